Source: an optimization exercise on an open RTL-to-GDS flow (aim: small area and a short achievable clock period). Production flows keep margins and buffers that such runs may drop.
Where RTL was checked, it was by simulation tests only, not by an equivalence proof against the original.
The runs stand in the order in which they began. Some may have run side by side, so a run need not build on the results above it, and the first need not be the original design.
The series may have gaps, and a smaller design here may also do less where the tests do not look.
Only the layout flow was run in runs 2 to 7, 13, 15, 16, 21 to 23, 26 to 29, 32, 33, 38 and 39; the RTL was not checked for function there.
Power figures rest on the tool's default switching activity, not on a simulated workload.

$ cat flow/design.v
`default_nettype none
module fadd_p2 (input wire [31:0] x1,
		input wire [31:0] x2,
		output reg [31:0] y,
		output reg 	  ovf,
		input wire 	  clk,
		input wire 	  rstn);
   wire s1 = x1[31];
    wire s2 = x2[31];
    wire [7:0] e1 = x1[30:23];
    wire [7:0] e2 = x2[30:23];
    wire [22:0] m1 = x1[22:0];
    wire [22:0] m2 = x2[22:0];
    wire [24:0] m1a = (e1 == 0) ? {2'b00, m1} : {2'b01, m1};
    wire [24:0] m2a = (e2 == 0) ? {2'b00, m2} : {2'b01, m2};
    wire [7:0] e1a = (e1 == 0) ? 1 : e1;
    wire [7:0] e2a = (e2 == 0) ? 1 : e2;
    wire [7:0] e2ai = ~e2a;
    wire [8:0] te = {1'b0, e1a} + {1'b0, e2ai};
    wire ce = te[8] ? 0 : 1;
    wire [7:0] te1 = te + 1; 
    wire [7:0] tde = (ce == 0) ? te1[7:0] : (~te[7:0]);
    wire [4:0] de = (|tde[7:5]) ? 31 : tde[4:0]; 
    wire sel = (de != 0) ? ce :
               (m1a > m2a) ? 0 : 1;
    wire [24:0] ms = sel ? m2a : m1a;
    wire [24:0] mi = sel ? m1a : m2a;
    wire [7:0] es = sel ? e2a : e1a;
    wire [7:0] ei = sel ? e1a : e2a;
    wire [55:0] mie = {mi, 31'b0};
    wire [55:0] mia = mie[55:0] >> de;
    wire [26:0] mye = (s1 == s2) ? {ms, 2'b0} + mia[55:29] : {ms, 2'b0} - mia[55:29];
    wire [7:0] esi = es + 1;
    wire [26:0] myd = (~mye[26]) ? mye :
                      (&esi) ? {2'b01, 25'b0} : (mye >> 1); 
    wire [7:0] eyd = (~mye[26]) ? es :
                     (&esi) ? 255 : esi; 
    wire tstck = |(mia[28:0]);
    wire stck = (~mye[26]) ? tstck :
                (&esi) ? 1'b0 : (tstck || mye[0]); 
    wire [4:0] se= myd[25] ? 0 :
                   myd[24] ? 1 :
                   myd[23] ? 2 :
                   myd[22] ? 3 :
                   myd[21] ? 4 :
                   myd[20] ? 5 :
                   myd[19] ? 6 :
                   myd[18] ? 7 :
                   myd[17] ? 8 :
                   myd[16] ? 9 :
                   myd[15] ? 10 :
                   myd[14] ? 11 :
                   myd[13] ? 12 :
                   myd[12] ? 13 :
                   myd[11] ? 14 :
                   myd[10] ? 15 :
                   myd[9] ? 16 :
                   myd[8] ? 17 :
                   myd[7] ? 18 :
                   myd[6] ? 19 :
                   myd[5] ? 20 :
                   myd[4] ? 21 :
                   myd[3] ? 22 :
                   myd[2] ? 23 :
                   myd[1] ? 24 :
                   myd[0] ? 25 : 26; 
    reg [7:0] eydreg;
    reg stckreg;
    reg selreg;
    reg [4:0] sereg;
    reg [26:0] mydreg;
    reg s1reg; 
    reg s2reg; 
    reg [7:0] e1reg;
    reg [7:0] e2reg;
    reg [22:0] m1reg;
    reg [22:0] m2reg;
    wire ss = selreg ? s2reg : s1reg;
    wire [8:0] eyf =  {1'b0, eydreg} - {4'b0, sereg};
    wire [7:0] eyr = (eyf[8] || (~(|eyf))) ? 8'b0 : eyf[7:0];
    wire [26:0] myf = (eyf[8] || (~(|eyf))) ? (mydreg << (eydreg[4:0] - 1)) : (mydreg << sereg);
    wire [24:0] myr = (myf[1] == 1 && myf[0] == 0 && stckreg == 0 && myf[2] == 1)
                    || (myf[1] == 1 && myf[0] == 0 && s1reg == s2reg && stckreg ==1)
                    || (myf[1] == 1 && myf[0] == 1)
                    ? myf[26:2] + 25'b1
                    : myf[26:2];
    wire [7:0] enri = eyr + 8'b1;
    wire [7:0] ey = (myr[24]) ? enri[7:0] :
                   (~(|myr[23:0]))  ? 0 : eyr;
    wire [22:0] my = (myr[24]) ? 23'b0 :
                   (~(|myr[23:0])) ? 23'b0 : myr[22:0];
    wire sy = ((ey == 0) && (my == 0)) ? (s1reg && s2reg) : ss;
    wire nzm1 = |(m1reg[22:0]);
    wire nzm2 = |(m2reg[22:0]);
    wire flag_e1 = (&e1reg) ? 1 : 0;  
    wire flag_e2 = (&e2reg) ? 1 : 0;
    reg [31:0] yr;
    assign yr = (flag_e1 && (~flag_e2)) ? {s1reg, 8'd255, nzm1, m1reg[21:0]} :
                       (flag_e2 && (~flag_e1)) ? {s2reg, 8'd255, nzm2, m2reg[21:0]} :
                       (flag_e1 && flag_e2 && nzm1) ? {s1reg, 8'd255, 1'b1, m1reg[21:0]} :
                       (flag_e1 && flag_e2 && nzm2) ? {s2reg, 8'd255, 1'b1, m2reg[21:0]} :
                       (flag_e1 && flag_e2 && (s1reg == s2reg)) ? {s1reg, 8'd255, 23'b0} :
                       (flag_e1 && flag_e2) ? {1'b1, 8'd255, 1'b1, 22'b0} : {sy, ey, my};
    reg ovfr;
    assign ovfr = ~(flag_e1) && ~(flag_e2) && (&ey) ? 1 : 0;
    always @(posedge clk) begin
        if (~rstn) begin
        y <= 0;
	    ovf <= 0;
        s1reg <= 0;
        s2reg <= 0;
        e1reg <= 0;
        e2reg <= 0;
        m1reg <= 0;
        m2reg <= 0;
        eydreg <= 0;
        stckreg <= 0;
        selreg <= 0;
        sereg <= 0;
        mydreg <= 0;
        end else begin
        s1reg <= s1;
        s2reg <= s2;
        e1reg <= e1;
        e2reg <= e2;
        m1reg <= m1;
        m2reg <= m2;
        eydreg <= eyd;
        stckreg <= stck;
        selreg <= sel;
        sereg <= se;
        mydreg <= myd;
        y <= yr;
        ovf <= ovfr;
        end
    end
endmodule
`default_nettype wire
$ cat flow/run.sh
#!/bin/bash
# synth_recipe.tcl (not shown) runs the flow's synth.tcl, then flattens the netlist and writes it again
# the make line also repeats each setting of config.mk as NAME=value (left out here)
make -C /OpenROAD-flow-scripts/flow DESIGN_CONFIG=/design/flow/config.mk WORK_HOME=/design/flow/orfs CLKGATE_MAP_FILE= SYNTH_SCRIPT=/design/flow/synth_recipe.tcl finish
$ cat flow/config.mk
export PLATFORM = sky130hd
export DESIGN_NAME = fadd_p2
export DESIGN_NICKNAME = fadd_p2
export VERILOG_FILES = /design/flow/design.v
export SDC_FILE = /design/flow/constraint.sdc
export NUM_CORES = 4
export LEC_CHECK = 0
export CAP_MARGIN = 20
export CORE_MARGIN = 2
export CORE_UTILIZATION = 45
export PLACE_DENSITY = 0.6
export SLEW_MARGIN = 20
$ cat flow/constraint.sdc
create_clock -name core_clock -period 15.0 [get_ports {clk}]
set_input_delay 3.0000 -clock core_clock [delete_from_list [all_inputs] [get_ports {clk}]]
set_output_delay 3.0000 -clock core_clock [all_outputs]
set_load 0.01 [all_outputs]
==> results of run 1 <==
-- logic make-up after synthesis --
group	Yosys count	synth area share
and+or+nand+nor	917	0.283
buffers and inverters	232	0.0616
muxes	88	0.0574
AOI/OAI and AO/OA	723	0.306
DFF	138	0.172
adders and majority gates	96	0.0760
xor gates and xnor gates	78	0.0436
-- worst max-delay path, delay by kind of cell --
family          cells  cell delay (ns)
fa+ha+maj           4             1.09
buf+inv             3             1.02
simple gates       12             2.53
xor+xnor            1             0.12
compound gates     20             5.37
mux                 3             0.82
-- layout make-up --
| type | instances | area [um^2] |
|---|---|---|
| timing repair buffer | 129 | 1220 |
| tap | 461 | 577 |
| multi-input combinational | 1902 | 12400 |
| clock inverter | 13 | 179 |
| clock buffer | 18 | 439 |
| inverter | 103 | 392 |
| fill | 3629 | 17400 |
| sequential | 138 | 2760 |
-- report_power, final --
group | internal (mW) | switching [mW] | leakage (nW)
clock | 0.269 | 0.168 | 0.301
combinational | 0.594 | 1.09 | 5.80
sequential | 0.424 | 0.0381 | 1.14
total | 1.29 | 1.29 | 7.25
-- registers in the layout (all words and copies together), names as in the netlist --
signal	count
selreg	1
stckreg	1
e2reg	8
s1reg	1
sereg	5
ovf	1
mydreg	26
m2reg	23
s2reg	1
y	32
m1reg	23
e1reg	8
eydreg	8
-- cells in the final DEF (no fill, tap or decap), types with 30 or more instances in the layout --
| master | n |
|---|---|
| clkdlybuf4s50_1 | 97 |
| nor3_1 | 73 |
| o21ai_0 | 154 |
| ha_1 | 93 |
| a211oi_1 | 32 |
| buf_4 | 30 |
| dfxtp_1 | 138 |
| mux2i_1 | 64 |
| nor2_1 | 267 |
| nand2_1 | 225 |
| and3_1 | 38 |
| nand3_1 | 69 |
| xnor2_1 | 53 |
| inv_1 | 100 |
| a21oi_1 | 166 |
| and2_1 | 58 |
-- per-layer routing --
metal,global-route usage,vias up,routed length (um)
met5,0,-,0
li1,-,8423,-
met1,0.463,8593,28100
met2,0.557,955,29400
met3,0.0351,187,4400
met4,0.200,0,4000
-- path summary, 6_finish.rpt --
| check | from | endpoint | slack, ns | cells after the start |
|---|---|---|---|---|
| setup / recovery | x2[24] | sereg[2] | 1.39 | 43 |
| hold / removal | m2reg[12] | y[12] | 0.54 | 2 |
| setup reg to reg | eydreg[0] | y[16] | 6.24 | 28 |
| hold reg to reg | m2reg[12] | y[12] | 0.54 | 2 |
-- through the flow --
| step | utilization | power (mW) | worst slack (ns) | instance area, um^2 |
|---|---|---|---|---|
| after floorplan | - | 1.60 | 3.45 | 16100 |
| after global placement | 0.490 | 2.10 | 1.43 | 17300 |
| after detailed placement | 0.490 | 2.09 | 1.19 | 17300 |
| after CTS | 0.507 | 2.54 | 1.61 | 17900 |
| after global routing | 0.508 | 2.72 | 0.338 | 18000 |
| final | 0.508 | 2.58 | 1.39 | 18000 |
==> run_results.csv, run 1 <==
group,metric,value,unit
yosys,post_synth.cell_area_avg,7.08,um^2
routing,routed_wl,66.0,mm
global_routing,antenna_found_initial,1,
clock_network,clockRootBuffer,"clkbuf_16",
routing,num_vias,18200,
sta,setup_viol,0,
clock_network,clk_path_buf_depth,2,
floorplan,core-area,35400,um^2
finish,fin_nets,2453,
worst_setup_path,cp_slowest_cell,"o21ai_2",
yosys,async_flop_share,0,
worst_setup_path,max_stage_delay,0.74,ns
placed_design,gp_congestion,1.00,
yosys,ys_top_cells_by_count,"nor2_1 (267), nand2_1 (225), a21oi_1 (166)",
yosys,syn_nets,2434,
worst_setup_path,arrival,13.97,ns
finish,diodes,0,
sta,slew_headroom,0.255,
worst_setup_path,crit_required,15.36,ns
sta,rsz0062_at_grt,"false",
global_routing,grt_pass1_wl,100,mm
floorplan,initial_utilization,0.455,
yosys,synth_area_leaders,"dfxtp_1 (17%), ha_1 (7.2%), nor2_1 (6.2%)",
global_routing,grtUsageTotal,0.350,
power,powerDensity,144,nW/um^2
yosys,ys_ff_latch,138,
sta,period_needed,13.61,ns
placed_design,portBuffers,98,
routing,drt_first_pass_iters,6,
power,p_leak,7.25,nW
finish,layout-drive-gt1-share,0.0769,
yosys,synth.most_common_cell,"nor2_1",
clock_network,cts-buffers-inserted,17,
worst_setup_path,startpoint_type,"primary input",
sta,finalCritPeriodShare,0.907,
yosys,yosysTopAreaCell,"dfxtp_1",
finish,syn2layout_area_growth,11.7,%
run,max_cap_viol_count,0,
floorplan,boundaryPins,99,
floorplan,dieHeight,193,um
yosys,synth_flop_cell,"dfxtp_1",
clock_network,worstSkewPairLatency,0.44,ns
clock_network,cts.htree.levels,4,
clock_network,clock_sinks,138,
yosys,syn_area,16100,um^2
global_routing,grt_max_degree,70,
sta,tightest_slew,1.11,ns
yosys,synth_top_area_share,0.172,
floorplan,dieArea,37300,um^2
floorplan,rows,69,
yosys,synth-edff-count,0,
sta,max_freq,73.5,MHz
placed_design,dp_hpwl,52.8,mm
routing,wl_per_cell,23.9,um
power,max-vdd-ir-drop,0.0744,mV
clock_network,cts.clk_slew.worst_paths,0.06,ns
sta,tns,0,ns
yosys,yosysWarnings,3,
worst_setup_path,crit_type,"in2reg",
routing,drc,0,
yosys,ys_seq_area_frac,0.172,
sta,slew_violations,0,
placed_design,placedCellCount,2732,
routing,drt_iter0_markers,2189,
clock_network,post_cts_resized,0,
clock_network,cts_tree,"done",
sta,fin_hold_ws,0.542,ns
sta,hold_viol_final,0,
worst_setup_path,cp_max_fo,35,
hold_path,hp-class,"reg2reg",
routing,ant_nets,0,
yosys,synth_cell_types,123,
worst_setup_path,cp_common_cell,"nor2_1",
finish,fin_cells,2764,
clock_network,cts_setup_buffers,0,
yosys,netlist_instances,2272,
sta,skew,0.0147,ns
global_routing,gr-total-overflow,0,
worst_setup_path,cp-end-kind,"flop",
floorplan,dieWidth,193,um
run_status,status,"timing/DRC/antenna clean",
global_routing,grt_pass1_vias,17000,
routing,viasPerCell,6.57,
clock_network,cts_hold_buf,0,
==> run 2: changes to the inputs <==
==> flow/design.v (replaced) <==
`default_nettype none
module fadd_p2 (input wire [31:0] x1,
                input wire [31:0] x2,
                output reg [31:0] y,
                output reg        ovf,
                input wire        clk,
                input wire        rstn);
   wire        s1 = x1[31];
   wire        s2 = x2[31];
   wire [7:0]  e1 = x1[30:23];
   wire [7:0]  e2 = x2[30:23];
   wire [22:0] m1 = x1[22:0];
   wire [22:0] m2 = x2[22:0];
   wire        h1 = |e1;
   wire        h2 = |e2;
   wire [7:0]  e1a = {e1[7:1], e1[0] | ~h1};
   wire [7:0]  e2a = {e2[7:1], e2[0] | ~h2};
   wire        f1 = &e1;
   wire        f2 = &e2;
   wire        spec = f1 | f2;
   wire        nz1 = |m1;
   wire        nz2 = |m2;
   wire        pick1 = f1 & (~f2 | nz1);
   wire        sub = s1 ^ s2;
   wire        infnan = f1 & f2 & ~nz1 & ~nz2 & sub;
   wire        nzp = pick1 ? nz1 : nz2;
   wire        sel = spec ? ~pick1 : (x2[30:0] >= x1[30:0]);
   wire [7:0]  es = sel ? e2a : e1a;
   wire [23:0] msx = sel ? {h2, m2} : {h1, m1};
   wire [23:0] ms = {msx[23], msx[22] | (spec & (nzp | infnan)), msx[21:0]};
   wire [23:0] mi = sel ? {h1, m1} : {h2, m2};
   wire        ss = (sel ? s2 : s1) | infnan;
   wire [8:0]  d12 = {1'b0, e1a} - {1'b0, e2a};
   wire [7:0]  d21 = e2a - e1a;
   wire [7:0]  tde = d12[8] ? d21 : d12[7:0];
   wire [4:0]  de = (spec | (|tde[7:5])) ? 5'd31 : tde[4:0];
   wire [25:0] a0 = {mi, 2'b00};
   wire [25:0] a1 = de[4] ? {16'b0, a0[25:16]} : a0;
   wire        t1 = de[4] & (|a0[15:0]);
   wire [25:0] a2 = de[3] ? {8'b0, a1[25:8]} : a1;
   wire        t2 = de[3] & (|a1[7:0]);
   wire [25:0] a3 = de[2] ? {4'b0, a2[25:4]} : a2;
   wire        t3 = de[2] & (|a2[3:0]);
   wire [25:0] a4 = de[1] ? {2'b0, a3[25:2]} : a3;
   wire        t4 = de[1] & (|a3[1:0]);
   wire [25:0] a5 = de[0] ? {1'b0, a4[25:1]} : a4;
   wire        t5 = de[0] & a4[0];
   wire        tstck = t1 | t2 | t3 | t4 | t5;
   reg [23:0]  msr;
   reg [25:0]  miar;
   reg         stckr;
   reg         subr;
   reg         ssr;
   reg         specr;
   reg [7:0]   er;       
   always @(posedge clk) begin
      msr   <= ms;
      miar  <= a5;
      stckr <= tstck;
      subr  <= sub;
      ssr   <= ss;
      specr <= spec;
      er    <= es + 8'd1;
   end
   wire [26:0] aa = {1'b0, msr, 2'b00};
   wire [26:0] bb = {1'b0, miar} ^ {27{subr}};
   wire [26:0] p0 = aa ^ bb;
   wire [26:0] g0 = aa & bb;
   reg  [26:0] g, p;
   integer     i, l;
   always @* begin
      g = g0; p = p0;
      g[0] = g0[0] | (p0[0] & subr);
      for (l = 0; l < 5; l = l + 1)
        for (i = (2 << l) - 1; i < 27; i = i + (2 << l)) begin
           g[i] = g[i] | (p[i] & g[i - (1 << l)]);
           p[i] = p[i] & p[i - (1 << l)];
        end
      for (l = 3; l >= 0; l = l - 1)
        for (i = (3 << l) - 1; i < 27; i = i + (2 << l)) begin
           g[i] = g[i] | (p[i] & g[i - (1 << l)]);
           p[i] = p[i] & p[i - (1 << l)];
        end
   end
   wire [26:0] mye = p0 ^ {g[25:0], subr};
   reg  [26:0] sent;
   always @* begin
      for (i = 0; i < 27; i = i + 1)
        sent[i] = (er == 8'd27 - i[7:0]);
   end
   wire [26:0] n0 = mye | sent;
   wire [31:0] lzi = {n0, 5'b11111};
   reg  [15:0] v1;  reg [15:0] c1;
   reg  [7:0]  v2;  reg [15:0] c2;
   reg  [3:0]  v3;  reg [11:0] c3;
   reg  [1:0]  v4;  reg [7:0]  c4;
   reg  [4:0]  sh;
   always @* begin
      for (i = 0; i < 16; i = i + 1) begin
         v1[i] = lzi[2*i+1] | lzi[2*i];
         c1[i] = ~lzi[2*i+1];
      end
      for (i = 0; i < 8; i = i + 1) begin
         v2[i] = v1[2*i+1] | v1[2*i];
         c2[2*i +: 2] = v1[2*i+1] ? {1'b0, c1[2*i+1]} : {1'b1, c1[2*i]};
      end
      for (i = 0; i < 4; i = i + 1) begin
         v3[i] = v2[2*i+1] | v2[2*i];
         c3[3*i +: 3] = v2[2*i+1] ? {1'b0, c2[2*(2*i+1) +: 2]} : {1'b1, c2[2*(2*i) +: 2]};
      end
      for (i = 0; i < 2; i = i + 1) begin
         v4[i] = v3[2*i+1] | v3[2*i];
         c4[4*i +: 4] = v3[2*i+1] ? {1'b0, c3[3*(2*i+1) +: 3]} : {1'b1, c3[3*(2*i) +: 3]};
      end
      sh = v4[1] ? {1'b0, c4[7:4]} : {1'b1, c4[3:0]};
   end
   wire [26:0] k1 = sh[4] ? {mye[10:0], 16'b0} : mye;
   wire [26:0] k2 = sh[3] ? {k1[18:0], 8'b0} : k1;
   wire [26:0] k3 = sh[2] ? {k2[22:0], 4'b0} : k2;
   wire [26:0] k4 = sh[1] ? {k3[24:0], 2'b0} : k3;
   wire [26:0] myf = sh[0] ? {k4[25:0], 1'b0} : k4;
   wire        den = ~myf[26];
   wire [7:0]  eyr = den ? 8'd0 : (er - {3'b0, sh});
   wire        ovfp = (&er) & mye[26];
   wire        stk = stckr | myf[0];
   wire        up = ~ovfp & myf[2] & (myf[1] | (stk ? ~subr : myf[3]));
   wire [30:0] yr = {eyr, myf[25:3] & {23{~ovfp}}} + {30'b0, up};
   wire        zero = ~|mye;
   wire        sy = ssr & (~subr | ~zero);
   always @(posedge clk) begin
      if (~rstn) begin
         y   <= 32'd0;
         ovf <= 1'b0;
      end else begin
         y   <= {sy, yr};
         ovf <= ~specr & (&yr[30:23]);
      end
   end
endmodule
`default_nettype wire
--- a/flow/config.mk
+++ b/flow/config.mk
@@ -5,6 +5,7 @@
 export SDC_FILE = /design/flow/constraint.sdc
 export NUM_CORES = 4
 export LEC_CHECK = 0
+export ABC_AREA = 1
 export CAP_MARGIN = 20
 export CORE_MARGIN = 2
 export CORE_UTILIZATION = 45
==> run_results.csv, run 2 <==
group,metric,value,unit
yosys,muxShareOfSynthArea,0.0218,
worst_setup_path,cp_max_fo,31,
floorplan,initial_utilization,0.454,
yosys,synthAdderAreaFrac,0.117,
sta,skew,0.00843,ns
finish,mostFrequentLayoutCells,"nand2_1 (395), inv_1 (182), nand3_1 (178)",
sta,tns,0,ns
placed_design,gp_congestion,0.950,
yosys,synth.most_common_cell,"nand2_1",
global_routing,antenna_found_initial,0,
global_routing,gr-total-overflow,0,
power,p_leak,5.67,nW
worst_setup_path,r2r_start,"subr",
floorplan,rows,56,
sta,tightest_slew,0.867,ns
clock_network,clockRootBuffer,"clkbuf_16",
clock_network,worstSkewPairLatency,0.35,ns
clock_network,cts_setup_buffers,0,
clock_network,cts_hold_buf,0,
global_routing,grt_pass1_wl,53.4,mm
sta,period_needed,7.81,ns
sta,rsz0062_at_grt,"false",
floorplan,dieArea,24700,um^2
clock_network,cts.htree.levels,3,
yosys,ys_seq_area_frac,0.180,
routing,ant_nets,0,
worst_setup_path,r2r_slack,7.63,ns
floorplan,core-area,23300,um^2
finish,fin_nets,1869,
sta,worst_slack,7.19,ns
worst_setup_path,r2r-end,"ovf",
routing,drt_first_pass_iters,7,
worst_setup_path,cp_slowest_cell,"nor2_1",
finish,largest_reg_flops,32,
clock_network,post_cts_resized,0,
finish,syn2layout_area_growth,13.6,%
yosys,yosysTopAreaCell,"dfxtp_1",
yosys,synth_flop_cell,"dfxtp_1",
floorplan,dieWidth,157,um
clock_network,cts_tree,"done",
yosys,ys_top_cells_by_count,"nand2_1 (396), inv_1 (182), nand3_1 (178)",
placed_design,dp_slack,6.84,ns
clock_network,clk_path_buf_depth,2,
finish,top_regs,"y x32, miar x26, msr x24",
yosys,synth-edff-count,0,
worst_setup_path,endpoint,"miar[0]",
placed_design,dp_hpwl,27.6,mm
worst_setup_path,ff2ff_path_depth,35,
sta,hold_viol_final,0,
yosys,synth-simple-area-share,0.373,
finish,final_common_cell,"nand2_1",
clock_network,clock_sinks,95,
finish,largest-register,"y",
sta,finalCritPeriodShare,0.521,
floorplan,dieHeight,157,um
global_routing,grtUsageTotal,0.272,
global_routing,grt_max_degree,113,
yosys,ys_ff_latch,95,
global_routing,grt_pass1_vias,10100,
sta,max_freq,128,MHz
placed_design,portBuffers,98,
yosys,synth-xor-area-share,0.0497,
worst_setup_path,crit_type,"in2reg",
worst_setup_path,path_cells,"clkdlybuf4s50_1 > nor4_1 > nand4_1 > inv_1 > nor2_1 > ha_1 > fa_1 > o21ai_1 > a21oi_1 > o21ai_1 > a21oi_1 > o21ai_2 > inv_2 > nand2_1 > nand2_1 > xnor2_1 > nor2_1 > nand3b_1 > nor2_1 > inv_1 > o21ai_0 > nand2_1 > nand2_1",
worst_setup_path,startpoint_type,"primary input",
worst_setup_path,startpoint,"x1[29]",
yosys,synth_area_leaders,"dfxtp_1 (18%), nand2_1 (14%), ha_1 (8.9%)",
finish,layout-drive-gt1-share,0.0711,
routing,routed_wl,33.2,mm
worst_setup_path,cp_common_cell,"nand2_1",
run,max_cap_viol_count,0,
yosys,post_synth.cell_area_avg,6.40,um^2
yosys,synth_top_area_share,0.180,
worst_setup_path,crit_required,15.29,ns
sta,slew_violations,0,
yosys,syn_area,10600,um^2
hold_path,hp-class,"reg2reg",
run_status,status,"timing/DRC/antenna clean",
finish,n_fill_cell,2474,
finish,diodes,0,
yosys,netlist_instances,1651,
yosys,synth_cell_types,63,
worst_setup_path,cp-end-kind,"flop",
hold_path,hp-start,"specr",
yosys,async_flop_share,0,
clock_network,cts-buffers-inserted,9,
clock_network,cts.clk_slew.worst_paths,0.07,ns
yosys,yosysWarnings,1,
power,powerDensity,197,nW/um^2
yosys,synth-compound-area-share,0.159,
routing,num_vias,11000,
routing,wl_per_cell,16.3,um
routing,drc,0,
routing,viasPerCell,5.40,
worst_setup_path,max_stage_delay,0.70,ns
power,max-vdd-ir-drop,0.104,mV
sta,slew_headroom,0.415,
sta,setup_viol,0,
routing,drt_iter0_markers,956,
yosys,syn_nets,1807,
worst_setup_path,arrival,8.10,ns
floorplan,boundaryPins,99,
sta,fin_hold_ws,0.494,ns
yosys,synth_top_family_by_area,"simple AND/OR/NAND/NOR gates",
==> run 2: how the worst min path moves through the flow <==
stage,to,slack [ns],cells after the start
floorplan,y[31],0.44,2
global placement,ovf,0.48,3
detailed placement,ovf,0.49,3
CTS,ovf,0.50,3
global route,ovf,0.51,3
finish,ovf,0.49,3
==> run 2: cells by family after synthesis <==
group | count (synthesis)
simple gates | 843
compound gates | 287
buf+inv | 253
flops | 95
fa+ha+maj | 90
xor+xnor | 60
mux | 23
==> run 2: power by group <==
part / total [mW] / internal, mW / switching [mW] / leakage, nW
clock network: 0.236 / 0.133 / 0.102 / 0.149
logic: 1.78 / 0.593 / 1.19 / 4.73
registers: 0.351 / 0.320 / 0.0311 / 0.789
==> run 2: critical path, delay by kind of cell <==
| family | cells | cell delay [ns] |
|---|---|---|
| fa+ha+maj | 2 | 0.63 |
| simple gates | 10 | 1.78 |
| xor+xnor | 1 | 0.11 |
| buf+inv | 4 | 1.32 |
| compound gates | 6 | 1.24 |
==> run 2: layout make-up <==
type | count | area (um^2) | share of cell area
Clock buffer | 10 | 239 | 0.0199
Sequential cell | 95 | 1900 | 0.158
Tap cell | 319 | 399 | 0.0333
Multi-Input combinational cell | 1303 | 7620 | 0.635
Clock inverter | 5 | 57.6 | 0.00479
Inverter | 198 | 748 | 0.0623
Timing Repair Buffer | 106 | 1040 | 0.0867
==> run 2: metrics by stage <==
stage | area (um^2) | total power, mW | instances | util
2_1_floorplan | 10600 | 1.67 | 1651 | -
3_3_place_gp | 11700 | 2.11 | 2020 | 0.503
3_5_place_dp | 11700 | 2.12 | 2021 | 0.503
4_1_cts | 12000 | 2.37 | 2036 | 0.516
5_1_grt | 12000 | 2.62 | 2036 | 0.516
6_report | 12000 | 2.37 | 2036 | 0.516
==> run 2: routing by layer <==
metal,wire [um],GRT usage,up-vias
li1,-,-,5630
met5,0,0,-
met1,16200,0.390,5024
met4,605,0.0632,0
met3,1420,0.0262,38
met2,14900,0.441,308
==> run 3: changes to the inputs <==
--- a/flow/design.v
+++ b/flow/design.v
@@ -124,17 +124,29 @@
    wire        ovfp = (&er) & mye[26];
    wire        stk = stckr | myf[0];
    wire        up = ~ovfp & myf[2] & (myf[1] | (stk ? ~subr : myf[3]));
-   wire [30:0] yr = {eyr, myf[25:3] & {23{~ovfp}}} + {30'b0, up};
    wire        zero = ~|mye;
    wire        sy = ssr & (~subr | ~zero);
+   reg         syr;
+   reg [30:0]  yur;
+   reg         upr;
+   reg         nspr;
    always @(posedge clk) begin
       if (~rstn) begin
-         y   <= 32'd0;
-         ovf <= 1'b0;
+         syr  <= 1'b0;
+         yur  <= 31'd0;
+         upr  <= 1'b0;
+         nspr <= 1'b0;
       end else begin
-         y   <= {sy, yr};
-         ovf <= ~specr & (&yr[30:23]);
+         syr  <= sy;
+         yur  <= {eyr, myf[25:3] & {23{~ovfp}}};
+         upr  <= up;
+         nspr <= ~specr;
       end
+   end
+   wire [30:0] yr = yur + {30'b0, upr};
+   always @* begin
+      y   = {syr, yr};
+      ovf = nspr & (&yr[30:23]);
    end
 endmodule
 `default_nettype wire
==> run_results.csv, run 3 <==
group,metric,value,unit
global_routing,gr-total-overflow,0,
placed_design,portBuffers,98,
sta,fin_hold_ws,0.493,ns
sta,skew,0.0133,ns
routing,drt_first_pass_iters,6,
global_routing,grtUsageTotal,0.255,
global_routing,grt_pass1_wl,50.9,mm
finish,diodes,0,
power,seqPwrFrac,0.182,
yosys,yosysWarnings,1,
finish,largest_reg_flops,31,
sta,setup_viol,0,
routing,ant_nets,0,
floorplan,dieWidth,159,um
yosys,post_synth.cell_area_avg,6.33,um^2
power,p_clk_frac,0.121,
clock_network,clk_path_buf_depth,2,
finish,final_core_util,0.516,
power,max-vdd-ir-drop,0.0779,mV
routing,wl_per_cell,15.0,um
run_status,status,"timing/DRC/antenna clean",
power,combPwrFrac,0.697,
yosys,ys_ff_latch,96,
yosys,async_flop_share,0,
clock_network,cts_hold_buf,0,
floorplan,core-area,23500,um^2
yosys,synth_cell_types,58,
sta,hold_viol_final,0,
global_routing,antenna_found_initial,0,
clock_network,worstSkewPairLatency,0.36,ns
clock_network,cts_setup_buffers,0,
run,max_cap_viol_count,0,
floorplan,rows,56,
sta,worst_slack,7.78,ns
worst_setup_path,r2r_slack,8.89,ns
yosys,synth_flop_cell,"dfxtp_1",
finish,syn2layout_area_growth,12.7,%
floorplan,initial_utilization,0.458,
finish,n_fill_cell,2471,
global_routing,grt_max_degree,92,
routing,num_vias,10900,
worst_setup_path,cp-end-kind,"flop",
finish,top_regs,"yur x31, miar x26, msr x24",
sta,max_freq,138,MHz
finish,final_common_cell,"nand2_1",
clock_network,cts.htree.levels,3,
global_routing,grt_pass1_vias,10100,
power,p_switching,1.10,mW
yosys,netlist_instances,1699,
yosys,synth-edff-count,0,
worst_setup_path,arrival,7.44,ns
yosys,ys_seq_area_frac,0.179,
yosys,synth.most_common_cell,"nand2_1",
clock_network,clockRootBuffer,"clkbuf_16",
worst_setup_path,cp_max_fo,28,
power,powerDensity,171,nW/um^2
placed_design,dp_hpwl,26.2,mm
placed_design,gp_congestion,0.943,
yosys,synth_area_leaders,"dfxtp_1 (18%), nand2_1 (16%), nand3_1 (10%)",
yosys,synth_top_area_share,0.179,
finish,largest-register,"yur",
placed_design,dp_slack,7.46,ns
hold_path,hp-class,"reg2reg",
routing,drt_iter0_markers,823,
floorplan,dieHeight,159,um
worst_setup_path,crit_type,"in2reg",
yosys,yosysTopAreaCell,"dfxtp_1",
floorplan,dieArea,25200,um^2
yosys,syn_area,10800,um^2
finish,stdcell_area,12100,um^2
finish,fin_nets,1904,
routing,drc,0,
finish,mostFrequentLayoutCells,"nand2_1 (453), nand3_1 (216), inv_1 (185)",
power,power,2.07,mW
sta,tightest_slew,1.01,ns
clock_network,post_cts_resized,0,
clock_network,cts_tree,"done",
floorplan,boundaryPins,99,
placed_design,placed_area,11800,um^2
finish,fin_cells,2074,
sta,period_needed,7.22,ns
worst_setup_path,startpoint_type,"primary input",
finish,layout-drive-gt1-share,0.0689,
routing,routed_wl,31.1,mm
worst_setup_path,crit_required,15.22,ns
sta,finalCritPeriodShare,0.482,
clock_network,cts.clk_slew.worst_paths,0.07,ns
power,p_leak,5.84,nW
sta,slew_violations,0,
sta,tns,0,ns
routing,viasPerCell,5.26,
yosys,ys_top_cells_by_count,"nand2_1 (453), nand3_1 (216), inv_1 (185)",
clock_network,cts-buffers-inserted,9,
power,p_sw_frac,0.529,
clock_network,clock_sinks,96,
placed_design,placedCellCount,2058,
sta,rsz0062_at_grt,"false",
power,internal_power,976,uW
sta,slew_headroom,0.328,
yosys,syn_nets,1853,
[run 3: changes by cell type after synthesis, moves of 9 or more]
cell,delta
a21oi_1,-19
buf_2,+18
clkbuf_1,-18
inv_2,+9
mux2i_1,-19
nand2_1,+57
nand3_1,+38
o211ai_1,+10
o21ai_0,-77
o21ai_1,+19
xor2_1,+26
[run 3: path summary, 6_finish.rpt]
kind | startpoint | to | depth (start not counted)
setup / recovery | x2[24] | miar[21] | 22
hold / removal | specr | nspr | 1
setup reg to reg | subr | yur[29] | 33
hold reg to reg | specr | nspr | 1
[run 3: logic make-up (layout without fill, tap and decap cells)]
family | after synthesis | after routing | synth area share
muxes | 4 | 4 | 0.00372
and+or+nand+nor | 950 | 950 | 0.414
AOI/OAI and AO/OA | 205 | 205 | 0.114
adders and majority gates | 88 | 88 | 0.113
buffers and inverters | 270 | 326 | 0.107
xor gates and xnor gates | 86 | 86 | 0.0700
DFF | 96 | 96 | 0.179
[run 3: cell type report]
cell class,count,area [um^2],area share
clock buffer,9,225,0.0186
clock inverter,7,97.6,0.00805
inverter,209,785,0.0647
multi-input combinational,1333,7680,0.634
sequential,96,1920,0.159
tap,319,399,0.0329
timing repair buffer,101,1000,0.0828
[run 3: per-layer routing]
layer  vias up  routed length [um]  global-route usage
li1       5686                   -                   -
met1      4822               14000               0.325
met2       335               14600               0.445
met3        60                1440              0.0259
met4         0                1010              0.0970
met5         -                   0                   0
[run 3: power by group through the flow]
stage | Combinational, mW | Sequential, mW | Clock [mW]
6_report | 1.45 | 0.378 | 0.251
5_1_grt | 1.63 | 0.387 | 0.267
4_1_cts | 1.44 | 0.379 | 0.257
3_5_place_dp | 1.44 | 0.385 | 0
3_3_place_gp | 1.43 | 0.383 | 0
2_1_floorplan | 1.08 | 0.371 | 0
[run 3: worst max-delay path, stage by stage]
cell and delay (ns):
clkdlybuf4s50_1 0.58, inv_1 0.14, nand4_1 0.12, nor2_1 0.07, nor2_1 0.13, inv_1 0.08
ha_1 0.21, fa_1 0.41, o21ai_2 0.23, nand2_1 0.09, nand3_2 0.18, inv_2 0.07
nand2_1 0.07, nand2_1 0.08, nor2_4 0.14, nand3_2 0.16, nor2_2 0.80, inv_2 0.42
nand2_1 0.16, o21ai_0 0.12, nand2_1 0.08, o21ai_0 0.08
==> run 4: changes to the inputs <==
==> flow/flow/run.sh (new file) <==
#!/bin/bash
# Standard ORFS layout with small port buffers and a tighter setup target for repair_timing.
set -euo pipefail
export BUFFER_PORTS_ARGS="-buffer_cell sky130_fd_sc_hd__buf_1"
export SETUP_SLACK_MARGIN=0
bash standard.sh > standard.log 2>&1
==> flow/standard.sh (new file) <==
#!/bin/bash
# synth_recipe.tcl (not shown) runs the flow's synth.tcl, then flattens the netlist and writes it again
# the make line also repeats each setting of config.mk as NAME=value (left out here)
make -C /OpenROAD-flow-scripts/flow DESIGN_CONFIG=/design/flow/config.mk WORK_HOME=/design/flow/orfs CLKGATE_MAP_FILE= SYNTH_SCRIPT=/design/flow/synth_recipe.tcl "${@:-finish}"
removed: flow/run.sh
==> run_results.csv, run 4 <==
group,metric,value,unit
run_status,status,"timing/DRC/antenna clean",
clock_network,cts.clk_slew.worst_paths,0.07,ns
placed_design,dp_hpwl,25.7,mm
floorplan,boundaryPins,99,
sta,hold_viol_final,0,
sta,max_freq,147,MHz
sta,rsz0062_at_grt,"false",
worst_setup_path,crit_type,"in2reg",
sta,slew_headroom,0.320,
routing,ant_nets,0,
sta,tns,0,ns
finish,largest_reg_flops,31,
power,combPwrFrac,0.697,
clock_network,cts_setup_buffers,0,
yosys,yosysWarnings,1,
floorplan,rows,56,
power,powerDensity,174,nW/um^2
floorplan,dieArea,25200,um^2
yosys,netlist_instances,1699,
yosys,post_synth.cell_area_avg,6.33,um^2
power,p_leak,5.57,nW
global_routing,grt_pass1_wl,49.9,mm
yosys,synth_cell_types,58,
yosys,ys_top_cells_by_count,"nand2_1 (453), nand3_1 (216), inv_1 (185)",
clock_network,cts_tree,"done",
floorplan,dieHeight,159,um
routing,num_vias,10900,
finish,final_core_util,0.489,
clock_network,cts-buffers-inserted,9,
sta,tightest_slew,1.02,ns
floorplan,dieWidth,159,um
yosys,syn_area,10800,um^2
yosys,async_flop_share,0,
worst_setup_path,arrival,7.02,ns
worst_setup_path,ff2ff_path_depth,33,
routing,routed_wl,30.9,mm
worst_setup_path,crit_required,15.23,ns
sta,setup_viol,0,
clock_network,cts.htree.levels,3,
sta,slew_violations,0,
clock_network,clockRootBuffer,"clkbuf_16",
routing,drt_iter0_markers,770,
power,max-vdd-ir-drop,0.0899,mV
power,p_sw_frac,0.548,
finish,top_regs,"yur x31, miar x26, msr x24",
clock_network,worstSkewPairLatency,0.36,ns
yosys,syn_nets,1853,
floorplan,core-area,23500,um^2
routing,wl_per_cell,14.9,um
global_routing,antenna_found_initial,0,
clock_network,clk_path_buf_depth,2,
routing,drt_first_pass_iters,6,
finish,diodes,0,
finish,syn2layout_area_growth,6.63,%
finish,final_common_cell,"nand2_1",
worst_setup_path,cp-end-kind,"flop",
run,max_cap_viol_count,0,
finish,largest-register,"yur",
yosys,synth_top_area_share,0.179,
finish,fin_nets,1904,
routing,viasPerCell,5.23,
yosys,yosysTopAreaCell,"dfxtp_1",
global_routing,grt_max_degree,92,
worst_setup_path,startpoint_type,"primary input",
routing,drc,0,
global_routing,grtUsageTotal,0.251,
yosys,synth_flop_cell,"dfxtp_1",
yosys,synth_area_leaders,"dfxtp_1 (18%), nand2_1 (16%), nand3_1 (10%)",
placed_design,portBuffers,98,
floorplan,initial_utilization,0.458,
power,p_clk_frac,0.113,
yosys,ys_ff_latch,96,
hold_path,holdPathStages,1,
finish,layout-drive-gt1-share,0.0689,
yosys,ys_seq_area_frac,0.179,
yosys,synth-edff-count,0,
finish,mostFrequentLayoutCells,"nand2_1 (453), nand3_1 (216), inv_1 (185)",
sta,skew,0.00922,ns
placed_design,gp_congestion,0.943,
clock_network,clock_sinks,96,
sta,finalCritPeriodShare,0.453,
clock_network,post_cts_resized,0,
global_routing,gr-total-overflow,0,
power,p_switching,1.10,mW
sta,period_needed,6.79,ns
power,internal_power,903,uW
worst_setup_path,cp_max_fo,28,
clock_network,cts_hold_buf,0,
hold_path,hp-class,"reg2reg",
yosys,synth.most_common_cell,"nand2_1",
global_routing,grt_pass1_vias,10000,
power,seqPwrFrac,0.190,
==> run 4: cell counts after synthesis <==
No cell type changed its count.
==> run 4: power by group through the flow <==
stage	registers, mW	clock network, mW	logic [mW]
final	0.379	0.226	1.39
after global routing	0.387	0.242	1.58
after floorplan	0.371	0	1.08
after CTS	0.379	0.233	1.39
after detailed placement	0.385	0	1.38
after global placement	0.384	0	1.38
==> run 4: critical path, stage by stage <==
cell and delay [ns]:
buf_1 0.16, nor4_1 0.30, nand2_1 0.11, inv_1 0.09, nor2_1 0.07, ha_1 0.23
fa_1 0.41, o21ai_2 0.20, nand2_1 0.08, nand3_2 0.18, inv_2 0.07, nand2_1 0.07
nand2_1 0.08, nor2_4 0.15, nand3_2 0.16, nor2_2 0.81, inv_2 0.40, nand2_1 0.15
o21ai_0 0.11, nand2_1 0.08, o21ai_0 0.09
==> run 4: logic make-up after synthesis <==
logic type | count (synthesis) | synth area share
xor gates and xnor gates | 86 | 0.0700
adders and majority gates | 88 | 0.113
AOI/OAI and AO/OA | 205 | 0.114
and+or+nand+nor | 950 | 0.414
muxes | 4 | 0.00372
DFF | 96 | 0.179
buffers and inverters | 270 | 0.107
==> run 4: cell type report <==
| type | count | area, um^2 |
|---|---|---|
| fill | 2544 | 12000 |
| inverter | 209 | 785 |
| sequential | 96 | 1920 |
| tap | 319 | 399 |
| multi-input combinational | 1333 | 7680 |
| clock buffer | 9 | 225 |
| timing repair buffer | 101 | 390 |
| clock inverter | 7 | 61.3 |
==> run 4: routing by layer <==
metal | up-vias | wire length, um | GRT usage
li1 | 5687 | - | -
met1 | 4793 | 14300 | 0.323
met2 | 310 | 14300 | 0.434
met3 | 66 | 1180 | 0.0269
met4 | 0 | 1080 | 0.0935
met5 | - | 0 | 0
==> run 4: stage by stage <==
stage | cell area [um^2] | hold slack [ns] | worst slack [ns] | std cells | total power [mW]
after global placement | 11200 | 0.469 | 7.95 | 2058 | 1.77
after CTS | 11500 | 0.490 | 8.23 | 2074 | 2.00
after detailed placement | 11200 | 0.470 | 7.85 | 2058 | 1.77
after global routing | 11500 | 0.498 | 7.64 | 2074 | 2.20
final | 11500 | 0.489 | 8.21 | 2074 | 2.00
after floorplan | 10800 | 0.366 | 9.06 | 1699 | 1.45
==> run 4: final timing paths <==
kind / slack, ns / start / endpoint
worst max-delay path: 8.21 / x1[24] / miar[21]
worst min-delay path: 0.49 / specr / nspr
worst max register to register: 8.85 / subr / yur[29]
worst min register to register: 0.49 / specr / nspr
==> run 5: changes to the inputs <==
==> flow/flow/run.sh (replaced) <==
#!/bin/bash
# Standard ORFS layout with small port buffers and a tighter setup target for repair_timing.
set -euo pipefail
export BUFFER_PORTS_ARGS="-buffer_cell sky130_fd_sc_hd__buf_1"
export SETUP_SLACK_MARGIN=8.5
bash standard.sh > standard.log 2>&1
==> run_results.csv, run 5 <==
group,metric,value,unit
finish,fin_nets,1931,
finish,largest-register,"yur",
yosys,ys_top_cells_by_count,"nand2_1 (453), nand3_1 (216), inv_1 (185)",
worst_setup_path,cp-end-kind,"primary output",
floorplan,boundaryPins,99,
worst_setup_path,max_stage_delay,0.32,ns
floorplan,dieHeight,159,um
finish,top_regs,"yur x31, miar x26, msr x24",
power,powerDensity,172,nW/um^2
finish,mostFrequentLayoutCells,"nand2_1 (453), nand3_1 (215), inv_1 (182)",
clock_network,cts_hold_buf,0,
clock_network,clockRootBuffer,"clkbuf_16",
yosys,post_synth.cell_area_avg,6.33,um^2
yosys,yosysWarnings,1,
sta,max_freq,160,MHz
clock_network,clk_path_buf_depth,2,
worst_setup_path,cp_max_fo,3,
power,p_clk_frac,0.111,
global_routing,antenna_found_initial,0,
routing,wl_met3,1.37,mm
worst_setup_path,path_depth,15,
routing,wl_per_cell,15.4,um
placed_design,placedCellCount,2058,
power,p_leak,5.71,nW
sta,rsz0062_at_grt,"true",
worst_setup_path,arrival,3.23,ns
finish,fin_cells,2101,
sta,tightest_slew,1.07,ns
finish,final_core_util,0.505,
sta,skew,0.00951,ns
worst_setup_path,critPathBufInv,2,
clock_network,cts_tree,"done",
sta,slew_headroom,0.286,
yosys,synth_flop_cell,"dfxtp_1",
routing,wl_met2,15.1,mm
sta,setup_viol,0,
power,combPwrFrac,0.703,
routing,route.layer.met1.wl,14.6,mm
sta,worst_slack,8.77,ns
yosys,yosysTopAreaCell,"dfxtp_1",
run_status,status,"timing/DRC/antenna clean",
routing,drt_iter0_markers,858,
yosys,synth_top_area_share,0.179,
yosys,synth_area_leaders,"dfxtp_1 (18%), nand2_1 (16%), nand3_1 (10%)",
floorplan,dieArea,25200,um^2
routing,ant_nets,0,
global_routing,gr-total-overflow,0,
routing,viasPerCell,5.34,
yosys,async_flop_share,0,
clock_network,clock_sinks,96,
routing,num_vias,11200,
floorplan,rows,56,
sta,finalCritPeriodShare,0.416,
yosys,syn_nets,1853,
placed_design,dp_slack,7.85,ns
clock_network,worstSkewPairLatency,0.36,ns
hold_path,hp-class,"reg2reg",
clock_network,cts.htree.levels,3,
power,internal_power,924,uW
routing,routed_wl,32.3,mm
worst_setup_path,cp_slowest_cell,"dfxtp_1",
floorplan,initial_utilization,0.458,
sta,hold_viol_final,0,
worst_setup_path,startpoint,"yur[0]",
finish,diodes,0,
finish,final_common_cell,"nand2_1",
hold_path,hp-start,"specr",
yosys,synth_cell_types,58,
global_routing,grt_pass1_vias,10100,
clock_network,cts.clk_slew.worst_paths,0.07,ns
placed_design,dp_hpwl,25.7,mm
finish,largest_reg_flops,31,
placed_design,gp_congestion,0.943,
yosys,synth.most_common_cell,"nand2_1",
worst_setup_path,crit_type,"reg2out",
sta,tns,0,ns
placed_design,portBuffers,98,
floorplan,core-area,23500,um^2
global_routing,grtUsageTotal,0.253,
routing,drt_first_pass_iters,6,
yosys,synth-edff-count,0,
power,p_sw_frac,0.548,
worst_setup_path,cp_common_cell,"nand4_1",
yosys,syn_area,10800,um^2
sta,slew_violations,0,
sta,period_needed,6.23,ns
finish,syn2layout_area_growth,10.3,%
power,p_switching,1.12,mW
power,seqPwrFrac,0.186,
yosys,netlist_instances,1699,
power,max-vdd-ir-drop,0.0889,mV
yosys,ys_seq_area_frac,0.179,
worst_setup_path,ff2ff_path_depth,33,
worst_setup_path,startpoint_type,"flop",
worst_setup_path,path_cells,"ha_1 > ha_2 > and3_4 > nand3_4 > nor3_4 > nand4_1 > nor3_2 > nand4_1 > nor3_2 > nand4_1 > xor2_1 > inv_1 > nand4_1 > nor3_2 > buf_2",
finish,layout-drive-gt1-share,0.0909,
hold_path,holdPathStages,1,
floorplan,dieWidth,159,um
routing,topRoutingLayerUsed,"met4",
routing,drc,0,
run,max_cap_viol_count,0,
worst_setup_path,r2r_start,"subr",
worst_setup_path,crit_required,12.00,ns
clock_network,cts-buffers-inserted,9,
worst_setup_path,critPathTopFamily,"simple AND/OR/NAND/NOR gates",
global_routing,grt_max_degree,92,
yosys,ys_ff_latch,96,
global_routing,grt_pass1_wl,50.3,mm
## run 5: cell counts after synthesis
No cell type changed its count.
## run 5: worst paths after layout
kind / endpoint / slack (ns)
worst max-delay path: ovf / 8.77
worst min-delay path: nspr / 0.49
worst max register to register: yur[29] / 9.07
worst min register to register: nspr / 0.49
## run 5: kinds of logic (layout without fill, tap and decap cells)
family / count (synthesis) / in the layout / share of synthesized area
and+or+nand+nor: 950 / 954 / 0.414
buffers and inverters: 270 / 349 / 0.107
AOI/OAI and AO/OA: 205 / 205 / 0.114
DFF: 96 / 96 / 0.179
adders and majority gates: 88 / 88 / 0.113
xor gates and xnor gates: 86 / 86 / 0.0700
muxes: 4 / 4 / 0.00372
## run 5: worst register-to-register path, delay by kind of cell, from the launching register on
kind                     cells  cell delay (ns)
AO/OA/AOI/OAI                4             0.47
AND/OR/NAND/NOR             15             2.02
buffers and inverters        8             1.10
flip-flops                   1             0.33
XOR/XNOR                     2             0.39
adder cells (fa/ha/maj)      4             1.57
## run 5: routing by layer
layer	track usage	up-vias
met5	0	-
met4	0.0957	0
met3	0.0269	86
met2	0.439	376
met1	0.324	5002
li1	-	5754
## run 5: power by group through the flow
stage / sequential (mW) / combinational, mW / clock [mW]
2_1_floorplan: 0.371 / 1.08 / 0
3_3_place_gp: 0.384 / 1.38 / 0
3_5_place_dp: 0.385 / 1.38 / 0
4_1_cts: 0.379 / 1.40 / 0.233
5_1_grt: 0.389 / 1.62 / 0.242
6_report: 0.381 / 1.44 / 0.226
## run 5: final cells by class
class                      count  area [um^2]
fill                        2499        11600
multi-input combinational   1337         7830
sequential                    96         1920
inverter                     209          813
timing repair buffer         121          589
tap                          319          399
clock buffer                   9          225
clock inverter                 7         61.3
timing repair inverter         3         22.5
## run 5: timing repair
action                                  in CTS  in global routing
gates cloned                                 3                  5
resized for setup                            6                 36
endpoints found under the setup margin      26                 36
endpoints found under the hold margin        0                  0
buffers inserted                             0                 19
pin swaps                                    1                 15
## run 5: through the flow
step | power, mW | hold WS [ns] | instance area, um^2
finish | 2.04 | 0.488 | 11900
global route | 2.25 | 0.498 | 11900
CTS | 2.01 | 0.490 | 11500
detailed placement | 1.77 | 0.470 | 11200
global placement | 1.77 | 0.469 | 11200
floorplan | 1.45 | 0.366 | 10800
==> run 6: changes to the inputs <==
==> flow/flow/run.sh (replaced) <==
#!/bin/bash
# Standard ORFS layout with small port buffers and a tighter setup target for repair_timing.
set -euo pipefail
export BUFFER_PORTS_ARGS="-buffer_cell sky130_fd_sc_hd__buf_1"
export SETUP_SLACK_MARGIN=9.5
bash standard.sh > standard.log 2>&1
==> run_results.csv, run 6 <==
group,metric,value,unit
global_routing,grt_pass1_vias,11100,
floorplan,core-area,23500,um^2
clock_network,cts-buffers-inserted,9,
run_status,status,"timing/DRC/antenna clean",
yosys,synth_top_area_share,0.179,
power,power,2.37,mW
clock_network,clockRootBuffer,"clkbuf_16",
power,p_leak,6.96,nW
finish,fin_nets,2053,
yosys,ys_top_cells_by_count,"nand2_1 (453), nand3_1 (216), inv_1 (185)",
placed_design,gp_congestion,0.940,
sta,slew_headroom,0.415,
finish,largest_reg_flops,31,
routing,wl_per_cell,17.6,um
worst_setup_path,startpoint_type,"primary input",
sta,slew_violations,0,
routing,routed_wl,39.1,mm
yosys,yosysWarnings,1,
global_routing,gr-total-overflow,0,
floorplan,rows,56,
clock_network,cts.htree.levels,3,
worst_setup_path,cp_common_cell,"nand2_2",
finish,diodes,0,
sta,finalCritPeriodShare,0.407,
finish,largest-register,"yur",
global_routing,grtUsageTotal,0.280,
sta,rsz0062_at_grt,"true",
sta,tightest_slew,0.868,ns
sta,period_needed,6.10,ns
clock_network,cts_tree,"done",
clock_network,cts_hold_buf,0,
yosys,synth-edff-count,0,
worst_setup_path,cp_slowest_cell,"fa_2",
finish,final_common_cell,"nand2_1",
yosys,synth.most_common_cell,"nand2_1",
clock_network,worstSkewPairLatency,0.36,ns
worst_setup_path,cp-end-kind,"flop",
global_routing,antenna_found_initial,1,
sta,tns,0,ns
run,max_cap_viol_count,0,
power,max-vdd-ir-drop,0.0797,mV
clock_network,cts.clk_slew.worst_paths,0.08,ns
finish,mostFrequentLayoutCells,"nand2_1 (396), inv_1 (175), nand3_1 (152)",
yosys,yosysTopAreaCell,"dfxtp_1",
worst_setup_path,max_stage_delay,0.42,ns
yosys,post_synth.cell_area_avg,6.33,um^2
yosys,netlist_instances,1699,
yosys,syn_area,10800,um^2
global_routing,grt_pass1_wl,55.6,mm
placed_design,portBuffers,98,
worst_setup_path,critPathBufInv,6,
routing,drc,0,
routing,viasPerCell,5.56,
yosys,ys_ff_latch,96,
finish,syn2layout_area_growth,37.9,%
routing,drt_iter0_markers,917,
global_routing,grt_max_degree,46,
worst_setup_path,cp_max_fo,7,
clock_network,clock_sinks,96,
worst_setup_path,crit_type,"in2reg",
sta,hold_viol_final,0,
routing,drt_first_pass_iters,5,
routing,ant_nets,0,
sta,setup_viol,0,
yosys,async_flop_share,0,
finish,layout-drive-gt1-share,0.288,
yosys,ys_seq_area_frac,0.179,
floorplan,initial_utilization,0.458,
routing,num_vias,12400,
floorplan,dieWidth,159,um
sta,max_freq,164,MHz
worst_setup_path,critPathTopFamily,"simple AND/OR/NAND/NOR gates",
clock_network,clk_path_buf_depth,2,
yosys,synth_cell_types,58,
floorplan,dieHeight,159,um
yosys,syn_nets,1853,
yosys,synth_area_leaders,"dfxtp_1 (18%), nand2_1 (16%), nand3_1 (10%)",
worst_setup_path,crit_required,15.31,ns
sta,skew,0.0144,ns
hold_path,hp-class,"reg2reg",
floorplan,dieArea,25200,um^2
worst_setup_path,arrival,6.41,ns
power,powerDensity,160,nW/um^2
placed_design,dp_hpwl,25.6,mm
yosys,synth_flop_cell,"dfxtp_1",
finish,top_regs,"yur x31, miar x26, msr x24",
floorplan,boundaryPins,99,
-- run 6: final timing paths --
path	startpoint	to	slack (ns)	cells after the start
hold / removal	specr	nspr	0.50	1
setup reg to reg	subr	yur[29]	9.84	32
setup / recovery	x2[23]	miar[9]	8.90	25
hold reg to reg	specr	nspr	0.50	1
-- run 6: repair_timing --
item | CTS | global route
gates resized for setup | 226 | 247
endpoints found under the setup margin | 65 | 52
hold endpoints to repair | 0 | 0
cloned | 15 | 13
pin swaps | 98 | 113
setup buffers | 75 | 46
-- run 6: area by class of cell --
class | instances | area (um^2)
Multi-Input combinational cell | 1343 | 9350
Fill cell | 2104 | 8640
Tap cell | 319 | 399
Timing Repair Buffer | 231 | 1890
Timing Repair inverter | 9 | 83.8
Sequential cell | 96 | 1930
Clock inverter | 7 | 95.1
Inverter | 209 | 855
Clock buffer | 9 | 225
-- run 6: per-layer routing --
| metal | GRT usage | share of wire |
|---|---|---|
| met3 | 0.0357 | 0.061 |
| met4 | 0.138 | 0.065 |
| met5 | 0 | 0 |
| met1 | 0.336 | 0.39 |
| met2 | 0.494 | 0.48 |
-- run 6: kinds of logic after synthesis --
kind of cell               count (synthesis)  share of synthesized area
muxes                                      4                    0.00372
DFF                                       96                      0.179
xor gates and xnor gates                  86                     0.0700
buffers and inverters                    270                      0.107
adders and majority gates                 88                      0.113
and+or+nand+nor                          950                      0.414
AOI/OAI and AO/OA                        205                      0.114
-- run 6: per-stage QoR --
stage,area (um^2),setup WS (ns),utilization,hold WS [ns],cells
after global placement,11300,8.02,0.479,0.473,2058
final,14800,8.90,0.632,0.498,2223
after CTS,13300,8.88,0.565,0.503,2164
after global routing,14800,8.75,0.632,0.536,2223
after detailed placement,11300,7.94,0.479,0.484,2058
after floorplan,10800,9.24,-,0.366,1699
-- run 6: worst register-to-register path, delay by kind of cell, from the launching register on --
family / cells / cell delay, ns
fa+ha+maj: 4 / 1.40
xor+xnor: 3 / 0.51
buf+inv: 6 / 0.59
flops: 1 / 0.39
simple gates: 15 / 1.70
compound gates: 4 / 0.49
-- run 6: power breakdown --
group / total (mW) / internal (mW) / leakage (nW) / switching [mW]
clock network: 0.251 / 0.135 / 0.157 / 0.117
logic: 1.73 / 0.629 / 6.00 / 1.11
registers: 0.387 / 0.327 / 0.799 / 0.0599
==> run 7: changes to the inputs <==
==> flow/flow/run.sh (replaced) <==
#!/bin/bash
# Standard ORFS layout with small port buffers and a tighter setup target for repair_timing.
set -euo pipefail
export BUFFER_PORTS_ARGS="-buffer_cell sky130_fd_sc_hd__buf_1"
export SETUP_SLACK_MARGIN=10.5
bash standard.sh > standard.log 2>&1
==> run_results.csv, run 7 <==
group,metric,value,unit
run_status,status,"timing/DRC/antenna clean",
placed_design,placed_area,11700,um^2
floorplan,dieArea,25200,um^2
worst_setup_path,ff2ff_path_depth,30,
global_routing,top_usage_layer,"met2",
yosys,synth_flop_cell,"dfxtp_1",
global_routing,antenna_found_initial,2,
worst_setup_path,endpoint,"ovf",
finish,final_common_cell,"nand2_1",
global_routing,grt_pass1_wl,63.1,mm
worst_setup_path,r2r-end,"yur[29]",
worst_setup_path,crit_type,"reg2out",
worst_setup_path,startpoint_type,"flop",
yosys,ys_seq_area_frac,0.179,
finish,stdcell_area,17100,um^2
yosys,ys_ff_latch,96,
sta,slew_violations,0,
worst_setup_path,path_cells,"ha_4 > ha_4 > and3_4 > nand3_4 > nor3_4 > nand4_1 > buf_4 > or4_4 > nor3_4 > xnor2_1 > inv_2 > nand4_1 > nor3_2 > buf_2",
global_routing,grt_max_degree,29,
global_routing,grtUsageMet1,0.356,
finish,fin_nets,2154,
global_routing,grtUsageTotal,0.324,
yosys,syn_area,10800,um^2
clock_network,cts.clk_slew.worst_paths,0.08,ns
clock_network,worstSkewPairLatency,0.37,ns
finish,fin_cells,2324,
clock_network,cts-buffers-inserted,9,
yosys,yosysTopAreaCell,"dfxtp_1",
finish,diodes,0,
floorplan,initial_utilization,0.458,
clock_network,cts_tree,"done",
sta,slew_headroom,0.512,
yosys,synth.most_common_cell,"nand2_1",
sta,hold_viol_final,0,
sta,setup_viol,0,
placed_design,dp_hpwl,26.3,mm
floorplan,dieWidth,159,um
worst_setup_path,r2r_slack,10.22,ns
worst_setup_path,arrival,3.02,ns
power,p_leak,7.80,nW
run,max_cap_viol_count,0,
clock_network,clockRootBuffer,"clkbuf_16",
routing,viasPerCell,5.72,
worst_setup_path,max_stage_delay,0.51,ns
sta,skew,0.0148,ns
worst_setup_path,r2r_start,"subr",
floorplan,rows,56,
yosys,post_synth.cell_area_avg,6.33,um^2
global_routing,met3_usage,0.0381,
clock_network,cts_hold_buf,0,
yosys,async_flop_share,0,
finish,n_fill_cell,1799,
hold_path,hp-class,"reg2reg",
finish,largest-register,"yur",
finish,mostFrequentLayoutCells,"nand2_1 (367), buf_4 (151), inv_1 (150)",
routing,drc,0,
routing,wl_per_cell,19.0,um
routing,ant_nets,0,
global_routing,gr-total-overflow,0,
finish,layout-drive-gt1-share,0.431,
worst_setup_path,startpoint,"yur[0]",
worst_setup_path,cp_max_fo,3,
clock_network,clk_path_buf_depth,2,
clock_network,clock_sinks,96,
global_routing,grt_pass1_vias,12300,
yosys,yosysWarnings,1,
routing,routed_wl,44.1,mm
finish,top_regs,"yur x31, miar x26, msr x24",
yosys,synth_area_leaders,"dfxtp_1 (18%), nand2_1 (16%), nand3_1 (10%)",
power,powerDensity,166,nW/um^2
hold_path,hp-start,"specr",
sta,tightest_slew,0.726,ns
yosys,netlist_instances,1699,
sta,rsz0062_at_grt,"true",
floorplan,dieHeight,159,um
routing,drt_first_pass_iters,6,
sta,finalCritPeriodShare,0.401,
finish,largest_reg_flops,31,
yosys,synth-edff-count,0,
yosys,synth_cell_types,58,
global_routing,grtUsageMet2,0.576,
yosys,synth_top_area_share,0.179,
routing,drt_iter0_markers,1131,
routing,num_vias,13300,
floorplan,core-area,23500,um^2
placed_design,portBuffers,98,
sta,tns,0,ns
yosys,ys_top_cells_by_count,"nand2_1 (453), nand3_1 (216), inv_1 (185)",
worst_setup_path,crit_required,12.00,ns
sta,max_freq,166,MHz
sta,period_needed,6.02,ns
placed_design,gp_congestion,0.952,
floorplan,boundaryPins,99,
worst_setup_path,cp-end-kind,"primary output",
worst_setup_path,cp_slowest_cell,"or4_4",
finish,syn2layout_area_growth,59.0,%
placed_design,placedCellCount,2057,
clock_network,cts.htree.levels,3,
yosys,syn_nets,1853,
power,max-vdd-ir-drop,0.0881,mV
run 7: through the flow:
step / setup slack [ns] / util / hold WS, ns / power [mW]
floorplan: 9.24 / - / 0.366 / 1.51
global placement: 7.98 / 0.500 / 0.470 / 1.82
detailed placement: 7.91 / 0.500 / 0.488 / 1.82
CTS: 9.06 / 0.665 / 0.518 / 2.51
global route: 8.82 / 0.729 / 0.527 / 3.03
finish: 8.98 / 0.729 / 0.533 / 2.84
run 7: critical path: cells and delay by family (launching register included):
kind	cells	cell delay, ns
and+or+nand+nor	8	1.55
buffers and inverters	3	0.40
DFF	1	0.34
adders and majority gates	2	0.27
xor gates and xnor gates	1	0.10
run 7: worst min path at each step:
stage                end  slack, ns  cells past startpoint
floorplan           nspr       0.37                      1
global placement    nspr       0.47                      1
detailed placement  nspr       0.49                      1
CTS                 nspr       0.52                      1
global route        nspr       0.53                      1
finish              nspr       0.53                      1
run 7: logic make-up after synthesis:
family / count (synthesis) / share of synthesized area
and+or+nand+nor: 950 / 0.414
buffers and inverters: 270 / 0.107
AOI/OAI and AO/OA: 205 / 0.114
DFF: 96 / 0.179
adders and majority gates: 88 / 0.113
xor gates and xnor gates: 86 / 0.0700
muxes: 4 / 0.00372
run 7: metal layers:
layer / vias up / wire (um)
met5: - / 24
met3: 273 / 2640
met4: 4 / 3880
met1: 6116 / 16300
met2: 682 / 21300
li1: 6223 / -
run 7: where the power goes:
group	switching (mW)	total, mW	internal, mW
Clock	0.115	0.236	0.121
Combinational	1.33	2.21	0.880
Sequential	0.0686	0.396	0.327
run 7: final cells by class:
type | count | area [um^2] | area share
well taps | 319 | 399 | 0.0233
inverters | 209 | 888 | 0.0519
repair inverters | 7 | 65.1 | 0.00380
clock buffers | 10 | 239 | 0.0140
flip-flops and latches | 96 | 1930 | 0.113
multi-input cells | 1352 | 10700 | 0.623
repair buffers | 325 | 2870 | 0.168
clock inverters | 6 | 61.3 | 0.00358
run 7: timing repair:
item / 4_1_cts / 5_1_grt
setup endpoints to repair: 120 / 121
cloned: 30 / 5
buffers inserted: 156 / 60
pin swaps: 129 / 119
hold endpoints to repair: 0 / 0
resized for setup: 476 / 225
==> run 8: changes to the inputs <==
--- a/flow/design.v
+++ b/flow/design.v
@@ -24,15 +24,44 @@
    wire        sub = s1 ^ s2;
    wire        infnan = f1 & f2 & ~nz1 & ~nz2 & sub;
    wire        nzp = pick1 ? nz1 : nz2;
-   wire        sel = spec ? ~pick1 : (x2[30:0] >= x1[30:0]);
-   wire [7:0]  es = sel ? e2a : e1a;
+   reg  [31:0] cg0, ce0;
+   reg  [15:0] cg1, ce1;
+   reg  [7:0]  cg2, ce2;
+   reg  [3:0]  cg3, ce3;
+   reg  [1:0]  cg4, ce4;
+   integer     k;
+   always @* begin
+      for (k = 0; k < 32; k = k + 1) begin
+         cg0[k] = (k < 31) ? (x2[k] & ~x1[k]) : 1'b0;
+         ce0[k] = (k < 31) ? ~(x2[k] ^ x1[k]) : 1'b1;
+      end
+      for (k = 0; k < 16; k = k + 1) begin
+         cg1[k] = cg0[2*k+1] | (ce0[2*k+1] & cg0[2*k]);
+         ce1[k] = ce0[2*k+1] & ce0[2*k];
+      end
+      for (k = 0; k < 8; k = k + 1) begin
+         cg2[k] = cg1[2*k+1] | (ce1[2*k+1] & cg1[2*k]);
+         ce2[k] = ce1[2*k+1] & ce1[2*k];
+      end
+      for (k = 0; k < 4; k = k + 1) begin
+         cg3[k] = cg2[2*k+1] | (ce2[2*k+1] & cg2[2*k]);
+         ce3[k] = ce2[2*k+1] & ce2[2*k];
+      end
+      for (k = 0; k < 2; k = k + 1) begin
+         cg4[k] = cg3[2*k+1] | (ce3[2*k+1] & cg3[2*k]);
+         ce4[k] = ce3[2*k+1] & ce3[2*k];
+      end
+   end
+   wire        ge21 = cg4[1] | (ce4[1] & (cg4[0] | ce4[0]));
+   wire        sel = spec ? ~pick1 : ge21;
    wire [23:0] msx = sel ? {h2, m2} : {h1, m1};
    wire [23:0] ms = {msx[23], msx[22] | (spec & (nzp | infnan)), msx[21:0]};
    wire [23:0] mi = sel ? {h1, m1} : {h2, m2};
    wire        ss = (sel ? s2 : s1) | infnan;
-   wire [8:0]  d12 = {1'b0, e1a} - {1'b0, e2a};
-   wire [7:0]  d21 = e2a - e1a;
-   wire [7:0]  tde = d12[8] ? d21 : d12[7:0];
+   wire        ce = (e2 > e1);
+   wire [7:0]  es = ce ? e2a : e1a;
+   wire [7:0]  ei = ce ? e1a : e2a;
+   wire [7:0]  tde = es - ei;
    wire [4:0]  de = (spec | (|tde[7:5])) ? 5'd31 : tde[4:0];
    wire [25:0] a0 = {mi, 2'b00};
    wire [25:0] a1 = de[4] ? {16'b0, a0[25:16]} : a0;
@@ -143,7 +172,17 @@
          nspr <= ~specr;
       end
    end
-   wire [30:0] yr = yur + {30'b0, upr};
+   wire [31:0] yu32 = {1'b0, yur};
+   reg  [31:0] ic;
+   reg  [7:0]  ibc;
+   always @* begin
+      ibc[0] = upr;
+      for (i = 1; i < 8; i = i + 1)
+        ibc[i] = ibc[i-1] & (&yu32[4*i-4 +: 4]);
+      for (i = 0; i < 32; i = i + 1)
+        ic[i] = (i % 4 == 0) ? ibc[i/4] : (ic[i-1] & yur[i-1]);
+   end
+   wire [30:0] yr = yur ^ ic[30:0];
    always @* begin
       y   = {syr, yr};
       ovf = nspr & (&yr[30:23]);
==> flow/flow/run.sh (replaced) <==
#!/bin/bash
# Standard ORFS layout with small port buffers and a tighter setup target for repair_timing.
set -euo pipefail
export BUFFER_PORTS_ARGS="-buffer_cell sky130_fd_sc_hd__buf_1"
export SETUP_SLACK_MARGIN=7.5
bash standard.sh > standard.log 2>&1
==> run_results.csv, run 8 <==
group,metric,value,unit
worst_setup_path,crit_type,"in2reg",
power,p_leak,5.46,nW
worst_setup_path,r2r_start,"subr",
clock_network,clockRootBuffer,"clkbuf_16",
floorplan,dieHeight,153,um
sta,slew_headroom,0.409,
sta,setup_viol,0,
yosys,syn_area,10000,um^2
routing,ant_nets,0,
worst_setup_path,cp_slowest_cell,"nor2_4",
yosys,ys_seq_area_frac,0.192,
yosys,synth_top_area_share,0.192,
finish,largest-register,"yur",
yosys,post_synth.cell_area_avg,6.41,um^2
floorplan,rows,54,
placed_design,placed_area,10400,um^2
worst_setup_path,path_cells,"buf_1 > inv_1 > ha_1 > nand2_1 > nor3_4 > nand2_2 > nand2_4 > inv_1 > o21ai_0 > ha_1 > inv_1 > nand3_1 > nand3_2 > nand2_1 > nand3_1 > nand2_1 > nand2_2 > nor2_4 > nand2_4 > nor2_4 > inv_2 > nor3_1",
global_routing,grt_pass1_vias,9033,
worst_setup_path,ff2ff_path_depth,31,
floorplan,initial_utilization,0.458,
finish,stdcell_area,10800,um^2
sta,rsz0062_at_grt,"false",
finish,mostFrequentLayoutCells,"nand2_1 (414), nand3_1 (197), inv_1 (169)",
floorplan,core-area,21800,um^2
clock_network,worstSkewPairLatency,0.36,ns
power,p_switching,954,uW
routing,drt_first_pass_iters,6,
yosys,yosysWarnings,1,
routing,wl_per_cell,14.9,um
worst_setup_path,startpoint_type,"primary input",
global_routing,gr-total-overflow,0,
worst_setup_path,crit_required,15.23,ns
power,combPwrFrac,0.666,
worst_setup_path,arrival,7.21,ns
yosys,synth_area_leaders,"dfxtp_1 (19%), nand2_1 (16%), ha_1 (11%)",
yosys,synth_flop_cell,"dfxtp_1",
routing,viasPerCell,5.35,
yosys,synth.most_common_cell,"nand2_1",
sta,slew_violations,0,
worst_setup_path,path_depth,22,
power,internal_power,842,uW
yosys,ys_top_cells_by_count,"nand2_1 (415), nand3_1 (197), inv_1 (169)",
worst_setup_path,cp-end-kind,"flop",
hold_path,hp-class,"reg2reg",
routing,num_vias,10200,
power,powerDensity,167,nW/um^2
sta,period_needed,6.98,ns
routing,drt_iter0_markers,691,
global_routing,grt_pass1_wl,46.0,mm
run,max_cap_viol_count,0,
clock_network,clk_path_buf_depth,2,
worst_setup_path,critPathBufInv,5,
worst_setup_path,max_stage_delay,0.49,ns
routing,drc,0,
worst_setup_path,r2r-end,"yur[29]",
finish,diodes,0,
worst_setup_path,r2r_slack,8.33,ns
routing,routed_wl,28.5,mm
power,seqPwrFrac,0.203,
power,p_clk_frac,0.131,
yosys,synth-edff-count,0,
sta,skew,0.00942,ns
finish,top_regs,"yur x31, miar x26, msr x24",
finish,syn2layout_area_growth,7.69,%
global_routing,antenna_found_initial,0,
hold_path,hp-start,"specr",
clock_network,cts.clk_slew.worst_paths,0.07,ns
yosys,synth_cell_types,56,
clock_network,cts_hold_buf,0,
yosys,ys_ff_latch,96,
placed_design,gp_congestion,0.922,
clock_network,cts.htree.levels,3,
global_routing,grt_max_degree,81,
worst_setup_path,critPathTopFamily,"simple AND/OR/NAND/NOR gates",
yosys,netlist_instances,1561,
placed_design,portBuffers,98,
floorplan,dieWidth,153,um
run_status,status,"timing/DRC/antenna clean",
finish,layout-drive-gt1-share,0.0528,
finish,fin_nets,1791,
floorplan,dieArea,23400,um^2
finish,largest_reg_flops,31,
hold_path,min_to,"nspr",
placed_design,dp_hpwl,23.2,mm
floorplan,boundaryPins,99,
power,max-vdd-ir-drop,0.0587,mV
yosys,yosysTopAreaCell,"dfxtp_1",
sta,finalCritPeriodShare,0.465,
clock_network,clock_sinks,96,
power,p_sw_frac,0.531,
sta,tns,0,ns
finish,final_core_util,0.494,
finish,final_common_cell,"nand2_1",
hold_path,holdPathStages,1,
worst_setup_path,cp_max_fo,26,
yosys,async_flop_share,0,
global_routing,grtUsageTotal,0.238,
yosys,syn_nets,1728,
clock_network,cts-buffers-inserted,9,
sta,max_freq,143,MHz
clock_network,cts_tree,"done",
sta,tightest_slew,0.887,ns
sta,hold_viol_final,0,
-- run 8: cell count changes after synthesis, moves of 16 or more --
cell | before | now
o21ai_0 | 69 | 88
o21ai_1 | 34 | 13
inv_1 | 185 | 169
nand2_1 | 453 | 415
xor2_1 | 66 | 43
nand3_1 | 216 | 197
-- run 8: power groups by stage --
stage,Combinational [mW],Clock (mW),Sequential [mW]
after floorplan,0.908,0,0.358
final,1.20,0.235,0.364
after detailed placement,1.18,0,0.370
after CTS,1.18,0.238,0.364
after global placement,1.17,0,0.369
after global routing,1.35,0.250,0.372
-- run 8: kinds of logic after synthesis --
| logic type | Yosys count | synth area share |
|---|---|---|
| flip-flops | 96 | 0.192 |
| buffers and inverters | 233 | 0.0996 |
| XOR/XNOR | 59 | 0.0517 |
| adder cells (fa/ha/maj) | 101 | 0.136 |
| AND/OR/NAND/NOR | 846 | 0.384 |
| multiplexers | 1 | 0.00100 |
| AO/OA/AOI/OAI | 225 | 0.135 |
-- run 8: stage by stage --
stage               total power, mW  worst slack, ns  cells  hold WS (ns)
global placement               1.54             7.49   1889         0.411
global route                   1.97             7.50   1909         0.458
finish                         1.80             8.02   1909         0.412
detailed placement             1.55             7.39   1889         0.424
floorplan                      1.27             8.77   1561         0.366
CTS                            1.78             7.77   1905         0.427
-- run 8: repair_timing --
item / in CTS / in global routing
resized for setup: 0 / 2
buffers inserted: 0 / 3
endpoints found under the setup margin: 0 / 28
-- run 8: area by class of cell --
class / instances / area [um^2]
Timing Repair Buffer: 105 / 433
Tap cell: 280 / 350
Clock buffer: 9 / 225
Sequential cell: 96 / 1920
Multi-Input combinational cell: 1233 / 7100
Fill cell: 2329 / 11100
Inverter: 179 / 674
Clock inverter: 7 / 62.6
-- run 8: worst max-delay path by stage --
stage                       from       end
after floorplan           x1[29]  miar[10]
after global placement    x1[29]     stckr
after detailed placement  x1[29]     stckr
after CTS                 x1[29]     stckr
after global routing      x1[29]  miar[21]
final                     x1[29]  miar[25]
-- run 8: metal layers --
layer,track usage,part of all wire
met4,0.0591,0.020
met3,0.0224,0.039
met5,0,0
met2,0.394,0.46
met1,0.334,0.48
==> run 9: changes to the inputs <==
==> flow/flow/run.sh (replaced) <==
#!/bin/bash
# Standard ORFS layout with small port buffers and a tighter setup target for repair_timing.
set -euo pipefail
export BUFFER_PORTS_ARGS="-buffer_cell sky130_fd_sc_hd__buf_1"
export SETUP_SLACK_MARGIN=8.5
bash standard.sh > standard.log 2>&1
==> run_results.csv, run 9 <==
group,metric,value,unit
run_status,status,"timing/DRC/antenna clean",
finish,final_core_util,0.517,
power,powerDensity,164,nW/um^2
worst_setup_path,crit_required,15.32,ns
yosys,async_flop_share,0,
global_routing,antenna_found_initial,0,
floorplan,rows,54,
sta,max_freq,160,MHz
yosys,post_synth.cell_area_avg,6.41,um^2
placed_design,dp_slack,7.39,ns
sta,slew_violations,0,
yosys,ys_seq_area_frac,0.192,
yosys,ys_top_cells_by_count,"nand2_1 (415), nand3_1 (197), inv_1 (169)",
placed_design,dp_hpwl,23.2,mm
sta,tightest_slew,0.809,ns
finish,n_fill_cell,2283,
placed_design,placed_area,10400,um^2
finish,final_common_cell,"nand2_1",
sta,rsz0062_at_grt,"false",
finish,fin_nets,1821,
worst_setup_path,cp_max_fo,9,
floorplan,dieWidth,153,um
floorplan,initial_utilization,0.458,
global_routing,grt_pass1_vias,9266,
finish,largest-register,"yur",
power,power,1.85,mW
yosys,synth_cell_types,56,
routing,num_vias,10600,
yosys,yosysWarnings,1,
clock_network,cts_tree,"done",
clock_network,cts-buffers-inserted,9,
yosys,synth.most_common_cell,"nand2_1",
power,p_clk_frac,0.127,
finish,layout-drive-gt1-share,0.0904,
clock_network,clockRootBuffer,"clkbuf_16",
clock_network,clk_path_buf_depth,2,
hold_path,hp-class,"reg2reg",
power,internal_power,867,uW
yosys,synth_top_area_share,0.192,
global_routing,grt_max_degree,81,
sta,slew_headroom,0.458,
global_routing,grtUsageTotal,0.248,
sta,tns,0,ns
routing,drt_first_pass_iters,6,
power,p_leak,5.64,nW
floorplan,dieHeight,153,um
worst_setup_path,crit_type,"in2reg",
sta,worst_slack,8.75,ns
finish,stdcell_area,11300,um^2
placed_design,gp_congestion,0.922,
finish,syn2layout_area_growth,12.9,%
routing,drt_iter0_markers,794,
worst_setup_path,arrival,6.57,ns
run,max_cap_viol_count,0,
global_routing,grt_pass1_wl,47.6,mm
finish,diodes,0,
sta,period_needed,6.25,ns
clock_network,worstSkewPairLatency,0.37,ns
yosys,yosysTopAreaCell,"dfxtp_1",
finish,top_regs,"yur x31, miar x26, msr x24",
yosys,syn_nets,1728,
sta,finalCritPeriodShare,0.417,
routing,ant_nets,0,
worst_setup_path,cp-end-kind,"flop",
sta,skew,0.00977,ns
global_routing,gr-total-overflow,0,
yosys,synth_area_leaders,"dfxtp_1 (19%), nand2_1 (16%), ha_1 (11%)",
yosys,synth_flop_cell,"dfxtp_1",
sta,hold_viol_final,0,
finish,mostFrequentLayoutCells,"nand2_1 (413), nand3_1 (195), inv_1 (167)",
floorplan,dieArea,23400,um^2
worst_setup_path,startpoint_type,"primary input",
sta,setup_viol,0,
finish,largest_reg_flops,31,
power,combPwrFrac,0.676,
routing,routed_wl,29.8,mm
yosys,ys_ff_latch,96,
power,max-vdd-ir-drop,0.0588,mV
clock_network,cts_hold_buf,0,
power,p_switching,985,uW
floorplan,core-area,21800,um^2
yosys,syn_area,10000,um^2
routing,wl_per_cell,15.3,um
power,seqPwrFrac,0.197,
clock_network,clock_sinks,96,
yosys,synth-edff-count,0,
routing,drc,0,
yosys,netlist_instances,1561,
floorplan,boundaryPins,99,
placed_design,portBuffers,98,
clock_network,cts.clk_slew.worst_paths,0.08,ns
power,p_sw_frac,0.532,
routing,viasPerCell,5.44,
clock_network,cts.htree.levels,3,
-- run 9: per-stage QoR --
step / instances / hold WS (ns)
after detailed placement: 1889 / 0.424
after floorplan: 1561 / 0.366
final: 1939 / 0.414
after global placement: 1889 / 0.411
after global routing: 1939 / 0.458
after CTS: 1921 / 0.427
-- run 9: timing repair --
action / CTS / global route
setup endpoints to repair: 31 / 31
gates cloned: 9 / 4
setup buffers: 7 / 14
pin swaps: 8 / 7
hold endpoints to repair: 0 / 0
resized for setup: 17 / 54
-- run 9: path summary, 6_finish.rpt --
kind / endpoint / start / slack [ns] / depth (start not counted)
min reg2reg: nspr / specr / 0.41 / 1
min: nspr / specr / 0.41 / 1
max reg2reg: yur[30] / subr / 9.05 / 28
max: miar[13] / x2[27] / 8.75 / 26
-- run 9: routing by layer --
layer | vias up | part of all wire | track usage
met4 | 0 | 0.021 | 0.0666
met1 | 4744 | 0.46 | 0.345
met5 | - | 0 | 0
met3 | 46 | 0.052 | 0.0232
li1 | 5415 | - | -
met2 | 347 | 0.46 | 0.410
-- run 9: power by group through the flow --
stage | clock network [mW] | registers [mW] | logic [mW]
3_5_place_dp | 0 | 0.370 | 1.18
4_1_cts | 0.238 | 0.364 | 1.21
3_3_place_gp | 0 | 0.369 | 1.17
5_1_grt | 0.251 | 0.372 | 1.41
6_report | 0.236 | 0.364 | 1.25
2_1_floorplan | 0 | 0.358 | 0.908
-- run 9: logic make-up after synthesis --
group | share of synthesized area
simple gates | 0.384
buf+inv | 0.0996
compound gates | 0.135
fa+ha+maj | 0.136
flops | 0.192
xor+xnor | 0.0517
mux | 0.00100
-- run 9: area by class of cell --
| class | count | area, um^2 | area share |
|---|---|---|---|
| clock inverters | 7 | 62.6 | 0.00554 |
| clock buffers | 9 | 225 | 0.0200 |
| inverters | 179 | 713 | 0.0632 |
| multi-input cells | 1241 | 7370 | 0.653 |
| well taps | 280 | 350 | 0.0310 |
| repair inverters | 4 | 35.0 | 0.00310 |
| flip-flops and latches | 96 | 1920 | 0.170 |
| repair buffers | 123 | 613 | 0.0543 |
-- run 9: worst max-delay path, stage by stage --
cell and delay (ns):
buf_1 0.18, ha_4 0.37, nand2_2 0.10, nor3_4 0.21, nand2_2 0.12, nand2_8 0.11, clkinvlp_4 0.16, nand2_1 0.10
o21ai_2 0.05, ha_1 0.17, inv_1 0.08, ha_1 0.15, inv_1 0.04, nand2_1 0.11, nand2_1 0.10, nand3_1 0.09
nand2_1 0.08, a21oi_4 0.17, buf_12 0.16, nand3_4 0.19, or2_1 0.30, nand2_1 0.10, nand3_1 0.10, o211ai_1 0.13
nand3_1 0.10, nand2_1 0.08
==> run 10: changes to the inputs <==
--- a/flow/config.mk
+++ b/flow/config.mk
@@ -8,6 +8,6 @@
 export ABC_AREA = 1
 export CAP_MARGIN = 20
 export CORE_MARGIN = 2
-export CORE_UTILIZATION = 45
-export PLACE_DENSITY = 0.6
+export CORE_UTILIZATION = 65
+export PLACE_DENSITY = 0.8
 export SLEW_MARGIN = 20
==> run_results.csv, run 10 <==
group,metric,value,unit
power,p_leak,5.65,nW
global_routing,grt_max_degree,81,
finish,diodes,0,
power,powerDensity,162,nW/um^2
clock_network,cts_tree,"done",
floorplan,boundaryPins,99,
yosys,synth-compound-area-share,0.135,
sta,setup_viol,0,
sta,finalCritPeriodShare,0.421,
yosys,async_flop_share,0,
routing,routed_wl,28.6,mm
placed_design,portBuffers,98,
finish,layout-drive-gt1-share,0.0945,
worst_setup_path,cp-end-kind,"flop",
finish,stdcell_area,11200,um^2
sta,slew_headroom,0.425,
floorplan,dieHeight,128,um
finish,largest-register,"yur",
finish,largest_reg_flops,31,
worst_setup_path,crit_type,"in2reg",
yosys,netlist_instances,1561,
yosys,yosysWarnings,1,
clock_network,cts.clk_slew.worst_paths,0.06,ns
yosys,synth-xor-area-share,0.0517,
worst_setup_path,cp_slowest_cell,"ha_4",
sta,tns,0,ns
routing,num_vias,10800,
routing,drc,0,
finish,final_common_cell,"nand2_1",
sta,slew_violations,0,
placed_design,dp_hpwl,21.8,mm
finish,fin_nets,1825,
hold_path,hp-class,"reg2reg",
floorplan,core-area,15100,um^2
sta,hold_viol_final,0,
run,max_cap_viol_count,0,
finish,final_core_util,0.739,
worst_setup_path,r2r_slack,9.04,ns
placed_design,placedCellCount,1796,
run_status,status,"timing/DRC/antenna clean",
power,internal_power,862,uW
worst_setup_path,cp_common_cell,"nand2_1",
worst_setup_path,arrival,6.60,ns
global_routing,gr-total-overflow,0,
placed_design,placed_area,10300,um^2
yosys,ys_top_cells_by_count,"nand2_1 (415), nand3_1 (197), inv_1 (169)",
worst_setup_path,max_stage_delay,0.34,ns
clock_network,cts.htree.levels,3,
worst_setup_path,cp_max_fo,9,
yosys,ys_ff_latch,96,
sta,max_freq,158,MHz
yosys,synthAdderAreaFrac,0.136,
power,p_sw_frac,0.526,
routing,drt_first_pass_iters,6,
placed_design,gp_congestion,0.982,
global_routing,antenna_found_initial,0,
power,p_clk_frac,0.118,
global_routing,grt_pass1_vias,9519,
finish,mostFrequentLayoutCells,"nand2_1 (409), nand3_1 (195), inv_1 (164)",
floorplan,initial_utilization,0.660,
yosys,synth-edff-count,0,
clock_network,clk_path_buf_depth,2,
yosys,synth_flop_cell,"dfxtp_1",
floorplan,dieArea,16400,um^2
routing,ant_nets,0,
routing,drt_iter0_markers,1280,
yosys,yosysTopAreaCell,"dfxtp_1",
clock_network,clockRootBuffer,"clkbuf_16",
routing,viasPerCell,5.86,
clock_network,worstSkewPairLatency,0.36,ns
yosys,synth-simple-area-share,0.384,
floorplan,dieWidth,128,um
yosys,synth_cell_types,56,
yosys,synth_top_family_by_area,"simple AND/OR/NAND/NOR gates",
power,seqPwrFrac,0.200,
sta,period_needed,6.32,ns
sta,rsz0062_at_grt,"false",
power,combPwrFrac,0.682,
yosys,syn_nets,1728,
worst_setup_path,crit_required,15.28,ns
global_routing,grt_pass1_wl,45.0,mm
yosys,ys_seq_area_frac,0.192,
routing,wl_per_cell,15.5,um
yosys,synth_area_leaders,"dfxtp_1 (19%), nand2_1 (16%), ha_1 (11%)",
floorplan,rows,45,
worst_setup_path,startpoint_type,"primary input",
yosys,syn_area,10000,um^2
sta,tightest_slew,0.858,ns
power,max-vdd-ir-drop,0.0822,mV
clock_network,cts-buffers-inserted,9,
finish,top_regs,"yur x31, miar x26, msr x24",
yosys,post_synth.cell_area_avg,6.41,um^2
finish,syn2layout_area_growth,12.0,%
sta,skew,0.00954,ns
power,p_switching,956,uW
global_routing,grtUsageTotal,0.340,
yosys,muxShareOfSynthArea,0.00100,
yosys,synth_top_area_share,0.192,
clock_network,clock_sinks,96,
yosys,synth.most_common_cell,"nand2_1",
finish,fin_cells,1850,
run 10: logic make-up after synthesis:
family / after synthesis
compound gates: 225
mux: 1
simple gates: 846
fa+ha+maj: 101
flops: 96
xor+xnor: 59
buf+inv: 233
run 10: routing by layer:
layer | track usage | up-vias | part of all wire
met3 | 0.0492 | 128 | 0.065
met5 | 0 | - | 0
li1 | - | 5429 | -
met2 | 0.590 | 499 | 0.46
met1 | 0.417 | 4791 | 0.42
met4 | 0.154 | 0 | 0.049
run 10: final cells by class:
| class | instances | area, um^2 |
|---|---|---|
| Clock buffer | 10 | 229 |
| Inverter | 179 | 718 |
| Sequential cell | 96 | 1920 |
| Timing Repair inverter | 1 | 11.3 |
| Fill cell | 1272 | 3950 |
| Clock inverter | 5 | 35.0 |
| Tap cell | 188 | 235 |
| Multi-Input combinational cell | 1239 | 7360 |
| Timing Repair Buffer | 132 | 683 |
run 10: timing repair:
action,CTS,global route
hold buffers,0,0
pin swaps,7,11
setup buffers,15,16
gates resized for setup,19,59
cloned,4,4
endpoints found under the setup margin,31,31
run 10: stage by stage:
stage	hold WS, ns	power (mW)	worst slack, ns
after floorplan	0.366	1.27	8.77
after global placement	0.442	1.50	7.51
after detailed placement	0.437	1.52	7.41
after CTS	0.450	1.76	8.49
after global routing	0.464	1.99	8.47
final	0.461	1.82	8.68
run 10: final timing paths:
kind	startpoint	end	depth (start not counted)
setup / recovery	x2[26]	miar[23]	29
hold / removal	specr	nspr	1
setup reg to reg	subr	yur[29]	28
hold reg to reg	specr	nspr	1
run 10: power groups by stage:
stage / Combinational, mW / Clock [mW] / Sequential (mW)
after floorplan: 0.908 / 0 / 0.358
after global placement: 1.14 / 0 / 0.367
after detailed placement: 1.15 / 0 / 0.369
after CTS: 1.18 / 0.214 / 0.364
after global routing: 1.39 / 0.225 / 0.370
final: 1.24 / 0.214 / 0.364
run 10: worst max-delay path: cells and delay by family:
family,cells,cell delay (ns)
AND/OR/NAND/NOR,15,1.53
buffers and inverters,7,0.72
adder cells (fa/ha/maj),3,0.67
AO/OA/AOI/OAI,4,0.65
==> run 11: changes to the inputs <==
==> flow/flow/run.sh (replaced) <==
#!/bin/bash
# Standard ORFS layout with small port buffers and a tighter setup target for repair_timing.
set -euo pipefail
export BUFFER_PORTS_ARGS="-buffer_cell sky130_fd_sc_hd__buf_1"
export SETUP_SLACK_MARGIN=9
bash standard.sh > standard.log 2>&1
--- a/flow/config.mk
+++ b/flow/config.mk
@@ -8,6 +8,6 @@
 export ABC_AREA = 1
 export CAP_MARGIN = 20
 export CORE_MARGIN = 2
-export CORE_UTILIZATION = 65
-export PLACE_DENSITY = 0.8
+export CORE_UTILIZATION = 45
+export PLACE_DENSITY = 0.6
 export SLEW_MARGIN = 20
==> run_results.csv, run 11 <==
group,metric,value,unit
sta,fin_hold_ws,0.421,ns
finish,n_fill_cell,2214,
power,p_leak,6.09,nW
finish,diodes,0,
sta,tightest_slew,0.809,ns
power,p_clk_frac,0.127,
sta,tns,0,ns
floorplan,dieWidth,153,um
finish,largest_reg_flops,31,
placed_design,dp_hpwl,23.7,mm
power,combPwrFrac,0.688,
yosys,synth.most_common_cell,"nand2_1",
clock_network,clock_sinks,96,
routing,ant_nets,0,
finish,layout-drive-gt1-share,0.167,
finish,fin_cells,1983,
worst_setup_path,cp_max_fo,6,
power,power,1.97,mW
global_routing,grt_pass1_vias,9818,
floorplan,rows,54,
yosys,yosysTopAreaCell,"dfxtp_1",
yosys,ys_seq_area_frac,0.192,
floorplan,dieHeight,153,um
yosys,synth_flop_cell,"dfxtp_1",
worst_setup_path,crit_required,15.30,ns
global_routing,gr-total-overflow,0,
clock_network,cts.clk_slew.worst_paths,0.07,ns
routing,drt_first_pass_iters,6,
yosys,ys_top_cells_by_count,"nand2_1 (415), nand3_1 (197), inv_1 (169)",
worst_setup_path,cp-end-kind,"flop",
worst_setup_path,crit_type,"in2reg",
finish,syn2layout_area_growth,24.3,%
power,powerDensity,158,nW/um^2
finish,top_regs,"yur x31, miar x26, msr x24",
sta,max_freq,166,MHz
yosys,ys_ff_latch,96,
finish,mostFrequentLayoutCells,"nand2_1 (386), nand3_1 (169), inv_1 (154)",
power,seqPwrFrac,0.186,
sta,rsz0062_at_grt,"true",
finish,fin_nets,1867,
finish,multi_input_area,7900,um^2
routing,routed_wl,32.1,mm
run_status,status,"timing/DRC/antenna clean",
global_routing,grtUsageTotal,0.256,
clock_network,cts_tree,"done",
power,p_sw_frac,0.519,
power,max-vdd-ir-drop,0.0627,mV
routing,drc,0,
global_routing,grt_max_degree,81,
run,max_cap_viol_count,0,
power,p_switching,1.02,mW
floorplan,dieArea,23400,um^2
worst_setup_path,cp_common_cell,"nand2_1",
finish,final_core_util,0.569,
clock_network,clockRootBuffer,"clkbuf_16",
hold_path,hp-class,"reg2reg",
placed_design,portBuffers,98,
yosys,async_flop_share,0,
yosys,syn_area,10000,um^2
sta,setup_viol,0,
sta,hold_viol_final,0,
routing,num_vias,10800,
yosys,yosysWarnings,1,
yosys,post_synth.cell_area_avg,6.41,um^2
finish,stdcell_area,12400,um^2
global_routing,grt_pass1_wl,49.2,mm
sta,skew,0.00718,ns
floorplan,boundaryPins,99,
sta,slew_headroom,0.458,
yosys,synth_cell_types,56,
yosys,synth-edff-count,0,
worst_setup_path,cp_slowest_cell,"ha_4",
finish,largest-register,"yur",
worst_setup_path,max_stage_delay,0.27,ns
routing,wl_per_cell,16.2,um
clock_network,cts_hold_buf,0,
clock_network,clk_path_buf_depth,2,
yosys,syn_nets,1728,
clock_network,cts.htree.levels,3,
placed_design,gp_congestion,0.915,
sta,finalCritPeriodShare,0.401,
global_routing,antenna_found_initial,0,
yosys,synth_area_leaders,"dfxtp_1 (19%), nand2_1 (16%), ha_1 (11%)",
routing,drt_iter0_markers,839,
floorplan,core-area,21800,um^2
sta,slew_violations,0,
worst_setup_path,arrival,6.32,ns
worst_setup_path,startpoint_type,"primary input",
worst_setup_path,critPathBufInv,7,
power,internal_power,947,uW
yosys,synth_top_area_share,0.192,
routing,viasPerCell,5.47,
clock_network,worstSkewPairLatency,0.35,ns
worst_setup_path,critPathTopFamily,"simple AND/OR/NAND/NOR gates",
finish,regArea,1920,um^2
placed_design,placedCellCount,1888,
placed_design,dp_slack,7.66,ns
clock_network,cts-buffers-inserted,9,
placed_design,placed_area,10600,um^2
yosys,netlist_instances,1561,
finish,final_common_cell,"nand2_1",
sta,period_needed,6.02,ns
floorplan,initial_utilization,0.458,
sta,worst_slack,8.98,ns
run 11: cell type report:
class / instances / area share
flip-flops and latches: 96 / 0.155
inverters: 179 / 0.0595
clock buffers: 9 / 0.0181
well taps: 280 / 0.0282
repair inverters: 3 / 0.00332
clock inverters: 5 / 0.00665
repair buffers: 167 / 0.0936
multi-input cells: 1244 / 0.636
run 11: per-layer routing:
metal  GRT usage  part of all wire  vias up
met2       0.446              0.49      334
met3      0.0250             0.042       77
met1       0.333              0.44     4925
met4      0.0798             0.029        0
li1            -                 -     5506
met5           0                 0        -
run 11: kinds of logic after synthesis:
logic type      after synthesis  synth area share
fa+ha+maj                   101             0.136
flops                        96             0.192
simple gates                846             0.384
buf+inv                     233            0.0996
xor+xnor                     59            0.0517
compound gates              225             0.135
mux                           1           0.00100
run 11: final timing paths:
path | start | endpoint | slack (ns) | depth (start not counted)
worst min-delay path | specr | nspr | 0.42 | 1
worst min register to register | specr | nspr | 0.42 | 1
worst max register to register | subr | yur[29] | 9.45 | 29
worst max-delay path | x2[26] | miar[20] | 8.98 | 30
run 11: power groups by stage:
| stage | registers, mW | clock network, mW | logic [mW] |
|---|---|---|---|
| 3_3_place_gp | 0.369 | 0 | 1.18 |
| 3_5_place_dp | 0.370 | 0 | 1.18 |
| 6_report | 0.365 | 0.249 | 1.35 |
| 2_1_floorplan | 0.358 | 0 | 0.919 |
| 5_1_grt | 0.374 | 0.264 | 1.52 |
| 4_1_cts | 0.365 | 0.255 | 1.24 |
run 11: repair_timing:
action,4_1_cts,5_1_grt
pin swaps,12,84
cloned,11,6
buffers inserted,18,46
resized for setup,44,200
endpoints found under the setup margin,40,34
run 11: worst register-to-register path, delay by kind of cell, from the launching register on:
family / cells / cell delay (ns)
and+or+nand+nor: 16 / 2.09
adders and majority gates: 4 / 1.63
buffers and inverters: 4 / 0.67
AOI/OAI and AO/OA: 4 / 0.52
DFF: 1 / 0.30
xor gates and xnor gates: 1 / 0.22
==> run 12: changes to the inputs <==
==> flow/flow/run.sh (replaced) <==
#!/bin/bash
# Standard ORFS layout with small port buffers and a tighter setup target for repair_timing.
set -euo pipefail
export BUFFER_PORTS_ARGS="-buffer_cell sky130_fd_sc_hd__buf_1"
export SETUP_SLACK_MARGIN=8.5
bash standard.sh > standard.log 2>&1
--- a/flow/config.mk
+++ b/flow/config.mk
@@ -9,5 +9,6 @@
 export CAP_MARGIN = 20
 export CORE_MARGIN = 2
 export CORE_UTILIZATION = 45
+export CTS_BUF_LIST = sky130_fd_sc_hd__clkbuf_8
 export PLACE_DENSITY = 0.6
 export SLEW_MARGIN = 20
==> run_results.csv, run 12 <==
group,metric,value,unit
yosys,synth_area_leaders,"dfxtp_1 (19%), nand2_1 (16%), ha_1 (11%)",
sta,hold_viol_final,0,
sta,tightest_slew,0.808,ns
routing,routed_wl,29.6,mm
routing,viasPerCell,5.42,
yosys,syn_nets,1728,
finish,final_core_util,0.511,
routing,drc,0,
yosys,yosysTopAreaCell,"dfxtp_1",
yosys,yosysWarnings,1,
worst_setup_path,crit_type,"in2reg",
yosys,syn_area,10000,um^2
global_routing,grt_max_degree,81,
sta,slew_headroom,0.459,
placed_design,portBuffers,98,
worst_setup_path,cp-end-kind,"flop",
floorplan,dieArea,23400,um^2
finish,mostFrequentLayoutCells,"nand2_1 (412), nand3_1 (196), inv_1 (167)",
routing,num_vias,10500,
yosys,synth_flop_cell,"dfxtp_1",
floorplan,initial_utilization,0.458,
worst_setup_path,startpoint_type,"primary input",
yosys,netlist_instances,1561,
yosys,post_synth.cell_area_avg,6.41,um^2
finish,largest-register,"yur",
hold_path,hp-class,"reg2reg",
worst_setup_path,crit_required,15.34,ns
sta,rsz0062_at_grt,"true",
run,max_cap_viol_count,0,
global_routing,gr-total-overflow,0,
global_routing,grt_pass1_vias,9271,
sta,tns,0,ns
sta,period_needed,6.26,ns
finish,fin_nets,1818,
finish,n_fill_cell,2295,
worst_setup_path,arrival,6.60,ns
power,p_leak,5.57,nW
sta,setup_viol,0,
yosys,ys_ff_latch,96,
routing,drt_iter0_markers,720,
yosys,synth_cell_types,56,
sta,worst_slack,8.74,ns
floorplan,boundaryPins,99,
placed_design,dp_slack,7.39,ns
yosys,ys_seq_area_frac,0.192,
floorplan,dieHeight,153,um
yosys,synth_top_area_share,0.192,
finish,final_common_cell,"nand2_1",
finish,syn2layout_area_growth,11.6,%
clock_network,cts_hold_buf,0,
yosys,ys_top_cells_by_count,"nand2_1 (415), nand3_1 (197), inv_1 (169)",
routing,drt_first_pass_iters,7,
worst_setup_path,cp_max_fo,9,
routing,ant_nets,0,
finish,top_regs,"yur x31, miar x26, msr x24",
clock_network,clk_path_buf_depth,2,
yosys,async_flop_share,0,
power,powerDensity,160,nW/um^2
placed_design,placed_area,10400,um^2
yosys,synth.most_common_cell,"nand2_1",
clock_network,cts.clk_slew.worst_paths,0.11,ns
routing,wl_per_cell,15.3,um
sta,skew,0.0142,ns
floorplan,dieWidth,153,um
sta,finalCritPeriodShare,0.417,
power,max-vdd-ir-drop,0.0662,mV
clock_network,cts-buffers-inserted,9,
clock_network,cts.htree.levels,3,
finish,fin_cells,1936,
floorplan,core-area,21800,um^2
yosys,synth-edff-count,0,
clock_network,cts_tree,"done",
global_routing,grt_pass1_wl,47.4,mm
placed_design,placedCellCount,1889,
finish,layout-drive-gt1-share,0.0845,
placed_design,dp_hpwl,23.2,mm
global_routing,antenna_found_initial,0,
run_status,status,"timing/DRC/antenna clean",
finish,stdcell_area,11200,um^2
clock_network,clock_sinks,96,
sta,slew_violations,0,
floorplan,rows,54,
clock_network,clockRootBuffer,"clkbuf_8",
placed_design,gp_congestion,0.922,
global_routing,grtUsageTotal,0.246,
sta,max_freq,160,MHz
finish,diodes,0,
clock_network,worstSkewPairLatency,0.40,ns
finish,largest_reg_flops,31,
run 12: power breakdown:
| part | internal, mW | total (mW) | switching, mW | leakage [nW] |
|---|---|---|---|---|
| Sequential | 0.324 | 0.364 | 0.0394 | 0.798 |
| Combinational | 0.424 | 1.25 | 0.824 | 4.68 |
| Clock | 0.0642 | 0.173 | 0.109 | 0.0980 |
run 12: final timing paths:
kind	from	endpoint	slack [ns]	depth (start not counted)
setup / recovery	x1[26]	stckr	8.74	27
hold / removal	specr	nspr	0.42	1
setup reg to reg	subr	yur[30]	9.04	28
hold reg to reg	specr	nspr	0.42	1
run 12: cells by family (layout without fill, tap and decap cells):
| family | after synthesis | count (layout) | share of synthesized area |
|---|---|---|---|
| buf+inv | 233 | 320 | 0.0996 |
| mux | 1 | 1 | 0.00100 |
| compound gates | 225 | 225 | 0.135 |
| fa+ha+maj | 101 | 101 | 0.136 |
| simple gates | 846 | 854 | 0.384 |
| flops | 96 | 96 | 0.192 |
| xor+xnor | 59 | 59 | 0.0517 |
run 12: stage by stage:
step | hold WS (ns) | power (mW)
global route | 0.457 | 1.96
finish | 0.420 | 1.78
detailed placement | 0.424 | 1.55
floorplan | 0.366 | 1.27
CTS | 0.427 | 1.75
global placement | 0.411 | 1.54
run 12: area by class of cell:
type / count / area, um^2 / share of cell area
multi-input combinational: 1240 / 7360 / 0.659
tap: 280 / 350 / 0.0314
clock inverter: 7 / 62.6 / 0.00561
sequential: 96 / 1920 / 0.172
inverter: 179 / 713 / 0.0639
timing repair buffer: 122 / 603 / 0.0541
timing repair inverter: 3 / 25.0 / 0.00224
clock buffer: 9 / 124 / 0.0111
run 12: critical path, cell delays in order:
cell	delay (ns)
buf_1	0.14
inv_1	0.11
ha_4	0.30
nand3_1	0.12
nor3_4	0.24
nand2_2	0.12
nand2_8	0.11
clkinvlp_4	0.14
nand2_1	0.08
o21ai_1	0.06
ha_1	0.17
inv_1	0.08
ha_1	0.15
inv_1	0.04
nand2_1	0.11
nand2_1	0.10
nand3_1	0.09
nand2_1	0.08
a21oi_4	0.17
buf_12	0.16
nand3_4	0.20
or2_1	0.31
nand2_1	0.11
nand3_1	0.10
nand3_1	0.11
nand3_1	0.08
nand3_1	0.10
run 12: layer usage:
metal | track usage | routed length, um | vias up
li1 | - | - | 5396
met4 | 0.0661 | 711 | 0
met1 | 0.336 | 13500 | 4718
met5 | 0 | 0 | -
met2 | 0.410 | 13700 | 323
met3 | 0.0323 | 1640 | 60
run 12: repair_timing:
action                                  CTS  global route
resized for setup                        15            47
gates cloned                              8             3
hold endpoints to repair                  0             0
pin swaps                                 8             4
setup buffers                             7            13
endpoints found under the setup margin   31            31
==> run 13: changes to the inputs <==
--- a/flow/design.v
+++ b/flow/design.v
@@ -58,12 +58,12 @@
    wire [23:0] ms = {msx[23], msx[22] | (spec & (nzp | infnan)), msx[21:0]};
    wire [23:0] mi = sel ? {h1, m1} : {h2, m2};
    wire        ss = (sel ? s2 : s1) | infnan;
-   wire        ce = (e2 > e1);
-   wire [7:0]  es = ce ? e2a : e1a;
-   wire [7:0]  ei = ce ? e1a : e2a;
-   wire [7:0]  tde = es - ei;
+   wire [8:0]  t9 = {1'b0, e1a} + {1'b0, ~e2a};
+   wire        cx = t9[8];
+   wire [7:0]  es = cx ? e1a : e2a;
+   wire [7:0]  tde = cx ? t9[7:0] : ~t9[7:0];
    wire [4:0]  de = (spec | (|tde[7:5])) ? 5'd31 : tde[4:0];
-   wire [25:0] a0 = {mi, 2'b00};
+   wire [25:0] a0 = cx ? {1'b0, h2, m2, 1'b0} : {mi, 2'b00};
    wire [25:0] a1 = de[4] ? {16'b0, a0[25:16]} : a0;
    wire        t1 = de[4] & (|a0[15:0]);
    wire [25:0] a2 = de[3] ? {8'b0, a1[25:8]} : a1;
==> run_results.csv, run 13 <==
group,metric,value,unit
placed_design,placed_area,11000,um^2
sta,finalCritPeriodShare,0.418,
sta,max_freq,160,MHz
yosys,synth_top_area_share,0.183,
yosys,synth-edff-count,0,
finish,final_common_cell,"nand2_1",
sta,period_needed,6.27,ns
floorplan,dieArea,24600,um^2
clock_network,cts-buffers-inserted,9,
run,max_cap_viol_count,0,
worst_setup_path,startpoint_type,"primary input",
routing,wl_per_cell,15.5,um
sta,slew_violations,0,
finish,final_core_util,0.507,
clock_network,cts_tree,"done",
routing,num_vias,10900,
yosys,synth_area_leaders,"dfxtp_1 (18%), nand2_1 (16%), nand3_1 (12%)",
floorplan,boundaryPins,99,
clock_network,clock_sinks,96,
clock_network,worstSkewPairLatency,0.40,ns
floorplan,initial_utilization,0.461,
finish,mostFrequentLayoutCells,"nand2_1 (439), nand3_1 (253), inv_1 (161)",
clock_network,cts.clk_slew.worst_paths,0.10,ns
sta,slew_headroom,0.316,
worst_setup_path,cp-end-kind,"flop",
power,max-vdd-ir-drop,0.0759,mV
yosys,async_flop_share,0,
global_routing,grt_max_degree,73,
routing,viasPerCell,5.31,
floorplan,dieHeight,157,um
yosys,synth.most_common_cell,"nand2_1",
global_routing,grtUsageTotal,0.261,
placed_design,dp_slack,7.40,ns
finish,syn2layout_area_growth,10.1,%
worst_setup_path,crit_type,"in2reg",
clock_network,clockRootBuffer,"clkbuf_8",
sta,skew,0.0164,ns
floorplan,dieWidth,157,um
power,powerDensity,176,nW/um^2
yosys,synth_cell_types,55,
global_routing,antenna_found_initial,0,
sta,fin_hold_ws,0.468,ns
sta,tns,0,ns
placed_design,portBuffers,98,
hold_path,hp-class,"reg2reg",
finish,layout-drive-gt1-share,0.0843,
sta,worst_slack,8.73,ns
yosys,netlist_instances,1657,
yosys,synth_flop_cell,"dfxtp_1",
worst_setup_path,max_stage_delay,0.40,ns
run_status,status,"timing/DRC/antenna clean",
yosys,ys_top_cells_by_count,"nand2_1 (443), nand3_1 (254), inv_1 (163)",
worst_setup_path,arrival,6.60,ns
floorplan,core-area,22800,um^2
finish,fin_nets,1899,
worst_setup_path,cp_max_fo,7,
finish,largest-register,"yur",
placed_design,dp_hpwl,25.6,mm
yosys,post_synth.cell_area_avg,6.33,um^2
yosys,syn_area,10500,um^2
finish,n_fill_cell,2412,
worst_setup_path,cp_slowest_cell,"fa_1",
yosys,syn_nets,1830,
yosys,ys_seq_area_frac,0.183,
power,p_leak,5.71,nW
routing,ant_nets,0,
routing,drt_iter0_markers,632,
clock_network,cts.htree.levels,3,
routing,routed_wl,31.8,mm
finish,diodes,0,
floorplan,rows,55,
finish,largest_reg_flops,31,
worst_setup_path,path_cells,"buf_1 > nor4_2 > nand3_1 > inv_1 > nor2_1 > ha_1 > fa_1 > nand3_1 > nand3_2 > nand2_2 > o211ai_4 > buf_4 > xor2_2 > nand4_4 > or2_2 > nor2_1 > o21ai_0 > o21ai_1 > nand2_1 > o21ai_1",
yosys,ys_ff_latch,96,
sta,setup_viol,0,
routing,drc,0,
sta,rsz0062_at_grt,"true",
sta,hold_viol_final,0,
global_routing,grt_pass1_wl,50.9,mm
routing,drt_first_pass_iters,5,
worst_setup_path,crit_required,15.33,ns
yosys,yosysTopAreaCell,"dfxtp_1",
finish,top_regs,"yur x31, miar x26, msr x24",
finish,stdcell_area,11600,um^2
clock_network,clk_path_buf_depth,2,
global_routing,grt_pass1_vias,9916,
placed_design,gp_congestion,0.992,
global_routing,gr-total-overflow,0,
sta,tightest_slew,1.02,ns
yosys,yosysWarnings,1,
[run 13: changes by cell type in the layout (fill, tap and decap cells not counted), moves of 9 or more]
cell	before	now
o21ai_0	84	62
buf_4	18	9
nor2_2	6	15
nand2_1	412	439
nand3_1	196	253
o211ai_1	22	5
o21ai_1	13	25
inv_2	2	12
ha_1	81	93
[run 13: through the flow]
| stage | total power, mW | cells |
|---|---|---|
| 6_report | 2.03 | 2044 |
| 4_1_cts | 2.02 | 2034 |
| 3_5_place_dp | 1.78 | 2010 |
| 2_1_floorplan | 1.46 | 1657 |
| 3_3_place_gp | 1.78 | 2010 |
| 5_1_grt | 2.25 | 2044 |
[run 13: cell families (layout without fill, tap and decap cells)]
logic type,count (synthesis),count (layout),share of synthesized area
AOI/OAI and AO/OA,190,191,0.104
xor gates and xnor gates,69,69,0.0576
adders and majority gates,107,107,0.138
buffers and inverters,245,314,0.0981
DFF,96,96,0.183
and+or+nand+nor,950,954,0.420
[run 13: worst paths after layout]
check                             from        to  slack [ns]  depth (start not counted)
worst max register to register    subr   yur[29]        9.02                         30
worst min register to register   specr      nspr        0.47                          1
worst min-delay path             specr      nspr        0.47                          1
worst max-delay path            x2[28]  miar[21]        8.73                         20
[run 13: power by group]
group	internal, mW	total (mW)	switching [mW]
registers	0.329	0.371	0.0419
logic	0.485	1.45	0.961
clock network	0.121	0.218	0.0971
total	0.935	2.03	1.10
[run 13: critical path: cells and delay by family]
| family | cells | cell delay, ns |
|---|---|---|
| AOI/OAI and AO/OA | 4 | 0.51 |
| adders and majority gates | 2 | 0.61 |
| and+or+nand+nor | 10 | 1.69 |
| xor gates and xnor gates | 1 | 0.33 |
| buffers and inverters | 3 | 0.44 |
[run 13: layout make-up]
type                       instances  area [um^2]  share of cell area
clock buffer                      11          151              0.0131
clock inverter                     5          108             0.00931
inverter                         180          697              0.0603
multi-input combinational       1321         7740               0.670
sequential                        96         1920               0.166
tap                              313          392              0.0339
timing repair buffer             113          505              0.0438
timing repair inverter             5         37.5             0.00325
[run 13: layer usage]
layer	part of all wire	track usage
met1	0.45	0.324
met2	0.48	0.458
met3	0.036	0.0235
met4	0.041	0.112
met5	0	0
[run 13: timing repair]
action / 4_1_cts / 5_1_grt
resized for setup: 20 / 29
setup buffers: 1 / 6
cloned: 7 / 4
hold buffers: 0 / 0
pin swaps: 2 / 4
endpoints found under the setup margin: 27 / 31
==> run 14: changes to the inputs <==
--- a/flow/design.v
+++ b/flow/design.v
@@ -54,16 +54,16 @@
    end
    wire        ge21 = cg4[1] | (ce4[1] & (cg4[0] | ce4[0]));
    wire        sel = spec ? ~pick1 : ge21;
+   wire [7:0]  es = sel ? e2a : e1a;
    wire [23:0] msx = sel ? {h2, m2} : {h1, m1};
    wire [23:0] ms = {msx[23], msx[22] | (spec & (nzp | infnan)), msx[21:0]};
    wire [23:0] mi = sel ? {h1, m1} : {h2, m2};
    wire        ss = (sel ? s2 : s1) | infnan;
-   wire [8:0]  t9 = {1'b0, e1a} + {1'b0, ~e2a};
-   wire        cx = t9[8];
-   wire [7:0]  es = cx ? e1a : e2a;
-   wire [7:0]  tde = cx ? t9[7:0] : ~t9[7:0];
+   wire [8:0]  d12 = {1'b0, e1a} - {1'b0, e2a};
+   wire [7:0]  d21 = e2a - e1a;
+   wire [7:0]  tde = d12[8] ? d21 : d12[7:0];
    wire [4:0]  de = (spec | (|tde[7:5])) ? 5'd31 : tde[4:0];
-   wire [25:0] a0 = cx ? {1'b0, h2, m2, 1'b0} : {mi, 2'b00};
+   wire [25:0] a0 = {mi, 2'b00};
    wire [25:0] a1 = de[4] ? {16'b0, a0[25:16]} : a0;
    wire        t1 = de[4] & (|a0[15:0]);
    wire [25:0] a2 = de[3] ? {8'b0, a1[25:8]} : a1;
==> flow/flow/run.sh (replaced) <==
#!/bin/bash
# Standard ORFS layout, except: synthesis leaves adders to ABC (no full/half-adder
# cell extraction), ports get small buffers, and repair_timing aims for extra setup slack.
set -euo pipefail
export BUFFER_PORTS_ARGS="-buffer_cell sky130_fd_sc_hd__buf_1"
export SETUP_SLACK_MARGIN=8.5
bash standard.sh ADDER_MAP_FILE= finish > standard.log 2>&1
==> run_results.csv, run 14 <==
group,metric,value,unit
yosys,synth_flop_cell,"dfxtp_1",
yosys,synth_cell_types,55,
sta,finalCritPeriodShare,0.419,
worst_setup_path,ff2ff_path_depth,27,
clock_network,cts.clk_slew.worst_paths,0.11,ns
worst_setup_path,crit_required,12.00,ns
worst_setup_path,max_stage_delay,0.37,ns
sta,rsz0062_at_grt,"true",
placed_design,placedCellCount,2247,
finish,top_regs,"yur x31, miar x26, msr x24",
global_routing,grt_pass1_wl,51.1,mm
clock_network,cts-buffers-inserted,9,
global_routing,grtUsageTotal,0.260,
sta,max_freq,159,MHz
run,max_cap_viol_count,0,
worst_setup_path,cp-end-kind,"primary output",
worst_setup_path,cp_slowest_cell,"dfxtp_2",
routing,viasPerCell,5.19,
power,p_leak,5.58,nW
clock_network,clockRootBuffer,"clkbuf_8",
worst_setup_path,cp_common_cell,"nand2_2",
placed_design,dp_hpwl,26.3,mm
finish,mostFrequentLayoutCells,"nand2_1 (618), inv_1 (241), nor2_1 (218)",
clock_network,clk_path_buf_depth,2,
run_status,status,"timing/DRC/antenna clean",
worst_setup_path,cp_max_fo,4,
finish,final_common_cell,"nand2_1",
floorplan,core-area,22600,um^2
clock_network,worstSkewPairLatency,0.40,ns
yosys,post_synth.cell_area_avg,5.41,um^2
worst_setup_path,startpoint_type,"flop",
sta,setup_viol,0,
sta,slew_headroom,0.309,
power,max-vdd-ir-drop,0.0497,mV
sta,fin_hold_ws,0.381,ns
clock_network,clock_sinks,96,
routing,num_vias,11800,
routing,drt_first_pass_iters,5,
floorplan,initial_utilization,0.458,
global_routing,grt_pass1_vias,10700,
hold_path,holdPathStages,1,
finish,final_core_util,0.494,
routing,drc,0,
yosys,netlist_instances,1917,
finish,largest-register,"yur",
hold_path,hp-class,"reg2reg",
floorplan,rows,55,
worst_setup_path,path_cells,"and3_4 > nand2_2 > nor2_4 > nand3_4 > nor3b_4 > nand4_1 > nor2_2 > nand2_2 > nor2_4 > nand2_2 > nor2_2 > nand4_1 > nor2_1 > nand4_1 > nand2_1 > nand2_2 > nor3_2 > nand3_1 > nor2_1 > buf_2",
yosys,yosysTopAreaCell,"nand2_1",
yosys,syn_area,10400,um^2
finish,fin_cells,2269,
finish,diodes,0,
clock_network,cts_tree,"done",
sta,tightest_slew,1.03,ns
finish,fin_nets,2045,
clock_network,cts.htree.levels,3,
yosys,syn_nets,1983,
worst_setup_path,r2r_start,"subr",
finish,largest_reg_flops,31,
floorplan,dieArea,24300,um^2
routing,routed_wl,31.4,mm
floorplan,dieHeight,156,um
global_routing,grt_max_degree,90,
floorplan,boundaryPins,99,
finish,stdcell_area,11200,um^2
global_routing,antenna_found_initial,2,
routing,ant_nets,0,
placed_design,placed_area,10800,um^2
yosys,synth-edff-count,0,
floorplan,dieWidth,156,um
sta,tns,0,ns
yosys,yosysWarnings,1,
yosys,synth_area_leaders,"nand2_1 (23%), dfxtp_1 (19%), nand3_1 (9.2%)",
finish,syn2layout_area_growth,7.87,%
worst_setup_path,r2r_slack,10.00,ns
global_routing,gr-total-overflow,0,
worst_setup_path,crit_type,"reg2out",
worst_setup_path,arrival,3.28,ns
finish,layout-drive-gt1-share,0.0685,
placed_design,gp_congestion,0.924,
yosys,ys_top_cells_by_count,"nand2_1 (628), inv_1 (241), nor2_1 (222)",
yosys,ys_seq_area_frac,0.185,
worst_setup_path,r2r-end,"yur[30]",
yosys,synth_top_area_share,0.227,
sta,hold_viol_final,0,
yosys,async_flop_share,0,
yosys,synth.most_common_cell,"nand2_1",
hold_path,hp-start,"specr",
routing,wl_per_cell,13.8,um
routing,drt_iter0_markers,620,
yosys,ys_ff_latch,96,
clock_network,cts_hold_buf,0,
sta,period_needed,6.28,ns
sta,slew_violations,0,
power,powerDensity,140,nW/um^2
hold_path,min_to,"nspr",
sta,skew,0.0127,ns
placed_design,portBuffers,98,
## run 14: power by group
group	switching (mW)	internal, mW	leakage (nW)
logic	0.697	0.319	4.69
registers	0.0558	0.324	0.799
clock network	0.107	0.0638	0.0934
total	0.860	0.707	5.58
## run 14: repair_timing
item,4_1_cts,5_1_grt
pin swaps,3,9
endpoints found under the setup margin,35,31
hold endpoints to repair,0,0
resized for setup,15,32
buffers inserted,3,3
## run 14: stage by stage
stage	setup slack, ns	power, mW
after floorplan	9.08	1.15
after global placement	7.68	1.37
after detailed placement	7.57	1.38
after CTS	8.52	1.56
after global routing	8.45	1.74
final	8.72	1.57
## run 14: per-layer routing
metal	routed length (um)	track usage
met1	14400	0.322
met2	14800	0.461
met3	1160	0.0258
met4	1090	0.107
met5	13	0
## run 14: worst max-delay path by stage
stage	startpoint	end	slack [ns]	cells after the start
after global routing	upr	ovf	8.45	20
after CTS	upr	ovf	8.52	17
final	upr	ovf	8.72	20
after detailed placement	x1[27]	miar[18]	7.57	24
after global placement	x1[30]	miar[16]	7.68	24
after floorplan	yur[0]	ovf	9.08	16
## run 14: critical path: cells and delay by family (launching register included)
kind          cells  cell delay (ns)
simple gates     19             2.37
buf+inv           1             0.14
flops             1             0.37
## run 14: final cells by class
cell class              instances  area, um^2
clock buffers                   9         124
clock inverters                 7        65.1
fillers                      2550       11500
inverters                     259         986
multi-input cells            1504        7260
flip-flops and latches         96        1920
well taps                     285         357
repair buffers                109         464
## run 14: kinds of logic (layout without fill, tap and decap cells)
family,Yosys count,after routing,share of synthesized area
DFF,96,96,0.185
AOI/OAI and AO/OA,244,244,0.132
buffers and inverters,317,384,0.126
xor gates and xnor gates,54,54,0.0463
and+or+nand+nor,1206,1206,0.511
==> run 15: changes to the inputs <==
--- a/flow/design.v
+++ b/flow/design.v
@@ -155,37 +155,26 @@
    wire        up = ~ovfp & myf[2] & (myf[1] | (stk ? ~subr : myf[3]));
    wire        zero = ~|mye;
    wire        sy = ssr & (~subr | ~zero);
-   reg         syr;
-   reg [30:0]  yur;
-   reg         upr;
-   reg         nspr;
-   always @(posedge clk) begin
-      if (~rstn) begin
-         syr  <= 1'b0;
-         yur  <= 31'd0;
-         upr  <= 1'b0;
-         nspr <= 1'b0;
-      end else begin
-         syr  <= sy;
-         yur  <= {eyr, myf[25:3] & {23{~ovfp}}};
-         upr  <= up;
-         nspr <= ~specr;
-      end
-   end
-   wire [31:0] yu32 = {1'b0, yur};
+   wire [30:0] yu = {eyr, myf[25:3] & {23{~ovfp}}};
+   wire [31:0] yu32 = {1'b0, yu};
    reg  [31:0] ic;
    reg  [7:0]  ibc;
    always @* begin
-      ibc[0] = upr;
+      ibc[0] = up;
       for (i = 1; i < 8; i = i + 1)
         ibc[i] = ibc[i-1] & (&yu32[4*i-4 +: 4]);
       for (i = 0; i < 32; i = i + 1)
-        ic[i] = (i % 4 == 0) ? ibc[i/4] : (ic[i-1] & yur[i-1]);
+        ic[i] = (i % 4 == 0) ? ibc[i/4] : (ic[i-1] & yu[i-1]);
    end
-   wire [30:0] yr = yur ^ ic[30:0];
-   always @* begin
-      y   = {syr, yr};
-      ovf = nspr & (&yr[30:23]);
+   wire [30:0] yr = yu ^ ic[30:0];
+   always @(posedge clk) begin
+      if (~rstn) begin
+         y   <= 32'd0;
+         ovf <= 1'b0;
+      end else begin
+         y   <= {sy, yr};
+         ovf <= ~specr & (&yr[30:23]);
+      end
    end
 endmodule
 `default_nettype wire
==> run_results.csv, run 15 <==
group,metric,value,unit
yosys,syn_area,10300,um^2
finish,fin_nets,2047,
floorplan,rows,55,
yosys,ys_ff_latch,95,
sta,hold_viol_final,0,
finish,largest_reg_flops,32,
yosys,post_synth.cell_area_avg,5.45,um^2
finish,syn2layout_area_growth,11.3,%
run,max_cap_viol_count,0,
sta,max_freq,157,MHz
sta,skew,0.0184,ns
power,powerDensity,160,nW/um^2
power,seqPwrFrac,0.192,
run_status,status,"timing/DRC/antenna clean",
finish,mostFrequentLayoutCells,"nand2_1 (612), inv_1 (231), nor2_1 (195)",
finish,final_common_cell,"nand2_1",
worst_setup_path,cp_slowest_cell,"nor4_1",
finish,diodes,0,
finish,largest-register,"y",
floorplan,boundaryPins,99,
yosys,netlist_instances,1897,
clock_network,cts-buffers-inserted,9,
clock_network,cts.clk_slew.worst_paths,0.10,ns
yosys,synth_flop_cell,"dfxtp_1",
routing,wl_per_cell,14.8,um
worst_setup_path,crit_type,"in2reg",
clock_network,clock_sinks,95,
global_routing,grt_pass1_wl,53.7,mm
finish,layout-drive-gt1-share,0.0967,
power,p_leak,5.83,nW
global_routing,grt_max_degree,104,
yosys,synth.most_common_cell,"nand2_1",
clock_network,clockRootBuffer,"clkbuf_8",
clock_network,cts.htree.levels,3,
sta,setup_viol,0,
power,p_switching,1.03,mW
yosys,syn_nets,1963,
routing,drt_iter0_markers,1111,
yosys,async_flop_share,0,
global_routing,gr-total-overflow,0,
power,p_clk_frac,0.109,
yosys,synth_cell_types,56,
floorplan,dieHeight,156,um
routing,viasPerCell,5.29,
routing,drc,0,
yosys,ys_seq_area_frac,0.184,
power,max-vdd-ir-drop,0.0630,mV
floorplan,dieWidth,156,um
routing,drt_first_pass_iters,6,
sta,slew_headroom,0.429,
sta,tns,0,ns
global_routing,grtUsageTotal,0.275,
floorplan,core-area,22600,um^2
clock_network,clk_path_buf_depth,2,
sta,slew_violations,0,
floorplan,dieArea,24200,um^2
worst_setup_path,cp_common_cell,"nand2_1",
finish,top_regs,"y x32, miar x26, msr x24",
worst_setup_path,cp-end-kind,"flop",
clock_network,cts_tree,"done",
yosys,yosysTopAreaCell,"nand2_1",
worst_setup_path,startpoint_type,"primary input",
power,internal_power,810,uW
placed_design,portBuffers,98,
global_routing,grt_pass1_vias,10700,
placed_design,dp_hpwl,26.9,mm
yosys,yosysWarnings,1,
yosys,synth-edff-count,0,
worst_setup_path,crit_required,15.28,ns
sta,rsz0062_at_grt,"true",
hold_path,hp-class,"reg2reg",
yosys,synth_area_leaders,"nand2_1 (22%), dfxtp_1 (18%), nand3_1 (9.0%)",
power,combPwrFrac,0.699,
finish,n_fill_cell,2453,
routing,num_vias,12000,
routing,routed_wl,33.5,mm
yosys,synth_top_area_share,0.224,
sta,tightest_slew,0.852,ns
floorplan,initial_utilization,0.458,
sta,period_needed,6.37,ns
worst_setup_path,max_stage_delay,0.30,ns
sta,finalCritPeriodShare,0.425,
worst_setup_path,arrival,6.65,ns
worst_setup_path,cp_max_fo,9,
routing,ant_nets,0,
global_routing,antenna_found_initial,1,
clock_network,worstSkewPairLatency,0.39,ns
power,p_sw_frac,0.559,
finish,final_core_util,0.510,
yosys,ys_top_cells_by_count,"nand2_1 (617), inv_1 (235), nor2_1 (208)",
placed_design,gp_congestion,0.977,
-- run 15: per-layer routing --
metal  wire, um  GRT usage
met3       1650     0.0283
met5          0          0
met2      15000      0.450
met1      16400      0.392
met4        512     0.0568
-- run 15: final cells by class --
class | instances | area, um^2 | area share
multi-input combinational | 1479 | 7290 | 0.634
sequential | 95 | 1900 | 0.165
inverter | 261 | 1000 | 0.0869
timing repair buffer | 127 | 663 | 0.0576
tap | 285 | 357 | 0.0310
clock buffer | 9 | 124 | 0.0108
clock inverter | 7 | 113 | 0.00979
timing repair inverter | 8 | 55.1 | 0.00479
-- run 15: worst paths after layout --
| path | start | end | slack (ns) | cells past startpoint |
|---|---|---|---|---|
| worst min-delay path | ssr | y[31] | 0.49 | 2 |
| worst max register to register | subr | ovf | 9.27 | 37 |
| worst max-delay path | x2[26] | miar[15] | 8.63 | 26 |
| worst min register to register | ssr | y[31] | 0.49 | 2 |
-- run 15: repair_timing --
item / 4_1_cts / 5_1_grt
hold buffers: 0 / 0
endpoints found under the setup margin: 29 / 31
gates cloned: 5 / 7
resized for setup: 27 / 73
hold endpoints to repair: 0 / 0
pin swaps: 0 / 11
buffers inserted: 4 / 10
-- run 15: worst max-delay path, delay by kind of cell --
kind | cells | cell delay (ns)
compound gates | 7 | 1.06
mux | 1 | 0.29
buf+inv | 5 | 0.67
simple gates | 13 | 1.66
-- run 15: cells by family (layout without fill, tap and decap cells) --
| kind of cell | Yosys count | count (layout) | synth area share |
|---|---|---|---|
| and+or+nand+nor | 1167 | 1167 | 0.506 |
| buffers and inverters | 323 | 412 | 0.130 |
| AOI/OAI and AO/OA | 274 | 274 | 0.146 |
| DFF | 95 | 95 | 0.184 |
| xor gates and xnor gates | 27 | 27 | 0.0229 |
| muxes | 11 | 11 | 0.0107 |
-- run 15: metrics by stage --
stage	setup slack (ns)	cells	hold slack (ns)	area (um^2)	power, mW
finish	8.63	2271	0.489	11500	1.84
global route	8.40	2271	0.520	11500	2.03
CTS	8.51	2254	0.500	11200	1.80
detailed placement	7.48	2229	0.456	10800	1.59
global placement	7.54	2229	0.452	10800	1.58
floorplan	8.57	1897	0.401	10300	1.32
-- run 15: power groups by stage --
stage	clock network (mW)	logic, mW	registers, mW
final	0.201	1.28	0.352
after CTS	0.206	1.25	0.353
after global routing	0.215	1.46	0.359
after global placement	0	1.22	0.357
after floorplan	0	0.952	0.367
after detailed placement	0	1.23	0.359
==> run 16: changes to the inputs <==
--- a/flow/design.v
+++ b/flow/design.v
@@ -70,13 +70,10 @@
    wire        t2 = de[3] & (|a1[7:0]);
    wire [25:0] a3 = de[2] ? {4'b0, a2[25:4]} : a2;
    wire        t3 = de[2] & (|a2[3:0]);
-   wire [25:0] a4 = de[1] ? {2'b0, a3[25:2]} : a3;
-   wire        t4 = de[1] & (|a3[1:0]);
-   wire [25:0] a5 = de[0] ? {1'b0, a4[25:1]} : a4;
-   wire        t5 = de[0] & a4[0];
-   wire        tstck = t1 | t2 | t3 | t4 | t5;
+   wire        tstck = t1 | t2 | t3;
    reg [23:0]  msr;
    reg [25:0]  miar;
+   reg [1:0]   der;
    reg         stckr;
    reg         subr;
    reg         ssr;
@@ -84,7 +81,8 @@
    reg [7:0]   er;       
    always @(posedge clk) begin
       msr   <= ms;
-      miar  <= a5;
+      miar  <= a3;
+      der   <= de[1:0];
       stckr <= tstck;
       subr  <= sub;
       ssr   <= ss;
@@ -92,7 +90,11 @@
       er    <= es + 8'd1;
    end
    wire [26:0] aa = {1'b0, msr, 2'b00};
-   wire [26:0] bb = {1'b0, miar} ^ {27{subr}};
+   wire [25:0] a4 = der[1] ? {2'b0, miar[25:2]} : miar;
+   wire        t4 = der[1] & (|miar[1:0]);
+   wire [25:0] a5 = der[0] ? {1'b0, a4[25:1]} : a4;
+   wire        t5 = der[0] & a4[0];
+   wire [26:0] bb = {1'b0, a5} ^ {27{subr}};
    wire [26:0] p0 = aa ^ bb;
    wire [26:0] g0 = aa & bb;
    reg  [26:0] g, p;
@@ -151,7 +153,7 @@
    wire        den = ~myf[26];
    wire [7:0]  eyr = den ? 8'd0 : (er - {3'b0, sh});
    wire        ovfp = (&er) & mye[26];
-   wire        stk = stckr | myf[0];
+   wire        stk = stckr | t4 | t5 | myf[0];
    wire        up = ~ovfp & myf[2] & (myf[1] | (stk ? ~subr : myf[3]));
    wire        zero = ~|mye;
    wire        sy = ssr & (~subr | ~zero);
==> run_results.csv, run 16 <==
group,metric,value,unit
yosys,synth_flop_cell,"dfxtp_1",
clock_network,worstSkewPairLatency,0.39,ns
worst_setup_path,arrival,6.44,ns
routing,num_vias,12100,
clock_network,cts.htree.levels,3,
yosys,yosysWarnings,1,
global_routing,grt_max_degree,89,
yosys,synth_area_leaders,"nand2_1 (19%), dfxtp_1 (18%), nand3_1 (11%)",
yosys,ys_ff_latch,97,
yosys,synth.most_common_cell,"nand2_1",
sta,max_freq,162,MHz
clock_network,cts-buffers-inserted,9,
sta,skew,0.0243,ns
floorplan,dieArea,25100,um^2
yosys,ys_seq_area_frac,0.181,
power,p_sw_frac,0.573,
power,p_switching,1.09,mW
worst_setup_path,startpoint_type,"primary input",
power,internal_power,814,uW
floorplan,initial_utilization,0.457,
routing,viasPerCell,5.24,
finish,top_regs,"y x32, miar x26, msr x24",
yosys,ys_top_cells_by_count,"nand2_1 (557), nand3_1 (231), inv_1 (227)",
worst_setup_path,crit_type,"in2reg",
placed_design,gp_congestion,0.949,
yosys,async_flop_share,0,
floorplan,core-area,23500,um^2
floorplan,boundaryPins,99,
worst_setup_path,crit_required,15.27,ns
clock_network,clockRootBuffer,"clkbuf_8",
run,max_cap_viol_count,0,
global_routing,grt_pass1_vias,10800,
global_routing,antenna_found_initial,1,
global_routing,grt_pass1_wl,53.9,mm
clock_network,cts_hold_buf,0,
finish,fin_nets,2057,
sta,finalCritPeriodShare,0.411,
placed_design,dp_hpwl,26.8,mm
routing,drt_first_pass_iters,5,
floorplan,rows,56,
sta,hold_viol_final,0,
power,seqPwrFrac,0.185,
hold_path,hp-class,"reg2reg",
clock_network,clock_sinks,97,
clock_network,cts.clk_slew.worst_paths,0.11,ns
sta,slew_headroom,0.430,
finish,largest-register,"y",
clock_network,cts_tree,"done",
routing,routed_wl,33.5,mm
finish,layout-drive-gt1-share,0.111,
finish,largest_reg_flops,32,
sta,rsz0062_at_grt,"true",
clock_network,clk_path_buf_depth,2,
finish,fin_cells,2314,
floorplan,dieWidth,158,um
sta,tns,0,ns
yosys,synth_cell_types,65,
power,powerDensity,164,nW/um^2
power,combPwrFrac,0.732,
power,p_leak,5.73,nW
yosys,post_synth.cell_area_avg,5.62,um^2
placed_design,placedCellCount,2271,
finish,mostFrequentLayoutCells,"nand2_1 (555), nand3_1 (230), inv_1 (225)",
power,power,1.91,mW
sta,period_needed,6.17,ns
routing,ant_nets,0,
power,max-vdd-ir-drop,0.0715,mV
routing,wl_per_cell,14.5,um
sta,setup_viol,0,
sta,slew_violations,0,
yosys,yosysTopAreaCell,"nand2_1",
global_routing,gr-total-overflow,0,
finish,final_common_cell,"nand2_1",
finish,final_core_util,0.495,
yosys,syn_nets,1976,
placed_design,portBuffers,98,
finish,syn2layout_area_growth,8.24,%
global_routing,grtUsageTotal,0.269,
floorplan,dieHeight,158,um
routing,drc,0,
routing,drt_iter0_markers,967,
run_status,status,"timing/DRC/antenna clean",
worst_setup_path,cp_max_fo,44,
yosys,synth_top_area_share,0.195,
yosys,synth-edff-count,0,
yosys,netlist_instances,1910,
sta,tightest_slew,0.846,ns
finish,diodes,0,
power,p_clk_frac,0.083,
worst_setup_path,cp-end-kind,"flop",
yosys,syn_area,10700,um^2
-- run 16: cell types whose count changed in the layout (fill, tap and decap cells not counted), sizes merged, moves of 5 or more --
cell and change:
nand4 -5, a31oi -10, mux2i -8, clkinvlp -6, nand3 +63, o21ai -9, xor2 +6, buf +8
xnor2 -7, nand2 -33
-- run 16: layout make-up --
class                           count  area, um^2
Fill cell                        2668       11900
Multi-Input combinational cell   1493        7440
Sequential cell                    97        1940
Inverter                          256         997
Timing Repair Buffer              130         646
Tap cell                          319         399
Clock buffer                       10         138
Clock inverter                      5        31.3
Timing Repair inverter              4        27.5
-- run 16: cells by family (layout without fill, tap and decap cells) --
kind of cell,Yosys count,after routing,share of synthesized area
DFF,97,97,0.181
muxes,3,3,0.00280
AOI/OAI and AO/OA,265,265,0.139
buffers and inverters,321,405,0.135
and+or+nand+nor,1198,1199,0.521
xor gates and xnor gates,26,26,0.0212
-- run 16: metal layers --
| metal | part of all wire | global-route usage | up-vias |
|---|---|---|---|
| met4 | 0.014 | 0.0639 | 0 |
| met2 | 0.44 | 0.431 | 334 |
| met1 | 0.50 | 0.390 | 5414 |
| met3 | 0.048 | 0.0229 | 27 |
| li1 | - | - | 6358 |
| met5 | 0 | 0 | - |
-- run 16: path summary, 6_finish.rpt --
kind	slack, ns	cells past startpoint	start	endpoint
setup / recovery	8.83	24	x1[1]	stckr
hold / removal	0.45	2	ssr	y[31]
setup reg to reg	9.19	40	der[1]	ovf
hold reg to reg	0.45	2	ssr	y[31]
-- run 16: per-stage QoR --
stage,area [um^2],worst slack (ns),hold WS [ns]
3_5_place_dp,11100,7.29,0.449
4_1_cts,11300,8.48,0.464
6_report,11600,8.83,0.455
2_1_floorplan,10700,8.79,0.401
3_3_place_gp,11100,7.39,0.440
5_1_grt,11600,8.45,0.490
-- run 16: power by group through the flow --
stage               clock network (mW)  logic, mW  registers [mW]
floorplan                            0       1.08           0.368
global placement                     0       1.35           0.359
detailed placement                   0       1.36           0.360
CTS                              0.163       1.37           0.354
global route                     0.170       1.59           0.361
finish                           0.158       1.40           0.354
-- run 16: timing repair --
action | 4_1_cts | 5_1_grt
resized for setup | 8 | 37
setup endpoints to repair | 28 | 57
setup buffers | 2 | 20
pin swaps | 1 | 3
gates cloned | 1 | 5
-- run 16: worst max-delay path, cell delays in order --
cell and delay, ns:
buf_1 0.15, inv_1 0.08, a211oi_1 0.20, o21bai_1 0.09, a21oi_1 0.13, a21oi_1 0.05
o21ai_0 0.16, nand2_1 0.07, a21oi_1 0.19, o21ai_0 0.13, nand4_1 0.09, nand3_1 0.08
a21oi_2 0.18, o21ai_0 0.10, a31o_2 0.27, nand2_8 0.15, buf_12 0.21, clkinvlp_4 0.17
nand2_1 0.08, o21ai_0 0.17, nor2_1 0.13, nand3b_1 0.09, nor4_1 0.29, o221ai_1 0.15
==> run 17: changes to the inputs <==
==> flow/design.v: back to that of run 14 <==
==> flow/flow/run.sh (replaced) <==
#!/bin/bash
# Standard ORFS layout with small port buffers and a tighter setup target for repair_timing.
set -euo pipefail
export BUFFER_PORTS_ARGS="-buffer_cell sky130_fd_sc_hd__buf_1"
export SETUP_SLACK_MARGIN=8.0
bash standard.sh > standard.log 2>&1
==> run_results.csv, run 17 <==
group,metric,value,unit
run_status,status,"timing/DRC/antenna clean",
routing,wl_met3,970,um
yosys,post_synth.cell_area_avg,6.33,um^2
sta,rsz0062_at_grt,"false",
sta,skew,0.0225,ns
routing,wl_met2,13.0,mm
finish,syn2layout_area_growth,6.65,%
yosys,yosysTopAreaCell,"dfxtp_1",
finish,mostFrequentLayoutCells,"nand2_1 (439), nand3_1 (173), inv_1 (160)",
global_routing,grt_max_degree,88,
global_routing,grt_pass1_vias,9336,
worst_setup_path,critPathTopFamily,"simple AND/OR/NAND/NOR gates",
floorplan,dieArea,23700,um^2
worst_setup_path,cp_max_fo,35,
sta,tightest_slew,0.830,ns
power,max-vdd-ir-drop,0.0570,mV
yosys,synth.most_common_cell,"nand2_1",
finish,diodes,0,
yosys,synth_cell_types,56,
power,combPwrFrac,0.698,
placed_design,dp_hpwl,23.8,mm
placed_design,gp_congestion,0.932,
routing,drt_iter0_markers,567,
sta,setup_viol,0,
clock_network,clock_sinks,96,
routing,routed_wl,28.4,mm
clock_network,cts_setup_buffers,0,
clock_network,worstSkewPairLatency,0.39,ns
sta,period_needed,6.52,ns
hold_path,hp-class,"reg2reg",
clock_network,cts.clk_slew.worst_paths,0.10,ns
power,p_clk_frac,0.100,
worst_setup_path,r2r_slack,8.77,ns
finish,top_regs,"yur x31, miar x26, msr x24",
routing,num_vias,10100,
sta,slew_headroom,0.441,
floorplan,dieWidth,154,um
yosys,syn_nets,1776,
sta,max_freq,153,MHz
sta,hold_viol_final,0,
worst_setup_path,startpoint_type,"primary input",
finish,layout-drive-gt1-share,0.0511,
clock_network,cts_tree,"done",
yosys,synth_area_leaders,"dfxtp_1 (19%), nand2_1 (16%), ha_1 (12%)",
yosys,netlist_instances,1601,
worst_setup_path,max_stage_delay,0.56,ns
finish,fin_nets,1833,
placed_design,placed_area,10600,um^2
finish,final_common_cell,"nand2_1",
power,powerDensity,170,nW/um^2
finish,stdcell_area,10800,um^2
clock_network,post_cts_resized,0,
hold_path,hp-start,"specr",
worst_setup_path,cp_slowest_cell,"nor2_4",
yosys,ys_top_cells_by_count,"nand2_1 (439), nand3_1 (173), inv_1 (160)",
worst_setup_path,critPathBufInv,5,
placed_design,placedCellCount,1927,
global_routing,grtUsageTotal,0.241,
sta,finalCritPeriodShare,0.435,
hold_path,min_to,"nspr",
power,p_sw_frac,0.539,
worst_setup_path,ff2ff_path_depth,31,
power,p_switching,990,uW
hold_path,holdPathStages,1,
finish,largest_reg_flops,31,
floorplan,dieHeight,154,um
clock_network,clockRootBuffer,"clkbuf_8",
clock_network,cts_hold_buf,0,
routing,ant_nets,0,
yosys,yosysWarnings,1,
routing,drc,0,
floorplan,core-area,22000,um^2
clock_network,cts.htree.levels,3,
worst_setup_path,cp-end-kind,"flop",
routing,topRoutingLayerUsed,"met4",
sta,tns,0,ns
global_routing,grt_pass1_wl,46.6,mm
finish,largest-register,"yur",
global_routing,antenna_found_initial,0,
routing,wl_per_cell,14.6,um
yosys,synth-edff-count,0,
finish,fin_cells,1943,
clock_network,cts-buffers-inserted,9,
yosys,async_flop_share,0,
floorplan,boundaryPins,99,
power,p_leak,5.40,nW
placed_design,portBuffers,98,
sta,fin_hold_ws,0.424,ns
yosys,synth_top_area_share,0.190,
yosys,syn_area,10100,um^2
worst_setup_path,r2r-end,"yur[29]",
routing,drt_first_pass_iters,5,
routing,route.layer.met1.wl,13.8,mm
floorplan,initial_utilization,0.461,
yosys,ys_ff_latch,96,
yosys,ys_seq_area_frac,0.190,
power,seqPwrFrac,0.201,
worst_setup_path,crit_type,"in2reg",
worst_setup_path,r2r_start,"subr",
routing,viasPerCell,5.21,
worst_setup_path,crit_required,15.25,ns
run,max_cap_viol_count,0,
sta,slew_violations,0,
power,internal_power,846,uW
yosys,synth_flop_cell,"dfxtp_1",
floorplan,rows,54,
worst_setup_path,cp_common_cell,"nand2_1",
worst_setup_path,arrival,6.77,ns
clock_network,clk_path_buf_depth,2,
global_routing,gr-total-overflow,0,
run 17: worst max-delay path by stage:
stage	startpoint	end	slack, ns	cells after the start
floorplan	x2[25]	stckr	9.14	23
global placement	x1[24]	miar[14]	8.22	24
detailed placement	x2[25]	miar[14]	8.18	26
CTS	yur[3]	ovf	8.58	12
global route	x2[25]	stckr	8.04	27
finish	x2[25]	stckr	8.48	27
run 17: layer usage:
metal | up-vias | global-route usage
met5 | - | 0
met4 | 0 | 0.0770
met3 | 38 | 0.0251
met2 | 229 | 0.404
met1 | 4472 | 0.325
li1 | 5382 | -
run 17: through the flow:
| stage | utilization | total power, mW | worst slack [ns] |
|---|---|---|---|
| 2_1_floorplan | - | 1.36 | 9.14 |
| 3_3_place_gp | 0.482 | 1.65 | 8.22 |
| 3_5_place_dp | 0.482 | 1.66 | 8.18 |
| 4_1_cts | 0.492 | 1.85 | 8.58 |
| 5_1_grt | 0.492 | 2.04 | 8.04 |
| 6_report | 0.492 | 1.84 | 8.48 |
run 17: worst register-to-register path, delay by kind of cell, from the launching register on:
family,cells,cell delay [ns]
xor+xnor,1,0.22
buf+inv,5,1.41
simple gates,17,1.93
flops,1,0.33
fa+ha+maj,4,1.69
compound gates,4,0.58
run 17: power by group through the flow:
stage	Combinational [mW]	Clock (mW)	Sequential [mW]
after detailed placement	1.28	0	0.376
final	1.28	0.184	0.369
after floorplan	0.998	0	0.362
after global routing	1.47	0.200	0.376
after global placement	1.28	0	0.374
after CTS	1.29	0.191	0.370
run 17: area by class of cell:
type / instances / area (um^2)
fillers: 2410 / 11200
multi-input cells: 1272 / 7240
flip-flops and latches: 96 / 1920
inverters: 174 / 653
repair buffers: 105 / 420
well taps: 280 / 350
clock buffers: 11 / 151
clock inverters: 5 / 60.1
run 17: logic make-up (layout without fill, tap and decap cells):
logic type                 Yosys count  count (layout)  share of synthesized area
AOI/OAI and AO/OA                  229             229                      0.127
xor gates and xnor gates            64              64                     0.0553
adders and majority gates          109             109                      0.146
buffers and inverters              233             295                     0.0955
DFF                                 96              96                      0.190
muxes                                3               3                    0.00297
and+or+nand+nor                    867             867                      0.384
==> run 18: changes to the inputs <==
==> flow/flow/run.sh (replaced) <==
#!/bin/bash
# Standard ORFS layout with small port buffers and a tighter setup target for repair_timing.
set -euo pipefail
export BUFFER_PORTS_ARGS="-buffer_cell sky130_fd_sc_hd__buf_1"
export SETUP_SLACK_MARGIN=8.8
bash standard.sh > standard.log 2>&1
==> run_results.csv, run 18 <==
group,metric,value,unit
global_routing,grt_max_degree,88,
power,seqPwrFrac,0.193,
yosys,ys_top_cells_by_count,"nand2_1 (439), nand3_1 (173), inv_1 (160)",
routing,wl_per_cell,15.1,um
yosys,syn_area,10100,um^2
yosys,yosysWarnings,1,
hold_path,hp-class,"reg2reg",
finish,mostFrequentLayoutCells,"nand2_1 (429), nand3_1 (171), inv_1 (158)",
global_routing,grtUsageTotal,0.244,
finish,fin_cells,1983,
sta,period_needed,6.04,ns
finish,fin_nets,1873,
floorplan,initial_utilization,0.461,
worst_setup_path,cp-end-kind,"flop",
floorplan,boundaryPins,99,
global_routing,grt_pass1_vias,9436,
floorplan,dieHeight,154,um
routing,drt_first_pass_iters,5,
sta,tightest_slew,0.891,ns
yosys,ys_seq_area_frac,0.190,
yosys,post_synth.cell_area_avg,6.33,um^2
clock_network,worstSkewPairLatency,0.39,ns
finish,diodes,0,
run,max_cap_viol_count,0,
yosys,yosysTopAreaCell,"dfxtp_1",
clock_network,clk_path_buf_depth,2,
yosys,synth_area_leaders,"dfxtp_1 (19%), nand2_1 (16%), ha_1 (12%)",
placed_design,dp_hpwl,23.8,mm
global_routing,gr-total-overflow,0,
finish,largest-register,"yur",
sta,slew_headroom,0.400,
floorplan,dieArea,23700,um^2
sta,max_freq,165,MHz
yosys,syn_nets,1776,
routing,num_vias,10400,
worst_setup_path,startpoint_type,"primary input",
global_routing,antenna_found_initial,0,
sta,skew,0.0249,ns
clock_network,cts_tree,"done",
clock_network,cts_hold_buf,0,
sta,slew_violations,0,
floorplan,core-area,22000,um^2
finish,final_core_util,0.526,
yosys,synth_top_area_share,0.190,
yosys,ys_ff_latch,96,
clock_network,clockRootBuffer,"clkbuf_8",
floorplan,rows,54,
power,powerDensity,166,nW/um^2
finish,largest_reg_flops,31,
power,p_leak,5.73,nW
routing,drt_iter0_markers,666,
clock_network,cts-buffers-inserted,9,
sta,finalCritPeriodShare,0.403,
routing,viasPerCell,5.22,
power,max-vdd-ir-drop,0.0575,mV
clock_network,cts.clk_slew.worst_paths,0.10,ns
clock_network,cts.htree.levels,3,
power,p_switching,1.03,mW
placed_design,gp_congestion,0.932,
routing,drc,0,
yosys,synth.most_common_cell,"nand2_1",
yosys,synth_flop_cell,"dfxtp_1",
worst_setup_path,cp_max_fo,8,
worst_setup_path,crit_required,15.34,ns
finish,top_regs,"yur x31, miar x26, msr x24",
worst_setup_path,crit_type,"in2reg",
floorplan,dieWidth,154,um
placed_design,portBuffers,98,
yosys,async_flop_share,0,
routing,routed_wl,30.0,mm
sta,tns,0,ns
placed_design,placedCellCount,1927,
power,internal_power,888,uW
global_routing,grt_pass1_wl,47.1,mm
power,combPwrFrac,0.710,
yosys,synth-edff-count,0,
sta,hold_viol_final,0,
sta,setup_viol,0,
sta,rsz0062_at_grt,"true",
yosys,synth_cell_types,56,
finish,layout-drive-gt1-share,0.104,
finish,final_common_cell,"nand2_1",
clock_network,clock_sinks,96,
run_status,status,"timing/DRC/antenna clean",
routing,ant_nets,0,
power,p_sw_frac,0.537,
worst_setup_path,arrival,6.38,ns
power,p_clk_frac,0.097,
yosys,netlist_instances,1601,
finish,syn2layout_area_growth,14.0,%
-- run 18: cell counts after synthesis --
No cell type changed its count.
-- run 18: cell families after synthesis --
group | Yosys count | share of synthesized area
AO/OA/AOI/OAI | 229 | 0.127
XOR/XNOR | 64 | 0.0553
adder cells (fa/ha/maj) | 109 | 0.146
buffers and inverters | 233 | 0.0955
flip-flops | 96 | 0.190
multiplexers | 3 | 0.00297
AND/OR/NAND/NOR | 867 | 0.384
-- run 18: final timing paths --
kind             end  depth (start not counted)   start  slack, ns
max reg2reg  yur[29]                         32    subr       9.26
min             nspr                          1   specr       0.42
min reg2reg     nspr                          1   specr       0.42
max          miar[7]                         27  x2[30]       8.96
-- run 18: area by class of cell --
cell class	count	area, um^2
repair buffers	141	848
well taps	280	350
clock inverters	5	60.1
fillers	2339	10400
multi-input cells	1275	7530
inverters	174	671
flip-flops and latches	96	1920
clock buffers	11	151
repair inverters	1	7.51
-- run 18: worst max-delay path, stage by stage --
cell,delay [ns]
buf_8,0.10
nor4_4,0.25
nand4_1,0.14
inv_1,0.10
nor2_2,0.05
inv_1,0.08
ha_2,0.21
fa_2,0.24
nor2_4,0.05
nor2_4,0.15
inv_2,0.06
a31oi_4,0.25
inv_2,0.11
nand2_2,0.07
nand2_2,0.06
nor2_4,0.13
nand3_4,0.13
nor2_4,0.20
buf_12,0.14
buf_8,0.13
nand2_1,0.10
o21ai_2,0.16
or2_1,0.14
o21ai_0,0.09
nand2_1,0.09
nand3_1,0.07
nand2_1,0.07
-- run 18: power by group through the flow --
stage	clock network (mW)	registers (mW)	logic, mW
global route	0.200	0.377	1.54
global placement	0	0.374	1.28
detailed placement	0	0.376	1.28
finish	0.186	0.370	1.36
CTS	0.191	0.370	1.30
floorplan	0	0.362	0.998
-- run 18: routing by layer --
metal	track usage	vias up	routed length, um
met5	0	-	0
met4	0.0797	0	762
met3	0.0251	50	1100
met2	0.413	238	14000
met1	0.325	4600	14000
li1	-	5472	-
-- run 18: stage by stage --
step / total power, mW / hold WS, ns / setup WS [ns] / area [um^2]
floorplan: 1.36 / 0.366 / 9.14 / 10100
global placement: 1.65 / 0.404 / 8.22 / 10600
detailed placement: 1.66 / 0.412 / 8.18 / 10600
CTS: 1.86 / 0.428 / 8.73 / 10900
global route: 2.12 / 0.454 / 8.73 / 11500
finish: 1.92 / 0.424 / 8.96 / 11500
-- run 18: repair_timing --
action                     in CTS  in global routing
cloned                          2                  5
gates resized for setup         5                109
buffers inserted                6                 27
pin swaps                       3                 29
setup endpoints to repair      27                 33
==> run 19: changes to the inputs <==
==> flow/flow/run.sh (replaced) <==
#!/bin/bash
# Standard ORFS layout with small port buffers and a tighter setup target for repair_timing.
set -euo pipefail
export BUFFER_PORTS_ARGS="-buffer_cell sky130_fd_sc_hd__buf_1"
export SETUP_SLACK_MARGIN=8.5
bash standard.sh > standard.log 2>&1
==> run_results.csv, run 19 <==
group,metric,value,unit
run_status,status,"timing/DRC/antenna clean",
floorplan,initial_utilization,0.461,
power,p_sw_frac,0.539,
yosys,synth.most_common_cell,"nand2_1",
routing,wl_per_cell,14.8,um
sta,period_needed,6.21,ns
global_routing,grt_max_degree,88,
placed_design,gp_congestion,0.932,
finish,largest_reg_flops,31,
finish,top_regs,"yur x31, miar x26, msr x24",
clock_network,cts-buffers-inserted,9,
worst_setup_path,arrival,6.46,ns
routing,ant_nets,0,
global_routing,gr-total-overflow,0,
worst_setup_path,cp_max_fo,17,
floorplan,dieArea,23700,um^2
finish,fin_nets,1843,
power,max-vdd-ir-drop,0.0575,mV
yosys,synth_cell_types,56,
yosys,synth_top_area_share,0.190,
placed_design,dp_hpwl,23.8,mm
sta,tightest_slew,0.856,ns
power,internal_power,856,uW
worst_setup_path,startpoint_type,"primary input",
hold_path,hp-class,"reg2reg",
sta,setup_viol,0,
yosys,synth_area_leaders,"dfxtp_1 (19%), nand2_1 (16%), ha_1 (12%)",
finish,n_fill_cell,2394,
yosys,syn_area,10100,um^2
finish,layout-drive-gt1-share,0.0592,
yosys,async_flop_share,0,
routing,routed_wl,29.0,mm
power,p_clk_frac,0.100,
run,max_cap_viol_count,0,
sta,finalCritPeriodShare,0.414,
clock_network,clockRootBuffer,"clkbuf_8",
clock_network,clk_path_buf_depth,2,
sta,slew_headroom,0.423,
placed_design,portBuffers,98,
yosys,yosysTopAreaCell,"dfxtp_1",
finish,multi_input_area,7290,um^2
placed_design,dp_slack,8.18,ns
finish,regArea,1920,um^2
floorplan,boundaryPins,99,
global_routing,grt_pass1_wl,46.6,mm
worst_setup_path,max_stage_delay,0.30,ns
routing,drc,0,
yosys,ys_ff_latch,96,
floorplan,core-area,22000,um^2
sta,slew_violations,0,
clock_network,worstSkewPairLatency,0.39,ns
worst_setup_path,cp_common_cell,"nand2_1",
yosys,yosysWarnings,1,
yosys,ys_seq_area_frac,0.190,
worst_setup_path,critPathTopFamily,"simple AND/OR/NAND/NOR gates",
worst_setup_path,crit_type,"in2reg",
clock_network,cts.htree.levels,3,
sta,skew,0.0238,ns
global_routing,grt_pass1_vias,9336,
routing,num_vias,10300,
finish,final_common_cell,"nand2_1",
routing,viasPerCell,5.25,
power,p_switching,1.00,mW
finish,mostFrequentLayoutCells,"nand2_1 (439), nand3_1 (173), inv_1 (159)",
global_routing,antenna_found_initial,0,
power,seqPwrFrac,0.199,
routing,drt_first_pass_iters,5,
power,power,1.86,mW
worst_setup_path,critPathBufInv,6,
finish,largest-register,"yur",
finish,diodes,0,
floorplan,dieWidth,154,um
yosys,netlist_instances,1601,
sta,hold_viol_final,0,
yosys,synth_flop_cell,"dfxtp_1",
sta,tns,0,ns
power,powerDensity,170,nW/um^2
yosys,syn_nets,1776,
worst_setup_path,cp_slowest_cell,"nor4_1",
yosys,ys_top_cells_by_count,"nand2_1 (439), nand3_1 (173), inv_1 (160)",
sta,rsz0062_at_grt,"true",
yosys,post_synth.cell_area_avg,6.33,um^2
clock_network,clock_sinks,96,
worst_setup_path,crit_required,15.26,ns
clock_network,cts.clk_slew.worst_paths,0.10,ns
floorplan,rows,54,
power,p_leak,5.44,nW
sta,max_freq,161,MHz
finish,syn2layout_area_growth,8.06,%
yosys,synth-edff-count,0,
power,combPwrFrac,0.701,
sta,worst_slack,8.79,ns
floorplan,dieHeight,154,um
routing,drt_iter0_markers,644,
clock_network,cts_tree,"done",
global_routing,grtUsageTotal,0.241,
worst_setup_path,cp-end-kind,"flop",
==> run 19: cell counts after synthesis <==
No cell type changed its count.
==> run 19: area by class of cell <==
cell class                      count  area share
Tap cell                          280      0.0320
Clock inverter                      5     0.00549
Inverter                          174      0.0605
Multi-Input combinational cell   1275       0.666
Sequential cell                    96       0.176
Clock buffer                       11      0.0138
Timing Repair Buffer              112      0.0465
==> run 19: timing repair <==
action	in CTS	in global routing
hold buffers	0	0
hold endpoints to repair	0	0
setup buffers	0	7
gates resized for setup	0	19
endpoints found under the setup margin	0	29
==> run 19: worst paths after layout <==
kind,from,endpoint,slack (ns),cells past startpoint
min,specr,nspr,0.42,1
max reg2reg,subr,yur[29],9.12,32
max,x2[25],stckr,8.79,28
min reg2reg,specr,nspr,0.42,1
==> run 19: cells by family (layout without fill, tap and decap cells) <==
family	after synthesis	in the layout	share of synthesized area
fa+ha+maj	109	109	0.146
compound gates	229	229	0.127
mux	3	3	0.00297
flops	96	96	0.190
simple gates	867	870	0.384
buf+inv	233	302	0.0955
xor+xnor	64	64	0.0553
==> run 19: metrics by stage <==
step	instance area [um^2]	hold slack, ns	util	cells
CTS	10800	0.428	0.492	1943
detailed placement	10600	0.412	0.482	1927
global placement	10600	0.404	0.482	1927
global route	10900	0.454	0.498	1953
floorplan	10100	0.366	-	1601
finish	10900	0.424	0.498	1953
==> run 19: layer usage <==
layer | GRT usage | wire length [um]
met1 | 0.325 | 13700
met4 | 0.0770 | 724
met2 | 0.404 | 13400
met5 | 0 | 0
met3 | 0.0251 | 1150
==> run 19: power by group through the flow <==
stage | clock network (mW) | registers [mW] | logic (mW)
after CTS | 0.191 | 0.370 | 1.29
after global placement | 0 | 0.374 | 1.28
after floorplan | 0 | 0.362 | 0.998
after global routing | 0.200 | 0.377 | 1.48
after detailed placement | 0 | 0.376 | 1.28
final | 0.185 | 0.370 | 1.30
==> run 19: worst register-to-register path: cells and delay by family (launching register included) <==
kind                     cells  cell delay, ns
AO/OA/AOI/OAI                5            0.79
XOR/XNOR                     1            0.30
adder cells (fa/ha/maj)      4            1.44
buffers and inverters        6            1.12
flip-flops                   1            0.38
AND/OR/NAND/NOR             16            1.75
==> run 20: changes to the inputs <==
--- a/flow/config.mk
+++ b/flow/config.mk
@@ -9,6 +9,8 @@
 export CAP_MARGIN = 20
 export CORE_MARGIN = 2
 export CORE_UTILIZATION = 45
-export CTS_BUF_LIST = sky130_fd_sc_hd__clkbuf_8
+export CTS_BUF_LIST = sky130_fd_sc_hd__clkbuf_16
+export CTS_CLUSTER_DIAMETER = 200
+export CTS_CLUSTER_SIZE = 40
 export PLACE_DENSITY = 0.6
 export SLEW_MARGIN = 20
==> run_results.csv, run 20 <==
group,metric,value,unit
floorplan,core-area,22000,um^2
global_routing,grtUsageTotal,0.242,
worst_setup_path,cp_common_cell,"nand2_1",
sta,tns,0,ns
global_routing,grt_max_degree,88,
yosys,ys_top_cells_by_count,"nand2_1 (439), nand3_1 (173), inv_1 (160)",
yosys,syn_area,10100,um^2
worst_setup_path,arrival,6.48,ns
floorplan,dieWidth,154,um
sta,max_freq,162,MHz
floorplan,boundaryPins,99,
power,combPwrFrac,0.684,
power,internal_power,898,uW
clock_network,cts-buffers-inserted,9,
finish,fin_nets,1843,
floorplan,dieArea,23700,um^2
routing,wl_per_cell,14.9,um
power,seqPwrFrac,0.194,
power,powerDensity,173,nW/um^2
finish,multi_input_area,7300,um^2
yosys,synth-edff-count,0,
floorplan,rows,54,
floorplan,initial_utilization,0.461,
placed_design,portBuffers,98,
yosys,synth_top_area_share,0.190,
routing,routed_wl,29.1,mm
worst_setup_path,startpoint_type,"primary input",
worst_setup_path,cp-end-kind,"flop",
clock_network,clk_path_buf_depth,2,
finish,syn2layout_area_growth,9.06,%
yosys,synth_flop_cell,"dfxtp_1",
power,p_clk_frac,0.122,
clock_network,cts_tree,"done",
floorplan,dieHeight,154,um
global_routing,antenna_found_initial,0,
worst_setup_path,max_stage_delay,0.28,ns
sta,period_needed,6.19,ns
run_status,status,"timing/DRC/antenna clean",
finish,final_core_util,0.503,
routing,drt_first_pass_iters,6,
worst_setup_path,cp_slowest_cell,"nor4_2",
routing,drc,0,
worst_setup_path,cp_max_fo,17,
yosys,async_flop_share,0,
finish,top_regs,"yur x31, miar x26, msr x24",
yosys,netlist_instances,1601,
routing,drt_iter0_markers,679,
sta,slew_headroom,0.434,
finish,diodes,0,
placed_design,dp_slack,8.18,ns
sta,tightest_slew,0.839,ns
sta,slew_violations,0,
run,max_cap_viol_count,0,
yosys,synth_area_leaders,"dfxtp_1 (19%), nand2_1 (16%), ha_1 (12%)",
yosys,yosysWarnings,1,
clock_network,cts.htree.levels,3,
yosys,ys_seq_area_frac,0.190,
routing,ant_nets,0,
yosys,syn_nets,1776,
placed_design,gp_congestion,0.932,
power,power,1.91,mW
yosys,post_synth.cell_area_avg,6.33,um^2
yosys,ys_ff_latch,96,
sta,setup_viol,0,
finish,n_fill_cell,2381,
clock_network,clock_sinks,96,
finish,final_common_cell,"nand2_1",
sta,worst_slack,8.81,ns
power,p_sw_frac,0.529,
power,p_leak,5.48,nW
global_routing,grt_pass1_wl,46.6,mm
clock_network,worstSkewPairLatency,0.35,ns
placed_design,dp_hpwl,23.8,mm
finish,layout-drive-gt1-share,0.0598,
global_routing,gr-total-overflow,0,
worst_setup_path,crit_type,"in2reg",
yosys,synth.most_common_cell,"nand2_1",
clock_network,cts.clk_slew.worst_paths,0.07,ns
finish,largest_reg_flops,31,
sta,finalCritPeriodShare,0.412,
routing,viasPerCell,5.27,
hold_path,hp-class,"reg2reg",
yosys,synth_cell_types,56,
sta,skew,0.0143,ns
finish,mostFrequentLayoutCells,"nand2_1 (439), nand3_1 (173), inv_1 (159)",
yosys,yosysTopAreaCell,"dfxtp_1",
power,p_switching,1.01,mW
sta,hold_viol_final,0,
worst_setup_path,crit_required,15.29,ns
finish,largest-register,"yur",
routing,num_vias,10300,
global_routing,grt_pass1_vias,9342,
finish,regArea,1920,um^2
clock_network,clockRootBuffer,"clkbuf_16",
sta,rsz0062_at_grt,"true",
power,max-vdd-ir-drop,0.0576,mV
-- run 20: cell counts after synthesis --
No cell type changed its count.
-- run 20: stage by stage --
step,hold slack (ns),instances,area (um^2)
global route,0.450,1953,11000
global placement,0.404,1927,10600
finish,0.419,1953,11000
detailed placement,0.412,1927,10600
floorplan,0.366,1601,10100
CTS,0.424,1943,10900
-- run 20: cell type report --
class / instances / area share
multi-input combinational: 1275 / 0.661
sequential: 96 / 0.174
inverter: 174 / 0.0599
timing repair buffer: 112 / 0.0466
tap: 280 / 0.0317
clock buffer: 9 / 0.0204
clock inverter: 7 / 0.00612
-- run 20: final timing paths --
kind | depth (start not counted) | startpoint | slack [ns] | endpoint
setup / recovery | 27 | x2[25] | 8.81 | miar[7]
hold / removal | 1 | specr | 0.42 | nspr
setup reg to reg | 32 | subr | 9.11 | yur[29]
hold reg to reg | 1 | specr | 0.42 | nspr
-- run 20: cells by family after synthesis --
kind of cell               Yosys count  share of synthesized area
and+or+nand+nor                    867                      0.384
buffers and inverters              233                     0.0955
muxes                                3                    0.00297
DFF                                 96                      0.190
xor gates and xnor gates            64                     0.0553
adders and majority gates          109                      0.146
AOI/OAI and AO/OA                  229                      0.127
-- run 20: power groups by stage --
stage | Combinational, mW | Sequential [mW] | Clock [mW]
after floorplan | 0.998 | 0.362 | 0
after global placement | 1.28 | 0.374 | 0
after detailed placement | 1.28 | 0.376 | 0
after CTS | 1.29 | 0.370 | 0.238
after global routing | 1.49 | 0.377 | 0.251
final | 1.31 | 0.370 | 0.232
-- run 20: repair_timing --
item / in CTS / in global routing
gates resized for setup: 0 / 22
hold buffers: 0 / 0
setup endpoints to repair: 0 / 29
endpoints found under the hold margin: 0 / 0
buffers inserted: 0 / 7
-- run 20: worst max-delay path: cells and delay by family --
| kind | cells | cell delay, ns |
|---|---|---|
| buf+inv | 7 | 0.75 |
| compound gates | 3 | 0.55 |
| fa+ha+maj | 2 | 0.39 |
| simple gates | 15 | 1.76 |
-- run 20: routing by layer --
| metal | wire length (um) | GRT usage | up-vias |
|---|---|---|---|
| li1 | - | - | 5411 |
| met1 | 14000 | 0.325 | 4596 |
| met2 | 13400 | 0.404 | 234 |
| met3 | 895 | 0.0276 | 49 |
| met4 | 777 | 0.0779 | 0 |
| met5 | 0 | 0 | - |
==> run 21: changes to the inputs <==
--- a/flow/design.v
+++ b/flow/design.v
@@ -58,7 +58,8 @@
    wire [23:0] msx = sel ? {h2, m2} : {h1, m1};
    wire [23:0] ms = {msx[23], msx[22] | (spec & (nzp | infnan)), msx[21:0]};
    wire [23:0] mi = sel ? {h1, m1} : {h2, m2};
-   wire        ss = (sel ? s2 : s1) | infnan;
+   wire        eqm = ce4[1] & ce4[0];
+   wire        ss = ((sel ? s2 : s1) & ~(sub & eqm & ~spec)) | infnan;
    wire [8:0]  d12 = {1'b0, e1a} - {1'b0, e2a};
    wire [7:0]  d21 = e2a - e1a;
    wire [7:0]  tde = d12[8] ? d21 : d12[7:0];
@@ -72,11 +73,10 @@
    wire        t3 = de[2] & (|a2[3:0]);
    wire [25:0] a4 = de[1] ? {2'b0, a3[25:2]} : a3;
    wire        t4 = de[1] & (|a3[1:0]);
-   wire [25:0] a5 = de[0] ? {1'b0, a4[25:1]} : a4;
-   wire        t5 = de[0] & a4[0];
-   wire        tstck = t1 | t2 | t3 | t4 | t5;
+   wire        tstck = t1 | t2 | t3 | t4;
    reg [23:0]  msr;
    reg [25:0]  miar;
+   reg         de0r;
    reg         stckr;
    reg         subr;
    reg         ssr;
@@ -84,7 +84,8 @@
    reg [7:0]   er;       
    always @(posedge clk) begin
       msr   <= ms;
-      miar  <= a5;
+      miar  <= a4;
+      de0r  <= de[0];
       stckr <= tstck;
       subr  <= sub;
       ssr   <= ss;
@@ -92,7 +93,9 @@
       er    <= es + 8'd1;
    end
    wire [26:0] aa = {1'b0, msr, 2'b00};
-   wire [26:0] bb = {1'b0, miar} ^ {27{subr}};
+   wire [25:0] a5 = de0r ? {1'b0, miar[25:1]} : miar;
+   wire        t5 = de0r & miar[0];
+   wire [26:0] bb = {1'b0, a5} ^ {27{subr}};
    wire [26:0] p0 = aa ^ bb;
    wire [26:0] g0 = aa & bb;
    reg  [26:0] g, p;
@@ -151,10 +154,9 @@
    wire        den = ~myf[26];
    wire [7:0]  eyr = den ? 8'd0 : (er - {3'b0, sh});
    wire        ovfp = (&er) & mye[26];
-   wire        stk = stckr | myf[0];
+   wire        stk = stckr | t5 | myf[0];
    wire        up = ~ovfp & myf[2] & (myf[1] | (stk ? ~subr : myf[3]));
-   wire        zero = ~|mye;
-   wire        sy = ssr & (~subr | ~zero);
+   wire        sy = ssr;
    reg         syr;
    reg [30:0]  yur;
    reg         upr;
--- a/flow/config.mk
+++ b/flow/config.mk
@@ -9,8 +9,6 @@
 export CAP_MARGIN = 20
 export CORE_MARGIN = 2
 export CORE_UTILIZATION = 45
-export CTS_BUF_LIST = sky130_fd_sc_hd__clkbuf_16
-export CTS_CLUSTER_DIAMETER = 200
-export CTS_CLUSTER_SIZE = 40
+export CTS_BUF_LIST = sky130_fd_sc_hd__clkbuf_8
 export PLACE_DENSITY = 0.6
 export SLEW_MARGIN = 20
==> run_results.csv, run 21 <==
group,metric,value,unit
yosys,yosysWarnings,1,
clock_network,worstSkewPairLatency,0.40,ns
global_routing,grt_pass1_vias,9327,
finish,top_regs,"yur x31, miar x26, msr x24",
routing,ant_nets,0,
yosys,post_synth.cell_area_avg,6.40,um^2
yosys,synth_area_leaders,"dfxtp_1 (19%), nand2_1 (17%), ha_1 (12%)",
yosys,yosysTopAreaCell,"dfxtp_1",
routing,routed_wl,29.7,mm
sta,finalCritPeriodShare,0.417,
yosys,ys_ff_latch,97,
placed_design,gp_congestion,0.965,
run_status,status,"timing/DRC/antenna clean",
placed_design,portBuffers,98,
sta,fin_hold_ws,0.394,ns
placed_design,placedCellCount,1905,
floorplan,rows,54,
worst_setup_path,crit_required,15.29,ns
sta,tightest_slew,0.820,ns
finish,mostFrequentLayoutCells,"nand2_1 (450), inv_1 (162), nand3_1 (123), nor2_1 (123), o21ai_0 (110)",
clock_network,cts-buffers-inserted,9,
worst_setup_path,path_cells,"clkbuf_2 > inv_2 > nand4_1 > nor4_1 > nor2_1 > ha_1 > fa_1 > o21ai_0 > a21oi_1 > o211ai_1 > nand2_1 > nand3_1 > nand2_1 > inv_1 > nand3_4 > nor2_4 > buf_12 > inv_6 > nand2_1 > o21ai_1 > or2_1 > o211ai_1 > nand2_1",
worst_setup_path,cp_common_cell,"nand2_1",
worst_setup_path,cp-end-kind,"flop",
clock_network,clk_path_buf_depth,2,
worst_setup_path,cp_max_fo,24,
placed_design,dp_hpwl,23.3,mm
sta,hold_viol_final,0,
floorplan,dieWidth,154,um
routing,drt_iter0_markers,894,
yosys,synth_flop_cell,"dfxtp_1",
worst_setup_path,crit_type,"in2reg",
placed_design,placed_area,10600,um^2
sta,worst_slack,8.75,ns
sta,skew,0.0129,ns
yosys,synth-compound-area-share,0.140,
finish,final_core_util,0.512,
sta,max_freq,160,MHz
finish,diodes,0,
yosys,syn_nets,1756,
yosys,netlist_instances,1581,
global_routing,gr-total-overflow,0,
finish,n_fill_cell,2306,
routing,viasPerCell,5.31,
floorplan,initial_utilization,0.461,
worst_setup_path,max_stage_delay,0.41,ns
global_routing,grt_pass1_wl,46.8,mm
yosys,ys_seq_area_frac,0.192,
finish,largest_reg_flops,31,
placed_design,dp_slack,7.56,ns
power,power,1.75,mW
global_routing,grt_max_degree,106,
yosys,synth.most_common_cell,"nand2_1",
clock_network,cts.clk_slew.worst_paths,0.11,ns
clock_network,cts.htree.levels,3,
yosys,synthAdderAreaFrac,0.146,
worst_setup_path,arrival,6.54,ns
power,powerDensity,156,nW/um^2
finish,fin_cells,1962,
worst_setup_path,cp_slowest_cell,"fa_1",
yosys,synth-xor-area-share,0.0537,
routing,num_vias,10400,
yosys,synth-edff-count,0,
clock_network,clockRootBuffer,"clkbuf_8",
routing,wl_per_cell,15.1,um
clock_network,cts_tree,"done",
floorplan,boundaryPins,99,
run,max_cap_viol_count,0,
clock_network,cts_hold_buf,0,
sta,rsz0062_at_grt,"true",
sta,slew_headroom,0.438,
yosys,muxShareOfSynthArea,0.00396,
finish,layout-drive-gt1-share,0.0916,
floorplan,dieHeight,154,um
finish,largest-register,"yur",
global_routing,grtUsageTotal,0.244,
hold_path,hp-class,"reg2reg",
finish,stdcell_area,11300,um^2
sta,period_needed,6.25,ns
sta,tns,0,ns
finish,syn2layout_area_growth,11.3,%
yosys,ys_top_cells_by_count,"nand2_1 (452), inv_1 (167), nand3_1 (124), nor2_1 (124), o21ai_0 (112)",
clock_network,clock_sinks,97,
power,max-vdd-ir-drop,0.0570,mV
sta,setup_viol,0,
floorplan,dieArea,23700,um^2
finish,fin_nets,1852,
global_routing,antenna_found_initial,0,
routing,drc,0,
floorplan,core-area,22000,um^2
yosys,synth_top_area_share,0.192,
sta,slew_violations,0,
yosys,synth-simple-area-share,0.366,
yosys,syn_area,10100,um^2
worst_setup_path,startpoint_type,"primary input",
yosys,async_flop_share,0,
yosys,synth_cell_types,59,
power,p_leak,5.51,nW
finish,final_common_cell,"nand2_1",
routing,drt_first_pass_iters,6,
yosys,synth_top_family_by_area,"simple AND/OR/NAND/NOR gates",
-- run 21: cell types whose count changed after synthesis, moves of 6 or more --
| cell | delta |
|---|---|
| a21oi_1 | -7 |
| clkbuf_1 | +6 |
| inv_1 | +7 |
| inv_2 | -6 |
| nand2_1 | +13 |
| nand3_1 | -49 |
| nor2_1 | -7 |
| nor2_2 | +6 |
| o211ai_1 | +8 |
| o21ai_0 | +20 |
| o21ai_1 | -14 |
| xnor2_1 | -7 |
-- run 21: cells by family after synthesis --
group	after synthesis
buf+inv	236
compound gates	249
flops	97
xor+xnor	62
simple gates	824
mux	4
fa+ha+maj	109
-- run 21: final timing paths --
path,startpoint,end,slack (ns),depth (start not counted)
worst max-delay path,x2[24],miar[3],8.75,23
worst max register to register,de0r,yur[29],8.83,34
worst min-delay path,specr,nspr,0.39,1
worst min register to register,specr,nspr,0.39,1
-- run 21: final cells by class --
type	count	area, um^2	share of cell area
Clock inverter	6	58.8	0.00523
Sequential cell	97	1940	0.173
Timing Repair Buffer	135	713	0.0634
Clock buffer	10	138	0.0122
Tap cell	280	350	0.0311
Multi-Input combinational cell	1254	7330	0.652
Timing Repair inverter	4	30.0	0.00267
Inverter	176	689	0.0613
-- run 21: repair_timing --
action                     in CTS  in global routing
gates cloned                    8                  3
buffers inserted                5                 25
setup endpoints to repair      34                 33
pin swaps                       4                  8
gates resized for setup        20                 22
-- run 21: routing by layer --
metal / vias up / GRT usage / wire length [um]
li1: 5398 / - / -
met1: 4641 / 0.320 / 13500
met2: 306 / 0.418 / 13900
met3: 73 / 0.0178 / 1220
met4: 0 / 0.0943 / 989
met5: - / 0 / 0
-- run 21: critical path, delay by kind of cell --
family,cells,cell delay (ns)
AND/OR/NAND/NOR,11,1.46
AO/OA/AOI/OAI,5,0.76
adder cells (fa/ha/maj),2,0.67
buffers and inverters,5,0.63
-- run 21: where the power goes --
part / switching, mW / internal (mW) / total (mW)
clock: 0.104 / 0.0689 / 0.173
combinational: 0.795 / 0.419 / 1.21
sequential: 0.0380 / 0.325 / 0.363
==> run 22: changes to the inputs <==
--- a/flow/design.v
+++ b/flow/design.v
@@ -58,8 +58,7 @@
    wire [23:0] msx = sel ? {h2, m2} : {h1, m1};
    wire [23:0] ms = {msx[23], msx[22] | (spec & (nzp | infnan)), msx[21:0]};
    wire [23:0] mi = sel ? {h1, m1} : {h2, m2};
-   wire        eqm = ce4[1] & ce4[0];
-   wire        ss = ((sel ? s2 : s1) & ~(sub & eqm & ~spec)) | infnan;
+   wire        ss = (sel ? s2 : s1) | infnan;
    wire [8:0]  d12 = {1'b0, e1a} - {1'b0, e2a};
    wire [7:0]  d21 = e2a - e1a;
    wire [7:0]  tde = d12[8] ? d21 : d12[7:0];
@@ -73,10 +72,11 @@
    wire        t3 = de[2] & (|a2[3:0]);
    wire [25:0] a4 = de[1] ? {2'b0, a3[25:2]} : a3;
    wire        t4 = de[1] & (|a3[1:0]);
-   wire        tstck = t1 | t2 | t3 | t4;
+   wire [25:0] a5 = de[0] ? {1'b0, a4[25:1]} : a4;
+   wire        t5 = de[0] & a4[0];
+   wire        tstck = t1 | t2 | t3 | t4 | t5;
    reg [23:0]  msr;
    reg [25:0]  miar;
-   reg         de0r;
    reg         stckr;
    reg         subr;
    reg         ssr;
@@ -84,8 +84,7 @@
    reg [7:0]   er;       
    always @(posedge clk) begin
       msr   <= ms;
-      miar  <= a4;
-      de0r  <= de[0];
+      miar  <= a5;
       stckr <= tstck;
       subr  <= sub;
       ssr   <= ss;
@@ -93,9 +92,7 @@
       er    <= es + 8'd1;
    end
    wire [26:0] aa = {1'b0, msr, 2'b00};
-   wire [25:0] a5 = de0r ? {1'b0, miar[25:1]} : miar;
-   wire        t5 = de0r & miar[0];
-   wire [26:0] bb = {1'b0, a5} ^ {27{subr}};
+   wire [26:0] bb = {1'b0, miar} ^ {27{subr}};
    wire [26:0] p0 = aa ^ bb;
    wire [26:0] g0 = aa & bb;
    reg  [26:0] g, p;
@@ -115,18 +112,13 @@
         end
    end
    wire [26:0] mye = p0 ^ {g[25:0], subr};
-   reg  [26:0] sent;
-   always @* begin
-      for (i = 0; i < 27; i = i + 1)
-        sent[i] = (er == 8'd27 - i[7:0]);
-   end
-   wire [26:0] n0 = mye | sent;
+   wire [26:0] n0 = mye;
    wire [31:0] lzi = {n0, 5'b11111};
    reg  [15:0] v1;  reg [15:0] c1;
    reg  [7:0]  v2;  reg [15:0] c2;
    reg  [3:0]  v3;  reg [11:0] c3;
    reg  [1:0]  v4;  reg [7:0]  c4;
-   reg  [4:0]  sh;
+   reg  [4:0]  lz;
    always @* begin
       for (i = 0; i < 16; i = i + 1) begin
          v1[i] = lzi[2*i+1] | lzi[2*i];
@@ -144,7 +136,19 @@
          v4[i] = v3[2*i+1] | v3[2*i];
          c4[4*i +: 4] = v3[2*i+1] ? {1'b0, c3[3*(2*i+1) +: 3]} : {1'b1, c3[3*(2*i) +: 3]};
       end
-      sh = v4[1] ? {1'b0, c4[7:4]} : {1'b1, c4[3:0]};
+      lz = v4[1] ? {1'b0, c4[7:4]} : {1'b1, c4[3:0]};
+   end
+   wire [4:0]  lim = (er == 8'd0 || er > 8'd27) ? 5'd31 : (er[4:0] - 5'd1);
+   reg  [4:0]  sh;
+   reg         eqa, lzlt;
+   integer     q;
+   always @* begin
+      eqa = 1'b1; lzlt = 1'b0;
+      for (q = 4; q >= 0; q = q - 1) begin
+         sh[q] = eqa ? (lz[q] & lim[q]) : (lzlt ? lz[q] : lim[q]);
+         lzlt = lzlt | (eqa & ~lz[q] & lim[q]);
+         eqa = eqa & ~(lz[q] ^ lim[q]);
+      end
    end
    wire [26:0] k1 = sh[4] ? {mye[10:0], 16'b0} : mye;
    wire [26:0] k2 = sh[3] ? {k1[18:0], 8'b0} : k1;
@@ -154,9 +158,10 @@
    wire        den = ~myf[26];
    wire [7:0]  eyr = den ? 8'd0 : (er - {3'b0, sh});
    wire        ovfp = (&er) & mye[26];
-   wire        stk = stckr | t5 | myf[0];
+   wire        stk = stckr | myf[0];
    wire        up = ~ovfp & myf[2] & (myf[1] | (stk ? ~subr : myf[3]));
-   wire        sy = ssr;
+   wire        zero = ~|mye;
+   wire        sy = ssr & (~subr | ~zero);
    reg         syr;
    reg [30:0]  yur;
    reg         upr;
==> run_results.csv, run 22 <==
group,metric,value,unit
routing,drt_iter0_markers,647,
routing,viasPerCell,5.22,
finish,final_core_util,0.506,
worst_setup_path,startpoint_type,"primary input",
power,p_leak,5.80,nW
worst_setup_path,max_stage_delay,0.35,ns
worst_setup_path,cp_common_cell,"nand2_1",
yosys,post_synth.cell_area_avg,6.27,um^2
run,max_cap_viol_count,0,
sta,finalCritPeriodShare,0.425,
placed_design,dp_slack,7.37,ns
power,power,1.77,mW
power,p_clk_frac,0.112,
power,p_sw_frac,0.528,
yosys,synth_flop_cell,"dfxtp_1",
yosys,ys_seq_area_frac,0.184,
global_routing,grtUsageTotal,0.227,
floorplan,core-area,22700,um^2
worst_setup_path,cp_max_fo,14,
sta,skew,0.0150,ns
clock_network,worstSkewPairLatency,0.40,ns
global_routing,grt_max_degree,78,
finish,final_common_cell,"nand2_1",
routing,routed_wl,28.6,mm
yosys,ys_top_cells_by_count,"nand2_1 (521), inv_1 (187), nand3_1 (123)",
routing,num_vias,10600,
clock_network,clockRootBuffer,"clkbuf_8",
yosys,synth_top_area_share,0.188,
global_routing,grtUsageMet2,0.387,
routing,ant_nets,0,
yosys,muxShareOfSynthArea,0.00288,
clock_network,cts-buffers-inserted,9,
finish,n_fill_cell,2396,
clock_network,cts.htree.levels,3,
power,max-vdd-ir-drop,0.0643,mV
yosys,async_flop_share,0,
finish,diodes,0,
yosys,synth_cell_types,59,
yosys,yosysWarnings,1,
power,seqPwrFrac,0.204,
sta,period_needed,6.38,ns
sta,slew_headroom,0.459,
worst_setup_path,arrival,6.68,ns
hold_path,hp-class,"reg2reg",
global_routing,antenna_found_initial,0,
floorplan,dieHeight,156,um
sta,tightest_slew,0.802,ns
finish,top_regs,"yur x31, miar x26, msr x24",
yosys,synth_area_leaders,"nand2_1 (19%), dfxtp_1 (18%), ha_1 (12%)",
finish,fin_nets,1920,
yosys,ys_ff_latch,96,
yosys,synth-simple-area-share,0.367,
finish,syn2layout_area_growth,10.3,%
yosys,synth-compound-area-share,0.138,
clock_network,cts_tree,"done",
sta,worst_slack,8.62,ns
power,p_switching,937,uW
finish,layout-drive-gt1-share,0.0838,
yosys,synth.most_common_cell,"nand2_1",
sta,max_freq,157,MHz
routing,drc,0,
worst_setup_path,crit_type,"in2reg",
floorplan,dieArea,24400,um^2
floorplan,boundaryPins,99,
clock_network,clk_path_buf_depth,2,
finish,largest-register,"yur",
run_status,status,"timing/DRC/antenna clean",
floorplan,rows,55,
yosys,synth-xor-area-share,0.0510,
sta,slew_violations,0,
worst_setup_path,cp_slowest_cell,"fa_1",
yosys,synth-edff-count,0,
global_routing,grt_pass1_vias,9216,
sta,rsz0062_at_grt,"true",
yosys,syn_area,10400,um^2
power,internal_power,837,uW
clock_network,clock_sinks,96,
finish,mostFrequentLayoutCells,"nand2_1 (519), inv_1 (186), nand3_1 (121)",
placed_design,gp_congestion,0.899,
worst_setup_path,cp-end-kind,"flop",
routing,wl_per_cell,14.1,um
yosys,syn_nets,1845,
global_routing,met3_usage,0.0191,
sta,hold_viol_final,0,
placed_design,portBuffers,98,
finish,largest_reg_flops,31,
worst_setup_path,crit_required,15.30,ns
placed_design,dp_hpwl,22.7,mm
global_routing,gr-total-overflow,0,
sta,setup_viol,0,
yosys,synthAdderAreaFrac,0.150,
floorplan,dieWidth,156,um
floorplan,initial_utilization,0.459,
routing,drt_first_pass_iters,5,
yosys,synth_top_family_by_area,"simple AND/OR/NAND/NOR gates",
power,powerDensity,154,nW/um^2
global_routing,grtUsageMet1,0.302,
sta,tns,0,ns
yosys,yosysTopAreaCell,"nand2_1",
global_routing,top_usage_layer,"met2",
global_routing,grt_pass1_wl,45.0,mm
yosys,netlist_instances,1662,
power,combPwrFrac,0.684,
clock_network,cts.clk_slew.worst_paths,0.10,ns
clock_network,cts_hold_buf,0,
[run 22: cell types whose count changed after synthesis, moves of 6 or more]
cell,previous run,this run
a31oi_1,6,12
ha_1,94,103
inv_1,167,187
nand2_1,452,521
nor2_2,12,3
nor3_2,0,6
o211ai_1,19,13
o21ai_0,112,101
o21ai_1,28,42
xor2_1,53,43
[run 22: cell type report]
class | count | area (um^2) | area share
well taps | 285 | 357 | 0.0310
inverters | 199 | 785 | 0.0682
multi-input cells | 1307 | 7560 | 0.657
repair buffers | 121 | 632 | 0.0549
repair inverters | 3 | 21.3 | 0.00185
clock buffers | 9 | 124 | 0.0108
flip-flops and latches | 96 | 1920 | 0.167
clock inverters | 7 | 104 | 0.00903
[run 22: kinds of logic (layout without fill, tap and decap cells)]
logic type	after synthesis	in the layout
DFF	96	96
adders and majority gates	117	117
AOI/OAI and AO/OA	250	250
muxes	3	3
xor gates and xnor gates	59	59
and+or+nand+nor	875	878
buffers and inverters	262	339
[run 22: power groups by stage]
stage,combinational [mW],clock [mW],sequential (mW)
after global placement,1.14,0,0.366
after detailed placement,1.15,0,0.366
after CTS,1.17,0.204,0.360
after global routing,1.38,0.213,0.369
after floorplan,0.920,0,0.355
final,1.21,0.198,0.361
[run 22: worst paths after layout]
| check | from | to | slack [ns] | cells after the start |
|---|---|---|---|---|
| setup / recovery | x1[29] | miar[9] | 8.62 | 26 |
| hold / removal | specr | nspr | 0.43 | 1 |
| setup reg to reg | subr | yur[29] | 9.03 | 42 |
| hold reg to reg | specr | nspr | 0.43 | 1 |
[run 22: per-layer routing]
| metal | up-vias | part of all wire |
|---|---|---|
| met5 | - | 0 |
| met4 | 0 | 0.024 |
| met3 | 46 | 0.044 |
| met2 | 298 | 0.46 |
| met1 | 4678 | 0.47 |
| li1 | 5555 | - |
[run 22: timing repair]
action	CTS	global route
setup endpoints to repair	34	45
buffers inserted	4	12
pin swaps	2	14
gates cloned	3	6
resized for setup	10	51
[run 22: metrics by stage]
step / cell area (um^2) / hold WS [ns] / instances
4_1_cts: 11100 / 0.443 / 2009
2_1_floorplan: 10400 / 0.366 / 1662
5_1_grt: 11500 / 0.448 / 2027
6_report: 11500 / 0.431 / 2027
3_3_place_gp: 10800 / 0.429 / 1986
3_5_place_dp: 10800 / 0.422 / 1986
[run 22: critical path: cells and delay by family]
family	cells	cell delay [ns]
mux	1	0.26
simple gates	14	1.85
xor+xnor	1	0.20
fa+ha+maj	2	0.55
compound gates	3	0.33
buf+inv	5	0.47
==> run 23: changes to the inputs <==
--- a/flow/design.v
+++ b/flow/design.v
@@ -62,19 +62,22 @@
    wire [8:0]  d12 = {1'b0, e1a} - {1'b0, e2a};
    wire [7:0]  d21 = e2a - e1a;
    wire [7:0]  tde = d12[8] ? d21 : d12[7:0];
-   wire [4:0]  de = (spec | (|tde[7:5])) ? 5'd31 : tde[4:0];
+   wire        sat = spec | (|tde[7:5]);
+   wire [4:0]  de = tde[4:0];
    wire [25:0] a0 = {mi, 2'b00};
-   wire [25:0] a1 = de[4] ? {16'b0, a0[25:16]} : a0;
-   wire        t1 = de[4] & (|a0[15:0]);
-   wire [25:0] a2 = de[3] ? {8'b0, a1[25:8]} : a1;
-   wire        t2 = de[3] & (|a1[7:0]);
+   wire [25:0] a1 = de[0] ? {1'b0, a0[25:1]} : a0;
+   wire        t1 = de[0] & a0[0];
+   wire [25:0] a2 = de[1] ? {2'b0, a1[25:2]} : a1;
+   wire        t2 = de[1] & (|a1[1:0]);
    wire [25:0] a3 = de[2] ? {4'b0, a2[25:4]} : a2;
    wire        t3 = de[2] & (|a2[3:0]);
-   wire [25:0] a4 = de[1] ? {2'b0, a3[25:2]} : a3;
-   wire        t4 = de[1] & (|a3[1:0]);
-   wire [25:0] a5 = de[0] ? {1'b0, a4[25:1]} : a4;
-   wire        t5 = de[0] & a4[0];
-   wire        tstck = t1 | t2 | t3 | t4 | t5;
+   wire [25:0] a4 = de[3] ? {8'b0, a3[25:8]} : a3;
+   wire        t4 = de[3] & (|a3[7:0]);
+   wire [25:0] a5s = de[4] ? {16'b0, a4[25:16]} : a4;
+   wire        t5 = de[4] & (|a4[15:0]);
+   wire [25:0] a5 = sat ? 26'd0 : a5s;
+   wire        nzi = sel ? (h1 | nz1) : (h2 | nz2);
+   wire        tstck = sat ? nzi : (t1 | t2 | t3 | t4 | t5);
    reg [23:0]  msr;
    reg [25:0]  miar;
    reg         stckr;
@@ -112,13 +115,18 @@
         end
    end
    wire [26:0] mye = p0 ^ {g[25:0], subr};
-   wire [26:0] n0 = mye;
+   reg  [26:0] sent;
+   always @* begin
+      for (i = 0; i < 27; i = i + 1)
+        sent[i] = (er == 8'd27 - i[7:0]);
+   end
+   wire [26:0] n0 = mye | sent;
    wire [31:0] lzi = {n0, 5'b11111};
    reg  [15:0] v1;  reg [15:0] c1;
    reg  [7:0]  v2;  reg [15:0] c2;
    reg  [3:0]  v3;  reg [11:0] c3;
    reg  [1:0]  v4;  reg [7:0]  c4;
-   reg  [4:0]  lz;
+   reg  [4:0]  sh;
    always @* begin
       for (i = 0; i < 16; i = i + 1) begin
          v1[i] = lzi[2*i+1] | lzi[2*i];
@@ -136,19 +144,7 @@
          v4[i] = v3[2*i+1] | v3[2*i];
          c4[4*i +: 4] = v3[2*i+1] ? {1'b0, c3[3*(2*i+1) +: 3]} : {1'b1, c3[3*(2*i) +: 3]};
       end
-      lz = v4[1] ? {1'b0, c4[7:4]} : {1'b1, c4[3:0]};
-   end
-   wire [4:0]  lim = (er == 8'd0 || er > 8'd27) ? 5'd31 : (er[4:0] - 5'd1);
-   reg  [4:0]  sh;
-   reg         eqa, lzlt;
-   integer     q;
-   always @* begin
-      eqa = 1'b1; lzlt = 1'b0;
-      for (q = 4; q >= 0; q = q - 1) begin
-         sh[q] = eqa ? (lz[q] & lim[q]) : (lzlt ? lz[q] : lim[q]);
-         lzlt = lzlt | (eqa & ~lz[q] & lim[q]);
-         eqa = eqa & ~(lz[q] ^ lim[q]);
-      end
+      sh = v4[1] ? {1'b0, c4[7:4]} : {1'b1, c4[3:0]};
    end
    wire [26:0] k1 = sh[4] ? {mye[10:0], 16'b0} : mye;
    wire [26:0] k2 = sh[3] ? {k1[18:0], 8'b0} : k1;
==> run_results.csv, run 23 <==
group,metric,value,unit
finish,final_common_cell,"nand2_1",
finish,top_regs,"yur x31, miar x26, msr x24",
sta,tns,0,ns
yosys,post_synth.cell_area_avg,6.33,um^2
yosys,yosysWarnings,1,
yosys,synth_flop_cell,"dfxtp_1",
routing,routed_wl,33.4,mm
finish,largest_reg_flops,31,
yosys,yosysTopAreaCell,"dfxtp_1",
floorplan,core-area,21900,um^2
routing,drt_first_pass_iters,5,
yosys,ys_ff_latch,96,
worst_setup_path,crit_type,"in2reg",
clock_network,clock_sinks,96,
routing,drt_iter0_markers,882,
global_routing,gr-total-overflow,0,
routing,drc,0,
clock_network,clk_path_buf_depth,2,
placed_design,portBuffers,98,
global_routing,grt_pass1_wl,53.0,mm
routing,viasPerCell,5.57,
clock_network,worstSkewPairLatency,0.38,ns
worst_setup_path,r2r_start,"subr",
floorplan,dieWidth,154,um
yosys,synth_top_area_share,0.191,
finish,mostFrequentLayoutCells,"nand2_1 (351), nand3_1 (303), inv_1 (164)",
floorplan,rows,54,
yosys,syn_nets,1769,
sta,finalCritPeriodShare,0.417,
floorplan,dieArea,23600,um^2
yosys,ys_top_cells_by_count,"nand2_1 (354), nand3_1 (303), inv_1 (164)",
yosys,netlist_instances,1594,
worst_setup_path,endpoint,"miar[1]",
routing,num_vias,10800,
yosys,syn_area,10100,um^2
worst_setup_path,r2r_slack,8.91,ns
worst_setup_path,arrival,6.53,ns
finish,layout-drive-gt1-share,0.0589,
clock_network,cts-buffers-inserted,9,
finish,largest-register,"yur",
sta,period_needed,6.26,ns
finish,n_fill_cell,2403,
placed_design,dp_hpwl,26.9,mm
sta,skew,0.0117,ns
yosys,ys_seq_area_frac,0.191,
run_status,status,"timing/DRC/antenna clean",
hold_path,hp-class,"reg2reg",
yosys,synth_area_leaders,"dfxtp_1 (19%), nand3_1 (15%), nand2_1 (13%)",
sta,setup_viol,0,
global_routing,grtUsageTotal,0.275,
clock_network,cts_tree,"done",
clock_network,clockRootBuffer,"clkbuf_8",
sta,max_freq,160,MHz
finish,syn2layout_area_growth,8.83,%
floorplan,boundaryPins,99,
worst_setup_path,cp_max_fo,11,
yosys,async_flop_share,0,
floorplan,dieHeight,154,um
yosys,synth_cell_types,54,
placed_design,gp_congestion,0.977,
run,max_cap_viol_count,0,
routing,wl_per_cell,17.2,um
worst_setup_path,startpoint,"x2[27]",
worst_setup_path,crit_required,15.27,ns
yosys,synth-edff-count,0,
global_routing,grt_max_degree,40,
power,p_leak,5.44,nW
worst_setup_path,cp-end-kind,"flop",
worst_setup_path,ff2ff_path_depth,30,
global_routing,antenna_found_initial,1,
worst_setup_path,startpoint_type,"primary input",
routing,ant_nets,0,
global_routing,grt_pass1_vias,10200,
power,powerDensity,157,nW/um^2
floorplan,initial_utilization,0.461,
power,max-vdd-ir-drop,0.0536,mV
sta,slew_violations,0,
finish,fin_nets,1835,
clock_network,cts_hold_buf,0,
sta,tightest_slew,1.04,ns
sta,hold_viol_final,0,
clock_network,cts.clk_slew.worst_paths,0.10,ns
sta,slew_headroom,0.307,
worst_setup_path,r2r-end,"yur[29]",
sta,rsz0062_at_grt,"true",
clock_network,cts.htree.levels,3,
finish,final_core_util,0.501,
yosys,synth.most_common_cell,"nand2_1",
run 23: area by class of cell:
class                           count  area [um^2]  share of cell area
Timing Repair Buffer              106          448              0.0408
Multi-Input combinational cell   1264         7320               0.667
Antenna cell                        1         2.50            0.000228
Sequential cell                    96         1920               0.175
Tap cell                          280          350              0.0319
Timing Repair inverter              1         7.51            0.000684
Clock buffer                       10          138              0.0125
Clock inverter                      6         78.8             0.00718
Inverter                          182          712              0.0649
run 23: critical path, stage by stage:
cell and delay (ns):
buf_1 0.12, nor4_1 0.35, nand2_1 0.11, inv_1 0.10, nor2_1 0.06, inv_1 0.07
ha_1 0.16, inv_1 0.07, fa_1 0.40, nand3_1 0.13, nand2_1 0.10, nand4_1 0.13
o311ai_4 0.20, o21ai_0 0.34, xor2_1 0.42, inv_1 0.12, nor2_2 0.19, inv_1 0.15
o21ai_0 0.29
run 23: cells by family (layout without fill, tap and decap cells):
kind of cell | Yosys count | count (layout) | synth area share
and+or+nand+nor | 904 | 907 | 0.408
buffers and inverters | 238 | 305 | 0.0964
DFF | 96 | 96 | 0.191
xor gates and xnor gates | 60 | 60 | 0.0528
other | 0 | 1 | 0
adders and majority gates | 109 | 109 | 0.146
AOI/OAI and AO/OA | 187 | 188 | 0.106
run 23: worst min path at each step:
stage                     startpoint    to  slack [ns]  cells after the start
after floorplan                specr  nspr        0.37                      1
after global placement         specr  nspr        0.43                      1
after detailed placement       specr  nspr        0.44                      1
after CTS                      specr  nspr        0.46                      1
after global routing           specr  nspr        0.49                      1
final                          specr  nspr        0.45                      1
run 23: routing by layer:
layer	track usage	share of wire	vias up
li1	-	-	5460
met1	0.356	0.44	4938
met2	0.484	0.48	362
met3	0.0183	0.040	71
met4	0.0987	0.040	0
met5	0	0	-
run 23: power breakdown:
part | switching [mW] | total [mW] | internal, mW
combinational | 0.806 | 1.19 | 0.380
sequential | 0.0358 | 0.352 | 0.316
clock | 0.0981 | 0.182 | 0.0842
total | 0.940 | 1.72 | 0.780
run 23: repair_timing:
item | CTS | global route
setup buffers | 0 | 5
cloned | 1 | 4
endpoints found under the setup margin | 33 | 37
pin swaps | 1 | 5
resized for setup | 8 | 27
run 23: metrics by stage:
| step | setup WS (ns) | power, mW | std cells | area, um^2 | hold slack [ns] |
|---|---|---|---|---|---|
| 2_1_floorplan | 9.06 | 1.23 | 1594 | 10100 | 0.366 |
| 3_3_place_gp | 7.57 | 1.50 | 1919 | 10500 | 0.426 |
| 3_5_place_dp | 7.59 | 1.50 | 1919 | 10500 | 0.438 |
| 4_1_cts | 8.54 | 1.69 | 1936 | 10800 | 0.459 |
| 5_1_grt | 8.37 | 1.89 | 1946 | 11000 | 0.490 |
| 6_report | 8.74 | 1.72 | 1946 | 11000 | 0.453 |
==> run 24: changes to the inputs <==
--- a/flow/design.v
+++ b/flow/design.v
@@ -62,22 +62,19 @@
    wire [8:0]  d12 = {1'b0, e1a} - {1'b0, e2a};
    wire [7:0]  d21 = e2a - e1a;
    wire [7:0]  tde = d12[8] ? d21 : d12[7:0];
-   wire        sat = spec | (|tde[7:5]);
-   wire [4:0]  de = tde[4:0];
+   wire [4:0]  de = (spec | (|tde[7:5])) ? 5'd31 : tde[4:0];
    wire [25:0] a0 = {mi, 2'b00};
-   wire [25:0] a1 = de[0] ? {1'b0, a0[25:1]} : a0;
-   wire        t1 = de[0] & a0[0];
-   wire [25:0] a2 = de[1] ? {2'b0, a1[25:2]} : a1;
-   wire        t2 = de[1] & (|a1[1:0]);
+   wire [25:0] a1 = de[4] ? {16'b0, a0[25:16]} : a0;
+   wire        t1 = de[4] & (|a0[15:0]);
+   wire [25:0] a2 = de[3] ? {8'b0, a1[25:8]} : a1;
+   wire        t2 = de[3] & (|a1[7:0]);
    wire [25:0] a3 = de[2] ? {4'b0, a2[25:4]} : a2;
    wire        t3 = de[2] & (|a2[3:0]);
-   wire [25:0] a4 = de[3] ? {8'b0, a3[25:8]} : a3;
-   wire        t4 = de[3] & (|a3[7:0]);
-   wire [25:0] a5s = de[4] ? {16'b0, a4[25:16]} : a4;
-   wire        t5 = de[4] & (|a4[15:0]);
-   wire [25:0] a5 = sat ? 26'd0 : a5s;
-   wire        nzi = sel ? (h1 | nz1) : (h2 | nz2);
-   wire        tstck = sat ? nzi : (t1 | t2 | t3 | t4 | t5);
+   wire [25:0] a4 = de[1] ? {2'b0, a3[25:2]} : a3;
+   wire        t4 = de[1] & (|a3[1:0]);
+   wire [25:0] a5 = de[0] ? {1'b0, a4[25:1]} : a4;
+   wire        t5 = de[0] & a4[0];
+   wire        tstck = t1 | t2 | t3 | t4 | t5;
    reg [23:0]  msr;
    reg [25:0]  miar;
    reg         stckr;
--- a/flow/flow/run.sh
+++ b/flow/flow/run.sh
@@ -3,4 +3,5 @@
 set -euo pipefail
 export BUFFER_PORTS_ARGS="-buffer_cell sky130_fd_sc_hd__buf_1"
 export SETUP_SLACK_MARGIN=8.5
+export RECOVER_POWER=50
 bash standard.sh > standard.log 2>&1
==> run_results.csv, run 24 <==
group,metric,value,unit
routing,num_vias,10200,
global_routing,met3_usage,0.0251,
floorplan,core-area,22000,um^2
worst_setup_path,r2r_slack,7.29,ns
finish,top_regs,"yur x31, miar x26, msr x24",
routing,drc,0,
routing,ant_nets,0,
sta,skew,0.0227,ns
run_status,so_faults,"capacitance limit, slew limit",
global_routing,grtUsageTotal,0.241,
placed_design,dp_hpwl,23.8,mm
routing,drt_first_pass_iters,5,
worst_setup_path,cp_common_cell,"nand2_1",
worst_setup_path,cp_slowest_cell,"clkbuf_1",
global_routing,gr-total-overflow,0,
clock_network,clockRootBuffer,"clkbuf_8",
worst_setup_path,cp-end-kind,"flop",
yosys,netlist_instances,1601,
yosys,ys_ff_latch,96,
sta,setup_viol,0,
sta,slew_headroom,-0.788,
sta,slew_violations,119,
clock_network,worstSkewPairLatency,0.39,ns
worst_setup_path,r2r_start,"subr",
clock_network,cts_tree,"done",
finish,largest_reg_flops,31,
sta,period_needed,8.75,ns
clock_network,cts_hold_buf,0,
finish,final_common_cell,"nand2_1",
clock_network,clock_sinks,96,
floorplan,dieHeight,154,um
finish,mostFrequentLayoutCells,"nand2_1 (442), nand3_1 (175), inv_1 (161)",
yosys,ys_seq_area_frac,0.190,
routing,drt_iter0_markers,697,
worst_setup_path,arrival,9.08,ns
global_routing,grt_max_degree,88,
yosys,yosysWarnings,1,
worst_setup_path,endpoint,"stckr",
placed_design,portBuffers,98,
floorplan,boundaryPins,99,
power,max-vdd-ir-drop,0.0568,mV
power,powerDensity,170,nW/um^2
finish,layout-drive-gt1-share,0.0514,
worst_setup_path,ff2ff_path_depth,28,
clock_network,cts-buffers-inserted,9,
clock_network,cts.clk_slew.worst_paths,0.10,ns
power,p_leak,5.42,nW
worst_setup_path,cp_max_fo,87,
routing,wl_per_cell,14.9,um
finish,regArea,1920,um^2
sta,tns,0,ns
yosys,synth_cell_types,56,
finish,multi_input_area,7230,um^2
worst_setup_path,max_stage_delay,1.96,ns
global_routing,grtUsageMet1,0.325,
routing,routed_wl,29.0,mm
clock_network,cts.htree.levels,3,
placed_design,placedCellCount,1927,
floorplan,rows,54,
finish,largest-register,"yur",
clock_network,clk_path_buf_depth,2,
yosys,syn_nets,1776,
worst_setup_path,critPathTopFamily,"buffers and inverters",
global_routing,grt_pass1_wl,46.6,mm
worst_setup_path,path_cells,"clkbuf_1 > inv_1 > nor4_1 > nand2_1 > nand2_1 > clkbuf_1 > clkinv_1 > nand2_1 > nand2_1 > nand2_1 > o21ai_0 > nand2_1 > nor2_1 > nand2_1 > nand2_1 > nand2_1 > nor2_1 > nand3_1",
global_routing,grtUsageMet2,0.404,
finish,n_fill_cell,2410,
worst_setup_path,critPathBufInv,4,
run,max_cap_viol_count,2,
finish,fin_nets,1843,
sta,max_freq,114,MHz
hold_path,hp-class,"reg2reg",
yosys,async_flop_share,0,
worst_setup_path,startpoint,"x1[24]",
yosys,ys_top_cells_by_count,"nand2_1 (439), nand3_1 (173), inv_1 (160)",
sta,rsz0062_at_grt,"true",
global_routing,top_usage_layer,"met2",
yosys,post_synth.cell_area_avg,6.33,um^2
finish,fin_cells,1953,
yosys,synth_flop_cell,"dfxtp_1",
yosys,synth-edff-count,0,
routing,viasPerCell,5.23,
floorplan,initial_utilization,0.461,
finish,syn2layout_area_growth,7.19,%
yosys,syn_area,10100,um^2
yosys,synth_top_area_share,0.190,
yosys,synth_area_leaders,"dfxtp_1 (19%), nand2_1 (16%), ha_1 (12%)",
sta,hold_viol_final,0,
worst_setup_path,crit_required,15.32,ns
sta,tightest_slew,2.68,ns
sta,finalCritPeriodShare,0.584,
worst_setup_path,startpoint_type,"primary input",
worst_setup_path,crit_type,"in2reg",
worst_setup_path,path_depth,18,
run_status,status,"failed layout checks",
yosys,synth.most_common_cell,"nand2_1",
finish,diodes,0,
floorplan,dieArea,23700,um^2
placed_design,gp_congestion,0.932,
global_routing,grt_pass1_vias,9336,
floorplan,dieWidth,154,um
global_routing,antenna_found_initial,0,
worst_setup_path,r2r-end,"yur[30]",
yosys,yosysTopAreaCell,"dfxtp_1",
## run 24: cell types whose count changed after synthesis, sizes merged, moves of 4 or more
cell and delta:
a21oi -6, inv -8, nand2 +81, nand3 -124, nor2 -14, nor3 +4
o211ai +4, o21ai +49, or2 +9, xor2 +4
## run 24: how the worst min path moves through the flow
stage	start	endpoint	slack, ns	cells after the start
finish	specr	nspr	0.42	1
global route	specr	nspr	0.45	1
CTS	specr	nspr	0.43	1
detailed placement	specr	nspr	0.41	1
global placement	specr	nspr	0.40	1
floorplan	specr	nspr	0.37	1
## run 24: logic make-up (layout without fill, tap and decap cells)
kind of cell	Yosys count	in the layout	share of synthesized area
XOR/XNOR	64	64	0.0553
AND/OR/NAND/NOR	867	870	0.384
adder cells (fa/ha/maj)	109	109	0.146
AO/OA/AOI/OAI	229	229	0.127
buffers and inverters	233	302	0.0955
flip-flops	96	96	0.190
multiplexers	3	3	0.00297
## run 24: per-stage QoR
stage / hold WS (ns) / power (mW) / instance area [um^2] / setup slack (ns) / utilization
finish: 0.424 / 1.85 / 10900 / 6.25 / 0.494
detailed placement: 0.412 / 1.66 / 10600 / 8.18 / 0.482
global placement: 0.404 / 1.65 / 10600 / 8.22 / 0.482
CTS: 0.428 / 1.85 / 10800 / 8.58 / 0.492
global route: 0.454 / 2.05 / 10900 / 5.52 / 0.494
floorplan: 0.366 / 1.36 / 10100 / 9.14 / -
## run 24: routing by layer
metal	part of all wire	vias to the layer above	wire, um
li1	-	5409	-
met1	0.48	4540	14000
met2	0.46	225	13300
met3	0.033	48	951
met4	0.026	0	749
met5	0	-	0
## run 24: what timing repair did
action	4_1_cts	5_1_grt
gates resized for setup	0	19
setup endpoints to repair	0	29
setup buffers	0	7
## run 24: area by class of cell
cell class,count,area share
Clock buffer,11,0.0139
Clock inverter,5,0.00553
Inverter,174,0.0610
Multi-Input combinational cell,1275,0.666
Sequential cell,96,0.177
Tap cell,280,0.0323
Timing Repair Buffer,112,0.0440
## run 24: worst reg2reg max path, delay by kind of cell, from the launching register on
family                   cells  cell delay, ns
flip-flops                   1            0.33
buffers and inverters        3            2.57
AND/OR/NAND/NOR             15            1.67
adder cells (fa/ha/maj)      3            1.30
AO/OA/AOI/OAI                6            1.45
XOR/XNOR                     1            0.35
## run 24: power breakdown
group          switching (mW)  internal [mW]  leakage, nW  total (mW)
logic                   0.855          0.438         4.51        1.29
clock network          0.0976         0.0872        0.106       0.185
registers              0.0428          0.327        0.799       0.370
==> run 25: changes to the inputs <==
--- a/flow/flow/run.sh
+++ b/flow/flow/run.sh
@@ -3,5 +3,5 @@
 set -euo pipefail
 export BUFFER_PORTS_ARGS="-buffer_cell sky130_fd_sc_hd__buf_1"
 export SETUP_SLACK_MARGIN=8.5
-export RECOVER_POWER=50
+export RECOVER_POWER=100
 bash standard.sh > standard.log 2>&1
==> run_results.csv, run 25 <==
group,metric,value,unit
run_status,status,"failed layout checks",
run_status,so_faults,"capacitance limit, slew limit",
worst_setup_path,cp_max_fo,87,
floorplan,core-area,22000,um^2
yosys,synth_flop_cell,"dfxtp_1",
yosys,synth_cell_types,56,
yosys,netlist_instances,1601,
yosys,syn_nets,1776,
yosys,synth.most_common_cell,"nand2_1",
finish,syn2layout_area_growth,7.03,%
finish,mostFrequentLayoutCells,"nand2_1 (442), nand3_1 (176), inv_1 (161)",
clock_network,worstSkewPairLatency,0.39,ns
placed_design,gp_congestion,0.932,
sta,period_needed,8.76,ns
routing,drc,0,
finish,final_common_cell,"nand2_1",
yosys,ys_seq_area_frac,0.190,
finish,largest_reg_flops,31,
hold_path,hp-class,"reg2reg",
floorplan,dieHeight,154,um
finish,diodes,0,
worst_setup_path,crit_type,"in2reg",
finish,stdcell_area,10800,um^2
power,powerDensity,170,nW/um^2
floorplan,dieArea,23700,um^2
power,p_leak,5.41,nW
power,max-vdd-ir-drop,0.0573,mV
clock_network,clk_path_buf_depth,2,
yosys,yosysTopAreaCell,"dfxtp_1",
floorplan,rows,54,
routing,ant_nets,0,
routing,routed_wl,29.0,mm
yosys,yosysWarnings,1,
global_routing,grt_max_degree,88,
finish,n_fill_cell,2414,
run,max_cap_viol_count,2,
placed_design,dp_hpwl,23.8,mm
global_routing,antenna_found_initial,0,
sta,rsz0062_at_grt,"true",
worst_setup_path,cp-end-kind,"flop",
sta,tns,0,ns
worst_setup_path,crit_required,15.28,ns
sta,slew_violations,119,
global_routing,grt_pass1_vias,9336,
sta,slew_headroom,-0.781,
routing,viasPerCell,5.23,
finish,final_core_util,0.494,
yosys,async_flop_share,0,
yosys,ys_ff_latch,96,
clock_network,cts.clk_slew.worst_paths,0.10,ns
yosys,synth_area_leaders,"dfxtp_1 (19%), nand2_1 (16%), ha_1 (12%)",
sta,tightest_slew,2.67,ns
routing,num_vias,10200,
clock_network,cts-buffers-inserted,9,
global_routing,gr-total-overflow,0,
worst_setup_path,startpoint_type,"primary input",
worst_setup_path,cp_slowest_cell,"clkbuf_1",
sta,skew,0.0245,ns
sta,hold_viol_final,0,
routing,drt_iter0_markers,661,
yosys,post_synth.cell_area_avg,6.33,um^2
finish,multi_input_area,7220,um^2
finish,layout-drive-gt1-share,0.0502,
worst_setup_path,max_stage_delay,1.95,ns
yosys,syn_area,10100,um^2
yosys,synth_top_area_share,0.190,
yosys,synth-edff-count,0,
sta,finalCritPeriodShare,0.584,
yosys,ys_top_cells_by_count,"nand2_1 (439), nand3_1 (173), inv_1 (160)",
floorplan,dieWidth,154,um
routing,wl_per_cell,14.8,um
worst_setup_path,arrival,9.04,ns
placed_design,dp_slack,8.18,ns
placed_design,portBuffers,98,
routing,drt_first_pass_iters,6,
placed_design,placed_area,10600,um^2
clock_network,cts.htree.levels,3,
floorplan,initial_utilization,0.461,
finish,regArea,1920,um^2
global_routing,grtUsageTotal,0.241,
floorplan,boundaryPins,99,
worst_setup_path,path_cells,"clkbuf_1 > inv_1 > nor4_1 > nand2_1 > nand2_1 > clkbuf_1 > clkinv_1 > nand2_1 > a21oi_1 > nand2_1 > o21ai_0 > o21ai_0 > mux2i_1 > nand2_1 > nand2_1",
worst_setup_path,cp_common_cell,"nand2_1",
finish,fin_nets,1843,
finish,largest-register,"yur",
clock_network,cts_tree,"done",
global_routing,grt_pass1_wl,46.6,mm
finish,top_regs,"yur x31, miar x26, msr x24",
clock_network,clockRootBuffer,"clkbuf_8",
sta,max_freq,114,MHz
clock_network,clock_sinks,96,
power,power,1.84,mW
sta,setup_viol,0,
sta,worst_slack,6.24,ns
-- run 25: repair_timing --
action,in CTS,in global routing
setup endpoints to repair,0,29
hold buffers,0,0
buffers inserted,0,7
resized for setup,0,19
endpoints found under the hold margin,0,0
-- run 25: layout make-up --
class / count / area share
multi-input combinational: 1275 / 0.666
sequential: 96 / 0.177
inverter: 174 / 0.0611
timing repair buffer: 112 / 0.0441
tap: 280 / 0.0323
clock buffer: 11 / 0.0140
clock inverter: 5 / 0.00554
-- run 25: metal layers --
metal,part of all wire,GRT usage
met2,0.46,0.404
met5,0,0
met4,0.027,0.0770
met1,0.48,0.325
met3,0.036,0.0251
-- run 25: cells by family (layout without fill, tap and decap cells) --
family | after synthesis | count (layout) | synth area share
AOI/OAI and AO/OA | 229 | 229 | 0.127
DFF | 96 | 96 | 0.190
adders and majority gates | 109 | 109 | 0.146
muxes | 3 | 3 | 0.00297
buffers and inverters | 233 | 302 | 0.0955
and+or+nand+nor | 867 | 870 | 0.384
xor gates and xnor gates | 64 | 64 | 0.0553
-- run 25: power breakdown --
group | switching, mW | internal, mW | total [mW]
Sequential | 0.0426 | 0.327 | 0.369
Combinational | 0.851 | 0.436 | 1.29
Clock | 0.0982 | 0.0872 | 0.185
-- run 25: worst paths after layout --
kind / start / to / slack, ns / cells after the start
hold / removal: specr / nspr / 0.42 / 1
setup reg to reg: subr / yur[27] / 7.14 / 24
hold reg to reg: specr / nspr / 0.42 / 1
setup / recovery: x1[24] / miar[10] / 6.24 / 15
-- run 25: worst max-delay path, delay by kind of cell --
kind,cells,cell delay [ns]
AOI/OAI and AO/OA,3,0.51
buffers and inverters,4,3.29
muxes,1,0.15
and+or+nand+nor,7,2.06
-- run 25: per-stage QoR --
step / hold slack (ns) / instances
floorplan: 0.366 / 1601
global placement: 0.404 / 1927
detailed placement: 0.412 / 1927
CTS: 0.428 / 1943
global route: 0.454 / 1953
finish: 0.423 / 1953
==> run 26: changes to the inputs <==
--- a/flow/design.v
+++ b/flow/design.v
@@ -57,10 +57,13 @@
    wire [7:0]  es = sel ? e2a : e1a;
    wire [23:0] msx = sel ? {h2, m2} : {h1, m1};
    wire [23:0] ms = {msx[23], msx[22] | (spec & (nzp | infnan)), msx[21:0]};
-   wire [23:0] mi = sel ? {h1, m1} : {h2, m2};
+   wire        hx = h1 ^ h2;
+   wire [23:0] mv1 = hx ? {m1, 1'b0} : {h1, m1};
+   wire [23:0] mv2 = hx ? {m2, 1'b0} : {h2, m2};
+   wire [23:0] mi = sel ? mv1 : mv2;
    wire        ss = (sel ? s2 : s1) | infnan;
-   wire [8:0]  d12 = {1'b0, e1a} - {1'b0, e2a};
-   wire [7:0]  d21 = e2a - e1a;
+   wire [8:0]  d12 = {1'b0, e1} - {1'b0, e2};
+   wire [7:0]  d21 = e2 - e1;
    wire [7:0]  tde = d12[8] ? d21 : d12[7:0];
    wire [4:0]  de = (spec | (|tde[7:5])) ? 5'd31 : tde[4:0];
    wire [25:0] a0 = {mi, 2'b00};
@@ -149,7 +152,21 @@
    wire [26:0] k4 = sh[1] ? {k3[24:0], 2'b0} : k3;
    wire [26:0] myf = sh[0] ? {k4[25:0], 1'b0} : k4;
    wire        den = ~myf[26];
-   wire [7:0]  eyr = den ? 8'd0 : (er - {3'b0, sh});
+   wire [7:0]  xb = ~{3'b0, sh};
+   wire [7:0]  xp0 = er ^ xb;
+   reg  [7:0]  xg, xp;
+   always @* begin
+      xg = er & xb; xp = xp0;
+      xg[0] = xg[0] | xp0[0];
+      for (l = 0; l < 3; l = l + 1)
+        for (i = 0; i < 8; i = i + 1)
+          if (i[l]) begin
+             xg[i] = xg[i] | (xp[i] & xg[((i >> l) << l) - 1]);
+             xp[i] = xp[i] & xp[((i >> l) << l) - 1];
+          end
+   end
+   wire [7:0]  xd = xp0 ^ {xg[6:0], 1'b1};
+   wire [7:0]  eyr = den ? 8'd0 : xd;
    wire        ovfp = (&er) & mye[26];
    wire        stk = stckr | myf[0];
    wire        up = ~ovfp & myf[2] & (myf[1] | (stk ? ~subr : myf[3]));
@@ -174,18 +191,24 @@
    end
    wire [31:0] yu32 = {1'b0, yur};
    reg  [31:0] ic;
-   reg  [7:0]  ibc;
-   always @* begin
+   reg  [7:0]  ibc, ibk;
+   reg         ibp;
+   always @* begin
+      for (i = 0; i < 8; i = i + 1)
+        ibk[i] = &yu32[4*i +: 4];
       ibc[0] = upr;
-      for (i = 1; i < 8; i = i + 1)
-        ibc[i] = ibc[i-1] & (&yu32[4*i-4 +: 4]);
+      ibp = 1'b1;
+      for (i = 1; i < 8; i = i + 1) begin
+         ibp = ibp & ibk[i-1];
+         ibc[i] = upr & ibp;
+      end
       for (i = 0; i < 32; i = i + 1)
         ic[i] = (i % 4 == 0) ? ibc[i/4] : (ic[i-1] & yur[i-1]);
    end
    wire [30:0] yr = yur ^ ic[30:0];
    always @* begin
       y   = {syr, yr};
-      ovf = nspr & (&yr[30:23]);
+      ovf = nspr & ((&yur[30:23]) | ((yur[30:23] == 8'hfe) & ic[23]));
    end
 endmodule
 `default_nettype wire
--- a/flow/flow/run.sh
+++ b/flow/flow/run.sh
@@ -3,5 +3,4 @@
 set -euo pipefail
 export BUFFER_PORTS_ARGS="-buffer_cell sky130_fd_sc_hd__buf_1"
 export SETUP_SLACK_MARGIN=8.5
-export RECOVER_POWER=100
 bash standard.sh > standard.log 2>&1
==> run_results.csv, run 26 <==
group,metric,value,unit
run_status,status,"timing/DRC/antenna clean",
finish,diodes,0,
floorplan,boundaryPins,99,
sta,finalCritPeriodShare,0.410,
finish,largest_reg_flops,31,
finish,largest-register,"yur",
clock_network,clk_path_buf_depth,2,
finish,fin_nets,1928,
global_routing,grt_pass1_vias,9677,
sta,slew_violations,0,
sta,max_freq,162,MHz
routing,wl_per_cell,15.0,um
sta,rsz0062_at_grt,"true",
worst_setup_path,startpoint_type,"primary input",
worst_setup_path,path_cells,"buf_1 > inv_1 > ha_1 > fa_1 > inv_1 > nand2_2 > nand2_2 > a21oi_2 > o21ai_2 > nand2_2 > nand2_4 > inv_4 > nand2_1 > o21ai_0 > xnor2_1 > nor2_4 > inv_2 > nand3_1 > nand2_1 > nand2_1 > nand3_1 > nand2_1",
yosys,syn_area,10700,um^2
yosys,synth_top_area_share,0.180,
global_routing,gr-total-overflow,0,
sta,period_needed,6.16,ns
yosys,synth_flop_cell,"dfxtp_1",
sta,setup_viol,0,
clock_network,clock_sinks,96,
worst_setup_path,startpoint,"x1[23]",
worst_setup_path,r2r_slack,9.02,ns
placed_design,gp_congestion,0.905,
routing,drt_first_pass_iters,6,
routing,ant_nets,0,
sta,worst_slack,8.84,ns
finish,regArea,1920,um^2
finish,multi_input_area,7730,um^2
placed_design,dp_hpwl,25.2,mm
global_routing,grt_pass1_wl,48.8,mm
sta,tightest_slew,0.722,ns
global_routing,top_usage_layer,"met2",
floorplan,rows,56,
yosys,ys_ff_latch,96,
sta,skew,0.0197,ns
power,powerDensity,163,nW/um^2
clock_network,cts.clk_slew.worst_paths,0.10,ns
floorplan,initial_utilization,0.457,
clock_network,cts-buffers-inserted,9,
hold_path,hp-start,"specr",
worst_setup_path,crit_required,15.29,ns
yosys,syn_nets,1877,
routing,drc,0,
finish,mostFrequentLayoutCells,"nand2_1 (491), nand3_1 (177), inv_1 (169)",
yosys,yosysWarnings,1,
yosys,post_synth.cell_area_avg,6.29,um^2
yosys,netlist_instances,1700,
floorplan,dieArea,25000,um^2
finish,layout-drive-gt1-share,0.0649,
hold_path,hp-class,"reg2reg",
clock_network,cts.htree.levels,3,
clock_network,cts_tree,"done",
worst_setup_path,cp_common_cell,"nand2_1",
global_routing,grt_max_degree,105,
yosys,synth.most_common_cell,"nand2_1",
yosys,ys_seq_area_frac,0.180,
yosys,synth_area_leaders,"dfxtp_1 (18%), nand2_1 (17%), ha_1 (11%)",
clock_network,worstSkewPairLatency,0.40,ns
yosys,yosysTopAreaCell,"dfxtp_1",
yosys,async_flop_share,0,
finish,syn2layout_area_growth,6.79,%
finish,final_core_util,0.488,
floorplan,core-area,23400,um^2
global_routing,grtUsageMet1,0.331,
worst_setup_path,cp_max_fo,24,
floorplan,dieWidth,158,um
worst_setup_path,max_stage_delay,0.57,ns
worst_setup_path,cp_slowest_cell,"xnor2_1",
routing,drt_iter0_markers,554,
power,max-vdd-ir-drop,0.0737,mV
worst_setup_path,arrival,6.45,ns
routing,routed_wl,31.1,mm
global_routing,met3_usage,0.0172,
placed_design,dp_slack,8.05,ns
floorplan,dieHeight,158,um
yosys,synth_cell_types,60,
run,max_cap_viol_count,0,
global_routing,antenna_found_initial,0,
routing,num_vias,10900,
worst_setup_path,crit_type,"in2reg",
yosys,synth-edff-count,0,
clock_network,clockRootBuffer,"clkbuf_8",
routing,viasPerCell,5.23,
placed_design,portBuffers,98,
worst_setup_path,r2r_start,"subr",
yosys,ys_top_cells_by_count,"nand2_1 (493), nand3_1 (177), inv_1 (169)",
finish,final_common_cell,"nand2_1",
sta,slew_headroom,0.519,
finish,n_fill_cell,2542,
global_routing,grtUsageTotal,0.245,
finish,top_regs,"yur x31, miar x26, msr x24",
power,p_leak,5.68,nW
sta,tns,0,ns
worst_setup_path,cp-end-kind,"flop",
global_routing,grtUsageMet2,0.412,
sta,hold_viol_final,0,
==> run 26: cell count changes after synthesis, moves of 6 or more <==
cell,before,now
nor3_1,17,10
o31ai_1,1,7
o211ai_1,11,5
nand2_2,9,17
o21ai_0,92,118
o21ai_1,42,36
a21oi_1,57,49
o21ai_2,2,8
nand2_1,439,493
inv_1,160,169
==> run 26: through the flow <==
step | power, mW | hold WS [ns] | cells | instance area (um^2)
floorplan | 1.35 | 0.366 | 1700 | 10700
global placement | 1.63 | 0.403 | 2055 | 11100
detailed placement | 1.64 | 0.405 | 2055 | 11100
CTS | 1.85 | 0.418 | 2071 | 11400
global route | 2.05 | 0.446 | 2075 | 11400
finish | 1.86 | 0.415 | 2075 | 11400
==> run 26: area by class of cell <==
cell class,count,share of cell area
clock buffers,9,0.0108
clock inverters,7,0.00997
inverters,184,0.0619
multi-input cells,1356,0.677
flip-flops and latches,96,0.168
well taps,319,0.0350
repair buffers,104,0.0370
==> run 26: repair_timing <==
| action | 4_1_cts | 5_1_grt |
|---|---|---|
| hold buffers | 0 | 0 |
| pin swaps | 0 | 4 |
| gates resized for setup | 3 | 7 |
| setup endpoints to repair | 8 | 36 |
| cloned | 0 | 4 |
| buffers inserted | 0 | 0 |
==> run 26: layer usage <==
layer / vias to the layer above / routed length, um / share of wire
met4: 0 / 816 / 0.026
met3: 44 / 1280 / 0.041
met1: 4831 / 14600 / 0.47
li1: 5682 / - / -
met2: 303 / 14400 / 0.46
met5: - / 0 / 0
==> run 26: logic make-up after synthesis <==
kind of cell | synth area share
flops | 0.180
mux | 0.00386
compound gates | 0.141
fa+ha+maj | 0.142
buf+inv | 0.102
simple gates | 0.377
xor+xnor | 0.0549
==> run 26: final timing paths <==
check | cells past startpoint | endpoint
setup / recovery | 22 | miar[11]
hold / removal | 1 | nspr
setup reg to reg | 30 | yur[28]
hold reg to reg | 1 | nspr
==> run 26: where the power goes <==
part           internal (mW)  total, mW  switching (mW)
clock network         0.0977      0.203           0.105
registers              0.326      0.367          0.0410
logic                  0.431       1.29           0.854
==> run 26: worst max-delay path: cells and delay by family <==
family	cells	cell delay, ns
AND/OR/NAND/NOR	11	1.16
buffers and inverters	5	0.81
adder cells (fa/ha/maj)	2	0.61
XOR/XNOR	1	0.57
AO/OA/AOI/OAI	3	0.28
==> run 27: changes to the inputs <==
==> flow/flow/run.sh (replaced) <==
#!/bin/bash
# Standard ORFS layout with small port buffers and a tighter setup target for repair_timing.
set -euo pipefail
export BUFFER_PORTS_ARGS="-buffer_cell sky130_fd_sc_hd__buf_1"
export SETUP_SLACK_MARGIN=9.0
bash standard.sh > standard.log 2>&1
==> run_results.csv, run 27 <==
group,metric,value,unit
worst_setup_path,cp_common_cell,"nand2_2",
yosys,synth_flop_cell,"dfxtp_1",
finish,final_common_cell,"nand2_1",
worst_setup_path,cp_slowest_cell,"ha_2",
floorplan,dieArea,25000,um^2
finish,top_regs,"yur x31, miar x26, msr x24",
run_status,status,"timing/DRC/antenna clean",
floorplan,rows,56,
sta,skew,0.0172,ns
finish,layout-drive-gt1-share,0.0946,
yosys,post_synth.cell_area_avg,6.29,um^2
routing,drt_iter0_markers,558,
placed_design,portBuffers,98,
worst_setup_path,crit_required,15.35,ns
finish,fin_nets,1959,
sta,period_needed,5.80,ns
clock_network,cts_tree,"done",
global_routing,grt_pass1_vias,9825,
routing,drt_first_pass_iters,6,
finish,n_fill_cell,2504,
global_routing,grt_pass1_wl,50.1,mm
global_routing,met3_usage,0.0194,
routing,viasPerCell,5.27,
yosys,syn_nets,1877,
yosys,ys_ff_latch,96,
power,powerDensity,162,nW/um^2
yosys,synth_top_area_share,0.180,
finish,mostFrequentLayoutCells,"nand2_1 (489), nand3_1 (177), inv_1 (165)",
yosys,synth-edff-count,0,
yosys,ys_seq_area_frac,0.180,
worst_setup_path,arrival,6.15,ns
worst_setup_path,path_cells,"buf_1 > ha_2 > nand2_2 > inv_2 > nand2_2 > nand2_2 > a21oi_2 > o21ai_2 > nand2_2 > nand2_4 > buf_4 > nand2_1 > nand2_2 > nor2_4 > nand3_4 > buf_12 > nor2_8 > nand3_1 > o21ai_1 > o21ai_1 > o21ai_1 > nand2_1 > nand2_1",
floorplan,initial_utilization,0.457,
floorplan,dieHeight,158,um
placed_design,gp_congestion,0.905,
floorplan,dieWidth,158,um
worst_setup_path,cp_max_fo,6,
run,max_cap_viol_count,0,
global_routing,grtUsageMet1,0.334,
clock_network,worstSkewPairLatency,0.40,ns
finish,diodes,0,
clock_network,clk_path_buf_depth,2,
global_routing,top_usage_layer,"met2",
global_routing,grtUsageMet2,0.435,
worst_setup_path,crit_type,"in2reg",
sta,finalCritPeriodShare,0.387,
power,p_leak,5.90,nW
global_routing,gr-total-overflow,0,
yosys,yosysTopAreaCell,"dfxtp_1",
hold_path,hp-class,"reg2reg",
finish,largest-register,"yur",
yosys,syn_area,10700,um^2
finish,largest_reg_flops,31,
yosys,ys_top_cells_by_count,"nand2_1 (493), nand3_1 (177), inv_1 (169)",
finish,fin_cells,2106,
sta,rsz0062_at_grt,"true",
floorplan,boundaryPins,99,
clock_network,clock_sinks,96,
sta,slew_violations,0,
routing,drc,0,
sta,tightest_slew,0.697,ns
global_routing,grtUsageTotal,0.252,
sta,slew_headroom,0.522,
global_routing,antenna_found_initial,0,
worst_setup_path,r2r_slack,9.41,ns
yosys,yosysWarnings,1,
worst_setup_path,cp-end-kind,"flop",
worst_setup_path,max_stage_delay,0.41,ns
placed_design,dp_hpwl,25.2,mm
routing,ant_nets,0,
clock_network,cts.clk_slew.worst_paths,0.11,ns
finish,syn2layout_area_growth,11.5,%
global_routing,grt_max_degree,105,
sta,max_freq,172,MHz
routing,wl_per_cell,15.4,um
clock_network,cts-buffers-inserted,9,
yosys,synth.most_common_cell,"nand2_1",
finish,final_core_util,0.509,
power,max-vdd-ir-drop,0.0744,mV
sta,setup_viol,0,
clock_network,cts_hold_buf,0,
sta,hold_viol_final,0,
yosys,netlist_instances,1700,
sta,tns,0,ns
yosys,synth_cell_types,60,
floorplan,core-area,23400,um^2
worst_setup_path,startpoint_type,"primary input",
routing,num_vias,11100,
clock_network,clockRootBuffer,"clkbuf_8",
clock_network,cts.htree.levels,3,
yosys,async_flop_share,0,
placed_design,placedCellCount,2055,
yosys,synth_area_leaders,"dfxtp_1 (18%), nand2_1 (17%), ha_1 (11%)",
routing,routed_wl,32.5,mm
run 27: cell counts after synthesis:
Identical to the previous run, type by type.
run 27: cells by family (layout without fill, tap and decap cells):
| kind of cell | count (synthesis) | in the layout | share of synthesized area |
|---|---|---|---|
| xor+xnor | 67 | 67 | 0.0549 |
| simple gates | 909 | 918 | 0.377 |
| buf+inv | 252 | 330 | 0.102 |
| mux | 4 | 4 | 0.00386 |
| compound gates | 261 | 261 | 0.141 |
| fa+ha+maj | 111 | 111 | 0.142 |
| flops | 96 | 96 | 0.180 |
run 27: worst paths after layout:
path / cells after the start / to / start
worst min-delay path: 1 / nspr / specr
worst max register to register: 30 / yur[30] / subr
worst max-delay path: 23 / miar[15] / x2[26]
worst min register to register: 1 / nspr / specr
run 27: metrics by stage:
stage	instance area, um^2	power, mW	hold slack (ns)	setup slack (ns)
floorplan	10700	1.35	0.366	9.32
global placement	11100	1.63	0.403	8.04
CTS	11500	1.87	0.418	9.00
finish	11900	1.93	0.414	9.20
global route	11900	2.11	0.446	8.96
detailed placement	11100	1.64	0.405	8.05
run 27: what timing repair did:
action                     CTS  global route
gates resized for setup     12            45
setup buffers                4            20
gates cloned                 5             6
pin swaps                    5            11
setup endpoints to repair   46            39
run 27: area by class of cell:
class	instances	area, um^2	area share
Clock inverter	7	114	0.00955
Tap cell	319	399	0.0335
Inverter	184	724	0.0608
Multi-Input combinational cell	1361	7930	0.665
Timing Repair inverter	1	7.51	0.000630
Timing Repair Buffer	129	703	0.0590
Sequential cell	96	1920	0.161
Clock buffer	9	124	0.0104
run 27: worst max-delay path, delay by kind of cell:
kind | cells | cell delay, ns
simple gates | 13 | 1.29
compound gates | 5 | 0.84
buf+inv | 4 | 0.59
fa+ha+maj | 1 | 0.41
run 27: per-layer routing:
metal,share of wire,up-vias
met1,0.46,4977
met4,0.024,0
li1,-,5753
met2,0.48,323
met5,0,-
met3,0.042,46
run 27: power by group:
part	leakage, nW	switching (mW)	internal, mW
Sequential	0.798	0.0419	0.326
Clock	0.119	0.105	0.0976
Combinational	4.98	0.889	0.466
==> run 28: changes to the inputs <==
--- a/flow/design.v
+++ b/flow/design.v
@@ -87,7 +87,7 @@
    reg [7:0]   er;       
    always @(posedge clk) begin
       msr   <= ms;
-      miar  <= a5;
+      miar  <= a5 ^ {26{sub}};    
       stckr <= tstck;
       subr  <= sub;
       ssr   <= ss;
@@ -95,7 +95,7 @@
       er    <= es + 8'd1;
    end
    wire [26:0] aa = {1'b0, msr, 2'b00};
-   wire [26:0] bb = {1'b0, miar} ^ {27{subr}};
+   wire [26:0] bb = {subr, miar};
    wire [26:0] p0 = aa ^ bb;
    wire [26:0] g0 = aa & bb;
    reg  [26:0] g, p;
==> run_results.csv, run 28 <==
group,metric,value,unit
run_status,status,"timing/DRC/antenna clean",
routing,route.layer.met1.wl,15.2,mm
clock_network,cts_hold_buf,0,
clock_network,clock_sinks,96,
yosys,ys_top_cells_by_count,"nand2_1 (500), nand3_1 (270), inv_1 (182)",
sta,worst_slack,9.23,ns
worst_setup_path,endpoint,"miar[4]",
sta,setup_viol,0,
finish,layout-drive-gt1-share,0.0705,
worst_setup_path,r2r_start,"subr",
finish,largest-register,"yur",
floorplan,core-area,23300,um^2
power,p_leak,6.08,nW
finish,syn2layout_area_growth,11.9,%
finish,n_fill_cell,2537,
yosys,synth.most_common_cell,"nand2_1",
global_routing,grt_max_degree,86,
yosys,ys_seq_area_frac,0.181,
placed_design,placed_area,11100,um^2
routing,routed_wl,36.2,mm
yosys,syn_area,10600,um^2
yosys,ys_ff_latch,96,
sta,skew,0.0141,ns
yosys,synth-compound-area-share,0.120,
sta,slew_headroom,0.438,
sta,slew_violations,0,
global_routing,antenna_found_initial,0,
worst_setup_path,cp-end-kind,"flop",
global_routing,grt_pass1_wl,55.5,mm
global_routing,grt_pass1_vias,10800,
placed_design,gp_congestion,1.05,
clock_network,cts_tree,"done",
finish,largest_reg_flops,31,
yosys,netlist_instances,1743,
yosys,synth-edff-count,0,
global_routing,gr-total-overflow,0,
sta,fin_hold_ws,0.422,ns
worst_setup_path,startpoint_type,"primary input",
finish,mostFrequentLayoutCells,"nand2_1 (499), nand3_1 (269), inv_1 (180)",
clock_network,clockRootBuffer,"clkbuf_8",
worst_setup_path,r2r_slack,9.42,ns
placed_design,dp_hpwl,28.0,mm
worst_setup_path,startpoint,"x2[23]",
yosys,synth-simple-area-share,0.417,
yosys,muxShareOfSynthArea,0.00188,
power,power,1.81,mW
worst_setup_path,ff2ff_path_depth,30,
routing,drt_iter0_markers,888,
routing,drc,0,
placed_design,portBuffers,98,
routing,drt_first_pass_iters,6,
clock_network,clk_path_buf_depth,2,
clock_network,worstSkewPairLatency,0.40,ns
clock_network,cts-buffers-inserted,9,
finish,diodes,0,
yosys,synth_flop_cell,"dfxtp_1",
worst_setup_path,r2r-end,"yur[28]",
floorplan,dieArea,24900,um^2
sta,period_needed,5.77,ns
yosys,synth-xor-area-share,0.0386,
yosys,post_synth.cell_area_avg,6.10,um^2
yosys,synth_cell_types,55,
sta,rsz0062_at_grt,"true",
yosys,synth_top_area_share,0.181,
routing,wl_met2,17.2,mm
floorplan,boundaryPins,99,
worst_setup_path,cp_max_fo,8,
finish,top_regs,"yur x31, miar x26, msr x24",
finish,fin_nets,2014,
floorplan,dieHeight,158,um
yosys,async_flop_share,0,
placed_design,placedCellCount,2100,
sta,finalCritPeriodShare,0.384,
sta,max_freq,173,MHz
sta,tns,0,ns
yosys,syn_nets,1919,
clock_network,cts.htree.levels,3,
finish,stdcell_area,11900,um^2
floorplan,rows,56,
sta,hold_viol_final,0,
finish,final_core_util,0.510,
power,powerDensity,152,nW/um^2
routing,wl_per_cell,16.7,um
finish,fin_cells,2162,
global_routing,grtUsageTotal,0.283,
run,max_cap_viol_count,0,
worst_setup_path,crit_type,"in2reg",
sta,tightest_slew,0.820,ns
worst_setup_path,crit_required,15.30,ns
yosys,synth_top_family_by_area,"simple AND/OR/NAND/NOR gates",
floorplan,initial_utilization,0.455,
floorplan,dieWidth,158,um
finish,final_common_cell,"nand2_1",
yosys,yosysTopAreaCell,"dfxtp_1",
routing,num_vias,11900,
placed_design,dp_slack,8.38,ns
clock_network,cts.clk_slew.worst_paths,0.11,ns
yosys,synthAdderAreaFrac,0.142,
routing,viasPerCell,5.48,
routing,ant_nets,0,
worst_setup_path,arrival,6.07,ns
yosys,synth_area_leaders,"dfxtp_1 (18%), nand2_1 (18%), nand3_1 (13%)",
routing,wl_met3,1.84,mm
yosys,yosysWarnings,1,
hold_path,hp-start,"specr",
power,max-vdd-ir-drop,0.0617,mV
hold_path,hp-class,"reg2reg",
routing,topRoutingLayerUsed,"met4",
## run 28: area by class of cell
cell class              count  area (um^2)  area share
clock buffers               9          124      0.0104
clock inverters             7         83.8     0.00705
inverters                 192          743      0.0625
multi-input cells        1395         7850       0.660
flip-flops and latches     96         1920       0.162
well taps                 319          399      0.0336
repair buffers            143          758      0.0638
repair inverters            1         7.51    0.000631
## run 28: worst max-delay path: stages
cell and delay [ns]:
clkbuf_2 0.15, inv_1 0.07, ha_1 0.23, fa_1 0.37, inv_1 0.08, nand3_1 0.06
nand2_1 0.11, a21oi_1 0.08, o21ai_1 0.16, nand2_1 0.09, nand3_1 0.08, nand2_1 0.09
nor2_4 0.16, buf_4 0.19, nand2_8 0.13, nor2_8 0.21, buf_4 0.15, nand3_1 0.11
nand3_1 0.13, nand3_1 0.12, nand3_1 0.12, nand2_1 0.06, nand2_1 0.05, nand2_1 0.06
## run 28: cells by family (layout without fill, tap and decap cells)
group                      Yosys count  after routing
and+or+nand+nor                   1000           1009
buffers and inverters              261            352
AOI/OAI and AO/OA                  228            228
adders and majority gates          110            110
DFF                                 96             96
xor gates and xnor gates            46             46
muxes                                2              2
## run 28: worst min-delay path by stage
| stage | endpoint | slack (ns) | depth (start not counted) |
|---|---|---|---|
| global route | nspr | 0.43 | 1 |
| global placement | nspr | 0.39 | 1 |
| finish | nspr | 0.42 | 1 |
| detailed placement | nspr | 0.40 | 1 |
| CTS | nspr | 0.42 | 1 |
| floorplan | nspr | 0.37 | 1 |
## run 28: metal layers
| metal | global-route usage | vias to the layer above |
|---|---|---|
| li1 | - | 5976 |
| met1 | 0.337 | 5392 |
| met2 | 0.502 | 383 |
| met3 | 0.0389 | 101 |
| met4 | 0.133 | 0 |
| met5 | 0 | - |
## run 28: power by group
part           switching [mW]  internal, mW  leakage (nW)
combinational           0.819         0.421          5.17
sequential             0.0520         0.329         0.805
clock                   0.109        0.0804         0.103
total                   0.981         0.830          6.08
## run 28: repair_timing
item,CTS,global route
setup endpoints to repair,35,38
gates resized for setup,8,34
endpoints found under the hold margin,0,0
cloned,3,8
setup buffers,0,35
pin swaps,4,15
==> run 29: changes to the inputs <==
--- a/flow/design.v
+++ b/flow/design.v
@@ -75,11 +75,10 @@
    wire        t3 = de[2] & (|a2[3:0]);
    wire [25:0] a4 = de[1] ? {2'b0, a3[25:2]} : a3;
    wire        t4 = de[1] & (|a3[1:0]);
-   wire [25:0] a5 = de[0] ? {1'b0, a4[25:1]} : a4;
-   wire        t5 = de[0] & a4[0];
-   wire        tstck = t1 | t2 | t3 | t4 | t5;
+   wire        tstck = t1 | t2 | t3 | t4;
    reg [23:0]  msr;
    reg [25:0]  miar;
+   reg         de0r;
    reg         stckr;
    reg         subr;
    reg         ssr;
@@ -87,7 +86,8 @@
    reg [7:0]   er;       
    always @(posedge clk) begin
       msr   <= ms;
-      miar  <= a5 ^ {26{sub}};    
+      miar  <= a4 ^ {26{sub}};    
+      de0r  <= de[0];
       stckr <= tstck;
       subr  <= sub;
       ssr   <= ss;
@@ -95,7 +95,9 @@
       er    <= es + 8'd1;
    end
    wire [26:0] aa = {1'b0, msr, 2'b00};
-   wire [26:0] bb = {subr, miar};
+   wire [25:0] a5 = de0r ? {subr, miar[25:1]} : miar;
+   wire        t5 = de0r & (miar[0] ^ subr);
+   wire [26:0] bb = {subr, a5};
    wire [26:0] p0 = aa ^ bb;
    wire [26:0] g0 = aa & bb;
    reg  [26:0] g, p;
@@ -168,7 +170,7 @@
    wire [7:0]  xd = xp0 ^ {xg[6:0], 1'b1};
    wire [7:0]  eyr = den ? 8'd0 : xd;
    wire        ovfp = (&er) & mye[26];
-   wire        stk = stckr | myf[0];
+   wire        stk = stckr | t5 | myf[0];
    wire        up = ~ovfp & myf[2] & (myf[1] | (stk ? ~subr : myf[3]));
    wire        zero = ~|mye;
    wire        sy = ssr & (~subr | ~zero);
==> run_results.csv, run 29 <==
group,metric,value,unit
finish,final_common_cell,"nand2_1",
worst_setup_path,crit_type,"in2reg",
routing,drt_first_pass_iters,6,
placed_design,gp_congestion,1.02,
power,powerDensity,175,nW/um^2
global_routing,grtUsageTotal,0.270,
finish,syn2layout_area_growth,11.5,%
worst_setup_path,crit_required,15.35,ns
placed_design,portBuffers,98,
clock_network,clock_sinks,97,
worst_setup_path,max_stage_delay,0.77,ns
sta,period_needed,5.81,ns
sta,tightest_slew,0.994,ns
finish,layout-drive-gt1-share,0.0887,
placed_design,dp_hpwl,27.5,mm
yosys,syn_area,10800,um^2
clock_network,worstSkewPairLatency,0.41,ns
routing,ant_nets,0,
yosys,synth_cell_types,57,
yosys,synth_top_area_share,0.182,
yosys,syn_nets,1932,
routing,num_vias,11600,
clock_network,cts.htree.levels,3,
worst_setup_path,r2r-end,"yur[28]",
worst_setup_path,r2r_slack,9.35,ns
sta,skew,0.0219,ns
sta,finalCritPeriodShare,0.387,
run,max_cap_viol_count,0,
worst_setup_path,cp_max_fo,13,
sta,slew_violations,0,
worst_setup_path,path_cells,"clkbuf_2 > inv_2 > ha_1 > fa_1 > inv_1 > nand3_1 > nand2_2 > a21oi_2 > o21bai_2 > nand2_2 > nand2_4 > mux2i_1 > nor2_4 > clkinvlp_4 > buf_4 > nand4_1 > o21ai_1 > xor2_1",
clock_network,clockRootBuffer,"clkbuf_8",
run_status,status,"timing/DRC/antenna clean",
worst_setup_path,startpoint,"x1[23]",
hold_path,hp-start,"specr",
finish,diodes,0,
routing,wl_per_cell,16.2,um
global_routing,gr-total-overflow,0,
clock_network,clk_path_buf_depth,2,
floorplan,dieHeight,159,um
sta,setup_viol,0,
floorplan,boundaryPins,99,
routing,viasPerCell,5.34,
clock_network,cts_tree,"done",
yosys,ys_seq_area_frac,0.180,
finish,n_fill_cell,2549,
floorplan,dieWidth,159,um
yosys,yosysTopAreaCell,"nand2_1",
global_routing,grt_pass1_wl,55.5,mm
clock_network,cts.clk_slew.worst_paths,0.12,ns
routing,routed_wl,35.1,mm
yosys,synth.most_common_cell,"nand2_1",
hold_path,min_to,"nspr",
yosys,async_flop_share,0,
floorplan,rows,56,
power,seqPwrFrac,0.179,
power,internal_power,938,uW
power,p_leak,6.12,nW
worst_setup_path,cp-end-kind,"flop",
hold_path,holdPathStages,1,
placed_design,dp_slack,8.41,ns
sta,tns,0,ns
finish,fin_nets,2019,
global_routing,grt_pass1_vias,10600,
clock_network,cts-buffers-inserted,9,
sta,hold_viol_final,0,
finish,mostFrequentLayoutCells,"nand2_1 (520), inv_1 (183), nand3_1 (177)",
floorplan,initial_utilization,0.459,
floorplan,core-area,23500,um^2
hold_path,hp-class,"reg2reg",
sta,rsz0062_at_grt,"true",
worst_setup_path,cp_common_cell,"nand2_2",
global_routing,antenna_found_initial,0,
yosys,synth_flop_cell,"dfxtp_1",
clock_network,cts_hold_buf,0,
power,p_sw_frac,0.554,
power,p_switching,1.16,mW
yosys,yosysWarnings,1,
power,combPwrFrac,0.730,
sta,slew_headroom,0.337,
finish,multi_input_area,7900,um^2
routing,drc,0,
worst_setup_path,startpoint_type,"primary input",
worst_setup_path,cp_slowest_cell,"mux2i_1",
sta,worst_slack,9.19,ns
yosys,netlist_instances,1756,
routing,drt_iter0_markers,802,
finish,largest_reg_flops,31,
sta,max_freq,172,MHz
power,p_clk_frac,0.091,
power,max-vdd-ir-drop,0.0934,mV
yosys,post_synth.cell_area_avg,6.15,um^2
yosys,synth_area_leaders,"nand2_1 (18%), dfxtp_1 (18%), ha_1 (11%)",
global_routing,grt_max_degree,90,
finish,top_regs,"yur x31, miar x26, msr x24",
worst_setup_path,ff2ff_path_depth,33,
worst_setup_path,arrival,6.16,ns
finish,regArea,1950,um^2
yosys,ys_top_cells_by_count,"nand2_1 (523), inv_1 (186), nand3_1 (178)",
finish,largest-register,"yur",
yosys,ys_ff_latch,97,
worst_setup_path,r2r_start,"de0r",
floorplan,dieArea,25300,um^2
yosys,synth-edff-count,0,
==> run 29: changes by cell type in the layout (fill, tap and decap cells not counted), sizes merged, moves of 6 or more <==
cell and delta:
a21oi +8, o21ai +47, nor4 +6, nand2 +31
nand3 -90, inv +6, nand4 -8
==> run 29: layout make-up <==
class	count	share of cell area
Timing Repair inverter	1	0.000624
Timing Repair Buffer	140	0.0666
Clock buffer	10	0.0114
Sequential cell	97	0.162
Inverter	200	0.0640
Tap cell	319	0.0332
Clock inverter	6	0.00655
Multi-Input combinational cell	1394	0.656
==> run 29: logic make-up after synthesis <==
family,count (synthesis),share of synthesized area
and+or+nand+nor,944,0.386
AOI/OAI and AO/OA,285,0.148
buffers and inverters,271,0.107
adders and majority gates,110,0.139
DFF,97,0.180
xor gates and xnor gates,47,0.0381
muxes,2,0.00197
==> run 29: stage by stage <==
| step | power [mW] | utilization | instances | hold slack, ns | cell area [um^2] |
|---|---|---|---|---|---|
| finish | 2.10 | 0.511 | 2167 | 0.411 | 12000 |
| global route | 2.32 | 0.511 | 2167 | 0.434 | 12000 |
| CTS | 2.04 | 0.492 | 2131 | 0.416 | 11600 |
| detailed placement | 1.82 | 0.477 | 2110 | 0.414 | 11200 |
| global placement | 1.82 | 0.477 | 2110 | 0.405 | 11200 |
| floorplan | 1.47 | - | 1756 | 0.366 | 10800 |
==> run 29: power by group through the flow <==
stage | clock, mW | combinational [mW] | sequential, mW
after floorplan | 0 | 1.11 | 0.368
after detailed placement | 0 | 1.43 | 0.381
after global routing | 0.207 | 1.72 | 0.386
after global placement | 0 | 1.44 | 0.381
after CTS | 0.195 | 1.47 | 0.376
final | 0.192 | 1.53 | 0.377
==> run 29: layer usage <==
| metal | wire, um | vias to the layer above | global-route usage |
|---|---|---|---|
| met3 | 1470 | 67 | 0.0219 |
| met2 | 17000 | 339 | 0.479 |
| li1 | - | 5966 | - |
| met4 | 1230 | 0 | 0.0930 |
| met1 | 15400 | 5201 | 0.345 |
| met5 | 0 | - | 0 |
==> run 29: repair_timing <==
| action | in CTS | in global routing |
|---|---|---|
| pin swaps | 4 | 9 |
| endpoints found under the setup margin | 39 | 43 |
| cloned | 5 | 4 |
| buffers inserted | 0 | 32 |
| resized for setup | 22 | 40 |
==> run 29: critical path: cells and delay by family <==
kind / cells / cell delay, ns
muxes: 1 / 0.77
and+or+nand+nor: 6 / 0.67
adders and majority gates: 2 / 0.60
AOI/OAI and AO/OA: 3 / 0.38
xor gates and xnor gates: 1 / 0.17
buffers and inverters: 5 / 0.57
==> run 29: worst max-delay path by stage <==
stage               end  cells past startpoint
2_1_floorplan  miar[22]                     21
3_3_place_gp   miar[18]                     19
3_5_place_dp   miar[18]                     19
4_1_cts         yur[27]                     30
5_1_grt         yur[28]                     35
6_report       miar[21]                     18
==> run 30: changes to the inputs <==
==> flow/design.v: back to that of run 14 <==
==> flow/flow/run.sh (replaced) <==
#!/bin/bash
# Standard ORFS layout with small port buffers and a tighter setup target for repair_timing.
set -euo pipefail
export BUFFER_PORTS_ARGS="-buffer_cell sky130_fd_sc_hd__buf_1"
export SETUP_SLACK_MARGIN=8.3
bash standard.sh > standard.log 2>&1
==> run_results.csv, run 30 <==
group,metric,value,unit
run_status,status,"timing/DRC/antenna clean",
power,p_switching,996,uW
yosys,yosysWarnings,1,
yosys,synth_area_leaders,"dfxtp_1 (19%), nand2_1 (16%), ha_1 (12%)",
global_routing,antenna_found_initial,0,
floorplan,dieHeight,154,um
sta,hold_viol_final,0,
worst_setup_path,arrival,6.72,ns
hold_path,hp-class,"reg2reg",
yosys,async_flop_share,0,
global_routing,grt_max_degree,88,
clock_network,clock_sinks,96,
sta,rsz0062_at_grt,"true",
sta,slew_violations,0,
worst_setup_path,cp_max_fo,17,
worst_setup_path,startpoint,"x2[25]",
floorplan,rows,54,
routing,viasPerCell,5.23,
floorplan,dieArea,23700,um^2
floorplan,core-area,22000,um^2
routing,drt_first_pass_iters,5,
power,powerDensity,170,nW/um^2
power,p_leak,5.42,nW
finish,final_common_cell,"nand2_1",
finish,largest-register,"yur",
worst_setup_path,ff2ff_path_depth,32,
routing,drt_iter0_markers,573,
power,seqPwrFrac,0.200,
yosys,ys_seq_area_frac,0.190,
clock_network,cts.clk_slew.worst_paths,0.10,ns
finish,layout-drive-gt1-share,0.0563,
global_routing,gr-total-overflow,0,
worst_setup_path,crit_type,"in2reg",
yosys,synth_flop_cell,"dfxtp_1",
routing,drc,0,
yosys,synth_top_area_share,0.190,
worst_setup_path,startpoint_type,"primary input",
clock_network,cts.htree.levels,3,
routing,routed_wl,28.9,mm
finish,mostFrequentLayoutCells,"nand2_1 (439), nand3_1 (173), inv_1 (159)",
sta,tightest_slew,0.825,ns
finish,syn2layout_area_growth,7.31,%
run,max_cap_viol_count,0,
clock_network,cts_tree,"done",
power,internal_power,850,uW
yosys,syn_area,10100,um^2
worst_setup_path,r2r_start,"subr",
worst_setup_path,r2r_slack,8.93,ns
finish,diodes,0,
sta,fin_hold_ws,0.424,ns
clock_network,cts-buffers-inserted,9,
sta,setup_viol,0,
hold_path,holdPathStages,1,
worst_setup_path,cp-end-kind,"flop",
clock_network,clockRootBuffer,"clkbuf_8",
yosys,ys_ff_latch,96,
placed_design,gp_congestion,0.932,
placed_design,placedCellCount,1927,
floorplan,initial_utilization,0.461,
power,combPwrFrac,0.700,
worst_setup_path,crit_required,15.33,ns
worst_setup_path,r2r-end,"yur[29]",
yosys,netlist_instances,1601,
finish,largest_reg_flops,31,
sta,max_freq,157,MHz
routing,ant_nets,0,
floorplan,dieWidth,154,um
yosys,yosysTopAreaCell,"dfxtp_1",
clock_network,worstSkewPairLatency,0.39,ns
power,max-vdd-ir-drop,0.0570,mV
yosys,synth.most_common_cell,"nand2_1",
sta,period_needed,6.39,ns
floorplan,boundaryPins,99,
sta,slew_headroom,0.444,
placed_design,portBuffers,98,
yosys,ys_top_cells_by_count,"nand2_1 (439), nand3_1 (173), inv_1 (160)",
global_routing,grtUsageTotal,0.241,
routing,num_vias,10200,
sta,skew,0.0227,ns
power,p_sw_frac,0.540,
sta,finalCritPeriodShare,0.426,
finish,fin_nets,1841,
finish,top_regs,"yur x31, miar x26, msr x24",
clock_network,clk_path_buf_depth,2,
yosys,post_synth.cell_area_avg,6.33,um^2
yosys,synth_cell_types,56,
sta,tns,0,ns
placed_design,dp_hpwl,23.8,mm
global_routing,grt_pass1_wl,46.6,mm
yosys,syn_nets,1776,
routing,wl_per_cell,14.8,um
worst_setup_path,endpoint,"miar[7]",
power,p_clk_frac,0.100,
yosys,synth-edff-count,0,
finish,fin_cells,1951,
global_routing,grt_pass1_vias,9336,
## run 30: area by class of cell
type                    instances  area [um^2]
flip-flops and latches         96         1920
repair buffers                110          465
clock inverters                 5         60.1
inverters                     174          657
well taps                     280          350
clock buffers                  11          151
multi-input cells            1275         7260
fillers                      2408        11100
## run 30: power groups by stage
stage	Sequential, mW	Clock, mW	Combinational [mW]
floorplan	0.362	0	0.998
global placement	0.374	0	1.28
detailed placement	0.376	0	1.28
CTS	0.370	0.191	1.29
global route	0.376	0.200	1.48
finish	0.369	0.185	1.29
## run 30: worst min path at each step
stage          startpoint    to  slack (ns)
6_report            specr  nspr        0.42
5_1_grt             specr  nspr        0.45
3_5_place_dp        specr  nspr        0.41
4_1_cts             specr  nspr        0.43
2_1_floorplan       specr  nspr        0.37
3_3_place_gp        specr  nspr        0.40
## run 30: stage by stage
step | utilization | instance area [um^2] | power (mW) | setup WS [ns]
global placement | 0.482 | 10600 | 1.65 | 8.22
detailed placement | 0.482 | 10600 | 1.66 | 8.18
finish | 0.495 | 10900 | 1.85 | 8.61
floorplan | - | 10100 | 1.36 | 9.14
CTS | 0.492 | 10800 | 1.85 | 8.58
global route | 0.495 | 10900 | 2.05 | 8.23
## run 30: repair_timing
| item | 4_1_cts | 5_1_grt |
|---|---|---|
| setup endpoints to repair | 0 | 25 |
| setup buffers | 0 | 5 |
| hold buffers | 0 | 0 |
| gates resized for setup | 0 | 3 |
## run 30: layer usage
| layer | global-route usage | up-vias | part of all wire |
|---|---|---|---|
| met3 | 0.0251 | 40 | 0.032 |
| met2 | 0.404 | 218 | 0.46 |
| met4 | 0.0770 | 0 | 0.022 |
| li1 | - | 5405 | - |
| met1 | 0.325 | 4543 | 0.48 |
| met5 | 0 | - | 0 |
## run 30: worst max-delay path, cell delays in order
cell and delay [ns]:
buf_1 0.12, nor4_1 0.31, nand4_1 0.15, inv_1 0.09
nor2_1 0.05, inv_1 0.08, ha_1 0.20, fa_1 0.20
nor2_1 0.06, nor2_2 0.14, inv_2 0.07, a31oi_4 0.24
inv_2 0.11, nand2_1 0.09, nand2_2 0.06, nor2_4 0.13
nand3_4 0.16, nor2_2 0.62, nand2_1 0.16, o21ai_1 0.28
o21ai_0 0.12, nand2_1 0.09, nand3_1 0.08, nand2_1 0.10
## run 30: logic make-up (layout without fill, tap and decap cells)
kind of cell               count (synthesis)  count (layout)  share of synthesized area
and+or+nand+nor                          867             870                      0.384
DFF                                       96              96                      0.190
xor gates and xnor gates                  64              64                     0.0553
muxes                                      3               3                    0.00297
AOI/OAI and AO/OA                        229             229                      0.127
buffers and inverters                    233             300                     0.0955
adders and majority gates                109             109                      0.146
==> run 31: changes to the inputs <==
==> flow/flow/run.sh (replaced) <==
#!/bin/bash
# Standard ORFS layout with small port buffers and a tighter setup target for repair_timing.
set -euo pipefail
export BUFFER_PORTS_ARGS="-buffer_cell sky130_fd_sc_hd__buf_1"
export SETUP_SLACK_MARGIN=8.7
bash standard.sh > standard.log 2>&1
==> run_results.csv, run 31 <==
group,metric,value,unit
sta,finalCritPeriodShare,0.413,
yosys,async_flop_share,0,
worst_setup_path,arrival,6.46,ns
floorplan,dieArea,23700,um^2
sta,setup_viol,0,
sta,slew_violations,0,
yosys,muxShareOfSynthArea,0.00297,
placed_design,placed_area,10600,um^2
finish,diodes,0,
power,p_switching,1.01,mW
power,powerDensity,168,nW/um^2
finish,largest-register,"yur",
global_routing,grt_pass1_wl,47.0,mm
worst_setup_path,startpoint,"x2[30]",
global_routing,grt_max_degree,88,
yosys,netlist_instances,1601,
yosys,yosysTopAreaCell,"dfxtp_1",
run_status,status,"timing/DRC/antenna clean",
placed_design,dp_hpwl,23.8,mm
sta,tightest_slew,0.854,ns
sta,rsz0062_at_grt,"true",
yosys,syn_nets,1776,
sta,worst_slack,8.81,ns
clock_network,cts.htree.levels,3,
yosys,ys_ff_latch,96,
yosys,synth_cell_types,56,
floorplan,boundaryPins,99,
power,internal_power,872,uW
yosys,synth_flop_cell,"dfxtp_1",
clock_network,cts.clk_slew.worst_paths,0.10,ns
power,max-vdd-ir-drop,0.0574,mV
yosys,ys_seq_area_frac,0.190,
floorplan,core-area,22000,um^2
routing,drc,0,
worst_setup_path,startpoint_type,"primary input",
global_routing,grt_pass1_vias,9409,
finish,final_common_cell,"nand2_1",
global_routing,antenna_found_initial,0,
finish,layout-drive-gt1-share,0.0845,
yosys,synth.most_common_cell,"nand2_1",
sta,max_freq,161,MHz
run,max_cap_viol_count,0,
hold_path,holdPathStages,1,
clock_network,cts_hold_buf,0,
hold_path,hp-start,"specr",
finish,largest_reg_flops,31,
placed_design,portBuffers,98,
finish,regArea,1920,um^2
yosys,synth-simple-area-share,0.384,
floorplan,rows,54,
routing,drt_iter0_markers,660,
finish,stdcell_area,11200,um^2
worst_setup_path,cp-end-kind,"flop",
finish,final_core_util,0.512,
power,p_sw_frac,0.538,
finish,multi_input_area,7390,um^2
hold_path,hp-class,"reg2reg",
routing,num_vias,10300,
routing,ant_nets,0,
sta,hold_viol_final,0,
finish,syn2layout_area_growth,11.0,%
yosys,synthAdderAreaFrac,0.146,
yosys,ys_top_cells_by_count,"nand2_1 (439), nand3_1 (173), inv_1 (160)",
worst_setup_path,cp_max_fo,25,
power,p_leak,5.59,nW
worst_setup_path,crit_type,"in2reg",
yosys,synth_top_area_share,0.190,
clock_network,clockRootBuffer,"clkbuf_8",
clock_network,clk_path_buf_depth,2,
clock_network,clock_sinks,96,
sta,fin_hold_ws,0.424,ns
clock_network,cts-buffers-inserted,9,
power,power,1.89,mW
placed_design,placedCellCount,1927,
sta,skew,0.0215,ns
yosys,post_synth.cell_area_avg,6.33,um^2
finish,n_fill_cell,2368,
routing,routed_wl,29.5,mm
routing,wl_per_cell,14.9,um
clock_network,cts_tree,"done",
yosys,synth_top_family_by_area,"simple AND/OR/NAND/NOR gates",
finish,mostFrequentLayoutCells,"nand2_1 (436), nand3_1 (171), inv_1 (158)",
sta,tns,0,ns
floorplan,initial_utilization,0.461,
sta,slew_headroom,0.424,
yosys,synth_area_leaders,"dfxtp_1 (19%), nand2_1 (16%), ha_1 (12%)",
yosys,yosysWarnings,1,
power,p_clk_frac,0.098,
worst_setup_path,ff2ff_path_depth,32,
routing,viasPerCell,5.25,
placed_design,dp_slack,8.18,ns
worst_setup_path,crit_required,15.27,ns
routing,drt_first_pass_iters,6,
finish,fin_nets,1862,
yosys,synth-xor-area-share,0.0553,
floorplan,dieWidth,154,um
global_routing,gr-total-overflow,0,
yosys,syn_area,10100,um^2
power,seqPwrFrac,0.196,
placed_design,gp_congestion,0.932,
global_routing,grtUsageTotal,0.243,
clock_network,worstSkewPairLatency,0.39,ns
yosys,synth-compound-area-share,0.127,
sta,period_needed,6.19,ns
worst_setup_path,r2r_start,"subr",
finish,fin_cells,1972,
floorplan,dieHeight,154,um
yosys,synth-edff-count,0,
finish,top_regs,"yur x31, miar x26, msr x24",
power,combPwrFrac,0.706,
## run 31: power by group through the flow
stage                     clock (mW)  combinational (mW)  sequential [mW]
after floorplan                    0               0.998            0.362
after global placement             0                1.28            0.374
after detailed placement           0                1.28            0.376
after CTS                      0.191                1.29            0.370
after global routing           0.200                1.51            0.377
final                          0.185                1.33            0.370
## run 31: critical path: stages
cell	delay (ns)
buf_2	0.13
nor4_4	0.26
nand4_1	0.14
inv_1	0.09
nor2_1	0.05
inv_1	0.09
ha_2	0.20
fa_2	0.21
nor2_1	0.05
nor2_2	0.17
inv_2	0.07
a31oi_4	0.25
inv_2	0.10
buf_4	0.14
nand2_1	0.05
nand2_1	0.08
xor2_2	0.34
nor2_4	0.11
inv_4	0.21
o21ai_0	0.21
nand3_1	0.17
nand3_1	0.11
nand3_1	0.13
nand3_2	0.08
## run 31: path summary, 6_finish.rpt
kind	slack, ns	to
max	8.81	stckr
min	0.42	nspr
max reg2reg	9.25	yur[29]
min reg2reg	0.42	nspr
## run 31: routing by layer
layer  wire [um]  part of all wire  up-vias  global-route usage
met2       13600              0.46      244               0.411
met5           0                 0        -                   0
met3        1140             0.039       59              0.0256
li1            -                 -     5452                   -
met1       13900              0.47     4589               0.325
met4         785             0.027        0              0.0801
## run 31: cells by family after synthesis
family | count (synthesis)
muxes | 3
DFF | 96
AOI/OAI and AO/OA | 229
buffers and inverters | 233
xor gates and xnor gates | 64
and+or+nand+nor | 867
adders and majority gates | 109
## run 31: area by class of cell
type / count / area share
multi-input combinational: 1275 / 0.657
sequential: 96 / 0.171
timing repair buffer: 130 / 0.0615
inverter: 174 / 0.0597
tap: 280 / 0.0312
clock buffer: 11 / 0.0135
clock inverter: 5 / 0.00534
timing repair inverter: 1 / 0.000668
## run 31: what timing repair did
item,in CTS,in global routing
setup endpoints to repair,20,32
resized for setup,2,60
buffers inserted,3,21
pin swaps,3,12
cloned,2,3
==> run 32: changes to the inputs <==
--- a/flow/design.v
+++ b/flow/design.v
@@ -57,10 +57,13 @@
    wire [7:0]  es = sel ? e2a : e1a;
    wire [23:0] msx = sel ? {h2, m2} : {h1, m1};
    wire [23:0] ms = {msx[23], msx[22] | (spec & (nzp | infnan)), msx[21:0]};
-   wire [23:0] mi = sel ? {h1, m1} : {h2, m2};
+   wire        hx = h1 ^ h2;
+   wire [23:0] mv1 = hx ? {m1, 1'b0} : {h1, m1};
+   wire [23:0] mv2 = hx ? {m2, 1'b0} : {h2, m2};
+   wire [23:0] mi = sel ? mv1 : mv2;
    wire        ss = (sel ? s2 : s1) | infnan;
-   wire [8:0]  d12 = {1'b0, e1a} - {1'b0, e2a};
-   wire [7:0]  d21 = e2a - e1a;
+   wire [8:0]  d12 = {1'b0, e1} - {1'b0, e2};
+   wire [7:0]  d21 = e2 - e1;
    wire [7:0]  tde = d12[8] ? d21 : d12[7:0];
    wire [4:0]  de = (spec | (|tde[7:5])) ? 5'd31 : tde[4:0];
    wire [25:0] a0 = {mi, 2'b00};
@@ -72,11 +75,10 @@
    wire        t3 = de[2] & (|a2[3:0]);
    wire [25:0] a4 = de[1] ? {2'b0, a3[25:2]} : a3;
    wire        t4 = de[1] & (|a3[1:0]);
-   wire [25:0] a5 = de[0] ? {1'b0, a4[25:1]} : a4;
-   wire        t5 = de[0] & a4[0];
-   wire        tstck = t1 | t2 | t3 | t4 | t5;
+   wire        tstck = t1 | t2 | t3 | t4;
    reg [23:0]  msr;
    reg [25:0]  miar;
+   reg         de0r;
    reg         stckr;
    reg         subr;
    reg         ssr;
@@ -84,7 +86,8 @@
    reg [7:0]   er;       
    always @(posedge clk) begin
       msr   <= ms;
-      miar  <= a5;
+      miar  <= a4 ^ {26{sub}};    
+      de0r  <= de[0];
       stckr <= tstck;
       subr  <= sub;
       ssr   <= ss;
@@ -92,7 +95,9 @@
       er    <= es + 8'd1;
    end
    wire [26:0] aa = {1'b0, msr, 2'b00};
-   wire [26:0] bb = {1'b0, miar} ^ {27{subr}};
+   wire [25:0] a5 = de0r ? {subr, miar[25:1]} : miar;
+   wire        t5 = de0r & (miar[0] ^ subr);
+   wire [26:0] bb = {subr, a5};
    wire [26:0] p0 = aa ^ bb;
    wire [26:0] g0 = aa & bb;
    reg  [26:0] g, p;
@@ -149,9 +154,23 @@
    wire [26:0] k4 = sh[1] ? {k3[24:0], 2'b0} : k3;
    wire [26:0] myf = sh[0] ? {k4[25:0], 1'b0} : k4;
    wire        den = ~myf[26];
-   wire [7:0]  eyr = den ? 8'd0 : (er - {3'b0, sh});
+   wire [7:0]  xb = ~{3'b0, sh};
+   wire [7:0]  xp0 = er ^ xb;
+   reg  [7:0]  xg, xp;
+   always @* begin
+      xg = er & xb; xp = xp0;
+      xg[0] = xg[0] | xp0[0];
+      for (l = 0; l < 3; l = l + 1)
+        for (i = 0; i < 8; i = i + 1)
+          if (i[l]) begin
+             xg[i] = xg[i] | (xp[i] & xg[((i >> l) << l) - 1]);
+             xp[i] = xp[i] & xp[((i >> l) << l) - 1];
+          end
+   end
+   wire [7:0]  xd = xp0 ^ {xg[6:0], 1'b1};
+   wire [7:0]  eyr = den ? 8'd0 : xd;
    wire        ovfp = (&er) & mye[26];
-   wire        stk = stckr | myf[0];
+   wire        stk = stckr | t5 | myf[0];
    wire        up = ~ovfp & myf[2] & (myf[1] | (stk ? ~subr : myf[3]));
    wire        zero = ~|mye;
    wire        sy = ssr & (~subr | ~zero);
@@ -172,20 +191,17 @@
          nspr <= ~specr;
       end
    end
-   wire [31:0] yu32 = {1'b0, yur};
    reg  [31:0] ic;
-   reg  [7:0]  ibc;
-   always @* begin
-      ibc[0] = upr;
-      for (i = 1; i < 8; i = i + 1)
-        ibc[i] = ibc[i-1] & (&yu32[4*i-4 +: 4]);
-      for (i = 0; i < 32; i = i + 1)
-        ic[i] = (i % 4 == 0) ? ibc[i/4] : (ic[i-1] & yur[i-1]);
+   always @* begin
+      ic = {yur, upr};
+      for (l = 0; l < 5; l = l + 1)
+        for (i = 0; i < 32; i = i + 1)
+          if (i[l]) ic[i] = ic[i] & ic[((i >> l) << l) - 1];
    end
    wire [30:0] yr = yur ^ ic[30:0];
    always @* begin
       y   = {syr, yr};
-      ovf = nspr & (&yr[30:23]);
+      ovf = nspr & ((&yur[30:23]) | ((yur[30:23] == 8'hfe) & ic[23]));
    end
 endmodule
 `default_nettype wire
==> flow/flow/run.sh (replaced) <==
#!/bin/bash
# Standard ORFS layout with small port buffers and a tighter setup target for repair_timing.
set -euo pipefail
export BUFFER_PORTS_ARGS="-buffer_cell sky130_fd_sc_hd__buf_1"
export SETUP_SLACK_MARGIN=9.0
bash standard.sh > standard.log 2>&1
==> run_results.csv, run 32 <==
group,metric,value,unit
global_routing,grt_pass1_wl,54.7,mm
global_routing,grt_pass1_vias,10600,
worst_setup_path,path_cells,"ha_4 > nand3_4 > nor2_4 > nand2_2 > nor2_4 > nand3_4 > nor2_4 > nand2_2 > nor2_4 > nand2_2 > nor2_4 > nand3_4 > nor2_4 > nand2_2 > nor2_4 > nand2_2 > nor2_4 > nand2_2 > nor2_4 > nand2_4 > nor2_4 > nand2_1 > a21oi_1 > buf_2",
finish,layout-drive-gt1-share,0.107,
finish,top_regs,"yur x31, miar x26, msr x24",
power,combPwrFrac,0.729,
finish,final_core_util,0.528,
yosys,async_flop_share,0,
finish,diodes,0,
floorplan,rows,56,
hold_path,hp-class,"reg2reg",
routing,wl_per_cell,15.8,um
routing,ant_nets,0,
worst_setup_path,cp_max_fo,4,
hold_path,hp-start,"specr",
global_routing,grt_max_degree,56,
placed_design,dp_hpwl,27.4,mm
worst_setup_path,arrival,3.08,ns
yosys,synth_area_leaders,"nand2_1 (19%), dfxtp_1 (18%), nand3_1 (10%)",
finish,largest_reg_flops,31,
worst_setup_path,crit_required,12.00,ns
finish,mostFrequentLayoutCells,"nand2_1 (527), nand3_1 (211), inv_1 (197)",
finish,final_common_cell,"nand2_1",
clock_network,cts_tree,"done",
worst_setup_path,r2r-end,"yur[28]",
worst_setup_path,cp-end-kind,"primary output",
global_routing,grtUsageTotal,0.277,
routing,drt_iter0_markers,884,
clock_network,clock_sinks,97,
power,internal_power,909,uW
finish,fin_nets,2059,
finish,largest-register,"yur",
yosys,synth-edff-count,0,
yosys,syn_nets,1954,
worst_setup_path,cp_common_cell,"nor2_4",
sta,slew_headroom,0.274,
sta,hold_viol_final,0,
global_routing,gr-total-overflow,0,
sta,skew,0.0176,ns
clock_network,cts.htree.levels,3,
hold_path,holdPathStages,1,
worst_setup_path,crit_type,"reg2out",
floorplan,initial_utilization,0.458,
routing,viasPerCell,5.36,
placed_design,portBuffers,98,
clock_network,clk_path_buf_depth,2,
sta,period_needed,6.08,ns
sta,slew_violations,0,
clock_network,cts-buffers-inserted,9,
yosys,synth_top_area_share,0.186,
yosys,synth_flop_cell,"dfxtp_1",
power,seqPwrFrac,0.185,
floorplan,dieHeight,159,um
yosys,ys_top_cells_by_count,"nand2_1 (532), nand3_1 (219), inv_1 (199)",
yosys,post_synth.cell_area_avg,5.98,um^2
worst_setup_path,cp_slowest_cell,"dfxtp_2",
routing,routed_wl,35.2,mm
yosys,yosysTopAreaCell,"nand2_1",
sta,tightest_slew,1.09,ns
yosys,synth.most_common_cell,"nand2_1",
yosys,ys_seq_area_frac,0.181,
floorplan,core-area,23500,um^2
routing,drt_first_pass_iters,6,
clock_network,cts.clk_slew.worst_paths,0.11,ns
yosys,netlist_instances,1796,
floorplan,boundaryPins,99,
sta,max_freq,165,MHz
power,max-vdd-ir-drop,0.0717,mV
hold_path,min_to,"nspr",
yosys,ys_ff_latch,97,
finish,n_fill_cell,2463,
yosys,syn_area,10700,um^2
worst_setup_path,r2r_start,"de0r",
power,p_clk_frac,0.086,
routing,num_vias,11900,
sta,finalCritPeriodShare,0.405,
power,powerDensity,164,nW/um^2
worst_setup_path,r2r_slack,9.26,ns
clock_network,clockRootBuffer,"clkbuf_8",
floorplan,dieArea,25100,um^2
power,p_sw_frac,0.552,
power,p_switching,1.12,mW
run,max_cap_viol_count,0,
power,p_leak,6.24,nW
yosys,yosysWarnings,1,
floorplan,dieWidth,159,um
finish,syn2layout_area_growth,15.4,%
worst_setup_path,startpoint_type,"flop",
worst_setup_path,max_stage_delay,0.36,ns
placed_design,gp_congestion,0.968,
run_status,status,"timing/DRC/antenna clean",
sta,tns,0,ns
yosys,synth_cell_types,53,
routing,drc,0,
global_routing,antenna_found_initial,2,
clock_network,worstSkewPairLatency,0.39,ns
worst_setup_path,ff2ff_path_depth,32,
sta,rsz0062_at_grt,"true",
sta,setup_viol,0,
-- run 32: kinds of logic (layout without fill, tap and decap cells) --
logic type               after synthesis  after routing  synth area share
AO/OA/AOI/OAI                        267            267             0.139
XOR/XNOR                              50             50            0.0408
adder cells (fa/ha/maj)               92             92             0.119
buffers and inverters                278            383             0.103
flip-flops                            97             97             0.181
multiplexers                           3              3           0.00291
AND/OR/NAND/NOR                     1009           1014             0.414
-- run 32: repair_timing --
action / in CTS / in global routing
endpoints found under the hold margin: 0 / 0
setup endpoints to repair: 58 / 49
gates resized for setup: 59 / 69
pin swaps: 17 / 21
gates cloned: 6 / 2
buffers inserted: 22 / 27
hold buffers: 0 / 0
-- run 32: layout make-up --
type	count	area, um^2	share of cell area
Sequential cell	97	1940	0.157
Timing Repair inverter	2	15.0	0.00121
Clock inverter	7	81.3	0.00656
Clock buffer	9	124	0.00999
Inverter	208	811	0.0654
Multi-Input combinational cell	1426	8080	0.652
Tap cell	319	399	0.0322
Timing Repair Buffer	157	946	0.0763
-- run 32: metrics by stage --
step                      hold WS (ns)  setup WS (ns)  instances  power, mW  instance area [um^2]
after global placement           0.484           7.63       2152       1.72                 11300
after CTS                        0.491           8.72       2196       1.95                 11900
final                            0.483           8.92       2225       2.03                 12400
after global routing             0.511           8.65       2225       2.24                 12400
after detailed placement         0.472           7.56       2152       1.72                 11300
after floorplan                  0.366           9.36       1796       1.40                 10700
-- run 32: how the worst max path moves through the flow --
stage / from / end / slack [ns] / cells past startpoint
after global placement: x1[13] / er[6] / 7.63 / 20
final: yur[0] / y[28] / 8.92 / 24
after CTS: yur[0] / y[29] / 8.72 / 23
after detailed placement: x1[14] / er[6] / 7.56 / 20
after global routing: yur[0] / y[28] / 8.65 / 24
after floorplan: x1[23] / miar[23] / 9.36 / 20
-- run 32: power groups by stage --
stage               logic [mW]  clock network [mW]  registers (mW)
global placement          1.34                   0           0.377
floorplan                 1.03                   0           0.368
global route              1.67               0.191           0.383
finish                    1.48               0.175           0.375
CTS                       1.39               0.180           0.375
detailed placement        1.34                   0           0.379
-- run 32: routing by layer --
| metal | part of all wire | vias up | GRT usage |
|---|---|---|---|
| met5 | 0.00037 | - | 0 |
| met4 | 0.047 | 2 | 0.104 |
| met3 | 0.051 | 89 | 0.0365 |
| met2 | 0.46 | 387 | 0.476 |
| met1 | 0.44 | 5355 | 0.355 |
| li1 | - | 6092 | - |
-- run 32: worst max-delay path: cells and delay by family, from the launching register on --
kind / cells / cell delay (ns)
and+or+nand+nor: 21 / 1.90
DFF: 1 / 0.36
adders and majority gates: 1 / 0.14
AOI/OAI and AO/OA: 1 / 0.13
buffers and inverters: 1 / 0.14
==> run 33: changes to the inputs <==
==> flow/flow/run.sh (replaced) <==
#!/bin/bash
# Standard ORFS layout, except: synthesis leaves adders to ABC (no full/half-adder
# cell extraction), ports get small buffers, and repair_timing aims for extra setup slack.
set -euo pipefail
export BUFFER_PORTS_ARGS="-buffer_cell sky130_fd_sc_hd__buf_1"
export SETUP_SLACK_MARGIN=9.0
bash standard.sh ADDER_MAP_FILE= finish > standard.log 2>&1
==> run_results.csv, run 33 <==
group,metric,value,unit
placed_design,placedCellCount,2297,
sta,rsz0062_at_grt,"true",
routing,num_vias,12500,
worst_setup_path,cp_max_fo,3,
yosys,ys_top_cells_by_count,"nand2_1 (646), inv_1 (239), nor2_1 (200)",
clock_network,clockRootBuffer,"clkbuf_8",
routing,viasPerCell,5.20,
finish,final_common_cell,"nand2_1",
global_routing,grt_max_degree,93,
placed_design,portBuffers,98,
sta,max_freq,152,MHz
worst_setup_path,crit_required,12.00,ns
routing,drc,0,
global_routing,grtUsageTotal,0.276,
finish,largest_reg_flops,31,
yosys,synth_area_leaders,"nand2_1 (23%), dfxtp_1 (18%), inv_1 (8.5%)",
clock_network,clk_path_buf_depth,2,
sta,fin_hold_ws,0.388,ns
finish,regArea,1950,um^2
floorplan,rows,55,
finish,mostFrequentLayoutCells,"nand2_1 (628), inv_1 (223), nor2_1 (183)",
sta,tightest_slew,0.886,ns
global_routing,gr-total-overflow,0,
yosys,synth_cell_types,57,
yosys,yosysTopAreaCell,"nand2_1",
yosys,synth.most_common_cell,"nand2_1",
routing,wl_per_cell,14.3,um
global_routing,antenna_found_initial,1,
floorplan,dieHeight,157,um
clock_network,cts.htree.levels,3,
sta,worst_slack,8.41,ns
yosys,synth-edff-count,0,
worst_setup_path,critPathBufInv,11,
floorplan,boundaryPins,99,
power,max-vdd-ir-drop,0.0575,mV
finish,fin_nets,2155,
routing,drt_iter0_markers,919,
yosys,synth_flop_cell,"dfxtp_1",
placed_design,dp_slack,6.90,ns
worst_setup_path,arrival,3.59,ns
finish,layout-drive-gt1-share,0.144,
global_routing,grt_pass1_wl,54.3,mm
clock_network,cts-buffers-inserted,9,
sta,period_needed,6.59,ns
finish,top_regs,"yur x31, miar x26, msr x24",
worst_setup_path,startpoint_type,"flop",
worst_setup_path,critPathTopFamily,"simple AND/OR/NAND/NOR gates",
finish,syn2layout_area_growth,19.9,%
finish,stdcell_area,12600,um^2
floorplan,dieWidth,157,um
yosys,yosysWarnings,1,
sta,setup_viol,0,
yosys,synth_top_area_share,0.231,
worst_setup_path,cp_common_cell,"buf_6",
placed_design,gp_congestion,0.949,
yosys,ys_seq_area_frac,0.185,
clock_network,clock_sinks,97,
clock_network,worstSkewPairLatency,0.39,ns
clock_network,cts.clk_slew.worst_paths,0.11,ns
floorplan,core-area,22800,um^2
sta,finalCritPeriodShare,0.440,
finish,diodes,0,
yosys,syn_nets,2015,
yosys,async_flop_share,0,
routing,routed_wl,34.5,mm
sta,hold_viol_final,0,
run_status,status,"timing/DRC/antenna clean",
power,powerDensity,141,nW/um^2
floorplan,dieArea,24600,um^2
global_routing,grt_pass1_vias,10800,
yosys,post_synth.cell_area_avg,5.39,um^2
worst_setup_path,max_stage_delay,0.37,ns
sta,skew,0.0208,ns
power,p_leak,6.52,nW
yosys,netlist_instances,1949,
finish,fin_cells,2407,
finish,largest-register,"yur",
yosys,syn_area,10500,um^2
yosys,ys_ff_latch,97,
sta,tns,0,ns
routing,ant_nets,0,
sta,slew_violations,0,
finish,multi_input_area,7750,um^2
routing,drt_first_pass_iters,7,
placed_design,dp_hpwl,25.7,mm
placed_design,placed_area,11100,um^2
worst_setup_path,cp_slowest_cell,"dfxtp_4",
run,max_cap_viol_count,0,
floorplan,initial_utilization,0.462,
hold_path,hp-class,"reg2reg",
power,power,1.77,mW
finish,n_fill_cell,2406,
worst_setup_path,crit_type,"reg2out",
finish,final_core_util,0.553,
clock_network,cts_tree,"done",
worst_setup_path,cp-end-kind,"primary output",
sta,slew_headroom,0.408,
run 33: changes by cell type after synthesis, sizes merged, moves of 10 or more:
cell    delta
a21oi     -16
buf       -13
clkbuf    +13
fa        -17
ha        -75
inv       +41
nand2    +124
nand3     -56
nand3b    +11
nor2      +53
o211ai    +10
o21ai     +54
or2       +10
run 33: logic make-up after synthesis:
kind of cell	Yosys count	synth area share
muxes	9	0.00857
AOI/OAI and AO/OA	310	0.162
xor gates and xnor gates	52	0.0433
and+or+nand+nor	1161	0.480
buffers and inverters	320	0.122
DFF	97	0.185
run 33: final cells by class:
class,count,area share
well taps,313,0.0311
clock inverters,7,0.00566
flip-flops and latches,97,0.155
repair inverters,4,0.00179
multi-input cells,1536,0.615
repair buffers,191,0.105
inverters,250,0.0767
clock buffers,9,0.00983
run 33: metal layers:
layer,up-vias,global-route usage,share of wire
li1,6540,-,-
met1,5530,0.386,0.46
met2,382,0.449,0.46
met3,52,0.0318,0.055
met4,2,0.0747,0.022
met5,-,0,0.00035
run 33: what timing repair did:
action / in CTS / in global routing
gates resized for setup: 67 / 139
endpoints found under the setup margin: 40 / 49
endpoints found under the hold margin: 0 / 0
cloned: 8 / 2
pin swaps: 20 / 41
hold buffers: 0 / 0
setup buffers: 51 / 33
run 33: worst paths after layout:
path / start / to / slack, ns / depth (start not counted)
max: yur[0] / y[19] / 8.41 / 27
min: specr / nspr / 0.39 / 1
max reg2reg: de0r / yur[23] / 9.57 / 23
min reg2reg: specr / nspr / 0.39 / 1
run 33: report_power, final:
part	switching, mW	total (mW)	internal, mW	leakage [nW]
clock	0.108	0.173	0.0652	0.0979
combinational	0.810	1.21	0.400	5.61
sequential	0.0566	0.388	0.332	0.814
==> run 34: changes to the inputs <==
==> flow/design.v: back to that of run 14 <==
==> flow/flow/run.sh (replaced) <==
#!/bin/bash
# Standard ORFS layout with small port buffers and a tighter setup target for repair_timing.
set -euo pipefail
export BUFFER_PORTS_ARGS="-buffer_cell sky130_fd_sc_hd__buf_1"
export SETUP_SLACK_MARGIN=8.5
bash standard.sh > standard.log 2>&1
--- a/flow/config.mk
+++ b/flow/config.mk
@@ -8,7 +8,7 @@
 export ABC_AREA = 1
 export CAP_MARGIN = 20
 export CORE_MARGIN = 2
-export CORE_UTILIZATION = 45
+export CORE_UTILIZATION = 35
 export CTS_BUF_LIST = sky130_fd_sc_hd__clkbuf_8
-export PLACE_DENSITY = 0.6
+export PLACE_DENSITY = 0.5
 export SLEW_MARGIN = 20
==> run_results.csv, run 34 <==
group,metric,value,unit
run_status,status,"timing/DRC/antenna clean",
yosys,synth_cell_types,56,
worst_setup_path,cp_max_fo,28,
worst_setup_path,critPathTopFamily,"simple AND/OR/NAND/NOR gates",
finish,top_regs,"yur x31, miar x26, msr x24",
finish,n_fill_cell,3217,
worst_setup_path,crit_type,"in2reg",
worst_setup_path,arrival,6.54,ns
worst_setup_path,cp_slowest_cell,"or2_2",
hold_path,holdPathStages,1,
yosys,ys_seq_area_frac,0.190,
routing,ant_nets,0,
worst_setup_path,crit_required,15.30,ns
finish,largest_reg_flops,31,
clock_network,clockRootBuffer,"clkbuf_8",
clock_network,cts_tree,"done",
clock_network,worstSkewPairLatency,0.39,ns
sta,tns,0,ns
sta,period_needed,6.24,ns
power,powerDensity,168,nW/um^2
yosys,ys_top_cells_by_count,"nand2_1 (439), nand3_1 (173), inv_1 (160)",
clock_network,cts-buffers-inserted,9,
global_routing,grtUsageTotal,0.203,
yosys,netlist_instances,1601,
sta,skew,0.0164,ns
sta,max_freq,160,MHz
sta,setup_viol,0,
routing,drt_first_pass_iters,5,
worst_setup_path,r2r_slack,9.04,ns
power,max-vdd-ir-drop,0.0647,mV
global_routing,gr-total-overflow,0,
yosys,syn_area,10100,um^2
global_routing,grt_pass1_vias,9528,
yosys,post_synth.cell_area_avg,6.33,um^2
power,combPwrFrac,0.710,
power,p_sw_frac,0.548,
power,p_leak,5.45,nW
yosys,yosysTopAreaCell,"dfxtp_1",
yosys,yosysWarnings,1,
yosys,synth_area_leaders,"dfxtp_1 (19%), nand2_1 (16%), ha_1 (12%)",
global_routing,antenna_found_initial,0,
finish,layout-drive-gt1-share,0.0633,
yosys,synth_flop_cell,"dfxtp_1",
power,p_clk_frac,0.092,
sta,hold_viol_final,0,
worst_setup_path,max_stage_delay,0.37,ns
global_routing,grt_max_degree,88,
sta,fin_hold_ws,0.431,ns
finish,mostFrequentLayoutCells,"nand2_1 (439), nand3_1 (173), inv_1 (159)",
finish,largest-register,"yur",
floorplan,rows,62,
clock_network,clock_sinks,96,
finish,final_common_cell,"nand2_1",
floorplan,core-area,28600,um^2
run,max_cap_viol_count,0,
yosys,syn_nets,1776,
placed_design,gp_congestion,0.944,
worst_setup_path,path_depth,23,
hold_path,hp-class,"reg2reg",
sta,tightest_slew,1.02,ns
routing,drc,0,
sta,slew_headroom,0.314,
clock_network,clk_path_buf_depth,2,
yosys,synth.most_common_cell,"nand2_1",
yosys,async_flop_share,0,
worst_setup_path,cp-end-kind,"flop",
finish,diodes,0,
yosys,synth-edff-count,0,
floorplan,initial_utilization,0.354,
placed_design,dp_hpwl,25.2,mm
floorplan,dieHeight,174,um
worst_setup_path,path_cells,"buf_1 > nor4_2 > nand4_1 > inv_1 > nor2_1 > inv_1 > ha_1 > fa_1 > nor2_1 > nor2_2 > inv_2 > a31oi_4 > inv_2 > nand2_1 > nand2_2 > nor2_4 > nand3_4 > nor2_1 > buf_4 > inv_2 > or2_2 > nand3_1 > nand2_1",
floorplan,dieArea,30300,um^2
routing,routed_wl,30.8,mm
finish,syn2layout_area_growth,9.66,%
floorplan,boundaryPins,99,
clock_network,cts.htree.levels,3,
worst_setup_path,ff2ff_path_depth,32,
finish,fin_nets,1845,
power,internal_power,842,uW
routing,drt_iter0_markers,628,
floorplan,dieWidth,174,um
placed_design,portBuffers,98,
sta,slew_violations,0,
clock_network,cts.clk_slew.worst_paths,0.11,ns
worst_setup_path,critPathBufInv,7,
power,seqPwrFrac,0.198,
yosys,synth_top_area_share,0.190,
sta,rsz0062_at_grt,"true",
routing,wl_per_cell,15.0,um
routing,viasPerCell,4.98,
sta,finalCritPeriodShare,0.416,
power,p_switching,1.02,mW
worst_setup_path,startpoint_type,"primary input",
routing,num_vias,10300,
yosys,ys_ff_latch,96,
global_routing,grt_pass1_wl,49.6,mm
[run 34: cell types whose count changed in the layout (fill, tap and decap cells not counted), sizes merged, moves of 7 or more]
cell | before | now
xnor2 | 8 | 16
nand3 | 172 | 183
nor2 | 225 | 146
ha | 0 | 94
inv | 249 | 175
clkbuf | 22 | 11
buf | 177 | 113
nand3b | 13 | 2
and2 | 10 | 3
fa | 0 | 15
o21ai | 204 | 136
nand2 | 666 | 448
o211ai | 23 | 11
nand4 | 22 | 36
[run 34: timing repair]
action | CTS | global route
pin swaps | 3 | 5
resized for setup | 1 | 25
buffers inserted | 2 | 6
setup endpoints to repair | 21 | 30
cloned | 2 | 1
hold buffers | 0 | 0
[run 34: logic make-up after synthesis]
| logic type | synth area share |
|---|---|
| AOI/OAI and AO/OA | 0.127 |
| adders and majority gates | 0.146 |
| and+or+nand+nor | 0.384 |
| buffers and inverters | 0.0955 |
| xor gates and xnor gates | 0.0553 |
| muxes | 0.00297 |
| DFF | 0.190 |
[run 34: power by group through the flow]
stage / clock network, mW / logic (mW) / registers [mW]
floorplan: 0 / 0.998 / 0.362
CTS: 0.180 / 1.31 / 0.369
finish: 0.172 / 1.32 / 0.369
global placement: 0 / 1.30 / 0.375
global route: 0.187 / 1.51 / 0.378
detailed placement: 0 / 1.30 / 0.375
[run 34: layer usage]
metal / part of all wire / global-route usage
met4: 0.028 / 0.0742
met2: 0.46 / 0.333
met1: 0.47 / 0.275
met3: 0.042 / 0.0210
met5: 0 / 0
[run 34: worst register-to-register path, delay by kind of cell, from the launching register on]
family / cells / cell delay (ns)
flops: 1 / 0.33
simple gates: 16 / 1.76
compound gates: 5 / 0.79
buf+inv: 6 / 1.20
xor+xnor: 1 / 0.33
fa+ha+maj: 4 / 1.44
[run 34: path summary, 6_finish.rpt]
path / endpoint / start
min reg2reg: nspr / specr
min: nspr / specr
max: miar[15] / x2[30]
max reg2reg: yur[29] / subr
[run 34: per-stage QoR]
step	std cells	instance area (um^2)	power, mW	worst slack [ns]	utilization
after global routing	2059	11100	2.07	8.46	0.388
after CTS	2052	11000	1.86	8.52	0.383
after global placement	2032	10700	1.68	7.97	0.375
final	2059	11100	1.86	8.76	0.388
after floorplan	1601	10100	1.36	9.14	-
after detailed placement	2032	10700	1.67	7.97	0.375
[run 34: area by class of cell]
class / instances / area [um^2] / area share
clock buffer: 10 / 138 / 0.0124
clock inverter: 6 / 51.3 / 0.00462
inverter: 174 / 662 / 0.0596
multi-input combinational: 1275 / 7310 / 0.659
sequential: 96 / 1920 / 0.173
tap: 384 / 480 / 0.0433
timing repair buffer: 114 / 539 / 0.0486
==> run 35: changes to the inputs <==
--- a/flow/config.mk
+++ b/flow/config.mk
@@ -8,7 +8,7 @@
 export ABC_AREA = 1
 export CAP_MARGIN = 20
 export CORE_MARGIN = 2
-export CORE_UTILIZATION = 35
+export CORE_UTILIZATION = 65
 export CTS_BUF_LIST = sky130_fd_sc_hd__clkbuf_8
-export PLACE_DENSITY = 0.5
+export PLACE_DENSITY = 0.8
 export SLEW_MARGIN = 20
==> run_results.csv, run 35 <==
group,metric,value,unit
run_status,status,"timing/DRC/antenna clean",
worst_setup_path,path_cells,"buf_1 > nor4_1 > nand4_1 > inv_1 > nor2_1 > ha_1 > fa_1 > o31ai_2 > xor2_1 > nand2_1 > nand2_1 > nor2_4 > nand3_4 > nor2_4 > buf_12 > nand2_1 > o21ai_1 > nand2_1 > o21ai_1 > or2_2 > nand3_1 > nand2_1",
floorplan,boundaryPins,99,
clock_network,clk_path_buf_depth,2,
finish,syn2layout_area_growth,7.03,%
yosys,netlist_instances,1601,
global_routing,gr-total-overflow,0,
yosys,synth_area_leaders,"dfxtp_1 (19%), nand2_1 (16%), ha_1 (12%)",
sta,skew,0.0187,ns
routing,num_vias,10700,
finish,largest-register,"yur",
yosys,ys_top_cells_by_count,"nand2_1 (439), nand3_1 (173), inv_1 (160)",
yosys,ys_seq_area_frac,0.190,
yosys,yosysTopAreaCell,"dfxtp_1",
worst_setup_path,crit_required,15.34,ns
yosys,synth_top_area_share,0.190,
worst_setup_path,cp_common_cell,"nand2_1",
routing,drt_first_pass_iters,6,
sta,max_freq,161,MHz
finish,final_common_cell,"nand2_1",
floorplan,dieHeight,129,um
sta,worst_slack,8.77,ns
yosys,synthAdderAreaFrac,0.146,
sta,setup_viol,0,
routing,drc,0,
worst_setup_path,critPathBufInv,3,
sta,period_needed,6.23,ns
routing,viasPerCell,5.72,
routing,ant_nets,0,
sta,slew_headroom,0.520,
finish,largest_reg_flops,31,
routing,wl_per_cell,14.6,um
global_routing,grt_max_degree,88,
yosys,synth_flop_cell,"dfxtp_1",
clock_network,worstSkewPairLatency,0.40,ns
sta,hold_viol_final,0,
clock_network,cts_tree,"done",
clock_network,cts.htree.levels,3,
yosys,synth-xor-area-share,0.0553,
yosys,post_synth.cell_area_avg,6.33,um^2
sta,fin_hold_ws,0.455,ns
floorplan,initial_utilization,0.666,
yosys,synth-edff-count,0,
yosys,ys_ff_latch,96,
worst_setup_path,max_stage_delay,0.43,ns
finish,stdcell_area,10800,um^2
worst_setup_path,cp_max_fo,18,
placed_design,dp_slack,7.79,ns
clock_network,cts-buffers-inserted,9,
floorplan,core-area,15200,um^2
clock_network,cts.clk_slew.worst_paths,0.10,ns
sta,slew_violations,0,
power,power,1.85,mW
finish,n_fill_cell,1364,
global_routing,antenna_found_initial,0,
yosys,syn_nets,1776,
yosys,synth.most_common_cell,"nand2_1",
floorplan,rows,45,
placed_design,gp_congestion,0.977,
floorplan,dieWidth,129,um
worst_setup_path,arrival,6.57,ns
finish,layout-drive-gt1-share,0.0621,
yosys,syn_area,10100,um^2
yosys,async_flop_share,0,
worst_setup_path,startpoint_type,"primary input",
floorplan,dieArea,16600,um^2
finish,multi_input_area,7290,um^2
run,max_cap_viol_count,0,
yosys,synth_top_family_by_area,"simple AND/OR/NAND/NOR gates",
finish,diodes,0,
sta,tightest_slew,0.714,ns
placed_design,dp_hpwl,21.8,mm
clock_network,clock_sinks,96,
yosys,muxShareOfSynthArea,0.00297,
placed_design,placed_area,10500,um^2
hold_path,hp-class,"reg2reg",
yosys,synth_cell_types,56,
yosys,yosysWarnings,1,
global_routing,grtUsageTotal,0.324,
finish,regArea,1920,um^2
global_routing,grt_pass1_wl,43.5,mm
finish,mostFrequentLayoutCells,"nand2_1 (439), nand3_1 (173), inv_1 (159)",
routing,routed_wl,27.3,mm
worst_setup_path,crit_type,"in2reg",
yosys,synth-simple-area-share,0.384,
global_routing,grt_pass1_vias,9336,
clock_network,clockRootBuffer,"clkbuf_8",
finish,fin_nets,1845,
worst_setup_path,cp_slowest_cell,"fa_1",
power,p_leak,5.45,nW
routing,drt_iter0_markers,1024,
placed_design,portBuffers,98,
finish,top_regs,"yur x31, miar x26, msr x24",
power,max-vdd-ir-drop,0.0890,mV
sta,finalCritPeriodShare,0.415,
yosys,synth-compound-area-share,0.127,
worst_setup_path,critPathTopFamily,"simple AND/OR/NAND/NOR gates",
power,powerDensity,171,nW/um^2
sta,rsz0062_at_grt,"false",
sta,tns,0,ns
worst_setup_path,cp-end-kind,"flop",
==> run 35: report_power, final <==
group | switching (mW) | internal, mW
clock | 0.103 | 0.0840
sequential | 0.0420 | 0.327
combinational | 0.854 | 0.443
==> run 35: final cells by class <==
cell class                      count  share of cell area
Multi-Input combinational cell   1275               0.673
Tap cell                          188              0.0217
Clock buffer                       10              0.0127
Timing Repair Buffer              114              0.0470
Sequential cell                    96               0.177
Clock inverter                      6             0.00681
Inverter                          174              0.0616
==> run 35: worst register-to-register path, delay by kind of cell, from the launching register on <==
kind,cells,cell delay (ns)
flip-flops,1,0.35
AND/OR/NAND/NOR,16,1.83
AO/OA/AOI/OAI,4,0.59
adder cells (fa/ha/maj),4,1.61
XOR/XNOR,1,0.26
buffers and inverters,7,1.25
==> run 35: path summary, 6_finish.rpt <==
| check | start | to | slack (ns) | cells past startpoint |
|---|---|---|---|---|
| min | specr | nspr | 0.46 | 1 |
| min reg2reg | specr | nspr | 0.46 | 1 |
| max reg2reg | subr | yur[29] | 9.03 | 32 |
| max | x2[25] | miar[14] | 8.77 | 22 |
==> run 35: stage by stage <==
stage	std cells	utilization
after floorplan	1601	-
after global placement	1835	0.689
after global routing	1863	0.713
after detailed placement	1835	0.689
final	1863	0.713
after CTS	1852	0.703
==> run 35: repair_timing <==
item,in CTS,in global routing
hold buffers,0,0
setup endpoints to repair,23,31
gates cloned,1,2
gates resized for setup,1,18
pin swaps,1,6
buffers inserted,0,9
==> run 35: routing by layer <==
layer	up-vias	routed length [um]	track usage
met4	0	1110	0.149
met2	447	12700	0.550
met1	4711	11700	0.415
li1	5412	-	-
met3	84	1750	0.0345
met5	-	0	0
==> run 35: kinds of logic (layout without fill, tap and decap cells) <==
kind of cell	Yosys count	in the layout
flops	96	96
simple gates	867	870
xor+xnor	64	64
fa+ha+maj	109	109
buf+inv	233	304
mux	3	3
compound gates	229	229
==> run 36: changes to the inputs <==
--- a/flow/config.mk
+++ b/flow/config.mk
@@ -8,7 +8,7 @@
 export ABC_AREA = 1
 export CAP_MARGIN = 20
 export CORE_MARGIN = 2
-export CORE_UTILIZATION = 65
+export CORE_UTILIZATION = 55
 export CTS_BUF_LIST = sky130_fd_sc_hd__clkbuf_8
-export PLACE_DENSITY = 0.8
+export PLACE_DENSITY = 0.65
 export SLEW_MARGIN = 20
==> run_results.csv, run 36 <==
group,metric,value,unit
floorplan,initial_utilization,0.562,
sta,max_freq,161,MHz
yosys,yosysWarnings,1,
yosys,ys_seq_area_frac,0.190,
yosys,async_flop_share,0,
power,max-vdd-ir-drop,0.131,mV
power,powerDensity,170,nW/um^2
worst_setup_path,cp_slowest_cell,"o21ai_0",
sta,tns,0,ns
yosys,syn_nets,1776,
worst_setup_path,crit_type,"in2reg",
run,max_cap_viol_count,0,
routing,routed_wl,27.9,mm
finish,fin_nets,1854,
clock_network,clockRootBuffer,"clkbuf_8",
finish,layout-drive-gt1-share,0.0659,
yosys,synth_flop_cell,"dfxtp_1",
worst_setup_path,path_cells,"buf_1 > inv_1 > ha_1 > nand2_1 > nor2_1 > nand3_1 > nor4_1 > nand2_1 > nand3_1 > nand2_2 > buf_6 > o21ai_0 > nand2_1 > o21ai_1 > nand2_1 > nand3_1 > nand3_1 > nand2_1",
sta,period_needed,6.22,ns
clock_network,worstSkewPairLatency,0.41,ns
yosys,syn_area,10100,um^2
yosys,yosysTopAreaCell,"dfxtp_1",
finish,n_fill_cell,1815,
clock_network,cts-buffers-inserted,9,
sta,finalCritPeriodShare,0.415,
worst_setup_path,startpoint_type,"primary input",
yosys,netlist_instances,1601,
yosys,ys_ff_latch,96,
run_status,status,"timing/DRC/antenna clean",
floorplan,dieHeight,140,um
yosys,ys_top_cells_by_count,"nand2_1 (439), nand3_1 (173), inv_1 (160)",
global_routing,grt_pass1_vias,9299,
worst_setup_path,arrival,6.57,ns
global_routing,grt_pass1_wl,44.9,mm
floorplan,core-area,18000,um^2
finish,mostFrequentLayoutCells,"nand2_1 (439), nand3_1 (173), inv_1 (159)",
clock_network,clk_path_buf_depth,2,
global_routing,grt_max_degree,89,
worst_setup_path,cp_common_cell,"nand2_1",
hold_path,holdPathStages,1,
routing,viasPerCell,5.44,
power,p_leak,5.49,nW
finish,stdcell_area,10900,um^2
sta,hold_viol_final,0,
clock_network,cts_tree,"done",
finish,largest_reg_flops,31,
clock_network,cts.clk_slew.worst_paths,0.10,ns
clock_network,clock_sinks,96,
routing,num_vias,10400,
worst_setup_path,r2r-end,"yur[29]",
routing,drt_iter0_markers,724,
finish,final_common_cell,"nand2_1",
yosys,synth.most_common_cell,"nand2_1",
worst_setup_path,max_stage_delay,0.57,ns
routing,drc,0,
hold_path,min_to,"nspr",
floorplan,rows,49,
placed_design,placed_area,10500,um^2
yosys,synth_cell_types,56,
clock_network,cts.htree.levels,3,
worst_setup_path,ff2ff_path_depth,32,
floorplan,boundaryPins,99,
worst_setup_path,cp_max_fo,88,
floorplan,dieWidth,140,um
sta,rsz0062_at_grt,"false",
yosys,synth-edff-count,0,
placed_design,gp_congestion,0.967,
floorplan,dieArea,19500,um^2
finish,largest-register,"yur",
worst_setup_path,r2r_slack,9.11,ns
sta,skew,0.0228,ns
global_routing,grtUsageTotal,0.280,
clock_network,cts_hold_buf,0,
yosys,post_synth.cell_area_avg,6.33,um^2
hold_path,hp-start,"specr",
finish,diodes,0,
worst_setup_path,cp-end-kind,"flop",
placed_design,portBuffers,98,
routing,wl_per_cell,14.6,um
placed_design,dp_hpwl,22.3,mm
worst_setup_path,r2r_start,"subr",
finish,final_core_util,0.607,
routing,drt_first_pass_iters,5,
routing,ant_nets,0,
sta,slew_violations,0,
finish,syn2layout_area_growth,7.96,%
sta,tightest_slew,0.757,ns
finish,top_regs,"yur x31, miar x26, msr x24",
sta,setup_viol,0,
global_routing,gr-total-overflow,0,
sta,slew_headroom,0.492,
worst_setup_path,crit_required,15.35,ns
global_routing,antenna_found_initial,0,
hold_path,hp-class,"reg2reg",
yosys,synth_area_leaders,"dfxtp_1 (19%), nand2_1 (16%), ha_1 (12%)",
yosys,synth_top_area_share,0.190,
run 36: cell count changes in the layout (fill, tap and decap cells not counted), sizes merged:
cell / before / now
buf: 113 / 120
nor2: 146 / 147
clkinv: 0 / 3
inv: 175 / 174
clkbuf: 11 / 10
run 36: how the worst max path moves through the flow:
stage / to / depth (start not counted) / startpoint / slack [ns]
floorplan: stckr / 23 / x2[25] / 9.14
global placement: miar[7] / 24 / x2[25] / 7.89
detailed placement: miar[7] / 20 / x2[25] / 7.81
CTS: miar[7] / 25 / x2[25] / 8.50
global route: miar[6] / 25 / x2[25] / 8.44
finish: miar[14] / 18 / x1[27] / 8.78
run 36: per-layer routing:
layer	wire length [um]	vias to the layer above	global-route usage	share of wire
met5	0	-	0	0
li1	-	5434	-	-
met3	1150	59	0.0220	0.041
met4	1020	0	0.116	0.036
met1	12800	4623	0.373	0.46
met2	12900	295	0.468	0.46
run 36: report_power, final:
part           total [mW]  internal, mW  switching (mW)  leakage [nW]
Clock               0.177        0.0774           0.100         0.105
Sequential          0.368         0.327          0.0416         0.799
Combinational        1.31         0.448           0.860          4.58
Total                1.85         0.852            1.00          5.49
run 36: kinds of logic after synthesis:
group / Yosys count / share of synthesized area
buffers and inverters: 233 / 0.0955
AND/OR/NAND/NOR: 867 / 0.384
multiplexers: 3 / 0.00297
AO/OA/AOI/OAI: 229 / 0.127
adder cells (fa/ha/maj): 109 / 0.146
XOR/XNOR: 64 / 0.0553
flip-flops: 96 / 0.190
run 36: through the flow:
step	worst slack (ns)	hold WS, ns	power [mW]	instances
4_1_cts	8.50	0.437	1.82	1893
3_3_place_gp	7.89	0.409	1.63	1876
6_report	8.78	0.426	1.85	1913
5_1_grt	8.44	0.456	2.05	1913
3_5_place_dp	7.81	0.423	1.64	1876
2_1_floorplan	9.14	0.366	1.36	1601
run 36: final cells by class:
class                           count  area [um^2]  share of cell area
Multi-Input combinational cell   1276         7290               0.667
Clock buffer                        9          124              0.0113
Sequential cell                    96         1920               0.176
Timing Repair inverter              1         7.51            0.000687
Timing Repair Buffer              121          562              0.0514
Tap cell                          229          287              0.0262
Inverter                          174          669              0.0612
Clock inverter                      7         70.1             0.00641
run 36: critical path, delay by kind of cell:
family	cells	cell delay, ns
AND/OR/NAND/NOR	12	1.64
AO/OA/AOI/OAI	2	0.87
buffers and inverters	3	0.59
adder cells (fa/ha/maj)	1	0.44
run 36: what timing repair did:
action,CTS,global route
resized for setup,1,15
pin swaps,1,6
setup endpoints to repair,23,28
endpoints found under the hold margin,0,0
cloned,1,4
setup buffers,0,16
==> run 37: changes to the inputs <==
--- a/flow/config.mk
+++ b/flow/config.mk
@@ -10,5 +10,5 @@
 export CORE_MARGIN = 2
 export CORE_UTILIZATION = 55
 export CTS_BUF_LIST = sky130_fd_sc_hd__clkbuf_8
-export PLACE_DENSITY = 0.65
+export PLACE_DENSITY = 0.7
 export SLEW_MARGIN = 20
==> run_results.csv, run 37 <==
group,metric,value,unit
placed_design,portBuffers,98,
yosys,yosysWarnings,1,
routing,viasPerCell,5.48,
sta,setup_viol,0,
finish,fin_cells,1904,
clock_network,clk_path_buf_depth,2,
routing,drc,0,
sta,finalCritPeriodShare,0.411,
finish,syn2layout_area_growth,7.34,%
power,seqPwrFrac,0.201,
power,p_clk_frac,0.093,
sta,tightest_slew,0.846,ns
hold_path,hp-class,"reg2reg",
floorplan,dieHeight,140,um
sta,period_needed,6.17,ns
yosys,synth.most_common_cell,"nand2_1",
worst_setup_path,cp_max_fo,6,
yosys,synth_cell_types,56,
sta,max_freq,162,MHz
global_routing,grt_pass1_vias,9377,
sta,fin_hold_ws,0.439,ns
finish,fin_nets,1845,
yosys,synth-edff-count,0,
routing,ant_nets,0,
finish,layout-drive-gt1-share,0.0621,
finish,top_regs,"yur x31, miar x26, msr x24",
sta,rsz0062_at_grt,"false",
global_routing,grt_pass1_wl,45.3,mm
yosys,synth_flop_cell,"dfxtp_1",
finish,n_fill_cell,1899,
sta,worst_slack,8.83,ns
placed_design,dp_hpwl,22.4,mm
finish,largest_reg_flops,31,
yosys,async_flop_share,0,
sta,tns,0,ns
routing,drt_first_pass_iters,5,
clock_network,cts_tree,"done",
yosys,yosysTopAreaCell,"dfxtp_1",
yosys,syn_nets,1776,
finish,diodes,0,
clock_network,clockRootBuffer,"clkbuf_8",
run_status,status,"timing/DRC/antenna clean",
power,combPwrFrac,0.706,
sta,hold_viol_final,0,
yosys,synth_area_leaders,"dfxtp_1 (19%), nand2_1 (16%), ha_1 (12%)",
yosys,ys_seq_area_frac,0.190,
floorplan,initial_utilization,0.562,
power,powerDensity,169,nW/um^2
clock_network,cts-buffers-inserted,9,
power,p_sw_frac,0.544,
floorplan,rows,49,
worst_setup_path,cp-end-kind,"flop",
placed_design,gp_congestion,1.01,
clock_network,cts_hold_buf,0,
finish,final_common_cell,"nand2_1",
placed_design,dp_slack,8.20,ns
floorplan,core-area,18000,um^2
routing,routed_wl,27.5,mm
clock_network,cts.clk_slew.worst_paths,0.10,ns
yosys,post_synth.cell_area_avg,6.33,um^2
global_routing,grtUsageTotal,0.280,
yosys,ys_ff_latch,96,
power,internal_power,836,uW
clock_network,cts.htree.levels,3,
global_routing,antenna_found_initial,0,
clock_network,worstSkewPairLatency,0.41,ns
worst_setup_path,startpoint_type,"primary input",
finish,mostFrequentLayoutCells,"nand2_1 (439), nand3_1 (173), inv_1 (159)",
routing,wl_per_cell,14.4,um
yosys,synth_top_area_share,0.190,
placed_design,placedCellCount,1877,
finish,largest-register,"yur",
worst_setup_path,crit_required,15.30,ns
worst_setup_path,crit_type,"in2reg",
yosys,netlist_instances,1601,
global_routing,gr-total-overflow,0,
power,max-vdd-ir-drop,0.134,mV
run,max_cap_viol_count,0,
routing,drt_iter0_markers,787,
sta,skew,0.0254,ns
yosys,syn_area,10100,um^2
power,p_leak,5.45,nW
sta,slew_violations,0,
floorplan,dieWidth,140,um
power,p_switching,999,uW
global_routing,grt_max_degree,88,
yosys,ys_top_cells_by_count,"nand2_1 (439), nand3_1 (173), inv_1 (160)",
power,power,1.83,mW
routing,num_vias,10400,
sta,slew_headroom,0.430,
clock_network,clock_sinks,96,
worst_setup_path,arrival,6.47,ns
floorplan,dieArea,19500,um^2
floorplan,boundaryPins,99,
-- run 37: cell counts after synthesis --
Identical to the previous run, type by type.
-- run 37: kinds of logic (layout without fill, tap and decap cells) --
family,count (synthesis),after routing,share of synthesized area
multiplexers,3,3,0.00297
AO/OA/AOI/OAI,229,229,0.127
buffers and inverters,233,305,0.0955
adder cells (fa/ha/maj),109,109,0.146
flip-flops,96,96,0.190
XOR/XNOR,64,64,0.0553
AND/OR/NAND/NOR,867,869,0.384
-- run 37: power by group through the flow --
stage / clock (mW) / combinational, mW / sequential, mW
after global placement: 0 / 1.25 / 0.373
after global routing: 0.183 / 1.47 / 0.375
final: 0.171 / 1.30 / 0.368
after CTS: 0.174 / 1.27 / 0.369
after floorplan: 0 / 0.998 / 0.362
after detailed placement: 0 / 1.26 / 0.375
-- run 37: repair_timing --
action	4_1_cts	5_1_grt
hold endpoints to repair	0	0
resized for setup	0	19
setup endpoints to repair	0	30
setup buffers	0	9
-- run 37: critical path: stages --
cell and delay (ns):
buf_1 0.13, nor4_2 0.28, nand2_1 0.11, inv_1 0.09, nor2_1 0.07, ha_1 0.22
fa_1 0.39, nor2_1 0.14, nor2_2 0.06, inv_2 0.07, a31oi_4 0.11, inv_2 0.11
nand2_1 0.06, nand2_1 0.08, xor2_1 0.46, nor2_4 0.13, buf_4 0.19, nand3_1 0.08
o21ai_0 0.12, or2_1 0.25, o21ai_0 0.08, nand2_1 0.09, nand3_1 0.08, nand2_1 0.06
-- run 37: final timing paths --
path         startpoint       to  slack [ns]  cells past startpoint
max              x1[28]  miar[7]        8.83                     24
min               specr     nspr        0.44                      1
max reg2reg        subr  yur[29]        9.07                     32
min reg2reg       specr     nspr        0.44                      1
-- run 37: metrics by stage --
stage	cell area, um^2	util
5_1_grt	10900	0.603
2_1_floorplan	10100	-
6_report	10900	0.603
3_5_place_dp	10500	0.584
3_3_place_gp	10500	0.584
4_1_cts	10700	0.595
-- run 37: final cells by class --
| type | count | area (um^2) | share of cell area |
|---|---|---|---|
| repair buffers | 115 | 524 | 0.0482 |
| multi-input cells | 1274 | 7280 | 0.670 |
| clock inverters | 6 | 51.3 | 0.00472 |
| clock buffers | 10 | 138 | 0.0127 |
| flip-flops and latches | 96 | 1920 | 0.177 |
| well taps | 229 | 287 | 0.0264 |
| inverters | 174 | 664 | 0.0611 |
-- run 37: layer usage --
metal  vias up  wire length, um  track usage
met2       351            12700        0.474
li1       5417                -            -
met1      4602            12600        0.371
met5         -                0            0
met3        67             1230       0.0237
met4         0              976        0.108
==> run 38: changes to the inputs <==
--- a/flow/design.v
+++ b/flow/design.v
@@ -24,44 +24,42 @@
    wire        sub = s1 ^ s2;
    wire        infnan = f1 & f2 & ~nz1 & ~nz2 & sub;
    wire        nzp = pick1 ? nz1 : nz2;
-   reg  [31:0] cg0, ce0;
-   reg  [15:0] cg1, ce1;
-   reg  [7:0]  cg2, ce2;
-   reg  [3:0]  cg3, ce3;
-   reg  [1:0]  cg4, ce4;
+   wire [8:0]  d12 = {1'b0, e1a} - {1'b0, e2a};
+   wire [7:0]  d21 = e2a - e1a;
+   wire [7:0]  tde = d12[8] ? d21 : d12[7:0];
+   wire [23:0] mm1 = {h1, m1};
+   wire [23:0] mm2 = {h2, m2};
+   reg  [23:0] cg0, ce0;
+   reg  [11:0] cg1, ce1;
+   reg  [5:0]  cg2, ce2;
+   reg  [2:0]  cg3, ce3;
    integer     k;
    always @* begin
-      for (k = 0; k < 32; k = k + 1) begin
-         cg0[k] = (k < 31) ? (x2[k] & ~x1[k]) : 1'b0;
-         ce0[k] = (k < 31) ? ~(x2[k] ^ x1[k]) : 1'b1;
+      for (k = 0; k < 24; k = k + 1) begin
+         cg0[k] = mm2[k] & ~mm1[k];
+         ce0[k] = ~(mm2[k] ^ mm1[k]);
       end
-      for (k = 0; k < 16; k = k + 1) begin
+      for (k = 0; k < 12; k = k + 1) begin
          cg1[k] = cg0[2*k+1] | (ce0[2*k+1] & cg0[2*k]);
          ce1[k] = ce0[2*k+1] & ce0[2*k];
       end
-      for (k = 0; k < 8; k = k + 1) begin
+      for (k = 0; k < 6; k = k + 1) begin
          cg2[k] = cg1[2*k+1] | (ce1[2*k+1] & cg1[2*k]);
          ce2[k] = ce1[2*k+1] & ce1[2*k];
       end
-      for (k = 0; k < 4; k = k + 1) begin
+      for (k = 0; k < 3; k = k + 1) begin
          cg3[k] = cg2[2*k+1] | (ce2[2*k+1] & cg2[2*k]);
          ce3[k] = ce2[2*k+1] & ce2[2*k];
       end
-      for (k = 0; k < 2; k = k + 1) begin
-         cg4[k] = cg3[2*k+1] | (ce3[2*k+1] & cg3[2*k]);
-         ce4[k] = ce3[2*k+1] & ce3[2*k];
-      end
    end
-   wire        ge21 = cg4[1] | (ce4[1] & (cg4[0] | ce4[0]));
-   wire        sel = spec ? ~pick1 : ge21;
-   wire [7:0]  es = sel ? e2a : e1a;
-   wire [23:0] msx = sel ? {h2, m2} : {h1, m1};
+   wire        mge = cg3[2] | (ce3[2] & (cg3[1] | (ce3[1] & (cg3[0] | ce3[0]))));
+   wire        eeq = ~|d12;
+   wire        sel = spec ? ~pick1 : (d12[8] | (eeq & mge));
+   wire [7:0]  es = d12[8] ? e2a : e1a;
+   wire [23:0] msx = sel ? mm2 : mm1;
    wire [23:0] ms = {msx[23], msx[22] | (spec & (nzp | infnan)), msx[21:0]};
-   wire [23:0] mi = sel ? {h1, m1} : {h2, m2};
+   wire [23:0] mi = sel ? mm1 : mm2;
    wire        ss = (sel ? s2 : s1) | infnan;
-   wire [8:0]  d12 = {1'b0, e1a} - {1'b0, e2a};
-   wire [7:0]  d21 = e2a - e1a;
-   wire [7:0]  tde = d12[8] ? d21 : d12[7:0];
    wire [4:0]  de = (spec | (|tde[7:5])) ? 5'd31 : tde[4:0];
    wire [25:0] a0 = {mi, 2'b00};
    wire [25:0] a1 = de[4] ? {16'b0, a0[25:16]} : a0;
==> run_results.csv, run 38 <==
group,metric,value,unit
clock_network,cts_tree,"done",
finish,final_core_util,0.611,
routing,viasPerCell,5.64,
floorplan,dieArea,20100,um^2
yosys,synth_top_area_share,0.184,
sta,tightest_slew,0.746,ns
yosys,synth_cell_types,60,
floorplan,dieWidth,142,um
clock_network,clk_path_buf_depth,2,
clock_network,clock_sinks,96,
placed_design,placed_area,10800,um^2
routing,drt_iter0_markers,786,
finish,mostFrequentLayoutCells,"nand2_1 (430), nand3_1 (244), inv_1 (163)",
floorplan,rows,50,
hold_path,hp-class,"reg2reg",
worst_setup_path,arrival,6.53,ns
routing,drt_first_pass_iters,6,
power,internal_power,922,uW
global_routing,antenna_found_initial,0,
clock_network,cts_hold_buf,0,
placed_design,portBuffers,98,
yosys,ys_seq_area_frac,0.184,
yosys,yosysTopAreaCell,"dfxtp_1",
yosys,yosysWarnings,1,
sta,period_needed,6.24,ns
floorplan,core-area,18600,um^2
worst_setup_path,cp-end-kind,"flop",
global_routing,grtUsageTotal,0.294,
power,p_sw_frac,0.561,
finish,largest-register,"yur",
sta,tns,0,ns
worst_setup_path,crit_required,15.29,ns
sta,finalCritPeriodShare,0.416,
global_routing,grt_max_degree,37,
clock_network,cts.clk_slew.worst_paths,0.11,ns
sta,hold_viol_final,0,
floorplan,boundaryPins,99,
power,p_switching,1.18,mW
placed_design,gp_congestion,0.974,
yosys,synth.most_common_cell,"nand2_1",
routing,ant_nets,0,
floorplan,initial_utilization,0.559,
routing,wl_per_cell,15.2,um
yosys,netlist_instances,1634,
power,max-vdd-ir-drop,0.0851,mV
yosys,syn_nets,1808,
routing,routed_wl,29.7,mm
placed_design,dp_hpwl,23.3,mm
global_routing,grt_pass1_wl,48.3,mm
yosys,syn_area,10400,um^2
clock_network,worstSkewPairLatency,0.40,ns
power,seqPwrFrac,0.177,
clock_network,clockRootBuffer,"clkbuf_8",
yosys,post_synth.cell_area_avg,6.38,um^2
sta,rsz0062_at_grt,"false",
power,p_leak,5.70,nW
sta,max_freq,160,MHz
clock_network,cts.htree.levels,3,
finish,syn2layout_area_growth,9.34,%
finish,fin_nets,1891,
worst_setup_path,startpoint_type,"primary input",
power,powerDensity,184,nW/um^2
yosys,synth_flop_cell,"dfxtp_1",
yosys,synth-edff-count,0,
finish,layout-drive-gt1-share,0.0929,
yosys,ys_ff_latch,96,
clock_network,cts-buffers-inserted,9,
sta,slew_headroom,0.501,
sta,skew,0.0167,ns
global_routing,grt_pass1_vias,10100,
sta,fin_hold_ws,0.440,ns
sta,setup_viol,0,
global_routing,gr-total-overflow,0,
floorplan,dieHeight,142,um
power,p_clk_frac,0.082,
yosys,ys_top_cells_by_count,"nand2_1 (431), nand3_1 (244), inv_1 (166)",
finish,top_regs,"yur x31, miar x26, msr x24",
finish,largest_reg_flops,31,
routing,num_vias,11000,
worst_setup_path,cp_max_fo,25,
run,max_cap_viol_count,0,
routing,drc,0,
finish,stdcell_area,11400,um^2
worst_setup_path,crit_type,"in2reg",
yosys,synth_area_leaders,"dfxtp_1 (18%), nand2_1 (16%), nand3_1 (12%)",
yosys,async_flop_share,0,
power,combPwrFrac,0.741,
run_status,status,"timing/DRC/antenna clean",
sta,slew_violations,0,
finish,final_common_cell,"nand2_1",
finish,diodes,0,
==> run 38: cell count changes in the layout (fill, tap and decap cells not counted), moves of 8 or more <==
cell and delta:
nand3_1 +71, o21ai_0 -37, o21ai_1 -16, nor2_1 -13, nor2_2 +12, inv_2 +10, nand2_1 -9, a21oi_1 -8
==> run 38: stage by stage <==
step	setup WS, ns	std cells	total power, mW
floorplan	9.02	1634	1.54
global placement	7.03	1915	1.86
detailed placement	6.84	1915	1.87
CTS	8.50	1948	2.07
global route	8.42	1956	2.30
finish	8.76	1956	2.10
==> run 38: worst paths after layout <==
path,startpoint,to,slack (ns),depth (start not counted)
hold reg to reg,specr,nspr,0.44,1
setup reg to reg,subr,yur[29],8.99,31
setup / recovery,x1[23],miar[19],8.76,20
hold / removal,specr,nspr,0.44,1
==> run 38: layer usage <==
| metal | share of wire | GRT usage |
|---|---|---|
| met1 | 0.44 | 0.380 |
| met4 | 0.039 | 0.123 |
| met3 | 0.053 | 0.0334 |
| met5 | 0 | 0 |
| met2 | 0.47 | 0.501 |
==> run 38: power by group through the flow <==
stage,sequential [mW],combinational [mW],clock (mW)
2_1_floorplan,0.368,1.17,0
3_3_place_gp,0.377,1.48,0
3_5_place_dp,0.379,1.49,0
4_1_cts,0.373,1.52,0.174
5_1_grt,0.380,1.74,0.182
6_report,0.373,1.56,0.172
==> run 38: final cells by class <==
class / count / area (um^2)
Clock buffer: 10 / 138
Inverter: 188 / 719
Timing Repair Buffer: 120 / 603
Fill cell: 1896 / 7250
Multi-Input combinational cell: 1301 / 7650
Timing Repair inverter: 1 / 7.51
Clock inverter: 6 / 61.3
Tap cell: 234 / 293
Sequential cell: 96 / 1920
==> run 38: worst max-delay path: stages <==
cell,delay (ns)
buf_1,0.12
nor4_2,0.31
nand2_1,0.15
inv_2,0.09
nor2_1,0.06
ha_1,0.25
fa_2,0.37
nor2_2,0.14
or2_1,0.15
nand4_1,0.17
nand2_4,0.16
mux2i_2,0.48
nor2_4,0.10
inv_4,0.22
nor2_1,0.12
nand2_1,0.08
o21ai_0,0.11
or2_2,0.31
nand3_1,0.08
o21ai_1,0.06
==> run 38: cells by family after synthesis <==
| logic type | count (synthesis) | synth area share |
|---|---|---|
| AOI/OAI and AO/OA | 187 | 0.110 |
| xor gates and xnor gates | 65 | 0.0546 |
| adders and majority gates | 108 | 0.140 |
| buffers and inverters | 244 | 0.0972 |
| DFF | 96 | 0.184 |
| muxes | 2 | 0.00192 |
| and+or+nand+nor | 932 | 0.412 |
==> run 38: timing repair <==
action	CTS	global route
setup buffers	10	6
gates resized for setup	12	21
pin swaps	5	9
endpoints found under the setup margin	52	31
cloned	7	1
==> run 39: changes to the inputs <==
==> flow/design.v: back to that of run 23 <==
==> run_results.csv, run 39 <==
group,metric,value,unit
sta,worst_slack,8.74,ns
hold_path,holdPathStages,1,
clock_network,clk_path_buf_depth,2,
sta,fin_hold_ws,0.448,ns
worst_setup_path,cp_common_cell,"nand2_1",
routing,ant_nets,0,
global_routing,antenna_found_initial,1,
routing,routed_wl,32.1,mm
placed_design,portBuffers,98,
placed_design,gp_congestion,1.04,
global_routing,grt_max_degree,44,
hold_path,hp-start,"specr",
sta,hold_viol_final,0,
floorplan,boundaryPins,99,
yosys,synth-edff-count,0,
sta,slew_headroom,0.355,
clock_network,cts.clk_slew.worst_paths,0.10,ns
yosys,netlist_instances,1594,
hold_path,min_to,"nspr",
yosys,muxShareOfSynthArea,0,
yosys,async_flop_share,0,
worst_setup_path,r2r_slack,9.02,ns
sta,finalCritPeriodShare,0.417,
yosys,synth-simple-area-share,0.408,
worst_setup_path,startpoint_type,"primary input",
sta,max_freq,160,MHz
finish,layout-drive-gt1-share,0.0578,
sta,tightest_slew,0.968,ns
floorplan,core-area,18000,um^2
worst_setup_path,crit_type,"in2reg",
yosys,synth_cell_types,54,
worst_setup_path,arrival,6.53,ns
yosys,syn_area,10100,um^2
yosys,yosysTopAreaCell,"dfxtp_1",
clock_network,clock_sinks,96,
worst_setup_path,ff2ff_path_depth,30,
placed_design,dp_hpwl,25.7,mm
global_routing,grtUsageTotal,0.321,
yosys,synth_flop_cell,"dfxtp_1",
yosys,ys_seq_area_frac,0.191,
power,p_clk_frac,0.126,
yosys,synth-compound-area-share,0.106,
finish,largest_reg_flops,31,
finish,largest-register,"yur",
worst_setup_path,crit_required,15.28,ns
floorplan,dieHeight,139,um
sta,rsz0062_at_grt,"true",
run_status,status,"timing/DRC/antenna clean",
power,combPwrFrac,0.673,
floorplan,dieWidth,139,um
floorplan,initial_utilization,0.562,
floorplan,rows,49,
power,seqPwrFrac,0.201,
sta,slew_violations,0,
yosys,synthAdderAreaFrac,0.146,
worst_setup_path,cp-end-kind,"flop",
run,max_cap_viol_count,0,
global_routing,grt_pass1_vias,10200,
power,p_sw_frac,0.528,
worst_setup_path,max_stage_delay,0.40,ns
power,internal_power,827,uW
clock_network,cts-buffers-inserted,9,
yosys,synth_top_family_by_area,"simple AND/OR/NAND/NOR gates",
power,max-vdd-ir-drop,0.142,mV
sta,skew,0.0152,ns
clock_network,cts.htree.levels,3,
hold_path,hp-class,"reg2reg",
yosys,synth.most_common_cell,"nand2_1",
routing,drt_iter0_markers,1019,
worst_setup_path,cp_slowest_cell,"fa_1",
yosys,yosysWarnings,1,
worst_setup_path,critPathBufInv,5,
sta,setup_viol,0,
worst_setup_path,cp_max_fo,26,
power,p_switching,926,uW
worst_setup_path,r2r-end,"yur[29]",
routing,drt_first_pass_iters,5,
finish,top_regs,"yur x31, miar x26, msr x24",
clock_network,cts_hold_buf,0,
clock_network,worstSkewPairLatency,0.38,ns
power,p_leak,5.46,nW
finish,fin_nets,1833,
power,power,1.75,mW
floorplan,dieArea,19400,um^2
yosys,post_synth.cell_area_avg,6.33,um^2
routing,wl_per_cell,17.0,um
sta,tns,0,ns
finish,syn2layout_area_growth,8.70,%
yosys,synth-xor-area-share,0.0528,
clock_network,cts_tree,"done",
yosys,synth_top_area_share,0.191,
finish,final_common_cell,"nand2_1",
placed_design,dp_slack,7.63,ns
yosys,ys_top_cells_by_count,"nand2_1 (354), nand3_1 (303), inv_1 (164)",
worst_setup_path,r2r_start,"subr",
finish,mostFrequentLayoutCells,"nand2_1 (351), nand3_1 (303), inv_1 (164)",
worst_setup_path,critPathTopFamily,"simple AND/OR/NAND/NOR gates",
routing,drc,0,
yosys,synth_area_leaders,"dfxtp_1 (19%), nand3_1 (15%), nand2_1 (13%)",
sta,period_needed,6.26,ns
routing,viasPerCell,5.79,
clock_network,clockRootBuffer,"clkbuf_8",
power,powerDensity,160,nW/um^2
routing,num_vias,11000,
yosys,ys_ff_latch,96,
yosys,syn_nets,1769,
global_routing,gr-total-overflow,0,
finish,n_fill_cell,1774,
global_routing,grt_pass1_wl,51.1,mm
==> run 39: changes by cell type after synthesis, sizes merged, moves of 7 or more <==
cell   before  now
nand2     447  367
nand3     258  307
nor2      144  157
a21oi      54   64
and2        7    0
or2        10    3
==> run 39: worst max-delay path by stage <==
stage	cells after the start	to	startpoint
floorplan	25	stckr	x2[26]
global placement	25	stckr	x2[23]
detailed placement	25	stckr	x2[27]
CTS	25	stckr	x1[30]
global route	26	stckr	x2[27]
finish	25	stckr	x2[27]
==> run 39: kinds of logic (layout without fill, tap and decap cells) <==
kind of cell             count (synthesis)  in the layout
AND/OR/NAND/NOR                        904            906
buffers and inverters                  238            302
AO/OA/AOI/OAI                          187            189
adder cells (fa/ha/maj)                109            109
flip-flops                              96             96
XOR/XNOR                                60             60
other                                    0              1
==> run 39: area by class of cell <==
type | instances | area (um^2) | area share
multi-input combinational | 1264 | 7330 | 0.669
sequential | 96 | 1920 | 0.175
inverter | 182 | 708 | 0.0646
timing repair buffer | 104 | 445 | 0.0406
tap | 229 | 287 | 0.0261
clock inverter | 6 | 138 | 0.0126
clock buffer | 9 | 124 | 0.0113
timing repair inverter | 1 | 7.51 | 0.000685
antenna | 1 | 2.50 | 0.000228
==> run 39: per-stage QoR <==
step / instance area, um^2 / std cells / util
finish: 11000 / 1892 / 0.610
global route: 11000 / 1892 / 0.610
CTS: 10800 / 1885 / 0.600
detailed placement: 10500 / 1869 / 0.584
global placement: 10500 / 1869 / 0.584
floorplan: 10100 / 1594 / -
==> run 39: per-layer routing <==
metal / up-vias / share of wire / GRT usage / wire (um)
met4: 0 / 0.047 / 0.137 / 1510
met3: 100 / 0.063 / 0.0348 / 2010
met2: 485 / 0.48 / 0.556 / 15300
met5: - / 0 / 0 / 0
li1: 5462 / - / - / -
met1: 4908 / 0.41 / 0.406 / 13300
==> run 39: power by group through the flow <==
stage | Sequential, mW | Combinational, mW | Clock [mW]
global placement | 0.356 | 1.13 | 0
CTS | 0.352 | 1.14 | 0.224
floorplan | 0.348 | 0.877 | 0
detailed placement | 0.358 | 1.13 | 0
global route | 0.359 | 1.32 | 0.234
finish | 0.352 | 1.18 | 0.222
==> run 39: timing repair <==
action                     4_1_cts  5_1_grt
buffers inserted                 0        2
resized for setup                5       35
gates cloned                     1        4
setup endpoints to repair       29       39
pin swaps                        1        3

## what the ideal ports hide
Ports are ideal in the flow. The routed layouts listed here were re-timed in OpenROAD.
Step 1, drivers: a clkbuf_16 drives clk and a buf_2 each remaining input, both assumed.
Step 2 also shifts input and output timing later by t, the mid clock arrival at the registers, as if the neighbouring blocks saw the same clock.
a / b / c = ideal ports / drivers / drivers and shift; a / b = the first two.
run	t (ns)	slack for setup (ns)	worst register clock-pin slew, ns
run 1	0.481	1.392 / 1.424 / 0.943	0.06 / 0.06
run 2	0.395	7.191 / 7.217 / 6.822	0.07 / 0.07
run 3	0.401	7.775 / 7.793 / 7.391	0.08 / 0.08
run 4	0.403	8.206 / 8.230 / 7.827	0.07 / 0.07
run 5	0.401	8.765 / 8.722 / 8.385	0.07 / 0.07
run 6	0.396	8.897 / 8.916 / 8.521	0.08 / 0.08
run 7	0.410	8.985 / 8.936 / 8.595	0.08 / 0.08
run 8	0.400	8.020 / 8.038 / 7.638	0.08 / 0.08
run 9	0.404	8.748 / 8.772 / 8.368	0.08 / 0.08
run 10	0.392	8.680 / 8.696 / 8.304	0.07 / 0.07
run 11	0.391	8.980 / 8.971 / 8.580	0.07 / 0.07
run 12	0.425	8.745 / 8.750 / 8.325	0.12 / 0.12
run 13	0.431	8.731 / 8.751 / 8.319	0.10 / 0.10
run 14	0.430	8.717 / 8.677 / 8.471	0.11 / 0.11
run 15	0.418	8.631 / 8.650 / 8.231	0.11 / 0.11
run 16	0.416	8.828 / 8.846 / 8.429	0.11 / 0.11
run 17	0.412	8.480 / 8.496 / 8.084	0.11 / 0.11
run 18	0.416	8.957 / 8.953 / 8.537	0.11 / 0.11
run 19	0.412	8.791 / 8.807 / 8.395	0.11 / 0.11
run 20	0.388	8.815 / 8.835 / 8.448	0.07 / 0.07
run 21	0.424	8.751 / 8.764 / 8.340	0.11 / 0.11
run 22	0.433	8.618 / 8.636 / 8.202	0.11 / 0.11
run 23	0.413	8.743 / 8.761 / 8.348	0.10 / 0.10
run 24	0.414	6.246 / 6.259 / 5.845	0.11 / 0.11
run 25	0.414	6.242 / 6.256 / 5.841	0.11 / 0.11
run 26	0.428	8.844 / 8.863 / 8.435	0.11 / 0.11
run 27	0.427	9.196 / 9.215 / 8.788	0.11 / 0.11
run 28	0.443	9.234 / 9.254 / 8.811	0.11 / 0.11
run 29	0.442	9.190 / 9.207 / 8.766	0.12 / 0.12
run 30	0.413	8.612 / 8.628 / 8.214	0.11 / 0.11
run 31	0.413	8.808 / 8.822 / 8.409	0.11 / 0.11
run 32	0.420	8.923 / 8.886 / 8.661	0.12 / 0.12
run 33	0.418	8.407 / 8.369 / 8.760	0.11 / 0.11
run 34	0.429	8.763 / 8.783 / 8.353	0.11 / 0.11
run 35	0.428	8.772 / 8.790 / 8.361	0.11 / 0.11
run 36	0.437	8.778 / 8.752 / 8.356	0.11 / 0.11
run 37	0.428	8.831 / 8.846 / 8.418	0.11 / 0.11
run 38	0.428	8.762 / 8.753 / 8.349	0.11 / 0.11
run 39	0.408	8.742 / 8.756 / 8.348	0.10 / 0.10
For run 1, which loses most, drivers alone change the setup slack by +0.032 ns; drivers and shift together by -0.449 ns.
